This design comes from an exercise in tuning for small area on the open sky130 flow, not from production work.
Only simulation tests tie the RTL to the original design; equivalence was not proved.
The runs stand in the order in which they began. Some may have run side by side, so a run need not build on the results above it, and the first need not be the original design.
Some runs may be left out. An edit can pass the tests and still lose a function that they never use.

===== flow/design.v =====
localparam STAGE_WIDTH = 3;
localparam [STAGE_WIDTH-1:0]
    STAGE_IDLE = 0,
    STAGE_SPREAD_CLUSTER = 1,
    STAGE_GROW_BOUNDARY = 2,
    STAGE_SYNC_IS_ODD_CLUSTER = 3,
    STAGE_MEASUREMENT_LOADING = 4;
module fifo_fwft #(
    parameter DEPTH     = 16,        
    parameter WIDTH     = 4          
    ) (
    input  wire             clk,
    input wire srst,
    input  wire             wr_en,
    input  wire [WIDTH-1:0] din,
    output wire             full,
    output wire             empty,
    output wire [WIDTH-1:0] dout,
    input  wire             rd_en
    );
    localparam PW = $clog2(DEPTH);
    reg  [PW-1:0]   head;    
    reg  [PW-1:0]   tail;    
    wire in_ready;
    wire out_valid;
    reg  [WIDTH-1:0] fifo [0:DEPTH-1];
    reg [PW:0] count;
    always @(posedge clk) begin
        if (srst) begin
            count <= 0;
        end else begin
            if (wr_en & in_ready & out_valid & rd_en) begin
                count <= count;
            end else if (wr_en & in_ready) begin
                count <= count + 1;
            end else if (out_valid & rd_en) begin
                count <= count - 1;
            end
        end
    end
    always @(posedge clk) begin
        if (srst) begin
            tail <= 0;
        end else begin
            if (wr_en & in_ready) begin
                tail <= tail + 1;
                fifo[tail] <= din;
            end
        end
    end
    always @(posedge clk) begin
        if (srst) begin
            head <= 0;
        end else begin
            if (rd_en & out_valid) begin
                head <= head + 1;
            end
        end
    end
    assign out_valid = head != tail;
    assign in_ready = (tail + 1) != head;
    assign dout = fifo[head];
    assign full = !in_ready;
    assign empty = !out_valid;
endmodule
`timescale 1ns / 1ps
module blocking_channel #(
    parameter WIDTH = 8   
) (
    input [WIDTH-1:0] in_data,
    input in_valid,
    output in_is_full,
    output [WIDTH-1:0] out_data,
    output out_valid,
    input out_is_taken,
    input clk,
    input reset,
    input initialize
);
wire empty;
assign out_valid = !empty;
fifo_fwft #(.DEPTH(4), .WIDTH(WIDTH)) temp_fifo 
    (
    .clk(clk),
    .srst(initialize | reset),
    .wr_en(in_valid),
    .din(in_data),
    .full(in_is_full),
    .empty(empty),
    .dout(out_data),
    .rd_en(out_is_taken)
);
endmodule
`timescale 1ns / 1ps
module nonblocking_channel #(
    parameter WIDTH = 8   
) (
    input [WIDTH-1:0] in_data,
    input in_valid,
    output [WIDTH-1:0] out_data,
    output out_valid,
    input clk,
    input reset,
    input initialize
);
reg [WIDTH-1:0] buffer_data;
reg buffer_valid;
assign out_data = buffer_data;
assign out_valid = buffer_valid;
always @(posedge clk) begin
    if (reset) begin
        buffer_valid <= 0;
    end else if (initialize) begin
        buffer_valid <= 0;
    end else begin
        buffer_valid <= in_valid;
        buffer_data <= in_data;
    end
end
endmodule
`timescale 1ns / 1ps
module neighbor_link #(
    parameter LENGTH = 2,   
    parameter ADDRESS_WIDTH = 12   
) (
    input clk,
    input reset,
    input initialize,
    output is_fully_grown,
    input [ADDRESS_WIDTH-1:0] a_old_root_in,
    output [ADDRESS_WIDTH-1:0] b_old_root_out,
    input a_increase,   
    input [ADDRESS_WIDTH-1:0] b_old_root_in,
    output [ADDRESS_WIDTH-1:0] a_old_root_out,
    input b_increase   
);
localparam COUNTER_WIDTH = $clog2(LENGTH + 2);   
reg [ADDRESS_WIDTH-1:0] a_old_root;
reg [ADDRESS_WIDTH-1:0] b_old_root;
reg [COUNTER_WIDTH-1:0] increased;
assign a_old_root_out = a_old_root;
assign b_old_root_out = b_old_root;
assign is_fully_grown = increased >= LENGTH;
always @(posedge clk) begin
    if (reset) begin
        increased <= 0;
        a_old_root <= 0;
        b_old_root <= 0;
    end else if (initialize) begin
        increased <= 0;
        a_old_root <= 0;
        b_old_root <= 0;
    end else begin
        a_old_root <= a_old_root_in;
        b_old_root <= b_old_root_in;
        if (increased < LENGTH) begin
            increased <= increased + a_increase + b_increase;
        end
    end
end
endmodule
`timescale 1ns / 1ps
module tree_compare_solver #(
    parameter DATA_WIDTH = 8,   
    parameter CHANNEL_COUNT = 6   
) (
    input wire [DATA_WIDTH-1:0] default_value,
    input wire [(DATA_WIDTH * CHANNEL_COUNT)-1:0] values,
    input wire [CHANNEL_COUNT-1:0] valids,
    output wire [DATA_WIDTH-1:0] result
);
localparam DEPTH = $clog2(CHANNEL_COUNT);
localparam EXPAND_COUNT = 2 ** DEPTH;
localparam ALL_EXPAND_COUNT = 2 * EXPAND_COUNT - 1;   
wire [ALL_EXPAND_COUNT-1:0] expanded_valids;
wire [(DATA_WIDTH * ALL_EXPAND_COUNT)-1:0] expanded_values;
generate
genvar i;
for (i=0; i < EXPAND_COUNT; i=i+1) begin: initialization
    if (i < CHANNEL_COUNT) begin
        assign expanded_values[((i+1) * DATA_WIDTH) - 1 : (i * DATA_WIDTH)] = values[((i+1) * DATA_WIDTH) - 1 : (i * DATA_WIDTH)];
        assign expanded_valids[i] = valids[i];
    end else begin
        assign expanded_valids[i] = 0;   
    end
end
for (i=0; i < DEPTH; i=i+1) begin: election
    genvar j;
    for (j=0; j < (2 ** (DEPTH - 1 - i)); j=j+1) begin: layer_election
        assign expanded_valids[((2 ** (DEPTH + 1) - 2 ** (DEPTH - i)) + j)] = expanded_valids[((2 ** (DEPTH + 1) - 2 ** (DEPTH + 1 - i)) + 2 * j)] || expanded_valids[(((2 ** (DEPTH + 1) - 2 ** (DEPTH + 1 - i)) + 2 * j) + 1)];
        assign expanded_values[((((2 ** (DEPTH + 1) - 2 ** (DEPTH - i)) + j)+1) * DATA_WIDTH) - 1 : (((2 ** (DEPTH + 1) - 2 ** (DEPTH - i)) + j) * DATA_WIDTH)] = expanded_valids[((2 ** (DEPTH + 1) - 2 ** (DEPTH + 1 - i)) + 2 * j)] ? 
            (expanded_valids[(((2 ** (DEPTH + 1) - 2 ** (DEPTH + 1 - i)) + 2 * j) + 1)] ? (
                expanded_values[((((2 ** (DEPTH + 1) - 2 ** (DEPTH + 1 - i)) + 2 * j)+1) * DATA_WIDTH) - 1 : (((2 ** (DEPTH + 1) - 2 ** (DEPTH + 1 - i)) + 2 * j) * DATA_WIDTH)] < expanded_values[(((((2 ** (DEPTH + 1) - 2 ** (DEPTH + 1 - i)) + 2 * j) + 1)+1) * DATA_WIDTH) - 1 : ((((2 ** (DEPTH + 1) - 2 ** (DEPTH + 1 - i)) + 2 * j) + 1) * DATA_WIDTH)] ? expanded_values[((((2 ** (DEPTH + 1) - 2 ** (DEPTH + 1 - i)) + 2 * j)+1) * DATA_WIDTH) - 1 : (((2 ** (DEPTH + 1) - 2 ** (DEPTH + 1 - i)) + 2 * j) * DATA_WIDTH)] : expanded_values[(((((2 ** (DEPTH + 1) - 2 ** (DEPTH + 1 - i)) + 2 * j) + 1)+1) * DATA_WIDTH) - 1 : ((((2 ** (DEPTH + 1) - 2 ** (DEPTH + 1 - i)) + 2 * j) + 1) * DATA_WIDTH)]
            ) : (expanded_values[((((2 ** (DEPTH + 1) - 2 ** (DEPTH + 1 - i)) + 2 * j)+1) * DATA_WIDTH) - 1 : (((2 ** (DEPTH + 1) - 2 ** (DEPTH + 1 - i)) + 2 * j) * DATA_WIDTH)])):
            (expanded_valids[(((2 ** (DEPTH + 1) - 2 ** (DEPTH + 1 - i)) + 2 * j) + 1)] ? (expanded_values[(((((2 ** (DEPTH + 1) - 2 ** (DEPTH + 1 - i)) + 2 * j) + 1)+1) * DATA_WIDTH) - 1 : ((((2 ** (DEPTH + 1) - 2 ** (DEPTH + 1 - i)) + 2 * j) + 1) * DATA_WIDTH)]) : (0));
    end
end
endgenerate
localparam ROOT_IDX = ALL_EXPAND_COUNT - 1;
assign result = expanded_valids[ROOT_IDX] ? (
    expanded_values[((ROOT_IDX+1) * DATA_WIDTH) - 1 : (ROOT_IDX * DATA_WIDTH)] < default_value ? expanded_values[((ROOT_IDX+1) * DATA_WIDTH) - 1 : (ROOT_IDX * DATA_WIDTH)] : default_value
) : (default_value);
endmodule
`timescale 1ns / 1ps
module tree_distance_3d_solver #(
    parameter PER_DIMENSION_WIDTH = 4,   
    parameter CHANNEL_COUNT = 6   
) (
    points,
    target,
    result_idx
);
localparam ADDRESS_WIDTH = PER_DIMENSION_WIDTH * 3;
localparam CHANNEL_WIDTH = $clog2(CHANNEL_COUNT);   
localparam DISTANCE_WIDTH = 2 + PER_DIMENSION_WIDTH;   
localparam DEPTH = $clog2(CHANNEL_COUNT);
localparam EXPAND_COUNT = 2 ** DEPTH;
localparam ALL_EXPAND_COUNT = 2 * EXPAND_COUNT - 1;   
input [(ADDRESS_WIDTH * CHANNEL_COUNT)-1:0] points;
input [ADDRESS_WIDTH-1:0] target;
output [CHANNEL_WIDTH-1:0] result_idx;
wire [ALL_EXPAND_COUNT:0] expanded_valids;
wire [(CHANNEL_WIDTH * ALL_EXPAND_COUNT)-1:0] expanded_indices;
wire [(DISTANCE_WIDTH * ALL_EXPAND_COUNT)-1:0] expanded_distances;
generate
genvar i;
for (i=0; i < EXPAND_COUNT; i=i+1) begin: initialization
    if (i < CHANNEL_COUNT) begin
        assign expanded_valids[i] = 1;
        assign expanded_indices[((i+1) * CHANNEL_WIDTH) - 1 : (i * CHANNEL_WIDTH)] = i;
        wire [DISTANCE_WIDTH-1:0] distance_x;
        assign distance_x = { 2'b0, ((points[((i+1) * ADDRESS_WIDTH) - 1 - PER_DIMENSION_WIDTH : (i * ADDRESS_WIDTH) + PER_DIMENSION_WIDTH] < target[PER_DIMENSION_WIDTH*2 - 1 : PER_DIMENSION_WIDTH]) ? (target[PER_DIMENSION_WIDTH*2 - 1 : PER_DIMENSION_WIDTH] - points[((i+1) * ADDRESS_WIDTH) - 1 - PER_DIMENSION_WIDTH : (i * ADDRESS_WIDTH) + PER_DIMENSION_WIDTH]) : (points[((i+1) * ADDRESS_WIDTH) - 1 - PER_DIMENSION_WIDTH : (i * ADDRESS_WIDTH) + PER_DIMENSION_WIDTH] - target[PER_DIMENSION_WIDTH*2 - 1 : PER_DIMENSION_WIDTH])) };
        wire [DISTANCE_WIDTH-1:0] distance_y;
        assign distance_y = { 2'b0, ((points[((i+1) * ADDRESS_WIDTH) - 1 - 2*PER_DIMENSION_WIDTH : (i * ADDRESS_WIDTH)] < target[PER_DIMENSION_WIDTH - 1 : 0]) ? (target[PER_DIMENSION_WIDTH - 1 : 0] - points[((i+1) * ADDRESS_WIDTH) - 1 - 2*PER_DIMENSION_WIDTH : (i * ADDRESS_WIDTH)]) : (points[((i+1) * ADDRESS_WIDTH) - 1 - 2*PER_DIMENSION_WIDTH : (i * ADDRESS_WIDTH)] - target[PER_DIMENSION_WIDTH - 1 : 0])) };
        wire [DISTANCE_WIDTH-1:0] distance_z;
        assign distance_z = { 2'b0, ((points[((i+1) * ADDRESS_WIDTH) - 1 : (i * ADDRESS_WIDTH) + 2*PER_DIMENSION_WIDTH] < target[ADDRESS_WIDTH - 1 : PER_DIMENSION_WIDTH*2]) ? (target[ADDRESS_WIDTH - 1 : PER_DIMENSION_WIDTH*2] - points[((i+1) * ADDRESS_WIDTH) - 1 : (i * ADDRESS_WIDTH) + 2*PER_DIMENSION_WIDTH]) : (points[((i+1) * ADDRESS_WIDTH) - 1 : (i * ADDRESS_WIDTH) + 2*PER_DIMENSION_WIDTH] - target[ADDRESS_WIDTH - 1 : PER_DIMENSION_WIDTH*2])) };
        assign expanded_distances[((i+1) * DISTANCE_WIDTH) - 1 : (i * DISTANCE_WIDTH)] = distance_x + distance_y + distance_z;
    end else begin
        assign expanded_valids[i] = 0;   
    end
end
for (i=0; i < DEPTH; i=i+1) begin: election
    genvar j;
    for (j=0; j < (2 ** (DEPTH - 1 - i)); j=j+1) begin: layer_election
        wire is_child_1_smaller;
        assign is_child_1_smaller = (expanded_distances[((((2 ** (DEPTH + 1) - 2 ** (DEPTH + 1 - i)) + 2 * j)+1) * DISTANCE_WIDTH) - 1 : (((2 ** (DEPTH + 1) - 2 ** (DEPTH + 1 - i)) + 2 * j) * DISTANCE_WIDTH)] < expanded_distances[(((((2 ** (DEPTH + 1) - 2 ** (DEPTH + 1 - i)) + 2 * j) + 1)+1) * DISTANCE_WIDTH) - 1 : ((((2 ** (DEPTH + 1) - 2 ** (DEPTH + 1 - i)) + 2 * j) + 1) * DISTANCE_WIDTH)]);
        assign expanded_valids[((2 ** (DEPTH + 1) - 2 ** (DEPTH - i)) + j)] = expanded_valids[((2 ** (DEPTH + 1) - 2 ** (DEPTH + 1 - i)) + 2 * j)] | expanded_valids[(((2 ** (DEPTH + 1) - 2 ** (DEPTH + 1 - i)) + 2 * j) + 1)];
        assign expanded_distances[((((2 ** (DEPTH + 1) - 2 ** (DEPTH - i)) + j)+1) * DISTANCE_WIDTH) - 1 : (((2 ** (DEPTH + 1) - 2 ** (DEPTH - i)) + j) * DISTANCE_WIDTH)] = expanded_valids[((2 ** (DEPTH + 1) - 2 ** (DEPTH + 1 - i)) + 2 * j)] ? (
            expanded_valids[(((2 ** (DEPTH + 1) - 2 ** (DEPTH + 1 - i)) + 2 * j) + 1)] ? (
                is_child_1_smaller ? expanded_distances[((((2 ** (DEPTH + 1) - 2 ** (DEPTH + 1 - i)) + 2 * j)+1) * DISTANCE_WIDTH) - 1 : (((2 ** (DEPTH + 1) - 2 ** (DEPTH + 1 - i)) + 2 * j) * DISTANCE_WIDTH)] : expanded_distances[(((((2 ** (DEPTH + 1) - 2 ** (DEPTH + 1 - i)) + 2 * j) + 1)+1) * DISTANCE_WIDTH) - 1 : ((((2 ** (DEPTH + 1) - 2 ** (DEPTH + 1 - i)) + 2 * j) + 1) * DISTANCE_WIDTH)]
            ) : (expanded_distances[((((2 ** (DEPTH + 1) - 2 ** (DEPTH + 1 - i)) + 2 * j)+1) * DISTANCE_WIDTH) - 1 : (((2 ** (DEPTH + 1) - 2 ** (DEPTH + 1 - i)) + 2 * j) * DISTANCE_WIDTH)])
        ) : (
            expanded_distances[(((((2 ** (DEPTH + 1) - 2 ** (DEPTH + 1 - i)) + 2 * j) + 1)+1) * DISTANCE_WIDTH) - 1 : ((((2 ** (DEPTH + 1) - 2 ** (DEPTH + 1 - i)) + 2 * j) + 1) * DISTANCE_WIDTH)]
        );
        assign expanded_indices[((((2 ** (DEPTH + 1) - 2 ** (DEPTH - i)) + j)+1) * CHANNEL_WIDTH) - 1 : (((2 ** (DEPTH + 1) - 2 ** (DEPTH - i)) + j) * CHANNEL_WIDTH)] = expanded_valids[((2 ** (DEPTH + 1) - 2 ** (DEPTH + 1 - i)) + 2 * j)] ? (
            expanded_valids[(((2 ** (DEPTH + 1) - 2 ** (DEPTH + 1 - i)) + 2 * j) + 1)] ? (
                is_child_1_smaller ? expanded_indices[((((2 ** (DEPTH + 1) - 2 ** (DEPTH + 1 - i)) + 2 * j)+1) * CHANNEL_WIDTH) - 1 : (((2 ** (DEPTH + 1) - 2 ** (DEPTH + 1 - i)) + 2 * j) * CHANNEL_WIDTH)] : expanded_indices[(((((2 ** (DEPTH + 1) - 2 ** (DEPTH + 1 - i)) + 2 * j) + 1)+1) * CHANNEL_WIDTH) - 1 : ((((2 ** (DEPTH + 1) - 2 ** (DEPTH + 1 - i)) + 2 * j) + 1) * CHANNEL_WIDTH)]
            ) : (expanded_indices[((((2 ** (DEPTH + 1) - 2 ** (DEPTH + 1 - i)) + 2 * j)+1) * CHANNEL_WIDTH) - 1 : (((2 ** (DEPTH + 1) - 2 ** (DEPTH + 1 - i)) + 2 * j) * CHANNEL_WIDTH)])
        ) : (
            expanded_indices[(((((2 ** (DEPTH + 1) - 2 ** (DEPTH + 1 - i)) + 2 * j) + 1)+1) * CHANNEL_WIDTH) - 1 : ((((2 ** (DEPTH + 1) - 2 ** (DEPTH + 1 - i)) + 2 * j) + 1) * CHANNEL_WIDTH)]
        );
    end
end
endgenerate
localparam ROOT_IDX = ALL_EXPAND_COUNT - 1;
assign result_idx = expanded_indices[((ROOT_IDX+1) * CHANNEL_WIDTH) - 1 : (ROOT_IDX * CHANNEL_WIDTH)];
endmodule
`timescale 1ns / 1ps
module processing_unit #(
    parameter ADDRESS_WIDTH = 18,   
    parameter DISTANCE_WIDTH = 6,   
    parameter BOUNDARY_WIDTH = 2,   
    parameter NEIGHBOR_COUNT = 6,   
    parameter FAST_CHANNEL_COUNT = 0,   
    parameter I = 0,
    parameter J = 0,
    parameter K = 0,
    parameter CODE_DISTANCE = 5,
    parameter INIT_BOUNDARY_COST = 2
) (
    clk,
    reset,
    init_is_error_syndrome,
    stage_in,
    neighbor_is_fully_grown,
    neighbor_old_roots,   
    neighbor_increase,   
    union_out_channels_data,
    union_out_channels_valid,
    union_in_channels_data,
    union_in_channels_valid,
    direct_out_channels_data_single,
    direct_out_channels_valid,
    direct_out_channels_is_full,
    direct_in_channels_data,
    direct_in_channels_valid,
    direct_in_channels_is_taken,
    old_root,
    updated_root,
    is_error_syndrome,
    boundary_increased,
    is_odd_cluster,
    is_touching_boundary,
    is_odd_cardinality,
    pending_tell_new_root_touching_boundary,
    is_processing
);
localparam STAGE_WIDTH = 3;
localparam [STAGE_WIDTH-1:0]
    STAGE_IDLE = 0,
    STAGE_SPREAD_CLUSTER = 1,
    STAGE_GROW_BOUNDARY = 2,
    STAGE_SYNC_IS_ODD_CLUSTER = 3,
    STAGE_MEASUREMENT_LOADING = 4;
localparam CHANNEL_COUNT = NEIGHBOR_COUNT + FAST_CHANNEL_COUNT;
localparam CHANNEL_WIDTH = $clog2(CHANNEL_COUNT);   
localparam UNION_MESSAGE_WIDTH = 2 * ADDRESS_WIDTH;   
localparam DIRECT_MESSAGE_WIDTH = ADDRESS_WIDTH + 1 + 1;   
localparam PER_DIMENSION_WIDTH = DISTANCE_WIDTH - 1;
input clk;
input reset;
input init_is_error_syndrome;
input [STAGE_WIDTH-1:0] stage_in;
input [NEIGHBOR_COUNT-1:0] neighbor_is_fully_grown;
input [(ADDRESS_WIDTH * NEIGHBOR_COUNT)-1:0] neighbor_old_roots;   
output neighbor_increase;   
output [(UNION_MESSAGE_WIDTH * CHANNEL_COUNT)-1:0] union_out_channels_data;
output union_out_channels_valid;  
input [(UNION_MESSAGE_WIDTH * CHANNEL_COUNT)-1:0] union_in_channels_data;
input [CHANNEL_COUNT-1:0] union_in_channels_valid;
output [DIRECT_MESSAGE_WIDTH-1:0] direct_out_channels_data_single;
output [CHANNEL_COUNT-1:0] direct_out_channels_valid;
input [CHANNEL_COUNT-1:0] direct_out_channels_is_full;
input [(DIRECT_MESSAGE_WIDTH * CHANNEL_COUNT)-1:0] direct_in_channels_data;
input [CHANNEL_COUNT-1:0] direct_in_channels_valid;
output [CHANNEL_COUNT-1:0] direct_in_channels_is_taken;
reg [ADDRESS_WIDTH-1:0] address;   
output reg [ADDRESS_WIDTH-1:0] old_root;
output reg [ADDRESS_WIDTH-1:0] updated_root;
reg [STAGE_WIDTH-1:0] last_stage;
reg [STAGE_WIDTH-1:0] stage;
reg [STAGE_WIDTH-1:0] stage_delayed;
output reg is_error_syndrome;
reg has_boundary;
reg [BOUNDARY_WIDTH-1:0] boundary_cost;
output reg [BOUNDARY_WIDTH-1:0] boundary_increased;
output reg is_odd_cluster;
output reg is_touching_boundary;
output reg is_odd_cardinality;
output reg pending_tell_new_root_touching_boundary;
output is_processing;
assign is_processing = union_out_channels_valid | (|union_in_channels_valid) | (|direct_out_channels_valid) | (|direct_in_channels_valid) | pending_direct_message_valid_delayed | my_stored_direct_message_valid;
wire [ADDRESS_WIDTH-1:0] init_address;
assign init_address[ADDRESS_WIDTH-1:PER_DIMENSION_WIDTH*2] = K;
assign init_address[PER_DIMENSION_WIDTH*2-1:PER_DIMENSION_WIDTH] = I;
assign init_address[PER_DIMENSION_WIDTH-1:0] = J;
wire init_has_boundary;
assign init_has_boundary = ((J==0) || (J==(CODE_DISTANCE-2)) || K==0);
wire [BOUNDARY_WIDTH-1:0] init_boundary_cost;
assign init_boundary_cost = INIT_BOUNDARY_COST;
genvar i;
wire is_stage_spread_cluster;
assign is_stage_spread_cluster = (stage == STAGE_SPREAD_CLUSTER);
wire is_stage_spread_cluster_delayed;
assign is_stage_spread_cluster_delayed = (stage_delayed == STAGE_SPREAD_CLUSTER);
wire [ADDRESS_WIDTH-1:0] compare_solver_default_addr;
wire [(ADDRESS_WIDTH * CHANNEL_COUNT)-1:0] compare_solver_addrs;
wire [CHANNEL_COUNT-1:0] compare_solver_addrs_valid;
wire [ADDRESS_WIDTH-1:0] compare_solver_result;
reg [ADDRESS_WIDTH-1:0] compare_solver_result_stored;
tree_compare_solver #(
    .DATA_WIDTH(ADDRESS_WIDTH),
    .CHANNEL_COUNT(NEIGHBOR_COUNT)
) u_tree_compare_solver (
    .default_value(compare_solver_default_addr),
    .values(compare_solver_addrs),
    .valids(compare_solver_addrs_valid),
    .result(compare_solver_result)
);
wire [ADDRESS_WIDTH-1:0] distance_solver_target;
wire [CHANNEL_WIDTH-1:0] distance_solver_result_idx;
wire [(ADDRESS_WIDTH * CHANNEL_COUNT)-1:0] channel_addresses;
generate
    if (I>0) begin
        if (I<(CODE_DISTANCE-1)) begin
            if (J>0) begin
                if (J<(CODE_DISTANCE-2)) begin
                    assign channel_addresses[(0+1)*ADDRESS_WIDTH-1-PER_DIMENSION_WIDTH : 0*ADDRESS_WIDTH+PER_DIMENSION_WIDTH] = I - 1;
                    assign channel_addresses[(0+1)*ADDRESS_WIDTH-1-2*PER_DIMENSION_WIDTH : 0*ADDRESS_WIDTH] = J;
                    assign channel_addresses[(0+1)*ADDRESS_WIDTH-1 : 0*ADDRESS_WIDTH+2*PER_DIMENSION_WIDTH] = K;
                    assign channel_addresses[(1+1)*ADDRESS_WIDTH-1-PER_DIMENSION_WIDTH : 1*ADDRESS_WIDTH+PER_DIMENSION_WIDTH] = I + 1;
                    assign channel_addresses[(1+1)*ADDRESS_WIDTH-1-2*PER_DIMENSION_WIDTH : 1*ADDRESS_WIDTH] = J;
                    assign channel_addresses[(1+1)*ADDRESS_WIDTH-1 : 1*ADDRESS_WIDTH+2*PER_DIMENSION_WIDTH] = K;
                    assign channel_addresses[(2+1)*ADDRESS_WIDTH-1-PER_DIMENSION_WIDTH : 2*ADDRESS_WIDTH+PER_DIMENSION_WIDTH] = I;
                    assign channel_addresses[(2+1)*ADDRESS_WIDTH-1-2*PER_DIMENSION_WIDTH : 2*ADDRESS_WIDTH] = J - 1;
                    assign channel_addresses[(2+1)*ADDRESS_WIDTH-1 : 2*ADDRESS_WIDTH+2*PER_DIMENSION_WIDTH] = K;
                    assign channel_addresses[(3+1)*ADDRESS_WIDTH-1-PER_DIMENSION_WIDTH : 3*ADDRESS_WIDTH+PER_DIMENSION_WIDTH] = I;
                    assign channel_addresses[(3+1)*ADDRESS_WIDTH-1-2*PER_DIMENSION_WIDTH : 3*ADDRESS_WIDTH] = J + 1;
                    assign channel_addresses[(3+1)*ADDRESS_WIDTH-1 : 3*ADDRESS_WIDTH+2*PER_DIMENSION_WIDTH] = K;
                    if (K>0) begin
                        if (K < CODE_DISTANCE - 1) begin
                            assign channel_addresses[(4+1)*ADDRESS_WIDTH-1-PER_DIMENSION_WIDTH : 4*ADDRESS_WIDTH+PER_DIMENSION_WIDTH] = I;
                            assign channel_addresses[(4+1)*ADDRESS_WIDTH-1-2*PER_DIMENSION_WIDTH : 4*ADDRESS_WIDTH] = J;
                            assign channel_addresses[(4+1)*ADDRESS_WIDTH-1 : 4*ADDRESS_WIDTH+2*PER_DIMENSION_WIDTH] = K-1;
                            assign channel_addresses[(5+1)*ADDRESS_WIDTH-1-PER_DIMENSION_WIDTH : 5*ADDRESS_WIDTH+PER_DIMENSION_WIDTH] = I;
                            assign channel_addresses[(5+1)*ADDRESS_WIDTH-1-2*PER_DIMENSION_WIDTH : 5*ADDRESS_WIDTH] = J;
                            assign channel_addresses[(5+1)*ADDRESS_WIDTH-1 : 5*ADDRESS_WIDTH+2*PER_DIMENSION_WIDTH] = K+1;
                        end else begin
                            assign channel_addresses[(4+1)*ADDRESS_WIDTH-1-PER_DIMENSION_WIDTH : 4*ADDRESS_WIDTH+PER_DIMENSION_WIDTH] = I;
                            assign channel_addresses[(4+1)*ADDRESS_WIDTH-1-2*PER_DIMENSION_WIDTH : 4*ADDRESS_WIDTH] = J;
                            assign channel_addresses[(4+1)*ADDRESS_WIDTH-1 : 4*ADDRESS_WIDTH+2*PER_DIMENSION_WIDTH] = K-1;
                        end
                    end else begin
                        assign channel_addresses[(4+1)*ADDRESS_WIDTH-1-PER_DIMENSION_WIDTH : 4*ADDRESS_WIDTH+PER_DIMENSION_WIDTH] = I;
                        assign channel_addresses[(4+1)*ADDRESS_WIDTH-1-2*PER_DIMENSION_WIDTH : 4*ADDRESS_WIDTH] = J;
                        assign channel_addresses[(4+1)*ADDRESS_WIDTH-1 : 4*ADDRESS_WIDTH+2*PER_DIMENSION_WIDTH] = K+1;
                    end
                end else begin   
                    assign channel_addresses[(0+1)*ADDRESS_WIDTH-1-PER_DIMENSION_WIDTH : 0*ADDRESS_WIDTH+PER_DIMENSION_WIDTH] = I - 1;
                    assign channel_addresses[(0+1)*ADDRESS_WIDTH-1-2*PER_DIMENSION_WIDTH : 0*ADDRESS_WIDTH] = J;
                    assign channel_addresses[(0+1)*ADDRESS_WIDTH-1 : 0*ADDRESS_WIDTH+2*PER_DIMENSION_WIDTH] = K;
                    assign channel_addresses[(1+1)*ADDRESS_WIDTH-1-PER_DIMENSION_WIDTH : 1*ADDRESS_WIDTH+PER_DIMENSION_WIDTH] = I + 1;
                    assign channel_addresses[(1+1)*ADDRESS_WIDTH-1-2*PER_DIMENSION_WIDTH : 1*ADDRESS_WIDTH] = J;
                    assign channel_addresses[(1+1)*ADDRESS_WIDTH-1 : 1*ADDRESS_WIDTH+2*PER_DIMENSION_WIDTH] = K;
                    assign channel_addresses[(2+1)*ADDRESS_WIDTH-1-PER_DIMENSION_WIDTH : 2*ADDRESS_WIDTH+PER_DIMENSION_WIDTH] = I;
                    assign channel_addresses[(2+1)*ADDRESS_WIDTH-1-2*PER_DIMENSION_WIDTH : 2*ADDRESS_WIDTH] = J - 1;
                    assign channel_addresses[(2+1)*ADDRESS_WIDTH-1 : 2*ADDRESS_WIDTH+2*PER_DIMENSION_WIDTH] = K;
                    if (K>0) begin
                        if (K < CODE_DISTANCE - 1) begin
                            assign channel_addresses[(3+1)*ADDRESS_WIDTH-1-PER_DIMENSION_WIDTH : 3*ADDRESS_WIDTH+PER_DIMENSION_WIDTH] = I;
                            assign channel_addresses[(3+1)*ADDRESS_WIDTH-1-2*PER_DIMENSION_WIDTH : 3*ADDRESS_WIDTH] = J;
                            assign channel_addresses[(3+1)*ADDRESS_WIDTH-1 : 3*ADDRESS_WIDTH+2*PER_DIMENSION_WIDTH] = K-1;
                            assign channel_addresses[(4+1)*ADDRESS_WIDTH-1-PER_DIMENSION_WIDTH : 4*ADDRESS_WIDTH+PER_DIMENSION_WIDTH] = I;
                            assign channel_addresses[(4+1)*ADDRESS_WIDTH-1-2*PER_DIMENSION_WIDTH : 4*ADDRESS_WIDTH] = J;
                            assign channel_addresses[(4+1)*ADDRESS_WIDTH-1 : 4*ADDRESS_WIDTH+2*PER_DIMENSION_WIDTH] = K+1;
                        end else begin
                            assign channel_addresses[(3+1)*ADDRESS_WIDTH-1-PER_DIMENSION_WIDTH : 3*ADDRESS_WIDTH+PER_DIMENSION_WIDTH] = I;
                            assign channel_addresses[(3+1)*ADDRESS_WIDTH-1-2*PER_DIMENSION_WIDTH : 3*ADDRESS_WIDTH] = J;
                            assign channel_addresses[(3+1)*ADDRESS_WIDTH-1 : 3*ADDRESS_WIDTH+2*PER_DIMENSION_WIDTH] = K-1;
                        end
                    end else begin
                        assign channel_addresses[(3+1)*ADDRESS_WIDTH-1-PER_DIMENSION_WIDTH : 3*ADDRESS_WIDTH+PER_DIMENSION_WIDTH] = I;
                        assign channel_addresses[(3+1)*ADDRESS_WIDTH-1-2*PER_DIMENSION_WIDTH : 3*ADDRESS_WIDTH] = J;
                        assign channel_addresses[(3+1)*ADDRESS_WIDTH-1 : 3*ADDRESS_WIDTH+2*PER_DIMENSION_WIDTH] = K+1;
                    end
                end   
            end else begin   
                assign channel_addresses[(0+1)*ADDRESS_WIDTH-1-PER_DIMENSION_WIDTH : 0*ADDRESS_WIDTH+PER_DIMENSION_WIDTH] = I - 1;
                assign channel_addresses[(0+1)*ADDRESS_WIDTH-1-2*PER_DIMENSION_WIDTH : 0*ADDRESS_WIDTH] = J;
                assign channel_addresses[(0+1)*ADDRESS_WIDTH-1 : 0*ADDRESS_WIDTH+2*PER_DIMENSION_WIDTH] = K;
                assign channel_addresses[(1+1)*ADDRESS_WIDTH-1-PER_DIMENSION_WIDTH : 1*ADDRESS_WIDTH+PER_DIMENSION_WIDTH] = I + 1;
                assign channel_addresses[(1+1)*ADDRESS_WIDTH-1-2*PER_DIMENSION_WIDTH : 1*ADDRESS_WIDTH] = J;
                assign channel_addresses[(1+1)*ADDRESS_WIDTH-1 : 1*ADDRESS_WIDTH+2*PER_DIMENSION_WIDTH] = K;
                assign channel_addresses[(2+1)*ADDRESS_WIDTH-1-PER_DIMENSION_WIDTH : 2*ADDRESS_WIDTH+PER_DIMENSION_WIDTH] = I;
                assign channel_addresses[(2+1)*ADDRESS_WIDTH-1-2*PER_DIMENSION_WIDTH : 2*ADDRESS_WIDTH] = J + 1;
                assign channel_addresses[(2+1)*ADDRESS_WIDTH-1 : 2*ADDRESS_WIDTH+2*PER_DIMENSION_WIDTH] = K;
                if (K>0) begin
                    if (K < CODE_DISTANCE - 1) begin
                        assign channel_addresses[(3+1)*ADDRESS_WIDTH-1-PER_DIMENSION_WIDTH : 3*ADDRESS_WIDTH+PER_DIMENSION_WIDTH] = I;
                        assign channel_addresses[(3+1)*ADDRESS_WIDTH-1-2*PER_DIMENSION_WIDTH : 3*ADDRESS_WIDTH] = J;
                        assign channel_addresses[(3+1)*ADDRESS_WIDTH-1 : 3*ADDRESS_WIDTH+2*PER_DIMENSION_WIDTH] = K-1;
                        assign channel_addresses[(4+1)*ADDRESS_WIDTH-1-PER_DIMENSION_WIDTH : 4*ADDRESS_WIDTH+PER_DIMENSION_WIDTH] = I;
                        assign channel_addresses[(4+1)*ADDRESS_WIDTH-1-2*PER_DIMENSION_WIDTH : 4*ADDRESS_WIDTH] = J;
                        assign channel_addresses[(4+1)*ADDRESS_WIDTH-1 : 4*ADDRESS_WIDTH+2*PER_DIMENSION_WIDTH] = K+1;
                    end else begin
                        assign channel_addresses[(3+1)*ADDRESS_WIDTH-1-PER_DIMENSION_WIDTH : 3*ADDRESS_WIDTH+PER_DIMENSION_WIDTH] = I;
                        assign channel_addresses[(3+1)*ADDRESS_WIDTH-1-2*PER_DIMENSION_WIDTH : 3*ADDRESS_WIDTH] = J;
                        assign channel_addresses[(3+1)*ADDRESS_WIDTH-1 : 3*ADDRESS_WIDTH+2*PER_DIMENSION_WIDTH] = K-1;
                    end
                end else begin
                    assign channel_addresses[(3+1)*ADDRESS_WIDTH-1-PER_DIMENSION_WIDTH : 3*ADDRESS_WIDTH+PER_DIMENSION_WIDTH] = I;
                    assign channel_addresses[(3+1)*ADDRESS_WIDTH-1-2*PER_DIMENSION_WIDTH : 3*ADDRESS_WIDTH] = J;
                    assign channel_addresses[(3+1)*ADDRESS_WIDTH-1 : 3*ADDRESS_WIDTH+2*PER_DIMENSION_WIDTH] = K+1;
                end
            end   
        end else begin   
            if (J>0) begin
                if (J<(CODE_DISTANCE-2)) begin
                    assign channel_addresses[(0+1)*ADDRESS_WIDTH-1-PER_DIMENSION_WIDTH : 0*ADDRESS_WIDTH+PER_DIMENSION_WIDTH] = I - 1;
                    assign channel_addresses[(0+1)*ADDRESS_WIDTH-1-2*PER_DIMENSION_WIDTH : 0*ADDRESS_WIDTH] = J;
                    assign channel_addresses[(0+1)*ADDRESS_WIDTH-1 : 0*ADDRESS_WIDTH+2*PER_DIMENSION_WIDTH] = K;
                    assign channel_addresses[(1+1)*ADDRESS_WIDTH-1-PER_DIMENSION_WIDTH : 1*ADDRESS_WIDTH+PER_DIMENSION_WIDTH] = I;
                    assign channel_addresses[(1+1)*ADDRESS_WIDTH-1-2*PER_DIMENSION_WIDTH : 1*ADDRESS_WIDTH] = J - 1;
                    assign channel_addresses[(1+1)*ADDRESS_WIDTH-1 : 1*ADDRESS_WIDTH+2*PER_DIMENSION_WIDTH] = K;
                    assign channel_addresses[(2+1)*ADDRESS_WIDTH-1-PER_DIMENSION_WIDTH : 2*ADDRESS_WIDTH+PER_DIMENSION_WIDTH] = I;
                    assign channel_addresses[(2+1)*ADDRESS_WIDTH-1-2*PER_DIMENSION_WIDTH : 2*ADDRESS_WIDTH] = J + 1;
                    assign channel_addresses[(2+1)*ADDRESS_WIDTH-1 : 2*ADDRESS_WIDTH+2*PER_DIMENSION_WIDTH] = K;
                    if (K>0) begin
                        if (K < CODE_DISTANCE - 1) begin
                            assign channel_addresses[(3+1)*ADDRESS_WIDTH-1-PER_DIMENSION_WIDTH : 3*ADDRESS_WIDTH+PER_DIMENSION_WIDTH] = I;
                            assign channel_addresses[(3+1)*ADDRESS_WIDTH-1-2*PER_DIMENSION_WIDTH : 3*ADDRESS_WIDTH] = J;
                            assign channel_addresses[(3+1)*ADDRESS_WIDTH-1 : 3*ADDRESS_WIDTH+2*PER_DIMENSION_WIDTH] = K-1;
                            assign channel_addresses[(4+1)*ADDRESS_WIDTH-1-PER_DIMENSION_WIDTH : 4*ADDRESS_WIDTH+PER_DIMENSION_WIDTH] = I;
                            assign channel_addresses[(4+1)*ADDRESS_WIDTH-1-2*PER_DIMENSION_WIDTH : 4*ADDRESS_WIDTH] = J;
                            assign channel_addresses[(4+1)*ADDRESS_WIDTH-1 : 4*ADDRESS_WIDTH+2*PER_DIMENSION_WIDTH] = K+1;
                        end else begin
                            assign channel_addresses[(3+1)*ADDRESS_WIDTH-1-PER_DIMENSION_WIDTH : 3*ADDRESS_WIDTH+PER_DIMENSION_WIDTH] = I;
                            assign channel_addresses[(3+1)*ADDRESS_WIDTH-1-2*PER_DIMENSION_WIDTH : 3*ADDRESS_WIDTH] = J;
                            assign channel_addresses[(3+1)*ADDRESS_WIDTH-1 : 3*ADDRESS_WIDTH+2*PER_DIMENSION_WIDTH] = K-1;
                        end
                    end else begin
                        assign channel_addresses[(3+1)*ADDRESS_WIDTH-1-PER_DIMENSION_WIDTH : 3*ADDRESS_WIDTH+PER_DIMENSION_WIDTH] = I;
                        assign channel_addresses[(3+1)*ADDRESS_WIDTH-1-2*PER_DIMENSION_WIDTH : 3*ADDRESS_WIDTH] = J;
                        assign channel_addresses[(3+1)*ADDRESS_WIDTH-1 : 3*ADDRESS_WIDTH+2*PER_DIMENSION_WIDTH] = K+1;
                    end
                end else begin   
                    assign channel_addresses[(0+1)*ADDRESS_WIDTH-1-PER_DIMENSION_WIDTH : 0*ADDRESS_WIDTH+PER_DIMENSION_WIDTH] = I - 1;
                    assign channel_addresses[(0+1)*ADDRESS_WIDTH-1-2*PER_DIMENSION_WIDTH : 0*ADDRESS_WIDTH] = J;
                    assign channel_addresses[(0+1)*ADDRESS_WIDTH-1 : 0*ADDRESS_WIDTH+2*PER_DIMENSION_WIDTH] = K;
                    assign channel_addresses[(1+1)*ADDRESS_WIDTH-1-PER_DIMENSION_WIDTH : 1*ADDRESS_WIDTH+PER_DIMENSION_WIDTH] = I;
                    assign channel_addresses[(1+1)*ADDRESS_WIDTH-1-2*PER_DIMENSION_WIDTH : 1*ADDRESS_WIDTH] = J - 1;
                    assign channel_addresses[(1+1)*ADDRESS_WIDTH-1 : 1*ADDRESS_WIDTH+2*PER_DIMENSION_WIDTH] = K;
                    if (K>0) begin
                        if (K < CODE_DISTANCE - 1) begin
                            assign channel_addresses[(2+1)*ADDRESS_WIDTH-1-PER_DIMENSION_WIDTH : 2*ADDRESS_WIDTH+PER_DIMENSION_WIDTH] = I;
                            assign channel_addresses[(2+1)*ADDRESS_WIDTH-1-2*PER_DIMENSION_WIDTH : 2*ADDRESS_WIDTH] = J;
                            assign channel_addresses[(2+1)*ADDRESS_WIDTH-1 : 2*ADDRESS_WIDTH+2*PER_DIMENSION_WIDTH] = K-1;
                            assign channel_addresses[(3+1)*ADDRESS_WIDTH-1-PER_DIMENSION_WIDTH : 3*ADDRESS_WIDTH+PER_DIMENSION_WIDTH] = I;
                            assign channel_addresses[(3+1)*ADDRESS_WIDTH-1-2*PER_DIMENSION_WIDTH : 3*ADDRESS_WIDTH] = J;
                            assign channel_addresses[(3+1)*ADDRESS_WIDTH-1 : 3*ADDRESS_WIDTH+2*PER_DIMENSION_WIDTH] = K+1;
                        end else begin
                            assign channel_addresses[(2+1)*ADDRESS_WIDTH-1-PER_DIMENSION_WIDTH : 2*ADDRESS_WIDTH+PER_DIMENSION_WIDTH] = I;
                            assign channel_addresses[(2+1)*ADDRESS_WIDTH-1-2*PER_DIMENSION_WIDTH : 2*ADDRESS_WIDTH] = J;
                            assign channel_addresses[(2+1)*ADDRESS_WIDTH-1 : 2*ADDRESS_WIDTH+2*PER_DIMENSION_WIDTH] = K-1;
                        end
                    end else begin
                        assign channel_addresses[(2+1)*ADDRESS_WIDTH-1-PER_DIMENSION_WIDTH : 2*ADDRESS_WIDTH+PER_DIMENSION_WIDTH] = I;
                        assign channel_addresses[(2+1)*ADDRESS_WIDTH-1-2*PER_DIMENSION_WIDTH : 2*ADDRESS_WIDTH] = J;
                        assign channel_addresses[(2+1)*ADDRESS_WIDTH-1 : 2*ADDRESS_WIDTH+2*PER_DIMENSION_WIDTH] = K+1;
                    end
                end   
            end else begin   
                assign channel_addresses[(0+1)*ADDRESS_WIDTH-1-PER_DIMENSION_WIDTH : 0*ADDRESS_WIDTH+PER_DIMENSION_WIDTH] = I - 1;
                assign channel_addresses[(0+1)*ADDRESS_WIDTH-1-2*PER_DIMENSION_WIDTH : 0*ADDRESS_WIDTH] = J;
                assign channel_addresses[(0+1)*ADDRESS_WIDTH-1 : 0*ADDRESS_WIDTH+2*PER_DIMENSION_WIDTH] = K;
                assign channel_addresses[(1+1)*ADDRESS_WIDTH-1-PER_DIMENSION_WIDTH : 1*ADDRESS_WIDTH+PER_DIMENSION_WIDTH] = I;
                assign channel_addresses[(1+1)*ADDRESS_WIDTH-1-2*PER_DIMENSION_WIDTH : 1*ADDRESS_WIDTH] = J + 1;
                assign channel_addresses[(1+1)*ADDRESS_WIDTH-1 : 1*ADDRESS_WIDTH+2*PER_DIMENSION_WIDTH] = K;
                if (K>0) begin
                    if (K < CODE_DISTANCE - 1) begin
                        assign channel_addresses[(2+1)*ADDRESS_WIDTH-1-PER_DIMENSION_WIDTH : 2*ADDRESS_WIDTH+PER_DIMENSION_WIDTH] = I;
                        assign channel_addresses[(2+1)*ADDRESS_WIDTH-1-2*PER_DIMENSION_WIDTH : 2*ADDRESS_WIDTH] = J;
                        assign channel_addresses[(2+1)*ADDRESS_WIDTH-1 : 2*ADDRESS_WIDTH+2*PER_DIMENSION_WIDTH] = K-1;
                        assign channel_addresses[(3+1)*ADDRESS_WIDTH-1-PER_DIMENSION_WIDTH : 3*ADDRESS_WIDTH+PER_DIMENSION_WIDTH] = I;
                        assign channel_addresses[(3+1)*ADDRESS_WIDTH-1-2*PER_DIMENSION_WIDTH : 3*ADDRESS_WIDTH] = J;
                        assign channel_addresses[(3+1)*ADDRESS_WIDTH-1 : 3*ADDRESS_WIDTH+2*PER_DIMENSION_WIDTH] = K+1;
                    end else begin
                        assign channel_addresses[(2+1)*ADDRESS_WIDTH-1-PER_DIMENSION_WIDTH : 2*ADDRESS_WIDTH+PER_DIMENSION_WIDTH] = I;
                        assign channel_addresses[(2+1)*ADDRESS_WIDTH-1-2*PER_DIMENSION_WIDTH : 2*ADDRESS_WIDTH] = J;
                        assign channel_addresses[(2+1)*ADDRESS_WIDTH-1 : 2*ADDRESS_WIDTH+2*PER_DIMENSION_WIDTH] = K-1;
                    end
                end else begin
                    assign channel_addresses[(2+1)*ADDRESS_WIDTH-1-PER_DIMENSION_WIDTH : 2*ADDRESS_WIDTH+PER_DIMENSION_WIDTH] = I;
                    assign channel_addresses[(2+1)*ADDRESS_WIDTH-1-2*PER_DIMENSION_WIDTH : 2*ADDRESS_WIDTH] = J;
                    assign channel_addresses[(2+1)*ADDRESS_WIDTH-1 : 2*ADDRESS_WIDTH+2*PER_DIMENSION_WIDTH] = K+1;
                end
            end   
        end   
    end else begin   
        if (J>0) begin
            if (J<(CODE_DISTANCE-2)) begin
                assign channel_addresses[(0+1)*ADDRESS_WIDTH-1-PER_DIMENSION_WIDTH : 0*ADDRESS_WIDTH+PER_DIMENSION_WIDTH] = I + 1;
                assign channel_addresses[(0+1)*ADDRESS_WIDTH-1-2*PER_DIMENSION_WIDTH : 0*ADDRESS_WIDTH] = J;
                assign channel_addresses[(0+1)*ADDRESS_WIDTH-1 : 0*ADDRESS_WIDTH+2*PER_DIMENSION_WIDTH] = K;
                assign channel_addresses[(1+1)*ADDRESS_WIDTH-1-PER_DIMENSION_WIDTH : 1*ADDRESS_WIDTH+PER_DIMENSION_WIDTH] = I;
                assign channel_addresses[(1+1)*ADDRESS_WIDTH-1-2*PER_DIMENSION_WIDTH : 1*ADDRESS_WIDTH] = J - 1;
                assign channel_addresses[(1+1)*ADDRESS_WIDTH-1 : 1*ADDRESS_WIDTH+2*PER_DIMENSION_WIDTH] = K;
                assign channel_addresses[(2+1)*ADDRESS_WIDTH-1-PER_DIMENSION_WIDTH : 2*ADDRESS_WIDTH+PER_DIMENSION_WIDTH] = I;
                assign channel_addresses[(2+1)*ADDRESS_WIDTH-1-2*PER_DIMENSION_WIDTH : 2*ADDRESS_WIDTH] = J + 1;
                assign channel_addresses[(2+1)*ADDRESS_WIDTH-1 : 2*ADDRESS_WIDTH+2*PER_DIMENSION_WIDTH] = K;
                if (K>0) begin
                    if (K < CODE_DISTANCE - 1) begin
                        assign channel_addresses[(3+1)*ADDRESS_WIDTH-1-PER_DIMENSION_WIDTH : 3*ADDRESS_WIDTH+PER_DIMENSION_WIDTH] = I;
                        assign channel_addresses[(3+1)*ADDRESS_WIDTH-1-2*PER_DIMENSION_WIDTH : 3*ADDRESS_WIDTH] = J;
                        assign channel_addresses[(3+1)*ADDRESS_WIDTH-1 : 3*ADDRESS_WIDTH+2*PER_DIMENSION_WIDTH] = K-1;
                        assign channel_addresses[(4+1)*ADDRESS_WIDTH-1-PER_DIMENSION_WIDTH : 4*ADDRESS_WIDTH+PER_DIMENSION_WIDTH] = I;
                        assign channel_addresses[(4+1)*ADDRESS_WIDTH-1-2*PER_DIMENSION_WIDTH : 4*ADDRESS_WIDTH] = J;
                        assign channel_addresses[(4+1)*ADDRESS_WIDTH-1 : 4*ADDRESS_WIDTH+2*PER_DIMENSION_WIDTH] = K+1;
                    end else begin
                        assign channel_addresses[(3+1)*ADDRESS_WIDTH-1-PER_DIMENSION_WIDTH : 3*ADDRESS_WIDTH+PER_DIMENSION_WIDTH] = I;
                        assign channel_addresses[(3+1)*ADDRESS_WIDTH-1-2*PER_DIMENSION_WIDTH : 3*ADDRESS_WIDTH] = J;
                        assign channel_addresses[(3+1)*ADDRESS_WIDTH-1 : 3*ADDRESS_WIDTH+2*PER_DIMENSION_WIDTH] = K-1;
                    end
                end else begin
                    assign channel_addresses[(3+1)*ADDRESS_WIDTH-1-PER_DIMENSION_WIDTH : 3*ADDRESS_WIDTH+PER_DIMENSION_WIDTH] = I;
                    assign channel_addresses[(3+1)*ADDRESS_WIDTH-1-2*PER_DIMENSION_WIDTH : 3*ADDRESS_WIDTH] = J;
                    assign channel_addresses[(3+1)*ADDRESS_WIDTH-1 : 3*ADDRESS_WIDTH+2*PER_DIMENSION_WIDTH] = K+1;
                end
            end else begin   
                assign channel_addresses[(0+1)*ADDRESS_WIDTH-1-PER_DIMENSION_WIDTH : 0*ADDRESS_WIDTH+PER_DIMENSION_WIDTH] = I + 1;
                assign channel_addresses[(0+1)*ADDRESS_WIDTH-1-2*PER_DIMENSION_WIDTH : 0*ADDRESS_WIDTH] = J;
                assign channel_addresses[(0+1)*ADDRESS_WIDTH-1 : 0*ADDRESS_WIDTH+2*PER_DIMENSION_WIDTH] = K;
                assign channel_addresses[(1+1)*ADDRESS_WIDTH-1-PER_DIMENSION_WIDTH : 1*ADDRESS_WIDTH+PER_DIMENSION_WIDTH] = I;
                assign channel_addresses[(1+1)*ADDRESS_WIDTH-1-2*PER_DIMENSION_WIDTH : 1*ADDRESS_WIDTH] = J - 1;
                assign channel_addresses[(1+1)*ADDRESS_WIDTH-1 : 1*ADDRESS_WIDTH+2*PER_DIMENSION_WIDTH] = K;
                if (K>0) begin
                    if (K < CODE_DISTANCE - 1) begin
                        assign channel_addresses[(2+1)*ADDRESS_WIDTH-1-PER_DIMENSION_WIDTH : 2*ADDRESS_WIDTH+PER_DIMENSION_WIDTH] = I;
                        assign channel_addresses[(2+1)*ADDRESS_WIDTH-1-2*PER_DIMENSION_WIDTH : 2*ADDRESS_WIDTH] = J;
                        assign channel_addresses[(2+1)*ADDRESS_WIDTH-1 : 2*ADDRESS_WIDTH+2*PER_DIMENSION_WIDTH] = K-1;
                        assign channel_addresses[(3+1)*ADDRESS_WIDTH-1-PER_DIMENSION_WIDTH : 3*ADDRESS_WIDTH+PER_DIMENSION_WIDTH] = I;
                        assign channel_addresses[(3+1)*ADDRESS_WIDTH-1-2*PER_DIMENSION_WIDTH : 3*ADDRESS_WIDTH] = J;
                        assign channel_addresses[(3+1)*ADDRESS_WIDTH-1 : 3*ADDRESS_WIDTH+2*PER_DIMENSION_WIDTH] = K+1;
                    end else begin
                        assign channel_addresses[(2+1)*ADDRESS_WIDTH-1-PER_DIMENSION_WIDTH : 2*ADDRESS_WIDTH+PER_DIMENSION_WIDTH] = I;
                        assign channel_addresses[(2+1)*ADDRESS_WIDTH-1-2*PER_DIMENSION_WIDTH : 2*ADDRESS_WIDTH] = J;
                        assign channel_addresses[(2+1)*ADDRESS_WIDTH-1 : 2*ADDRESS_WIDTH+2*PER_DIMENSION_WIDTH] = K-1;
                    end
                end else begin
                    assign channel_addresses[(2+1)*ADDRESS_WIDTH-1-PER_DIMENSION_WIDTH : 2*ADDRESS_WIDTH+PER_DIMENSION_WIDTH] = I;
                    assign channel_addresses[(2+1)*ADDRESS_WIDTH-1-2*PER_DIMENSION_WIDTH : 2*ADDRESS_WIDTH] = J;
                    assign channel_addresses[(2+1)*ADDRESS_WIDTH-1 : 2*ADDRESS_WIDTH+2*PER_DIMENSION_WIDTH] = K+1;
                end
            end   
        end else begin   
            assign channel_addresses[(0+1)*ADDRESS_WIDTH-1-PER_DIMENSION_WIDTH : 0*ADDRESS_WIDTH+PER_DIMENSION_WIDTH] = I + 1;
            assign channel_addresses[(0+1)*ADDRESS_WIDTH-1-2*PER_DIMENSION_WIDTH : 0*ADDRESS_WIDTH] = J;
            assign channel_addresses[(0+1)*ADDRESS_WIDTH-1 : 0*ADDRESS_WIDTH+2*PER_DIMENSION_WIDTH] = K;
            assign channel_addresses[(1+1)*ADDRESS_WIDTH-1-PER_DIMENSION_WIDTH : 1*ADDRESS_WIDTH+PER_DIMENSION_WIDTH] = I;
            assign channel_addresses[(1+1)*ADDRESS_WIDTH-1-2*PER_DIMENSION_WIDTH : 1*ADDRESS_WIDTH] = J + 1;
            assign channel_addresses[(1+1)*ADDRESS_WIDTH-1 : 1*ADDRESS_WIDTH+2*PER_DIMENSION_WIDTH] = K;
            if (K>0) begin
                if (K < CODE_DISTANCE - 1) begin
                    assign channel_addresses[(2+1)*ADDRESS_WIDTH-1-PER_DIMENSION_WIDTH : 2*ADDRESS_WIDTH+PER_DIMENSION_WIDTH] = I;
                    assign channel_addresses[(2+1)*ADDRESS_WIDTH-1-2*PER_DIMENSION_WIDTH : 2*ADDRESS_WIDTH] = J;
                    assign channel_addresses[(2+1)*ADDRESS_WIDTH-1 : 2*ADDRESS_WIDTH+2*PER_DIMENSION_WIDTH] = K-1;
                    assign channel_addresses[(3+1)*ADDRESS_WIDTH-1-PER_DIMENSION_WIDTH : 3*ADDRESS_WIDTH+PER_DIMENSION_WIDTH] = I;
                    assign channel_addresses[(3+1)*ADDRESS_WIDTH-1-2*PER_DIMENSION_WIDTH : 3*ADDRESS_WIDTH] = J;
                    assign channel_addresses[(3+1)*ADDRESS_WIDTH-1 : 3*ADDRESS_WIDTH+2*PER_DIMENSION_WIDTH] = K+1;
                end else begin
                    assign channel_addresses[(2+1)*ADDRESS_WIDTH-1-PER_DIMENSION_WIDTH : 2*ADDRESS_WIDTH+PER_DIMENSION_WIDTH] = I;
                    assign channel_addresses[(2+1)*ADDRESS_WIDTH-1-2*PER_DIMENSION_WIDTH : 2*ADDRESS_WIDTH] = J;
                    assign channel_addresses[(2+1)*ADDRESS_WIDTH-1 : 2*ADDRESS_WIDTH+2*PER_DIMENSION_WIDTH] = K-1;
                end
            end else begin
                assign channel_addresses[(2+1)*ADDRESS_WIDTH-1-PER_DIMENSION_WIDTH : 2*ADDRESS_WIDTH+PER_DIMENSION_WIDTH] = I;
                assign channel_addresses[(2+1)*ADDRESS_WIDTH-1-2*PER_DIMENSION_WIDTH : 2*ADDRESS_WIDTH] = J;
                assign channel_addresses[(2+1)*ADDRESS_WIDTH-1 : 2*ADDRESS_WIDTH+2*PER_DIMENSION_WIDTH] = K+1;
            end
        end   
    end   
endgenerate
tree_distance_3d_solver #(
    .PER_DIMENSION_WIDTH(PER_DIMENSION_WIDTH),
    .CHANNEL_COUNT(NEIGHBOR_COUNT)
) u_tree_distance_3d_solver (
    .points(channel_addresses),
    .target(distance_solver_target),
    .result_idx(distance_solver_result_idx)
);
localparam CHANNEL_DEPTH = $clog2(CHANNEL_COUNT);  
localparam CHANNEL_EXPAND_COUNT = 2 ** CHANNEL_DEPTH;  
localparam CHANNEL_ALL_EXPAND_COUNT = 2 * CHANNEL_EXPAND_COUNT - 1;   
wire [CHANNEL_COUNT-1:0] direct_in_channels_data_is_odd_cardinality;
wire [CHANNEL_COUNT-1:0] direct_in_channels_data_is_touching_boundary;
generate
    for (i=0; i < CHANNEL_EXPAND_COUNT; i=i+1) begin: splitting_direct_in_channel_messages
        assign direct_in_channels_data_is_odd_cardinality[i] = direct_in_channels_data[(i * DIRECT_MESSAGE_WIDTH) + 1];
        assign direct_in_channels_data_is_touching_boundary[i] = direct_in_channels_data[(i * DIRECT_MESSAGE_WIDTH)];
    end
endgenerate
localparam CHANNEL_ROOT_IDX = CHANNEL_ALL_EXPAND_COUNT - 1;  
wire myself_is_odd_cardinality_but_not_touching_boundary;
assign myself_is_odd_cardinality_but_not_touching_boundary = (address == updated_root) && (!is_touching_boundary) && is_odd_cardinality;
wire updated_is_odd_cluster;
wire [CHANNEL_ALL_EXPAND_COUNT-1:0] tree_gathering_is_odd_cluster;
generate
    for (i=0; i < CHANNEL_EXPAND_COUNT; i=i+1) begin: pending_is_odd_cluster_gathering_initialization
        if (i < CHANNEL_COUNT) begin
            assign tree_gathering_is_odd_cluster[i] = union_in_channels_valid[i] && union_in_channels_data[((i+1) * UNION_MESSAGE_WIDTH) - 1 : (i * UNION_MESSAGE_WIDTH) + ADDRESS_WIDTH] == old_root;
        end else begin
            assign tree_gathering_is_odd_cluster[i] = 0;
        end
    end
    for (i=0; i < CHANNEL_DEPTH; i=i+1) begin: pending_is_odd_cluster_gathering_election
        genvar j;
        for (j=0; j < (2 ** (CHANNEL_DEPTH - 1 - i)); j=j+1) begin: direct_channel_gathering_layer_election
            assign tree_gathering_is_odd_cluster[((2 ** (CHANNEL_DEPTH + 1) - 2 ** (CHANNEL_DEPTH - i)) + j)] =
                tree_gathering_is_odd_cluster[((2 ** (CHANNEL_DEPTH + 1) - 2 ** (CHANNEL_DEPTH + 1 - i)) + 2 * j)] | tree_gathering_is_odd_cluster[(((2 ** (CHANNEL_DEPTH + 1) - 2 ** (CHANNEL_DEPTH + 1 - i)) + 2 * j) + 1)];
        end
    end
endgenerate
assign updated_is_odd_cluster = is_odd_cluster | (tree_gathering_is_odd_cluster[CHANNEL_ROOT_IDX]);
wire should_broadcast_is_odd_cardinality;
assign should_broadcast_is_odd_cardinality = (stage == STAGE_SYNC_IS_ODD_CLUSTER) && 
    ((last_stage != STAGE_SYNC_IS_ODD_CLUSTER) ? (myself_is_odd_cardinality_but_not_touching_boundary) : (updated_is_odd_cluster != is_odd_cluster));
wire [ADDRESS_WIDTH-1:0] new_updated_root;
assign compare_solver_default_addr = updated_root;
generate
    for (i=0; i < CHANNEL_COUNT; i=i+1) begin: compare_new_updated_root
        wire [ADDRESS_WIDTH-1:0] elected_updated_root;
        wire elected_valid;
        wire union_in_accepted;
        assign union_in_accepted = union_in_channels_valid[i] && union_in_channels_data[((i+1) * UNION_MESSAGE_WIDTH) - 1 : (i * UNION_MESSAGE_WIDTH) + ADDRESS_WIDTH] == old_root;
        if (i < NEIGHBOR_COUNT) begin   
            assign elected_valid = union_in_accepted || neighbor_is_fully_grown[i];
            assign elected_updated_root = union_in_accepted ? union_in_channels_data[((i+1) * UNION_MESSAGE_WIDTH) - 1 - ADDRESS_WIDTH : (i * UNION_MESSAGE_WIDTH)] : neighbor_old_roots[((i+1) * ADDRESS_WIDTH) - 1 : (i * ADDRESS_WIDTH)];
        end else begin   
            assign elected_valid = union_in_accepted;
            assign elected_updated_root = union_in_channels_data[((i+1) * UNION_MESSAGE_WIDTH) - 1 - ADDRESS_WIDTH : (i * UNION_MESSAGE_WIDTH)];
        end
        assign compare_solver_addrs[((i+1) * ADDRESS_WIDTH) - 1 : (i * ADDRESS_WIDTH)] = elected_updated_root;
        assign compare_solver_addrs_valid[i] = elected_valid;
    end
endgenerate
assign new_updated_root = compare_solver_result;   
wire should_send_union_messages;
assign union_out_channels_valid = (is_stage_spread_cluster && (new_updated_root != updated_root)) || should_broadcast_is_odd_cardinality;
generate
    for (i=0; i < CHANNEL_COUNT; i=i+1) begin: sending_union_messages
        assign union_out_channels_data[((i+1) * UNION_MESSAGE_WIDTH) - 1 : (i * UNION_MESSAGE_WIDTH)] = should_broadcast_is_odd_cardinality ? (
            { updated_root, updated_root }
        ) : (
            { ((i < NEIGHBOR_COUNT && neighbor_is_fully_grown[i]) ? (neighbor_old_roots[((i+1) * ADDRESS_WIDTH) - 1 : (i * ADDRESS_WIDTH)]) : (old_root)), new_updated_root }
        );
    end
endgenerate
wire [CHANNEL_COUNT-1:0] direct_in_channels_local_handled;
wire [CHANNEL_COUNT-1:0] direct_in_channels_address_matched;
generate
    for (i=0; i < CHANNEL_COUNT; i=i+1) begin: direct_in_channels_local_handling
        assign direct_in_channels_address_matched[i] = (direct_in_channels_data[((i+1) * DIRECT_MESSAGE_WIDTH) - 1 : (i * DIRECT_MESSAGE_WIDTH) + 2] == address);
        assign direct_in_channels_local_handled[i] = direct_in_channels_valid[i] && direct_in_channels_address_matched[i];
    end
endgenerate
wire [CHANNEL_ALL_EXPAND_COUNT-1:0] tree_gathering_elected_direct_message_valid;
wire [(DIRECT_MESSAGE_WIDTH * CHANNEL_ALL_EXPAND_COUNT)-1:0] tree_gathering_elected_direct_message_data;
wire [(CHANNEL_WIDTH * CHANNEL_ALL_EXPAND_COUNT)-1:0] tree_gathering_elected_direct_message_index;
generate
    for (i=0; i < CHANNEL_EXPAND_COUNT; i=i+1) begin: direct_channel_gathering_initialization
        if (i < CHANNEL_COUNT) begin
            assign tree_gathering_elected_direct_message_valid[i] = direct_in_channels_valid[i] && !direct_in_channels_address_matched[i];
            assign tree_gathering_elected_direct_message_index[((i+1) * CHANNEL_WIDTH) - 1 : (i * CHANNEL_WIDTH)] = i;
            assign tree_gathering_elected_direct_message_data[((i+1) * DIRECT_MESSAGE_WIDTH) - 1 : (i * DIRECT_MESSAGE_WIDTH)] = direct_in_channels_data[((i+1) * DIRECT_MESSAGE_WIDTH) - 1 : (i * DIRECT_MESSAGE_WIDTH)];
        end else begin
            assign tree_gathering_elected_direct_message_valid[i] = 0;
        end
    end
    for (i=0; i < CHANNEL_DEPTH; i=i+1) begin: direct_channel_gathering_election
        genvar j;
        for (j=0; j < (2 ** (CHANNEL_DEPTH - 1 - i)); j=j+1) begin: direct_channel_gathering_layer_election
            assign tree_gathering_elected_direct_message_valid[((2 ** (CHANNEL_DEPTH + 1) - 2 ** (CHANNEL_DEPTH - i)) + j)] = tree_gathering_elected_direct_message_valid[((2 ** (CHANNEL_DEPTH + 1) - 2 ** (CHANNEL_DEPTH + 1 - i)) + 2 * j)] | tree_gathering_elected_direct_message_valid[(((2 ** (CHANNEL_DEPTH + 1) - 2 ** (CHANNEL_DEPTH + 1 - i)) + 2 * j) + 1)];
            assign tree_gathering_elected_direct_message_index[((((2 ** (CHANNEL_DEPTH + 1) - 2 ** (CHANNEL_DEPTH - i)) + j)+1) * CHANNEL_WIDTH) - 1 : (((2 ** (CHANNEL_DEPTH + 1) - 2 ** (CHANNEL_DEPTH - i)) + j) * CHANNEL_WIDTH)] = tree_gathering_elected_direct_message_valid[((2 ** (CHANNEL_DEPTH + 1) - 2 ** (CHANNEL_DEPTH + 1 - i)) + 2 * j)] ? (
                tree_gathering_elected_direct_message_index[((((2 ** (CHANNEL_DEPTH + 1) - 2 ** (CHANNEL_DEPTH + 1 - i)) + 2 * j)+1) * CHANNEL_WIDTH) - 1 : (((2 ** (CHANNEL_DEPTH + 1) - 2 ** (CHANNEL_DEPTH + 1 - i)) + 2 * j) * CHANNEL_WIDTH)]
            ) : (
                tree_gathering_elected_direct_message_index[(((((2 ** (CHANNEL_DEPTH + 1) - 2 ** (CHANNEL_DEPTH + 1 - i)) + 2 * j) + 1)+1) * CHANNEL_WIDTH) - 1 : ((((2 ** (CHANNEL_DEPTH + 1) - 2 ** (CHANNEL_DEPTH + 1 - i)) + 2 * j) + 1) * CHANNEL_WIDTH)]
            );
            assign tree_gathering_elected_direct_message_data[((((2 ** (CHANNEL_DEPTH + 1) - 2 ** (CHANNEL_DEPTH - i)) + j)+1) * DIRECT_MESSAGE_WIDTH) - 1 : (((2 ** (CHANNEL_DEPTH + 1) - 2 ** (CHANNEL_DEPTH - i)) + j) * DIRECT_MESSAGE_WIDTH)] = tree_gathering_elected_direct_message_valid[((2 ** (CHANNEL_DEPTH + 1) - 2 ** (CHANNEL_DEPTH + 1 - i)) + 2 * j)] ? (
                tree_gathering_elected_direct_message_data[((((2 ** (CHANNEL_DEPTH + 1) - 2 ** (CHANNEL_DEPTH + 1 - i)) + 2 * j)+1) * DIRECT_MESSAGE_WIDTH) - 1 : (((2 ** (CHANNEL_DEPTH + 1) - 2 ** (CHANNEL_DEPTH + 1 - i)) + 2 * j) * DIRECT_MESSAGE_WIDTH)]
            ) : (
                tree_gathering_elected_direct_message_data[(((((2 ** (CHANNEL_DEPTH + 1) - 2 ** (CHANNEL_DEPTH + 1 - i)) + 2 * j) + 1)+1) * DIRECT_MESSAGE_WIDTH) - 1 : ((((2 ** (CHANNEL_DEPTH + 1) - 2 ** (CHANNEL_DEPTH + 1 - i)) + 2 * j) + 1) * DIRECT_MESSAGE_WIDTH)]
            );
        end
    end
endgenerate
wire updated_is_touching_boundary;
assign updated_is_touching_boundary = is_touching_boundary || (has_boundary && (boundary_increased == boundary_cost)) || (|(direct_in_channels_local_handled & direct_in_channels_data_is_touching_boundary));
wire updated_is_odd_cardinality;
assign updated_is_odd_cardinality = is_odd_cardinality ^ (^(direct_in_channels_local_handled & direct_in_channels_data_is_odd_cardinality));
wire intermediate_pending_tell_new_root_cardinality;
wire intermediate_pending_tell_new_root_touching_boundary;
assign intermediate_pending_tell_new_root_cardinality = 
    new_updated_root != updated_root && is_error_syndrome ;
assign intermediate_pending_tell_new_root_touching_boundary = 
     ((new_updated_root != updated_root && updated_is_touching_boundary) || (updated_is_touching_boundary != is_touching_boundary));
wire pending_message_sent_successfully;
wire pending_direct_message_valid;
wire [DIRECT_MESSAGE_WIDTH-1:0] pending_direct_message;
wire intermediate_buffer_is_full;
wire pending_direct_message_valid_delayed;
wire [DIRECT_MESSAGE_WIDTH-1:0] pending_direct_message_delayed;
wire intermediate_buffer_is_taken;
wire intermediatre_initialize;
wire intermediate_message_sent_sucessfully;
assign intermediatre_initialize = stage == STAGE_MEASUREMENT_LOADING;
assign intermediate_message_sent_sucessfully = pending_direct_message_valid && !intermediate_buffer_is_full;
blocking_channel #(
    .WIDTH(DIRECT_MESSAGE_WIDTH)  
) intermediate_stage (
    .in_data(pending_direct_message),
    .in_valid(pending_direct_message_valid),
    .in_is_full(intermediate_buffer_is_full),
    .out_data(pending_direct_message_delayed),
    .out_valid(pending_direct_message_valid_delayed),
    .out_is_taken(pending_message_sent_successfully),
    .clk(clk),
    .reset(reset),
    .initialize(intermediatre_initialize)
);
reg my_stored_direct_message_valid;
reg [DIRECT_MESSAGE_WIDTH-1:0] my_stored_direct_message;
wire generate_my_direct_message;
assign generate_my_direct_message = intermediate_pending_tell_new_root_cardinality || intermediate_pending_tell_new_root_touching_boundary;
assign pending_direct_message_valid = ((tree_gathering_elected_direct_message_valid[CHANNEL_ROOT_IDX]) || my_stored_direct_message_valid);
assign pending_direct_message = (tree_gathering_elected_direct_message_valid[CHANNEL_ROOT_IDX]) ? (
    (tree_gathering_elected_direct_message_data[((CHANNEL_ROOT_IDX+1) * DIRECT_MESSAGE_WIDTH) - 1 : (CHANNEL_ROOT_IDX * DIRECT_MESSAGE_WIDTH)]) ) : (
        my_stored_direct_message
);
always@(posedge clk) begin
    if (reset) begin
        my_stored_direct_message_valid <= 0;
    end else begin
        if (intermediatre_initialize) begin
            my_stored_direct_message_valid <= 0;
        end else if (generate_my_direct_message && is_stage_spread_cluster) begin
            my_stored_direct_message_valid <= 1;
        end else if (intermediate_message_sent_sucessfully && !(tree_gathering_elected_direct_message_valid[CHANNEL_ROOT_IDX])) begin
            my_stored_direct_message_valid <= 0;
        end
    end
end
always@(posedge clk) begin
    if (generate_my_direct_message) begin
        my_stored_direct_message <= { new_updated_root, intermediate_pending_tell_new_root_cardinality, intermediate_pending_tell_new_root_touching_boundary };
    end
end 
assign distance_solver_target = (pending_direct_message_delayed[DIRECT_MESSAGE_WIDTH-1:2]);
wire [CHANNEL_ALL_EXPAND_COUNT-1:0] tree_gathering_pending_message_sent_successfully;
generate
    for (i=0; i < CHANNEL_EXPAND_COUNT; i=i+1) begin: pending_message_sent_successfully_gathering_initialization
        if (i < CHANNEL_COUNT) begin
            assign tree_gathering_pending_message_sent_successfully[i] = (i == distance_solver_result_idx) ? (
                !direct_out_channels_is_full[i]
            ) : 0;
        end else begin
            assign tree_gathering_pending_message_sent_successfully[i] = 0;
        end
    end
    for (i=0; i < CHANNEL_DEPTH; i=i+1) begin: pending_message_sent_successfully_gathering_election
        genvar j;
        for (j=0; j < (2 ** (CHANNEL_DEPTH - 1 - i)); j=j+1) begin: direct_channel_gathering_layer_election
            assign tree_gathering_pending_message_sent_successfully[((2 ** (CHANNEL_DEPTH + 1) - 2 ** (CHANNEL_DEPTH - i)) + j)] =
                tree_gathering_pending_message_sent_successfully[((2 ** (CHANNEL_DEPTH + 1) - 2 ** (CHANNEL_DEPTH + 1 - i)) + 2 * j)] | tree_gathering_pending_message_sent_successfully[(((2 ** (CHANNEL_DEPTH + 1) - 2 ** (CHANNEL_DEPTH + 1 - i)) + 2 * j) + 1)];
        end
    end
endgenerate
assign pending_message_sent_successfully = (tree_gathering_pending_message_sent_successfully[CHANNEL_ROOT_IDX]) && pending_direct_message_valid_delayed;
wire new_pending_tell_new_root_cardinality;
wire new_pending_tell_new_root_touching_boundary;
assign new_pending_tell_new_root_cardinality = intermediate_pending_tell_new_root_cardinality && !intermediate_message_sent_sucessfully;
assign new_pending_tell_new_root_touching_boundary = intermediate_pending_tell_new_root_touching_boundary && !intermediate_message_sent_sucessfully;
assign direct_out_channels_data_single = pending_direct_message_delayed;
wire not_addressed_to_me;
assign not_addressed_to_me = (pending_direct_message_delayed[DIRECT_MESSAGE_WIDTH-1:2]) != address;
generate
    for (i=0; i < CHANNEL_COUNT; i=i+1) begin: sending_direct_message
        assign direct_out_channels_valid[i] = is_stage_spread_cluster_delayed && pending_direct_message_valid_delayed && (i == distance_solver_result_idx) && not_addressed_to_me;
    end
endgenerate
generate
    for (i=0; i < CHANNEL_COUNT; i=i+1) begin: taking_direct_message
        assign direct_in_channels_is_taken[i] = is_stage_spread_cluster && 
            (((i == (tree_gathering_elected_direct_message_index[((CHANNEL_ROOT_IDX+1) * CHANNEL_WIDTH) - 1 : (CHANNEL_ROOT_IDX * CHANNEL_WIDTH)])) && (tree_gathering_elected_direct_message_valid[CHANNEL_ROOT_IDX])  && intermediate_message_sent_sucessfully) || 
                direct_in_channels_local_handled[i]);   
    end
endgenerate
assign neighbor_increase = is_odd_cluster && (stage == STAGE_GROW_BOUNDARY) && (last_stage != STAGE_GROW_BOUNDARY);
always @(posedge clk) begin
    if (reset) begin
        address <= init_address;  
        old_root <= init_address;  
        updated_root <= init_address;  
        last_stage <= STAGE_IDLE;
        is_error_syndrome <= 0;
        has_boundary <= init_has_boundary;  
        boundary_cost <= init_boundary_cost;  
        boundary_increased <= 0;
        is_odd_cluster <= 0;
        is_touching_boundary <= 0;
        is_odd_cardinality <= 0;
    end else begin
        last_stage <= stage;   
        if (stage == STAGE_IDLE) begin
        end else if (stage == STAGE_SPREAD_CLUSTER) begin
            is_touching_boundary <= updated_is_touching_boundary;
            is_odd_cardinality <= updated_is_odd_cardinality;
            updated_root <= new_updated_root;
        end else if (stage == STAGE_GROW_BOUNDARY) begin
            if (is_odd_cluster && last_stage != STAGE_GROW_BOUNDARY) begin
                if (has_boundary && (boundary_increased < boundary_cost)) begin
                    boundary_increased <= boundary_increased + 1;
                end
            end
        end else if (stage == STAGE_SYNC_IS_ODD_CLUSTER) begin
            if (last_stage != STAGE_SYNC_IS_ODD_CLUSTER) begin
                is_odd_cluster <= myself_is_odd_cardinality_but_not_touching_boundary;
                old_root <= updated_root;   
            end else begin
                is_odd_cluster <= updated_is_odd_cluster;
            end
        end else if (stage == STAGE_MEASUREMENT_LOADING) begin
            address <= init_address;
            old_root <= init_address;
            updated_root <= init_address;
            last_stage <= STAGE_IDLE;
            is_error_syndrome <= init_is_error_syndrome;
            has_boundary <= init_has_boundary;
            boundary_cost <= init_boundary_cost;
            boundary_increased <= 0;
            is_odd_cluster <= init_is_error_syndrome;
            is_touching_boundary <= 0;
            is_odd_cardinality <= init_is_error_syndrome;
        end
    end
end
always @(posedge clk) begin
    if (reset) begin
        stage <= STAGE_IDLE;
        stage_delayed <= STAGE_IDLE;
    end else begin
        stage <= stage_in;
        stage_delayed <= stage;
    end
end
endmodule
`timescale 1ns / 1ps
module duf_decoder (
    input clk,
    input reset,
    input [2:0] stage,
    input [17:0] is_error_syndromes,
    output [107:0] roots,
    output [17:0] is_odd_clusters,
    output [17:0] is_odd_cardinalities,
    output [17:0] is_touching_boundaries,
    output has_message_flying
);
localparam STAGE_WIDTH = 3;
localparam [STAGE_WIDTH-1:0]
    STAGE_IDLE = 0,
    STAGE_SPREAD_CLUSTER = 1,
    STAGE_GROW_BOUNDARY = 2,
    STAGE_SYNC_IS_ODD_CLUSTER = 3,
    STAGE_MEASUREMENT_LOADING = 4;
localparam CODE_DISTANCE = 3;
localparam PU_COUNT = 18;
localparam PER_DIMENSION_WIDTH = 2;
localparam ADDRESS_WIDTH = 6;
localparam DISTANCE_WIDTH = PER_DIMENSION_WIDTH + 1;
localparam UNION_MESSAGE_WIDTH = 2 * ADDRESS_WIDTH;
localparam DIRECT_MESSAGE_WIDTH = ADDRESS_WIDTH + 1 + 1;
wire [PU_COUNT-1:0] has_message_flyings;
reg [PU_COUNT-1:0] has_message_flyings_reg;
reg [STAGE_WIDTH-1:0] stage_internal;
wire initialize_neighbors;
assign has_message_flying = |has_message_flyings_reg;
always @(posedge clk) begin
    has_message_flyings_reg <= has_message_flyings;
end
always @(posedge clk) begin
    if (reset) begin
        stage_internal <= STAGE_IDLE;
    end else begin
        stage_internal <= stage;
    end
end
assign initialize_neighbors = (stage_internal == STAGE_MEASUREMENT_LOADING);
wire [2:0] pu_0_0_0_neighbor_is_fully_grown;
wire [17:0] pu_0_0_0_neighbor_old_roots;
wire pu_0_0_0_neighbor_increase;
wire [35:0] pu_0_0_0_union_out_channels_data;
wire pu_0_0_0_union_out_channels_valid;
wire [35:0] pu_0_0_0_union_in_channels_data;
wire [2:0] pu_0_0_0_union_in_channels_valid;
wire [7:0] pu_0_0_0_direct_out_channels_data_single;
wire [2:0] pu_0_0_0_direct_out_channels_valid;
wire [2:0] pu_0_0_0_direct_out_channels_is_full;
wire [23:0] pu_0_0_0_direct_in_channels_data;
wire [2:0] pu_0_0_0_direct_in_channels_valid;
wire [2:0] pu_0_0_0_direct_in_channels_is_taken;
wire [ADDRESS_WIDTH-1:0] pu_0_0_0_old_root;
wire [1:0] pu_0_0_0_boundary_increased;
wire pu_0_0_0_is_error_syndrome;
wire pu_0_0_0_pending_tell_new_root_touching_boundary;
processing_unit #(
    .ADDRESS_WIDTH(ADDRESS_WIDTH), .DISTANCE_WIDTH(DISTANCE_WIDTH), .BOUNDARY_WIDTH(2),
    .NEIGHBOR_COUNT(3), .FAST_CHANNEL_COUNT(0), .I(0), .J(0), .K(0),
    .CODE_DISTANCE(CODE_DISTANCE), .INIT_BOUNDARY_COST(2)
) u_pu_0_0_0 (
    .clk(clk), .reset(reset),
    .init_is_error_syndrome(is_error_syndromes[0]),
    .stage_in(stage),
    .neighbor_is_fully_grown(pu_0_0_0_neighbor_is_fully_grown),
    .neighbor_old_roots(pu_0_0_0_neighbor_old_roots),
    .neighbor_increase(pu_0_0_0_neighbor_increase),
    .union_out_channels_data(pu_0_0_0_union_out_channels_data),
    .union_out_channels_valid(pu_0_0_0_union_out_channels_valid),
    .union_in_channels_data(pu_0_0_0_union_in_channels_data),
    .union_in_channels_valid(pu_0_0_0_union_in_channels_valid),
    .direct_out_channels_data_single(pu_0_0_0_direct_out_channels_data_single),
    .direct_out_channels_valid(pu_0_0_0_direct_out_channels_valid),
    .direct_out_channels_is_full(pu_0_0_0_direct_out_channels_is_full),
    .direct_in_channels_data(pu_0_0_0_direct_in_channels_data),
    .direct_in_channels_valid(pu_0_0_0_direct_in_channels_valid),
    .direct_in_channels_is_taken(pu_0_0_0_direct_in_channels_is_taken),
    .old_root(pu_0_0_0_old_root),
    .is_error_syndrome(pu_0_0_0_is_error_syndrome),
    .boundary_increased(pu_0_0_0_boundary_increased),
    .pending_tell_new_root_touching_boundary(pu_0_0_0_pending_tell_new_root_touching_boundary),
    .updated_root(roots[5:0]),
    .is_odd_cluster(is_odd_clusters[0]),
    .is_touching_boundary(is_touching_boundaries[0]),
    .is_odd_cardinality(is_odd_cardinalities[0]),
    .is_processing(has_message_flyings[0])
);
wire [2:0] pu_0_1_0_neighbor_is_fully_grown;
wire [17:0] pu_0_1_0_neighbor_old_roots;
wire pu_0_1_0_neighbor_increase;
wire [35:0] pu_0_1_0_union_out_channels_data;
wire pu_0_1_0_union_out_channels_valid;
wire [35:0] pu_0_1_0_union_in_channels_data;
wire [2:0] pu_0_1_0_union_in_channels_valid;
wire [7:0] pu_0_1_0_direct_out_channels_data_single;
wire [2:0] pu_0_1_0_direct_out_channels_valid;
wire [2:0] pu_0_1_0_direct_out_channels_is_full;
wire [23:0] pu_0_1_0_direct_in_channels_data;
wire [2:0] pu_0_1_0_direct_in_channels_valid;
wire [2:0] pu_0_1_0_direct_in_channels_is_taken;
wire [ADDRESS_WIDTH-1:0] pu_0_1_0_old_root;
wire [1:0] pu_0_1_0_boundary_increased;
wire pu_0_1_0_is_error_syndrome;
wire pu_0_1_0_pending_tell_new_root_touching_boundary;
processing_unit #(
    .ADDRESS_WIDTH(ADDRESS_WIDTH), .DISTANCE_WIDTH(DISTANCE_WIDTH), .BOUNDARY_WIDTH(2),
    .NEIGHBOR_COUNT(3), .FAST_CHANNEL_COUNT(0), .I(0), .J(1), .K(0),
    .CODE_DISTANCE(CODE_DISTANCE), .INIT_BOUNDARY_COST(2)
) u_pu_0_1_0 (
    .clk(clk), .reset(reset),
    .init_is_error_syndrome(is_error_syndromes[1]),
    .stage_in(stage),
    .neighbor_is_fully_grown(pu_0_1_0_neighbor_is_fully_grown),
    .neighbor_old_roots(pu_0_1_0_neighbor_old_roots),
    .neighbor_increase(pu_0_1_0_neighbor_increase),
    .union_out_channels_data(pu_0_1_0_union_out_channels_data),
    .union_out_channels_valid(pu_0_1_0_union_out_channels_valid),
    .union_in_channels_data(pu_0_1_0_union_in_channels_data),
    .union_in_channels_valid(pu_0_1_0_union_in_channels_valid),
    .direct_out_channels_data_single(pu_0_1_0_direct_out_channels_data_single),
    .direct_out_channels_valid(pu_0_1_0_direct_out_channels_valid),
    .direct_out_channels_is_full(pu_0_1_0_direct_out_channels_is_full),
    .direct_in_channels_data(pu_0_1_0_direct_in_channels_data),
    .direct_in_channels_valid(pu_0_1_0_direct_in_channels_valid),
    .direct_in_channels_is_taken(pu_0_1_0_direct_in_channels_is_taken),
    .old_root(pu_0_1_0_old_root),
    .is_error_syndrome(pu_0_1_0_is_error_syndrome),
    .boundary_increased(pu_0_1_0_boundary_increased),
    .pending_tell_new_root_touching_boundary(pu_0_1_0_pending_tell_new_root_touching_boundary),
    .updated_root(roots[11:6]),
    .is_odd_cluster(is_odd_clusters[1]),
    .is_touching_boundary(is_touching_boundaries[1]),
    .is_odd_cardinality(is_odd_cardinalities[1]),
    .is_processing(has_message_flyings[1])
);
wire [3:0] pu_1_0_0_neighbor_is_fully_grown;
wire [23:0] pu_1_0_0_neighbor_old_roots;
wire pu_1_0_0_neighbor_increase;
wire [47:0] pu_1_0_0_union_out_channels_data;
wire pu_1_0_0_union_out_channels_valid;
wire [47:0] pu_1_0_0_union_in_channels_data;
wire [3:0] pu_1_0_0_union_in_channels_valid;
wire [7:0] pu_1_0_0_direct_out_channels_data_single;
wire [3:0] pu_1_0_0_direct_out_channels_valid;
wire [3:0] pu_1_0_0_direct_out_channels_is_full;
wire [31:0] pu_1_0_0_direct_in_channels_data;
wire [3:0] pu_1_0_0_direct_in_channels_valid;
wire [3:0] pu_1_0_0_direct_in_channels_is_taken;
wire [ADDRESS_WIDTH-1:0] pu_1_0_0_old_root;
wire [1:0] pu_1_0_0_boundary_increased;
wire pu_1_0_0_is_error_syndrome;
wire pu_1_0_0_pending_tell_new_root_touching_boundary;
processing_unit #(
    .ADDRESS_WIDTH(ADDRESS_WIDTH), .DISTANCE_WIDTH(DISTANCE_WIDTH), .BOUNDARY_WIDTH(2),
    .NEIGHBOR_COUNT(4), .FAST_CHANNEL_COUNT(0), .I(1), .J(0), .K(0),
    .CODE_DISTANCE(CODE_DISTANCE), .INIT_BOUNDARY_COST(2)
) u_pu_1_0_0 (
    .clk(clk), .reset(reset),
    .init_is_error_syndrome(is_error_syndromes[2]),
    .stage_in(stage),
    .neighbor_is_fully_grown(pu_1_0_0_neighbor_is_fully_grown),
    .neighbor_old_roots(pu_1_0_0_neighbor_old_roots),
    .neighbor_increase(pu_1_0_0_neighbor_increase),
    .union_out_channels_data(pu_1_0_0_union_out_channels_data),
    .union_out_channels_valid(pu_1_0_0_union_out_channels_valid),
    .union_in_channels_data(pu_1_0_0_union_in_channels_data),
    .union_in_channels_valid(pu_1_0_0_union_in_channels_valid),
    .direct_out_channels_data_single(pu_1_0_0_direct_out_channels_data_single),
    .direct_out_channels_valid(pu_1_0_0_direct_out_channels_valid),
    .direct_out_channels_is_full(pu_1_0_0_direct_out_channels_is_full),
    .direct_in_channels_data(pu_1_0_0_direct_in_channels_data),
    .direct_in_channels_valid(pu_1_0_0_direct_in_channels_valid),
    .direct_in_channels_is_taken(pu_1_0_0_direct_in_channels_is_taken),
    .old_root(pu_1_0_0_old_root),
    .is_error_syndrome(pu_1_0_0_is_error_syndrome),
    .boundary_increased(pu_1_0_0_boundary_increased),
    .pending_tell_new_root_touching_boundary(pu_1_0_0_pending_tell_new_root_touching_boundary),
    .updated_root(roots[17:12]),
    .is_odd_cluster(is_odd_clusters[2]),
    .is_touching_boundary(is_touching_boundaries[2]),
    .is_odd_cardinality(is_odd_cardinalities[2]),
    .is_processing(has_message_flyings[2])
);
wire [3:0] pu_1_1_0_neighbor_is_fully_grown;
wire [23:0] pu_1_1_0_neighbor_old_roots;
wire pu_1_1_0_neighbor_increase;
wire [47:0] pu_1_1_0_union_out_channels_data;
wire pu_1_1_0_union_out_channels_valid;
wire [47:0] pu_1_1_0_union_in_channels_data;
wire [3:0] pu_1_1_0_union_in_channels_valid;
wire [7:0] pu_1_1_0_direct_out_channels_data_single;
wire [3:0] pu_1_1_0_direct_out_channels_valid;
wire [3:0] pu_1_1_0_direct_out_channels_is_full;
wire [31:0] pu_1_1_0_direct_in_channels_data;
wire [3:0] pu_1_1_0_direct_in_channels_valid;
wire [3:0] pu_1_1_0_direct_in_channels_is_taken;
wire [ADDRESS_WIDTH-1:0] pu_1_1_0_old_root;
wire [1:0] pu_1_1_0_boundary_increased;
wire pu_1_1_0_is_error_syndrome;
wire pu_1_1_0_pending_tell_new_root_touching_boundary;
processing_unit #(
    .ADDRESS_WIDTH(ADDRESS_WIDTH), .DISTANCE_WIDTH(DISTANCE_WIDTH), .BOUNDARY_WIDTH(2),
    .NEIGHBOR_COUNT(4), .FAST_CHANNEL_COUNT(0), .I(1), .J(1), .K(0),
    .CODE_DISTANCE(CODE_DISTANCE), .INIT_BOUNDARY_COST(2)
) u_pu_1_1_0 (
    .clk(clk), .reset(reset),
    .init_is_error_syndrome(is_error_syndromes[3]),
    .stage_in(stage),
    .neighbor_is_fully_grown(pu_1_1_0_neighbor_is_fully_grown),
    .neighbor_old_roots(pu_1_1_0_neighbor_old_roots),
    .neighbor_increase(pu_1_1_0_neighbor_increase),
    .union_out_channels_data(pu_1_1_0_union_out_channels_data),
    .union_out_channels_valid(pu_1_1_0_union_out_channels_valid),
    .union_in_channels_data(pu_1_1_0_union_in_channels_data),
    .union_in_channels_valid(pu_1_1_0_union_in_channels_valid),
    .direct_out_channels_data_single(pu_1_1_0_direct_out_channels_data_single),
    .direct_out_channels_valid(pu_1_1_0_direct_out_channels_valid),
    .direct_out_channels_is_full(pu_1_1_0_direct_out_channels_is_full),
    .direct_in_channels_data(pu_1_1_0_direct_in_channels_data),
    .direct_in_channels_valid(pu_1_1_0_direct_in_channels_valid),
    .direct_in_channels_is_taken(pu_1_1_0_direct_in_channels_is_taken),
    .old_root(pu_1_1_0_old_root),
    .is_error_syndrome(pu_1_1_0_is_error_syndrome),
    .boundary_increased(pu_1_1_0_boundary_increased),
    .pending_tell_new_root_touching_boundary(pu_1_1_0_pending_tell_new_root_touching_boundary),
    .updated_root(roots[23:18]),
    .is_odd_cluster(is_odd_clusters[3]),
    .is_touching_boundary(is_touching_boundaries[3]),
    .is_odd_cardinality(is_odd_cardinalities[3]),
    .is_processing(has_message_flyings[3])
);
wire [2:0] pu_2_0_0_neighbor_is_fully_grown;
wire [17:0] pu_2_0_0_neighbor_old_roots;
wire pu_2_0_0_neighbor_increase;
wire [35:0] pu_2_0_0_union_out_channels_data;
wire pu_2_0_0_union_out_channels_valid;
wire [35:0] pu_2_0_0_union_in_channels_data;
wire [2:0] pu_2_0_0_union_in_channels_valid;
wire [7:0] pu_2_0_0_direct_out_channels_data_single;
wire [2:0] pu_2_0_0_direct_out_channels_valid;
wire [2:0] pu_2_0_0_direct_out_channels_is_full;
wire [23:0] pu_2_0_0_direct_in_channels_data;
wire [2:0] pu_2_0_0_direct_in_channels_valid;
wire [2:0] pu_2_0_0_direct_in_channels_is_taken;
wire [ADDRESS_WIDTH-1:0] pu_2_0_0_old_root;
wire [1:0] pu_2_0_0_boundary_increased;
wire pu_2_0_0_is_error_syndrome;
wire pu_2_0_0_pending_tell_new_root_touching_boundary;
processing_unit #(
    .ADDRESS_WIDTH(ADDRESS_WIDTH), .DISTANCE_WIDTH(DISTANCE_WIDTH), .BOUNDARY_WIDTH(2),
    .NEIGHBOR_COUNT(3), .FAST_CHANNEL_COUNT(0), .I(2), .J(0), .K(0),
    .CODE_DISTANCE(CODE_DISTANCE), .INIT_BOUNDARY_COST(2)
) u_pu_2_0_0 (
    .clk(clk), .reset(reset),
    .init_is_error_syndrome(is_error_syndromes[4]),
    .stage_in(stage),
    .neighbor_is_fully_grown(pu_2_0_0_neighbor_is_fully_grown),
    .neighbor_old_roots(pu_2_0_0_neighbor_old_roots),
    .neighbor_increase(pu_2_0_0_neighbor_increase),
    .union_out_channels_data(pu_2_0_0_union_out_channels_data),
    .union_out_channels_valid(pu_2_0_0_union_out_channels_valid),
    .union_in_channels_data(pu_2_0_0_union_in_channels_data),
    .union_in_channels_valid(pu_2_0_0_union_in_channels_valid),
    .direct_out_channels_data_single(pu_2_0_0_direct_out_channels_data_single),
    .direct_out_channels_valid(pu_2_0_0_direct_out_channels_valid),
    .direct_out_channels_is_full(pu_2_0_0_direct_out_channels_is_full),
    .direct_in_channels_data(pu_2_0_0_direct_in_channels_data),
    .direct_in_channels_valid(pu_2_0_0_direct_in_channels_valid),
    .direct_in_channels_is_taken(pu_2_0_0_direct_in_channels_is_taken),
    .old_root(pu_2_0_0_old_root),
    .is_error_syndrome(pu_2_0_0_is_error_syndrome),
    .boundary_increased(pu_2_0_0_boundary_increased),
    .pending_tell_new_root_touching_boundary(pu_2_0_0_pending_tell_new_root_touching_boundary),
    .updated_root(roots[29:24]),
    .is_odd_cluster(is_odd_clusters[4]),
    .is_touching_boundary(is_touching_boundaries[4]),
    .is_odd_cardinality(is_odd_cardinalities[4]),
    .is_processing(has_message_flyings[4])
);
wire [2:0] pu_2_1_0_neighbor_is_fully_grown;
wire [17:0] pu_2_1_0_neighbor_old_roots;
wire pu_2_1_0_neighbor_increase;
wire [35:0] pu_2_1_0_union_out_channels_data;
wire pu_2_1_0_union_out_channels_valid;
wire [35:0] pu_2_1_0_union_in_channels_data;
wire [2:0] pu_2_1_0_union_in_channels_valid;
wire [7:0] pu_2_1_0_direct_out_channels_data_single;
wire [2:0] pu_2_1_0_direct_out_channels_valid;
wire [2:0] pu_2_1_0_direct_out_channels_is_full;
wire [23:0] pu_2_1_0_direct_in_channels_data;
wire [2:0] pu_2_1_0_direct_in_channels_valid;
wire [2:0] pu_2_1_0_direct_in_channels_is_taken;
wire [ADDRESS_WIDTH-1:0] pu_2_1_0_old_root;
wire [1:0] pu_2_1_0_boundary_increased;
wire pu_2_1_0_is_error_syndrome;
wire pu_2_1_0_pending_tell_new_root_touching_boundary;
processing_unit #(
    .ADDRESS_WIDTH(ADDRESS_WIDTH), .DISTANCE_WIDTH(DISTANCE_WIDTH), .BOUNDARY_WIDTH(2),
    .NEIGHBOR_COUNT(3), .FAST_CHANNEL_COUNT(0), .I(2), .J(1), .K(0),
    .CODE_DISTANCE(CODE_DISTANCE), .INIT_BOUNDARY_COST(2)
) u_pu_2_1_0 (
    .clk(clk), .reset(reset),
    .init_is_error_syndrome(is_error_syndromes[5]),
    .stage_in(stage),
    .neighbor_is_fully_grown(pu_2_1_0_neighbor_is_fully_grown),
    .neighbor_old_roots(pu_2_1_0_neighbor_old_roots),
    .neighbor_increase(pu_2_1_0_neighbor_increase),
    .union_out_channels_data(pu_2_1_0_union_out_channels_data),
    .union_out_channels_valid(pu_2_1_0_union_out_channels_valid),
    .union_in_channels_data(pu_2_1_0_union_in_channels_data),
    .union_in_channels_valid(pu_2_1_0_union_in_channels_valid),
    .direct_out_channels_data_single(pu_2_1_0_direct_out_channels_data_single),
    .direct_out_channels_valid(pu_2_1_0_direct_out_channels_valid),
    .direct_out_channels_is_full(pu_2_1_0_direct_out_channels_is_full),
    .direct_in_channels_data(pu_2_1_0_direct_in_channels_data),
    .direct_in_channels_valid(pu_2_1_0_direct_in_channels_valid),
    .direct_in_channels_is_taken(pu_2_1_0_direct_in_channels_is_taken),
    .old_root(pu_2_1_0_old_root),
    .is_error_syndrome(pu_2_1_0_is_error_syndrome),
    .boundary_increased(pu_2_1_0_boundary_increased),
    .pending_tell_new_root_touching_boundary(pu_2_1_0_pending_tell_new_root_touching_boundary),
    .updated_root(roots[35:30]),
    .is_odd_cluster(is_odd_clusters[5]),
    .is_touching_boundary(is_touching_boundaries[5]),
    .is_odd_cardinality(is_odd_cardinalities[5]),
    .is_processing(has_message_flyings[5])
);
wire [3:0] pu_0_0_1_neighbor_is_fully_grown;
wire [23:0] pu_0_0_1_neighbor_old_roots;
wire pu_0_0_1_neighbor_increase;
wire [47:0] pu_0_0_1_union_out_channels_data;
wire pu_0_0_1_union_out_channels_valid;
wire [47:0] pu_0_0_1_union_in_channels_data;
wire [3:0] pu_0_0_1_union_in_channels_valid;
wire [7:0] pu_0_0_1_direct_out_channels_data_single;
wire [3:0] pu_0_0_1_direct_out_channels_valid;
wire [3:0] pu_0_0_1_direct_out_channels_is_full;
wire [31:0] pu_0_0_1_direct_in_channels_data;
wire [3:0] pu_0_0_1_direct_in_channels_valid;
wire [3:0] pu_0_0_1_direct_in_channels_is_taken;
wire [ADDRESS_WIDTH-1:0] pu_0_0_1_old_root;
wire [1:0] pu_0_0_1_boundary_increased;
wire pu_0_0_1_is_error_syndrome;
wire pu_0_0_1_pending_tell_new_root_touching_boundary;
processing_unit #(
    .ADDRESS_WIDTH(ADDRESS_WIDTH), .DISTANCE_WIDTH(DISTANCE_WIDTH), .BOUNDARY_WIDTH(2),
    .NEIGHBOR_COUNT(4), .FAST_CHANNEL_COUNT(0), .I(0), .J(0), .K(1),
    .CODE_DISTANCE(CODE_DISTANCE), .INIT_BOUNDARY_COST(2)
) u_pu_0_0_1 (
    .clk(clk), .reset(reset),
    .init_is_error_syndrome(is_error_syndromes[6]),
    .stage_in(stage),
    .neighbor_is_fully_grown(pu_0_0_1_neighbor_is_fully_grown),
    .neighbor_old_roots(pu_0_0_1_neighbor_old_roots),
    .neighbor_increase(pu_0_0_1_neighbor_increase),
    .union_out_channels_data(pu_0_0_1_union_out_channels_data),
    .union_out_channels_valid(pu_0_0_1_union_out_channels_valid),
    .union_in_channels_data(pu_0_0_1_union_in_channels_data),
    .union_in_channels_valid(pu_0_0_1_union_in_channels_valid),
    .direct_out_channels_data_single(pu_0_0_1_direct_out_channels_data_single),
    .direct_out_channels_valid(pu_0_0_1_direct_out_channels_valid),
    .direct_out_channels_is_full(pu_0_0_1_direct_out_channels_is_full),
    .direct_in_channels_data(pu_0_0_1_direct_in_channels_data),
    .direct_in_channels_valid(pu_0_0_1_direct_in_channels_valid),
    .direct_in_channels_is_taken(pu_0_0_1_direct_in_channels_is_taken),
    .old_root(pu_0_0_1_old_root),
    .is_error_syndrome(pu_0_0_1_is_error_syndrome),
    .boundary_increased(pu_0_0_1_boundary_increased),
    .pending_tell_new_root_touching_boundary(pu_0_0_1_pending_tell_new_root_touching_boundary),
    .updated_root(roots[41:36]),
    .is_odd_cluster(is_odd_clusters[6]),
    .is_touching_boundary(is_touching_boundaries[6]),
    .is_odd_cardinality(is_odd_cardinalities[6]),
    .is_processing(has_message_flyings[6])
);
wire [3:0] pu_0_1_1_neighbor_is_fully_grown;
wire [23:0] pu_0_1_1_neighbor_old_roots;
wire pu_0_1_1_neighbor_increase;
wire [47:0] pu_0_1_1_union_out_channels_data;
wire pu_0_1_1_union_out_channels_valid;
wire [47:0] pu_0_1_1_union_in_channels_data;
wire [3:0] pu_0_1_1_union_in_channels_valid;
wire [7:0] pu_0_1_1_direct_out_channels_data_single;
wire [3:0] pu_0_1_1_direct_out_channels_valid;
wire [3:0] pu_0_1_1_direct_out_channels_is_full;
wire [31:0] pu_0_1_1_direct_in_channels_data;
wire [3:0] pu_0_1_1_direct_in_channels_valid;
wire [3:0] pu_0_1_1_direct_in_channels_is_taken;
wire [ADDRESS_WIDTH-1:0] pu_0_1_1_old_root;
wire [1:0] pu_0_1_1_boundary_increased;
wire pu_0_1_1_is_error_syndrome;
wire pu_0_1_1_pending_tell_new_root_touching_boundary;
processing_unit #(
    .ADDRESS_WIDTH(ADDRESS_WIDTH), .DISTANCE_WIDTH(DISTANCE_WIDTH), .BOUNDARY_WIDTH(2),
    .NEIGHBOR_COUNT(4), .FAST_CHANNEL_COUNT(0), .I(0), .J(1), .K(1),
    .CODE_DISTANCE(CODE_DISTANCE), .INIT_BOUNDARY_COST(2)
) u_pu_0_1_1 (
    .clk(clk), .reset(reset),
    .init_is_error_syndrome(is_error_syndromes[7]),
    .stage_in(stage),
    .neighbor_is_fully_grown(pu_0_1_1_neighbor_is_fully_grown),
    .neighbor_old_roots(pu_0_1_1_neighbor_old_roots),
    .neighbor_increase(pu_0_1_1_neighbor_increase),
    .union_out_channels_data(pu_0_1_1_union_out_channels_data),
    .union_out_channels_valid(pu_0_1_1_union_out_channels_valid),
    .union_in_channels_data(pu_0_1_1_union_in_channels_data),
    .union_in_channels_valid(pu_0_1_1_union_in_channels_valid),
    .direct_out_channels_data_single(pu_0_1_1_direct_out_channels_data_single),
    .direct_out_channels_valid(pu_0_1_1_direct_out_channels_valid),
    .direct_out_channels_is_full(pu_0_1_1_direct_out_channels_is_full),
    .direct_in_channels_data(pu_0_1_1_direct_in_channels_data),
    .direct_in_channels_valid(pu_0_1_1_direct_in_channels_valid),
    .direct_in_channels_is_taken(pu_0_1_1_direct_in_channels_is_taken),
    .old_root(pu_0_1_1_old_root),
    .is_error_syndrome(pu_0_1_1_is_error_syndrome),
    .boundary_increased(pu_0_1_1_boundary_increased),
    .pending_tell_new_root_touching_boundary(pu_0_1_1_pending_tell_new_root_touching_boundary),
    .updated_root(roots[47:42]),
    .is_odd_cluster(is_odd_clusters[7]),
    .is_touching_boundary(is_touching_boundaries[7]),
    .is_odd_cardinality(is_odd_cardinalities[7]),
    .is_processing(has_message_flyings[7])
);
wire [4:0] pu_1_0_1_neighbor_is_fully_grown;
wire [29:0] pu_1_0_1_neighbor_old_roots;
wire pu_1_0_1_neighbor_increase;
wire [59:0] pu_1_0_1_union_out_channels_data;
wire pu_1_0_1_union_out_channels_valid;
wire [59:0] pu_1_0_1_union_in_channels_data;
wire [4:0] pu_1_0_1_union_in_channels_valid;
wire [7:0] pu_1_0_1_direct_out_channels_data_single;
wire [4:0] pu_1_0_1_direct_out_channels_valid;
wire [4:0] pu_1_0_1_direct_out_channels_is_full;
wire [39:0] pu_1_0_1_direct_in_channels_data;
wire [4:0] pu_1_0_1_direct_in_channels_valid;
wire [4:0] pu_1_0_1_direct_in_channels_is_taken;
wire [ADDRESS_WIDTH-1:0] pu_1_0_1_old_root;
wire [1:0] pu_1_0_1_boundary_increased;
wire pu_1_0_1_is_error_syndrome;
wire pu_1_0_1_pending_tell_new_root_touching_boundary;
processing_unit #(
    .ADDRESS_WIDTH(ADDRESS_WIDTH), .DISTANCE_WIDTH(DISTANCE_WIDTH), .BOUNDARY_WIDTH(2),
    .NEIGHBOR_COUNT(5), .FAST_CHANNEL_COUNT(0), .I(1), .J(0), .K(1),
    .CODE_DISTANCE(CODE_DISTANCE), .INIT_BOUNDARY_COST(2)
) u_pu_1_0_1 (
    .clk(clk), .reset(reset),
    .init_is_error_syndrome(is_error_syndromes[8]),
    .stage_in(stage),
    .neighbor_is_fully_grown(pu_1_0_1_neighbor_is_fully_grown),
    .neighbor_old_roots(pu_1_0_1_neighbor_old_roots),
    .neighbor_increase(pu_1_0_1_neighbor_increase),
    .union_out_channels_data(pu_1_0_1_union_out_channels_data),
    .union_out_channels_valid(pu_1_0_1_union_out_channels_valid),
    .union_in_channels_data(pu_1_0_1_union_in_channels_data),
    .union_in_channels_valid(pu_1_0_1_union_in_channels_valid),
    .direct_out_channels_data_single(pu_1_0_1_direct_out_channels_data_single),
    .direct_out_channels_valid(pu_1_0_1_direct_out_channels_valid),
    .direct_out_channels_is_full(pu_1_0_1_direct_out_channels_is_full),
    .direct_in_channels_data(pu_1_0_1_direct_in_channels_data),
    .direct_in_channels_valid(pu_1_0_1_direct_in_channels_valid),
    .direct_in_channels_is_taken(pu_1_0_1_direct_in_channels_is_taken),
    .old_root(pu_1_0_1_old_root),
    .is_error_syndrome(pu_1_0_1_is_error_syndrome),
    .boundary_increased(pu_1_0_1_boundary_increased),
    .pending_tell_new_root_touching_boundary(pu_1_0_1_pending_tell_new_root_touching_boundary),
    .updated_root(roots[53:48]),
    .is_odd_cluster(is_odd_clusters[8]),
    .is_touching_boundary(is_touching_boundaries[8]),
    .is_odd_cardinality(is_odd_cardinalities[8]),
    .is_processing(has_message_flyings[8])
);
wire [4:0] pu_1_1_1_neighbor_is_fully_grown;
wire [29:0] pu_1_1_1_neighbor_old_roots;
wire pu_1_1_1_neighbor_increase;
wire [59:0] pu_1_1_1_union_out_channels_data;
wire pu_1_1_1_union_out_channels_valid;
wire [59:0] pu_1_1_1_union_in_channels_data;
wire [4:0] pu_1_1_1_union_in_channels_valid;
wire [7:0] pu_1_1_1_direct_out_channels_data_single;
wire [4:0] pu_1_1_1_direct_out_channels_valid;
wire [4:0] pu_1_1_1_direct_out_channels_is_full;
wire [39:0] pu_1_1_1_direct_in_channels_data;
wire [4:0] pu_1_1_1_direct_in_channels_valid;
wire [4:0] pu_1_1_1_direct_in_channels_is_taken;
wire [ADDRESS_WIDTH-1:0] pu_1_1_1_old_root;
wire [1:0] pu_1_1_1_boundary_increased;
wire pu_1_1_1_is_error_syndrome;
wire pu_1_1_1_pending_tell_new_root_touching_boundary;
processing_unit #(
    .ADDRESS_WIDTH(ADDRESS_WIDTH), .DISTANCE_WIDTH(DISTANCE_WIDTH), .BOUNDARY_WIDTH(2),
    .NEIGHBOR_COUNT(5), .FAST_CHANNEL_COUNT(0), .I(1), .J(1), .K(1),
    .CODE_DISTANCE(CODE_DISTANCE), .INIT_BOUNDARY_COST(2)
) u_pu_1_1_1 (
    .clk(clk), .reset(reset),
    .init_is_error_syndrome(is_error_syndromes[9]),
    .stage_in(stage),
    .neighbor_is_fully_grown(pu_1_1_1_neighbor_is_fully_grown),
    .neighbor_old_roots(pu_1_1_1_neighbor_old_roots),
    .neighbor_increase(pu_1_1_1_neighbor_increase),
    .union_out_channels_data(pu_1_1_1_union_out_channels_data),
    .union_out_channels_valid(pu_1_1_1_union_out_channels_valid),
    .union_in_channels_data(pu_1_1_1_union_in_channels_data),
    .union_in_channels_valid(pu_1_1_1_union_in_channels_valid),
    .direct_out_channels_data_single(pu_1_1_1_direct_out_channels_data_single),
    .direct_out_channels_valid(pu_1_1_1_direct_out_channels_valid),
    .direct_out_channels_is_full(pu_1_1_1_direct_out_channels_is_full),
    .direct_in_channels_data(pu_1_1_1_direct_in_channels_data),
    .direct_in_channels_valid(pu_1_1_1_direct_in_channels_valid),
    .direct_in_channels_is_taken(pu_1_1_1_direct_in_channels_is_taken),
    .old_root(pu_1_1_1_old_root),
    .is_error_syndrome(pu_1_1_1_is_error_syndrome),
    .boundary_increased(pu_1_1_1_boundary_increased),
    .pending_tell_new_root_touching_boundary(pu_1_1_1_pending_tell_new_root_touching_boundary),
    .updated_root(roots[59:54]),
    .is_odd_cluster(is_odd_clusters[9]),
    .is_touching_boundary(is_touching_boundaries[9]),
    .is_odd_cardinality(is_odd_cardinalities[9]),
    .is_processing(has_message_flyings[9])
);
wire [3:0] pu_2_0_1_neighbor_is_fully_grown;
wire [23:0] pu_2_0_1_neighbor_old_roots;
wire pu_2_0_1_neighbor_increase;
wire [47:0] pu_2_0_1_union_out_channels_data;
wire pu_2_0_1_union_out_channels_valid;
wire [47:0] pu_2_0_1_union_in_channels_data;
wire [3:0] pu_2_0_1_union_in_channels_valid;
wire [7:0] pu_2_0_1_direct_out_channels_data_single;
wire [3:0] pu_2_0_1_direct_out_channels_valid;
wire [3:0] pu_2_0_1_direct_out_channels_is_full;
wire [31:0] pu_2_0_1_direct_in_channels_data;
wire [3:0] pu_2_0_1_direct_in_channels_valid;
wire [3:0] pu_2_0_1_direct_in_channels_is_taken;
wire [ADDRESS_WIDTH-1:0] pu_2_0_1_old_root;
wire [1:0] pu_2_0_1_boundary_increased;
wire pu_2_0_1_is_error_syndrome;
wire pu_2_0_1_pending_tell_new_root_touching_boundary;
processing_unit #(
    .ADDRESS_WIDTH(ADDRESS_WIDTH), .DISTANCE_WIDTH(DISTANCE_WIDTH), .BOUNDARY_WIDTH(2),
    .NEIGHBOR_COUNT(4), .FAST_CHANNEL_COUNT(0), .I(2), .J(0), .K(1),
    .CODE_DISTANCE(CODE_DISTANCE), .INIT_BOUNDARY_COST(2)
) u_pu_2_0_1 (
    .clk(clk), .reset(reset),
    .init_is_error_syndrome(is_error_syndromes[10]),
    .stage_in(stage),
    .neighbor_is_fully_grown(pu_2_0_1_neighbor_is_fully_grown),
    .neighbor_old_roots(pu_2_0_1_neighbor_old_roots),
    .neighbor_increase(pu_2_0_1_neighbor_increase),
    .union_out_channels_data(pu_2_0_1_union_out_channels_data),
    .union_out_channels_valid(pu_2_0_1_union_out_channels_valid),
    .union_in_channels_data(pu_2_0_1_union_in_channels_data),
    .union_in_channels_valid(pu_2_0_1_union_in_channels_valid),
    .direct_out_channels_data_single(pu_2_0_1_direct_out_channels_data_single),
    .direct_out_channels_valid(pu_2_0_1_direct_out_channels_valid),
    .direct_out_channels_is_full(pu_2_0_1_direct_out_channels_is_full),
    .direct_in_channels_data(pu_2_0_1_direct_in_channels_data),
    .direct_in_channels_valid(pu_2_0_1_direct_in_channels_valid),
    .direct_in_channels_is_taken(pu_2_0_1_direct_in_channels_is_taken),
    .old_root(pu_2_0_1_old_root),
    .is_error_syndrome(pu_2_0_1_is_error_syndrome),
    .boundary_increased(pu_2_0_1_boundary_increased),
    .pending_tell_new_root_touching_boundary(pu_2_0_1_pending_tell_new_root_touching_boundary),
    .updated_root(roots[65:60]),
    .is_odd_cluster(is_odd_clusters[10]),
    .is_touching_boundary(is_touching_boundaries[10]),
    .is_odd_cardinality(is_odd_cardinalities[10]),
    .is_processing(has_message_flyings[10])
);
wire [3:0] pu_2_1_1_neighbor_is_fully_grown;
wire [23:0] pu_2_1_1_neighbor_old_roots;
wire pu_2_1_1_neighbor_increase;
wire [47:0] pu_2_1_1_union_out_channels_data;
wire pu_2_1_1_union_out_channels_valid;
wire [47:0] pu_2_1_1_union_in_channels_data;
wire [3:0] pu_2_1_1_union_in_channels_valid;
wire [7:0] pu_2_1_1_direct_out_channels_data_single;
wire [3:0] pu_2_1_1_direct_out_channels_valid;
wire [3:0] pu_2_1_1_direct_out_channels_is_full;
wire [31:0] pu_2_1_1_direct_in_channels_data;
wire [3:0] pu_2_1_1_direct_in_channels_valid;
wire [3:0] pu_2_1_1_direct_in_channels_is_taken;
wire [ADDRESS_WIDTH-1:0] pu_2_1_1_old_root;
wire [1:0] pu_2_1_1_boundary_increased;
wire pu_2_1_1_is_error_syndrome;
wire pu_2_1_1_pending_tell_new_root_touching_boundary;
processing_unit #(
    .ADDRESS_WIDTH(ADDRESS_WIDTH), .DISTANCE_WIDTH(DISTANCE_WIDTH), .BOUNDARY_WIDTH(2),
    .NEIGHBOR_COUNT(4), .FAST_CHANNEL_COUNT(0), .I(2), .J(1), .K(1),
    .CODE_DISTANCE(CODE_DISTANCE), .INIT_BOUNDARY_COST(2)
) u_pu_2_1_1 (
    .clk(clk), .reset(reset),
    .init_is_error_syndrome(is_error_syndromes[11]),
    .stage_in(stage),
    .neighbor_is_fully_grown(pu_2_1_1_neighbor_is_fully_grown),
    .neighbor_old_roots(pu_2_1_1_neighbor_old_roots),
    .neighbor_increase(pu_2_1_1_neighbor_increase),
    .union_out_channels_data(pu_2_1_1_union_out_channels_data),
    .union_out_channels_valid(pu_2_1_1_union_out_channels_valid),
    .union_in_channels_data(pu_2_1_1_union_in_channels_data),
    .union_in_channels_valid(pu_2_1_1_union_in_channels_valid),
    .direct_out_channels_data_single(pu_2_1_1_direct_out_channels_data_single),
    .direct_out_channels_valid(pu_2_1_1_direct_out_channels_valid),
    .direct_out_channels_is_full(pu_2_1_1_direct_out_channels_is_full),
    .direct_in_channels_data(pu_2_1_1_direct_in_channels_data),
    .direct_in_channels_valid(pu_2_1_1_direct_in_channels_valid),
    .direct_in_channels_is_taken(pu_2_1_1_direct_in_channels_is_taken),
    .old_root(pu_2_1_1_old_root),
    .is_error_syndrome(pu_2_1_1_is_error_syndrome),
    .boundary_increased(pu_2_1_1_boundary_increased),
    .pending_tell_new_root_touching_boundary(pu_2_1_1_pending_tell_new_root_touching_boundary),
    .updated_root(roots[71:66]),
    .is_odd_cluster(is_odd_clusters[11]),
    .is_touching_boundary(is_touching_boundaries[11]),
    .is_odd_cardinality(is_odd_cardinalities[11]),
    .is_processing(has_message_flyings[11])
);
wire [2:0] pu_0_0_2_neighbor_is_fully_grown;
wire [17:0] pu_0_0_2_neighbor_old_roots;
wire pu_0_0_2_neighbor_increase;
wire [35:0] pu_0_0_2_union_out_channels_data;
wire pu_0_0_2_union_out_channels_valid;
wire [35:0] pu_0_0_2_union_in_channels_data;
wire [2:0] pu_0_0_2_union_in_channels_valid;
wire [7:0] pu_0_0_2_direct_out_channels_data_single;
wire [2:0] pu_0_0_2_direct_out_channels_valid;
wire [2:0] pu_0_0_2_direct_out_channels_is_full;
wire [23:0] pu_0_0_2_direct_in_channels_data;
wire [2:0] pu_0_0_2_direct_in_channels_valid;
wire [2:0] pu_0_0_2_direct_in_channels_is_taken;
wire [ADDRESS_WIDTH-1:0] pu_0_0_2_old_root;
wire [1:0] pu_0_0_2_boundary_increased;
wire pu_0_0_2_is_error_syndrome;
wire pu_0_0_2_pending_tell_new_root_touching_boundary;
processing_unit #(
    .ADDRESS_WIDTH(ADDRESS_WIDTH), .DISTANCE_WIDTH(DISTANCE_WIDTH), .BOUNDARY_WIDTH(2),
    .NEIGHBOR_COUNT(3), .FAST_CHANNEL_COUNT(0), .I(0), .J(0), .K(2),
    .CODE_DISTANCE(CODE_DISTANCE), .INIT_BOUNDARY_COST(2)
) u_pu_0_0_2 (
    .clk(clk), .reset(reset),
    .init_is_error_syndrome(is_error_syndromes[12]),
    .stage_in(stage),
    .neighbor_is_fully_grown(pu_0_0_2_neighbor_is_fully_grown),
    .neighbor_old_roots(pu_0_0_2_neighbor_old_roots),
    .neighbor_increase(pu_0_0_2_neighbor_increase),
    .union_out_channels_data(pu_0_0_2_union_out_channels_data),
    .union_out_channels_valid(pu_0_0_2_union_out_channels_valid),
    .union_in_channels_data(pu_0_0_2_union_in_channels_data),
    .union_in_channels_valid(pu_0_0_2_union_in_channels_valid),
    .direct_out_channels_data_single(pu_0_0_2_direct_out_channels_data_single),
    .direct_out_channels_valid(pu_0_0_2_direct_out_channels_valid),
    .direct_out_channels_is_full(pu_0_0_2_direct_out_channels_is_full),
    .direct_in_channels_data(pu_0_0_2_direct_in_channels_data),
    .direct_in_channels_valid(pu_0_0_2_direct_in_channels_valid),
    .direct_in_channels_is_taken(pu_0_0_2_direct_in_channels_is_taken),
    .old_root(pu_0_0_2_old_root),
    .is_error_syndrome(pu_0_0_2_is_error_syndrome),
    .boundary_increased(pu_0_0_2_boundary_increased),
    .pending_tell_new_root_touching_boundary(pu_0_0_2_pending_tell_new_root_touching_boundary),
    .updated_root(roots[77:72]),
    .is_odd_cluster(is_odd_clusters[12]),
    .is_touching_boundary(is_touching_boundaries[12]),
    .is_odd_cardinality(is_odd_cardinalities[12]),
    .is_processing(has_message_flyings[12])
);
wire [2:0] pu_0_1_2_neighbor_is_fully_grown;
wire [17:0] pu_0_1_2_neighbor_old_roots;
wire pu_0_1_2_neighbor_increase;
wire [35:0] pu_0_1_2_union_out_channels_data;
wire pu_0_1_2_union_out_channels_valid;
wire [35:0] pu_0_1_2_union_in_channels_data;
wire [2:0] pu_0_1_2_union_in_channels_valid;
wire [7:0] pu_0_1_2_direct_out_channels_data_single;
wire [2:0] pu_0_1_2_direct_out_channels_valid;
wire [2:0] pu_0_1_2_direct_out_channels_is_full;
wire [23:0] pu_0_1_2_direct_in_channels_data;
wire [2:0] pu_0_1_2_direct_in_channels_valid;
wire [2:0] pu_0_1_2_direct_in_channels_is_taken;
wire [ADDRESS_WIDTH-1:0] pu_0_1_2_old_root;
wire [1:0] pu_0_1_2_boundary_increased;
wire pu_0_1_2_is_error_syndrome;
wire pu_0_1_2_pending_tell_new_root_touching_boundary;
processing_unit #(
    .ADDRESS_WIDTH(ADDRESS_WIDTH), .DISTANCE_WIDTH(DISTANCE_WIDTH), .BOUNDARY_WIDTH(2),
    .NEIGHBOR_COUNT(3), .FAST_CHANNEL_COUNT(0), .I(0), .J(1), .K(2),
    .CODE_DISTANCE(CODE_DISTANCE), .INIT_BOUNDARY_COST(2)
) u_pu_0_1_2 (
    .clk(clk), .reset(reset),
    .init_is_error_syndrome(is_error_syndromes[13]),
    .stage_in(stage),
    .neighbor_is_fully_grown(pu_0_1_2_neighbor_is_fully_grown),
    .neighbor_old_roots(pu_0_1_2_neighbor_old_roots),
    .neighbor_increase(pu_0_1_2_neighbor_increase),
    .union_out_channels_data(pu_0_1_2_union_out_channels_data),
    .union_out_channels_valid(pu_0_1_2_union_out_channels_valid),
    .union_in_channels_data(pu_0_1_2_union_in_channels_data),
    .union_in_channels_valid(pu_0_1_2_union_in_channels_valid),
    .direct_out_channels_data_single(pu_0_1_2_direct_out_channels_data_single),
    .direct_out_channels_valid(pu_0_1_2_direct_out_channels_valid),
    .direct_out_channels_is_full(pu_0_1_2_direct_out_channels_is_full),
    .direct_in_channels_data(pu_0_1_2_direct_in_channels_data),
    .direct_in_channels_valid(pu_0_1_2_direct_in_channels_valid),
    .direct_in_channels_is_taken(pu_0_1_2_direct_in_channels_is_taken),
    .old_root(pu_0_1_2_old_root),
    .is_error_syndrome(pu_0_1_2_is_error_syndrome),
    .boundary_increased(pu_0_1_2_boundary_increased),
    .pending_tell_new_root_touching_boundary(pu_0_1_2_pending_tell_new_root_touching_boundary),
    .updated_root(roots[83:78]),
    .is_odd_cluster(is_odd_clusters[13]),
    .is_touching_boundary(is_touching_boundaries[13]),
    .is_odd_cardinality(is_odd_cardinalities[13]),
    .is_processing(has_message_flyings[13])
);
wire [3:0] pu_1_0_2_neighbor_is_fully_grown;
wire [23:0] pu_1_0_2_neighbor_old_roots;
wire pu_1_0_2_neighbor_increase;
wire [47:0] pu_1_0_2_union_out_channels_data;
wire pu_1_0_2_union_out_channels_valid;
wire [47:0] pu_1_0_2_union_in_channels_data;
wire [3:0] pu_1_0_2_union_in_channels_valid;
wire [7:0] pu_1_0_2_direct_out_channels_data_single;
wire [3:0] pu_1_0_2_direct_out_channels_valid;
wire [3:0] pu_1_0_2_direct_out_channels_is_full;
wire [31:0] pu_1_0_2_direct_in_channels_data;
wire [3:0] pu_1_0_2_direct_in_channels_valid;
wire [3:0] pu_1_0_2_direct_in_channels_is_taken;
wire [ADDRESS_WIDTH-1:0] pu_1_0_2_old_root;
wire [1:0] pu_1_0_2_boundary_increased;
wire pu_1_0_2_is_error_syndrome;
wire pu_1_0_2_pending_tell_new_root_touching_boundary;
processing_unit #(
    .ADDRESS_WIDTH(ADDRESS_WIDTH), .DISTANCE_WIDTH(DISTANCE_WIDTH), .BOUNDARY_WIDTH(2),
    .NEIGHBOR_COUNT(4), .FAST_CHANNEL_COUNT(0), .I(1), .J(0), .K(2),
    .CODE_DISTANCE(CODE_DISTANCE), .INIT_BOUNDARY_COST(2)
) u_pu_1_0_2 (
    .clk(clk), .reset(reset),
    .init_is_error_syndrome(is_error_syndromes[14]),
    .stage_in(stage),
    .neighbor_is_fully_grown(pu_1_0_2_neighbor_is_fully_grown),
    .neighbor_old_roots(pu_1_0_2_neighbor_old_roots),
    .neighbor_increase(pu_1_0_2_neighbor_increase),
    .union_out_channels_data(pu_1_0_2_union_out_channels_data),
    .union_out_channels_valid(pu_1_0_2_union_out_channels_valid),
    .union_in_channels_data(pu_1_0_2_union_in_channels_data),
    .union_in_channels_valid(pu_1_0_2_union_in_channels_valid),
    .direct_out_channels_data_single(pu_1_0_2_direct_out_channels_data_single),
    .direct_out_channels_valid(pu_1_0_2_direct_out_channels_valid),
    .direct_out_channels_is_full(pu_1_0_2_direct_out_channels_is_full),
    .direct_in_channels_data(pu_1_0_2_direct_in_channels_data),
    .direct_in_channels_valid(pu_1_0_2_direct_in_channels_valid),
    .direct_in_channels_is_taken(pu_1_0_2_direct_in_channels_is_taken),
    .old_root(pu_1_0_2_old_root),
    .is_error_syndrome(pu_1_0_2_is_error_syndrome),
    .boundary_increased(pu_1_0_2_boundary_increased),
    .pending_tell_new_root_touching_boundary(pu_1_0_2_pending_tell_new_root_touching_boundary),
    .updated_root(roots[89:84]),
    .is_odd_cluster(is_odd_clusters[14]),
    .is_touching_boundary(is_touching_boundaries[14]),
    .is_odd_cardinality(is_odd_cardinalities[14]),
    .is_processing(has_message_flyings[14])
);
wire [3:0] pu_1_1_2_neighbor_is_fully_grown;
wire [23:0] pu_1_1_2_neighbor_old_roots;
wire pu_1_1_2_neighbor_increase;
wire [47:0] pu_1_1_2_union_out_channels_data;
wire pu_1_1_2_union_out_channels_valid;
wire [47:0] pu_1_1_2_union_in_channels_data;
wire [3:0] pu_1_1_2_union_in_channels_valid;
wire [7:0] pu_1_1_2_direct_out_channels_data_single;
wire [3:0] pu_1_1_2_direct_out_channels_valid;
wire [3:0] pu_1_1_2_direct_out_channels_is_full;
wire [31:0] pu_1_1_2_direct_in_channels_data;
wire [3:0] pu_1_1_2_direct_in_channels_valid;
wire [3:0] pu_1_1_2_direct_in_channels_is_taken;
wire [ADDRESS_WIDTH-1:0] pu_1_1_2_old_root;
wire [1:0] pu_1_1_2_boundary_increased;
wire pu_1_1_2_is_error_syndrome;
wire pu_1_1_2_pending_tell_new_root_touching_boundary;
processing_unit #(
    .ADDRESS_WIDTH(ADDRESS_WIDTH), .DISTANCE_WIDTH(DISTANCE_WIDTH), .BOUNDARY_WIDTH(2),
    .NEIGHBOR_COUNT(4), .FAST_CHANNEL_COUNT(0), .I(1), .J(1), .K(2),
    .CODE_DISTANCE(CODE_DISTANCE), .INIT_BOUNDARY_COST(2)
) u_pu_1_1_2 (
    .clk(clk), .reset(reset),
    .init_is_error_syndrome(is_error_syndromes[15]),
    .stage_in(stage),
    .neighbor_is_fully_grown(pu_1_1_2_neighbor_is_fully_grown),
    .neighbor_old_roots(pu_1_1_2_neighbor_old_roots),
    .neighbor_increase(pu_1_1_2_neighbor_increase),
    .union_out_channels_data(pu_1_1_2_union_out_channels_data),
    .union_out_channels_valid(pu_1_1_2_union_out_channels_valid),
    .union_in_channels_data(pu_1_1_2_union_in_channels_data),
    .union_in_channels_valid(pu_1_1_2_union_in_channels_valid),
    .direct_out_channels_data_single(pu_1_1_2_direct_out_channels_data_single),
    .direct_out_channels_valid(pu_1_1_2_direct_out_channels_valid),
    .direct_out_channels_is_full(pu_1_1_2_direct_out_channels_is_full),
    .direct_in_channels_data(pu_1_1_2_direct_in_channels_data),
    .direct_in_channels_valid(pu_1_1_2_direct_in_channels_valid),
    .direct_in_channels_is_taken(pu_1_1_2_direct_in_channels_is_taken),
    .old_root(pu_1_1_2_old_root),
    .is_error_syndrome(pu_1_1_2_is_error_syndrome),
    .boundary_increased(pu_1_1_2_boundary_increased),
    .pending_tell_new_root_touching_boundary(pu_1_1_2_pending_tell_new_root_touching_boundary),
    .updated_root(roots[95:90]),
    .is_odd_cluster(is_odd_clusters[15]),
    .is_touching_boundary(is_touching_boundaries[15]),
    .is_odd_cardinality(is_odd_cardinalities[15]),
    .is_processing(has_message_flyings[15])
);
wire [2:0] pu_2_0_2_neighbor_is_fully_grown;
wire [17:0] pu_2_0_2_neighbor_old_roots;
wire pu_2_0_2_neighbor_increase;
wire [35:0] pu_2_0_2_union_out_channels_data;
wire pu_2_0_2_union_out_channels_valid;
wire [35:0] pu_2_0_2_union_in_channels_data;
wire [2:0] pu_2_0_2_union_in_channels_valid;
wire [7:0] pu_2_0_2_direct_out_channels_data_single;
wire [2:0] pu_2_0_2_direct_out_channels_valid;
wire [2:0] pu_2_0_2_direct_out_channels_is_full;
wire [23:0] pu_2_0_2_direct_in_channels_data;
wire [2:0] pu_2_0_2_direct_in_channels_valid;
wire [2:0] pu_2_0_2_direct_in_channels_is_taken;
wire [ADDRESS_WIDTH-1:0] pu_2_0_2_old_root;
wire [1:0] pu_2_0_2_boundary_increased;
wire pu_2_0_2_is_error_syndrome;
wire pu_2_0_2_pending_tell_new_root_touching_boundary;
processing_unit #(
    .ADDRESS_WIDTH(ADDRESS_WIDTH), .DISTANCE_WIDTH(DISTANCE_WIDTH), .BOUNDARY_WIDTH(2),
    .NEIGHBOR_COUNT(3), .FAST_CHANNEL_COUNT(0), .I(2), .J(0), .K(2),
    .CODE_DISTANCE(CODE_DISTANCE), .INIT_BOUNDARY_COST(2)
) u_pu_2_0_2 (
    .clk(clk), .reset(reset),
    .init_is_error_syndrome(is_error_syndromes[16]),
    .stage_in(stage),
    .neighbor_is_fully_grown(pu_2_0_2_neighbor_is_fully_grown),
    .neighbor_old_roots(pu_2_0_2_neighbor_old_roots),
    .neighbor_increase(pu_2_0_2_neighbor_increase),
    .union_out_channels_data(pu_2_0_2_union_out_channels_data),
    .union_out_channels_valid(pu_2_0_2_union_out_channels_valid),
    .union_in_channels_data(pu_2_0_2_union_in_channels_data),
    .union_in_channels_valid(pu_2_0_2_union_in_channels_valid),
    .direct_out_channels_data_single(pu_2_0_2_direct_out_channels_data_single),
    .direct_out_channels_valid(pu_2_0_2_direct_out_channels_valid),
    .direct_out_channels_is_full(pu_2_0_2_direct_out_channels_is_full),
    .direct_in_channels_data(pu_2_0_2_direct_in_channels_data),
    .direct_in_channels_valid(pu_2_0_2_direct_in_channels_valid),
    .direct_in_channels_is_taken(pu_2_0_2_direct_in_channels_is_taken),
    .old_root(pu_2_0_2_old_root),
    .is_error_syndrome(pu_2_0_2_is_error_syndrome),
    .boundary_increased(pu_2_0_2_boundary_increased),
    .pending_tell_new_root_touching_boundary(pu_2_0_2_pending_tell_new_root_touching_boundary),
    .updated_root(roots[101:96]),
    .is_odd_cluster(is_odd_clusters[16]),
    .is_touching_boundary(is_touching_boundaries[16]),
    .is_odd_cardinality(is_odd_cardinalities[16]),
    .is_processing(has_message_flyings[16])
);
wire [2:0] pu_2_1_2_neighbor_is_fully_grown;
wire [17:0] pu_2_1_2_neighbor_old_roots;
wire pu_2_1_2_neighbor_increase;
wire [35:0] pu_2_1_2_union_out_channels_data;
wire pu_2_1_2_union_out_channels_valid;
wire [35:0] pu_2_1_2_union_in_channels_data;
wire [2:0] pu_2_1_2_union_in_channels_valid;
wire [7:0] pu_2_1_2_direct_out_channels_data_single;
wire [2:0] pu_2_1_2_direct_out_channels_valid;
wire [2:0] pu_2_1_2_direct_out_channels_is_full;
wire [23:0] pu_2_1_2_direct_in_channels_data;
wire [2:0] pu_2_1_2_direct_in_channels_valid;
wire [2:0] pu_2_1_2_direct_in_channels_is_taken;
wire [ADDRESS_WIDTH-1:0] pu_2_1_2_old_root;
wire [1:0] pu_2_1_2_boundary_increased;
wire pu_2_1_2_is_error_syndrome;
wire pu_2_1_2_pending_tell_new_root_touching_boundary;
processing_unit #(
    .ADDRESS_WIDTH(ADDRESS_WIDTH), .DISTANCE_WIDTH(DISTANCE_WIDTH), .BOUNDARY_WIDTH(2),
    .NEIGHBOR_COUNT(3), .FAST_CHANNEL_COUNT(0), .I(2), .J(1), .K(2),
    .CODE_DISTANCE(CODE_DISTANCE), .INIT_BOUNDARY_COST(2)
) u_pu_2_1_2 (
    .clk(clk), .reset(reset),
    .init_is_error_syndrome(is_error_syndromes[17]),
    .stage_in(stage),
    .neighbor_is_fully_grown(pu_2_1_2_neighbor_is_fully_grown),
    .neighbor_old_roots(pu_2_1_2_neighbor_old_roots),
    .neighbor_increase(pu_2_1_2_neighbor_increase),
    .union_out_channels_data(pu_2_1_2_union_out_channels_data),
    .union_out_channels_valid(pu_2_1_2_union_out_channels_valid),
    .union_in_channels_data(pu_2_1_2_union_in_channels_data),
    .union_in_channels_valid(pu_2_1_2_union_in_channels_valid),
    .direct_out_channels_data_single(pu_2_1_2_direct_out_channels_data_single),
    .direct_out_channels_valid(pu_2_1_2_direct_out_channels_valid),
    .direct_out_channels_is_full(pu_2_1_2_direct_out_channels_is_full),
    .direct_in_channels_data(pu_2_1_2_direct_in_channels_data),
    .direct_in_channels_valid(pu_2_1_2_direct_in_channels_valid),
    .direct_in_channels_is_taken(pu_2_1_2_direct_in_channels_is_taken),
    .old_root(pu_2_1_2_old_root),
    .is_error_syndrome(pu_2_1_2_is_error_syndrome),
    .boundary_increased(pu_2_1_2_boundary_increased),
    .pending_tell_new_root_touching_boundary(pu_2_1_2_pending_tell_new_root_touching_boundary),
    .updated_root(roots[107:102]),
    .is_odd_cluster(is_odd_clusters[17]),
    .is_touching_boundary(is_touching_boundaries[17]),
    .is_odd_cardinality(is_odd_cardinalities[17]),
    .is_processing(has_message_flyings[17])
);
neighbor_link #(.LENGTH(2), .ADDRESS_WIDTH(ADDRESS_WIDTH)) link_pu_0_0_0_pu_1_0_0 (
    .clk(clk), .reset(reset), .initialize(initialize_neighbors), .is_fully_grown(pu_0_0_0_neighbor_is_fully_grown[0]),
    .a_old_root_in(pu_0_0_0_old_root), .a_increase(pu_0_0_0_neighbor_increase),
    .b_old_root_out(pu_0_0_0_neighbor_old_roots[5:0]),
    .b_old_root_in(pu_1_0_0_old_root), .b_increase(pu_1_0_0_neighbor_increase),
    .a_old_root_out(pu_1_0_0_neighbor_old_roots[5:0])
);
assign pu_1_0_0_neighbor_is_fully_grown[0] = pu_0_0_0_neighbor_is_fully_grown[0];
nonblocking_channel #(.WIDTH(UNION_MESSAGE_WIDTH)) union_pu_0_0_0_to_pu_1_0_0 (
    .clk(clk), .reset(reset), .initialize(initialize_neighbors),
    .in_data(pu_0_0_0_union_out_channels_data[11:0]), .in_valid(pu_0_0_0_union_out_channels_valid),
    .out_data(pu_1_0_0_union_in_channels_data[11:0]), .out_valid(pu_1_0_0_union_in_channels_valid[0])
);
blocking_channel #(.WIDTH(DIRECT_MESSAGE_WIDTH)) direct_pu_0_0_0_to_pu_1_0_0 (
    .clk(clk), .reset(reset), .initialize(initialize_neighbors),
    .in_data(pu_0_0_0_direct_out_channels_data_single), .in_valid(pu_0_0_0_direct_out_channels_valid[0]),
    .in_is_full(pu_0_0_0_direct_out_channels_is_full[0]),
    .out_data(pu_1_0_0_direct_in_channels_data[7:0]), .out_valid(pu_1_0_0_direct_in_channels_valid[0]),
    .out_is_taken(pu_1_0_0_direct_in_channels_is_taken[0])
);
nonblocking_channel #(.WIDTH(UNION_MESSAGE_WIDTH)) union_pu_1_0_0_to_pu_0_0_0 (
    .clk(clk), .reset(reset), .initialize(initialize_neighbors),
    .in_data(pu_1_0_0_union_out_channels_data[11:0]), .in_valid(pu_1_0_0_union_out_channels_valid),
    .out_data(pu_0_0_0_union_in_channels_data[11:0]), .out_valid(pu_0_0_0_union_in_channels_valid[0])
);
blocking_channel #(.WIDTH(DIRECT_MESSAGE_WIDTH)) direct_pu_1_0_0_to_pu_0_0_0 (
    .clk(clk), .reset(reset), .initialize(initialize_neighbors),
    .in_data(pu_1_0_0_direct_out_channels_data_single), .in_valid(pu_1_0_0_direct_out_channels_valid[0]),
    .in_is_full(pu_1_0_0_direct_out_channels_is_full[0]),
    .out_data(pu_0_0_0_direct_in_channels_data[7:0]), .out_valid(pu_0_0_0_direct_in_channels_valid[0]),
    .out_is_taken(pu_0_0_0_direct_in_channels_is_taken[0])
);
neighbor_link #(.LENGTH(2), .ADDRESS_WIDTH(ADDRESS_WIDTH)) link_pu_0_0_0_pu_0_1_0 (
    .clk(clk), .reset(reset), .initialize(initialize_neighbors), .is_fully_grown(pu_0_0_0_neighbor_is_fully_grown[1]),
    .a_old_root_in(pu_0_0_0_old_root), .a_increase(pu_0_0_0_neighbor_increase),
    .b_old_root_out(pu_0_0_0_neighbor_old_roots[11:6]),
    .b_old_root_in(pu_0_1_0_old_root), .b_increase(pu_0_1_0_neighbor_increase),
    .a_old_root_out(pu_0_1_0_neighbor_old_roots[11:6])
);
assign pu_0_1_0_neighbor_is_fully_grown[1] = pu_0_0_0_neighbor_is_fully_grown[1];
nonblocking_channel #(.WIDTH(UNION_MESSAGE_WIDTH)) union_pu_0_0_0_to_pu_0_1_0 (
    .clk(clk), .reset(reset), .initialize(initialize_neighbors),
    .in_data(pu_0_0_0_union_out_channels_data[23:12]), .in_valid(pu_0_0_0_union_out_channels_valid),
    .out_data(pu_0_1_0_union_in_channels_data[23:12]), .out_valid(pu_0_1_0_union_in_channels_valid[1])
);
blocking_channel #(.WIDTH(DIRECT_MESSAGE_WIDTH)) direct_pu_0_0_0_to_pu_0_1_0 (
    .clk(clk), .reset(reset), .initialize(initialize_neighbors),
    .in_data(pu_0_0_0_direct_out_channels_data_single), .in_valid(pu_0_0_0_direct_out_channels_valid[1]),
    .in_is_full(pu_0_0_0_direct_out_channels_is_full[1]),
    .out_data(pu_0_1_0_direct_in_channels_data[15:8]), .out_valid(pu_0_1_0_direct_in_channels_valid[1]),
    .out_is_taken(pu_0_1_0_direct_in_channels_is_taken[1])
);
nonblocking_channel #(.WIDTH(UNION_MESSAGE_WIDTH)) union_pu_0_1_0_to_pu_0_0_0 (
    .clk(clk), .reset(reset), .initialize(initialize_neighbors),
    .in_data(pu_0_1_0_union_out_channels_data[23:12]), .in_valid(pu_0_1_0_union_out_channels_valid),
    .out_data(pu_0_0_0_union_in_channels_data[23:12]), .out_valid(pu_0_0_0_union_in_channels_valid[1])
);
blocking_channel #(.WIDTH(DIRECT_MESSAGE_WIDTH)) direct_pu_0_1_0_to_pu_0_0_0 (
    .clk(clk), .reset(reset), .initialize(initialize_neighbors),
    .in_data(pu_0_1_0_direct_out_channels_data_single), .in_valid(pu_0_1_0_direct_out_channels_valid[1]),
    .in_is_full(pu_0_1_0_direct_out_channels_is_full[1]),
    .out_data(pu_0_0_0_direct_in_channels_data[15:8]), .out_valid(pu_0_0_0_direct_in_channels_valid[1]),
    .out_is_taken(pu_0_0_0_direct_in_channels_is_taken[1])
);
neighbor_link #(.LENGTH(2), .ADDRESS_WIDTH(ADDRESS_WIDTH)) link_pu_0_0_0_pu_0_0_1 (
    .clk(clk), .reset(reset), .initialize(initialize_neighbors), .is_fully_grown(pu_0_0_0_neighbor_is_fully_grown[2]),
    .a_old_root_in(pu_0_0_0_old_root), .a_increase(pu_0_0_0_neighbor_increase),
    .b_old_root_out(pu_0_0_0_neighbor_old_roots[17:12]),
    .b_old_root_in(pu_0_0_1_old_root), .b_increase(pu_0_0_1_neighbor_increase),
    .a_old_root_out(pu_0_0_1_neighbor_old_roots[17:12])
);
assign pu_0_0_1_neighbor_is_fully_grown[2] = pu_0_0_0_neighbor_is_fully_grown[2];
nonblocking_channel #(.WIDTH(UNION_MESSAGE_WIDTH)) union_pu_0_0_0_to_pu_0_0_1 (
    .clk(clk), .reset(reset), .initialize(initialize_neighbors),
    .in_data(pu_0_0_0_union_out_channels_data[35:24]), .in_valid(pu_0_0_0_union_out_channels_valid),
    .out_data(pu_0_0_1_union_in_channels_data[35:24]), .out_valid(pu_0_0_1_union_in_channels_valid[2])
);
blocking_channel #(.WIDTH(DIRECT_MESSAGE_WIDTH)) direct_pu_0_0_0_to_pu_0_0_1 (
    .clk(clk), .reset(reset), .initialize(initialize_neighbors),
    .in_data(pu_0_0_0_direct_out_channels_data_single), .in_valid(pu_0_0_0_direct_out_channels_valid[2]),
    .in_is_full(pu_0_0_0_direct_out_channels_is_full[2]),
    .out_data(pu_0_0_1_direct_in_channels_data[23:16]), .out_valid(pu_0_0_1_direct_in_channels_valid[2]),
    .out_is_taken(pu_0_0_1_direct_in_channels_is_taken[2])
);
nonblocking_channel #(.WIDTH(UNION_MESSAGE_WIDTH)) union_pu_0_0_1_to_pu_0_0_0 (
    .clk(clk), .reset(reset), .initialize(initialize_neighbors),
    .in_data(pu_0_0_1_union_out_channels_data[35:24]), .in_valid(pu_0_0_1_union_out_channels_valid),
    .out_data(pu_0_0_0_union_in_channels_data[35:24]), .out_valid(pu_0_0_0_union_in_channels_valid[2])
);
blocking_channel #(.WIDTH(DIRECT_MESSAGE_WIDTH)) direct_pu_0_0_1_to_pu_0_0_0 (
    .clk(clk), .reset(reset), .initialize(initialize_neighbors),
    .in_data(pu_0_0_1_direct_out_channels_data_single), .in_valid(pu_0_0_1_direct_out_channels_valid[2]),
    .in_is_full(pu_0_0_1_direct_out_channels_is_full[2]),
    .out_data(pu_0_0_0_direct_in_channels_data[23:16]), .out_valid(pu_0_0_0_direct_in_channels_valid[2]),
    .out_is_taken(pu_0_0_0_direct_in_channels_is_taken[2])
);
neighbor_link #(.LENGTH(2), .ADDRESS_WIDTH(ADDRESS_WIDTH)) link_pu_0_1_0_pu_1_1_0 (
    .clk(clk), .reset(reset), .initialize(initialize_neighbors), .is_fully_grown(pu_0_1_0_neighbor_is_fully_grown[0]),
    .a_old_root_in(pu_0_1_0_old_root), .a_increase(pu_0_1_0_neighbor_increase),
    .b_old_root_out(pu_0_1_0_neighbor_old_roots[5:0]),
    .b_old_root_in(pu_1_1_0_old_root), .b_increase(pu_1_1_0_neighbor_increase),
    .a_old_root_out(pu_1_1_0_neighbor_old_roots[5:0])
);
assign pu_1_1_0_neighbor_is_fully_grown[0] = pu_0_1_0_neighbor_is_fully_grown[0];
nonblocking_channel #(.WIDTH(UNION_MESSAGE_WIDTH)) union_pu_0_1_0_to_pu_1_1_0 (
    .clk(clk), .reset(reset), .initialize(initialize_neighbors),
    .in_data(pu_0_1_0_union_out_channels_data[11:0]), .in_valid(pu_0_1_0_union_out_channels_valid),
    .out_data(pu_1_1_0_union_in_channels_data[11:0]), .out_valid(pu_1_1_0_union_in_channels_valid[0])
);
blocking_channel #(.WIDTH(DIRECT_MESSAGE_WIDTH)) direct_pu_0_1_0_to_pu_1_1_0 (
    .clk(clk), .reset(reset), .initialize(initialize_neighbors),
    .in_data(pu_0_1_0_direct_out_channels_data_single), .in_valid(pu_0_1_0_direct_out_channels_valid[0]),
    .in_is_full(pu_0_1_0_direct_out_channels_is_full[0]),
    .out_data(pu_1_1_0_direct_in_channels_data[7:0]), .out_valid(pu_1_1_0_direct_in_channels_valid[0]),
    .out_is_taken(pu_1_1_0_direct_in_channels_is_taken[0])
);
nonblocking_channel #(.WIDTH(UNION_MESSAGE_WIDTH)) union_pu_1_1_0_to_pu_0_1_0 (
    .clk(clk), .reset(reset), .initialize(initialize_neighbors),
    .in_data(pu_1_1_0_union_out_channels_data[11:0]), .in_valid(pu_1_1_0_union_out_channels_valid),
    .out_data(pu_0_1_0_union_in_channels_data[11:0]), .out_valid(pu_0_1_0_union_in_channels_valid[0])
);
blocking_channel #(.WIDTH(DIRECT_MESSAGE_WIDTH)) direct_pu_1_1_0_to_pu_0_1_0 (
    .clk(clk), .reset(reset), .initialize(initialize_neighbors),
    .in_data(pu_1_1_0_direct_out_channels_data_single), .in_valid(pu_1_1_0_direct_out_channels_valid[0]),
    .in_is_full(pu_1_1_0_direct_out_channels_is_full[0]),
    .out_data(pu_0_1_0_direct_in_channels_data[7:0]), .out_valid(pu_0_1_0_direct_in_channels_valid[0]),
    .out_is_taken(pu_0_1_0_direct_in_channels_is_taken[0])
);
neighbor_link #(.LENGTH(2), .ADDRESS_WIDTH(ADDRESS_WIDTH)) link_pu_0_1_0_pu_0_1_1 (
    .clk(clk), .reset(reset), .initialize(initialize_neighbors), .is_fully_grown(pu_0_1_0_neighbor_is_fully_grown[2]),
    .a_old_root_in(pu_0_1_0_old_root), .a_increase(pu_0_1_0_neighbor_increase),
    .b_old_root_out(pu_0_1_0_neighbor_old_roots[17:12]),
    .b_old_root_in(pu_0_1_1_old_root), .b_increase(pu_0_1_1_neighbor_increase),
    .a_old_root_out(pu_0_1_1_neighbor_old_roots[17:12])
);
assign pu_0_1_1_neighbor_is_fully_grown[2] = pu_0_1_0_neighbor_is_fully_grown[2];
nonblocking_channel #(.WIDTH(UNION_MESSAGE_WIDTH)) union_pu_0_1_0_to_pu_0_1_1 (
    .clk(clk), .reset(reset), .initialize(initialize_neighbors),
    .in_data(pu_0_1_0_union_out_channels_data[35:24]), .in_valid(pu_0_1_0_union_out_channels_valid),
    .out_data(pu_0_1_1_union_in_channels_data[35:24]), .out_valid(pu_0_1_1_union_in_channels_valid[2])
);
blocking_channel #(.WIDTH(DIRECT_MESSAGE_WIDTH)) direct_pu_0_1_0_to_pu_0_1_1 (
    .clk(clk), .reset(reset), .initialize(initialize_neighbors),
    .in_data(pu_0_1_0_direct_out_channels_data_single), .in_valid(pu_0_1_0_direct_out_channels_valid[2]),
    .in_is_full(pu_0_1_0_direct_out_channels_is_full[2]),
    .out_data(pu_0_1_1_direct_in_channels_data[23:16]), .out_valid(pu_0_1_1_direct_in_channels_valid[2]),
    .out_is_taken(pu_0_1_1_direct_in_channels_is_taken[2])
);
nonblocking_channel #(.WIDTH(UNION_MESSAGE_WIDTH)) union_pu_0_1_1_to_pu_0_1_0 (
    .clk(clk), .reset(reset), .initialize(initialize_neighbors),
    .in_data(pu_0_1_1_union_out_channels_data[35:24]), .in_valid(pu_0_1_1_union_out_channels_valid),
    .out_data(pu_0_1_0_union_in_channels_data[35:24]), .out_valid(pu_0_1_0_union_in_channels_valid[2])
);
blocking_channel #(.WIDTH(DIRECT_MESSAGE_WIDTH)) direct_pu_0_1_1_to_pu_0_1_0 (
    .clk(clk), .reset(reset), .initialize(initialize_neighbors),
    .in_data(pu_0_1_1_direct_out_channels_data_single), .in_valid(pu_0_1_1_direct_out_channels_valid[2]),
    .in_is_full(pu_0_1_1_direct_out_channels_is_full[2]),
    .out_data(pu_0_1_0_direct_in_channels_data[23:16]), .out_valid(pu_0_1_0_direct_in_channels_valid[2]),
    .out_is_taken(pu_0_1_0_direct_in_channels_is_taken[2])
);
neighbor_link #(.LENGTH(2), .ADDRESS_WIDTH(ADDRESS_WIDTH)) link_pu_1_0_0_pu_2_0_0 (
    .clk(clk), .reset(reset), .initialize(initialize_neighbors), .is_fully_grown(pu_1_0_0_neighbor_is_fully_grown[1]),
    .a_old_root_in(pu_1_0_0_old_root), .a_increase(pu_1_0_0_neighbor_increase),
    .b_old_root_out(pu_1_0_0_neighbor_old_roots[11:6]),
    .b_old_root_in(pu_2_0_0_old_root), .b_increase(pu_2_0_0_neighbor_increase),
    .a_old_root_out(pu_2_0_0_neighbor_old_roots[5:0])
);
assign pu_2_0_0_neighbor_is_fully_grown[0] = pu_1_0_0_neighbor_is_fully_grown[1];
nonblocking_channel #(.WIDTH(UNION_MESSAGE_WIDTH)) union_pu_1_0_0_to_pu_2_0_0 (
    .clk(clk), .reset(reset), .initialize(initialize_neighbors),
    .in_data(pu_1_0_0_union_out_channels_data[23:12]), .in_valid(pu_1_0_0_union_out_channels_valid),
    .out_data(pu_2_0_0_union_in_channels_data[11:0]), .out_valid(pu_2_0_0_union_in_channels_valid[0])
);
blocking_channel #(.WIDTH(DIRECT_MESSAGE_WIDTH)) direct_pu_1_0_0_to_pu_2_0_0 (
    .clk(clk), .reset(reset), .initialize(initialize_neighbors),
    .in_data(pu_1_0_0_direct_out_channels_data_single), .in_valid(pu_1_0_0_direct_out_channels_valid[1]),
    .in_is_full(pu_1_0_0_direct_out_channels_is_full[1]),
    .out_data(pu_2_0_0_direct_in_channels_data[7:0]), .out_valid(pu_2_0_0_direct_in_channels_valid[0]),
    .out_is_taken(pu_2_0_0_direct_in_channels_is_taken[0])
);
nonblocking_channel #(.WIDTH(UNION_MESSAGE_WIDTH)) union_pu_2_0_0_to_pu_1_0_0 (
    .clk(clk), .reset(reset), .initialize(initialize_neighbors),
    .in_data(pu_2_0_0_union_out_channels_data[11:0]), .in_valid(pu_2_0_0_union_out_channels_valid),
    .out_data(pu_1_0_0_union_in_channels_data[23:12]), .out_valid(pu_1_0_0_union_in_channels_valid[1])
);
blocking_channel #(.WIDTH(DIRECT_MESSAGE_WIDTH)) direct_pu_2_0_0_to_pu_1_0_0 (
    .clk(clk), .reset(reset), .initialize(initialize_neighbors),
    .in_data(pu_2_0_0_direct_out_channels_data_single), .in_valid(pu_2_0_0_direct_out_channels_valid[0]),
    .in_is_full(pu_2_0_0_direct_out_channels_is_full[0]),
    .out_data(pu_1_0_0_direct_in_channels_data[15:8]), .out_valid(pu_1_0_0_direct_in_channels_valid[1]),
    .out_is_taken(pu_1_0_0_direct_in_channels_is_taken[1])
);
neighbor_link #(.LENGTH(2), .ADDRESS_WIDTH(ADDRESS_WIDTH)) link_pu_1_0_0_pu_1_1_0 (
    .clk(clk), .reset(reset), .initialize(initialize_neighbors), .is_fully_grown(pu_1_0_0_neighbor_is_fully_grown[2]),
    .a_old_root_in(pu_1_0_0_old_root), .a_increase(pu_1_0_0_neighbor_increase),
    .b_old_root_out(pu_1_0_0_neighbor_old_roots[17:12]),
    .b_old_root_in(pu_1_1_0_old_root), .b_increase(pu_1_1_0_neighbor_increase),
    .a_old_root_out(pu_1_1_0_neighbor_old_roots[17:12])
);
assign pu_1_1_0_neighbor_is_fully_grown[2] = pu_1_0_0_neighbor_is_fully_grown[2];
nonblocking_channel #(.WIDTH(UNION_MESSAGE_WIDTH)) union_pu_1_0_0_to_pu_1_1_0 (
    .clk(clk), .reset(reset), .initialize(initialize_neighbors),
    .in_data(pu_1_0_0_union_out_channels_data[35:24]), .in_valid(pu_1_0_0_union_out_channels_valid),
    .out_data(pu_1_1_0_union_in_channels_data[35:24]), .out_valid(pu_1_1_0_union_in_channels_valid[2])
);
blocking_channel #(.WIDTH(DIRECT_MESSAGE_WIDTH)) direct_pu_1_0_0_to_pu_1_1_0 (
    .clk(clk), .reset(reset), .initialize(initialize_neighbors),
    .in_data(pu_1_0_0_direct_out_channels_data_single), .in_valid(pu_1_0_0_direct_out_channels_valid[2]),
    .in_is_full(pu_1_0_0_direct_out_channels_is_full[2]),
    .out_data(pu_1_1_0_direct_in_channels_data[23:16]), .out_valid(pu_1_1_0_direct_in_channels_valid[2]),
    .out_is_taken(pu_1_1_0_direct_in_channels_is_taken[2])
);
nonblocking_channel #(.WIDTH(UNION_MESSAGE_WIDTH)) union_pu_1_1_0_to_pu_1_0_0 (
    .clk(clk), .reset(reset), .initialize(initialize_neighbors),
    .in_data(pu_1_1_0_union_out_channels_data[35:24]), .in_valid(pu_1_1_0_union_out_channels_valid),
    .out_data(pu_1_0_0_union_in_channels_data[35:24]), .out_valid(pu_1_0_0_union_in_channels_valid[2])
);
blocking_channel #(.WIDTH(DIRECT_MESSAGE_WIDTH)) direct_pu_1_1_0_to_pu_1_0_0 (
    .clk(clk), .reset(reset), .initialize(initialize_neighbors),
    .in_data(pu_1_1_0_direct_out_channels_data_single), .in_valid(pu_1_1_0_direct_out_channels_valid[2]),
    .in_is_full(pu_1_1_0_direct_out_channels_is_full[2]),
    .out_data(pu_1_0_0_direct_in_channels_data[23:16]), .out_valid(pu_1_0_0_direct_in_channels_valid[2]),
    .out_is_taken(pu_1_0_0_direct_in_channels_is_taken[2])
);
neighbor_link #(.LENGTH(2), .ADDRESS_WIDTH(ADDRESS_WIDTH)) link_pu_1_0_0_pu_1_0_1 (
    .clk(clk), .reset(reset), .initialize(initialize_neighbors), .is_fully_grown(pu_1_0_0_neighbor_is_fully_grown[3]),
    .a_old_root_in(pu_1_0_0_old_root), .a_increase(pu_1_0_0_neighbor_increase),
    .b_old_root_out(pu_1_0_0_neighbor_old_roots[23:18]),
    .b_old_root_in(pu_1_0_1_old_root), .b_increase(pu_1_0_1_neighbor_increase),
    .a_old_root_out(pu_1_0_1_neighbor_old_roots[23:18])
);
assign pu_1_0_1_neighbor_is_fully_grown[3] = pu_1_0_0_neighbor_is_fully_grown[3];
nonblocking_channel #(.WIDTH(UNION_MESSAGE_WIDTH)) union_pu_1_0_0_to_pu_1_0_1 (
    .clk(clk), .reset(reset), .initialize(initialize_neighbors),
    .in_data(pu_1_0_0_union_out_channels_data[47:36]), .in_valid(pu_1_0_0_union_out_channels_valid),
    .out_data(pu_1_0_1_union_in_channels_data[47:36]), .out_valid(pu_1_0_1_union_in_channels_valid[3])
);
blocking_channel #(.WIDTH(DIRECT_MESSAGE_WIDTH)) direct_pu_1_0_0_to_pu_1_0_1 (
    .clk(clk), .reset(reset), .initialize(initialize_neighbors),
    .in_data(pu_1_0_0_direct_out_channels_data_single), .in_valid(pu_1_0_0_direct_out_channels_valid[3]),
    .in_is_full(pu_1_0_0_direct_out_channels_is_full[3]),
    .out_data(pu_1_0_1_direct_in_channels_data[31:24]), .out_valid(pu_1_0_1_direct_in_channels_valid[3]),
    .out_is_taken(pu_1_0_1_direct_in_channels_is_taken[3])
);
nonblocking_channel #(.WIDTH(UNION_MESSAGE_WIDTH)) union_pu_1_0_1_to_pu_1_0_0 (
    .clk(clk), .reset(reset), .initialize(initialize_neighbors),
    .in_data(pu_1_0_1_union_out_channels_data[47:36]), .in_valid(pu_1_0_1_union_out_channels_valid),
    .out_data(pu_1_0_0_union_in_channels_data[47:36]), .out_valid(pu_1_0_0_union_in_channels_valid[3])
);
blocking_channel #(.WIDTH(DIRECT_MESSAGE_WIDTH)) direct_pu_1_0_1_to_pu_1_0_0 (
    .clk(clk), .reset(reset), .initialize(initialize_neighbors),
    .in_data(pu_1_0_1_direct_out_channels_data_single), .in_valid(pu_1_0_1_direct_out_channels_valid[3]),
    .in_is_full(pu_1_0_1_direct_out_channels_is_full[3]),
    .out_data(pu_1_0_0_direct_in_channels_data[31:24]), .out_valid(pu_1_0_0_direct_in_channels_valid[3]),
    .out_is_taken(pu_1_0_0_direct_in_channels_is_taken[3])
);
neighbor_link #(.LENGTH(2), .ADDRESS_WIDTH(ADDRESS_WIDTH)) link_pu_1_1_0_pu_2_1_0 (
    .clk(clk), .reset(reset), .initialize(initialize_neighbors), .is_fully_grown(pu_1_1_0_neighbor_is_fully_grown[1]),
    .a_old_root_in(pu_1_1_0_old_root), .a_increase(pu_1_1_0_neighbor_increase),
    .b_old_root_out(pu_1_1_0_neighbor_old_roots[11:6]),
    .b_old_root_in(pu_2_1_0_old_root), .b_increase(pu_2_1_0_neighbor_increase),
    .a_old_root_out(pu_2_1_0_neighbor_old_roots[5:0])
);
assign pu_2_1_0_neighbor_is_fully_grown[0] = pu_1_1_0_neighbor_is_fully_grown[1];
nonblocking_channel #(.WIDTH(UNION_MESSAGE_WIDTH)) union_pu_1_1_0_to_pu_2_1_0 (
    .clk(clk), .reset(reset), .initialize(initialize_neighbors),
    .in_data(pu_1_1_0_union_out_channels_data[23:12]), .in_valid(pu_1_1_0_union_out_channels_valid),
    .out_data(pu_2_1_0_union_in_channels_data[11:0]), .out_valid(pu_2_1_0_union_in_channels_valid[0])
);
blocking_channel #(.WIDTH(DIRECT_MESSAGE_WIDTH)) direct_pu_1_1_0_to_pu_2_1_0 (
    .clk(clk), .reset(reset), .initialize(initialize_neighbors),
    .in_data(pu_1_1_0_direct_out_channels_data_single), .in_valid(pu_1_1_0_direct_out_channels_valid[1]),
    .in_is_full(pu_1_1_0_direct_out_channels_is_full[1]),
    .out_data(pu_2_1_0_direct_in_channels_data[7:0]), .out_valid(pu_2_1_0_direct_in_channels_valid[0]),
    .out_is_taken(pu_2_1_0_direct_in_channels_is_taken[0])
);
nonblocking_channel #(.WIDTH(UNION_MESSAGE_WIDTH)) union_pu_2_1_0_to_pu_1_1_0 (
    .clk(clk), .reset(reset), .initialize(initialize_neighbors),
    .in_data(pu_2_1_0_union_out_channels_data[11:0]), .in_valid(pu_2_1_0_union_out_channels_valid),
    .out_data(pu_1_1_0_union_in_channels_data[23:12]), .out_valid(pu_1_1_0_union_in_channels_valid[1])
);
blocking_channel #(.WIDTH(DIRECT_MESSAGE_WIDTH)) direct_pu_2_1_0_to_pu_1_1_0 (
    .clk(clk), .reset(reset), .initialize(initialize_neighbors),
    .in_data(pu_2_1_0_direct_out_channels_data_single), .in_valid(pu_2_1_0_direct_out_channels_valid[0]),
    .in_is_full(pu_2_1_0_direct_out_channels_is_full[0]),
    .out_data(pu_1_1_0_direct_in_channels_data[15:8]), .out_valid(pu_1_1_0_direct_in_channels_valid[1]),
    .out_is_taken(pu_1_1_0_direct_in_channels_is_taken[1])
);
neighbor_link #(.LENGTH(2), .ADDRESS_WIDTH(ADDRESS_WIDTH)) link_pu_1_1_0_pu_1_1_1 (
    .clk(clk), .reset(reset), .initialize(initialize_neighbors), .is_fully_grown(pu_1_1_0_neighbor_is_fully_grown[3]),
    .a_old_root_in(pu_1_1_0_old_root), .a_increase(pu_1_1_0_neighbor_increase),
    .b_old_root_out(pu_1_1_0_neighbor_old_roots[23:18]),
    .b_old_root_in(pu_1_1_1_old_root), .b_increase(pu_1_1_1_neighbor_increase),
    .a_old_root_out(pu_1_1_1_neighbor_old_roots[23:18])
);
assign pu_1_1_1_neighbor_is_fully_grown[3] = pu_1_1_0_neighbor_is_fully_grown[3];
nonblocking_channel #(.WIDTH(UNION_MESSAGE_WIDTH)) union_pu_1_1_0_to_pu_1_1_1 (
    .clk(clk), .reset(reset), .initialize(initialize_neighbors),
    .in_data(pu_1_1_0_union_out_channels_data[47:36]), .in_valid(pu_1_1_0_union_out_channels_valid),
    .out_data(pu_1_1_1_union_in_channels_data[47:36]), .out_valid(pu_1_1_1_union_in_channels_valid[3])
);
blocking_channel #(.WIDTH(DIRECT_MESSAGE_WIDTH)) direct_pu_1_1_0_to_pu_1_1_1 (
    .clk(clk), .reset(reset), .initialize(initialize_neighbors),
    .in_data(pu_1_1_0_direct_out_channels_data_single), .in_valid(pu_1_1_0_direct_out_channels_valid[3]),
    .in_is_full(pu_1_1_0_direct_out_channels_is_full[3]),
    .out_data(pu_1_1_1_direct_in_channels_data[31:24]), .out_valid(pu_1_1_1_direct_in_channels_valid[3]),
    .out_is_taken(pu_1_1_1_direct_in_channels_is_taken[3])
);
nonblocking_channel #(.WIDTH(UNION_MESSAGE_WIDTH)) union_pu_1_1_1_to_pu_1_1_0 (
    .clk(clk), .reset(reset), .initialize(initialize_neighbors),
    .in_data(pu_1_1_1_union_out_channels_data[47:36]), .in_valid(pu_1_1_1_union_out_channels_valid),
    .out_data(pu_1_1_0_union_in_channels_data[47:36]), .out_valid(pu_1_1_0_union_in_channels_valid[3])
);
blocking_channel #(.WIDTH(DIRECT_MESSAGE_WIDTH)) direct_pu_1_1_1_to_pu_1_1_0 (
    .clk(clk), .reset(reset), .initialize(initialize_neighbors),
    .in_data(pu_1_1_1_direct_out_channels_data_single), .in_valid(pu_1_1_1_direct_out_channels_valid[3]),
    .in_is_full(pu_1_1_1_direct_out_channels_is_full[3]),
    .out_data(pu_1_1_0_direct_in_channels_data[31:24]), .out_valid(pu_1_1_0_direct_in_channels_valid[3]),
    .out_is_taken(pu_1_1_0_direct_in_channels_is_taken[3])
);
neighbor_link #(.LENGTH(2), .ADDRESS_WIDTH(ADDRESS_WIDTH)) link_pu_2_0_0_pu_2_1_0 (
    .clk(clk), .reset(reset), .initialize(initialize_neighbors), .is_fully_grown(pu_2_0_0_neighbor_is_fully_grown[1]),
    .a_old_root_in(pu_2_0_0_old_root), .a_increase(pu_2_0_0_neighbor_increase),
    .b_old_root_out(pu_2_0_0_neighbor_old_roots[11:6]),
    .b_old_root_in(pu_2_1_0_old_root), .b_increase(pu_2_1_0_neighbor_increase),
    .a_old_root_out(pu_2_1_0_neighbor_old_roots[11:6])
);
assign pu_2_1_0_neighbor_is_fully_grown[1] = pu_2_0_0_neighbor_is_fully_grown[1];
nonblocking_channel #(.WIDTH(UNION_MESSAGE_WIDTH)) union_pu_2_0_0_to_pu_2_1_0 (
    .clk(clk), .reset(reset), .initialize(initialize_neighbors),
    .in_data(pu_2_0_0_union_out_channels_data[23:12]), .in_valid(pu_2_0_0_union_out_channels_valid),
    .out_data(pu_2_1_0_union_in_channels_data[23:12]), .out_valid(pu_2_1_0_union_in_channels_valid[1])
);
blocking_channel #(.WIDTH(DIRECT_MESSAGE_WIDTH)) direct_pu_2_0_0_to_pu_2_1_0 (
    .clk(clk), .reset(reset), .initialize(initialize_neighbors),
    .in_data(pu_2_0_0_direct_out_channels_data_single), .in_valid(pu_2_0_0_direct_out_channels_valid[1]),
    .in_is_full(pu_2_0_0_direct_out_channels_is_full[1]),
    .out_data(pu_2_1_0_direct_in_channels_data[15:8]), .out_valid(pu_2_1_0_direct_in_channels_valid[1]),
    .out_is_taken(pu_2_1_0_direct_in_channels_is_taken[1])
);
nonblocking_channel #(.WIDTH(UNION_MESSAGE_WIDTH)) union_pu_2_1_0_to_pu_2_0_0 (
    .clk(clk), .reset(reset), .initialize(initialize_neighbors),
    .in_data(pu_2_1_0_union_out_channels_data[23:12]), .in_valid(pu_2_1_0_union_out_channels_valid),
    .out_data(pu_2_0_0_union_in_channels_data[23:12]), .out_valid(pu_2_0_0_union_in_channels_valid[1])
);
blocking_channel #(.WIDTH(DIRECT_MESSAGE_WIDTH)) direct_pu_2_1_0_to_pu_2_0_0 (
    .clk(clk), .reset(reset), .initialize(initialize_neighbors),
    .in_data(pu_2_1_0_direct_out_channels_data_single), .in_valid(pu_2_1_0_direct_out_channels_valid[1]),
    .in_is_full(pu_2_1_0_direct_out_channels_is_full[1]),
    .out_data(pu_2_0_0_direct_in_channels_data[15:8]), .out_valid(pu_2_0_0_direct_in_channels_valid[1]),
    .out_is_taken(pu_2_0_0_direct_in_channels_is_taken[1])
);
neighbor_link #(.LENGTH(2), .ADDRESS_WIDTH(ADDRESS_WIDTH)) link_pu_2_0_0_pu_2_0_1 (
    .clk(clk), .reset(reset), .initialize(initialize_neighbors), .is_fully_grown(pu_2_0_0_neighbor_is_fully_grown[2]),
    .a_old_root_in(pu_2_0_0_old_root), .a_increase(pu_2_0_0_neighbor_increase),
    .b_old_root_out(pu_2_0_0_neighbor_old_roots[17:12]),
    .b_old_root_in(pu_2_0_1_old_root), .b_increase(pu_2_0_1_neighbor_increase),
    .a_old_root_out(pu_2_0_1_neighbor_old_roots[17:12])
);
assign pu_2_0_1_neighbor_is_fully_grown[2] = pu_2_0_0_neighbor_is_fully_grown[2];
nonblocking_channel #(.WIDTH(UNION_MESSAGE_WIDTH)) union_pu_2_0_0_to_pu_2_0_1 (
    .clk(clk), .reset(reset), .initialize(initialize_neighbors),
    .in_data(pu_2_0_0_union_out_channels_data[35:24]), .in_valid(pu_2_0_0_union_out_channels_valid),
    .out_data(pu_2_0_1_union_in_channels_data[35:24]), .out_valid(pu_2_0_1_union_in_channels_valid[2])
);
blocking_channel #(.WIDTH(DIRECT_MESSAGE_WIDTH)) direct_pu_2_0_0_to_pu_2_0_1 (
    .clk(clk), .reset(reset), .initialize(initialize_neighbors),
    .in_data(pu_2_0_0_direct_out_channels_data_single), .in_valid(pu_2_0_0_direct_out_channels_valid[2]),
    .in_is_full(pu_2_0_0_direct_out_channels_is_full[2]),
    .out_data(pu_2_0_1_direct_in_channels_data[23:16]), .out_valid(pu_2_0_1_direct_in_channels_valid[2]),
    .out_is_taken(pu_2_0_1_direct_in_channels_is_taken[2])
);
nonblocking_channel #(.WIDTH(UNION_MESSAGE_WIDTH)) union_pu_2_0_1_to_pu_2_0_0 (
    .clk(clk), .reset(reset), .initialize(initialize_neighbors),
    .in_data(pu_2_0_1_union_out_channels_data[35:24]), .in_valid(pu_2_0_1_union_out_channels_valid),
    .out_data(pu_2_0_0_union_in_channels_data[35:24]), .out_valid(pu_2_0_0_union_in_channels_valid[2])
);
blocking_channel #(.WIDTH(DIRECT_MESSAGE_WIDTH)) direct_pu_2_0_1_to_pu_2_0_0 (
    .clk(clk), .reset(reset), .initialize(initialize_neighbors),
    .in_data(pu_2_0_1_direct_out_channels_data_single), .in_valid(pu_2_0_1_direct_out_channels_valid[2]),
    .in_is_full(pu_2_0_1_direct_out_channels_is_full[2]),
    .out_data(pu_2_0_0_direct_in_channels_data[23:16]), .out_valid(pu_2_0_0_direct_in_channels_valid[2]),
    .out_is_taken(pu_2_0_0_direct_in_channels_is_taken[2])
);
neighbor_link #(.LENGTH(2), .ADDRESS_WIDTH(ADDRESS_WIDTH)) link_pu_2_1_0_pu_2_1_1 (
    .clk(clk), .reset(reset), .initialize(initialize_neighbors), .is_fully_grown(pu_2_1_0_neighbor_is_fully_grown[2]),
    .a_old_root_in(pu_2_1_0_old_root), .a_increase(pu_2_1_0_neighbor_increase),
    .b_old_root_out(pu_2_1_0_neighbor_old_roots[17:12]),
    .b_old_root_in(pu_2_1_1_old_root), .b_increase(pu_2_1_1_neighbor_increase),
    .a_old_root_out(pu_2_1_1_neighbor_old_roots[17:12])
);
assign pu_2_1_1_neighbor_is_fully_grown[2] = pu_2_1_0_neighbor_is_fully_grown[2];
nonblocking_channel #(.WIDTH(UNION_MESSAGE_WIDTH)) union_pu_2_1_0_to_pu_2_1_1 (
    .clk(clk), .reset(reset), .initialize(initialize_neighbors),
    .in_data(pu_2_1_0_union_out_channels_data[35:24]), .in_valid(pu_2_1_0_union_out_channels_valid),
    .out_data(pu_2_1_1_union_in_channels_data[35:24]), .out_valid(pu_2_1_1_union_in_channels_valid[2])
);
blocking_channel #(.WIDTH(DIRECT_MESSAGE_WIDTH)) direct_pu_2_1_0_to_pu_2_1_1 (
    .clk(clk), .reset(reset), .initialize(initialize_neighbors),
    .in_data(pu_2_1_0_direct_out_channels_data_single), .in_valid(pu_2_1_0_direct_out_channels_valid[2]),
    .in_is_full(pu_2_1_0_direct_out_channels_is_full[2]),
    .out_data(pu_2_1_1_direct_in_channels_data[23:16]), .out_valid(pu_2_1_1_direct_in_channels_valid[2]),
    .out_is_taken(pu_2_1_1_direct_in_channels_is_taken[2])
);
nonblocking_channel #(.WIDTH(UNION_MESSAGE_WIDTH)) union_pu_2_1_1_to_pu_2_1_0 (
    .clk(clk), .reset(reset), .initialize(initialize_neighbors),
    .in_data(pu_2_1_1_union_out_channels_data[35:24]), .in_valid(pu_2_1_1_union_out_channels_valid),
    .out_data(pu_2_1_0_union_in_channels_data[35:24]), .out_valid(pu_2_1_0_union_in_channels_valid[2])
);
blocking_channel #(.WIDTH(DIRECT_MESSAGE_WIDTH)) direct_pu_2_1_1_to_pu_2_1_0 (
    .clk(clk), .reset(reset), .initialize(initialize_neighbors),
    .in_data(pu_2_1_1_direct_out_channels_data_single), .in_valid(pu_2_1_1_direct_out_channels_valid[2]),
    .in_is_full(pu_2_1_1_direct_out_channels_is_full[2]),
    .out_data(pu_2_1_0_direct_in_channels_data[23:16]), .out_valid(pu_2_1_0_direct_in_channels_valid[2]),
    .out_is_taken(pu_2_1_0_direct_in_channels_is_taken[2])
);
neighbor_link #(.LENGTH(2), .ADDRESS_WIDTH(ADDRESS_WIDTH)) link_pu_0_0_1_pu_1_0_1 (
    .clk(clk), .reset(reset), .initialize(initialize_neighbors), .is_fully_grown(pu_0_0_1_neighbor_is_fully_grown[0]),
    .a_old_root_in(pu_0_0_1_old_root), .a_increase(pu_0_0_1_neighbor_increase),
    .b_old_root_out(pu_0_0_1_neighbor_old_roots[5:0]),
    .b_old_root_in(pu_1_0_1_old_root), .b_increase(pu_1_0_1_neighbor_increase),
    .a_old_root_out(pu_1_0_1_neighbor_old_roots[5:0])
);
assign pu_1_0_1_neighbor_is_fully_grown[0] = pu_0_0_1_neighbor_is_fully_grown[0];
nonblocking_channel #(.WIDTH(UNION_MESSAGE_WIDTH)) union_pu_0_0_1_to_pu_1_0_1 (
    .clk(clk), .reset(reset), .initialize(initialize_neighbors),
    .in_data(pu_0_0_1_union_out_channels_data[11:0]), .in_valid(pu_0_0_1_union_out_channels_valid),
    .out_data(pu_1_0_1_union_in_channels_data[11:0]), .out_valid(pu_1_0_1_union_in_channels_valid[0])
);
blocking_channel #(.WIDTH(DIRECT_MESSAGE_WIDTH)) direct_pu_0_0_1_to_pu_1_0_1 (
    .clk(clk), .reset(reset), .initialize(initialize_neighbors),
    .in_data(pu_0_0_1_direct_out_channels_data_single), .in_valid(pu_0_0_1_direct_out_channels_valid[0]),
    .in_is_full(pu_0_0_1_direct_out_channels_is_full[0]),
    .out_data(pu_1_0_1_direct_in_channels_data[7:0]), .out_valid(pu_1_0_1_direct_in_channels_valid[0]),
    .out_is_taken(pu_1_0_1_direct_in_channels_is_taken[0])
);
nonblocking_channel #(.WIDTH(UNION_MESSAGE_WIDTH)) union_pu_1_0_1_to_pu_0_0_1 (
    .clk(clk), .reset(reset), .initialize(initialize_neighbors),
    .in_data(pu_1_0_1_union_out_channels_data[11:0]), .in_valid(pu_1_0_1_union_out_channels_valid),
    .out_data(pu_0_0_1_union_in_channels_data[11:0]), .out_valid(pu_0_0_1_union_in_channels_valid[0])
);
blocking_channel #(.WIDTH(DIRECT_MESSAGE_WIDTH)) direct_pu_1_0_1_to_pu_0_0_1 (
    .clk(clk), .reset(reset), .initialize(initialize_neighbors),
    .in_data(pu_1_0_1_direct_out_channels_data_single), .in_valid(pu_1_0_1_direct_out_channels_valid[0]),
    .in_is_full(pu_1_0_1_direct_out_channels_is_full[0]),
    .out_data(pu_0_0_1_direct_in_channels_data[7:0]), .out_valid(pu_0_0_1_direct_in_channels_valid[0]),
    .out_is_taken(pu_0_0_1_direct_in_channels_is_taken[0])
);
neighbor_link #(.LENGTH(2), .ADDRESS_WIDTH(ADDRESS_WIDTH)) link_pu_0_0_1_pu_0_1_1 (
    .clk(clk), .reset(reset), .initialize(initialize_neighbors), .is_fully_grown(pu_0_0_1_neighbor_is_fully_grown[1]),
    .a_old_root_in(pu_0_0_1_old_root), .a_increase(pu_0_0_1_neighbor_increase),
    .b_old_root_out(pu_0_0_1_neighbor_old_roots[11:6]),
    .b_old_root_in(pu_0_1_1_old_root), .b_increase(pu_0_1_1_neighbor_increase),
    .a_old_root_out(pu_0_1_1_neighbor_old_roots[11:6])
);
assign pu_0_1_1_neighbor_is_fully_grown[1] = pu_0_0_1_neighbor_is_fully_grown[1];
nonblocking_channel #(.WIDTH(UNION_MESSAGE_WIDTH)) union_pu_0_0_1_to_pu_0_1_1 (
    .clk(clk), .reset(reset), .initialize(initialize_neighbors),
    .in_data(pu_0_0_1_union_out_channels_data[23:12]), .in_valid(pu_0_0_1_union_out_channels_valid),
    .out_data(pu_0_1_1_union_in_channels_data[23:12]), .out_valid(pu_0_1_1_union_in_channels_valid[1])
);
blocking_channel #(.WIDTH(DIRECT_MESSAGE_WIDTH)) direct_pu_0_0_1_to_pu_0_1_1 (
    .clk(clk), .reset(reset), .initialize(initialize_neighbors),
    .in_data(pu_0_0_1_direct_out_channels_data_single), .in_valid(pu_0_0_1_direct_out_channels_valid[1]),
    .in_is_full(pu_0_0_1_direct_out_channels_is_full[1]),
    .out_data(pu_0_1_1_direct_in_channels_data[15:8]), .out_valid(pu_0_1_1_direct_in_channels_valid[1]),
    .out_is_taken(pu_0_1_1_direct_in_channels_is_taken[1])
);
nonblocking_channel #(.WIDTH(UNION_MESSAGE_WIDTH)) union_pu_0_1_1_to_pu_0_0_1 (
    .clk(clk), .reset(reset), .initialize(initialize_neighbors),
    .in_data(pu_0_1_1_union_out_channels_data[23:12]), .in_valid(pu_0_1_1_union_out_channels_valid),
    .out_data(pu_0_0_1_union_in_channels_data[23:12]), .out_valid(pu_0_0_1_union_in_channels_valid[1])
);
blocking_channel #(.WIDTH(DIRECT_MESSAGE_WIDTH)) direct_pu_0_1_1_to_pu_0_0_1 (
    .clk(clk), .reset(reset), .initialize(initialize_neighbors),
    .in_data(pu_0_1_1_direct_out_channels_data_single), .in_valid(pu_0_1_1_direct_out_channels_valid[1]),
    .in_is_full(pu_0_1_1_direct_out_channels_is_full[1]),
    .out_data(pu_0_0_1_direct_in_channels_data[15:8]), .out_valid(pu_0_0_1_direct_in_channels_valid[1]),
    .out_is_taken(pu_0_0_1_direct_in_channels_is_taken[1])
);
neighbor_link #(.LENGTH(2), .ADDRESS_WIDTH(ADDRESS_WIDTH)) link_pu_0_0_1_pu_0_0_2 (
    .clk(clk), .reset(reset), .initialize(initialize_neighbors), .is_fully_grown(pu_0_0_1_neighbor_is_fully_grown[3]),
    .a_old_root_in(pu_0_0_1_old_root), .a_increase(pu_0_0_1_neighbor_increase),
    .b_old_root_out(pu_0_0_1_neighbor_old_roots[23:18]),
    .b_old_root_in(pu_0_0_2_old_root), .b_increase(pu_0_0_2_neighbor_increase),
    .a_old_root_out(pu_0_0_2_neighbor_old_roots[17:12])
);
assign pu_0_0_2_neighbor_is_fully_grown[2] = pu_0_0_1_neighbor_is_fully_grown[3];
nonblocking_channel #(.WIDTH(UNION_MESSAGE_WIDTH)) union_pu_0_0_1_to_pu_0_0_2 (
    .clk(clk), .reset(reset), .initialize(initialize_neighbors),
    .in_data(pu_0_0_1_union_out_channels_data[47:36]), .in_valid(pu_0_0_1_union_out_channels_valid),
    .out_data(pu_0_0_2_union_in_channels_data[35:24]), .out_valid(pu_0_0_2_union_in_channels_valid[2])
);
blocking_channel #(.WIDTH(DIRECT_MESSAGE_WIDTH)) direct_pu_0_0_1_to_pu_0_0_2 (
    .clk(clk), .reset(reset), .initialize(initialize_neighbors),
    .in_data(pu_0_0_1_direct_out_channels_data_single), .in_valid(pu_0_0_1_direct_out_channels_valid[3]),
    .in_is_full(pu_0_0_1_direct_out_channels_is_full[3]),
    .out_data(pu_0_0_2_direct_in_channels_data[23:16]), .out_valid(pu_0_0_2_direct_in_channels_valid[2]),
    .out_is_taken(pu_0_0_2_direct_in_channels_is_taken[2])
);
nonblocking_channel #(.WIDTH(UNION_MESSAGE_WIDTH)) union_pu_0_0_2_to_pu_0_0_1 (
    .clk(clk), .reset(reset), .initialize(initialize_neighbors),
    .in_data(pu_0_0_2_union_out_channels_data[35:24]), .in_valid(pu_0_0_2_union_out_channels_valid),
    .out_data(pu_0_0_1_union_in_channels_data[47:36]), .out_valid(pu_0_0_1_union_in_channels_valid[3])
);
blocking_channel #(.WIDTH(DIRECT_MESSAGE_WIDTH)) direct_pu_0_0_2_to_pu_0_0_1 (
    .clk(clk), .reset(reset), .initialize(initialize_neighbors),
    .in_data(pu_0_0_2_direct_out_channels_data_single), .in_valid(pu_0_0_2_direct_out_channels_valid[2]),
    .in_is_full(pu_0_0_2_direct_out_channels_is_full[2]),
    .out_data(pu_0_0_1_direct_in_channels_data[31:24]), .out_valid(pu_0_0_1_direct_in_channels_valid[3]),
    .out_is_taken(pu_0_0_1_direct_in_channels_is_taken[3])
);
neighbor_link #(.LENGTH(2), .ADDRESS_WIDTH(ADDRESS_WIDTH)) link_pu_0_1_1_pu_1_1_1 (
    .clk(clk), .reset(reset), .initialize(initialize_neighbors), .is_fully_grown(pu_0_1_1_neighbor_is_fully_grown[0]),
    .a_old_root_in(pu_0_1_1_old_root), .a_increase(pu_0_1_1_neighbor_increase),
    .b_old_root_out(pu_0_1_1_neighbor_old_roots[5:0]),
    .b_old_root_in(pu_1_1_1_old_root), .b_increase(pu_1_1_1_neighbor_increase),
    .a_old_root_out(pu_1_1_1_neighbor_old_roots[5:0])
);
assign pu_1_1_1_neighbor_is_fully_grown[0] = pu_0_1_1_neighbor_is_fully_grown[0];
nonblocking_channel #(.WIDTH(UNION_MESSAGE_WIDTH)) union_pu_0_1_1_to_pu_1_1_1 (
    .clk(clk), .reset(reset), .initialize(initialize_neighbors),
    .in_data(pu_0_1_1_union_out_channels_data[11:0]), .in_valid(pu_0_1_1_union_out_channels_valid),
    .out_data(pu_1_1_1_union_in_channels_data[11:0]), .out_valid(pu_1_1_1_union_in_channels_valid[0])
);
blocking_channel #(.WIDTH(DIRECT_MESSAGE_WIDTH)) direct_pu_0_1_1_to_pu_1_1_1 (
    .clk(clk), .reset(reset), .initialize(initialize_neighbors),
    .in_data(pu_0_1_1_direct_out_channels_data_single), .in_valid(pu_0_1_1_direct_out_channels_valid[0]),
    .in_is_full(pu_0_1_1_direct_out_channels_is_full[0]),
    .out_data(pu_1_1_1_direct_in_channels_data[7:0]), .out_valid(pu_1_1_1_direct_in_channels_valid[0]),
    .out_is_taken(pu_1_1_1_direct_in_channels_is_taken[0])
);
nonblocking_channel #(.WIDTH(UNION_MESSAGE_WIDTH)) union_pu_1_1_1_to_pu_0_1_1 (
    .clk(clk), .reset(reset), .initialize(initialize_neighbors),
    .in_data(pu_1_1_1_union_out_channels_data[11:0]), .in_valid(pu_1_1_1_union_out_channels_valid),
    .out_data(pu_0_1_1_union_in_channels_data[11:0]), .out_valid(pu_0_1_1_union_in_channels_valid[0])
);
blocking_channel #(.WIDTH(DIRECT_MESSAGE_WIDTH)) direct_pu_1_1_1_to_pu_0_1_1 (
    .clk(clk), .reset(reset), .initialize(initialize_neighbors),
    .in_data(pu_1_1_1_direct_out_channels_data_single), .in_valid(pu_1_1_1_direct_out_channels_valid[0]),
    .in_is_full(pu_1_1_1_direct_out_channels_is_full[0]),
    .out_data(pu_0_1_1_direct_in_channels_data[7:0]), .out_valid(pu_0_1_1_direct_in_channels_valid[0]),
    .out_is_taken(pu_0_1_1_direct_in_channels_is_taken[0])
);
neighbor_link #(.LENGTH(2), .ADDRESS_WIDTH(ADDRESS_WIDTH)) link_pu_0_1_1_pu_0_1_2 (
    .clk(clk), .reset(reset), .initialize(initialize_neighbors), .is_fully_grown(pu_0_1_1_neighbor_is_fully_grown[3]),
    .a_old_root_in(pu_0_1_1_old_root), .a_increase(pu_0_1_1_neighbor_increase),
    .b_old_root_out(pu_0_1_1_neighbor_old_roots[23:18]),
    .b_old_root_in(pu_0_1_2_old_root), .b_increase(pu_0_1_2_neighbor_increase),
    .a_old_root_out(pu_0_1_2_neighbor_old_roots[17:12])
);
assign pu_0_1_2_neighbor_is_fully_grown[2] = pu_0_1_1_neighbor_is_fully_grown[3];
nonblocking_channel #(.WIDTH(UNION_MESSAGE_WIDTH)) union_pu_0_1_1_to_pu_0_1_2 (
    .clk(clk), .reset(reset), .initialize(initialize_neighbors),
    .in_data(pu_0_1_1_union_out_channels_data[47:36]), .in_valid(pu_0_1_1_union_out_channels_valid),
    .out_data(pu_0_1_2_union_in_channels_data[35:24]), .out_valid(pu_0_1_2_union_in_channels_valid[2])
);
blocking_channel #(.WIDTH(DIRECT_MESSAGE_WIDTH)) direct_pu_0_1_1_to_pu_0_1_2 (
    .clk(clk), .reset(reset), .initialize(initialize_neighbors),
    .in_data(pu_0_1_1_direct_out_channels_data_single), .in_valid(pu_0_1_1_direct_out_channels_valid[3]),
    .in_is_full(pu_0_1_1_direct_out_channels_is_full[3]),
    .out_data(pu_0_1_2_direct_in_channels_data[23:16]), .out_valid(pu_0_1_2_direct_in_channels_valid[2]),
    .out_is_taken(pu_0_1_2_direct_in_channels_is_taken[2])
);
nonblocking_channel #(.WIDTH(UNION_MESSAGE_WIDTH)) union_pu_0_1_2_to_pu_0_1_1 (
    .clk(clk), .reset(reset), .initialize(initialize_neighbors),
    .in_data(pu_0_1_2_union_out_channels_data[35:24]), .in_valid(pu_0_1_2_union_out_channels_valid),
    .out_data(pu_0_1_1_union_in_channels_data[47:36]), .out_valid(pu_0_1_1_union_in_channels_valid[3])
);
blocking_channel #(.WIDTH(DIRECT_MESSAGE_WIDTH)) direct_pu_0_1_2_to_pu_0_1_1 (
    .clk(clk), .reset(reset), .initialize(initialize_neighbors),
    .in_data(pu_0_1_2_direct_out_channels_data_single), .in_valid(pu_0_1_2_direct_out_channels_valid[2]),
    .in_is_full(pu_0_1_2_direct_out_channels_is_full[2]),
    .out_data(pu_0_1_1_direct_in_channels_data[31:24]), .out_valid(pu_0_1_1_direct_in_channels_valid[3]),
    .out_is_taken(pu_0_1_1_direct_in_channels_is_taken[3])
);
neighbor_link #(.LENGTH(2), .ADDRESS_WIDTH(ADDRESS_WIDTH)) link_pu_1_0_1_pu_2_0_1 (
    .clk(clk), .reset(reset), .initialize(initialize_neighbors), .is_fully_grown(pu_1_0_1_neighbor_is_fully_grown[1]),
    .a_old_root_in(pu_1_0_1_old_root), .a_increase(pu_1_0_1_neighbor_increase),
    .b_old_root_out(pu_1_0_1_neighbor_old_roots[11:6]),
    .b_old_root_in(pu_2_0_1_old_root), .b_increase(pu_2_0_1_neighbor_increase),
    .a_old_root_out(pu_2_0_1_neighbor_old_roots[5:0])
);
assign pu_2_0_1_neighbor_is_fully_grown[0] = pu_1_0_1_neighbor_is_fully_grown[1];
nonblocking_channel #(.WIDTH(UNION_MESSAGE_WIDTH)) union_pu_1_0_1_to_pu_2_0_1 (
    .clk(clk), .reset(reset), .initialize(initialize_neighbors),
    .in_data(pu_1_0_1_union_out_channels_data[23:12]), .in_valid(pu_1_0_1_union_out_channels_valid),
    .out_data(pu_2_0_1_union_in_channels_data[11:0]), .out_valid(pu_2_0_1_union_in_channels_valid[0])
);
blocking_channel #(.WIDTH(DIRECT_MESSAGE_WIDTH)) direct_pu_1_0_1_to_pu_2_0_1 (
    .clk(clk), .reset(reset), .initialize(initialize_neighbors),
    .in_data(pu_1_0_1_direct_out_channels_data_single), .in_valid(pu_1_0_1_direct_out_channels_valid[1]),
    .in_is_full(pu_1_0_1_direct_out_channels_is_full[1]),
    .out_data(pu_2_0_1_direct_in_channels_data[7:0]), .out_valid(pu_2_0_1_direct_in_channels_valid[0]),
    .out_is_taken(pu_2_0_1_direct_in_channels_is_taken[0])
);
nonblocking_channel #(.WIDTH(UNION_MESSAGE_WIDTH)) union_pu_2_0_1_to_pu_1_0_1 (
    .clk(clk), .reset(reset), .initialize(initialize_neighbors),
    .in_data(pu_2_0_1_union_out_channels_data[11:0]), .in_valid(pu_2_0_1_union_out_channels_valid),
    .out_data(pu_1_0_1_union_in_channels_data[23:12]), .out_valid(pu_1_0_1_union_in_channels_valid[1])
);
blocking_channel #(.WIDTH(DIRECT_MESSAGE_WIDTH)) direct_pu_2_0_1_to_pu_1_0_1 (
    .clk(clk), .reset(reset), .initialize(initialize_neighbors),
    .in_data(pu_2_0_1_direct_out_channels_data_single), .in_valid(pu_2_0_1_direct_out_channels_valid[0]),
    .in_is_full(pu_2_0_1_direct_out_channels_is_full[0]),
    .out_data(pu_1_0_1_direct_in_channels_data[15:8]), .out_valid(pu_1_0_1_direct_in_channels_valid[1]),
    .out_is_taken(pu_1_0_1_direct_in_channels_is_taken[1])
);
neighbor_link #(.LENGTH(2), .ADDRESS_WIDTH(ADDRESS_WIDTH)) link_pu_1_0_1_pu_1_1_1 (
    .clk(clk), .reset(reset), .initialize(initialize_neighbors), .is_fully_grown(pu_1_0_1_neighbor_is_fully_grown[2]),
    .a_old_root_in(pu_1_0_1_old_root), .a_increase(pu_1_0_1_neighbor_increase),
    .b_old_root_out(pu_1_0_1_neighbor_old_roots[17:12]),
    .b_old_root_in(pu_1_1_1_old_root), .b_increase(pu_1_1_1_neighbor_increase),
    .a_old_root_out(pu_1_1_1_neighbor_old_roots[17:12])
);
assign pu_1_1_1_neighbor_is_fully_grown[2] = pu_1_0_1_neighbor_is_fully_grown[2];
nonblocking_channel #(.WIDTH(UNION_MESSAGE_WIDTH)) union_pu_1_0_1_to_pu_1_1_1 (
    .clk(clk), .reset(reset), .initialize(initialize_neighbors),
    .in_data(pu_1_0_1_union_out_channels_data[35:24]), .in_valid(pu_1_0_1_union_out_channels_valid),
    .out_data(pu_1_1_1_union_in_channels_data[35:24]), .out_valid(pu_1_1_1_union_in_channels_valid[2])
);
blocking_channel #(.WIDTH(DIRECT_MESSAGE_WIDTH)) direct_pu_1_0_1_to_pu_1_1_1 (
    .clk(clk), .reset(reset), .initialize(initialize_neighbors),
    .in_data(pu_1_0_1_direct_out_channels_data_single), .in_valid(pu_1_0_1_direct_out_channels_valid[2]),
    .in_is_full(pu_1_0_1_direct_out_channels_is_full[2]),
    .out_data(pu_1_1_1_direct_in_channels_data[23:16]), .out_valid(pu_1_1_1_direct_in_channels_valid[2]),
    .out_is_taken(pu_1_1_1_direct_in_channels_is_taken[2])
);
nonblocking_channel #(.WIDTH(UNION_MESSAGE_WIDTH)) union_pu_1_1_1_to_pu_1_0_1 (
    .clk(clk), .reset(reset), .initialize(initialize_neighbors),
    .in_data(pu_1_1_1_union_out_channels_data[35:24]), .in_valid(pu_1_1_1_union_out_channels_valid),
    .out_data(pu_1_0_1_union_in_channels_data[35:24]), .out_valid(pu_1_0_1_union_in_channels_valid[2])
);
blocking_channel #(.WIDTH(DIRECT_MESSAGE_WIDTH)) direct_pu_1_1_1_to_pu_1_0_1 (
    .clk(clk), .reset(reset), .initialize(initialize_neighbors),
    .in_data(pu_1_1_1_direct_out_channels_data_single), .in_valid(pu_1_1_1_direct_out_channels_valid[2]),
    .in_is_full(pu_1_1_1_direct_out_channels_is_full[2]),
    .out_data(pu_1_0_1_direct_in_channels_data[23:16]), .out_valid(pu_1_0_1_direct_in_channels_valid[2]),
    .out_is_taken(pu_1_0_1_direct_in_channels_is_taken[2])
);
neighbor_link #(.LENGTH(2), .ADDRESS_WIDTH(ADDRESS_WIDTH)) link_pu_1_0_1_pu_1_0_2 (
    .clk(clk), .reset(reset), .initialize(initialize_neighbors), .is_fully_grown(pu_1_0_1_neighbor_is_fully_grown[4]),
    .a_old_root_in(pu_1_0_1_old_root), .a_increase(pu_1_0_1_neighbor_increase),
    .b_old_root_out(pu_1_0_1_neighbor_old_roots[29:24]),
    .b_old_root_in(pu_1_0_2_old_root), .b_increase(pu_1_0_2_neighbor_increase),
    .a_old_root_out(pu_1_0_2_neighbor_old_roots[23:18])
);
assign pu_1_0_2_neighbor_is_fully_grown[3] = pu_1_0_1_neighbor_is_fully_grown[4];
nonblocking_channel #(.WIDTH(UNION_MESSAGE_WIDTH)) union_pu_1_0_1_to_pu_1_0_2 (
    .clk(clk), .reset(reset), .initialize(initialize_neighbors),
    .in_data(pu_1_0_1_union_out_channels_data[59:48]), .in_valid(pu_1_0_1_union_out_channels_valid),
    .out_data(pu_1_0_2_union_in_channels_data[47:36]), .out_valid(pu_1_0_2_union_in_channels_valid[3])
);
blocking_channel #(.WIDTH(DIRECT_MESSAGE_WIDTH)) direct_pu_1_0_1_to_pu_1_0_2 (
    .clk(clk), .reset(reset), .initialize(initialize_neighbors),
    .in_data(pu_1_0_1_direct_out_channels_data_single), .in_valid(pu_1_0_1_direct_out_channels_valid[4]),
    .in_is_full(pu_1_0_1_direct_out_channels_is_full[4]),
    .out_data(pu_1_0_2_direct_in_channels_data[31:24]), .out_valid(pu_1_0_2_direct_in_channels_valid[3]),
    .out_is_taken(pu_1_0_2_direct_in_channels_is_taken[3])
);
nonblocking_channel #(.WIDTH(UNION_MESSAGE_WIDTH)) union_pu_1_0_2_to_pu_1_0_1 (
    .clk(clk), .reset(reset), .initialize(initialize_neighbors),
    .in_data(pu_1_0_2_union_out_channels_data[47:36]), .in_valid(pu_1_0_2_union_out_channels_valid),
    .out_data(pu_1_0_1_union_in_channels_data[59:48]), .out_valid(pu_1_0_1_union_in_channels_valid[4])
);
blocking_channel #(.WIDTH(DIRECT_MESSAGE_WIDTH)) direct_pu_1_0_2_to_pu_1_0_1 (
    .clk(clk), .reset(reset), .initialize(initialize_neighbors),
    .in_data(pu_1_0_2_direct_out_channels_data_single), .in_valid(pu_1_0_2_direct_out_channels_valid[3]),
    .in_is_full(pu_1_0_2_direct_out_channels_is_full[3]),
    .out_data(pu_1_0_1_direct_in_channels_data[39:32]), .out_valid(pu_1_0_1_direct_in_channels_valid[4]),
    .out_is_taken(pu_1_0_1_direct_in_channels_is_taken[4])
);
neighbor_link #(.LENGTH(2), .ADDRESS_WIDTH(ADDRESS_WIDTH)) link_pu_1_1_1_pu_2_1_1 (
    .clk(clk), .reset(reset), .initialize(initialize_neighbors), .is_fully_grown(pu_1_1_1_neighbor_is_fully_grown[1]),
    .a_old_root_in(pu_1_1_1_old_root), .a_increase(pu_1_1_1_neighbor_increase),
    .b_old_root_out(pu_1_1_1_neighbor_old_roots[11:6]),
    .b_old_root_in(pu_2_1_1_old_root), .b_increase(pu_2_1_1_neighbor_increase),
    .a_old_root_out(pu_2_1_1_neighbor_old_roots[5:0])
);
assign pu_2_1_1_neighbor_is_fully_grown[0] = pu_1_1_1_neighbor_is_fully_grown[1];
nonblocking_channel #(.WIDTH(UNION_MESSAGE_WIDTH)) union_pu_1_1_1_to_pu_2_1_1 (
    .clk(clk), .reset(reset), .initialize(initialize_neighbors),
    .in_data(pu_1_1_1_union_out_channels_data[23:12]), .in_valid(pu_1_1_1_union_out_channels_valid),
    .out_data(pu_2_1_1_union_in_channels_data[11:0]), .out_valid(pu_2_1_1_union_in_channels_valid[0])
);
blocking_channel #(.WIDTH(DIRECT_MESSAGE_WIDTH)) direct_pu_1_1_1_to_pu_2_1_1 (
    .clk(clk), .reset(reset), .initialize(initialize_neighbors),
    .in_data(pu_1_1_1_direct_out_channels_data_single), .in_valid(pu_1_1_1_direct_out_channels_valid[1]),
    .in_is_full(pu_1_1_1_direct_out_channels_is_full[1]),
    .out_data(pu_2_1_1_direct_in_channels_data[7:0]), .out_valid(pu_2_1_1_direct_in_channels_valid[0]),
    .out_is_taken(pu_2_1_1_direct_in_channels_is_taken[0])
);
nonblocking_channel #(.WIDTH(UNION_MESSAGE_WIDTH)) union_pu_2_1_1_to_pu_1_1_1 (
    .clk(clk), .reset(reset), .initialize(initialize_neighbors),
    .in_data(pu_2_1_1_union_out_channels_data[11:0]), .in_valid(pu_2_1_1_union_out_channels_valid),
    .out_data(pu_1_1_1_union_in_channels_data[23:12]), .out_valid(pu_1_1_1_union_in_channels_valid[1])
);
blocking_channel #(.WIDTH(DIRECT_MESSAGE_WIDTH)) direct_pu_2_1_1_to_pu_1_1_1 (
    .clk(clk), .reset(reset), .initialize(initialize_neighbors),
    .in_data(pu_2_1_1_direct_out_channels_data_single), .in_valid(pu_2_1_1_direct_out_channels_valid[0]),
    .in_is_full(pu_2_1_1_direct_out_channels_is_full[0]),
    .out_data(pu_1_1_1_direct_in_channels_data[15:8]), .out_valid(pu_1_1_1_direct_in_channels_valid[1]),
    .out_is_taken(pu_1_1_1_direct_in_channels_is_taken[1])
);
neighbor_link #(.LENGTH(2), .ADDRESS_WIDTH(ADDRESS_WIDTH)) link_pu_1_1_1_pu_1_1_2 (
    .clk(clk), .reset(reset), .initialize(initialize_neighbors), .is_fully_grown(pu_1_1_1_neighbor_is_fully_grown[4]),
    .a_old_root_in(pu_1_1_1_old_root), .a_increase(pu_1_1_1_neighbor_increase),
    .b_old_root_out(pu_1_1_1_neighbor_old_roots[29:24]),
    .b_old_root_in(pu_1_1_2_old_root), .b_increase(pu_1_1_2_neighbor_increase),
    .a_old_root_out(pu_1_1_2_neighbor_old_roots[23:18])
);
assign pu_1_1_2_neighbor_is_fully_grown[3] = pu_1_1_1_neighbor_is_fully_grown[4];
nonblocking_channel #(.WIDTH(UNION_MESSAGE_WIDTH)) union_pu_1_1_1_to_pu_1_1_2 (
    .clk(clk), .reset(reset), .initialize(initialize_neighbors),
    .in_data(pu_1_1_1_union_out_channels_data[59:48]), .in_valid(pu_1_1_1_union_out_channels_valid),
    .out_data(pu_1_1_2_union_in_channels_data[47:36]), .out_valid(pu_1_1_2_union_in_channels_valid[3])
);
blocking_channel #(.WIDTH(DIRECT_MESSAGE_WIDTH)) direct_pu_1_1_1_to_pu_1_1_2 (
    .clk(clk), .reset(reset), .initialize(initialize_neighbors),
    .in_data(pu_1_1_1_direct_out_channels_data_single), .in_valid(pu_1_1_1_direct_out_channels_valid[4]),
    .in_is_full(pu_1_1_1_direct_out_channels_is_full[4]),
    .out_data(pu_1_1_2_direct_in_channels_data[31:24]), .out_valid(pu_1_1_2_direct_in_channels_valid[3]),
    .out_is_taken(pu_1_1_2_direct_in_channels_is_taken[3])
);
nonblocking_channel #(.WIDTH(UNION_MESSAGE_WIDTH)) union_pu_1_1_2_to_pu_1_1_1 (
    .clk(clk), .reset(reset), .initialize(initialize_neighbors),
    .in_data(pu_1_1_2_union_out_channels_data[47:36]), .in_valid(pu_1_1_2_union_out_channels_valid),
    .out_data(pu_1_1_1_union_in_channels_data[59:48]), .out_valid(pu_1_1_1_union_in_channels_valid[4])
);
blocking_channel #(.WIDTH(DIRECT_MESSAGE_WIDTH)) direct_pu_1_1_2_to_pu_1_1_1 (
    .clk(clk), .reset(reset), .initialize(initialize_neighbors),
    .in_data(pu_1_1_2_direct_out_channels_data_single), .in_valid(pu_1_1_2_direct_out_channels_valid[3]),
    .in_is_full(pu_1_1_2_direct_out_channels_is_full[3]),
    .out_data(pu_1_1_1_direct_in_channels_data[39:32]), .out_valid(pu_1_1_1_direct_in_channels_valid[4]),
    .out_is_taken(pu_1_1_1_direct_in_channels_is_taken[4])
);
neighbor_link #(.LENGTH(2), .ADDRESS_WIDTH(ADDRESS_WIDTH)) link_pu_2_0_1_pu_2_1_1 (
    .clk(clk), .reset(reset), .initialize(initialize_neighbors), .is_fully_grown(pu_2_0_1_neighbor_is_fully_grown[1]),
    .a_old_root_in(pu_2_0_1_old_root), .a_increase(pu_2_0_1_neighbor_increase),
    .b_old_root_out(pu_2_0_1_neighbor_old_roots[11:6]),
    .b_old_root_in(pu_2_1_1_old_root), .b_increase(pu_2_1_1_neighbor_increase),
    .a_old_root_out(pu_2_1_1_neighbor_old_roots[11:6])
);
assign pu_2_1_1_neighbor_is_fully_grown[1] = pu_2_0_1_neighbor_is_fully_grown[1];
nonblocking_channel #(.WIDTH(UNION_MESSAGE_WIDTH)) union_pu_2_0_1_to_pu_2_1_1 (
    .clk(clk), .reset(reset), .initialize(initialize_neighbors),
    .in_data(pu_2_0_1_union_out_channels_data[23:12]), .in_valid(pu_2_0_1_union_out_channels_valid),
    .out_data(pu_2_1_1_union_in_channels_data[23:12]), .out_valid(pu_2_1_1_union_in_channels_valid[1])
);
blocking_channel #(.WIDTH(DIRECT_MESSAGE_WIDTH)) direct_pu_2_0_1_to_pu_2_1_1 (
    .clk(clk), .reset(reset), .initialize(initialize_neighbors),
    .in_data(pu_2_0_1_direct_out_channels_data_single), .in_valid(pu_2_0_1_direct_out_channels_valid[1]),
    .in_is_full(pu_2_0_1_direct_out_channels_is_full[1]),
    .out_data(pu_2_1_1_direct_in_channels_data[15:8]), .out_valid(pu_2_1_1_direct_in_channels_valid[1]),
    .out_is_taken(pu_2_1_1_direct_in_channels_is_taken[1])
);
nonblocking_channel #(.WIDTH(UNION_MESSAGE_WIDTH)) union_pu_2_1_1_to_pu_2_0_1 (
    .clk(clk), .reset(reset), .initialize(initialize_neighbors),
    .in_data(pu_2_1_1_union_out_channels_data[23:12]), .in_valid(pu_2_1_1_union_out_channels_valid),
    .out_data(pu_2_0_1_union_in_channels_data[23:12]), .out_valid(pu_2_0_1_union_in_channels_valid[1])
);
blocking_channel #(.WIDTH(DIRECT_MESSAGE_WIDTH)) direct_pu_2_1_1_to_pu_2_0_1 (
    .clk(clk), .reset(reset), .initialize(initialize_neighbors),
    .in_data(pu_2_1_1_direct_out_channels_data_single), .in_valid(pu_2_1_1_direct_out_channels_valid[1]),
    .in_is_full(pu_2_1_1_direct_out_channels_is_full[1]),
    .out_data(pu_2_0_1_direct_in_channels_data[15:8]), .out_valid(pu_2_0_1_direct_in_channels_valid[1]),
    .out_is_taken(pu_2_0_1_direct_in_channels_is_taken[1])
);
neighbor_link #(.LENGTH(2), .ADDRESS_WIDTH(ADDRESS_WIDTH)) link_pu_2_0_1_pu_2_0_2 (
    .clk(clk), .reset(reset), .initialize(initialize_neighbors), .is_fully_grown(pu_2_0_1_neighbor_is_fully_grown[3]),
    .a_old_root_in(pu_2_0_1_old_root), .a_increase(pu_2_0_1_neighbor_increase),
    .b_old_root_out(pu_2_0_1_neighbor_old_roots[23:18]),
    .b_old_root_in(pu_2_0_2_old_root), .b_increase(pu_2_0_2_neighbor_increase),
    .a_old_root_out(pu_2_0_2_neighbor_old_roots[17:12])
);
assign pu_2_0_2_neighbor_is_fully_grown[2] = pu_2_0_1_neighbor_is_fully_grown[3];
nonblocking_channel #(.WIDTH(UNION_MESSAGE_WIDTH)) union_pu_2_0_1_to_pu_2_0_2 (
    .clk(clk), .reset(reset), .initialize(initialize_neighbors),
    .in_data(pu_2_0_1_union_out_channels_data[47:36]), .in_valid(pu_2_0_1_union_out_channels_valid),
    .out_data(pu_2_0_2_union_in_channels_data[35:24]), .out_valid(pu_2_0_2_union_in_channels_valid[2])
);
blocking_channel #(.WIDTH(DIRECT_MESSAGE_WIDTH)) direct_pu_2_0_1_to_pu_2_0_2 (
    .clk(clk), .reset(reset), .initialize(initialize_neighbors),
    .in_data(pu_2_0_1_direct_out_channels_data_single), .in_valid(pu_2_0_1_direct_out_channels_valid[3]),
    .in_is_full(pu_2_0_1_direct_out_channels_is_full[3]),
    .out_data(pu_2_0_2_direct_in_channels_data[23:16]), .out_valid(pu_2_0_2_direct_in_channels_valid[2]),
    .out_is_taken(pu_2_0_2_direct_in_channels_is_taken[2])
);
nonblocking_channel #(.WIDTH(UNION_MESSAGE_WIDTH)) union_pu_2_0_2_to_pu_2_0_1 (
    .clk(clk), .reset(reset), .initialize(initialize_neighbors),
    .in_data(pu_2_0_2_union_out_channels_data[35:24]), .in_valid(pu_2_0_2_union_out_channels_valid),
    .out_data(pu_2_0_1_union_in_channels_data[47:36]), .out_valid(pu_2_0_1_union_in_channels_valid[3])
);
blocking_channel #(.WIDTH(DIRECT_MESSAGE_WIDTH)) direct_pu_2_0_2_to_pu_2_0_1 (
    .clk(clk), .reset(reset), .initialize(initialize_neighbors),
    .in_data(pu_2_0_2_direct_out_channels_data_single), .in_valid(pu_2_0_2_direct_out_channels_valid[2]),
    .in_is_full(pu_2_0_2_direct_out_channels_is_full[2]),
    .out_data(pu_2_0_1_direct_in_channels_data[31:24]), .out_valid(pu_2_0_1_direct_in_channels_valid[3]),
    .out_is_taken(pu_2_0_1_direct_in_channels_is_taken[3])
);
neighbor_link #(.LENGTH(2), .ADDRESS_WIDTH(ADDRESS_WIDTH)) link_pu_2_1_1_pu_2_1_2 (
    .clk(clk), .reset(reset), .initialize(initialize_neighbors), .is_fully_grown(pu_2_1_1_neighbor_is_fully_grown[3]),
    .a_old_root_in(pu_2_1_1_old_root), .a_increase(pu_2_1_1_neighbor_increase),
    .b_old_root_out(pu_2_1_1_neighbor_old_roots[23:18]),
    .b_old_root_in(pu_2_1_2_old_root), .b_increase(pu_2_1_2_neighbor_increase),
    .a_old_root_out(pu_2_1_2_neighbor_old_roots[17:12])
);
assign pu_2_1_2_neighbor_is_fully_grown[2] = pu_2_1_1_neighbor_is_fully_grown[3];
nonblocking_channel #(.WIDTH(UNION_MESSAGE_WIDTH)) union_pu_2_1_1_to_pu_2_1_2 (
    .clk(clk), .reset(reset), .initialize(initialize_neighbors),
    .in_data(pu_2_1_1_union_out_channels_data[47:36]), .in_valid(pu_2_1_1_union_out_channels_valid),
    .out_data(pu_2_1_2_union_in_channels_data[35:24]), .out_valid(pu_2_1_2_union_in_channels_valid[2])
);
blocking_channel #(.WIDTH(DIRECT_MESSAGE_WIDTH)) direct_pu_2_1_1_to_pu_2_1_2 (
    .clk(clk), .reset(reset), .initialize(initialize_neighbors),
    .in_data(pu_2_1_1_direct_out_channels_data_single), .in_valid(pu_2_1_1_direct_out_channels_valid[3]),
    .in_is_full(pu_2_1_1_direct_out_channels_is_full[3]),
    .out_data(pu_2_1_2_direct_in_channels_data[23:16]), .out_valid(pu_2_1_2_direct_in_channels_valid[2]),
    .out_is_taken(pu_2_1_2_direct_in_channels_is_taken[2])
);
nonblocking_channel #(.WIDTH(UNION_MESSAGE_WIDTH)) union_pu_2_1_2_to_pu_2_1_1 (
    .clk(clk), .reset(reset), .initialize(initialize_neighbors),
    .in_data(pu_2_1_2_union_out_channels_data[35:24]), .in_valid(pu_2_1_2_union_out_channels_valid),
    .out_data(pu_2_1_1_union_in_channels_data[47:36]), .out_valid(pu_2_1_1_union_in_channels_valid[3])
);
blocking_channel #(.WIDTH(DIRECT_MESSAGE_WIDTH)) direct_pu_2_1_2_to_pu_2_1_1 (
    .clk(clk), .reset(reset), .initialize(initialize_neighbors),
    .in_data(pu_2_1_2_direct_out_channels_data_single), .in_valid(pu_2_1_2_direct_out_channels_valid[2]),
    .in_is_full(pu_2_1_2_direct_out_channels_is_full[2]),
    .out_data(pu_2_1_1_direct_in_channels_data[31:24]), .out_valid(pu_2_1_1_direct_in_channels_valid[3]),
    .out_is_taken(pu_2_1_1_direct_in_channels_is_taken[3])
);
neighbor_link #(.LENGTH(2), .ADDRESS_WIDTH(ADDRESS_WIDTH)) link_pu_0_0_2_pu_1_0_2 (
    .clk(clk), .reset(reset), .initialize(initialize_neighbors), .is_fully_grown(pu_0_0_2_neighbor_is_fully_grown[0]),
    .a_old_root_in(pu_0_0_2_old_root), .a_increase(pu_0_0_2_neighbor_increase),
    .b_old_root_out(pu_0_0_2_neighbor_old_roots[5:0]),
    .b_old_root_in(pu_1_0_2_old_root), .b_increase(pu_1_0_2_neighbor_increase),
    .a_old_root_out(pu_1_0_2_neighbor_old_roots[5:0])
);
assign pu_1_0_2_neighbor_is_fully_grown[0] = pu_0_0_2_neighbor_is_fully_grown[0];
nonblocking_channel #(.WIDTH(UNION_MESSAGE_WIDTH)) union_pu_0_0_2_to_pu_1_0_2 (
    .clk(clk), .reset(reset), .initialize(initialize_neighbors),
    .in_data(pu_0_0_2_union_out_channels_data[11:0]), .in_valid(pu_0_0_2_union_out_channels_valid),
    .out_data(pu_1_0_2_union_in_channels_data[11:0]), .out_valid(pu_1_0_2_union_in_channels_valid[0])
);
blocking_channel #(.WIDTH(DIRECT_MESSAGE_WIDTH)) direct_pu_0_0_2_to_pu_1_0_2 (
    .clk(clk), .reset(reset), .initialize(initialize_neighbors),
    .in_data(pu_0_0_2_direct_out_channels_data_single), .in_valid(pu_0_0_2_direct_out_channels_valid[0]),
    .in_is_full(pu_0_0_2_direct_out_channels_is_full[0]),
    .out_data(pu_1_0_2_direct_in_channels_data[7:0]), .out_valid(pu_1_0_2_direct_in_channels_valid[0]),
    .out_is_taken(pu_1_0_2_direct_in_channels_is_taken[0])
);
nonblocking_channel #(.WIDTH(UNION_MESSAGE_WIDTH)) union_pu_1_0_2_to_pu_0_0_2 (
    .clk(clk), .reset(reset), .initialize(initialize_neighbors),
    .in_data(pu_1_0_2_union_out_channels_data[11:0]), .in_valid(pu_1_0_2_union_out_channels_valid),
    .out_data(pu_0_0_2_union_in_channels_data[11:0]), .out_valid(pu_0_0_2_union_in_channels_valid[0])
);
blocking_channel #(.WIDTH(DIRECT_MESSAGE_WIDTH)) direct_pu_1_0_2_to_pu_0_0_2 (
    .clk(clk), .reset(reset), .initialize(initialize_neighbors),
    .in_data(pu_1_0_2_direct_out_channels_data_single), .in_valid(pu_1_0_2_direct_out_channels_valid[0]),
    .in_is_full(pu_1_0_2_direct_out_channels_is_full[0]),
    .out_data(pu_0_0_2_direct_in_channels_data[7:0]), .out_valid(pu_0_0_2_direct_in_channels_valid[0]),
    .out_is_taken(pu_0_0_2_direct_in_channels_is_taken[0])
);
neighbor_link #(.LENGTH(2), .ADDRESS_WIDTH(ADDRESS_WIDTH)) link_pu_0_0_2_pu_0_1_2 (
    .clk(clk), .reset(reset), .initialize(initialize_neighbors), .is_fully_grown(pu_0_0_2_neighbor_is_fully_grown[1]),
    .a_old_root_in(pu_0_0_2_old_root), .a_increase(pu_0_0_2_neighbor_increase),
    .b_old_root_out(pu_0_0_2_neighbor_old_roots[11:6]),
    .b_old_root_in(pu_0_1_2_old_root), .b_increase(pu_0_1_2_neighbor_increase),
    .a_old_root_out(pu_0_1_2_neighbor_old_roots[11:6])
);
assign pu_0_1_2_neighbor_is_fully_grown[1] = pu_0_0_2_neighbor_is_fully_grown[1];
nonblocking_channel #(.WIDTH(UNION_MESSAGE_WIDTH)) union_pu_0_0_2_to_pu_0_1_2 (
    .clk(clk), .reset(reset), .initialize(initialize_neighbors),
    .in_data(pu_0_0_2_union_out_channels_data[23:12]), .in_valid(pu_0_0_2_union_out_channels_valid),
    .out_data(pu_0_1_2_union_in_channels_data[23:12]), .out_valid(pu_0_1_2_union_in_channels_valid[1])
);
blocking_channel #(.WIDTH(DIRECT_MESSAGE_WIDTH)) direct_pu_0_0_2_to_pu_0_1_2 (
    .clk(clk), .reset(reset), .initialize(initialize_neighbors),
    .in_data(pu_0_0_2_direct_out_channels_data_single), .in_valid(pu_0_0_2_direct_out_channels_valid[1]),
    .in_is_full(pu_0_0_2_direct_out_channels_is_full[1]),
    .out_data(pu_0_1_2_direct_in_channels_data[15:8]), .out_valid(pu_0_1_2_direct_in_channels_valid[1]),
    .out_is_taken(pu_0_1_2_direct_in_channels_is_taken[1])
);
nonblocking_channel #(.WIDTH(UNION_MESSAGE_WIDTH)) union_pu_0_1_2_to_pu_0_0_2 (
    .clk(clk), .reset(reset), .initialize(initialize_neighbors),
    .in_data(pu_0_1_2_union_out_channels_data[23:12]), .in_valid(pu_0_1_2_union_out_channels_valid),
    .out_data(pu_0_0_2_union_in_channels_data[23:12]), .out_valid(pu_0_0_2_union_in_channels_valid[1])
);
blocking_channel #(.WIDTH(DIRECT_MESSAGE_WIDTH)) direct_pu_0_1_2_to_pu_0_0_2 (
    .clk(clk), .reset(reset), .initialize(initialize_neighbors),
    .in_data(pu_0_1_2_direct_out_channels_data_single), .in_valid(pu_0_1_2_direct_out_channels_valid[1]),
    .in_is_full(pu_0_1_2_direct_out_channels_is_full[1]),
    .out_data(pu_0_0_2_direct_in_channels_data[15:8]), .out_valid(pu_0_0_2_direct_in_channels_valid[1]),
    .out_is_taken(pu_0_0_2_direct_in_channels_is_taken[1])
);
neighbor_link #(.LENGTH(2), .ADDRESS_WIDTH(ADDRESS_WIDTH)) link_pu_0_1_2_pu_1_1_2 (
    .clk(clk), .reset(reset), .initialize(initialize_neighbors), .is_fully_grown(pu_0_1_2_neighbor_is_fully_grown[0]),
    .a_old_root_in(pu_0_1_2_old_root), .a_increase(pu_0_1_2_neighbor_increase),
    .b_old_root_out(pu_0_1_2_neighbor_old_roots[5:0]),
    .b_old_root_in(pu_1_1_2_old_root), .b_increase(pu_1_1_2_neighbor_increase),
    .a_old_root_out(pu_1_1_2_neighbor_old_roots[5:0])
);
assign pu_1_1_2_neighbor_is_fully_grown[0] = pu_0_1_2_neighbor_is_fully_grown[0];
nonblocking_channel #(.WIDTH(UNION_MESSAGE_WIDTH)) union_pu_0_1_2_to_pu_1_1_2 (
    .clk(clk), .reset(reset), .initialize(initialize_neighbors),
    .in_data(pu_0_1_2_union_out_channels_data[11:0]), .in_valid(pu_0_1_2_union_out_channels_valid),
    .out_data(pu_1_1_2_union_in_channels_data[11:0]), .out_valid(pu_1_1_2_union_in_channels_valid[0])
);
blocking_channel #(.WIDTH(DIRECT_MESSAGE_WIDTH)) direct_pu_0_1_2_to_pu_1_1_2 (
    .clk(clk), .reset(reset), .initialize(initialize_neighbors),
    .in_data(pu_0_1_2_direct_out_channels_data_single), .in_valid(pu_0_1_2_direct_out_channels_valid[0]),
    .in_is_full(pu_0_1_2_direct_out_channels_is_full[0]),
    .out_data(pu_1_1_2_direct_in_channels_data[7:0]), .out_valid(pu_1_1_2_direct_in_channels_valid[0]),
    .out_is_taken(pu_1_1_2_direct_in_channels_is_taken[0])
);
nonblocking_channel #(.WIDTH(UNION_MESSAGE_WIDTH)) union_pu_1_1_2_to_pu_0_1_2 (
    .clk(clk), .reset(reset), .initialize(initialize_neighbors),
    .in_data(pu_1_1_2_union_out_channels_data[11:0]), .in_valid(pu_1_1_2_union_out_channels_valid),
    .out_data(pu_0_1_2_union_in_channels_data[11:0]), .out_valid(pu_0_1_2_union_in_channels_valid[0])
);
blocking_channel #(.WIDTH(DIRECT_MESSAGE_WIDTH)) direct_pu_1_1_2_to_pu_0_1_2 (
    .clk(clk), .reset(reset), .initialize(initialize_neighbors),
    .in_data(pu_1_1_2_direct_out_channels_data_single), .in_valid(pu_1_1_2_direct_out_channels_valid[0]),
    .in_is_full(pu_1_1_2_direct_out_channels_is_full[0]),
    .out_data(pu_0_1_2_direct_in_channels_data[7:0]), .out_valid(pu_0_1_2_direct_in_channels_valid[0]),
    .out_is_taken(pu_0_1_2_direct_in_channels_is_taken[0])
);
neighbor_link #(.LENGTH(2), .ADDRESS_WIDTH(ADDRESS_WIDTH)) link_pu_1_0_2_pu_2_0_2 (
    .clk(clk), .reset(reset), .initialize(initialize_neighbors), .is_fully_grown(pu_1_0_2_neighbor_is_fully_grown[1]),
    .a_old_root_in(pu_1_0_2_old_root), .a_increase(pu_1_0_2_neighbor_increase),
    .b_old_root_out(pu_1_0_2_neighbor_old_roots[11:6]),
    .b_old_root_in(pu_2_0_2_old_root), .b_increase(pu_2_0_2_neighbor_increase),
    .a_old_root_out(pu_2_0_2_neighbor_old_roots[5:0])
);
assign pu_2_0_2_neighbor_is_fully_grown[0] = pu_1_0_2_neighbor_is_fully_grown[1];
nonblocking_channel #(.WIDTH(UNION_MESSAGE_WIDTH)) union_pu_1_0_2_to_pu_2_0_2 (
    .clk(clk), .reset(reset), .initialize(initialize_neighbors),
    .in_data(pu_1_0_2_union_out_channels_data[23:12]), .in_valid(pu_1_0_2_union_out_channels_valid),
    .out_data(pu_2_0_2_union_in_channels_data[11:0]), .out_valid(pu_2_0_2_union_in_channels_valid[0])
);
blocking_channel #(.WIDTH(DIRECT_MESSAGE_WIDTH)) direct_pu_1_0_2_to_pu_2_0_2 (
    .clk(clk), .reset(reset), .initialize(initialize_neighbors),
    .in_data(pu_1_0_2_direct_out_channels_data_single), .in_valid(pu_1_0_2_direct_out_channels_valid[1]),
    .in_is_full(pu_1_0_2_direct_out_channels_is_full[1]),
    .out_data(pu_2_0_2_direct_in_channels_data[7:0]), .out_valid(pu_2_0_2_direct_in_channels_valid[0]),
    .out_is_taken(pu_2_0_2_direct_in_channels_is_taken[0])
);
nonblocking_channel #(.WIDTH(UNION_MESSAGE_WIDTH)) union_pu_2_0_2_to_pu_1_0_2 (
    .clk(clk), .reset(reset), .initialize(initialize_neighbors),
    .in_data(pu_2_0_2_union_out_channels_data[11:0]), .in_valid(pu_2_0_2_union_out_channels_valid),
    .out_data(pu_1_0_2_union_in_channels_data[23:12]), .out_valid(pu_1_0_2_union_in_channels_valid[1])
);
blocking_channel #(.WIDTH(DIRECT_MESSAGE_WIDTH)) direct_pu_2_0_2_to_pu_1_0_2 (
    .clk(clk), .reset(reset), .initialize(initialize_neighbors),
    .in_data(pu_2_0_2_direct_out_channels_data_single), .in_valid(pu_2_0_2_direct_out_channels_valid[0]),
    .in_is_full(pu_2_0_2_direct_out_channels_is_full[0]),
    .out_data(pu_1_0_2_direct_in_channels_data[15:8]), .out_valid(pu_1_0_2_direct_in_channels_valid[1]),
    .out_is_taken(pu_1_0_2_direct_in_channels_is_taken[1])
);
neighbor_link #(.LENGTH(2), .ADDRESS_WIDTH(ADDRESS_WIDTH)) link_pu_1_0_2_pu_1_1_2 (
    .clk(clk), .reset(reset), .initialize(initialize_neighbors), .is_fully_grown(pu_1_0_2_neighbor_is_fully_grown[2]),
    .a_old_root_in(pu_1_0_2_old_root), .a_increase(pu_1_0_2_neighbor_increase),
    .b_old_root_out(pu_1_0_2_neighbor_old_roots[17:12]),
    .b_old_root_in(pu_1_1_2_old_root), .b_increase(pu_1_1_2_neighbor_increase),
    .a_old_root_out(pu_1_1_2_neighbor_old_roots[17:12])
);
assign pu_1_1_2_neighbor_is_fully_grown[2] = pu_1_0_2_neighbor_is_fully_grown[2];
nonblocking_channel #(.WIDTH(UNION_MESSAGE_WIDTH)) union_pu_1_0_2_to_pu_1_1_2 (
    .clk(clk), .reset(reset), .initialize(initialize_neighbors),
    .in_data(pu_1_0_2_union_out_channels_data[35:24]), .in_valid(pu_1_0_2_union_out_channels_valid),
    .out_data(pu_1_1_2_union_in_channels_data[35:24]), .out_valid(pu_1_1_2_union_in_channels_valid[2])
);
blocking_channel #(.WIDTH(DIRECT_MESSAGE_WIDTH)) direct_pu_1_0_2_to_pu_1_1_2 (
    .clk(clk), .reset(reset), .initialize(initialize_neighbors),
    .in_data(pu_1_0_2_direct_out_channels_data_single), .in_valid(pu_1_0_2_direct_out_channels_valid[2]),
    .in_is_full(pu_1_0_2_direct_out_channels_is_full[2]),
    .out_data(pu_1_1_2_direct_in_channels_data[23:16]), .out_valid(pu_1_1_2_direct_in_channels_valid[2]),
    .out_is_taken(pu_1_1_2_direct_in_channels_is_taken[2])
);
nonblocking_channel #(.WIDTH(UNION_MESSAGE_WIDTH)) union_pu_1_1_2_to_pu_1_0_2 (
    .clk(clk), .reset(reset), .initialize(initialize_neighbors),
    .in_data(pu_1_1_2_union_out_channels_data[35:24]), .in_valid(pu_1_1_2_union_out_channels_valid),
    .out_data(pu_1_0_2_union_in_channels_data[35:24]), .out_valid(pu_1_0_2_union_in_channels_valid[2])
);
blocking_channel #(.WIDTH(DIRECT_MESSAGE_WIDTH)) direct_pu_1_1_2_to_pu_1_0_2 (
    .clk(clk), .reset(reset), .initialize(initialize_neighbors),
    .in_data(pu_1_1_2_direct_out_channels_data_single), .in_valid(pu_1_1_2_direct_out_channels_valid[2]),
    .in_is_full(pu_1_1_2_direct_out_channels_is_full[2]),
    .out_data(pu_1_0_2_direct_in_channels_data[23:16]), .out_valid(pu_1_0_2_direct_in_channels_valid[2]),
    .out_is_taken(pu_1_0_2_direct_in_channels_is_taken[2])
);
neighbor_link #(.LENGTH(2), .ADDRESS_WIDTH(ADDRESS_WIDTH)) link_pu_1_1_2_pu_2_1_2 (
    .clk(clk), .reset(reset), .initialize(initialize_neighbors), .is_fully_grown(pu_1_1_2_neighbor_is_fully_grown[1]),
    .a_old_root_in(pu_1_1_2_old_root), .a_increase(pu_1_1_2_neighbor_increase),
    .b_old_root_out(pu_1_1_2_neighbor_old_roots[11:6]),
    .b_old_root_in(pu_2_1_2_old_root), .b_increase(pu_2_1_2_neighbor_increase),
    .a_old_root_out(pu_2_1_2_neighbor_old_roots[5:0])
);
assign pu_2_1_2_neighbor_is_fully_grown[0] = pu_1_1_2_neighbor_is_fully_grown[1];
nonblocking_channel #(.WIDTH(UNION_MESSAGE_WIDTH)) union_pu_1_1_2_to_pu_2_1_2 (
    .clk(clk), .reset(reset), .initialize(initialize_neighbors),
    .in_data(pu_1_1_2_union_out_channels_data[23:12]), .in_valid(pu_1_1_2_union_out_channels_valid),
    .out_data(pu_2_1_2_union_in_channels_data[11:0]), .out_valid(pu_2_1_2_union_in_channels_valid[0])
);
blocking_channel #(.WIDTH(DIRECT_MESSAGE_WIDTH)) direct_pu_1_1_2_to_pu_2_1_2 (
    .clk(clk), .reset(reset), .initialize(initialize_neighbors),
    .in_data(pu_1_1_2_direct_out_channels_data_single), .in_valid(pu_1_1_2_direct_out_channels_valid[1]),
    .in_is_full(pu_1_1_2_direct_out_channels_is_full[1]),
    .out_data(pu_2_1_2_direct_in_channels_data[7:0]), .out_valid(pu_2_1_2_direct_in_channels_valid[0]),
    .out_is_taken(pu_2_1_2_direct_in_channels_is_taken[0])
);
nonblocking_channel #(.WIDTH(UNION_MESSAGE_WIDTH)) union_pu_2_1_2_to_pu_1_1_2 (
    .clk(clk), .reset(reset), .initialize(initialize_neighbors),
    .in_data(pu_2_1_2_union_out_channels_data[11:0]), .in_valid(pu_2_1_2_union_out_channels_valid),
    .out_data(pu_1_1_2_union_in_channels_data[23:12]), .out_valid(pu_1_1_2_union_in_channels_valid[1])
);
blocking_channel #(.WIDTH(DIRECT_MESSAGE_WIDTH)) direct_pu_2_1_2_to_pu_1_1_2 (
    .clk(clk), .reset(reset), .initialize(initialize_neighbors),
    .in_data(pu_2_1_2_direct_out_channels_data_single), .in_valid(pu_2_1_2_direct_out_channels_valid[0]),
    .in_is_full(pu_2_1_2_direct_out_channels_is_full[0]),
    .out_data(pu_1_1_2_direct_in_channels_data[15:8]), .out_valid(pu_1_1_2_direct_in_channels_valid[1]),
    .out_is_taken(pu_1_1_2_direct_in_channels_is_taken[1])
);
neighbor_link #(.LENGTH(2), .ADDRESS_WIDTH(ADDRESS_WIDTH)) link_pu_2_0_2_pu_2_1_2 (
    .clk(clk), .reset(reset), .initialize(initialize_neighbors), .is_fully_grown(pu_2_0_2_neighbor_is_fully_grown[1]),
    .a_old_root_in(pu_2_0_2_old_root), .a_increase(pu_2_0_2_neighbor_increase),
    .b_old_root_out(pu_2_0_2_neighbor_old_roots[11:6]),
    .b_old_root_in(pu_2_1_2_old_root), .b_increase(pu_2_1_2_neighbor_increase),
    .a_old_root_out(pu_2_1_2_neighbor_old_roots[11:6])
);
assign pu_2_1_2_neighbor_is_fully_grown[1] = pu_2_0_2_neighbor_is_fully_grown[1];
nonblocking_channel #(.WIDTH(UNION_MESSAGE_WIDTH)) union_pu_2_0_2_to_pu_2_1_2 (
    .clk(clk), .reset(reset), .initialize(initialize_neighbors),
    .in_data(pu_2_0_2_union_out_channels_data[23:12]), .in_valid(pu_2_0_2_union_out_channels_valid),
    .out_data(pu_2_1_2_union_in_channels_data[23:12]), .out_valid(pu_2_1_2_union_in_channels_valid[1])
);
blocking_channel #(.WIDTH(DIRECT_MESSAGE_WIDTH)) direct_pu_2_0_2_to_pu_2_1_2 (
    .clk(clk), .reset(reset), .initialize(initialize_neighbors),
    .in_data(pu_2_0_2_direct_out_channels_data_single), .in_valid(pu_2_0_2_direct_out_channels_valid[1]),
    .in_is_full(pu_2_0_2_direct_out_channels_is_full[1]),
    .out_data(pu_2_1_2_direct_in_channels_data[15:8]), .out_valid(pu_2_1_2_direct_in_channels_valid[1]),
    .out_is_taken(pu_2_1_2_direct_in_channels_is_taken[1])
);
nonblocking_channel #(.WIDTH(UNION_MESSAGE_WIDTH)) union_pu_2_1_2_to_pu_2_0_2 (
    .clk(clk), .reset(reset), .initialize(initialize_neighbors),
    .in_data(pu_2_1_2_union_out_channels_data[23:12]), .in_valid(pu_2_1_2_union_out_channels_valid),
    .out_data(pu_2_0_2_union_in_channels_data[23:12]), .out_valid(pu_2_0_2_union_in_channels_valid[1])
);
blocking_channel #(.WIDTH(DIRECT_MESSAGE_WIDTH)) direct_pu_2_1_2_to_pu_2_0_2 (
    .clk(clk), .reset(reset), .initialize(initialize_neighbors),
    .in_data(pu_2_1_2_direct_out_channels_data_single), .in_valid(pu_2_1_2_direct_out_channels_valid[1]),
    .in_is_full(pu_2_1_2_direct_out_channels_is_full[1]),
    .out_data(pu_2_0_2_direct_in_channels_data[15:8]), .out_valid(pu_2_0_2_direct_in_channels_valid[1]),
    .out_is_taken(pu_2_0_2_direct_in_channels_is_taken[1])
);
endmodule

===== flow/run.sh =====
#!/bin/bash
# synth_recipe.tcl (not shown) runs the flow's synth.tcl, then flattens the netlist and writes it again
# the make line also repeats each setting of config.mk as NAME=value (left out here)
make -C /OpenROAD-flow-scripts/flow DESIGN_CONFIG=/design/flow/config.mk WORK_HOME=/design/flow/orfs CLKGATE_MAP_FILE= SYNTH_SCRIPT=/design/flow/synth_recipe.tcl finish

===== flow/config.mk =====
export PLATFORM = sky130hd
export DESIGN_NAME = duf_decoder
export DESIGN_NICKNAME = duf_decoder
export VERILOG_FILES = /design/flow/design.v
export SDC_FILE = /design/flow/constraint.sdc
export NUM_CORES = 4
export LEC_CHECK = 0
export CAP_MARGIN = 20
export CORE_MARGIN = 2
export CORE_UTILIZATION = 40
export SLEW_MARGIN = 20

===== flow/constraint.sdc =====
create_clock -name core_clock -period 12.0 [get_ports {clk}]
set_input_delay 2.4000 -clock core_clock [delete_from_list [all_inputs] [get_ports {clk}]]
set_output_delay 2.4000 -clock core_clock [all_outputs]
set_load 0.01 [all_outputs]

==> results of run 1 <==
-- per-stage QoR --
step                instance area, µm²  setup WS [ns]  hold slack [ns]  utilization
floorplan                       222000           1.80            0.436            -
global placement                232000           1.06            0.445        0.420
detailed placement              232000           1.10            0.451        0.420
CTS                             248000           1.08            0.460        0.448
global route                    248000          0.216            0.487        0.448
finish                          248000          0.755            0.462        0.448
-- placed cells by master, fill, tap and decap left out, drive strengths merged, types with 87 or more instances in the layout --
master / Yosys / final
nor4: 103 / 103
nor3: 272 / 272
a31oi: 102 / 102
a211oi: 124 / 124
nand4: 117 / 117
o211ai: 90 / 90
inv: 1062 / 1081
or3: 106 / 106
xnor2: 712 / 712
nand2b: 87 / 87
and3: 156 / 156
nand3: 278 / 278
mux2i: 850 / 850
o21ai: 539 / 539
and2: 442 / 442
dfxtp: 1065 / 1065
clkdlybuf4s50: 0 / 184
nor2: 1397 / 1397
xor2: 352 / 352
o21a: 101 / 101
ha: 1037 / 1037
mux2: 296 / 296
a21oi: 1101 / 1101
clkbuf: 561 / 592
clkinv: 1 / 170
a22oi: 95 / 95
a21o: 169 / 169
nand2: 1006 / 1006
mux4: 693 / 693
buf: 318 / 375
edfxtp: 3336 / 3336
fa: 153 / 153
nor2b: 94 / 94
-- worst max-delay path, delay by kind of cell, from the launching register on --
family / cells / cell delay [ns]
multiplexers: 3 / 1.35
flip-flops: 1 / 0.82
AO/OA/AOI/OAI: 21 / 5.44
AND/OR/NAND/NOR: 7 / 1.64
buffers and inverters: 1 / 0.08
XOR/XNOR: 1 / 0.21
adder cells (fa/ha/maj): 4 / 1.30
-- kinds of logic (layout without fill, tap and decap cells) --
family	count (synthesis)	count (layout)
flops	4401	4401
compound gates	2923	2923
xor+xnor	1064	1064
mux	1839	1839
buf+inv	1942	2483
fa+ha+maj	1190	1190
simple gates	4344	4344
other cells	0	70
-- metal layers --
layer / wire, µm / track usage / vias up / share of wire
li1: - / - / 65500 / -
met5: 227 / 0 / - / 0.00027
met1: 340000 / 0.401 / 78300 / 0.40
met4: 46700 / 0.136 / 30 / 0.056
met3: 97200 / 0.0786 / 1605 / 0.12
met2: 356000 / 0.423 / 8477 / 0.42
-- worst max-delay path by stage --
stage / endpoint / depth (start not counted)
after floorplan: union_pu_0_0_0_to_pu_0_0_1.buffer_data[10] / 5
after global placement: u_pu_1_1_1.my_stored_direct_message[3] / 37
after detailed placement: u_pu_1_1_1.my_stored_direct_message[3] / 37
after CTS: u_pu_1_1_1.my_stored_direct_message[1] / 37
after global routing: u_pu_1_1_1.my_stored_direct_message[1] / 37
final: u_pu_1_1_1.my_stored_direct_message[6] / 37
-- final cells by class --
class	count	area (µm²)	share of cell area
clock buffer	591	12300	0.0496
tap	7287	9120	0.0368
multi-input combinational	11400	92900	0.375
inverter	1063	4000	0.0161
antenna	70	175	0.000707
timing repair buffer	560	4760	0.0192
clock inverter	269	3100	0.0125
sequential	4401	121000	0.490
==> results.py, run 1 <==
metrics = {
    "timing": {
        "max_slew_margin": 0.0737,
        "fin_crit_sh": 0.937,
        "grt_setup_unrepaired": "no",
        "finalSetupTns_ns": 0,
        "setup_viol": 0,
        "finalMaxSlewViolations": 0,
        "worst_pin_slew_ns": 1.38,
        "hold_viol_final": 0,
        "fin_crit_ns": 11.25,
        "fin_skew_ns": 0.0921,
        "fmax_ghz": 0.0889,
    },
    "placement": {
        "dp_cells": 24700,
        "place_hpwl_um": 636000,
        "globalplace.congestion": 1.03,
        "port_buffers": 185,
    },
    "global_routing": {
        "grt_pass1_vias": 144000,
        "grt_pass1_wl_um": 1150000,
        "grt_max_degree": 168,
        "antenna_found_initial": 90,
        "gr-usage-all-layers": 0.290,
        "grt_overflow": 0,
    },
    "cts": {
        "cts_setup_buffers": 0,
        "clkTransAtPathRegs_ns": 0.06,
        "cts_max_level": 5,
        "post_cts_resized": 0,
        "clk_latency_ns": 1.09,
        "numCtsBuffers": 452,
        "clock_path_buffers": 4,
        "cts_tree": "done",
        "hold_buffers": 0,
        "cts.sinks": 4401,
        "cts_root_buf": "clkbuf_16",
    },
    "floorplan": {
        "rows": 273,
        "die_height_um": 749,
        "start_util": 0.401,
        "dieArea_um2": 560000,
        "ios": 186,
        "core-area_um2": 553000,
        "die_w_um": 749,
    },
    "worst_setup_path": {
        "critPathLaunchType": "register",
        "worstReg2RegEnd": "u_pu_1_1_1.my_stored_direct_message[6]",
        "critPathMaxStageDelay_ns": 0.85,
        "end_kind": "register",
        "crit_top_cell": "a21oi_1",
        "reg2reg_depth": 37,
        "crit_start": "u_pu_1_1_1.old_root[1]",
        "rrSetupSlack_ns": 0.75,
        "required_ns": 12.68,
        "critPathKind": "reg -> reg",
        "r2r_start": "u_pu_1_1_1.old_root[1]",
        "slowest_stage": "o22ai_1",
        "path_max_fanout": 12,
        "arrival_ns": 11.93,
    },
    "detailed_routing": {
        "wl_per_cell_um": 32.8,
        "drcViolationCount": 0,
        "drt_wl_total_um": 840000,
        "viasPerCell": 6.01,
        "vias": 154000,
        "drt_first_iter_violations": 22000,
        "first_pass_iters": 6,
        "postRouteAntennaNets": 0,
    },
    "hold_path": {
        "hold_end": "u_pu_1_1_1.is_error_syndrome",
        "worstHoldStart": "u_pu_1_1_1.is_error_syndrome",
        "whs_path_depth": 2,
        "hold_class": "reg -> reg",
    },
    "logic_synthesis": {
        "syn_avg_cell_area_um2": 12.5,
        "yosysTopAreaCell": "edfxtp_1",
        "synth_mux_area_frac": 0.124,
        "synth_area_um2": 222000,
        "synth-edff-count": 3336,
        "syn_inst": 17700,
        "synth_top_area_share": 0.452,
        "synth_most_common_cell": "edfxtp_1",
        "synth_top_family_by_area": "multiplexers",
        "yosys-top-cells-count": "edfxtp_1 (3,336), nor2_1 (1,388), a21oi_1 (1,098)",
        "synth_seq_area_share": 0.548,
        "synth-seq-cells": 4401,
        "yosys_warnings": 230,
        "synthSimpleGateAreaFrac": 0.0956,
        "synth-compound-area-share": 0.0834,
        "ys.flop_type": "edfxtp_1",
        "synth_cell_types": 130,
        "synth_fa_ha_area_frac": 0.0723,
        "synthXorXnorAreaFrac": 0.0421,
        "synth_area_leaders": "edfxtp_1 (45%), dfxtp_1 (9.6%), mux4_2 (7.0%)",
        "async_reset_ff_frac": 0,
    },
    "layout": {
        "instances_no_fill": 25600,
        "area_delta_synth_final_pct": 11.8,
        "final_layout_size_suffix_gt1_frac": 0.128,
        "fill_cells": 50100,
        "final_nets": 19100,
    },
    "outcome": {
        "status": "no timing/DRC/antenna violations",
    },
    "run": {
        "max_cap_viol_count": 0,
    },
}
Power of run 1 is not shown: the default activity estimate is doubtful for this run.
## Run 2: large edit since run 1, in outline
flow/design.v: 2878 -> 2325 lines; modules unchanged: 0
  fifo_fwft: edited, 58 -> 34 lines
  duf_decoder: edited, 1962 -> 2283 lines, shown in part
  removed: blocking_channel, nonblocking_channel, neighbor_link, tree_compare_solver, tree_distance_3d_solver, processing_unit
  code outside the modules changed too, not shown
==> module fifo_fwft as of run 2 <==
module fifo_fwft #(
    parameter WIDTH = 4
) (
    input  wire             clk,
    input  wire             srst,
    input  wire             wr_en,
    input  wire [WIDTH-1:0] din,
    output wire             full,
    output wire             empty,
    output wire [WIDTH-1:0] dout,
    input  wire             rd_en
);
reg [1:0] cnt;
reg [1:0] tail;
reg [WIDTH-1:0] e0, e1, e2;
assign empty = cnt == 2'd0;
assign full = (cnt == 2'd3) && (tail != 2'd3);
assign dout = e0;
wire w = wr_en && !full;
wire r = rd_en && !empty;
wire [1:0] pos = cnt - {1'b0, r};
always @(posedge clk) begin
    if (srst) begin
        cnt <= 2'd0;
        tail <= 2'd0;
    end else begin
        cnt <= cnt + {1'b0, w} - {1'b0, r};
        tail <= tail + {1'b0, w};
    end
    e0 <= (w && pos == 2'd0) ? din : (r ? e1 : e0);
    e1 <= (w && pos == 2'd1) ? din : (r ? e2 : e1);
    if (w && pos == 2'd2) e2 <= din;
end
endmodule
==> module duf_decoder, changes in run 2, first 56 of 4220 lines <==
@@ -9,1954 +9,2275 @@
     output [17:0] is_touching_boundaries,
     output has_message_flying
 );
-localparam STAGE_WIDTH = 3;
-localparam [STAGE_WIDTH-1:0]
-    STAGE_IDLE = 0,
-    STAGE_SPREAD_CLUSTER = 1,
-    STAGE_GROW_BOUNDARY = 2,
-    STAGE_SYNC_IS_ODD_CLUSTER = 3,
-    STAGE_MEASUREMENT_LOADING = 4;
-localparam CODE_DISTANCE = 3;
-localparam PU_COUNT = 18;
-localparam PER_DIMENSION_WIDTH = 2;
-localparam ADDRESS_WIDTH = 6;
-localparam DISTANCE_WIDTH = PER_DIMENSION_WIDTH + 1;
-localparam UNION_MESSAGE_WIDTH = 2 * ADDRESS_WIDTH;
-localparam DIRECT_MESSAGE_WIDTH = ADDRESS_WIDTH + 1 + 1;
-wire [PU_COUNT-1:0] has_message_flyings;
-reg [PU_COUNT-1:0] has_message_flyings_reg;
-reg [STAGE_WIDTH-1:0] stage_internal;
-wire initialize_neighbors;
-assign has_message_flying = |has_message_flyings_reg;
+reg [2:0] st;
+reg spread_d, last_sync, last_grow;
 always @(posedge clk) begin
-    has_message_flyings_reg <= has_message_flyings;
+    st <= reset ? 3'd0 : stage;
+    spread_d <= !reset && st == 3'd1;
+    last_sync <= !reset && st == 3'd3;
+    last_grow <= !reset && st == 3'd2;
 end
+wire s_spread = st == 3'd1;
+wire s_grow = st == 3'd2;
+wire s_sync = st == 3'd3;
+wire s_load = st == 3'd4;
+wire clr = reset | s_load;
+reg [4:0] p0_or, p0_ur, p0_l;
+reg p0_e, p0_oc, p0_tb, p0_ocd, p0_sv, p0_g, p0_uv;
+reg [1:0] p0_bi;
+reg [6:0] p0_sm;
+wire p0_uov, p0_inc;
+reg [4:0] p1_or, p1_ur, p1_l;
+reg p1_e, p1_oc, p1_tb, p1_ocd, p1_sv, p1_g, p1_uv;
+reg [1:0] p1_bi;
+reg [6:0] p1_sm;
+wire p1_uov, p1_inc;
+reg [4:0] p2_or, p2_ur, p2_l;
+reg p2_e, p2_oc, p2_tb, p2_ocd, p2_sv, p2_g, p2_uv;
+reg [1:0] p2_bi;
+reg [6:0] p2_sm;
+wire p2_uov, p2_inc;
+reg [4:0] p3_or, p3_ur, p3_l;
+reg p3_e, p3_oc, p3_tb, p3_ocd, p3_sv, p3_g, p3_uv;
+reg [1:0] p3_bi;
+reg [6:0] p3_sm;
==> run 2 against run 1 <==
Against the previous run: fmax down 2.3%; count of clock-buffer cells in the layout down 274; register-to-register slack worse by 0.27 ns; largest cell class is now multi-input combinational cells; worst setup slack worse by 0.27 ns; sequential share of layout area down 6.5 points; final cell count down 39%; clock skew up 0.011 ns.
==> results.py, run 2 <==
metrics = {
    "global_routing": {
        "grt_overflow": 0,
        "grt_pass1_vias": 88100,
        "grt_pass1_wl_um": 644000,
        "gr-usage-all-layers": 0.303,
        "antenna_found_initial": 38,
        "grt_max_degree": 116,
    },
    "floorplan": {
        "rows": 198,
        "dieArea_um2": 296000,
        "ios": 186,
        "start_util": 0.402,
        "core-area_um2": 291000,
        "die_w_um": 545,
        "die_height_um": 545,
    },
    "detailed_routing": {
        "wl_met3_um": 36100,
        "wl_per_cell_um": 29.4,
        "postRouteAntennaNets": 0,
        "routed.top_layer": "met5",
        "vias": 92000,
        "wirelength_met1_um": 182000,
        "drt_wl_total_um": 461000,
        "first_pass_iters": 8,
        "route.met2.wl_um": 204000,
        "drt_first_iter_violations": 9892,
        "viasPerCell": 5.86,
        "drcViolationCount": 0,
    },
    "layout": {
        "layout_commonest_cell": "edfxtp_1",
        "area_delta_synth_final_pct": 12.3,
        "final_nets": 12200,
        "final_layout_size_suffix_gt1_frac": 0.135,
        "final_cell_mix": "edfxtp_1 (1,296), nand2_1 (1,066), nor2_1 (1,054)",
        "final_cell_area_um2": 131000,
        "instances_no_fill": 15700,
    },
    "cts": {
        "cts_root_buf": "clkbuf_16",
        "cts_tree": "done",
        "cts_max_level": 4,
        "cts.sinks": 2137,
        "hold_buffers": 0,
        "numCtsBuffers": 234,
        "clock_path_buffers": 4,
        "clkTransAtPathRegs_ns": 0.06,
        "clk_latency_ns": 0.96,
    },
    "worst_setup_path": {
        "path_max_fanout": 5,
        "rrSetupSlack_ns": 0.49,
        "end_kind": "register",
        "r2r_start": "p8_or[0]",
        "critPathMaxStageDelay_ns": 0.46,
        "arrival_ns": 12.29,
        "worstReg2RegEnd": "fly",
        "critPathKind": "reg -> reg",
        "crit_start": "p8_or[0]",
        "required_ns": 12.78,
        "reg2reg_depth": 49,
        "crit_family": "compound AO/OA/AOI/OAI gates",
        "path_buf_inv": 3,
        "critPathLaunchType": "register",
        "crit_top_cell": "a21o_1",
        "slowest_stage": "a2111oi_1",
    },
    "timing": {
        "worst_pin_slew_ns": 1.22,
        "fin_crit_sh": 0.959,
        "fin_crit_ns": 11.51,
        "finalMaxSlewViolations": 0,
        "fin_skew_ns": 0.103,
        "fmax_ghz": 0.0869,
        "finalSetupTns_ns": 0,
        "hold_viol_final": 0,
        "max_slew_margin": 0.184,
        "setup_viol": 0,
    },
    "placement": {
        "dp_cells": 15300,
        "globalplace.congestion": 0.999,
        "port_buffers": 167,
        "place_hpwl_um": 358000,
        "postPlaceCellArea_um2": 123000,
    },
    "logic_synthesis": {
        "synth-compound-area-share": 0.114,
        "synth_fa_ha_area_frac": 0.0626,
        "synth_seq_area_share": 0.477,
        "synth-seq-cells": 2137,
        "ys.flop_type": "edfxtp_1",
        "synth-edff-count": 1296,
        "synth_area_leaders": "edfxtp_1 (33%), dfxtp_1 (14%), mux2_2 (7.5%)",
        "synth_cell_types": 111,
        "syn_inst": 11400,
        "synth_top_family_by_area": "simple AND/OR/NAND/NOR gates",
        "synth_top_area_share": 0.333,
        "synth_area_um2": 117000,
        "synth_most_common_cell": "edfxtp_1",
        "yosys-top-cells-count": "edfxtp_1 (1,296), nand2_1 (1,071), nor2_1 (1,064)",
        "yosys_warnings": 7,
        "synthSimpleGateAreaFrac": 0.153,
        "synthXorXnorAreaFrac": 0.0520,
        "yosysTopAreaCell": "edfxtp_1",
        "synth_mux_area_frac": 0.0989,
        "syn_avg_cell_area_um2": 10.2,
        "async_reset_ff_frac": 0,
    },
    "hold_path": {
        "hold_class": "reg -> reg",
        "whs_path_depth": 2,
        "worstHoldStart": "p12_bi[1]",
        "hold_end": "p12_bi[1]",
    },
    "outcome": {
        "status": "no timing/DRC/antenna violations",
    },
    "run": {
        "max_cap_viol_count": 0,
    },
}
[run 2: cells by family after synthesis]
kind of cell | Yosys count
compound gates | 2040
mux | 1055
simple gates | 3726
flops | 2137
xor+xnor | 691
other cells | 1
buf+inv | 1220
fa+ha+maj | 565
[run 2: worst max path at each step]
stage,endpoint,slack [ns],depth (start not counted)
6_report,fly,0.49,49
5_1_grt,fly,-0.15,49
4_1_cts,p14_sv,0.17,42
3_5_place_dp,p8_sm[1],0.25,47
3_3_place_gp,p8_sm[6],0.26,47
2_1_floorplan,fly,0.77,53
[run 2: repair_timing]
action / 4_1_cts / 5_1_grt
setup endpoints to repair: 0 / 47
resized for setup: 0 / 34
setup buffers: 0 / 3
[run 2: metrics by stage]
| step | hold WS (ns) | worst slack, ns | util |
|---|---|---|---|
| after floorplan | 0.436 | 0.771 | - |
| after global placement | 0.442 | 0.260 | 0.423 |
| after detailed placement | 0.450 | 0.251 | 0.423 |
| after CTS | 0.457 | 0.174 | 0.450 |
| after global routing | 0.477 | -0.149 | 0.451 |
| final | 0.461 | 0.487 | 0.451 |
[run 2: tightest hold or removal path: stages (launching register included)]
cell     delay [ns]
dfxtp_1        0.32
nand2_1        0.05
a21oi_1        0.05
[run 2: final cells by class]
class	instances	area (µm²)
timing repair buffer	424	3660
clock inverter	116	1320
clock buffer	317	6560
multi-input combinational	8095	56400
sequential	2137	55800
tap	3900	4880
fill	27300	160000
antenna	8	20.0
inverter	699	2630
[run 2: per-layer routing]
layer | vias up | GRT usage
met3 | 1106 | 0.0450
met4 | 6 | 0.217
met5 | - | 0
met2 | 4273 | 0.474
met1 | 45400 | 0.382
li1 | 41200 | -
Power of run 2 is not shown: the default activity estimate is doubtful for this run.
==> run 3: changes to the inputs <==
--- a/flow/design.v
+++ b/flow/design.v
@@ -17,26 +17,30 @@
     output wire [WIDTH-1:0] dout,
     input  wire             rd_en
 );
-reg [1:0] cnt;
-reg [1:0] tail;
+reg c0, c1, t0, t1;
 reg [WIDTH-1:0] e0, e1, e2;
-assign empty = cnt == 2'd0;
-assign full = (cnt == 2'd3) && (tail != 2'd3);
+assign empty = !c0 && !c1;
+assign full = c0 && c1 && !(t0 && t1);
 assign dout = e0;
 wire w = wr_en && !full;
 wire r = rd_en && !empty;
-wire [1:0] pos = cnt - {1'b0, r};
-always @(posedge clk) begin
-    if (srst) begin
-        cnt <= 2'd0;
-        tail <= 2'd0;
-    end else begin
-        cnt <= cnt + {1'b0, w} - {1'b0, r};
-        tail <= tail + {1'b0, w};
-    end
-    e0 <= (w && pos == 2'd0) ? din : (r ? e1 : e0);
-    e1 <= (w && pos == 2'd1) ? din : (r ? e2 : e1);
-    if (w && pos == 2'd2) e2 <= din;
+wire inc = w && !r;
+wire dec = r && !w;
+wire l0 = !c1 && (!c0 || r);
+wire l1 = !c1 || (!c0 && r);
+wire h2 = c1 && c0 && !r;
+wire k0 = !l0 && !r;
+wire s0 = !l0 && r;
+wire k1 = !l1 && !r;
+wire s1 = !l1 && r;
+always @(posedge clk) begin
+    c0 <= !srst && (c0 ^ (inc || dec));
+    c1 <= !srst && (c1 ^ ((inc && c0) || (dec && !c0)));
+    t0 <= !srst && (t0 ^ w);
+    t1 <= !srst && (t1 ^ (w && t0));
+    e0 <= ({WIDTH{l0}} & din) | ({WIDTH{s0}} & e1) | ({WIDTH{k0}} & e0);
+    e1 <= ({WIDTH{l1}} & din) | ({WIDTH{s1}} & e2) | ({WIDTH{k1}} & e1);
+    if (!h2) e2 <= din;
 end
 endmodule
 `timescale 1ns / 1ps
@@ -427,12 +431,33 @@
 wire p0_acc2 = p6_uv && ((lk2[1] && !last_sync) ? p0_g : eq2);
 wire p0_cv2 = p0_acc2 || lk2[1];
 wire [4:0] p0_cr2 = p0_acc2 ? p6_ur : p6_l;
-wire [4:0] p0_m0 = p0_ur;
-wire [4:0] p0_m1 = (p0_cv0 && p0_cr0 < p0_m0) ? p0_cr0 : p0_m0;
-wire [4:0] p0_m2 = (p0_cv1 && p0_cr1 < p0_m1) ? p0_cr1 : p0_m1;
-wire [4:0] p0_m3 = (p0_cv2 && p0_cr2 < p0_m2) ? p0_cr2 : p0_m2;
-wire [4:0] p0_nur = p0_m3;
-wire p0_chg = p0_nur != p0_ur;
+wire p0_z4 = (p0_cv0 & !p0_cr0[4]) | (p0_cv1 & !p0_cr1[4]) | (p0_cv2 & !p0_cr2[4]) | (1'b1 & !p0_ur[4]);
+wire p0_a4_0 = p0_cv0 & !(p0_z4 & p0_cr0[4]);
+wire p0_a4_1 = p0_cv1 & !(p0_z4 & p0_cr1[4]);
+wire p0_a4_2 = p0_cv2 & !(p0_z4 & p0_cr2[4]);
+wire p0_a4_3 = 1'b1 & !(p0_z4 & p0_ur[4]);
+wire p0_z3 = (p0_a4_0 & !p0_cr0[3]) | (p0_a4_1 & !p0_cr1[3]) | (p0_a4_2 & !p0_cr2[3]) | (p0_a4_3 & !p0_ur[3]);
+wire p0_a3_0 = p0_a4_0 & !(p0_z3 & p0_cr0[3]);
+wire p0_a3_1 = p0_a4_1 & !(p0_z3 & p0_cr1[3]);
+wire p0_a3_2 = p0_a4_2 & !(p0_z3 & p0_cr2[3]);
+wire p0_a3_3 = p0_a4_3 & !(p0_z3 & p0_ur[3]);
+wire p0_z2 = (p0_a3_0 & !p0_cr0[2]) | (p0_a3_1 & !p0_cr1[2]) | (p0_a3_2 & !p0_cr2[2]) | (p0_a3_3 & !p0_ur[2]);
+wire p0_a2_0 = p0_a3_0 & !(p0_z2 & p0_cr0[2]);
+wire p0_a2_1 = p0_a3_1 & !(p0_z2 & p0_cr1[2]);
+wire p0_a2_2 = p0_a3_2 & !(p0_z2 & p0_cr2[2]);
+wire p0_a2_3 = p0_a3_3 & !(p0_z2 & p0_ur[2]);
+wire p0_z1 = (p0_a2_0 & !p0_cr0[1]) | (p0_a2_1 & !p0_cr1[1]) | (p0_a2_2 & !p0_cr2[1]) | (p0_a2_3 & !p0_ur[1]);
+wire p0_a1_0 = p0_a2_0 & !(p0_z1 & p0_cr0[1]);
+wire p0_a1_1 = p0_a2_1 & !(p0_z1 & p0_cr1[1]);
+wire p0_a1_2 = p0_a2_2 & !(p0_z1 & p0_cr2[1]);
+wire p0_a1_3 = p0_a2_3 & !(p0_z1 & p0_ur[1]);
+wire p0_z0 = (p0_a1_0 & !p0_cr0[0]) | (p0_a1_1 & !p0_cr1[0]) | (p0_a1_2 & !p0_cr2[0]) | (p0_a1_3 & !p0_ur[0]);
+wire p0_a0_0 = p0_a1_0 & !(p0_z0 & p0_cr0[0]);
+wire p0_a0_1 = p0_a1_1 & !(p0_z0 & p0_cr1[0]);
+wire p0_a0_2 = p0_a1_2 & !(p0_z0 & p0_cr2[0]);
+wire p0_a0_3 = p0_a1_3 & !(p0_z0 & p0_ur[0]);
+wire [4:0] p0_nur = {!p0_z4, !p0_z3, !p0_z2, !p0_z1, !p0_z0};
+wire p0_chg = !p0_a0_3;
 wire p0_uoc = p0_oc | p0_acc0 | p0_acc1 | p0_acc2;
 wire p0_myself = (p0_ur == 5'd0) && !p0_tb && p0_ocd;
 wire p0_bc = s_sync && (!last_sync ? p0_myself : (p0_uoc != p0_oc));
@@ -522,12 +547,33 @@
 wire p1_acc2 = p7_uv && ((lk4[1] && !last_sync) ? p1_g : eq4);
 wire p1_cv2 = p1_acc2 || lk4[1];
 wire [4:0] p1_cr2 = p1_acc2 ? p7_ur : p7_l;
-wire [4:0] p1_m0 = p1_ur;
-wire [4:0] p1_m1 = (p1_cv0 && p1_cr0 < p1_m0) ? p1_cr0 : p1_m0;
-wire [4:0] p1_m2 = (p1_cv1 && p1_cr1 < p1_m1) ? p1_cr1 : p1_m1;
-wire [4:0] p1_m3 = (p1_cv2 && p1_cr2 < p1_m2) ? p1_cr2 : p1_m2;
-wire [4:0] p1_nur = p1_m3;
-wire p1_chg = p1_nur != p1_ur;
+wire p1_z4 = (p1_cv0 & !p1_cr0[4]) | (p1_cv1 & !p1_cr1[4]) | (p1_cv2 & !p1_cr2[4]) | (1'b1 & !p1_ur[4]);
+wire p1_a4_0 = p1_cv0 & !(p1_z4 & p1_cr0[4]);
+wire p1_a4_1 = p1_cv1 & !(p1_z4 & p1_cr1[4]);
+wire p1_a4_2 = p1_cv2 & !(p1_z4 & p1_cr2[4]);
+wire p1_a4_3 = 1'b1 & !(p1_z4 & p1_ur[4]);
+wire p1_z3 = (p1_a4_0 & !p1_cr0[3]) | (p1_a4_1 & !p1_cr1[3]) | (p1_a4_2 & !p1_cr2[3]) | (p1_a4_3 & !p1_ur[3]);
+wire p1_a3_0 = p1_a4_0 & !(p1_z3 & p1_cr0[3]);
+wire p1_a3_1 = p1_a4_1 & !(p1_z3 & p1_cr1[3]);
+wire p1_a3_2 = p1_a4_2 & !(p1_z3 & p1_cr2[3]);
+wire p1_a3_3 = p1_a4_3 & !(p1_z3 & p1_ur[3]);
+wire p1_z2 = (p1_a3_0 & !p1_cr0[2]) | (p1_a3_1 & !p1_cr1[2]) | (p1_a3_2 & !p1_cr2[2]) | (p1_a3_3 & !p1_ur[2]);
+wire p1_a2_0 = p1_a3_0 & !(p1_z2 & p1_cr0[2]);
+wire p1_a2_1 = p1_a3_1 & !(p1_z2 & p1_cr1[2]);
+wire p1_a2_2 = p1_a3_2 & !(p1_z2 & p1_cr2[2]);
+wire p1_a2_3 = p1_a3_3 & !(p1_z2 & p1_ur[2]);
+wire p1_z1 = (p1_a2_0 & !p1_cr0[1]) | (p1_a2_1 & !p1_cr1[1]) | (p1_a2_2 & !p1_cr2[1]) | (p1_a2_3 & !p1_ur[1]);
+wire p1_a1_0 = p1_a2_0 & !(p1_z1 & p1_cr0[1]);
+wire p1_a1_1 = p1_a2_1 & !(p1_z1 & p1_cr1[1]);
+wire p1_a1_2 = p1_a2_2 & !(p1_z1 & p1_cr2[1]);
+wire p1_a1_3 = p1_a2_3 & !(p1_z1 & p1_ur[1]);
+wire p1_z0 = (p1_a1_0 & !p1_cr0[0]) | (p1_a1_1 & !p1_cr1[0]) | (p1_a1_2 & !p1_cr2[0]) | (p1_a1_3 & !p1_ur[0]);
+wire p1_a0_0 = p1_a1_0 & !(p1_z0 & p1_cr0[0]);
+wire p1_a0_1 = p1_a1_1 & !(p1_z0 & p1_cr1[0]);
+wire p1_a0_2 = p1_a1_2 & !(p1_z0 & p1_cr2[0]);
+wire p1_a0_3 = p1_a1_3 & !(p1_z0 & p1_ur[0]);
+wire [4:0] p1_nur = {!p1_z4, !p1_z3, !p1_z2, !p1_z1, !p1_z0};
+wire p1_chg = !p1_a0_3;
 wire p1_uoc = p1_oc | p1_acc0 | p1_acc1 | p1_acc2;
 wire p1_myself = (p1_ur == 5'd1) && !p1_tb && p1_ocd;
 wire p1_bc = s_sync && (!last_sync ? p1_myself : (p1_uoc != p1_oc));
@@ -620,13 +666,38 @@
 wire p2_acc3 = p8_uv && ((lk7[1] && !last_sync) ? p2_g : eq7);
 wire p2_cv3 = p2_acc3 || lk7[1];
 wire [4:0] p2_cr3 = p2_acc3 ? p8_ur : p8_l;
-wire [4:0] p2_m0 = p2_ur;
-wire [4:0] p2_m1 = (p2_cv0 && p2_cr0 < p2_m0) ? p2_cr0 : p2_m0;
-wire [4:0] p2_m2 = (p2_cv1 && p2_cr1 < p2_m1) ? p2_cr1 : p2_m1;
-wire [4:0] p2_m3 = (p2_cv2 && p2_cr2 < p2_m2) ? p2_cr2 : p2_m2;
-wire [4:0] p2_m4 = (p2_cv3 && p2_cr3 < p2_m3) ? p2_cr3 : p2_m3;
-wire [4:0] p2_nur = p2_m4;
-wire p2_chg = p2_nur != p2_ur;
+wire p2_z4 = (p2_cv0 & !p2_cr0[4]) | (p2_cv1 & !p2_cr1[4]) | (p2_cv2 & !p2_cr2[4]) | (p2_cv3 & !p2_cr3[4]) | (1'b1 & !p2_ur[4]);
+wire p2_a4_0 = p2_cv0 & !(p2_z4 & p2_cr0[4]);
+wire p2_a4_1 = p2_cv1 & !(p2_z4 & p2_cr1[4]);
+wire p2_a4_2 = p2_cv2 & !(p2_z4 & p2_cr2[4]);
+wire p2_a4_3 = p2_cv3 & !(p2_z4 & p2_cr3[4]);
+wire p2_a4_4 = 1'b1 & !(p2_z4 & p2_ur[4]);
+wire p2_z3 = (p2_a4_0 & !p2_cr0[3]) | (p2_a4_1 & !p2_cr1[3]) | (p2_a4_2 & !p2_cr2[3]) | (p2_a4_3 & !p2_cr3[3]) | (p2_a4_4 & !p2_ur[3]);
+wire p2_a3_0 = p2_a4_0 & !(p2_z3 & p2_cr0[3]);
+wire p2_a3_1 = p2_a4_1 & !(p2_z3 & p2_cr1[3]);
+wire p2_a3_2 = p2_a4_2 & !(p2_z3 & p2_cr2[3]);
+wire p2_a3_3 = p2_a4_3 & !(p2_z3 & p2_cr3[3]);
+wire p2_a3_4 = p2_a4_4 & !(p2_z3 & p2_ur[3]);
+wire p2_z2 = (p2_a3_0 & !p2_cr0[2]) | (p2_a3_1 & !p2_cr1[2]) | (p2_a3_2 & !p2_cr2[2]) | (p2_a3_3 & !p2_cr3[2]) | (p2_a3_4 & !p2_ur[2]);
+wire p2_a2_0 = p2_a3_0 & !(p2_z2 & p2_cr0[2]);
+wire p2_a2_1 = p2_a3_1 & !(p2_z2 & p2_cr1[2]);
+wire p2_a2_2 = p2_a3_2 & !(p2_z2 & p2_cr2[2]);
+wire p2_a2_3 = p2_a3_3 & !(p2_z2 & p2_cr3[2]);
+wire p2_a2_4 = p2_a3_4 & !(p2_z2 & p2_ur[2]);
+wire p2_z1 = (p2_a2_0 & !p2_cr0[1]) | (p2_a2_1 & !p2_cr1[1]) | (p2_a2_2 & !p2_cr2[1]) | (p2_a2_3 & !p2_cr3[1]) | (p2_a2_4 & !p2_ur[1]);
+wire p2_a1_0 = p2_a2_0 & !(p2_z1 & p2_cr0[1]);
+wire p2_a1_1 = p2_a2_1 & !(p2_z1 & p2_cr1[1]);
+wire p2_a1_2 = p2_a2_2 & !(p2_z1 & p2_cr2[1]);
+wire p2_a1_3 = p2_a2_3 & !(p2_z1 & p2_cr3[1]);
+wire p2_a1_4 = p2_a2_4 & !(p2_z1 & p2_ur[1]);
+wire p2_z0 = (p2_a1_0 & !p2_cr0[0]) | (p2_a1_1 & !p2_cr1[0]) | (p2_a1_2 & !p2_cr2[0]) | (p2_a1_3 & !p2_cr3[0]) | (p2_a1_4 & !p2_ur[0]);
+wire p2_a0_0 = p2_a1_0 & !(p2_z0 & p2_cr0[0]);
+wire p2_a0_1 = p2_a1_1 & !(p2_z0 & p2_cr1[0]);
+wire p2_a0_2 = p2_a1_2 & !(p2_z0 & p2_cr2[0]);
+wire p2_a0_3 = p2_a1_3 & !(p2_z0 & p2_cr3[0]);
+wire p2_a0_4 = p2_a1_4 & !(p2_z0 & p2_ur[0]);
+wire [4:0] p2_nur = {!p2_z4, !p2_z3, !p2_z2, !p2_z1, !p2_z0};
+wire p2_chg = !p2_a0_4;
 wire p2_uoc = p2_oc | p2_acc0 | p2_acc1 | p2_acc2 | p2_acc3;
 wire p2_myself = (p2_ur == 5'd2) && !p2_tb && p2_ocd;
 wire p2_bc = s_sync && (!last_sync ? p2_myself : (p2_uoc != p2_oc));
@@ -728,13 +799,38 @@
 wire p3_acc3 = p9_uv && ((lk9[1] && !last_sync) ? p3_g : eq9);
 wire p3_cv3 = p3_acc3 || lk9[1];
 wire [4:0] p3_cr3 = p3_acc3 ? p9_ur : p9_l;
-wire [4:0] p3_m0 = p3_ur;
-wire [4:0] p3_m1 = (p3_cv0 && p3_cr0 < p3_m0) ? p3_cr0 : p3_m0;
-wire [4:0] p3_m2 = (p3_cv1 && p3_cr1 < p3_m1) ? p3_cr1 : p3_m1;
-wire [4:0] p3_m3 = (p3_cv2 && p3_cr2 < p3_m2) ? p3_cr2 : p3_m2;
-wire [4:0] p3_m4 = (p3_cv3 && p3_cr3 < p3_m3) ? p3_cr3 : p3_m3;
-wire [4:0] p3_nur = p3_m4;
-wire p3_chg = p3_nur != p3_ur;
+wire p3_z4 = (p3_cv0 & !p3_cr0[4]) | (p3_cv1 & !p3_cr1[4]) | (p3_cv2 & !p3_cr2[4]) | (p3_cv3 & !p3_cr3[4]) | (1'b1 & !p3_ur[4]);
+wire p3_a4_0 = p3_cv0 & !(p3_z4 & p3_cr0[4]);
+wire p3_a4_1 = p3_cv1 & !(p3_z4 & p3_cr1[4]);
+wire p3_a4_2 = p3_cv2 & !(p3_z4 & p3_cr2[4]);
+wire p3_a4_3 = p3_cv3 & !(p3_z4 & p3_cr3[4]);
+wire p3_a4_4 = 1'b1 & !(p3_z4 & p3_ur[4]);
+wire p3_z3 = (p3_a4_0 & !p3_cr0[3]) | (p3_a4_1 & !p3_cr1[3]) | (p3_a4_2 & !p3_cr2[3]) | (p3_a4_3 & !p3_cr3[3]) | (p3_a4_4 & !p3_ur[3]);
+wire p3_a3_0 = p3_a4_0 & !(p3_z3 & p3_cr0[3]);
+wire p3_a3_1 = p3_a4_1 & !(p3_z3 & p3_cr1[3]);
+wire p3_a3_2 = p3_a4_2 & !(p3_z3 & p3_cr2[3]);
+wire p3_a3_3 = p3_a4_3 & !(p3_z3 & p3_cr3[3]);
+wire p3_a3_4 = p3_a4_4 & !(p3_z3 & p3_ur[3]);
+wire p3_z2 = (p3_a3_0 & !p3_cr0[2]) | (p3_a3_1 & !p3_cr1[2]) | (p3_a3_2 & !p3_cr2[2]) | (p3_a3_3 & !p3_cr3[2]) | (p3_a3_4 & !p3_ur[2]);
+wire p3_a2_0 = p3_a3_0 & !(p3_z2 & p3_cr0[2]);
+wire p3_a2_1 = p3_a3_1 & !(p3_z2 & p3_cr1[2]);
+wire p3_a2_2 = p3_a3_2 & !(p3_z2 & p3_cr2[2]);
+wire p3_a2_3 = p3_a3_3 & !(p3_z2 & p3_cr3[2]);
+wire p3_a2_4 = p3_a3_4 & !(p3_z2 & p3_ur[2]);
+wire p3_z1 = (p3_a2_0 & !p3_cr0[1]) | (p3_a2_1 & !p3_cr1[1]) | (p3_a2_2 & !p3_cr2[1]) | (p3_a2_3 & !p3_cr3[1]) | (p3_a2_4 & !p3_ur[1]);
+wire p3_a1_0 = p3_a2_0 & !(p3_z1 & p3_cr0[1]);
+wire p3_a1_1 = p3_a2_1 & !(p3_z1 & p3_cr1[1]);
+wire p3_a1_2 = p3_a2_2 & !(p3_z1 & p3_cr2[1]);
+wire p3_a1_3 = p3_a2_3 & !(p3_z1 & p3_cr3[1]);
+wire p3_a1_4 = p3_a2_4 & !(p3_z1 & p3_ur[1]);
+wire p3_z0 = (p3_a1_0 & !p3_cr0[0]) | (p3_a1_1 & !p3_cr1[0]) | (p3_a1_2 & !p3_cr2[0]) | (p3_a1_3 & !p3_cr3[0]) | (p3_a1_4 & !p3_ur[0]);
+wire p3_a0_0 = p3_a1_0 & !(p3_z0 & p3_cr0[0]);
+wire p3_a0_1 = p3_a1_1 & !(p3_z0 & p3_cr1[0]);
+wire p3_a0_2 = p3_a1_2 & !(p3_z0 & p3_cr2[0]);
+wire p3_a0_3 = p3_a1_3 & !(p3_z0 & p3_cr3[0]);
+wire p3_a0_4 = p3_a1_4 & !(p3_z0 & p3_ur[0]);
+wire [4:0] p3_nur = {!p3_z4, !p3_z3, !p3_z2, !p3_z1, !p3_z0};
+wire p3_chg = !p3_a0_4;
 wire p3_uoc = p3_oc | p3_acc0 | p3_acc1 | p3_acc2 | p3_acc3;
 wire p3_myself = (p3_ur == 5'd3) && !p3_tb && p3_ocd;
 wire p3_bc = s_sync && (!last_sync ? p3_myself : (p3_uoc != p3_oc));
@@ -833,12 +929,33 @@
 wire p4_acc2 = p10_uv && ((lk11[1] && !last_sync) ? p4_g : eq11);
 wire p4_cv2 = p4_acc2 || lk11[1];
 wire [4:0] p4_cr2 = p4_acc2 ? p10_ur : p10_l;
-wire [4:0] p4_m0 = p4_ur;
-wire [4:0] p4_m1 = (p4_cv0 && p4_cr0 < p4_m0) ? p4_cr0 : p4_m0;
-wire [4:0] p4_m2 = (p4_cv1 && p4_cr1 < p4_m1) ? p4_cr1 : p4_m1;
-wire [4:0] p4_m3 = (p4_cv2 && p4_cr2 < p4_m2) ? p4_cr2 : p4_m2;
-wire [4:0] p4_nur = p4_m3;
-wire p4_chg = p4_nur != p4_ur;
+wire p4_z4 = (p4_cv0 & !p4_cr0[4]) | (p4_cv1 & !p4_cr1[4]) | (p4_cv2 & !p4_cr2[4]) | (1'b1 & !p4_ur[4]);
+wire p4_a4_0 = p4_cv0 & !(p4_z4 & p4_cr0[4]);
+wire p4_a4_1 = p4_cv1 & !(p4_z4 & p4_cr1[4]);
+wire p4_a4_2 = p4_cv2 & !(p4_z4 & p4_cr2[4]);
+wire p4_a4_3 = 1'b1 & !(p4_z4 & p4_ur[4]);
+wire p4_z3 = (p4_a4_0 & !p4_cr0[3]) | (p4_a4_1 & !p4_cr1[3]) | (p4_a4_2 & !p4_cr2[3]) | (p4_a4_3 & !p4_ur[3]);
+wire p4_a3_0 = p4_a4_0 & !(p4_z3 & p4_cr0[3]);
+wire p4_a3_1 = p4_a4_1 & !(p4_z3 & p4_cr1[3]);
+wire p4_a3_2 = p4_a4_2 & !(p4_z3 & p4_cr2[3]);
+wire p4_a3_3 = p4_a4_3 & !(p4_z3 & p4_ur[3]);
+wire p4_z2 = (p4_a3_0 & !p4_cr0[2]) | (p4_a3_1 & !p4_cr1[2]) | (p4_a3_2 & !p4_cr2[2]) | (p4_a3_3 & !p4_ur[2]);
+wire p4_a2_0 = p4_a3_0 & !(p4_z2 & p4_cr0[2]);
+wire p4_a2_1 = p4_a3_1 & !(p4_z2 & p4_cr1[2]);
+wire p4_a2_2 = p4_a3_2 & !(p4_z2 & p4_cr2[2]);
+wire p4_a2_3 = p4_a3_3 & !(p4_z2 & p4_ur[2]);
+wire p4_z1 = (p4_a2_0 & !p4_cr0[1]) | (p4_a2_1 & !p4_cr1[1]) | (p4_a2_2 & !p4_cr2[1]) | (p4_a2_3 & !p4_ur[1]);
+wire p4_a1_0 = p4_a2_0 & !(p4_z1 & p4_cr0[1]);
+wire p4_a1_1 = p4_a2_1 & !(p4_z1 & p4_cr1[1]);
+wire p4_a1_2 = p4_a2_2 & !(p4_z1 & p4_cr2[1]);
+wire p4_a1_3 = p4_a2_3 & !(p4_z1 & p4_ur[1]);
+wire p4_z0 = (p4_a1_0 & !p4_cr0[0]) | (p4_a1_1 & !p4_cr1[0]) | (p4_a1_2 & !p4_cr2[0]) | (p4_a1_3 & !p4_ur[0]);
+wire p4_a0_0 = p4_a1_0 & !(p4_z0 & p4_cr0[0]);
+wire p4_a0_1 = p4_a1_1 & !(p4_z0 & p4_cr1[0]);
+wire p4_a0_2 = p4_a1_2 & !(p4_z0 & p4_cr2[0]);
+wire p4_a0_3 = p4_a1_3 & !(p4_z0 & p4_ur[0]);
+wire [4:0] p4_nur = {!p4_z4, !p4_z3, !p4_z2, !p4_z1, !p4_z0};
+wire p4_chg = !p4_a0_3;
 wire p4_uoc = p4_oc | p4_acc0 | p4_acc1 | p4_acc2;
 wire p4_myself = (p4_ur == 5'd4) && !p4_tb && p4_ocd;
 wire p4_bc = s_sync && (!last_sync ? p4_myself : (p4_uoc != p4_oc));
@@ -928,12 +1045,33 @@
 wire p5_acc2 = p11_uv && ((lk12[1] && !last_sync) ? p5_g : eq12);
 wire p5_cv2 = p5_acc2 || lk12[1];
 wire [4:0] p5_cr2 = p5_acc2 ? p11_ur : p11_l;
-wire [4:0] p5_m0 = p5_ur;
-wire [4:0] p5_m1 = (p5_cv0 && p5_cr0 < p5_m0) ? p5_cr0 : p5_m0;
-wire [4:0] p5_m2 = (p5_cv1 && p5_cr1 < p5_m1) ? p5_cr1 : p5_m1;
-wire [4:0] p5_m3 = (p5_cv2 && p5_cr2 < p5_m2) ? p5_cr2 : p5_m2;
-wire [4:0] p5_nur = p5_m3;
-wire p5_chg = p5_nur != p5_ur;
+wire p5_z4 = (p5_cv0 & !p5_cr0[4]) | (p5_cv1 & !p5_cr1[4]) | (p5_cv2 & !p5_cr2[4]) | (1'b1 & !p5_ur[4]);
+wire p5_a4_0 = p5_cv0 & !(p5_z4 & p5_cr0[4]);
+wire p5_a4_1 = p5_cv1 & !(p5_z4 & p5_cr1[4]);
+wire p5_a4_2 = p5_cv2 & !(p5_z4 & p5_cr2[4]);
+wire p5_a4_3 = 1'b1 & !(p5_z4 & p5_ur[4]);
+wire p5_z3 = (p5_a4_0 & !p5_cr0[3]) | (p5_a4_1 & !p5_cr1[3]) | (p5_a4_2 & !p5_cr2[3]) | (p5_a4_3 & !p5_ur[3]);
+wire p5_a3_0 = p5_a4_0 & !(p5_z3 & p5_cr0[3]);
+wire p5_a3_1 = p5_a4_1 & !(p5_z3 & p5_cr1[3]);
+wire p5_a3_2 = p5_a4_2 & !(p5_z3 & p5_cr2[3]);
+wire p5_a3_3 = p5_a4_3 & !(p5_z3 & p5_ur[3]);
+wire p5_z2 = (p5_a3_0 & !p5_cr0[2]) | (p5_a3_1 & !p5_cr1[2]) | (p5_a3_2 & !p5_cr2[2]) | (p5_a3_3 & !p5_ur[2]);
+wire p5_a2_0 = p5_a3_0 & !(p5_z2 & p5_cr0[2]);
+wire p5_a2_1 = p5_a3_1 & !(p5_z2 & p5_cr1[2]);
+wire p5_a2_2 = p5_a3_2 & !(p5_z2 & p5_cr2[2]);
+wire p5_a2_3 = p5_a3_3 & !(p5_z2 & p5_ur[2]);
+wire p5_z1 = (p5_a2_0 & !p5_cr0[1]) | (p5_a2_1 & !p5_cr1[1]) | (p5_a2_2 & !p5_cr2[1]) | (p5_a2_3 & !p5_ur[1]);
+wire p5_a1_0 = p5_a2_0 & !(p5_z1 & p5_cr0[1]);
+wire p5_a1_1 = p5_a2_1 & !(p5_z1 & p5_cr1[1]);
+wire p5_a1_2 = p5_a2_2 & !(p5_z1 & p5_cr2[1]);
+wire p5_a1_3 = p5_a2_3 & !(p5_z1 & p5_ur[1]);
+wire p5_z0 = (p5_a1_0 & !p5_cr0[0]) | (p5_a1_1 & !p5_cr1[0]) | (p5_a1_2 & !p5_cr2[0]) | (p5_a1_3 & !p5_ur[0]);
+wire p5_a0_0 = p5_a1_0 & !(p5_z0 & p5_cr0[0]);
+wire p5_a0_1 = p5_a1_1 & !(p5_z0 & p5_cr1[0]);
+wire p5_a0_2 = p5_a1_2 & !(p5_z0 & p5_cr2[0]);
+wire p5_a0_3 = p5_a1_3 & !(p5_z0 & p5_ur[0]);
+wire [4:0] p5_nur = {!p5_z4, !p5_z3, !p5_z2, !p5_z1, !p5_z0};
+wire p5_chg = !p5_a0_3;
 wire p5_uoc = p5_oc | p5_acc0 | p5_acc1 | p5_acc2;
 wire p5_myself = (p5_ur == 5'd5) && !p5_tb && p5_ocd;
 wire p5_bc = s_sync && (!last_sync ? p5_myself : (p5_uoc != p5_oc));
@@ -1026,13 +1164,38 @@
 wire p6_acc3 = p12_uv && ((lk15[1] && !last_sync) ? p6_g : eq15);
 wire p6_cv3 = p6_acc3 || lk15[1];
 wire [4:0] p6_cr3 = p6_acc3 ? p12_ur : p12_l;
-wire [4:0] p6_m0 = p6_ur;
-wire [4:0] p6_m1 = (p6_cv0 && p6_cr0 < p6_m0) ? p6_cr0 : p6_m0;
-wire [4:0] p6_m2 = (p6_cv1 && p6_cr1 < p6_m1) ? p6_cr1 : p6_m1;
-wire [4:0] p6_m3 = (p6_cv2 && p6_cr2 < p6_m2) ? p6_cr2 : p6_m2;
-wire [4:0] p6_m4 = (p6_cv3 && p6_cr3 < p6_m3) ? p6_cr3 : p6_m3;
-wire [4:0] p6_nur = p6_m4;
-wire p6_chg = p6_nur != p6_ur;
+wire p6_z4 = (p6_cv0 & !p6_cr0[4]) | (p6_cv1 & !p6_cr1[4]) | (p6_cv2 & !p6_cr2[4]) | (p6_cv3 & !p6_cr3[4]) | (1'b1 & !p6_ur[4]);
+wire p6_a4_0 = p6_cv0 & !(p6_z4 & p6_cr0[4]);
+wire p6_a4_1 = p6_cv1 & !(p6_z4 & p6_cr1[4]);
+wire p6_a4_2 = p6_cv2 & !(p6_z4 & p6_cr2[4]);
+wire p6_a4_3 = p6_cv3 & !(p6_z4 & p6_cr3[4]);
+wire p6_a4_4 = 1'b1 & !(p6_z4 & p6_ur[4]);
+wire p6_z3 = (p6_a4_0 & !p6_cr0[3]) | (p6_a4_1 & !p6_cr1[3]) | (p6_a4_2 & !p6_cr2[3]) | (p6_a4_3 & !p6_cr3[3]) | (p6_a4_4 & !p6_ur[3]);
+wire p6_a3_0 = p6_a4_0 & !(p6_z3 & p6_cr0[3]);
+wire p6_a3_1 = p6_a4_1 & !(p6_z3 & p6_cr1[3]);
+wire p6_a3_2 = p6_a4_2 & !(p6_z3 & p6_cr2[3]);
+wire p6_a3_3 = p6_a4_3 & !(p6_z3 & p6_cr3[3]);
+wire p6_a3_4 = p6_a4_4 & !(p6_z3 & p6_ur[3]);
+wire p6_z2 = (p6_a3_0 & !p6_cr0[2]) | (p6_a3_1 & !p6_cr1[2]) | (p6_a3_2 & !p6_cr2[2]) | (p6_a3_3 & !p6_cr3[2]) | (p6_a3_4 & !p6_ur[2]);
+wire p6_a2_0 = p6_a3_0 & !(p6_z2 & p6_cr0[2]);
+wire p6_a2_1 = p6_a3_1 & !(p6_z2 & p6_cr1[2]);
+wire p6_a2_2 = p6_a3_2 & !(p6_z2 & p6_cr2[2]);
+wire p6_a2_3 = p6_a3_3 & !(p6_z2 & p6_cr3[2]);
+wire p6_a2_4 = p6_a3_4 & !(p6_z2 & p6_ur[2]);
+wire p6_z1 = (p6_a2_0 & !p6_cr0[1]) | (p6_a2_1 & !p6_cr1[1]) | (p6_a2_2 & !p6_cr2[1]) | (p6_a2_3 & !p6_cr3[1]) | (p6_a2_4 & !p6_ur[1]);
+wire p6_a1_0 = p6_a2_0 & !(p6_z1 & p6_cr0[1]);
+wire p6_a1_1 = p6_a2_1 & !(p6_z1 & p6_cr1[1]);
+wire p6_a1_2 = p6_a2_2 & !(p6_z1 & p6_cr2[1]);
+wire p6_a1_3 = p6_a2_3 & !(p6_z1 & p6_cr3[1]);
+wire p6_a1_4 = p6_a2_4 & !(p6_z1 & p6_ur[1]);
+wire p6_z0 = (p6_a1_0 & !p6_cr0[0]) | (p6_a1_1 & !p6_cr1[0]) | (p6_a1_2 & !p6_cr2[0]) | (p6_a1_3 & !p6_cr3[0]) | (p6_a1_4 & !p6_ur[0]);
+wire p6_a0_0 = p6_a1_0 & !(p6_z0 & p6_cr0[0]);
+wire p6_a0_1 = p6_a1_1 & !(p6_z0 & p6_cr1[0]);
+wire p6_a0_2 = p6_a1_2 & !(p6_z0 & p6_cr2[0]);
+wire p6_a0_3 = p6_a1_3 & !(p6_z0 & p6_cr3[0]);
+wire p6_a0_4 = p6_a1_4 & !(p6_z0 & p6_ur[0]);
+wire [4:0] p6_nur = {!p6_z4, !p6_z3, !p6_z2, !p6_z1, !p6_z0};
+wire p6_chg = !p6_a0_4;
 wire p6_uoc = p6_oc | p6_acc0 | p6_acc1 | p6_acc2 | p6_acc3;
 wire p6_myself = (p6_ur == 5'd8) && !p6_tb && p6_ocd;
 wire p6_bc = s_sync && (!last_sync ? p6_myself : (p6_uoc != p6_oc));
@@ -1134,13 +1297,38 @@
 wire p7_acc3 = p13_uv && ((lk17[1] && !last_sync) ? p7_g : eq17);
 wire p7_cv3 = p7_acc3 || lk17[1];
 wire [4:0] p7_cr3 = p7_acc3 ? p13_ur : p13_l;
-wire [4:0] p7_m0 = p7_ur;
-wire [4:0] p7_m1 = (p7_cv0 && p7_cr0 < p7_m0) ? p7_cr0 : p7_m0;
-wire [4:0] p7_m2 = (p7_cv1 && p7_cr1 < p7_m1) ? p7_cr1 : p7_m1;
-wire [4:0] p7_m3 = (p7_cv2 && p7_cr2 < p7_m2) ? p7_cr2 : p7_m2;
-wire [4:0] p7_m4 = (p7_cv3 && p7_cr3 < p7_m3) ? p7_cr3 : p7_m3;
-wire [4:0] p7_nur = p7_m4;
-wire p7_chg = p7_nur != p7_ur;
+wire p7_z4 = (p7_cv0 & !p7_cr0[4]) | (p7_cv1 & !p7_cr1[4]) | (p7_cv2 & !p7_cr2[4]) | (p7_cv3 & !p7_cr3[4]) | (1'b1 & !p7_ur[4]);
+wire p7_a4_0 = p7_cv0 & !(p7_z4 & p7_cr0[4]);
+wire p7_a4_1 = p7_cv1 & !(p7_z4 & p7_cr1[4]);
+wire p7_a4_2 = p7_cv2 & !(p7_z4 & p7_cr2[4]);
+wire p7_a4_3 = p7_cv3 & !(p7_z4 & p7_cr3[4]);
+wire p7_a4_4 = 1'b1 & !(p7_z4 & p7_ur[4]);
+wire p7_z3 = (p7_a4_0 & !p7_cr0[3]) | (p7_a4_1 & !p7_cr1[3]) | (p7_a4_2 & !p7_cr2[3]) | (p7_a4_3 & !p7_cr3[3]) | (p7_a4_4 & !p7_ur[3]);
+wire p7_a3_0 = p7_a4_0 & !(p7_z3 & p7_cr0[3]);
+wire p7_a3_1 = p7_a4_1 & !(p7_z3 & p7_cr1[3]);
+wire p7_a3_2 = p7_a4_2 & !(p7_z3 & p7_cr2[3]);
+wire p7_a3_3 = p7_a4_3 & !(p7_z3 & p7_cr3[3]);
+wire p7_a3_4 = p7_a4_4 & !(p7_z3 & p7_ur[3]);
+wire p7_z2 = (p7_a3_0 & !p7_cr0[2]) | (p7_a3_1 & !p7_cr1[2]) | (p7_a3_2 & !p7_cr2[2]) | (p7_a3_3 & !p7_cr3[2]) | (p7_a3_4 & !p7_ur[2]);
+wire p7_a2_0 = p7_a3_0 & !(p7_z2 & p7_cr0[2]);
+wire p7_a2_1 = p7_a3_1 & !(p7_z2 & p7_cr1[2]);
+wire p7_a2_2 = p7_a3_2 & !(p7_z2 & p7_cr2[2]);
+wire p7_a2_3 = p7_a3_3 & !(p7_z2 & p7_cr3[2]);
+wire p7_a2_4 = p7_a3_4 & !(p7_z2 & p7_ur[2]);
+wire p7_z1 = (p7_a2_0 & !p7_cr0[1]) | (p7_a2_1 & !p7_cr1[1]) | (p7_a2_2 & !p7_cr2[1]) | (p7_a2_3 & !p7_cr3[1]) | (p7_a2_4 & !p7_ur[1]);
+wire p7_a1_0 = p7_a2_0 & !(p7_z1 & p7_cr0[1]);
+wire p7_a1_1 = p7_a2_1 & !(p7_z1 & p7_cr1[1]);
+wire p7_a1_2 = p7_a2_2 & !(p7_z1 & p7_cr2[1]);
+wire p7_a1_3 = p7_a2_3 & !(p7_z1 & p7_cr3[1]);
+wire p7_a1_4 = p7_a2_4 & !(p7_z1 & p7_ur[1]);
+wire p7_z0 = (p7_a1_0 & !p7_cr0[0]) | (p7_a1_1 & !p7_cr1[0]) | (p7_a1_2 & !p7_cr2[0]) | (p7_a1_3 & !p7_cr3[0]) | (p7_a1_4 & !p7_ur[0]);
+wire p7_a0_0 = p7_a1_0 & !(p7_z0 & p7_cr0[0]);
+wire p7_a0_1 = p7_a1_1 & !(p7_z0 & p7_cr1[0]);
+wire p7_a0_2 = p7_a1_2 & !(p7_z0 & p7_cr2[0]);
+wire p7_a0_3 = p7_a1_3 & !(p7_z0 & p7_cr3[0]);
+wire p7_a0_4 = p7_a1_4 & !(p7_z0 & p7_ur[0]);
+wire [4:0] p7_nur = {!p7_z4, !p7_z3, !p7_z2, !p7_z1, !p7_z0};
+wire p7_chg = !p7_a0_4;
 wire p7_uoc = p7_oc | p7_acc0 | p7_acc1 | p7_acc2 | p7_acc3;
 wire p7_myself = (p7_ur == 5'd9) && !p7_tb && p7_ocd;
 wire p7_bc = s_sync && (!last_sync ? p7_myself : (p7_uoc != p7_oc));
@@ -1245,14 +1433,43 @@
 wire p8_acc4 = p14_uv && ((lk20[1] && !last_sync) ? p8_g : eq20);
 wire p8_cv4 = p8_acc4 || lk20[1];
 wire [4:0] p8_cr4 = p8_acc4 ? p14_ur : p14_l;
-wire [4:0] p8_m0 = p8_ur;
-wire [4:0] p8_m1 = (p8_cv0 && p8_cr0 < p8_m0) ? p8_cr0 : p8_m0;
-wire [4:0] p8_m2 = (p8_cv1 && p8_cr1 < p8_m1) ? p8_cr1 : p8_m1;
-wire [4:0] p8_m3 = (p8_cv2 && p8_cr2 < p8_m2) ? p8_cr2 : p8_m2;
-wire [4:0] p8_m4 = (p8_cv3 && p8_cr3 < p8_m3) ? p8_cr3 : p8_m3;
-wire [4:0] p8_m5 = (p8_cv4 && p8_cr4 < p8_m4) ? p8_cr4 : p8_m4;
-wire [4:0] p8_nur = p8_m5;
-wire p8_chg = p8_nur != p8_ur;
+wire p8_z4 = (p8_cv0 & !p8_cr0[4]) | (p8_cv1 & !p8_cr1[4]) | (p8_cv2 & !p8_cr2[4]) | (p8_cv3 & !p8_cr3[4]) | (p8_cv4 & !p8_cr4[4]) | (1'b1 & !p8_ur[4]);
+wire p8_a4_0 = p8_cv0 & !(p8_z4 & p8_cr0[4]);
+wire p8_a4_1 = p8_cv1 & !(p8_z4 & p8_cr1[4]);
+wire p8_a4_2 = p8_cv2 & !(p8_z4 & p8_cr2[4]);
+wire p8_a4_3 = p8_cv3 & !(p8_z4 & p8_cr3[4]);
+wire p8_a4_4 = p8_cv4 & !(p8_z4 & p8_cr4[4]);
+wire p8_a4_5 = 1'b1 & !(p8_z4 & p8_ur[4]);
+wire p8_z3 = (p8_a4_0 & !p8_cr0[3]) | (p8_a4_1 & !p8_cr1[3]) | (p8_a4_2 & !p8_cr2[3]) | (p8_a4_3 & !p8_cr3[3]) | (p8_a4_4 & !p8_cr4[3]) | (p8_a4_5 & !p8_ur[3]);
+wire p8_a3_0 = p8_a4_0 & !(p8_z3 & p8_cr0[3]);
+wire p8_a3_1 = p8_a4_1 & !(p8_z3 & p8_cr1[3]);
+wire p8_a3_2 = p8_a4_2 & !(p8_z3 & p8_cr2[3]);
+wire p8_a3_3 = p8_a4_3 & !(p8_z3 & p8_cr3[3]);
+wire p8_a3_4 = p8_a4_4 & !(p8_z3 & p8_cr4[3]);
+wire p8_a3_5 = p8_a4_5 & !(p8_z3 & p8_ur[3]);
+wire p8_z2 = (p8_a3_0 & !p8_cr0[2]) | (p8_a3_1 & !p8_cr1[2]) | (p8_a3_2 & !p8_cr2[2]) | (p8_a3_3 & !p8_cr3[2]) | (p8_a3_4 & !p8_cr4[2]) | (p8_a3_5 & !p8_ur[2]);
+wire p8_a2_0 = p8_a3_0 & !(p8_z2 & p8_cr0[2]);
+wire p8_a2_1 = p8_a3_1 & !(p8_z2 & p8_cr1[2]);
+wire p8_a2_2 = p8_a3_2 & !(p8_z2 & p8_cr2[2]);
+wire p8_a2_3 = p8_a3_3 & !(p8_z2 & p8_cr3[2]);
+wire p8_a2_4 = p8_a3_4 & !(p8_z2 & p8_cr4[2]);
+wire p8_a2_5 = p8_a3_5 & !(p8_z2 & p8_ur[2]);
+wire p8_z1 = (p8_a2_0 & !p8_cr0[1]) | (p8_a2_1 & !p8_cr1[1]) | (p8_a2_2 & !p8_cr2[1]) | (p8_a2_3 & !p8_cr3[1]) | (p8_a2_4 & !p8_cr4[1]) | (p8_a2_5 & !p8_ur[1]);
+wire p8_a1_0 = p8_a2_0 & !(p8_z1 & p8_cr0[1]);
+wire p8_a1_1 = p8_a2_1 & !(p8_z1 & p8_cr1[1]);
+wire p8_a1_2 = p8_a2_2 & !(p8_z1 & p8_cr2[1]);
+wire p8_a1_3 = p8_a2_3 & !(p8_z1 & p8_cr3[1]);
+wire p8_a1_4 = p8_a2_4 & !(p8_z1 & p8_cr4[1]);
+wire p8_a1_5 = p8_a2_5 & !(p8_z1 & p8_ur[1]);
+wire p8_z0 = (p8_a1_0 & !p8_cr0[0]) | (p8_a1_1 & !p8_cr1[0]) | (p8_a1_2 & !p8_cr2[0]) | (p8_a1_3 & !p8_cr3[0]) | (p8_a1_4 & !p8_cr4[0]) | (p8_a1_5 & !p8_ur[0]);
+wire p8_a0_0 = p8_a1_0 & !(p8_z0 & p8_cr0[0]);
+wire p8_a0_1 = p8_a1_1 & !(p8_z0 & p8_cr1[0]);
+wire p8_a0_2 = p8_a1_2 & !(p8_z0 & p8_cr2[0]);
+wire p8_a0_3 = p8_a1_3 & !(p8_z0 & p8_cr3[0]);
+wire p8_a0_4 = p8_a1_4 & !(p8_z0 & p8_cr4[0]);
+wire p8_a0_5 = p8_a1_5 & !(p8_z0 & p8_ur[0]);
+wire [4:0] p8_nur = {!p8_z4, !p8_z3, !p8_z2, !p8_z1, !p8_z0};
+wire p8_chg = !p8_a0_5;
 wire p8_uoc = p8_oc | p8_acc0 | p8_acc1 | p8_acc2 | p8_acc3 | p8_acc4;
 wire p8_myself = (p8_ur == 5'd10) && !p8_tb && p8_ocd;
 wire p8_bc = s_sync && (!last_sync ? p8_myself : (p8_uoc != p8_oc));
@@ -1366,14 +1583,43 @@
 wire p9_acc4 = p15_uv && ((lk22[1] && !last_sync) ? p9_g : eq22);
 wire p9_cv4 = p9_acc4 || lk22[1];
 wire [4:0] p9_cr4 = p9_acc4 ? p15_ur : p15_l;
-wire [4:0] p9_m0 = p9_ur;
-wire [4:0] p9_m1 = (p9_cv0 && p9_cr0 < p9_m0) ? p9_cr0 : p9_m0;
-wire [4:0] p9_m2 = (p9_cv1 && p9_cr1 < p9_m1) ? p9_cr1 : p9_m1;
-wire [4:0] p9_m3 = (p9_cv2 && p9_cr2 < p9_m2) ? p9_cr2 : p9_m2;
-wire [4:0] p9_m4 = (p9_cv3 && p9_cr3 < p9_m3) ? p9_cr3 : p9_m3;
-wire [4:0] p9_m5 = (p9_cv4 && p9_cr4 < p9_m4) ? p9_cr4 : p9_m4;
-wire [4:0] p9_nur = p9_m5;
-wire p9_chg = p9_nur != p9_ur;
+wire p9_z4 = (p9_cv0 & !p9_cr0[4]) | (p9_cv1 & !p9_cr1[4]) | (p9_cv2 & !p9_cr2[4]) | (p9_cv3 & !p9_cr3[4]) | (p9_cv4 & !p9_cr4[4]) | (1'b1 & !p9_ur[4]);
+wire p9_a4_0 = p9_cv0 & !(p9_z4 & p9_cr0[4]);
+wire p9_a4_1 = p9_cv1 & !(p9_z4 & p9_cr1[4]);
+wire p9_a4_2 = p9_cv2 & !(p9_z4 & p9_cr2[4]);
+wire p9_a4_3 = p9_cv3 & !(p9_z4 & p9_cr3[4]);
+wire p9_a4_4 = p9_cv4 & !(p9_z4 & p9_cr4[4]);
+wire p9_a4_5 = 1'b1 & !(p9_z4 & p9_ur[4]);
+wire p9_z3 = (p9_a4_0 & !p9_cr0[3]) | (p9_a4_1 & !p9_cr1[3]) | (p9_a4_2 & !p9_cr2[3]) | (p9_a4_3 & !p9_cr3[3]) | (p9_a4_4 & !p9_cr4[3]) | (p9_a4_5 & !p9_ur[3]);
+wire p9_a3_0 = p9_a4_0 & !(p9_z3 & p9_cr0[3]);
+wire p9_a3_1 = p9_a4_1 & !(p9_z3 & p9_cr1[3]);
+wire p9_a3_2 = p9_a4_2 & !(p9_z3 & p9_cr2[3]);
+wire p9_a3_3 = p9_a4_3 & !(p9_z3 & p9_cr3[3]);
+wire p9_a3_4 = p9_a4_4 & !(p9_z3 & p9_cr4[3]);
+wire p9_a3_5 = p9_a4_5 & !(p9_z3 & p9_ur[3]);
+wire p9_z2 = (p9_a3_0 & !p9_cr0[2]) | (p9_a3_1 & !p9_cr1[2]) | (p9_a3_2 & !p9_cr2[2]) | (p9_a3_3 & !p9_cr3[2]) | (p9_a3_4 & !p9_cr4[2]) | (p9_a3_5 & !p9_ur[2]);
+wire p9_a2_0 = p9_a3_0 & !(p9_z2 & p9_cr0[2]);
+wire p9_a2_1 = p9_a3_1 & !(p9_z2 & p9_cr1[2]);
+wire p9_a2_2 = p9_a3_2 & !(p9_z2 & p9_cr2[2]);
+wire p9_a2_3 = p9_a3_3 & !(p9_z2 & p9_cr3[2]);
+wire p9_a2_4 = p9_a3_4 & !(p9_z2 & p9_cr4[2]);
+wire p9_a2_5 = p9_a3_5 & !(p9_z2 & p9_ur[2]);
+wire p9_z1 = (p9_a2_0 & !p9_cr0[1]) | (p9_a2_1 & !p9_cr1[1]) | (p9_a2_2 & !p9_cr2[1]) | (p9_a2_3 & !p9_cr3[1]) | (p9_a2_4 & !p9_cr4[1]) | (p9_a2_5 & !p9_ur[1]);
+wire p9_a1_0 = p9_a2_0 & !(p9_z1 & p9_cr0[1]);
+wire p9_a1_1 = p9_a2_1 & !(p9_z1 & p9_cr1[1]);
+wire p9_a1_2 = p9_a2_2 & !(p9_z1 & p9_cr2[1]);
+wire p9_a1_3 = p9_a2_3 & !(p9_z1 & p9_cr3[1]);
+wire p9_a1_4 = p9_a2_4 & !(p9_z1 & p9_cr4[1]);
+wire p9_a1_5 = p9_a2_5 & !(p9_z1 & p9_ur[1]);
+wire p9_z0 = (p9_a1_0 & !p9_cr0[0]) | (p9_a1_1 & !p9_cr1[0]) | (p9_a1_2 & !p9_cr2[0]) | (p9_a1_3 & !p9_cr3[0]) | (p9_a1_4 & !p9_cr4[0]) | (p9_a1_5 & !p9_ur[0]);
+wire p9_a0_0 = p9_a1_0 & !(p9_z0 & p9_cr0[0]);
+wire p9_a0_1 = p9_a1_1 & !(p9_z0 & p9_cr1[0]);
+wire p9_a0_2 = p9_a1_2 & !(p9_z0 & p9_cr2[0]);
+wire p9_a0_3 = p9_a1_3 & !(p9_z0 & p9_cr3[0]);
+wire p9_a0_4 = p9_a1_4 & !(p9_z0 & p9_cr4[0]);
+wire p9_a0_5 = p9_a1_5 & !(p9_z0 & p9_ur[0]);
+wire [4:0] p9_nur = {!p9_z4, !p9_z3, !p9_z2, !p9_z1, !p9_z0};
+wire p9_chg = !p9_a0_5;
 wire p9_uoc = p9_oc | p9_acc0 | p9_acc1 | p9_acc2 | p9_acc3 | p9_acc4;
 wire p9_myself = (p9_ur == 5'd11) && !p9_tb && p9_ocd;
 wire p9_bc = s_sync && (!last_sync ? p9_myself : (p9_uoc != p9_oc));
@@ -1484,13 +1730,38 @@
 wire p10_acc3 = p16_uv && ((lk24[1] && !last_sync) ? p10_g : eq24);
 wire p10_cv3 = p10_acc3 || lk24[1];
 wire [4:0] p10_cr3 = p10_acc3 ? p16_ur : p16_l;
-wire [4:0] p10_m0 = p10_ur;
-wire [4:0] p10_m1 = (p10_cv0 && p10_cr0 < p10_m0) ? p10_cr0 : p10_m0;
-wire [4:0] p10_m2 = (p10_cv1 && p10_cr1 < p10_m1) ? p10_cr1 : p10_m1;
-wire [4:0] p10_m3 = (p10_cv2 && p10_cr2 < p10_m2) ? p10_cr2 : p10_m2;
-wire [4:0] p10_m4 = (p10_cv3 && p10_cr3 < p10_m3) ? p10_cr3 : p10_m3;
-wire [4:0] p10_nur = p10_m4;
-wire p10_chg = p10_nur != p10_ur;
+wire p10_z4 = (p10_cv0 & !p10_cr0[4]) | (p10_cv1 & !p10_cr1[4]) | (p10_cv2 & !p10_cr2[4]) | (p10_cv3 & !p10_cr3[4]) | (1'b1 & !p10_ur[4]);
+wire p10_a4_0 = p10_cv0 & !(p10_z4 & p10_cr0[4]);
+wire p10_a4_1 = p10_cv1 & !(p10_z4 & p10_cr1[4]);
+wire p10_a4_2 = p10_cv2 & !(p10_z4 & p10_cr2[4]);
+wire p10_a4_3 = p10_cv3 & !(p10_z4 & p10_cr3[4]);
+wire p10_a4_4 = 1'b1 & !(p10_z4 & p10_ur[4]);
+wire p10_z3 = (p10_a4_0 & !p10_cr0[3]) | (p10_a4_1 & !p10_cr1[3]) | (p10_a4_2 & !p10_cr2[3]) | (p10_a4_3 & !p10_cr3[3]) | (p10_a4_4 & !p10_ur[3]);
+wire p10_a3_0 = p10_a4_0 & !(p10_z3 & p10_cr0[3]);
+wire p10_a3_1 = p10_a4_1 & !(p10_z3 & p10_cr1[3]);
+wire p10_a3_2 = p10_a4_2 & !(p10_z3 & p10_cr2[3]);
+wire p10_a3_3 = p10_a4_3 & !(p10_z3 & p10_cr3[3]);
+wire p10_a3_4 = p10_a4_4 & !(p10_z3 & p10_ur[3]);
+wire p10_z2 = (p10_a3_0 & !p10_cr0[2]) | (p10_a3_1 & !p10_cr1[2]) | (p10_a3_2 & !p10_cr2[2]) | (p10_a3_3 & !p10_cr3[2]) | (p10_a3_4 & !p10_ur[2]);
+wire p10_a2_0 = p10_a3_0 & !(p10_z2 & p10_cr0[2]);
+wire p10_a2_1 = p10_a3_1 & !(p10_z2 & p10_cr1[2]);
+wire p10_a2_2 = p10_a3_2 & !(p10_z2 & p10_cr2[2]);
+wire p10_a2_3 = p10_a3_3 & !(p10_z2 & p10_cr3[2]);
+wire p10_a2_4 = p10_a3_4 & !(p10_z2 & p10_ur[2]);
+wire p10_z1 = (p10_a2_0 & !p10_cr0[1]) | (p10_a2_1 & !p10_cr1[1]) | (p10_a2_2 & !p10_cr2[1]) | (p10_a2_3 & !p10_cr3[1]) | (p10_a2_4 & !p10_ur[1]);
+wire p10_a1_0 = p10_a2_0 & !(p10_z1 & p10_cr0[1]);
+wire p10_a1_1 = p10_a2_1 & !(p10_z1 & p10_cr1[1]);
+wire p10_a1_2 = p10_a2_2 & !(p10_z1 & p10_cr2[1]);
+wire p10_a1_3 = p10_a2_3 & !(p10_z1 & p10_cr3[1]);
+wire p10_a1_4 = p10_a2_4 & !(p10_z1 & p10_ur[1]);
+wire p10_z0 = (p10_a1_0 & !p10_cr0[0]) | (p10_a1_1 & !p10_cr1[0]) | (p10_a1_2 & !p10_cr2[0]) | (p10_a1_3 & !p10_cr3[0]) | (p10_a1_4 & !p10_ur[0]);
+wire p10_a0_0 = p10_a1_0 & !(p10_z0 & p10_cr0[0]);
+wire p10_a0_1 = p10_a1_1 & !(p10_z0 & p10_cr1[0]);
+wire p10_a0_2 = p10_a1_2 & !(p10_z0 & p10_cr2[0]);
+wire p10_a0_3 = p10_a1_3 & !(p10_z0 & p10_cr3[0]);
+wire p10_a0_4 = p10_a1_4 & !(p10_z0 & p10_ur[0]);
+wire [4:0] p10_nur = {!p10_z4, !p10_z3, !p10_z2, !p10_z1, !p10_z0};
+wire p10_chg = !p10_a0_4;
 wire p10_uoc = p10_oc | p10_acc0 | p10_acc1 | p10_acc2 | p10_acc3;
 wire p10_myself = (p10_ur == 5'd12) && !p10_tb && p10_ocd;
 wire p10_bc = s_sync && (!last_sync ? p10_myself : (p10_uoc != p10_oc));
@@ -1592,13 +1863,38 @@
 wire p11_acc3 = p17_uv && ((lk25[1] && !last_sync) ? p11_g : eq25);
 wire p11_cv3 = p11_acc3 || lk25[1];
 wire [4:0] p11_cr3 = p11_acc3 ? p17_ur : p17_l;
-wire [4:0] p11_m0 = p11_ur;
-wire [4:0] p11_m1 = (p11_cv0 && p11_cr0 < p11_m0) ? p11_cr0 : p11_m0;
-wire [4:0] p11_m2 = (p11_cv1 && p11_cr1 < p11_m1) ? p11_cr1 : p11_m1;
-wire [4:0] p11_m3 = (p11_cv2 && p11_cr2 < p11_m2) ? p11_cr2 : p11_m2;
-wire [4:0] p11_m4 = (p11_cv3 && p11_cr3 < p11_m3) ? p11_cr3 : p11_m3;
-wire [4:0] p11_nur = p11_m4;
-wire p11_chg = p11_nur != p11_ur;
+wire p11_z4 = (p11_cv0 & !p11_cr0[4]) | (p11_cv1 & !p11_cr1[4]) | (p11_cv2 & !p11_cr2[4]) | (p11_cv3 & !p11_cr3[4]) | (1'b1 & !p11_ur[4]);
+wire p11_a4_0 = p11_cv0 & !(p11_z4 & p11_cr0[4]);
+wire p11_a4_1 = p11_cv1 & !(p11_z4 & p11_cr1[4]);
+wire p11_a4_2 = p11_cv2 & !(p11_z4 & p11_cr2[4]);
+wire p11_a4_3 = p11_cv3 & !(p11_z4 & p11_cr3[4]);
+wire p11_a4_4 = 1'b1 & !(p11_z4 & p11_ur[4]);
+wire p11_z3 = (p11_a4_0 & !p11_cr0[3]) | (p11_a4_1 & !p11_cr1[3]) | (p11_a4_2 & !p11_cr2[3]) | (p11_a4_3 & !p11_cr3[3]) | (p11_a4_4 & !p11_ur[3]);
+wire p11_a3_0 = p11_a4_0 & !(p11_z3 & p11_cr0[3]);
+wire p11_a3_1 = p11_a4_1 & !(p11_z3 & p11_cr1[3]);
+wire p11_a3_2 = p11_a4_2 & !(p11_z3 & p11_cr2[3]);
+wire p11_a3_3 = p11_a4_3 & !(p11_z3 & p11_cr3[3]);
+wire p11_a3_4 = p11_a4_4 & !(p11_z3 & p11_ur[3]);
+wire p11_z2 = (p11_a3_0 & !p11_cr0[2]) | (p11_a3_1 & !p11_cr1[2]) | (p11_a3_2 & !p11_cr2[2]) | (p11_a3_3 & !p11_cr3[2]) | (p11_a3_4 & !p11_ur[2]);
+wire p11_a2_0 = p11_a3_0 & !(p11_z2 & p11_cr0[2]);
+wire p11_a2_1 = p11_a3_1 & !(p11_z2 & p11_cr1[2]);
+wire p11_a2_2 = p11_a3_2 & !(p11_z2 & p11_cr2[2]);
+wire p11_a2_3 = p11_a3_3 & !(p11_z2 & p11_cr3[2]);
+wire p11_a2_4 = p11_a3_4 & !(p11_z2 & p11_ur[2]);
+wire p11_z1 = (p11_a2_0 & !p11_cr0[1]) | (p11_a2_1 & !p11_cr1[1]) | (p11_a2_2 & !p11_cr2[1]) | (p11_a2_3 & !p11_cr3[1]) | (p11_a2_4 & !p11_ur[1]);
+wire p11_a1_0 = p11_a2_0 & !(p11_z1 & p11_cr0[1]);
+wire p11_a1_1 = p11_a2_1 & !(p11_z1 & p11_cr1[1]);
+wire p11_a1_2 = p11_a2_2 & !(p11_z1 & p11_cr2[1]);
+wire p11_a1_3 = p11_a2_3 & !(p11_z1 & p11_cr3[1]);
+wire p11_a1_4 = p11_a2_4 & !(p11_z1 & p11_ur[1]);
+wire p11_z0 = (p11_a1_0 & !p11_cr0[0]) | (p11_a1_1 & !p11_cr1[0]) | (p11_a1_2 & !p11_cr2[0]) | (p11_a1_3 & !p11_cr3[0]) | (p11_a1_4 & !p11_ur[0]);
+wire p11_a0_0 = p11_a1_0 & !(p11_z0 & p11_cr0[0]);
+wire p11_a0_1 = p11_a1_1 & !(p11_z0 & p11_cr1[0]);
+wire p11_a0_2 = p11_a1_2 & !(p11_z0 & p11_cr2[0]);
+wire p11_a0_3 = p11_a1_3 & !(p11_z0 & p11_cr3[0]);
+wire p11_a0_4 = p11_a1_4 & !(p11_z0 & p11_ur[0]);
+wire [4:0] p11_nur = {!p11_z4, !p11_z3, !p11_z2, !p11_z1, !p11_z0};
+wire p11_chg = !p11_a0_4;
 wire p11_uoc = p11_oc | p11_acc0 | p11_acc1 | p11_acc2 | p11_acc3;
 wire p11_myself = (p11_ur == 5'd13) && !p11_tb && p11_ocd;
 wire p11_bc = s_sync && (!last_sync ? p11_myself : (p11_uoc != p11_oc));
@@ -1697,12 +1993,33 @@
 wire p12_acc2 = p6_uv && ((lk15[1] && !last_sync) ? p12_g : eq15);
 wire p12_cv2 = p12_acc2 || lk15[1];
 wire [4:0] p12_cr2 = p12_acc2 ? p6_ur : p6_l;
-wire [4:0] p12_m0 = p12_ur;
-wire [4:0] p12_m1 = (p12_cv0 && p12_cr0 < p12_m0) ? p12_cr0 : p12_m0;
-wire [4:0] p12_m2 = (p12_cv1 && p12_cr1 < p12_m1) ? p12_cr1 : p12_m1;
-wire [4:0] p12_m3 = (p12_cv2 && p12_cr2 < p12_m2) ? p12_cr2 : p12_m2;
-wire [4:0] p12_nur = p12_m3;
-wire p12_chg = p12_nur != p12_ur;
+wire p12_z4 = (p12_cv0 & !p12_cr0[4]) | (p12_cv1 & !p12_cr1[4]) | (p12_cv2 & !p12_cr2[4]) | (1'b1 & !p12_ur[4]);
+wire p12_a4_0 = p12_cv0 & !(p12_z4 & p12_cr0[4]);
+wire p12_a4_1 = p12_cv1 & !(p12_z4 & p12_cr1[4]);
+wire p12_a4_2 = p12_cv2 & !(p12_z4 & p12_cr2[4]);
+wire p12_a4_3 = 1'b1 & !(p12_z4 & p12_ur[4]);
+wire p12_z3 = (p12_a4_0 & !p12_cr0[3]) | (p12_a4_1 & !p12_cr1[3]) | (p12_a4_2 & !p12_cr2[3]) | (p12_a4_3 & !p12_ur[3]);
+wire p12_a3_0 = p12_a4_0 & !(p12_z3 & p12_cr0[3]);
+wire p12_a3_1 = p12_a4_1 & !(p12_z3 & p12_cr1[3]);
+wire p12_a3_2 = p12_a4_2 & !(p12_z3 & p12_cr2[3]);
+wire p12_a3_3 = p12_a4_3 & !(p12_z3 & p12_ur[3]);
+wire p12_z2 = (p12_a3_0 & !p12_cr0[2]) | (p12_a3_1 & !p12_cr1[2]) | (p12_a3_2 & !p12_cr2[2]) | (p12_a3_3 & !p12_ur[2]);
+wire p12_a2_0 = p12_a3_0 & !(p12_z2 & p12_cr0[2]);
+wire p12_a2_1 = p12_a3_1 & !(p12_z2 & p12_cr1[2]);
+wire p12_a2_2 = p12_a3_2 & !(p12_z2 & p12_cr2[2]);
+wire p12_a2_3 = p12_a3_3 & !(p12_z2 & p12_ur[2]);
+wire p12_z1 = (p12_a2_0 & !p12_cr0[1]) | (p12_a2_1 & !p12_cr1[1]) | (p12_a2_2 & !p12_cr2[1]) | (p12_a2_3 & !p12_ur[1]);
+wire p12_a1_0 = p12_a2_0 & !(p12_z1 & p12_cr0[1]);
+wire p12_a1_1 = p12_a2_1 & !(p12_z1 & p12_cr1[1]);
+wire p12_a1_2 = p12_a2_2 & !(p12_z1 & p12_cr2[1]);
+wire p12_a1_3 = p12_a2_3 & !(p12_z1 & p12_ur[1]);
+wire p12_z0 = (p12_a1_0 & !p12_cr0[0]) | (p12_a1_1 & !p12_cr1[0]) | (p12_a1_2 & !p12_cr2[0]) | (p12_a1_3 & !p12_ur[0]);
+wire p12_a0_0 = p12_a1_0 & !(p12_z0 & p12_cr0[0]);
+wire p12_a0_1 = p12_a1_1 & !(p12_z0 & p12_cr1[0]);
+wire p12_a0_2 = p12_a1_2 & !(p12_z0 & p12_cr2[0]);
+wire p12_a0_3 = p12_a1_3 & !(p12_z0 & p12_ur[0]);
+wire [4:0] p12_nur = {!p12_z4, !p12_z3, !p12_z2, !p12_z1, !p12_z0};
+wire p12_chg = !p12_a0_3;
 wire p12_uoc = p12_oc | p12_acc0 | p12_acc1 | p12_acc2;
 wire p12_myself = (p12_ur == 5'd16) && !p12_tb && p12_ocd;
 wire p12_bc = s_sync && (!last_sync ? p12_myself : (p12_uoc != p12_oc));
@@ -1792,12 +2109,33 @@
 wire p13_acc2 = p7_uv && ((lk17[1] && !last_sync) ? p13_g : eq17);
 wire p13_cv2 = p13_acc2 || lk17[1];
 wire [4:0] p13_cr2 = p13_acc2 ? p7_ur : p7_l;
-wire [4:0] p13_m0 = p13_ur;
-wire [4:0] p13_m1 = (p13_cv0 && p13_cr0 < p13_m0) ? p13_cr0 : p13_m0;
-wire [4:0] p13_m2 = (p13_cv1 && p13_cr1 < p13_m1) ? p13_cr1 : p13_m1;
-wire [4:0] p13_m3 = (p13_cv2 && p13_cr2 < p13_m2) ? p13_cr2 : p13_m2;
-wire [4:0] p13_nur = p13_m3;
-wire p13_chg = p13_nur != p13_ur;
+wire p13_z4 = (p13_cv0 & !p13_cr0[4]) | (p13_cv1 & !p13_cr1[4]) | (p13_cv2 & !p13_cr2[4]) | (1'b1 & !p13_ur[4]);
+wire p13_a4_0 = p13_cv0 & !(p13_z4 & p13_cr0[4]);
+wire p13_a4_1 = p13_cv1 & !(p13_z4 & p13_cr1[4]);
+wire p13_a4_2 = p13_cv2 & !(p13_z4 & p13_cr2[4]);
+wire p13_a4_3 = 1'b1 & !(p13_z4 & p13_ur[4]);
+wire p13_z3 = (p13_a4_0 & !p13_cr0[3]) | (p13_a4_1 & !p13_cr1[3]) | (p13_a4_2 & !p13_cr2[3]) | (p13_a4_3 & !p13_ur[3]);
+wire p13_a3_0 = p13_a4_0 & !(p13_z3 & p13_cr0[3]);
+wire p13_a3_1 = p13_a4_1 & !(p13_z3 & p13_cr1[3]);
+wire p13_a3_2 = p13_a4_2 & !(p13_z3 & p13_cr2[3]);
+wire p13_a3_3 = p13_a4_3 & !(p13_z3 & p13_ur[3]);
+wire p13_z2 = (p13_a3_0 & !p13_cr0[2]) | (p13_a3_1 & !p13_cr1[2]) | (p13_a3_2 & !p13_cr2[2]) | (p13_a3_3 & !p13_ur[2]);
+wire p13_a2_0 = p13_a3_0 & !(p13_z2 & p13_cr0[2]);
+wire p13_a2_1 = p13_a3_1 & !(p13_z2 & p13_cr1[2]);
+wire p13_a2_2 = p13_a3_2 & !(p13_z2 & p13_cr2[2]);
+wire p13_a2_3 = p13_a3_3 & !(p13_z2 & p13_ur[2]);
+wire p13_z1 = (p13_a2_0 & !p13_cr0[1]) | (p13_a2_1 & !p13_cr1[1]) | (p13_a2_2 & !p13_cr2[1]) | (p13_a2_3 & !p13_ur[1]);
+wire p13_a1_0 = p13_a2_0 & !(p13_z1 & p13_cr0[1]);
+wire p13_a1_1 = p13_a2_1 & !(p13_z1 & p13_cr1[1]);
+wire p13_a1_2 = p13_a2_2 & !(p13_z1 & p13_cr2[1]);
+wire p13_a1_3 = p13_a2_3 & !(p13_z1 & p13_ur[1]);
+wire p13_z0 = (p13_a1_0 & !p13_cr0[0]) | (p13_a1_1 & !p13_cr1[0]) | (p13_a1_2 & !p13_cr2[0]) | (p13_a1_3 & !p13_ur[0]);
+wire p13_a0_0 = p13_a1_0 & !(p13_z0 & p13_cr0[0]);
+wire p13_a0_1 = p13_a1_1 & !(p13_z0 & p13_cr1[0]);
+wire p13_a0_2 = p13_a1_2 & !(p13_z0 & p13_cr2[0]);
+wire p13_a0_3 = p13_a1_3 & !(p13_z0 & p13_ur[0]);
+wire [4:0] p13_nur = {!p13_z4, !p13_z3, !p13_z2, !p13_z1, !p13_z0};
+wire p13_chg = !p13_a0_3;
 wire p13_uoc = p13_oc | p13_acc0 | p13_acc1 | p13_acc2;
 wire p13_myself = (p13_ur == 5'd17) && !p13_tb && p13_ocd;
 wire p13_bc = s_sync && (!last_sync ? p13_myself : (p13_uoc != p13_oc));
@@ -1890,13 +2228,38 @@
 wire p14_acc3 = p8_uv && ((lk20[1] && !last_sync) ? p14_g : eq20);
 wire p14_cv3 = p14_acc3 || lk20[1];
 wire [4:0] p14_cr3 = p14_acc3 ? p8_ur : p8_l;
-wire [4:0] p14_m0 = p14_ur;
-wire [4:0] p14_m1 = (p14_cv0 && p14_cr0 < p14_m0) ? p14_cr0 : p14_m0;
-wire [4:0] p14_m2 = (p14_cv1 && p14_cr1 < p14_m1) ? p14_cr1 : p14_m1;
-wire [4:0] p14_m3 = (p14_cv2 && p14_cr2 < p14_m2) ? p14_cr2 : p14_m2;
-wire [4:0] p14_m4 = (p14_cv3 && p14_cr3 < p14_m3) ? p14_cr3 : p14_m3;
-wire [4:0] p14_nur = p14_m4;
-wire p14_chg = p14_nur != p14_ur;
+wire p14_z4 = (p14_cv0 & !p14_cr0[4]) | (p14_cv1 & !p14_cr1[4]) | (p14_cv2 & !p14_cr2[4]) | (p14_cv3 & !p14_cr3[4]) | (1'b1 & !p14_ur[4]);
+wire p14_a4_0 = p14_cv0 & !(p14_z4 & p14_cr0[4]);
+wire p14_a4_1 = p14_cv1 & !(p14_z4 & p14_cr1[4]);
+wire p14_a4_2 = p14_cv2 & !(p14_z4 & p14_cr2[4]);
+wire p14_a4_3 = p14_cv3 & !(p14_z4 & p14_cr3[4]);
+wire p14_a4_4 = 1'b1 & !(p14_z4 & p14_ur[4]);
+wire p14_z3 = (p14_a4_0 & !p14_cr0[3]) | (p14_a4_1 & !p14_cr1[3]) | (p14_a4_2 & !p14_cr2[3]) | (p14_a4_3 & !p14_cr3[3]) | (p14_a4_4 & !p14_ur[3]);
+wire p14_a3_0 = p14_a4_0 & !(p14_z3 & p14_cr0[3]);
+wire p14_a3_1 = p14_a4_1 & !(p14_z3 & p14_cr1[3]);
+wire p14_a3_2 = p14_a4_2 & !(p14_z3 & p14_cr2[3]);
+wire p14_a3_3 = p14_a4_3 & !(p14_z3 & p14_cr3[3]);
+wire p14_a3_4 = p14_a4_4 & !(p14_z3 & p14_ur[3]);
+wire p14_z2 = (p14_a3_0 & !p14_cr0[2]) | (p14_a3_1 & !p14_cr1[2]) | (p14_a3_2 & !p14_cr2[2]) | (p14_a3_3 & !p14_cr3[2]) | (p14_a3_4 & !p14_ur[2]);
+wire p14_a2_0 = p14_a3_0 & !(p14_z2 & p14_cr0[2]);
+wire p14_a2_1 = p14_a3_1 & !(p14_z2 & p14_cr1[2]);
+wire p14_a2_2 = p14_a3_2 & !(p14_z2 & p14_cr2[2]);
+wire p14_a2_3 = p14_a3_3 & !(p14_z2 & p14_cr3[2]);
+wire p14_a2_4 = p14_a3_4 & !(p14_z2 & p14_ur[2]);
+wire p14_z1 = (p14_a2_0 & !p14_cr0[1]) | (p14_a2_1 & !p14_cr1[1]) | (p14_a2_2 & !p14_cr2[1]) | (p14_a2_3 & !p14_cr3[1]) | (p14_a2_4 & !p14_ur[1]);
+wire p14_a1_0 = p14_a2_0 & !(p14_z1 & p14_cr0[1]);
+wire p14_a1_1 = p14_a2_1 & !(p14_z1 & p14_cr1[1]);
+wire p14_a1_2 = p14_a2_2 & !(p14_z1 & p14_cr2[1]);
+wire p14_a1_3 = p14_a2_3 & !(p14_z1 & p14_cr3[1]);
+wire p14_a1_4 = p14_a2_4 & !(p14_z1 & p14_ur[1]);
+wire p14_z0 = (p14_a1_0 & !p14_cr0[0]) | (p14_a1_1 & !p14_cr1[0]) | (p14_a1_2 & !p14_cr2[0]) | (p14_a1_3 & !p14_cr3[0]) | (p14_a1_4 & !p14_ur[0]);
+wire p14_a0_0 = p14_a1_0 & !(p14_z0 & p14_cr0[0]);
+wire p14_a0_1 = p14_a1_1 & !(p14_z0 & p14_cr1[0]);
+wire p14_a0_2 = p14_a1_2 & !(p14_z0 & p14_cr2[0]);
+wire p14_a0_3 = p14_a1_3 & !(p14_z0 & p14_cr3[0]);
+wire p14_a0_4 = p14_a1_4 & !(p14_z0 & p14_ur[0]);
+wire [4:0] p14_nur = {!p14_z4, !p14_z3, !p14_z2, !p14_z1, !p14_z0};
+wire p14_chg = !p14_a0_4;
 wire p14_uoc = p14_oc | p14_acc0 | p14_acc1 | p14_acc2 | p14_acc3;
 wire p14_myself = (p14_ur == 5'd18) && !p14_tb && p14_ocd;
 wire p14_bc = s_sync && (!last_sync ? p14_myself : (p14_uoc != p14_oc));
@@ -1998,13 +2361,38 @@
 wire p15_acc3 = p9_uv && ((lk22[1] && !last_sync) ? p15_g : eq22);
 wire p15_cv3 = p15_acc3 || lk22[1];
 wire [4:0] p15_cr3 = p15_acc3 ? p9_ur : p9_l;
-wire [4:0] p15_m0 = p15_ur;
-wire [4:0] p15_m1 = (p15_cv0 && p15_cr0 < p15_m0) ? p15_cr0 : p15_m0;
-wire [4:0] p15_m2 = (p15_cv1 && p15_cr1 < p15_m1) ? p15_cr1 : p15_m1;
-wire [4:0] p15_m3 = (p15_cv2 && p15_cr2 < p15_m2) ? p15_cr2 : p15_m2;
-wire [4:0] p15_m4 = (p15_cv3 && p15_cr3 < p15_m3) ? p15_cr3 : p15_m3;
-wire [4:0] p15_nur = p15_m4;
-wire p15_chg = p15_nur != p15_ur;
+wire p15_z4 = (p15_cv0 & !p15_cr0[4]) | (p15_cv1 & !p15_cr1[4]) | (p15_cv2 & !p15_cr2[4]) | (p15_cv3 & !p15_cr3[4]) | (1'b1 & !p15_ur[4]);
+wire p15_a4_0 = p15_cv0 & !(p15_z4 & p15_cr0[4]);
+wire p15_a4_1 = p15_cv1 & !(p15_z4 & p15_cr1[4]);
+wire p15_a4_2 = p15_cv2 & !(p15_z4 & p15_cr2[4]);
+wire p15_a4_3 = p15_cv3 & !(p15_z4 & p15_cr3[4]);
+wire p15_a4_4 = 1'b1 & !(p15_z4 & p15_ur[4]);
+wire p15_z3 = (p15_a4_0 & !p15_cr0[3]) | (p15_a4_1 & !p15_cr1[3]) | (p15_a4_2 & !p15_cr2[3]) | (p15_a4_3 & !p15_cr3[3]) | (p15_a4_4 & !p15_ur[3]);
+wire p15_a3_0 = p15_a4_0 & !(p15_z3 & p15_cr0[3]);
+wire p15_a3_1 = p15_a4_1 & !(p15_z3 & p15_cr1[3]);
+wire p15_a3_2 = p15_a4_2 & !(p15_z3 & p15_cr2[3]);
+wire p15_a3_3 = p15_a4_3 & !(p15_z3 & p15_cr3[3]);
+wire p15_a3_4 = p15_a4_4 & !(p15_z3 & p15_ur[3]);
+wire p15_z2 = (p15_a3_0 & !p15_cr0[2]) | (p15_a3_1 & !p15_cr1[2]) | (p15_a3_2 & !p15_cr2[2]) | (p15_a3_3 & !p15_cr3[2]) | (p15_a3_4 & !p15_ur[2]);
+wire p15_a2_0 = p15_a3_0 & !(p15_z2 & p15_cr0[2]);
+wire p15_a2_1 = p15_a3_1 & !(p15_z2 & p15_cr1[2]);
+wire p15_a2_2 = p15_a3_2 & !(p15_z2 & p15_cr2[2]);
+wire p15_a2_3 = p15_a3_3 & !(p15_z2 & p15_cr3[2]);
+wire p15_a2_4 = p15_a3_4 & !(p15_z2 & p15_ur[2]);
+wire p15_z1 = (p15_a2_0 & !p15_cr0[1]) | (p15_a2_1 & !p15_cr1[1]) | (p15_a2_2 & !p15_cr2[1]) | (p15_a2_3 & !p15_cr3[1]) | (p15_a2_4 & !p15_ur[1]);
+wire p15_a1_0 = p15_a2_0 & !(p15_z1 & p15_cr0[1]);
+wire p15_a1_1 = p15_a2_1 & !(p15_z1 & p15_cr1[1]);
+wire p15_a1_2 = p15_a2_2 & !(p15_z1 & p15_cr2[1]);
+wire p15_a1_3 = p15_a2_3 & !(p15_z1 & p15_cr3[1]);
+wire p15_a1_4 = p15_a2_4 & !(p15_z1 & p15_ur[1]);
+wire p15_z0 = (p15_a1_0 & !p15_cr0[0]) | (p15_a1_1 & !p15_cr1[0]) | (p15_a1_2 & !p15_cr2[0]) | (p15_a1_3 & !p15_cr3[0]) | (p15_a1_4 & !p15_ur[0]);
+wire p15_a0_0 = p15_a1_0 & !(p15_z0 & p15_cr0[0]);
+wire p15_a0_1 = p15_a1_1 & !(p15_z0 & p15_cr1[0]);
+wire p15_a0_2 = p15_a1_2 & !(p15_z0 & p15_cr2[0]);
+wire p15_a0_3 = p15_a1_3 & !(p15_z0 & p15_cr3[0]);
+wire p15_a0_4 = p15_a1_4 & !(p15_z0 & p15_ur[0]);
+wire [4:0] p15_nur = {!p15_z4, !p15_z3, !p15_z2, !p15_z1, !p15_z0};
+wire p15_chg = !p15_a0_4;
 wire p15_uoc = p15_oc | p15_acc0 | p15_acc1 | p15_acc2 | p15_acc3;
 wire p15_myself = (p15_ur == 5'd19) && !p15_tb && p15_ocd;
 wire p15_bc = s_sync && (!last_sync ? p15_myself : (p15_uoc != p15_oc));
@@ -2103,12 +2491,33 @@
 wire p16_acc2 = p10_uv && ((lk24[1] && !last_sync) ? p16_g : eq24);
 wire p16_cv2 = p16_acc2 || lk24[1];
 wire [4:0] p16_cr2 = p16_acc2 ? p10_ur : p10_l;
-wire [4:0] p16_m0 = p16_ur;
-wire [4:0] p16_m1 = (p16_cv0 && p16_cr0 < p16_m0) ? p16_cr0 : p16_m0;
-wire [4:0] p16_m2 = (p16_cv1 && p16_cr1 < p16_m1) ? p16_cr1 : p16_m1;
-wire [4:0] p16_m3 = (p16_cv2 && p16_cr2 < p16_m2) ? p16_cr2 : p16_m2;
-wire [4:0] p16_nur = p16_m3;
-wire p16_chg = p16_nur != p16_ur;
+wire p16_z4 = (p16_cv0 & !p16_cr0[4]) | (p16_cv1 & !p16_cr1[4]) | (p16_cv2 & !p16_cr2[4]) | (1'b1 & !p16_ur[4]);
+wire p16_a4_0 = p16_cv0 & !(p16_z4 & p16_cr0[4]);
+wire p16_a4_1 = p16_cv1 & !(p16_z4 & p16_cr1[4]);
+wire p16_a4_2 = p16_cv2 & !(p16_z4 & p16_cr2[4]);
+wire p16_a4_3 = 1'b1 & !(p16_z4 & p16_ur[4]);
+wire p16_z3 = (p16_a4_0 & !p16_cr0[3]) | (p16_a4_1 & !p16_cr1[3]) | (p16_a4_2 & !p16_cr2[3]) | (p16_a4_3 & !p16_ur[3]);
+wire p16_a3_0 = p16_a4_0 & !(p16_z3 & p16_cr0[3]);
+wire p16_a3_1 = p16_a4_1 & !(p16_z3 & p16_cr1[3]);
+wire p16_a3_2 = p16_a4_2 & !(p16_z3 & p16_cr2[3]);
+wire p16_a3_3 = p16_a4_3 & !(p16_z3 & p16_ur[3]);
+wire p16_z2 = (p16_a3_0 & !p16_cr0[2]) | (p16_a3_1 & !p16_cr1[2]) | (p16_a3_2 & !p16_cr2[2]) | (p16_a3_3 & !p16_ur[2]);
+wire p16_a2_0 = p16_a3_0 & !(p16_z2 & p16_cr0[2]);
+wire p16_a2_1 = p16_a3_1 & !(p16_z2 & p16_cr1[2]);
+wire p16_a2_2 = p16_a3_2 & !(p16_z2 & p16_cr2[2]);
+wire p16_a2_3 = p16_a3_3 & !(p16_z2 & p16_ur[2]);
+wire p16_z1 = (p16_a2_0 & !p16_cr0[1]) | (p16_a2_1 & !p16_cr1[1]) | (p16_a2_2 & !p16_cr2[1]) | (p16_a2_3 & !p16_ur[1]);
+wire p16_a1_0 = p16_a2_0 & !(p16_z1 & p16_cr0[1]);
+wire p16_a1_1 = p16_a2_1 & !(p16_z1 & p16_cr1[1]);
+wire p16_a1_2 = p16_a2_2 & !(p16_z1 & p16_cr2[1]);
+wire p16_a1_3 = p16_a2_3 & !(p16_z1 & p16_ur[1]);
+wire p16_z0 = (p16_a1_0 & !p16_cr0[0]) | (p16_a1_1 & !p16_cr1[0]) | (p16_a1_2 & !p16_cr2[0]) | (p16_a1_3 & !p16_ur[0]);
+wire p16_a0_0 = p16_a1_0 & !(p16_z0 & p16_cr0[0]);
+wire p16_a0_1 = p16_a1_1 & !(p16_z0 & p16_cr1[0]);
+wire p16_a0_2 = p16_a1_2 & !(p16_z0 & p16_cr2[0]);
+wire p16_a0_3 = p16_a1_3 & !(p16_z0 & p16_ur[0]);
+wire [4:0] p16_nur = {!p16_z4, !p16_z3, !p16_z2, !p16_z1, !p16_z0};
+wire p16_chg = !p16_a0_3;
 wire p16_uoc = p16_oc | p16_acc0 | p16_acc1 | p16_acc2;
 wire p16_myself = (p16_ur == 5'd20) && !p16_tb && p16_ocd;
 wire p16_bc = s_sync && (!last_sync ? p16_myself : (p16_uoc != p16_oc));
@@ -2198,12 +2607,33 @@
 wire p17_acc2 = p11_uv && ((lk25[1] && !last_sync) ? p17_g : eq25);
 wire p17_cv2 = p17_acc2 || lk25[1];
 wire [4:0] p17_cr2 = p17_acc2 ? p11_ur : p11_l;
-wire [4:0] p17_m0 = p17_ur;
-wire [4:0] p17_m1 = (p17_cv0 && p17_cr0 < p17_m0) ? p17_cr0 : p17_m0;
-wire [4:0] p17_m2 = (p17_cv1 && p17_cr1 < p17_m1) ? p17_cr1 : p17_m1;
-wire [4:0] p17_m3 = (p17_cv2 && p17_cr2 < p17_m2) ? p17_cr2 : p17_m2;
-wire [4:0] p17_nur = p17_m3;
-wire p17_chg = p17_nur != p17_ur;
+wire p17_z4 = (p17_cv0 & !p17_cr0[4]) | (p17_cv1 & !p17_cr1[4]) | (p17_cv2 & !p17_cr2[4]) | (1'b1 & !p17_ur[4]);
+wire p17_a4_0 = p17_cv0 & !(p17_z4 & p17_cr0[4]);
+wire p17_a4_1 = p17_cv1 & !(p17_z4 & p17_cr1[4]);
+wire p17_a4_2 = p17_cv2 & !(p17_z4 & p17_cr2[4]);
+wire p17_a4_3 = 1'b1 & !(p17_z4 & p17_ur[4]);
+wire p17_z3 = (p17_a4_0 & !p17_cr0[3]) | (p17_a4_1 & !p17_cr1[3]) | (p17_a4_2 & !p17_cr2[3]) | (p17_a4_3 & !p17_ur[3]);
+wire p17_a3_0 = p17_a4_0 & !(p17_z3 & p17_cr0[3]);
+wire p17_a3_1 = p17_a4_1 & !(p17_z3 & p17_cr1[3]);
+wire p17_a3_2 = p17_a4_2 & !(p17_z3 & p17_cr2[3]);
+wire p17_a3_3 = p17_a4_3 & !(p17_z3 & p17_ur[3]);
+wire p17_z2 = (p17_a3_0 & !p17_cr0[2]) | (p17_a3_1 & !p17_cr1[2]) | (p17_a3_2 & !p17_cr2[2]) | (p17_a3_3 & !p17_ur[2]);
+wire p17_a2_0 = p17_a3_0 & !(p17_z2 & p17_cr0[2]);
+wire p17_a2_1 = p17_a3_1 & !(p17_z2 & p17_cr1[2]);
+wire p17_a2_2 = p17_a3_2 & !(p17_z2 & p17_cr2[2]);
+wire p17_a2_3 = p17_a3_3 & !(p17_z2 & p17_ur[2]);
+wire p17_z1 = (p17_a2_0 & !p17_cr0[1]) | (p17_a2_1 & !p17_cr1[1]) | (p17_a2_2 & !p17_cr2[1]) | (p17_a2_3 & !p17_ur[1]);
+wire p17_a1_0 = p17_a2_0 & !(p17_z1 & p17_cr0[1]);
+wire p17_a1_1 = p17_a2_1 & !(p17_z1 & p17_cr1[1]);
+wire p17_a1_2 = p17_a2_2 & !(p17_z1 & p17_cr2[1]);
+wire p17_a1_3 = p17_a2_3 & !(p17_z1 & p17_ur[1]);
+wire p17_z0 = (p17_a1_0 & !p17_cr0[0]) | (p17_a1_1 & !p17_cr1[0]) | (p17_a1_2 & !p17_cr2[0]) | (p17_a1_3 & !p17_ur[0]);
+wire p17_a0_0 = p17_a1_0 & !(p17_z0 & p17_cr0[0]);
+wire p17_a0_1 = p17_a1_1 & !(p17_z0 & p17_cr1[0]);
+wire p17_a0_2 = p17_a1_2 & !(p17_z0 & p17_cr2[0]);
+wire p17_a0_3 = p17_a1_3 & !(p17_z0 & p17_ur[0]);
+wire [4:0] p17_nur = {!p17_z4, !p17_z3, !p17_z2, !p17_z1, !p17_z0};
+wire p17_chg = !p17_a0_3;
 wire p17_uoc = p17_oc | p17_acc0 | p17_acc1 | p17_acc2;
 wire p17_myself = (p17_ur == 5'd21) && !p17_tb && p17_ocd;
 wire p17_bc = s_sync && (!last_sync ? p17_myself : (p17_uoc != p17_oc));
@@ -2285,39 +2715,72 @@
 assign is_odd_cardinalities[17] = p17_ocd;
 assign is_touching_boundaries[17] = p17_tb;
 always @(posedge clk) begin
-    if (clr) lk0 <= 2'd0; else if (!lk0[1]) lk0 <= lk0 + p0_inc + p2_inc;
-    if (clr) lk1 <= 2'd0; else if (!lk1[1]) lk1 <= lk1 + p0_inc + p1_inc;
-    if (clr) lk2 <= 2'd0; else if (!lk2[1]) lk2 <= lk2 + p0_inc + p6_inc;
-    if (clr) lk3 <= 2'd0; else if (!lk3[1]) lk3 <= lk3 + p1_inc + p3_inc;
-    if (clr) lk4 <= 2'd0; else if (!lk4[1]) lk4 <= lk4 + p1_inc + p7_inc;
-    if (clr) lk5 <= 2'd0; else if (!lk5[1]) lk5 <= lk5 + p2_inc + p4_inc;
-    if (clr) lk6 <= 2'd0; else if (!lk6[1]) lk6 <= lk6 + p2_inc + p3_inc;
-    if (clr) lk7 <= 2'd0; else if (!lk7[1]) lk7 <= lk7 + p2_inc + p8_inc;
-    if (clr) lk8 <= 2'd0; else if (!lk8[1]) lk8 <= lk8 + p3_inc + p5_inc;
-    if (clr) lk9 <= 2'd0; else if (!lk9[1]) lk9 <= lk9 + p3_inc + p9_inc;
-    if (clr) lk10 <= 2'd0; else if (!lk10[1]) lk10 <= lk10 + p4_inc + p5_inc;
-    if (clr) lk11 <= 2'd0; else if (!lk11[1]) lk11 <= lk11 + p4_inc + p10_inc;
-    if (clr) lk12 <= 2'd0; else if (!lk12[1]) lk12 <= lk12 + p5_inc + p11_inc;
-    if (clr) lk13 <= 2'd0; else if (!lk13[1]) lk13 <= lk13 + p6_inc + p8_inc;
-    if (clr) lk14 <= 2'd0; else if (!lk14[1]) lk14 <= lk14 + p6_inc + p7_inc;
-    if (clr) lk15 <= 2'd0; else if (!lk15[1]) lk15 <= lk15 + p6_inc + p12_inc;
-    if (clr) lk16 <= 2'd0; else if (!lk16[1]) lk16 <= lk16 + p7_inc + p9_inc;
-    if (clr) lk17 <= 2'd0; else if (!lk17[1]) lk17 <= lk17 + p7_inc + p13_inc;
-    if (clr) lk18 <= 2'd0; else if (!lk18[1]) lk18 <= lk18 + p8_inc + p10_inc;
-    if (clr) lk19 <= 2'd0; else if (!lk19[1]) lk19 <= lk19 + p8_inc + p9_inc;
-    if (clr) lk20 <= 2'd0; else if (!lk20[1]) lk20 <= lk20 + p8_inc + p14_inc;
-    if (clr) lk21 <= 2'd0; else if (!lk21[1]) lk21 <= lk21 + p9_inc + p11_inc;
-    if (clr) lk22 <= 2'd0; else if (!lk22[1]) lk22 <= lk22 + p9_inc + p15_inc;
-    if (clr) lk23 <= 2'd0; else if (!lk23[1]) lk23 <= lk23 + p10_inc + p11_inc;
-    if (clr) lk24 <= 2'd0; else if (!lk24[1]) lk24 <= lk24 + p10_inc + p16_inc;
-    if (clr) lk25 <= 2'd0; else if (!lk25[1]) lk25 <= lk25 + p11_inc + p17_inc;
-    if (clr) lk26 <= 2'd0; else if (!lk26[1]) lk26 <= lk26 + p12_inc + p14_inc;
-    if (clr) lk27 <= 2'd0; else if (!lk27[1]) lk27 <= lk27 + p12_inc + p13_inc;
-    if (clr) lk28 <= 2'd0; else if (!lk28[1]) lk28 <= lk28 + p13_inc + p15_inc;
-    if (clr) lk29 <= 2'd0; else if (!lk29[1]) lk29 <= lk29 + p14_inc + p16_inc;
-    if (clr) lk30 <= 2'd0; else if (!lk30[1]) lk30 <= lk30 + p14_inc + p15_inc;
-    if (clr) lk31 <= 2'd0; else if (!lk31[1]) lk31 <= lk31 + p15_inc + p17_inc;
-    if (clr) lk32 <= 2'd0; else if (!lk32[1]) lk32 <= lk32 + p16_inc + p17_inc;
+    lk0[1] <= !clr && (lk0[1] || (p0_inc && p2_inc) || (lk0[0] && (p0_inc || p2_inc)));
+    lk0[0] <= !clr && (lk0[0] || p0_inc || p2_inc);
+    lk1[1] <= !clr && (lk1[1] || (p0_inc && p1_inc) || (lk1[0] && (p0_inc || p1_inc)));
+    lk1[0] <= !clr && (lk1[0] || p0_inc || p1_inc);
+    lk2[1] <= !clr && (lk2[1] || (p0_inc && p6_inc) || (lk2[0] && (p0_inc || p6_inc)));
+    lk2[0] <= !clr && (lk2[0] || p0_inc || p6_inc);
+    lk3[1] <= !clr && (lk3[1] || (p1_inc && p3_inc) || (lk3[0] && (p1_inc || p3_inc)));
+    lk3[0] <= !clr && (lk3[0] || p1_inc || p3_inc);
+    lk4[1] <= !clr && (lk4[1] || (p1_inc && p7_inc) || (lk4[0] && (p1_inc || p7_inc)));
+    lk4[0] <= !clr && (lk4[0] || p1_inc || p7_inc);
+    lk5[1] <= !clr && (lk5[1] || (p2_inc && p4_inc) || (lk5[0] && (p2_inc || p4_inc)));
+    lk5[0] <= !clr && (lk5[0] || p2_inc || p4_inc);
+    lk6[1] <= !clr && (lk6[1] || (p2_inc && p3_inc) || (lk6[0] && (p2_inc || p3_inc)));
+    lk6[0] <= !clr && (lk6[0] || p2_inc || p3_inc);
+    lk7[1] <= !clr && (lk7[1] || (p2_inc && p8_inc) || (lk7[0] && (p2_inc || p8_inc)));
+    lk7[0] <= !clr && (lk7[0] || p2_inc || p8_inc);
+    lk8[1] <= !clr && (lk8[1] || (p3_inc && p5_inc) || (lk8[0] && (p3_inc || p5_inc)));
+    lk8[0] <= !clr && (lk8[0] || p3_inc || p5_inc);
+    lk9[1] <= !clr && (lk9[1] || (p3_inc && p9_inc) || (lk9[0] && (p3_inc || p9_inc)));
+    lk9[0] <= !clr && (lk9[0] || p3_inc || p9_inc);
+    lk10[1] <= !clr && (lk10[1] || (p4_inc && p5_inc) || (lk10[0] && (p4_inc || p5_inc)));
+    lk10[0] <= !clr && (lk10[0] || p4_inc || p5_inc);
+    lk11[1] <= !clr && (lk11[1] || (p4_inc && p10_inc) || (lk11[0] && (p4_inc || p10_inc)));
+    lk11[0] <= !clr && (lk11[0] || p4_inc || p10_inc);
+    lk12[1] <= !clr && (lk12[1] || (p5_inc && p11_inc) || (lk12[0] && (p5_inc || p11_inc)));
+    lk12[0] <= !clr && (lk12[0] || p5_inc || p11_inc);
+    lk13[1] <= !clr && (lk13[1] || (p6_inc && p8_inc) || (lk13[0] && (p6_inc || p8_inc)));
+    lk13[0] <= !clr && (lk13[0] || p6_inc || p8_inc);
+    lk14[1] <= !clr && (lk14[1] || (p6_inc && p7_inc) || (lk14[0] && (p6_inc || p7_inc)));
+    lk14[0] <= !clr && (lk14[0] || p6_inc || p7_inc);
+    lk15[1] <= !clr && (lk15[1] || (p6_inc && p12_inc) || (lk15[0] && (p6_inc || p12_inc)));
+    lk15[0] <= !clr && (lk15[0] || p6_inc || p12_inc);
+    lk16[1] <= !clr && (lk16[1] || (p7_inc && p9_inc) || (lk16[0] && (p7_inc || p9_inc)));
+    lk16[0] <= !clr && (lk16[0] || p7_inc || p9_inc);
+    lk17[1] <= !clr && (lk17[1] || (p7_inc && p13_inc) || (lk17[0] && (p7_inc || p13_inc)));
+    lk17[0] <= !clr && (lk17[0] || p7_inc || p13_inc);
+    lk18[1] <= !clr && (lk18[1] || (p8_inc && p10_inc) || (lk18[0] && (p8_inc || p10_inc)));
+    lk18[0] <= !clr && (lk18[0] || p8_inc || p10_inc);
+    lk19[1] <= !clr && (lk19[1] || (p8_inc && p9_inc) || (lk19[0] && (p8_inc || p9_inc)));
+    lk19[0] <= !clr && (lk19[0] || p8_inc || p9_inc);
+    lk20[1] <= !clr && (lk20[1] || (p8_inc && p14_inc) || (lk20[0] && (p8_inc || p14_inc)));
+    lk20[0] <= !clr && (lk20[0] || p8_inc || p14_inc);
+    lk21[1] <= !clr && (lk21[1] || (p9_inc && p11_inc) || (lk21[0] && (p9_inc || p11_inc)));
+    lk21[0] <= !clr && (lk21[0] || p9_inc || p11_inc);
+    lk22[1] <= !clr && (lk22[1] || (p9_inc && p15_inc) || (lk22[0] && (p9_inc || p15_inc)));
+    lk22[0] <= !clr && (lk22[0] || p9_inc || p15_inc);
+    lk23[1] <= !clr && (lk23[1] || (p10_inc && p11_inc) || (lk23[0] && (p10_inc || p11_inc)));
+    lk23[0] <= !clr && (lk23[0] || p10_inc || p11_inc);
+    lk24[1] <= !clr && (lk24[1] || (p10_inc && p16_inc) || (lk24[0] && (p10_inc || p16_inc)));
+    lk24[0] <= !clr && (lk24[0] || p10_inc || p16_inc);
+    lk25[1] <= !clr && (lk25[1] || (p11_inc && p17_inc) || (lk25[0] && (p11_inc || p17_inc)));
+    lk25[0] <= !clr && (lk25[0] || p11_inc || p17_inc);
+    lk26[1] <= !clr && (lk26[1] || (p12_inc && p14_inc) || (lk26[0] && (p12_inc || p14_inc)));
+    lk26[0] <= !clr && (lk26[0] || p12_inc || p14_inc);
+    lk27[1] <= !clr && (lk27[1] || (p12_inc && p13_inc) || (lk27[0] && (p12_inc || p13_inc)));
+    lk27[0] <= !clr && (lk27[0] || p12_inc || p13_inc);
+    lk28[1] <= !clr && (lk28[1] || (p13_inc && p15_inc) || (lk28[0] && (p13_inc || p15_inc)));
+    lk28[0] <= !clr && (lk28[0] || p13_inc || p15_inc);
+    lk29[1] <= !clr && (lk29[1] || (p14_inc && p16_inc) || (lk29[0] && (p14_inc || p16_inc)));
+    lk29[0] <= !clr && (lk29[0] || p14_inc || p16_inc);
+    lk30[1] <= !clr && (lk30[1] || (p14_inc && p15_inc) || (lk30[0] && (p14_inc || p15_inc)));
+    lk30[0] <= !clr && (lk30[0] || p14_inc || p15_inc);
+    lk31[1] <= !clr && (lk31[1] || (p15_inc && p17_inc) || (lk31[0] && (p15_inc || p17_inc)));
+    lk31[0] <= !clr && (lk31[0] || p15_inc || p17_inc);
+    lk32[1] <= !clr && (lk32[1] || (p16_inc && p17_inc) || (lk32[0] && (p16_inc || p17_inc)));
+    lk32[0] <= !clr && (lk32[0] || p16_inc || p17_inc);
 end
 reg fly;
 always @(posedge clk) fly <= p0_uov | p0_uv | !p0_iempty | p0_sv | !dc_p2_p0_empty | !dc_p1_p0_empty | !dc_p6_p0_empty | p1_uov | p1_uv | !p1_iempty | p1_sv | !dc_p3_p1_empty | !dc_p0_p1_empty | !dc_p7_p1_empty | p2_uov | p2_uv | !p2_iempty | p2_sv | !dc_p0_p2_empty | !dc_p4_p2_empty | !dc_p3_p2_empty | !dc_p8_p2_empty | p3_uov | p3_uv | !p3_iempty | p3_sv | !dc_p1_p3_empty | !dc_p5_p3_empty | !dc_p2_p3_empty | !dc_p9_p3_empty | p4_uov | p4_uv | !p4_iempty | p4_sv | !dc_p2_p4_empty | !dc_p5_p4_empty | !dc_p10_p4_empty | p5_uov | p5_uv | !p5_iempty | p5_sv | !dc_p3_p5_empty | !dc_p4_p5_empty | !dc_p11_p5_empty | p6_uov | p6_uv | !p6_iempty | p6_sv | !dc_p8_p6_empty | !dc_p7_p6_empty | !dc_p0_p6_empty | !dc_p12_p6_empty | p7_uov | p7_uv | !p7_iempty | p7_sv | !dc_p9_p7_empty | !dc_p6_p7_empty | !dc_p1_p7_empty | !dc_p13_p7_empty | p8_uov | p8_uv | !p8_iempty | p8_sv | !dc_p6_p8_empty | !dc_p10_p8_empty | !dc_p9_p8_empty | !dc_p2_p8_empty | !dc_p14_p8_empty | p9_uov | p9_uv | !p9_iempty | p9_sv | !dc_p7_p9_empty | !dc_p11_p9_empty | !dc_p8_p9_empty | !dc_p3_p9_empty | !dc_p15_p9_empty | p10_uov | p10_uv | !p10_iempty | p10_sv | !dc_p8_p10_empty | !dc_p11_p10_empty | !dc_p4_p10_empty | !dc_p16_p10_empty | p11_uov | p11_uv | !p11_iempty | p11_sv | !dc_p9_p11_empty | !dc_p10_p11_empty | !dc_p5_p11_empty | !dc_p17_p11_empty | p12_uov | p12_uv | !p12_iempty | p12_sv | !dc_p14_p12_empty | !dc_p13_p12_empty | !dc_p6_p12_empty | p13_uov | p13_uv | !p13_iempty | p13_sv | !dc_p15_p13_empty | !dc_p12_p13_empty | !dc_p7_p13_empty | p14_uov | p14_uv | !p14_iempty | p14_sv | !dc_p12_p14_empty | !dc_p16_p14_empty | !dc_p15_p14_empty | !dc_p8_p14_empty | p15_uov | p15_uv | !p15_iempty | p15_sv | !dc_p13_p15_empty | !dc_p17_p15_empty | !dc_p14_p15_empty | !dc_p9_p15_empty | p16_uov | p16_uv | !p16_iempty | p16_sv | !dc_p14_p16_empty | !dc_p17_p16_empty | !dc_p10_p16_empty | p17_uov | p17_uv | !p17_iempty | p17_sv | !dc_p15_p17_empty | !dc_p16_p17_empty | !dc_p11_p17_empty;
==> flow/flow/run.sh (new file) <==
#!/bin/bash
# Own layout flow: the standard ORFS flow (standard.sh), with two changes:
#  - synthesis is synth_recipe.tcl unchanged except that ABC maps with flow/area.abc
#    (an area-oriented mapping) instead of ORFS's script; registers are untouched;
#  - CTS uses small clock buffers and no dummy loads.
# Each tool's output goes to a log file in this folder (and ORFS's own logs under orfs/logs).
set -euo pipefail
W=$(pwd)
cat > "$W/own_synth.tcl" <<EOT
proc abc {args} {
  set i [lsearch -exact \$args -script]
  if {\$i >= 0} { lset args [expr {\$i + 1}] {$W/flow/area.abc} }
  yosys abc {*}\$args
}
source {$W/synth_recipe.tcl}
EOT
CTS="-sink_clustering_enable -repair_clock_nets -dont_use_dummy_load"
if [[ -f flow/cts_bufs.txt ]]; then CTS="$CTS -buf_list {$(cat flow/cts_bufs.txt)}"; fi
bash standard.sh "SYNTH_SCRIPT=$W/own_synth.tcl" "CTS_ARGS=$CTS" finish > "$W/orfs_make.log" 2>&1
==> flow/flow/area.abc (new file) <==
strash; &get -n; &dch; &nf -R 1000; &put; topo; dnsize -c
==> flow/flow/cts_bufs.txt (new file) <==
sky130_fd_sc_hd__clkbuf_4 sky130_fd_sc_hd__clkbuf_8
==> flow/standard.sh (new file) <==
#!/bin/bash
# synth_recipe.tcl (not shown) runs the flow's synth.tcl, then flattens the netlist and writes it again
# the make line also repeats each setting of config.mk as NAME=value (left out here)
make -C /OpenROAD-flow-scripts/flow DESIGN_CONFIG=/design/flow/config.mk WORK_HOME=/design/flow/orfs CLKGATE_MAP_FILE= SYNTH_SCRIPT=/design/flow/synth_recipe.tcl "${@:-finish}"
--- a/flow/config.mk
+++ b/flow/config.mk
@@ -7,5 +7,5 @@
 export LEC_CHECK = 0
 export CAP_MARGIN = 20
 export CORE_MARGIN = 2
-export CORE_UTILIZATION = 40
+export CORE_UTILIZATION = 65
 export SLEW_MARGIN = 20
removed: flow/run.sh
==> run 3 against run 2 <==
Against the previous run: clock skew fell by 0.019 ns; sequential share of layout area rose by 1.9 points; worst setup slack improved by 3.2 ns; core utilization rose by 27 points; die area fell by 48%; count of clock-buffer cells in the layout rose by 38; flip-flop and latch count did not move; global-route usage rose by 18 points; first-iteration DRC count rose by 41%; wire length fell by 16%; via count rose by 1.4%; register-to-register slack improved by 3.2 ns; critical endpoint is now p8_sm[5]; highest routed layer unchanged.
==> results.py, run 3 <==
metrics = {
    "logic_synthesis": {
        "syn_avg_cell_area_um2": 8.97,
        "synth-seq-cells": 2137,
        "ys.flop_type": "dfxtp_1",
        "synth_area_um2": 98300,
        "synth_cell_types": 65,
        "synth_seq_area_share": 0.488,
        "yosys_warnings": 7,
        "syn_inst": 11000,
        "synth-edff-count": 516,
        "yosysTopAreaCell": "dfxtp_1",
        "synth_top_area_share": 0.330,
        "async_reset_ff_frac": 0,
        "synth_most_common_cell": "nand2_1",
        "yosys-top-cells-count": "nand2_1 (2,026), dfxtp_1 (1,621), nor2_1 (1,255)",
        "synth_area_leaders": "dfxtp_1 (33%), edfxtp_1 (16%), nand2_1 (7.7%)",
    },
    "timing": {
        "fin_skew_ns": 0.0835,
        "finalSetupTns_ns": 0,
        "finalMaxSlewViolations": 0,
        "setup_viol": 0,
        "max_slew_margin": 0.145,
        "fin_crit_ns": 8.30,
        "fmax_ghz": 0.121,
        "fin_crit_sh": 0.691,
        "grt_setup_unrepaired": "no",
        "worst_pin_slew_ns": 1.28,
        "hold_viol_final": 0,
    },
    "layout": {
        "regArea_um2": 48000,
        "fill_cells": 11200,
        "area_delta_synth_final_pct": 10.1,
        "final_layout_size_suffix_gt1_frac": 0.0454,
        "final_nets": 11800,
        "layout_commonest_cell": "nand2_1",
        "multiInputGateArea_um2": 48500,
        "instances_no_fill": 13600,
        "final_cell_mix": "nand2_1 (2,025), dfxtp_1 (1,619), nor2_1 (1,246)",
    },
    "worst_setup_path": {
        "arrival_ns": 8.93,
        "critPathLaunchType": "register",
        "critPathKind": "reg -> reg",
        "slowest_stage": "buf_4",
        "critical_path_depth": 31,
        "reg2reg_depth": 31,
        "required_ns": 12.63,
        "rrSetupSlack_ns": 3.70,
        "path_buf_inv": 5,
        "worstReg2RegEnd": "p8_sm[5]",
        "crit_start": "last_sync",
        "r2r_start": "last_sync",
        "path_max_fanout": 63,
        "crit_end": "p8_sm[5]",
        "critPathMaxStageDelay_ns": 0.63,
        "end_kind": "register",
        "crit_family": "compound AO/OA/AOI/OAI gates",
    },
    "detailed_routing": {
        "wirelength_met1_um": 140000,
        "postRouteAntennaNets": 0,
        "routed.top_layer": "met5",
        "drcViolationCount": 0,
        "viasPerCell": 6.87,
        "vias": 93200,
        "wl_met3_um": 61400,
        "route.met2.wl_um": 154000,
        "drt_first_iter_violations": 14000,
        "first_pass_iters": 9,
        "drt_wl_total_um": 388000,
        "wl_per_cell_um": 28.5,
    },
    "cts": {
        "post_cts_resized": 0,
        "clk_latency_ns": 1.07,
        "cts_root_buf": "clkbuf_8",
        "cts_max_level": 5,
        "cts_tree": "done",
        "clock_path_buffers": 4,
        "numCtsBuffers": 355,
        "cts_setup_buffers": 0,
        "cts.sinks": 2137,
        "clkTransAtPathRegs_ns": 0.06,
        "hold_buffers": 0,
    },
    "hold_path": {
        "worstHoldStart": "u_p9_int.e2[4]",
        "whs_path_depth": 2,
        "hold_class": "reg -> reg",
    },
    "floorplan": {
        "rows": 142,
        "die_height_um": 393,
        "ios": 186,
        "die_w_um": 393,
        "start_util": 0.655,
        "core-area_um2": 150000,
        "dieArea_um2": 154000,
    },
    "global_routing": {
        "grt_pass1_vias": 86700,
        "antenna_found_initial": 28,
        "grt_pass1_wl_um": 556000,
        "gr-usage-all-layers": 0.488,
        "grt_overflow": 0,
        "grt_max_degree": 138,
    },
    "run": {
        "max_cap_viol_count": 0,
    },
    "placement": {
        "place_hpwl_um": 284000,
        "globalplace.congestion": 1.07,
        "dp_cells": 13200,
        "port_buffers": 167,
    },
    "outcome": {
        "status": "no timing/DRC/antenna violations",
    },
}
## run 3: changes by cell type in the layout (fill, tap and decap cells not counted), moves of 331 or more
cell      previous run  this run
dfxtp_1            840      1619
inv_1              682         0
a22oi_1             49       874
nand2_1           1066      2025
clkbuf_8            24       355
mux2_2             779         0
edfxtp_1          1296       516
clkinv_1            32       396
## run 3: worst min path at each step
stage | to | slack (ns)
final | u_p9_int.e1[4] | 0.42
after global routing | u_dc_p0_p6.e1[0] | 0.45
after floorplan | u_dc_p3_p1.e0[0] | 0.41
after CTS | u_p9_int.e1[4] | 0.43
after detailed placement | u_p9_int.e1[4] | 0.43
after global placement | u_p9_int.e1[4] | 0.42
## run 3: worst reg2reg max path: cells and delay by family (launching register included)
kind / cells / cell delay (ns)
and+or+nand+nor: 12 / 2.87
AOI/OAI and AO/OA: 14 / 3.41
DFF: 1 / 0.34
buffers and inverters: 5 / 1.24
## run 3: logic make-up (layout without fill, tap and decap cells)
logic type,after synthesis,count (layout),synth area share
xor+xnor,489,489,0.0436
other cells,1,30,0.0000382
simple gates,4413,4413,0.194
mux,283,283,0.0300
flops,2137,2137,0.488
fa+ha+maj,270,270,0.0344
compound gates,2891,2891,0.189
buf+inv,469,1053,0.0207
## run 3: area by class of cell
class                   count  share of cell area
multi-input cells        8364               0.449
flip-flops and latches   2137               0.443
clock buffers             355              0.0452
repair buffers            301              0.0255
well taps                2016              0.0233
inverters                 397              0.0138
diodes                     12            0.000278
## run 3: through the flow
step           area [µm²]  hold slack, ns   util  setup slack, ns
2_1_floorplan       98300           0.408      -             2.05
3_3_place_gp       103000           0.417  0.688             4.11
3_5_place_dp       103000           0.428  0.688             3.98
4_1_cts            108000           0.426  0.721             3.94
5_1_grt            108000           0.451  0.721             3.22
6_report           108000           0.420  0.721             3.70
## run 3: layer usage
metal	vias up	track usage
met5	-	0
met4	28	0.340
met3	1619	0.181
met2	7136	0.677
met1	44000	0.625
li1	40400	-
Power of run 3 is not shown: the default activity estimate is doubtful for this run.
==> run 4: changes to the inputs <==
--- a/flow/design.v
+++ b/flow/design.v
@@ -530,7 +530,7 @@
     else if (p0_gen && s_spread) p0_sv <= 1'b1;
     else if (p0_iso && !p0_ev) p0_sv <= 1'b0;
     if (p0_gen) p0_sm <= {p0_nur, p0_tc, p0_tt};
-    p0_l <= clr ? 5'd0 : p0_or;
+    p0_l <= p0_or;   
     p0_g <= p0_l == p0_or;
     p0_uv <= !clr && p0_uov;
 end
@@ -646,7 +646,7 @@
     else if (p1_gen && s_spread) p1_sv <= 1'b1;
     else if (p1_iso && !p1_ev) p1_sv <= 1'b0;
     if (p1_gen) p1_sm <= {p1_nur, p1_tc, p1_tt};
-    p1_l <= clr ? 5'd0 : p1_or;
+    p1_l <= p1_or;   
     p1_g <= p1_l == p1_or;
     p1_uv <= !clr && p1_uov;
 end
@@ -779,7 +779,7 @@
     else if (p2_gen && s_spread) p2_sv <= 1'b1;
     else if (p2_iso && !p2_ev) p2_sv <= 1'b0;
     if (p2_gen) p2_sm <= {p2_nur, p2_tc, p2_tt};
-    p2_l <= clr ? 5'd0 : p2_or;
+    p2_l <= p2_or;   
     p2_g <= p2_l == p2_or;
     p2_uv <= !clr && p2_uov;
 end
@@ -912,7 +912,7 @@
     else if (p3_gen && s_spread) p3_sv <= 1'b1;
     else if (p3_iso && !p3_ev) p3_sv <= 1'b0;
     if (p3_gen) p3_sm <= {p3_nur, p3_tc, p3_tt};
-    p3_l <= clr ? 5'd0 : p3_or;
+    p3_l <= p3_or;   
     p3_g <= p3_l == p3_or;
     p3_uv <= !clr && p3_uov;
 end
@@ -1028,7 +1028,7 @@
     else if (p4_gen && s_spread) p4_sv <= 1'b1;
     else if (p4_iso && !p4_ev) p4_sv <= 1'b0;
     if (p4_gen) p4_sm <= {p4_nur, p4_tc, p4_tt};
-    p4_l <= clr ? 5'd0 : p4_or;
+    p4_l <= p4_or;   
     p4_g <= p4_l == p4_or;
     p4_uv <= !clr && p4_uov;
 end
@@ -1144,7 +1144,7 @@
     else if (p5_gen && s_spread) p5_sv <= 1'b1;
     else if (p5_iso && !p5_ev) p5_sv <= 1'b0;
     if (p5_gen) p5_sm <= {p5_nur, p5_tc, p5_tt};
-    p5_l <= clr ? 5'd0 : p5_or;
+    p5_l <= p5_or;   
     p5_g <= p5_l == p5_or;
     p5_uv <= !clr && p5_uov;
 end
@@ -1277,7 +1277,7 @@
     else if (p6_gen && s_spread) p6_sv <= 1'b1;
     else if (p6_iso && !p6_ev) p6_sv <= 1'b0;
     if (p6_gen) p6_sm <= {p6_nur, p6_tc, p6_tt};
-    p6_l <= clr ? 5'd0 : p6_or;
+    p6_l <= p6_or;   
     p6_g <= p6_l == p6_or;
     p6_uv <= !clr && p6_uov;
 end
@@ -1410,7 +1410,7 @@
     else if (p7_gen && s_spread) p7_sv <= 1'b1;
     else if (p7_iso && !p7_ev) p7_sv <= 1'b0;
     if (p7_gen) p7_sm <= {p7_nur, p7_tc, p7_tt};
-    p7_l <= clr ? 5'd0 : p7_or;
+    p7_l <= p7_or;   
     p7_g <= p7_l == p7_or;
     p7_uv <= !clr && p7_uov;
 end
@@ -1560,7 +1560,7 @@
     else if (p8_gen && s_spread) p8_sv <= 1'b1;
     else if (p8_iso && !p8_ev) p8_sv <= 1'b0;
     if (p8_gen) p8_sm <= {p8_nur, p8_tc, p8_tt};
-    p8_l <= clr ? 5'd0 : p8_or;
+    p8_l <= p8_or;   
     p8_g <= p8_l == p8_or;
     p8_uv <= !clr && p8_uov;
 end
@@ -1710,7 +1710,7 @@
     else if (p9_gen && s_spread) p9_sv <= 1'b1;
     else if (p9_iso && !p9_ev) p9_sv <= 1'b0;
     if (p9_gen) p9_sm <= {p9_nur, p9_tc, p9_tt};
-    p9_l <= clr ? 5'd0 : p9_or;
+    p9_l <= p9_or;   
     p9_g <= p9_l == p9_or;
     p9_uv <= !clr && p9_uov;
 end
@@ -1843,7 +1843,7 @@
     else if (p10_gen && s_spread) p10_sv <= 1'b1;
     else if (p10_iso && !p10_ev) p10_sv <= 1'b0;
     if (p10_gen) p10_sm <= {p10_nur, p10_tc, p10_tt};
-    p10_l <= clr ? 5'd0 : p10_or;
+    p10_l <= p10_or;   
     p10_g <= p10_l == p10_or;
     p10_uv <= !clr && p10_uov;
 end
@@ -1976,7 +1976,7 @@
     else if (p11_gen && s_spread) p11_sv <= 1'b1;
     else if (p11_iso && !p11_ev) p11_sv <= 1'b0;
     if (p11_gen) p11_sm <= {p11_nur, p11_tc, p11_tt};
-    p11_l <= clr ? 5'd0 : p11_or;
+    p11_l <= p11_or;   
     p11_g <= p11_l == p11_or;
     p11_uv <= !clr && p11_uov;
 end
@@ -2092,7 +2092,7 @@
     else if (p12_gen && s_spread) p12_sv <= 1'b1;
     else if (p12_iso && !p12_ev) p12_sv <= 1'b0;
     if (p12_gen) p12_sm <= {p12_nur, p12_tc, p12_tt};
-    p12_l <= clr ? 5'd0 : p12_or;
+    p12_l <= p12_or;   
     p12_g <= p12_l == p12_or;
     p12_uv <= !clr && p12_uov;
 end
@@ -2208,7 +2208,7 @@
     else if (p13_gen && s_spread) p13_sv <= 1'b1;
     else if (p13_iso && !p13_ev) p13_sv <= 1'b0;
     if (p13_gen) p13_sm <= {p13_nur, p13_tc, p13_tt};
-    p13_l <= clr ? 5'd0 : p13_or;
+    p13_l <= p13_or;   
     p13_g <= p13_l == p13_or;
     p13_uv <= !clr && p13_uov;
 end
@@ -2341,7 +2341,7 @@
     else if (p14_gen && s_spread) p14_sv <= 1'b1;
     else if (p14_iso && !p14_ev) p14_sv <= 1'b0;
     if (p14_gen) p14_sm <= {p14_nur, p14_tc, p14_tt};
-    p14_l <= clr ? 5'd0 : p14_or;
+    p14_l <= p14_or;   
     p14_g <= p14_l == p14_or;
     p14_uv <= !clr && p14_uov;
 end
@@ -2474,7 +2474,7 @@
     else if (p15_gen && s_spread) p15_sv <= 1'b1;
     else if (p15_iso && !p15_ev) p15_sv <= 1'b0;
     if (p15_gen) p15_sm <= {p15_nur, p15_tc, p15_tt};
-    p15_l <= clr ? 5'd0 : p15_or;
+    p15_l <= p15_or;   
     p15_g <= p15_l == p15_or;
     p15_uv <= !clr && p15_uov;
 end
@@ -2590,7 +2590,7 @@
     else if (p16_gen && s_spread) p16_sv <= 1'b1;
     else if (p16_iso && !p16_ev) p16_sv <= 1'b0;
     if (p16_gen) p16_sm <= {p16_nur, p16_tc, p16_tt};
-    p16_l <= clr ? 5'd0 : p16_or;
+    p16_l <= p16_or;   
     p16_g <= p16_l == p16_or;
     p16_uv <= !clr && p16_uov;
 end
@@ -2706,7 +2706,7 @@
     else if (p17_gen && s_spread) p17_sv <= 1'b1;
     else if (p17_iso && !p17_ev) p17_sv <= 1'b0;
     if (p17_gen) p17_sm <= {p17_nur, p17_tc, p17_tt};
-    p17_l <= clr ? 5'd0 : p17_or;
+    p17_l <= p17_or;   
     p17_g <= p17_l == p17_or;
     p17_uv <= !clr && p17_uov;
 end
==> flow/flow/run.sh (replaced) <==
#!/bin/bash
# Own layout flow: the standard ORFS flow (standard.sh) with these changes:
#  - synthesis is synth_recipe.tcl unchanged except that ABC maps with flow/area.abc
#    (an area-oriented mapping) instead of ORFS's script; registers are untouched;
#  - CTS uses clkbuf_8 with larger sink clusters and no dummy loads (the clock tree
#    stays balanced: every register is reached through the same number of buffers);
#  - the port buffers that the standard flow inserts on every input and output are buf_1.
# Each tool's output goes to its own log under orfs/logs/ (ORFS), and make's to orfs_make.log.
set -euo pipefail
W=$(pwd)
cat > "$W/own_synth.tcl" <<EOT
proc abc {args} {
  set i [lsearch -exact \$args -script]
  if {\$i >= 0} { lset args [expr {\$i + 1}] {$W/flow/area.abc} }
  yosys abc {*}\$args
}
source {$W/synth_recipe.tcl}
EOT
CTS="-sink_clustering_enable -repair_clock_nets -dont_use_dummy_load -buf_list sky130_fd_sc_hd__clkbuf_8 -sink_clustering_size 16 -sink_clustering_max_diameter 60"
PORTS="-inputs -outputs -buffer_cell sky130_fd_sc_hd__buf_1"
bash standard.sh "SYNTH_SCRIPT=$W/own_synth.tcl" "CTS_ARGS=$CTS" "BUFFER_PORTS_ARGS=$PORTS" finish > "$W/orfs_make.log" 2>&1
--- a/flow/config.mk
+++ b/flow/config.mk
@@ -7,5 +7,5 @@
 export LEC_CHECK = 0
 export CAP_MARGIN = 20
 export CORE_MARGIN = 2
-export CORE_UTILIZATION = 65
+export CORE_UTILIZATION = 45
 export SLEW_MARGIN = 20
removed: flow/flow/cts_bufs.txt
==> run 4 against run 3 <==
Against the previous run: wire length up 0.61%; via count is 6.3% lower; synthesized cell count fell by 0.56%; final cell count increased by 4.6%; fmax shrank 6.7%; die area is 43% higher; first-iteration DRC count is 21% lower; flip-flop and latch count unchanged; core utilization down 23 points; global-route usage down 15 points.
==> results.py, run 4 <==
metrics = {
    "detailed_routing": {
        "first_pass_iters": 8,
        "wl_per_cell_um": 27.5,
        "viasPerCell": 6.15,
        "vias": 87400,
        "drt_first_iter_violations": 11000,
        "drcViolationCount": 0,
        "drt_wl_total_um": 390000,
        "postRouteAntennaNets": 0,
    },
    "layout": {
        "area_delta_synth_final_pct": 7.74,
        "final_cell_mix": "nand2_1 (1,954), dfxtp_1 (1,617), nor2_1 (1,336)",
        "multiInputGateArea_um2": 48000,
        "final_nets": 11600,
        "regArea_um2": 48000,
        "final_layout_size_suffix_gt1_frac": 0.0316,
        "fill_cells": 20600,
        "layout_commonest_cell": "nand2_1",
    },
    "cts": {
        "clkTransAtPathRegs_ns": 0.10,
        "post_cts_resized": 0,
        "cts_tree": "done",
        "cts.sinks": 2137,
        "cts_setup_buffers": 0,
        "numCtsBuffers": 184,
        "clock_path_buffers": 3,
        "cts_root_buf": "clkbuf_8",
        "cts_max_level": 4,
        "clk_latency_ns": 1.02,
        "hold_buffers": 0,
    },
    "worst_setup_path": {
        "reg2reg_depth": 26,
        "critPathKind": "reg -> reg",
        "crit_top_cell": "o21ai_0",
        "rrSetupSlack_ns": 3.11,
        "required_ns": 12.61,
        "critPathLaunchType": "register",
        "r2r_start": "last_sync",
        "arrival_ns": 9.50,
        "slowest_stage": "dfxtp_4",
        "path_max_fanout": 51,
        "end_kind": "register",
        "critPathMaxStageDelay_ns": 0.87,
        "worstReg2RegEnd": "p8_sm[0]",
    },
    "placement": {
        "globalplace.congestion": 1.01,
        "port_buffers": 167,
        "place_hpwl_um": 292000,
    },
    "logic_synthesis": {
        "yosys_warnings": 7,
        "synth_top_family_by_area": "simple AND/OR/NAND/NOR gates",
        "ys.flop_type": "dfxtp_1",
        "synth-seq-cells": 2137,
        "synth-compound-area-share": 0.190,
        "syn_inst": 10900,
        "synthXorXnorAreaFrac": 0.0435,
        "yosysTopAreaCell": "dfxtp_1",
        "synth_area_leaders": "dfxtp_1 (33%), edfxtp_1 (16%), nand2_1 (7.5%)",
        "async_reset_ff_frac": 0,
        "synth_most_common_cell": "nand2_1",
        "synth_top_area_share": 0.332,
        "synthSimpleGateAreaFrac": 0.191,
        "synth_cell_types": 63,
        "synth_area_um2": 97800,
        "syn_avg_cell_area_um2": 8.98,
        "synth_fa_ha_area_frac": 0.0346,
        "yosys-top-cells-count": "nand2_1 (1,956), dfxtp_1 (1,621), nor2_1 (1,343)",
        "synth-edff-count": 516,
        "synth_mux_area_frac": 0.0291,
        "synth_seq_area_share": 0.490,
    },
    "floorplan": {
        "start_util": 0.452,
        "die_w_um": 470,
        "ios": 186,
        "dieArea_um2": 221000,
        "core-area_um2": 217000,
        "die_height_um": 470,
        "rows": 171,
    },
    "global_routing": {
        "grt_pass1_vias": 80900,
        "grt_pass1_wl_um": 560000,
        "grt_max_degree": 144,
        "grt_overflow": 0,
        "gr-usage-all-layers": 0.341,
        "antenna_found_initial": 27,
    },
    "timing": {
        "setup_viol": 0,
        "finalMaxSlewViolations": 0,
        "worst_pin_slew_ns": 1.25,
        "grt_setup_unrepaired": "no",
        "fin_crit_ns": 8.89,
        "hold_viol_final": 0,
        "max_slew_margin": 0.160,
        "finalSetupTns_ns": 0,
        "fin_skew_ns": 0.130,
        "fmax_ghz": 0.112,
        "fin_crit_sh": 0.741,
    },
    "hold_path": {
        "hold_class": "reg -> reg",
        "hold_end": "u_dc_p9_p11.e1[0]",
        "whs_path_depth": 2,
        "worstHoldStart": "u_dc_p9_p11.e2[0]",
    },
    "outcome": {
        "status": "no timing/DRC/antenna violations",
    },
    "run": {
        "max_cap_viol_count": 0,
    },
}
-- run 4: worst max-delay path by stage --
stage,slack (ns),from,cells after the start,to
after global routing,2.78,last_sync,33,fly
after CTS,3.44,last_sync,33,fly
after floorplan,3.56,st[2],5,p11_ocd
after detailed placement,3.47,last_sync,33,fly
after global placement,3.58,last_sync,30,p9_sm[6]
final,3.11,last_sync,26,p8_sm[0]
-- run 4: worst max-delay path, delay by kind of cell, from the launching register on --
| kind | cells | cell delay (ns) |
|---|---|---|
| flops | 1 | 0.87 |
| simple gates | 10 | 2.92 |
| buf+inv | 2 | 0.87 |
| compound gates | 13 | 3.52 |
| mux | 1 | 0.24 |
-- run 4: cell type report --
class / instances / share of cell area
Inverter: 401 / 0.0143
Multi-Input combinational cell: 8299 / 0.456
Sequential cell: 2137 / 0.455
Clock buffer: 184 / 0.0240
Antenna cell: 20 / 0.000475
Tap cell: 2854 / 0.0339
Timing Repair Buffer: 308 / 0.0165
-- run 4: kinds of logic (layout without fill, tap and decap cells) --
group | after synthesis | after routing
XOR/XNOR | 485 | 485
multiplexers | 272 | 272
buffers and inverters | 473 | 893
adder cells (fa/ha/maj) | 270 | 270
other | 1 | 38
AND/OR/NAND/NOR | 4352 | 4352
AO/OA/AOI/OAI | 2902 | 2902
flip-flops | 2137 | 2137
-- run 4: routing by layer --
metal,routed length (µm),share of wire,track usage,vias to the layer above
met5,90,0.00023,0,-
met4,24200,0.062,0.180,14
met3,38000,0.097,0.0775,947
met2,165000,0.42,0.510,4297
met1,163000,0.42,0.458,42200
li1,-,-,-,40000
-- run 4: stage by stage --
stage	instance area, µm²	instances	utilization	setup WS [ns]	hold WS [ns]
2_1_floorplan	97800	10900	-	3.56	0.408
3_3_place_gp	103000	14000	0.474	3.58	0.416
3_5_place_dp	103000	14000	0.474	3.47	0.426
4_1_cts	105000	14200	0.486	3.44	0.386
5_1_grt	105000	14200	0.486	2.78	0.408
6_report	105000	14200	0.486	3.11	0.394
Power of run 4 is not shown: the default activity estimate is doubtful for this run.
==> run 5: changes to the inputs <==
--- a/flow/design.v
+++ b/flow/design.v
@@ -17,27 +17,36 @@
     output wire [WIDTH-1:0] dout,
     input  wire             rd_en
 );
-reg c0, c1, t0, t1;
+reg c1, c0;    
+reg t1, t0;    
 reg [WIDTH-1:0] e0, e1, e2;
-assign empty = !c0 && !c1;
-assign full = c0 && c1 && !(t0 && t1);
+wire n0 = !c1 && !c0;
+wire n1 = !c1 && c0;
+wire n2 = c1 && c0;
+wire n3 = c1 && !c0;
+assign empty = n0;
+assign full = n3 && !(t1 && !t0);
 assign dout = e0;
 wire w = wr_en && !full;
 wire r = rd_en && !empty;
 wire inc = w && !r;
 wire dec = r && !w;
-wire l0 = !c1 && (!c0 || r);
-wire l1 = !c1 || (!c0 && r);
-wire h2 = c1 && c0 && !r;
+wire l0 = n0 || (n1 && r);
+wire l1 = n0 || n1 || (n2 && r);
+wire h2 = n3 && !r;
 wire k0 = !l0 && !r;
 wire s0 = !l0 && r;
 wire k1 = !l1 && !r;
 wire s1 = !l1 && r;
 always @(posedge clk) begin
-    c0 <= !srst && (c0 ^ (inc || dec));
-    c1 <= !srst && (c1 ^ ((inc && c0) || (dec && !c0)));
-    t0 <= !srst && (t0 ^ w);
-    t1 <= !srst && (t1 ^ (w && t0));
+    if (srst) begin
+        c1 <= 1'b0; c0 <= 1'b0;
+        t1 <= 1'b0; t0 <= 1'b0;
+    end else begin
+        if (inc) begin c1 <= c0; c0 <= !c1; end
+        else if (dec) begin c1 <= !c0; c0 <= c1; end
+        if (w) begin t1 <= t0; t0 <= !t1; end
+    end
     e0 <= ({WIDTH{l0}} & din) | ({WIDTH{s0}} & e1) | ({WIDTH{k0}} & e0);
     e1 <= ({WIDTH{l1}} & din) | ({WIDTH{s1}} & e2) | ({WIDTH{k1}} & e1);
     if (!h2) e2 <= din;
@@ -482,7 +491,7 @@
 wire [6:0] p0_ed = (p0_fw0 ? p0_di0 : (p0_fw1 ? p0_di1 : p0_di2));
 wire p0_godd = (p0_lh0 & p0_di0[1]) ^ (p0_lh1 & p0_di1[1]) ^ (p0_lh2 & p0_di2[1]);
 wire p0_gtb = (p0_lh0 & p0_di0[0]) | (p0_lh1 & p0_di1[0]) | (p0_lh2 & p0_di2[0]);
-wire p0_utb = p0_tb || (p0_bi == 2'd2) || p0_gtb;
+wire p0_utb = p0_tb || p0_bi[1] || p0_gtb;
 wire p0_uocd = p0_ocd ^ p0_godd;
 wire p0_tc = p0_chg && p0_e;
 wire p0_tt = (p0_chg && p0_utb) || (p0_utb != p0_tb);
@@ -518,7 +527,7 @@
     end else if (s_spread) begin
         p0_tb <= p0_utb; p0_ocd <= p0_uocd; p0_ur <= p0_nur;
     end else if (s_grow) begin
-        if (p0_oc && !last_grow && p0_bi != 2'd2) p0_bi <= p0_bi + 2'd1;
+        if (p0_oc && !last_grow && !p0_bi[1]) p0_bi <= {p0_bi[0], 1'b1};
     end else if (s_sync) begin
         if (!last_sync) begin p0_oc <= p0_myself; p0_or <= p0_ur; end
         else p0_oc <= p0_uoc;
@@ -598,7 +607,7 @@
 wire [6:0] p1_ed = (p1_fw0 ? p1_di0 : (p1_fw1 ? p1_di1 : p1_di2));
 wire p1_godd = (p1_lh0 & p1_di0[1]) ^ (p1_lh1 & p1_di1[1]) ^ (p1_lh2 & p1_di2[1]);
 wire p1_gtb = (p1_lh0 & p1_di0[0]) | (p1_lh1 & p1_di1[0]) | (p1_lh2 & p1_di2[0]);
-wire p1_utb = p1_tb || (p1_bi == 2'd2) || p1_gtb;
+wire p1_utb = p1_tb || p1_bi[1] || p1_gtb;
 wire p1_uocd = p1_ocd ^ p1_godd;
 wire p1_tc = p1_chg && p1_e;
 wire p1_tt = (p1_chg && p1_utb) || (p1_utb != p1_tb);
@@ -634,7 +643,7 @@
     end else if (s_spread) begin
         p1_tb <= p1_utb; p1_ocd <= p1_uocd; p1_ur <= p1_nur;
     end else if (s_grow) begin
-        if (p1_oc && !last_grow && p1_bi != 2'd2) p1_bi <= p1_bi + 2'd1;
+        if (p1_oc && !last_grow && !p1_bi[1]) p1_bi <= {p1_bi[0], 1'b1};
     end else if (s_sync) begin
         if (!last_sync) begin p1_oc <= p1_myself; p1_or <= p1_ur; end
         else p1_oc <= p1_uoc;
@@ -727,7 +736,7 @@
 wire [6:0] p2_ed = (p2_fw0 ? p2_di0 : (p2_fw1 ? p2_di1 : (p2_fw2 ? p2_di2 : p2_di3)));
 wire p2_godd = (p2_lh0 & p2_di0[1]) ^ (p2_lh1 & p2_di1[1]) ^ (p2_lh2 & p2_di2[1]) ^ (p2_lh3 & p2_di3[1]);
 wire p2_gtb = (p2_lh0 & p2_di0[0]) | (p2_lh1 & p2_di1[0]) | (p2_lh2 & p2_di2[0]) | (p2_lh3 & p2_di3[0]);
-wire p2_utb = p2_tb || (p2_bi == 2'd2) || p2_gtb;
+wire p2_utb = p2_tb || p2_bi[1] || p2_gtb;
 wire p2_uocd = p2_ocd ^ p2_godd;
 wire p2_tc = p2_chg && p2_e;
 wire p2_tt = (p2_chg && p2_utb) || (p2_utb != p2_tb);
@@ -767,7 +776,7 @@
     end else if (s_spread) begin
         p2_tb <= p2_utb; p2_ocd <= p2_uocd; p2_ur <= p2_nur;
     end else if (s_grow) begin
-        if (p2_oc && !last_grow && p2_bi != 2'd2) p2_bi <= p2_bi + 2'd1;
+        if (p2_oc && !last_grow && !p2_bi[1]) p2_bi <= {p2_bi[0], 1'b1};
     end else if (s_sync) begin
         if (!last_sync) begin p2_oc <= p2_myself; p2_or <= p2_ur; end
         else p2_oc <= p2_uoc;
@@ -860,7 +869,7 @@
 wire [6:0] p3_ed = (p3_fw0 ? p3_di0 : (p3_fw1 ? p3_di1 : (p3_fw2 ? p3_di2 : p3_di3)));
 wire p3_godd = (p3_lh0 & p3_di0[1]) ^ (p3_lh1 & p3_di1[1]) ^ (p3_lh2 & p3_di2[1]) ^ (p3_lh3 & p3_di3[1]);
 wire p3_gtb = (p3_lh0 & p3_di0[0]) | (p3_lh1 & p3_di1[0]) | (p3_lh2 & p3_di2[0]) | (p3_lh3 & p3_di3[0]);
-wire p3_utb = p3_tb || (p3_bi == 2'd2) || p3_gtb;
+wire p3_utb = p3_tb || p3_bi[1] || p3_gtb;
 wire p3_uocd = p3_ocd ^ p3_godd;
 wire p3_tc = p3_chg && p3_e;
 wire p3_tt = (p3_chg && p3_utb) || (p3_utb != p3_tb);
@@ -900,7 +909,7 @@
     end else if (s_spread) begin
         p3_tb <= p3_utb; p3_ocd <= p3_uocd; p3_ur <= p3_nur;
     end else if (s_grow) begin
-        if (p3_oc && !last_grow && p3_bi != 2'd2) p3_bi <= p3_bi + 2'd1;
+        if (p3_oc && !last_grow && !p3_bi[1]) p3_bi <= {p3_bi[0], 1'b1};
     end else if (s_sync) begin
         if (!last_sync) begin p3_oc <= p3_myself; p3_or <= p3_ur; end
         else p3_oc <= p3_uoc;
@@ -980,7 +989,7 @@
 wire [6:0] p4_ed = (p4_fw0 ? p4_di0 : (p4_fw1 ? p4_di1 : p4_di2));
 wire p4_godd = (p4_lh0 & p4_di0[1]) ^ (p4_lh1 & p4_di1[1]) ^ (p4_lh2 & p4_di2[1]);
 wire p4_gtb = (p4_lh0 & p4_di0[0]) | (p4_lh1 & p4_di1[0]) | (p4_lh2 & p4_di2[0]);
-wire p4_utb = p4_tb || (p4_bi == 2'd2) || p4_gtb;
+wire p4_utb = p4_tb || p4_bi[1] || p4_gtb;
 wire p4_uocd = p4_ocd ^ p4_godd;
 wire p4_tc = p4_chg && p4_e;
 wire p4_tt = (p4_chg && p4_utb) || (p4_utb != p4_tb);
@@ -1016,7 +1025,7 @@
     end else if (s_spread) begin
         p4_tb <= p4_utb; p4_ocd <= p4_uocd; p4_ur <= p4_nur;
     end else if (s_grow) begin
-        if (p4_oc && !last_grow && p4_bi != 2'd2) p4_bi <= p4_bi + 2'd1;
+        if (p4_oc && !last_grow && !p4_bi[1]) p4_bi <= {p4_bi[0], 1'b1};
     end else if (s_sync) begin
         if (!last_sync) begin p4_oc <= p4_myself; p4_or <= p4_ur; end
         else p4_oc <= p4_uoc;
@@ -1096,7 +1105,7 @@
 wire [6:0] p5_ed = (p5_fw0 ? p5_di0 : (p5_fw1 ? p5_di1 : p5_di2));
 wire p5_godd = (p5_lh0 & p5_di0[1]) ^ (p5_lh1 & p5_di1[1]) ^ (p5_lh2 & p5_di2[1]);
 wire p5_gtb = (p5_lh0 & p5_di0[0]) | (p5_lh1 & p5_di1[0]) | (p5_lh2 & p5_di2[0]);
-wire p5_utb = p5_tb || (p5_bi == 2'd2) || p5_gtb;
+wire p5_utb = p5_tb || p5_bi[1] || p5_gtb;
 wire p5_uocd = p5_ocd ^ p5_godd;
 wire p5_tc = p5_chg && p5_e;
 wire p5_tt = (p5_chg && p5_utb) || (p5_utb != p5_tb);
@@ -1132,7 +1141,7 @@
     end else if (s_spread) begin
         p5_tb <= p5_utb; p5_ocd <= p5_uocd; p5_ur <= p5_nur;
     end else if (s_grow) begin
-        if (p5_oc && !last_grow && p5_bi != 2'd2) p5_bi <= p5_bi + 2'd1;
+        if (p5_oc && !last_grow && !p5_bi[1]) p5_bi <= {p5_bi[0], 1'b1};
     end else if (s_sync) begin
         if (!last_sync) begin p5_oc <= p5_myself; p5_or <= p5_ur; end
         else p5_oc <= p5_uoc;
@@ -1225,7 +1234,7 @@
 wire [6:0] p6_ed = (p6_fw0 ? p6_di0 : (p6_fw1 ? p6_di1 : (p6_fw2 ? p6_di2 : p6_di3)));
 wire p6_godd = (p6_lh0 & p6_di0[1]) ^ (p6_lh1 & p6_di1[1]) ^ (p6_lh2 & p6_di2[1]) ^ (p6_lh3 & p6_di3[1]);
 wire p6_gtb = (p6_lh0 & p6_di0[0]) | (p6_lh1 & p6_di1[0]) | (p6_lh2 & p6_di2[0]) | (p6_lh3 & p6_di3[0]);
-wire p6_utb = p6_tb || (p6_bi == 2'd2) || p6_gtb;
+wire p6_utb = p6_tb || p6_bi[1] || p6_gtb;
 wire p6_uocd = p6_ocd ^ p6_godd;
 wire p6_tc = p6_chg && p6_e;
 wire p6_tt = (p6_chg && p6_utb) || (p6_utb != p6_tb);
@@ -1265,7 +1274,7 @@
     end else if (s_spread) begin
         p6_tb <= p6_utb; p6_ocd <= p6_uocd; p6_ur <= p6_nur;
     end else if (s_grow) begin
-        if (p6_oc && !last_grow && p6_bi != 2'd2) p6_bi <= p6_bi + 2'd1;
+        if (p6_oc && !last_grow && !p6_bi[1]) p6_bi <= {p6_bi[0], 1'b1};
     end else if (s_sync) begin
         if (!last_sync) begin p6_oc <= p6_myself; p6_or <= p6_ur; end
         else p6_oc <= p6_uoc;
@@ -1358,7 +1367,7 @@
 wire [6:0] p7_ed = (p7_fw0 ? p7_di0 : (p7_fw1 ? p7_di1 : (p7_fw2 ? p7_di2 : p7_di3)));
 wire p7_godd = (p7_lh0 & p7_di0[1]) ^ (p7_lh1 & p7_di1[1]) ^ (p7_lh2 & p7_di2[1]) ^ (p7_lh3 & p7_di3[1]);
 wire p7_gtb = (p7_lh0 & p7_di0[0]) | (p7_lh1 & p7_di1[0]) | (p7_lh2 & p7_di2[0]) | (p7_lh3 & p7_di3[0]);
-wire p7_utb = p7_tb || (p7_bi == 2'd2) || p7_gtb;
+wire p7_utb = p7_tb || p7_bi[1] || p7_gtb;
 wire p7_uocd = p7_ocd ^ p7_godd;
 wire p7_tc = p7_chg && p7_e;
 wire p7_tt = (p7_chg && p7_utb) || (p7_utb != p7_tb);
@@ -1398,7 +1407,7 @@
     end else if (s_spread) begin
         p7_tb <= p7_utb; p7_ocd <= p7_uocd; p7_ur <= p7_nur;
     end else if (s_grow) begin
-        if (p7_oc && !last_grow && p7_bi != 2'd2) p7_bi <= p7_bi + 2'd1;
+        if (p7_oc && !last_grow && !p7_bi[1]) p7_bi <= {p7_bi[0], 1'b1};
     end else if (s_sync) begin
         if (!last_sync) begin p7_oc <= p7_myself; p7_or <= p7_ur; end
         else p7_oc <= p7_uoc;
@@ -1504,7 +1513,7 @@
 wire [6:0] p8_ed = (p8_fw0 ? p8_di0 : (p8_fw1 ? p8_di1 : (p8_fw2 ? p8_di2 : (p8_fw3 ? p8_di3 : p8_di4))));
 wire p8_godd = (p8_lh0 & p8_di0[1]) ^ (p8_lh1 & p8_di1[1]) ^ (p8_lh2 & p8_di2[1]) ^ (p8_lh3 & p8_di3[1]) ^ (p8_lh4 & p8_di4[1]);
 wire p8_gtb = (p8_lh0 & p8_di0[0]) | (p8_lh1 & p8_di1[0]) | (p8_lh2 & p8_di2[0]) | (p8_lh3 & p8_di3[0]) | (p8_lh4 & p8_di4[0]);
-wire p8_utb = p8_tb || (p8_bi == 2'd2) || p8_gtb;
+wire p8_utb = p8_tb || p8_bi[1] || p8_gtb;
 wire p8_uocd = p8_ocd ^ p8_godd;
 wire p8_tc = p8_chg && p8_e;
 wire p8_tt = (p8_chg && p8_utb) || (p8_utb != p8_tb);
@@ -1548,7 +1557,7 @@
     end else if (s_spread) begin
         p8_tb <= p8_utb; p8_ocd <= p8_uocd; p8_ur <= p8_nur;
     end else if (s_grow) begin
-        if (p8_oc && !last_grow && p8_bi != 2'd2) p8_bi <= p8_bi + 2'd1;
+        if (p8_oc && !last_grow && !p8_bi[1]) p8_bi <= {p8_bi[0], 1'b1};
     end else if (s_sync) begin
         if (!last_sync) begin p8_oc <= p8_myself; p8_or <= p8_ur; end
         else p8_oc <= p8_uoc;
@@ -1654,7 +1663,7 @@
 wire [6:0] p9_ed = (p9_fw0 ? p9_di0 : (p9_fw1 ? p9_di1 : (p9_fw2 ? p9_di2 : (p9_fw3 ? p9_di3 : p9_di4))));
 wire p9_godd = (p9_lh0 & p9_di0[1]) ^ (p9_lh1 & p9_di1[1]) ^ (p9_lh2 & p9_di2[1]) ^ (p9_lh3 & p9_di3[1]) ^ (p9_lh4 & p9_di4[1]);
 wire p9_gtb = (p9_lh0 & p9_di0[0]) | (p9_lh1 & p9_di1[0]) | (p9_lh2 & p9_di2[0]) | (p9_lh3 & p9_di3[0]) | (p9_lh4 & p9_di4[0]);
-wire p9_utb = p9_tb || (p9_bi == 2'd2) || p9_gtb;
+wire p9_utb = p9_tb || p9_bi[1] || p9_gtb;
 wire p9_uocd = p9_ocd ^ p9_godd;
 wire p9_tc = p9_chg && p9_e;
 wire p9_tt = (p9_chg && p9_utb) || (p9_utb != p9_tb);
@@ -1698,7 +1707,7 @@
     end else if (s_spread) begin
         p9_tb <= p9_utb; p9_ocd <= p9_uocd; p9_ur <= p9_nur;
     end else if (s_grow) begin
-        if (p9_oc && !last_grow && p9_bi != 2'd2) p9_bi <= p9_bi + 2'd1;
+        if (p9_oc && !last_grow && !p9_bi[1]) p9_bi <= {p9_bi[0], 1'b1};
     end else if (s_sync) begin
         if (!last_sync) begin p9_oc <= p9_myself; p9_or <= p9_ur; end
         else p9_oc <= p9_uoc;
@@ -1791,7 +1800,7 @@
 wire [6:0] p10_ed = (p10_fw0 ? p10_di0 : (p10_fw1 ? p10_di1 : (p10_fw2 ? p10_di2 : p10_di3)));
 wire p10_godd = (p10_lh0 & p10_di0[1]) ^ (p10_lh1 & p10_di1[1]) ^ (p10_lh2 & p10_di2[1]) ^ (p10_lh3 & p10_di3[1]);
 wire p10_gtb = (p10_lh0 & p10_di0[0]) | (p10_lh1 & p10_di1[0]) | (p10_lh2 & p10_di2[0]) | (p10_lh3 & p10_di3[0]);
-wire p10_utb = p10_tb || (p10_bi == 2'd2) || p10_gtb;
+wire p10_utb = p10_tb || p10_bi[1] || p10_gtb;
 wire p10_uocd = p10_ocd ^ p10_godd;
 wire p10_tc = p10_chg && p10_e;
 wire p10_tt = (p10_chg && p10_utb) || (p10_utb != p10_tb);
@@ -1831,7 +1840,7 @@
     end else if (s_spread) begin
         p10_tb <= p10_utb; p10_ocd <= p10_uocd; p10_ur <= p10_nur;
     end else if (s_grow) begin
-        if (p10_oc && !last_grow && p10_bi != 2'd2) p10_bi <= p10_bi + 2'd1;
+        if (p10_oc && !last_grow && !p10_bi[1]) p10_bi <= {p10_bi[0], 1'b1};
     end else if (s_sync) begin
         if (!last_sync) begin p10_oc <= p10_myself; p10_or <= p10_ur; end
         else p10_oc <= p10_uoc;
@@ -1924,7 +1933,7 @@
 wire [6:0] p11_ed = (p11_fw0 ? p11_di0 : (p11_fw1 ? p11_di1 : (p11_fw2 ? p11_di2 : p11_di3)));
 wire p11_godd = (p11_lh0 & p11_di0[1]) ^ (p11_lh1 & p11_di1[1]) ^ (p11_lh2 & p11_di2[1]) ^ (p11_lh3 & p11_di3[1]);
 wire p11_gtb = (p11_lh0 & p11_di0[0]) | (p11_lh1 & p11_di1[0]) | (p11_lh2 & p11_di2[0]) | (p11_lh3 & p11_di3[0]);
-wire p11_utb = p11_tb || (p11_bi == 2'd2) || p11_gtb;
+wire p11_utb = p11_tb || p11_bi[1] || p11_gtb;
 wire p11_uocd = p11_ocd ^ p11_godd;
 wire p11_tc = p11_chg && p11_e;
 wire p11_tt = (p11_chg && p11_utb) || (p11_utb != p11_tb);
@@ -1964,7 +1973,7 @@
     end else if (s_spread) begin
         p11_tb <= p11_utb; p11_ocd <= p11_uocd; p11_ur <= p11_nur;
     end else if (s_grow) begin
-        if (p11_oc && !last_grow && p11_bi != 2'd2) p11_bi <= p11_bi + 2'd1;
+        if (p11_oc && !last_grow && !p11_bi[1]) p11_bi <= {p11_bi[0], 1'b1};
     end else if (s_sync) begin
         if (!last_sync) begin p11_oc <= p11_myself; p11_or <= p11_ur; end
         else p11_oc <= p11_uoc;
@@ -2044,7 +2053,7 @@
 wire [6:0] p12_ed = (p12_fw0 ? p12_di0 : (p12_fw1 ? p12_di1 : p12_di2));
 wire p12_godd = (p12_lh0 & p12_di0[1]) ^ (p12_lh1 & p12_di1[1]) ^ (p12_lh2 & p12_di2[1]);
 wire p12_gtb = (p12_lh0 & p12_di0[0]) | (p12_lh1 & p12_di1[0]) | (p12_lh2 & p12_di2[0]);
-wire p12_utb = p12_tb || (p12_bi == 2'd2) || p12_gtb;
+wire p12_utb = p12_tb || p12_bi[1] || p12_gtb;
 wire p12_uocd = p12_ocd ^ p12_godd;
 wire p12_tc = p12_chg && p12_e;
 wire p12_tt = (p12_chg && p12_utb) || (p12_utb != p12_tb);
@@ -2080,7 +2089,7 @@
     end else if (s_spread) begin
         p12_tb <= p12_utb; p12_ocd <= p12_uocd; p12_ur <= p12_nur;
     end else if (s_grow) begin
-        if (p12_oc && !last_grow && p12_bi != 2'd2) p12_bi <= p12_bi + 2'd1;
+        if (p12_oc && !last_grow && !p12_bi[1]) p12_bi <= {p12_bi[0], 1'b1};
     end else if (s_sync) begin
         if (!last_sync) begin p12_oc <= p12_myself; p12_or <= p12_ur; end
         else p12_oc <= p12_uoc;
@@ -2160,7 +2169,7 @@
 wire [6:0] p13_ed = (p13_fw0 ? p13_di0 : (p13_fw1 ? p13_di1 : p13_di2));
 wire p13_godd = (p13_lh0 & p13_di0[1]) ^ (p13_lh1 & p13_di1[1]) ^ (p13_lh2 & p13_di2[1]);
 wire p13_gtb = (p13_lh0 & p13_di0[0]) | (p13_lh1 & p13_di1[0]) | (p13_lh2 & p13_di2[0]);
-wire p13_utb = p13_tb || (p13_bi == 2'd2) || p13_gtb;
+wire p13_utb = p13_tb || p13_bi[1] || p13_gtb;
 wire p13_uocd = p13_ocd ^ p13_godd;
 wire p13_tc = p13_chg && p13_e;
 wire p13_tt = (p13_chg && p13_utb) || (p13_utb != p13_tb);
@@ -2196,7 +2205,7 @@
     end else if (s_spread) begin
         p13_tb <= p13_utb; p13_ocd <= p13_uocd; p13_ur <= p13_nur;
     end else if (s_grow) begin
-        if (p13_oc && !last_grow && p13_bi != 2'd2) p13_bi <= p13_bi + 2'd1;
+        if (p13_oc && !last_grow && !p13_bi[1]) p13_bi <= {p13_bi[0], 1'b1};
     end else if (s_sync) begin
         if (!last_sync) begin p13_oc <= p13_myself; p13_or <= p13_ur; end
         else p13_oc <= p13_uoc;
@@ -2289,7 +2298,7 @@
 wire [6:0] p14_ed = (p14_fw0 ? p14_di0 : (p14_fw1 ? p14_di1 : (p14_fw2 ? p14_di2 : p14_di3)));
 wire p14_godd = (p14_lh0 & p14_di0[1]) ^ (p14_lh1 & p14_di1[1]) ^ (p14_lh2 & p14_di2[1]) ^ (p14_lh3 & p14_di3[1]);
 wire p14_gtb = (p14_lh0 & p14_di0[0]) | (p14_lh1 & p14_di1[0]) | (p14_lh2 & p14_di2[0]) | (p14_lh3 & p14_di3[0]);
-wire p14_utb = p14_tb || (p14_bi == 2'd2) || p14_gtb;
+wire p14_utb = p14_tb || p14_bi[1] || p14_gtb;
 wire p14_uocd = p14_ocd ^ p14_godd;
 wire p14_tc = p14_chg && p14_e;
 wire p14_tt = (p14_chg && p14_utb) || (p14_utb != p14_tb);
@@ -2329,7 +2338,7 @@
     end else if (s_spread) begin
         p14_tb <= p14_utb; p14_ocd <= p14_uocd; p14_ur <= p14_nur;
     end else if (s_grow) begin
-        if (p14_oc && !last_grow && p14_bi != 2'd2) p14_bi <= p14_bi + 2'd1;
+        if (p14_oc && !last_grow && !p14_bi[1]) p14_bi <= {p14_bi[0], 1'b1};
     end else if (s_sync) begin
         if (!last_sync) begin p14_oc <= p14_myself; p14_or <= p14_ur; end
         else p14_oc <= p14_uoc;
@@ -2422,7 +2431,7 @@
 wire [6:0] p15_ed = (p15_fw0 ? p15_di0 : (p15_fw1 ? p15_di1 : (p15_fw2 ? p15_di2 : p15_di3)));
 wire p15_godd = (p15_lh0 & p15_di0[1]) ^ (p15_lh1 & p15_di1[1]) ^ (p15_lh2 & p15_di2[1]) ^ (p15_lh3 & p15_di3[1]);
 wire p15_gtb = (p15_lh0 & p15_di0[0]) | (p15_lh1 & p15_di1[0]) | (p15_lh2 & p15_di2[0]) | (p15_lh3 & p15_di3[0]);
-wire p15_utb = p15_tb || (p15_bi == 2'd2) || p15_gtb;
+wire p15_utb = p15_tb || p15_bi[1] || p15_gtb;
 wire p15_uocd = p15_ocd ^ p15_godd;
 wire p15_tc = p15_chg && p15_e;
 wire p15_tt = (p15_chg && p15_utb) || (p15_utb != p15_tb);
@@ -2462,7 +2471,7 @@
     end else if (s_spread) begin
         p15_tb <= p15_utb; p15_ocd <= p15_uocd; p15_ur <= p15_nur;
     end else if (s_grow) begin
-        if (p15_oc && !last_grow && p15_bi != 2'd2) p15_bi <= p15_bi + 2'd1;
+        if (p15_oc && !last_grow && !p15_bi[1]) p15_bi <= {p15_bi[0], 1'b1};
     end else if (s_sync) begin
         if (!last_sync) begin p15_oc <= p15_myself; p15_or <= p15_ur; end
         else p15_oc <= p15_uoc;
@@ -2542,7 +2551,7 @@
 wire [6:0] p16_ed = (p16_fw0 ? p16_di0 : (p16_fw1 ? p16_di1 : p16_di2));
 wire p16_godd = (p16_lh0 & p16_di0[1]) ^ (p16_lh1 & p16_di1[1]) ^ (p16_lh2 & p16_di2[1]);
 wire p16_gtb = (p16_lh0 & p16_di0[0]) | (p16_lh1 & p16_di1[0]) | (p16_lh2 & p16_di2[0]);
-wire p16_utb = p16_tb || (p16_bi == 2'd2) || p16_gtb;
+wire p16_utb = p16_tb || p16_bi[1] || p16_gtb;
 wire p16_uocd = p16_ocd ^ p16_godd;
 wire p16_tc = p16_chg && p16_e;
 wire p16_tt = (p16_chg && p16_utb) || (p16_utb != p16_tb);
@@ -2578,7 +2587,7 @@
     end else if (s_spread) begin
         p16_tb <= p16_utb; p16_ocd <= p16_uocd; p16_ur <= p16_nur;
     end else if (s_grow) begin
-        if (p16_oc && !last_grow && p16_bi != 2'd2) p16_bi <= p16_bi + 2'd1;
+        if (p16_oc && !last_grow && !p16_bi[1]) p16_bi <= {p16_bi[0], 1'b1};
     end else if (s_sync) begin
         if (!last_sync) begin p16_oc <= p16_myself; p16_or <= p16_ur; end
         else p16_oc <= p16_uoc;
@@ -2658,7 +2667,7 @@
 wire [6:0] p17_ed = (p17_fw0 ? p17_di0 : (p17_fw1 ? p17_di1 : p17_di2));
 wire p17_godd = (p17_lh0 & p17_di0[1]) ^ (p17_lh1 & p17_di1[1]) ^ (p17_lh2 & p17_di2[1]);
 wire p17_gtb = (p17_lh0 & p17_di0[0]) | (p17_lh1 & p17_di1[0]) | (p17_lh2 & p17_di2[0]);
-wire p17_utb = p17_tb || (p17_bi == 2'd2) || p17_gtb;
+wire p17_utb = p17_tb || p17_bi[1] || p17_gtb;
 wire p17_uocd = p17_ocd ^ p17_godd;
 wire p17_tc = p17_chg && p17_e;
 wire p17_tt = (p17_chg && p17_utb) || (p17_utb != p17_tb);
@@ -2694,7 +2703,7 @@
     end else if (s_spread) begin
         p17_tb <= p17_utb; p17_ocd <= p17_uocd; p17_ur <= p17_nur;
     end else if (s_grow) begin
-        if (p17_oc && !last_grow && p17_bi != 2'd2) p17_bi <= p17_bi + 2'd1;
+        if (p17_oc && !last_grow && !p17_bi[1]) p17_bi <= {p17_bi[0], 1'b1};
     end else if (s_sync) begin
         if (!last_sync) begin p17_oc <= p17_myself; p17_or <= p17_ur; end
         else p17_oc <= p17_uoc;
==> run 5 against run 4 <==
Against the previous run: final cell count up 0.11%; critical endpoint unchanged; first-iteration DRC count down 5.5%; via count about the same; clock skew down 0.020 ns; fmax up 4.8%; still clean; worst setup slack better by 0.41 ns; register-to-register slack better by 0.41 ns.
==> results.py, run 5 <==
metrics = {
    "timing": {
        "hold_viol_final": 0,
        "fin_skew_ns": 0.110,
        "fmax_ghz": 0.118,
        "fin_crit_ns": 8.48,
        "max_slew_margin": 0.214,
        "finalSetupTns_ns": 0,
        "setup_viol": 0,
        "grt_setup_unrepaired": "no",
        "fin_crit_sh": 0.707,
        "finalMaxSlewViolations": 0,
        "worst_pin_slew_ns": 1.18,
    },
    "layout": {
        "instances_no_fill": 14200,
        "layout_commonest_cell": "nand2_1",
        "final_cell_mix": "nand2_1 (1,972), dfxtp_1 (1,618), nor2_1 (1,471)",
        "final_nets": 11500,
        "area_delta_synth_final_pct": 7.66,
        "final_layout_size_suffix_gt1_frac": 0.0310,
        "final_cell_area_um2": 103000,
        "fin_util": 0.488,
    },
    "cts": {
        "clock_path_buffers": 3,
        "hold_buffers": 0,
        "numCtsBuffers": 176,
        "clkTransAtPathRegs_ns": 0.09,
        "cts_max_level": 4,
        "clk_latency_ns": 1.01,
        "cts.sinks": 2137,
        "cts_root_buf": "clkbuf_8",
        "cts_setup_buffers": 0,
        "post_cts_resized": 0,
        "cts_tree": "done",
    },
    "worst_setup_path": {
        "arrival_ns": 9.04,
        "path_max_fanout": 56,
        "critPathMaxStageDelay_ns": 0.82,
        "slowest_stage": "dfxtp_4",
        "critPathKind": "reg -> reg",
        "path_buf_inv": 5,
        "end_kind": "register",
        "critical_path_depth": 31,
        "required_ns": 12.56,
        "critPathLaunchType": "register",
        "crit_family": "simple AND/OR/NAND/NOR gates",
        "reg2reg_depth": 31,
    },
    "logic_synthesis": {
        "syn_avg_cell_area_um2": 8.77,
        "syn_inst": 11000,
        "yosys-top-cells-count": "nand2_1 (1,975), dfxtp_1 (1,621), nor2_1 (1,481)",
        "async_reset_ff_frac": 0,
        "yosysTopAreaCell": "dfxtp_1",
        "synth_seq_area_share": 0.499,
        "ys.flop_type": "dfxtp_1",
        "synth_area_um2": 96100,
        "yosys_warnings": 7,
        "synth-edff-count": 516,
        "synth-seq-cells": 2137,
        "synth_area_leaders": "dfxtp_1 (34%), edfxtp_1 (16%), nand2_1 (7.7%)",
        "synth_most_common_cell": "nand2_1",
        "synth_cell_types": 64,
        "synth_top_area_share": 0.338,
    },
    "floorplan": {
        "start_util": 0.453,
        "die_w_um": 466,
        "core-area_um2": 212000,
        "dieArea_um2": 217000,
        "rows": 169,
        "die_height_um": 466,
        "ios": 186,
    },
    "global_routing": {
        "grt_overflow": 0,
        "antenna_found_initial": 29,
        "grt_pass1_vias": 79900,
        "grt_pass1_wl_um": 545000,
        "gr-usage-all-layers": 0.339,
        "grt_max_degree": 131,
    },
    "placement": {
        "dp_cells": 14000,
        "globalplace.congestion": 1.00,
        "place_hpwl_um": 288000,
        "postPlaceCellArea_um2": 101000,
        "port_buffers": 167,
    },
    "hold_path": {
        "hold_class": "reg -> reg",
        "whs_path_depth": 2,
    },
    "detailed_routing": {
        "drcViolationCount": 0,
        "drt_first_iter_violations": 10400,
        "postRouteAntennaNets": 0,
        "drt_wl_total_um": 381000,
        "first_pass_iters": 8,
        "vias": 87400,
        "viasPerCell": 6.15,
        "wl_per_cell_um": 26.8,
    },
    "run": {
        "max_cap_viol_count": 0,
    },
    "outcome": {
        "status": "no timing/DRC/antenna violations",
    },
}
run 5: cell count changes after synthesis, sizes merged, moves of 52 or more:
| cell | change |
|---|---|
| a21oi | +204 |
| clkinv | -52 |
| a22oi | -90 |
| o21ai | +120 |
| and2 | -85 |
| mux2 | -89 |
| nor2b | +108 |
| ha | -186 |
| nand3 | -102 |
| nor2 | +138 |
run 5: layer usage:
| metal | GRT usage | up-vias | routed length (µm) |
|---|---|---|---|
| li1 | - | 40300 | - |
| met1 | 0.460 | 41800 | 158000 |
| met2 | 0.494 | 4386 | 158000 |
| met3 | 0.0768 | 887 | 39600 |
| met4 | 0.197 | 24 | 25500 |
| met5 | 0 | - | 157 |
run 5: tightest hold or removal path, delay by kind of cell (launching register included):
kind | cells | cell delay [ns]
flops | 1 | 0.31
simple gates | 1 | 0.07
compound gates | 1 | 0.08
run 5: logic make-up (layout without fill, tap and decap cells):
logic type | Yosys count | after routing | synth area share
fa+ha+maj | 84 | 84 | 0.0109
simple gates | 4435 | 4435 | 0.196
xor+xnor | 489 | 489 | 0.0446
flops | 2137 | 2137 | 0.499
compound gates | 3198 | 3198 | 0.210
buf+inv | 421 | 836 | 0.0193
other cells | 1 | 22 | 0.0000390
mux | 197 | 197 | 0.0206
run 5: metrics by stage:
stage	setup WS, ns	hold slack, ns
6_report	3.52	0.390
5_1_grt	2.76	0.433
4_1_cts	3.63	0.398
3_5_place_dp	3.76	0.416
3_3_place_gp	3.83	0.415
2_1_floorplan	3.92	0.408
run 5: final cells by class:
class / instances / area (µm²)
timing repair buffer: 311 / 1740
inverter: 349 / 1310
tap: 2821 / 3530
multi-input combinational: 8421 / 46500
antenna: 4 / 10.0
sequential: 2137 / 48000
clock buffer: 176 / 2420
fill: 20200 / 109000
run 5: path summary, 6_finish.rpt:
path / start / end / slack, ns
worst max register to register: last_sync / p8_sm[0] / 3.52
worst min-delay path: u_dc_p17_p15.e2[2] / u_dc_p17_p15.e1[2] / 0.39
worst max-delay path: last_sync / p8_sm[0] / 3.52
worst min register to register: u_dc_p17_p15.e2[2] / u_dc_p17_p15.e1[2] / 0.39
Power of run 5 is not shown: the default activity estimate is doubtful for this run.
==> run 6: too many edits to list; what changed since run 5 <==
flow/design.v: 2797 -> 2995 lines; modules unchanged: 1
  duf_decoder: edited, 2742 -> 2940 lines, shown in part
==> module duf_decoder, changes in run 6, first 29 of 1710 lines <==
@@ -377,41 +377,50 @@
 wire [5:0] dc_p17_p11_din, dc_p17_p11_dout;
 fifo_fwft #(.WIDTH(6)) u_dc_p17_p11 (.clk(clk), .srst(clr), .wr_en(dc_p17_p11_wr), .din(dc_p17_p11_din), .full(dc_p17_p11_full), .empty(dc_p17_p11_empty), .dout(dc_p17_p11_dout), .rd_en(dc_p17_p11_rd));
 wire p0_acc0 = p2_uv && ((lk0[1] && !last_sync) ? p0_g : eq0);
-wire p0_cv0 = p0_acc0 || lk0[1];
-wire [4:0] p0_cr0 = p0_acc0 ? p2_ur : p2_l;
 wire p0_acc1 = p1_uv && ((lk1[1] && !last_sync) ? p0_g : eq1);
-wire p0_cv1 = p0_acc1 || lk1[1];
-wire [4:0] p0_cr1 = p0_acc1 ? p1_ur : p1_l;
 wire p0_acc2 = p6_uv && ((lk2[1] && !last_sync) ? p0_g : eq2);
-wire p0_cv2 = p0_acc2 || lk2[1];
-wire [4:0] p0_cr2 = p0_acc2 ? p6_ur : p6_l;
-wire p0_z4 = (p0_cv0 & !p0_cr0[4]) | (p0_cv1 & !p0_cr1[4]) | (p0_cv2 & !p0_cr2[4]) | (1'b1 & !p0_ur[4]);
-wire p0_a4_0 = p0_cv0 & !(p0_z4 & p0_cr0[4]);
-wire p0_a4_1 = p0_cv1 & !(p0_z4 & p0_cr1[4]);
-wire p0_a4_2 = p0_cv2 & !(p0_z4 & p0_cr2[4]);
-wire p0_a4_3 = 1'b1 & !(p0_z4 & p0_ur[4]);
-wire p0_z3 = (p0_a4_0 & !p0_cr0[3]) | (p0_a4_1 & !p0_cr1[3]) | (p0_a4_2 & !p0_cr2[3]) | (p0_a4_3 & !p0_ur[3]);
-wire p0_a3_0 = p0_a4_0 & !(p0_z3 & p0_cr0[3]);
-wire p0_a3_1 = p0_a4_1 & !(p0_z3 & p0_cr1[3]);
-wire p0_a3_2 = p0_a4_2 & !(p0_z3 & p0_cr2[3]);
-wire p0_a3_3 = p0_a4_3 & !(p0_z3 & p0_ur[3]);
-wire p0_z2 = (p0_a3_0 & !p0_cr0[2]) | (p0_a3_1 & !p0_cr1[2]) | (p0_a3_2 & !p0_cr2[2]) | (p0_a3_3 & !p0_ur[2]);
-wire p0_a2_0 = p0_a3_0 & !(p0_z2 & p0_cr0[2]);
-wire p0_a2_1 = p0_a3_1 & !(p0_z2 & p0_cr1[2]);
-wire p0_a2_2 = p0_a3_2 & !(p0_z2 & p0_cr2[2]);
-wire p0_a2_3 = p0_a3_3 & !(p0_z2 & p0_ur[2]);
-wire p0_z1 = (p0_a2_0 & !p0_cr0[1]) | (p0_a2_1 & !p0_cr1[1]) | (p0_a2_2 & !p0_cr2[1]) | (p0_a2_3 & !p0_ur[1]);
-wire p0_a1_0 = p0_a2_0 & !(p0_z1 & p0_cr0[1]);
==> run 6 against run 5 <==
Against the previous run: critical endpoint is now fly; cell area increased by 0.26%; synthesized cell count increased by 0.40%; fmax decreased by 12%; non-clock buffer count increased by 41; hold slack improved by 0.014 ns; core utilization increased by 0.18 points; flip-flop and latch count unchanged; worst setup slack got worse by 1.1 ns; wire length increased by 8.1%.
==> results.py, run 6 <==
metrics = {
    "logic_synthesis": {
        "synth_most_common_cell": "nand2_1",
        "async_reset_ff_frac": 0,
        "synth_seq_area_share": 0.500,
        "syn_inst": 11000,
        "yosys_warnings": 7,
        "synth_area_leaders": "dfxtp_1 (34%), edfxtp_1 (16%), nand2_1 (7.7%)",
        "syn_avg_cell_area_um2": 8.71,
        "ys.flop_type": "dfxtp_1",
        "synth-edff-count": 516,
        "synth_cell_types": 68,
        "synth_area_um2": 95900,
        "yosys-top-cells-count": "nand2_1 (1,977), dfxtp_1 (1,621), nor2_1 (1,316)",
        "synth_top_area_share": 0.338,
        "synth-seq-cells": 2137,
        "yosysTopAreaCell": "dfxtp_1",
    },
    "global_routing": {
        "grt_max_degree": 124,
        "grt_pass1_wl_um": 585000,
        "grt_pass1_vias": 83300,
        "antenna_found_initial": 40,
        "gr-usage-all-layers": 0.367,
        "grt_overflow": 0,
    },
    "outcome": {
        "status": "no timing/DRC/antenna violations",
    },
    "detailed_routing": {
        "drt_first_iter_violations": 11300,
        "wl_per_cell_um": 28.8,
        "drcViolationCount": 0,
        "first_pass_iters": 9,
        "vias": 90800,
        "postRouteAntennaNets": 0,
        "viasPerCell": 6.33,
        "drt_wl_total_um": 412000,
    },
    "cts": {
        "clock_path_buffers": 3,
        "hold_buffers": 0,
        "cts_setup_buffers": 0,
        "clk_latency_ns": 1.00,
        "numCtsBuffers": 184,
        "clkTransAtPathRegs_ns": 0.11,
        "cts.sinks": 2137,
        "cts_root_buf": "clkbuf_8",
        "cts_tree": "done",
        "cts_max_level": 4,
        "post_cts_resized": 0,
    },
    "layout": {
        "final_nets": 11600,
        "layout_commonest_cell": "nand2_1",
        "final_layout_size_suffix_gt1_frac": 0.0345,
        "area_delta_synth_final_pct": 8.15,
        "final_cell_mix": "nand2_1 (1,973), dfxtp_1 (1,618), nor2_1 (1,307)",
        "fin_util": 0.490,
        "fill_cells": 20500,
        "instances_no_fill": 14300,
    },
    "worst_setup_path": {
        "critPathMaxStageDelay_ns": 1.02,
        "critPathLaunchType": "register",
        "end_kind": "register",
        "critPathKind": "reg -> reg",
        "arrival_ns": 10.43,
        "path_max_fanout": 55,
        "slowest_stage": "o311ai_0",
        "required_ns": 12.80,
    },
    "timing": {
        "grt_setup_unrepaired": "no",
        "fin_crit_sh": 0.802,
        "max_slew_margin": 0.159,
        "worst_pin_slew_ns": 1.26,
        "fmax_ghz": 0.104,
        "setup_viol": 0,
        "fin_skew_ns": 0.0894,
        "fin_crit_ns": 9.63,
        "finalSetupTns_ns": 0,
        "finalMaxSlewViolations": 0,
        "hold_viol_final": 0,
    },
    "placement": {
        "dp_cells": 14100,
        "globalplace.congestion": 1.02,
        "place_hpwl_um": 305000,
        "port_buffers": 167,
    },
    "hold_path": {
        "hold_class": "reg -> reg",
    },
    "run": {
        "max_cap_viol_count": 0,
    },
    "floorplan": {
        "rows": 169,
        "die_height_um": 466,
        "ios": 186,
        "core-area_um2": 212000,
        "start_util": 0.453,
        "die_w_um": 466,
        "dieArea_um2": 217000,
    },
}
[run 6: changes by cell type in the layout (fill, tap and decap cells not counted), sizes merged, moves of 66 or more]
cell and change:
nor2 -165, mux2i -183, clkinv +66, a21o +76
a211oi +132, o22ai +141
[run 6: area by class of cell]
cell class	instances	area, µm²	share of cell area
sequential	2137	48000	0.462
multi-input combinational	8400	46000	0.444
tap	2821	3530	0.0340
clock buffer	184	2530	0.0244
timing repair buffer	352	2050	0.0198
inverter	414	1550	0.0150
antenna	27	67.6	0.000651
[run 6: cell families after synthesis]
| family | Yosys count | share of synthesized area |
|---|---|---|
| AOI/OAI and AO/OA | 3465 | 0.228 |
| xor gates and xnor gates | 489 | 0.0447 |
| adders and majority gates | 84 | 0.0110 |
| buffers and inverters | 486 | 0.0218 |
| DFF | 2137 | 0.500 |
| muxes | 6 | 0.000626 |
| other | 1 | 0.0000391 |
| and+or+nand+nor | 4338 | 0.194 |
[run 6: path summary, 6_finish.rpt]
kind,startpoint,endpoint,slack (ns),depth (start not counted)
max reg2reg,last_sync,fly,2.37,33
min reg2reg,u_dc_p15_p17.t0,u_dc_p15_p17.t1,0.40,2
max,last_sync,fly,2.37,33
min,u_dc_p15_p17.t0,u_dc_p15_p17.t1,0.40,2
[run 6: critical path: cells and delay by family, from the launching register on]
kind	cells	cell delay, ns
compound gates	14	4.94
simple gates	15	2.95
buf+inv	4	0.97
flops	1	0.54
[run 6: stage by stage]
stage / area, µm² / hold WS (ns) / worst slack, ns
final: 104000 / 0.404 / 2.37
after global routing: 104000 / 0.436 / 2.02
after CTS: 104000 / 0.408 / 3.03
after detailed placement: 101000 / 0.429 / 3.10
after global placement: 101000 / 0.414 / 3.04
after floorplan: 96000 / 0.408 / 2.55
[run 6: routing by layer]
metal / vias to the layer above / wire, µm / GRT usage
li1: 40700 / - / -
met1: 43700 / 166000 / 0.481
met2: 5046 / 171000 / 0.539
met3: 1214 / 44100 / 0.0923
met4: 26 / 30200 / 0.234
met5: - / 168 / 0
Power of run 6 is not shown: the default activity estimate is doubtful for this run.
==> run 7: changes to the inputs <==
--- a/flow/design.v
+++ b/flow/design.v
@@ -64,18 +64,17 @@
     output [17:0] is_touching_boundaries,
     output has_message_flying
 );
-reg [2:0] st;
+reg s_spread, s_grow, s_sync, s_load;
 reg spread_d, last_sync, last_grow;
 always @(posedge clk) begin
-    st <= reset ? 3'd0 : stage;
-    spread_d <= !reset && st == 3'd1;
-    last_sync <= !reset && st == 3'd3;
-    last_grow <= !reset && st == 3'd2;
+    s_spread <= !reset && stage == 3'd1;
+    s_grow <= !reset && stage == 3'd2;
+    s_sync <= !reset && stage == 3'd3;
+    s_load <= !reset && stage == 3'd4;
+    spread_d <= !reset && s_spread;
+    last_sync <= !reset && s_sync;
+    last_grow <= !reset && s_grow;
 end
-wire s_spread = st == 3'd1;
-wire s_grow = st == 3'd2;
-wire s_sync = st == 3'd3;
-wire s_load = st == 3'd4;
 wire clr = reset | s_load;
 reg [4:0] p0_or, p0_ur, p0_l;
 reg p0_e, p0_oc, p0_tb, p0_ocd, p0_sv, p0_g, p0_uv;
==> run 7 against run 6 <==
Against the previous run: critical endpoint unchanged; count of clock-buffer cells in the layout is 2 higher; critical path type unchanged; clock skew is 0.043 ns higher; die area fell by 0.27%; critical path depth decreased by 3; fmax is 1.4% higher; global-route usage is 0.20 points lower; flip-flop and latch count grew 1; core utilization is 0.052 points lower; first-iteration DRC count down 2.4%; register-to-register slack better by 0.13 ns; sequential share of layout area grew 0.12 points.
==> results.py, run 7 <==
metrics = {
    "worst_setup_path": {
        "critPathMaxStageDelay_ns": 0.89,
        "critPathKind": "reg -> reg",
        "required_ns": 12.81,
        "reg2reg_depth": 30,
        "worstReg2RegEnd": "fly",
        "r2r_start": "lk14[1]",
        "critPathLaunchType": "register",
        "rrSetupSlack_ns": 2.50,
        "path_max_fanout": 10,
        "slowest_stage": "a21oi_1",
        "arrival_ns": 10.30,
        "end_kind": "register",
    },
    "hold_path": {
        "whs_path_depth": 1,
        "hold_end": "u_dc_p3_p1.t0",
        "worstHoldStart": "u_dc_p3_p1.t1",
        "hold_class": "reg -> reg",
    },
    "cts": {
        "cts_root_buf": "clkbuf_8",
        "post_cts_resized": 0,
        "clk_latency_ns": 1.02,
        "clock_path_buffers": 3,
        "cts_setup_buffers": 0,
        "clkTransAtPathRegs_ns": 0.10,
        "cts_max_level": 4,
        "numCtsBuffers": 186,
        "cts.sinks": 2138,
        "cts_tree": "done",
        "hold_buffers": 0,
    },
    "floorplan": {
        "start_util": 0.452,
        "die_height_um": 465,
        "ios": 186,
        "core-area_um2": 212000,
        "rows": 169,
        "dieArea_um2": 216000,
        "die_w_um": 465,
    },
    "global_routing": {
        "grt_pass1_wl_um": 580000,
        "antenna_found_initial": 37,
        "grt_max_degree": 161,
        "grt_pass1_vias": 82300,
        "grt_overflow": 0,
        "gr-usage-all-layers": 0.365,
    },
    "timing": {
        "fin_crit_ns": 9.50,
        "fin_crit_sh": 0.791,
        "grt_setup_unrepaired": "no",
        "max_slew_margin": 0.0817,
        "fmax_ghz": 0.105,
        "setup_viol": 0,
        "fin_ws_ns": 2.50,
        "finalMaxSlewViolations": 0,
        "worst_pin_slew_ns": 1.38,
        "hold_slack_ns": 0.385,
        "finalSetupTns_ns": 0,
        "fin_skew_ns": 0.132,
        "hold_viol_final": 0,
    },
    "logic_synthesis": {
        "synth-seq-cells": 2138,
        "synth_area_um2": 95600,
        "synth_cell_types": 69,
        "syn_inst": 10900,
        "ys.flop_type": "dfxtp_1",
        "syn_avg_cell_area_um2": 8.77,
        "async_reset_ff_frac": 0,
        "yosys_warnings": 7,
        "yosys-top-cells-count": "nand2_1 (2,013), dfxtp_1 (1,622), nor2_1 (1,330)",
        "synth_seq_area_share": 0.501,
        "yosysTopAreaCell": "dfxtp_1",
        "synth_most_common_cell": "nand2_1",
        "synth_top_area_share": 0.339,
        "synth_area_leaders": "dfxtp_1 (34%), edfxtp_1 (16%), nand2_1 (7.9%)",
        "synth-edff-count": 516,
    },
    "detailed_routing": {
        "viasPerCell": 6.27,
        "drt_wl_total_um": 409000,
        "postRouteAntennaNets": 0,
        "routed.top_layer": "met5",
        "drt_first_iter_violations": 11000,
        "first_pass_iters": 9,
        "drcViolationCount": 0,
        "vias": 89300,
        "wl_per_cell_um": 28.7,
        "wl_met3_um": 41300,
        "wirelength_met1_um": 167000,
        "route.met2.wl_um": 173000,
    },
    "layout": {
        "fill_cells": 20200,
        "final_layout_size_suffix_gt1_frac": 0.0354,
        "final_cell_area_um2": 104000,
        "area_delta_synth_final_pct": 8.23,
        "final_nets": 11500,
        "final_cell_mix": "nand2_1 (2,012), dfxtp_1 (1,617), nor2_1 (1,325)",
        "layout_commonest_cell": "nand2_1",
    },
    "placement": {
        "dp_slack_ns": 2.85,
        "postPlaceCellArea_um2": 101000,
        "port_buffers": 167,
        "place_hpwl_um": 307000,
        "globalplace.congestion": 1.03,
    },
    "run": {
        "max_cap_viol_count": 0,
    },
    "outcome": {
        "status": "no timing/DRC/antenna violations",
    },
}
==> run 7: area by class of cell <==
type	count	area, µm²	share of cell area
diodes	19	47.5	0.000459
inverters	413	1550	0.0150
repair buffers	359	2130	0.0205
well taps	2821	3530	0.0341
flip-flops and latches	2138	48000	0.463
multi-input cells	8304	45700	0.442
clock buffers	186	2560	0.0247
==> run 7: cells by family (layout without fill, tap and decap cells) <==
kind of cell,count (synthesis),in the layout,synth area share
AND/OR/NAND/NOR,4341,4341,0.195
AO/OA/AOI/OAI,3352,3352,0.224
flip-flops,2138,2138,0.501
XOR/XNOR,486,486,0.0445
buffers and inverters,485,958,0.0219
adder cells (fa/ha/maj),84,84,0.0110
multiplexers,23,23,0.00241
other,1,37,0.0000392
==> run 7: worst max-delay path by stage <==
stage / from / to / slack [ns] / cells after the start
CTS: last_sync / p9_sv / 2.83 / 32
global placement: lk14[1] / fly / 2.54 / 30
floorplan: reset / lk0[0] / 1.86 / 2
detailed placement: last_sync / p9_sv / 2.85 / 32
global route: lk20[1] / p8_sv / 2.21 / 33
finish: lk14[1] / fly / 2.50 / 30
==> run 7: metrics by stage <==
| step | std cells | util |
|---|---|---|
| finish | 14200 | 0.489 |
| global route | 14200 | 0.489 |
| CTS | 14200 | 0.489 |
| detailed placement | 14000 | 0.477 |
| global placement | 14000 | 0.477 |
| floorplan | 10900 | - |
==> run 7: metal layers <==
metal,vias up,track usage
met5,-,0.00417
met1,43200,0.478
met2,4526,0.544
met3,1124,0.0968
li1,40400,-
met4,38,0.207
==> run 7: worst max-delay path: cells and delay by family (launching register included) <==
family | cells | cell delay [ns]
AO/OA/AOI/OAI | 14 | 4.87
buffers and inverters | 3 | 0.78
flip-flops | 1 | 0.62
AND/OR/NAND/NOR | 13 | 3.03
Power of run 7 is not shown: the default activity estimate is doubtful for this run.
## Run 8: large edit since run 7, in outline
flow/design.v: 2994 -> 2796 lines; modules unchanged: 1
  duf_decoder: edited, 2939 -> 2741 lines, shown in part
==> module duf_decoder, changes in run 8, first 27 of 1710 lines <==
@@ -376,50 +376,41 @@
 wire [5:0] dc_p17_p11_din, dc_p17_p11_dout;
 fifo_fwft #(.WIDTH(6)) u_dc_p17_p11 (.clk(clk), .srst(clr), .wr_en(dc_p17_p11_wr), .din(dc_p17_p11_din), .full(dc_p17_p11_full), .empty(dc_p17_p11_empty), .dout(dc_p17_p11_dout), .rd_en(dc_p17_p11_rd));
 wire p0_acc0 = p2_uv && ((lk0[1] && !last_sync) ? p0_g : eq0);
+wire p0_cv0 = p0_acc0 || lk0[1];
+wire [4:0] p0_cr0 = p0_acc0 ? p2_ur : p2_l;
 wire p0_acc1 = p1_uv && ((lk1[1] && !last_sync) ? p0_g : eq1);
+wire p0_cv1 = p0_acc1 || lk1[1];
+wire [4:0] p0_cr1 = p0_acc1 ? p1_ur : p1_l;
 wire p0_acc2 = p6_uv && ((lk2[1] && !last_sync) ? p0_g : eq2);
-wire p0_z4 = (p0_acc0 & !p2_ur[4]) | (p0_acc1 & !p1_ur[4]) | (p0_acc2 & !p6_ur[4]) | (lk0[1] & !p2_l[4]) | (lk1[1] & !p1_l[4]) | (lk2[1] & !p6_l[4]) | (1'b1 & !p0_ur[4]);
-wire p0_a4_0 = p0_acc0 & !(p0_z4 & p2_ur[4]);
-wire p0_a4_1 = p0_acc1 & !(p0_z4 & p1_ur[4]);
-wire p0_a4_2 = p0_acc2 & !(p0_z4 & p6_ur[4]);
-wire p0_a4_3 = lk0[1] & !(p0_z4 & p2_l[4]);
-wire p0_a4_4 = lk1[1] & !(p0_z4 & p1_l[4]);
-wire p0_a4_5 = lk2[1] & !(p0_z4 & p6_l[4]);
-wire p0_a4_6 = 1'b1 & !(p0_z4 & p0_ur[4]);
-wire p0_z3 = (p0_a4_0 & !p2_ur[3]) | (p0_a4_1 & !p1_ur[3]) | (p0_a4_2 & !p6_ur[3]) | (p0_a4_3 & !p2_l[3]) | (p0_a4_4 & !p1_l[3]) | (p0_a4_5 & !p6_l[3]) | (p0_a4_6 & !p0_ur[3]);
-wire p0_a3_0 = p0_a4_0 & !(p0_z3 & p2_ur[3]);
-wire p0_a3_1 = p0_a4_1 & !(p0_z3 & p1_ur[3]);
-wire p0_a3_2 = p0_a4_2 & !(p0_z3 & p6_ur[3]);
-wire p0_a3_3 = p0_a4_3 & !(p0_z3 & p2_l[3]);
-wire p0_a3_4 = p0_a4_4 & !(p0_z3 & p1_l[3]);
-wire p0_a3_5 = p0_a4_5 & !(p0_z3 & p6_l[3]);
-wire p0_a3_6 = p0_a4_6 & !(p0_z3 & p0_ur[3]);
-wire p0_z2 = (p0_a3_0 & !p2_ur[2]) | (p0_a3_1 & !p1_ur[2]) | (p0_a3_2 & !p6_ur[2]) | (p0_a3_3 & !p2_l[2]) | (p0_a3_4 & !p1_l[2]) | (p0_a3_5 & !p6_l[2]) | (p0_a3_6 & !p0_ur[2]);
==> run 8 against run 7 <==
Against the previous run: first-iteration DRC count is 8.0% lower; largest cell class unchanged; critical path type unchanged; register-to-register slack better by 0.78 ns; highest routed layer unchanged; critical path depth is 2 lower.
==> results.py, run 8 <==
metrics = {
    "detailed_routing": {
        "drcViolationCount": 0,
        "drt_wl_total_um": 395000,
        "wl_per_cell_um": 27.9,
        "postRouteAntennaNets": 0,
        "first_pass_iters": 21,
        "vias": 87400,
        "drt_first_iter_violations": 10200,
        "viasPerCell": 6.18,
    },
    "placement": {
        "place_hpwl_um": 298000,
        "globalplace.congestion": 1.00,
        "dp_slack_ns": 3.61,
        "port_buffers": 167,
    },
    "worst_setup_path": {
        "critPathKind": "reg -> reg",
        "arrival_ns": 9.33,
        "crit_start": "last_sync",
        "required_ns": 12.61,
        "critPathMaxStageDelay_ns": 0.91,
        "path_buf_inv": 3,
        "path_max_fanout": 63,
        "crit_top_cell": "o21ai_0",
        "end_kind": "register",
        "r2r_start": "last_sync",
        "crit_family": "compound AO/OA/AOI/OAI gates",
        "slowest_stage": "dfxtp_4",
        "critical_path_depth": 28,
        "reg2reg_depth": 28,
        "critPathLaunchType": "register",
    },
    "timing": {
        "finalSetupTns_ns": 0,
        "fmax_ghz": 0.115,
        "max_slew_margin": 0.190,
        "hold_viol_final": 0,
        "grt_setup_unrepaired": "no",
        "fin_skew_ns": 0.0970,
        "worst_pin_slew_ns": 1.20,
        "fin_ws_ns": 3.28,
        "fin_crit_sh": 0.727,
        "fin_crit_ns": 8.72,
        "setup_viol": 0,
        "finalMaxSlewViolations": 0,
    },
    "logic_synthesis": {
        "async_reset_ff_frac": 0,
        "synth-edff-count": 516,
        "synth_seq_area_share": 0.500,
        "syn_inst": 10900,
        "synth_cell_types": 69,
        "ys.flop_type": "dfxtp_1",
        "synth_most_common_cell": "nand2_1",
        "syn_avg_cell_area_um2": 8.83,
        "yosysTopAreaCell": "dfxtp_1",
        "yosys-top-cells-count": "nand2_1 (1,863), dfxtp_1 (1,622), nor2_1 (1,544)",
        "synth_area_leaders": "dfxtp_1 (34%), edfxtp_1 (16%), nand2_1 (7.3%)",
        "yosys_warnings": 7,
        "synth_area_um2": 95900,
        "synth_top_area_share": 0.338,
        "synth-seq-cells": 2138,
    },
    "cts": {
        "post_cts_resized": 0,
        "clkTransAtPathRegs_ns": 0.10,
        "cts.sinks": 2138,
        "numCtsBuffers": 180,
        "cts_max_level": 4,
        "hold_buffers": 0,
        "cts_setup_buffers": 0,
        "cts_tree": "done",
        "clock_path_buffers": 3,
        "cts_root_buf": "clkbuf_8",
        "clk_latency_ns": 1.01,
    },
    "outcome": {
        "status": "no timing/DRC/antenna violations",
    },
    "layout": {
        "layout_commonest_cell": "nand2_1",
        "final_layout_size_suffix_gt1_frac": 0.0320,
        "area_delta_synth_final_pct": 7.75,
        "final_nets": 11400,
        "final_cell_mix": "nand2_1 (1,862), dfxtp_1 (1,616), nor2_1 (1,527)",
    },
    "global_routing": {
        "gr-usage-all-layers": 0.352,
        "use_met1": 0.463,
        "grt_max_degree": 70,
        "grt_pass1_vias": 80400,
        "grt_busiest_layer": "met2",
        "grt_use_met3": 0.0815,
        "grt_pass1_wl_um": 561000,
        "grt_overflow": 0,
        "grtUsageMet2": 0.532,
        "antenna_found_initial": 25,
    },
    "run": {
        "max_cap_viol_count": 0,
    },
    "floorplan": {
        "dieArea_um2": 217000,
        "rows": 169,
        "start_util": 0.452,
        "die_height_um": 466,
        "core-area_um2": 212000,
        "ios": 186,
        "die_w_um": 466,
    },
    "hold_path": {
        "worstHoldStart": "u_dc_p17_p15.t0",
        "whs_path_depth": 2,
        "hold_class": "reg -> reg",
    },
}
## run 8: cell types whose count changed in the layout (fill, tap and decap cells not counted), moves of 51 or more
cell / previous run / this run
mux2i_1: 23 / 204
a21o_1: 107 / 28
nand2_1: 2012 / 1862
a211oi_1: 159 / 48
o21ai_0: 712 / 791
nor2_1: 1325 / 1527
o311ai_0: 51 / 0
o211ai_1: 17 / 68
o22ai_1: 222 / 58
## run 8: metal layers
metal	routed length, µm	vias up
met5	111	-
met4	25200	16
met1	161000	42300
met3	39300	883
li1	-	39900
met2	169000	4291
## run 8: worst paths after layout
| kind | to | slack (ns) |
|---|---|---|
| worst max-delay path | p8_sm[1] | 3.28 |
| worst min-delay path | u_dc_p17_p15.t1 | 0.42 |
| worst max register to register | p8_sm[1] | 3.28 |
| worst min register to register | u_dc_p17_p15.t1 | 0.42 |
## run 8: logic make-up (layout without fill, tap and decap cells)
logic type	after synthesis	after routing	share of synthesized area
flops	2138	2138	0.500
other cells	1	33	0.0000391
simple gates	4323	4323	0.192
buf+inv	441	856	0.0201
mux	211	211	0.0221
compound gates	3179	3179	0.211
fa+ha+maj	84	84	0.0110
xor+xnor	486	486	0.0444
## run 8: tightest hold or removal path: cells and delay by family (launching register included)
kind | cells | cell delay (ns)
buffers and inverters | 1 | 0.05
DFF | 1 | 0.32
AOI/OAI and AO/OA | 1 | 0.06
## run 8: area by class of cell
class | instances | area [µm²]
diodes | 15 | 37.5
clock buffers | 180 | 2480
fillers | 20200 | 109000
inverters | 369 | 1390
multi-input cells | 8301 | 46300
flip-flops and latches | 2138 | 48000
well taps | 2821 | 3530
repair buffers | 307 | 1710
## run 8: through the flow
step,std cells,util,hold slack [ns],instance area (µm²)
2_1_floorplan,10900,-,0.408,96000
3_3_place_gp,13900,0.475,0.421,101000
3_5_place_dp,13900,0.475,0.427,101000
4_1_cts,14100,0.487,0.394,103000
5_1_grt,14100,0.487,0.418,103000
6_report,14100,0.487,0.416,103000
Power of run 8 is not shown: the default activity estimate is doubtful for this run.
==> run 9: changes to the inputs <==
--- a/flow/config.mk
+++ b/flow/config.mk
@@ -7,5 +7,5 @@
 export LEC_CHECK = 0
 export CAP_MARGIN = 20
 export CORE_MARGIN = 2
-export CORE_UTILIZATION = 45
+export CORE_UTILIZATION = 55
 export SLEW_MARGIN = 20
==> run 9 against run 8 <==
Against the previous run: fmax up 7.6%; die area down 18%; final cell count down 3.5%; synthesized cell count unchanged; wire length down 1.9%; clock skew down 0.024 ns; register-to-register slack better by 0.62 ns; worst setup slack better by 0.62 ns; global-route usage up 6.9 points; flip-flop and latch count unchanged; first-iteration DRC count up 4.0%; cell area down 0.63%.
==> results.py, run 9 <==
metrics = {
    "outcome": {
        "status": "no timing/DRC/antenna violations",
    },
    "logic_synthesis": {
        "synth_area_leaders": "dfxtp_1 (34%), edfxtp_1 (16%), nand2_1 (7.3%)",
        "synth-seq-cells": 2138,
        "synth_seq_area_share": 0.500,
        "synth_most_common_cell": "nand2_1",
        "synth_cell_types": 69,
        "yosys_warnings": 7,
        "async_reset_ff_frac": 0,
        "synth_top_area_share": 0.338,
        "synth-edff-count": 516,
        "yosysTopAreaCell": "dfxtp_1",
        "syn_avg_cell_area_um2": 8.83,
        "syn_inst": 10900,
        "synth_area_um2": 95900,
        "yosys-top-cells-count": "nand2_1 (1,863), dfxtp_1 (1,622), nor2_1 (1,544)",
        "ys.flop_type": "dfxtp_1",
    },
    "timing": {
        "fin_crit_sh": 0.675,
        "finalMaxSlewViolations": 0,
        "fin_skew_ns": 0.0734,
        "hold_viol_final": 0,
        "grt_setup_unrepaired": "no",
        "fmax_ghz": 0.123,
        "setup_viol": 0,
        "hold_slack_ns": 0.430,
        "max_slew_margin": 0.0954,
        "fin_crit_ns": 8.10,
        "finalSetupTns_ns": 0,
        "worst_pin_slew_ns": 1.34,
    },
    "global_routing": {
        "grt_pass1_wl_um": 553000,
        "grtUsageMet2": 0.613,
        "grt_max_degree": 163,
        "gr-usage-all-layers": 0.421,
        "antenna_found_initial": 52,
        "grt_pass1_vias": 80900,
        "use_met1": 0.534,
        "grt_busiest_layer": "met2",
        "grt_use_met3": 0.127,
        "grt_overflow": 0,
    },
    "floorplan": {
        "rows": 153,
        "start_util": 0.553,
        "dieArea_um2": 178000,
        "die_w_um": 422,
        "ios": 186,
        "core-area_um2": 174000,
        "die_height_um": 422,
    },
    "cts": {
        "cts.sinks": 2138,
        "cts_max_level": 4,
        "clk_latency_ns": 1.02,
        "cts_root_buf": "clkbuf_8",
        "post_cts_resized": 0,
        "cts_tree": "done",
        "numCtsBuffers": 178,
        "clock_path_buffers": 3,
        "cts_setup_buffers": 0,
        "hold_buffers": 0,
        "clkTransAtPathRegs_ns": 0.10,
    },
    "worst_setup_path": {
        "critPathKind": "reg -> reg",
        "critPathMaxStageDelay_ns": 0.90,
        "critPathLaunchType": "register",
        "rrSetupSlack_ns": 3.90,
        "end_kind": "register",
        "r2r_start": "last_sync",
        "worstReg2RegEnd": "p6_sm[2]",
        "path_max_fanout": 57,
        "required_ns": 12.66,
        "arrival_ns": 8.76,
        "crit_top_cell": "nor2_1",
        "reg2reg_depth": 29,
        "slowest_stage": "dfxtp_4",
    },
    "detailed_routing": {
        "drt_first_iter_violations": 10600,
        "drcViolationCount": 0,
        "vias": 88600,
        "viasPerCell": 6.50,
        "first_pass_iters": 6,
        "postRouteAntennaNets": 0,
        "drt_wl_total_um": 387000,
        "wl_per_cell_um": 28.4,
    },
    "layout": {
        "layout_commonest_cell": "nand2_1",
        "final_nets": 11400,
        "area_delta_synth_final_pct": 7.08,
        "final_cell_area_um2": 103000,
        "final_cell_mix": "nand2_1 (1,862), dfxtp_1 (1,616), nor2_1 (1,534)",
        "regArea_um2": 48000,
        "fill_cells": 15600,
        "final_layout_size_suffix_gt1_frac": 0.0310,
        "multiInputGateArea_um2": 46300,
    },
    "hold_path": {
        "hold_class": "reg -> reg",
        "hold_end": "u_dc_p15_p14.t1",
        "whs_path_depth": 2,
        "worstHoldStart": "u_dc_p15_p14.t0",
    },
    "placement": {
        "postPlaceCellArea_um2": 100000,
        "place_hpwl_um": 289000,
        "port_buffers": 167,
        "globalplace.congestion": 1.03,
    },
    "run": {
        "max_cap_viol_count": 0,
    },
}
## run 9: cell types whose count changed in the layout (fill, tap and decap cells not counted), moves of 4 or more
cell | before | now
o311ai_1 | 38 | 33
diode_2 | 15 | 27
o311ai_2 | 1 | 5
buf_4 | 138 | 133
nor2_1 | 1527 | 1534
nor2_2 | 11 | 5
## run 9: per-stage QoR
stage | util | cells | setup slack [ns]
final | 0.592 | 13600 | 3.90
after global routing | 0.591 | 13600 | 3.31
after CTS | 0.591 | 13600 | 4.18
after detailed placement | 0.577 | 13400 | 4.15
after global placement | 0.577 | 13400 | 4.47
after floorplan | - | 10900 | 1.85
## run 9: final cells by class
type	instances	share of cell area
Tap cell	2325	0.0283
Antenna cell	27	0.000658
Multi-Input combinational cell	8301	0.450
Inverter	369	0.0135
Clock buffer	178	0.0238
Sequential cell	2138	0.467
Timing Repair Buffer	303	0.0164
## run 9: worst max-delay path: cells and delay by family (launching register included)
family	cells	cell delay, ns
and+or+nand+nor	13	2.31
buffers and inverters	3	0.74
AOI/OAI and AO/OA	12	3.56
muxes	1	0.25
DFF	1	0.90
## run 9: cells by family (layout without fill, tap and decap cells)
kind of cell / after synthesis / count (layout) / share of synthesized area
and+or+nand+nor: 4323 / 4323 / 0.192
AOI/OAI and AO/OA: 3179 / 3179 / 0.211
DFF: 2138 / 2138 / 0.500
xor gates and xnor gates: 486 / 486 / 0.0444
buffers and inverters: 441 / 850 / 0.0201
muxes: 211 / 211 / 0.0221
adders and majority gates: 84 / 84 / 0.0110
other: 1 / 45 / 0.0000391
## run 9: per-layer routing
metal	vias up	part of all wire
met2	5082	0.42
met5	-	0.00095
met4	48	0.081
li1	39900	-
met3	1300	0.12
met1	42300	0.38
## run 9: worst max-delay path by stage
stage                    from        to  slack, ns  cells past startpoint
global placement    last_sync  p6_sm[4]       4.47                     29
global route        last_sync     p6_sv       3.31                     31
CTS                 last_sync  p6_sm[3]       4.18                     29
floorplan               reset    lk0[0]       1.85                      2
finish              last_sync  p6_sm[2]       3.90                     29
detailed placement  last_sync  p6_sm[6]       4.15                     29
Power of run 9 is not shown: the default activity estimate is doubtful for this run.
==> run 10: changes to the inputs <==
--- a/flow/config.mk
+++ b/flow/config.mk
@@ -7,5 +7,6 @@
 export LEC_CHECK = 0
 export CAP_MARGIN = 20
 export CORE_MARGIN = 2
-export CORE_UTILIZATION = 55
+export CORE_UTILIZATION = 45
+export GPL_TIMING_DRIVEN = 0
 export SLEW_MARGIN = 20
==> run 10 against run 9 <==
Against the previous run: still clean; synthesized area stayed put; wire length fell by 0.75%; critical path depth rose by 2; sequential share of layout area down 0.91 points; core utilization is 9.8 points lower; non-clock buffer count rose by 34; via count decreased by 1.8%; final cell count increased by 3.8%; first-iteration DRC count down 7.3%; clock skew rose by 0.025 ns; count of clock-buffer cells in the layout increased by 6; critical endpoint is now p9_sm[0]; largest cell class unchanged; highest routed layer unchanged.
==> results.py, run 10 <==
metrics = {
    "cts": {
        "hold_buffers": 0,
        "cts.sinks": 2138,
        "post_cts_resized": 0,
        "cts_tree": "done",
        "clock_path_buffers": 3,
        "clk_latency_ns": 1.04,
        "numCtsBuffers": 184,
        "clkTransAtPathRegs_ns": 0.10,
        "cts_setup_buffers": 0,
        "cts_root_buf": "clkbuf_8",
        "cts_max_level": 4,
    },
    "logic_synthesis": {
        "ys.flop_type": "dfxtp_1",
        "synth-seq-cells": 2138,
        "synth_cell_types": 69,
        "yosys_warnings": 7,
        "synth_seq_area_share": 0.500,
        "synth_most_common_cell": "nand2_1",
        "synth-edff-count": 516,
        "synth_area_um2": 95900,
        "async_reset_ff_frac": 0,
        "syn_avg_cell_area_um2": 8.83,
        "synth_area_leaders": "dfxtp_1 (34%), edfxtp_1 (16%), nand2_1 (7.3%)",
        "synth_top_area_share": 0.338,
        "yosysTopAreaCell": "dfxtp_1",
        "syn_inst": 10900,
        "yosys-top-cells-count": "nand2_1 (1,863), dfxtp_1 (1,622), nor2_1 (1,544)",
    },
    "layout": {
        "area_delta_synth_final_pct": 9.22,
        "fin_util": 0.494,
        "final_cell_mix": "nand2_1 (1,861), dfxtp_1 (1,614), nor2_1 (1,526)",
        "final_nets": 11400,
        "final_cell_area_um2": 105000,
        "layout_commonest_cell": "nand2_1",
        "final_layout_size_suffix_gt1_frac": 0.0390,
    },
    "worst_setup_path": {
        "path_max_fanout": 10,
        "r2r_start": "p9_or[0]",
        "crit_end": "p9_sm[0]",
        "end_kind": "register",
        "worstReg2RegEnd": "p9_sm[0]",
        "critPathMaxStageDelay_ns": 0.79,
        "crit_start": "p9_or[0]",
        "critPathKind": "reg -> reg",
        "critPathLaunchType": "register",
        "required_ns": 12.65,
        "reg2reg_depth": 31,
        "arrival_ns": 10.16,
        "slowest_stage": "nor2_1",
        "crit_top_cell": "nand4_1",
        "rrSetupSlack_ns": 2.49,
    },
    "placement": {
        "postPlaceCellArea_um2": 102000,
        "place_hpwl_um": 293000,
        "port_buffers": 167,
        "globalplace.congestion": 0.998,
    },
    "hold_path": {
        "hold_class": "reg -> reg",
    },
    "timing": {
        "finalSetupTns_ns": 0,
        "fin_crit_ns": 9.51,
        "finalMaxSlewViolations": 0,
        "setup_viol": 0,
        "fin_skew_ns": 0.0984,
        "hold_viol_final": 0,
        "worst_pin_slew_ns": 1.21,
        "max_slew_margin": 0.182,
        "fmax_ghz": 0.105,
        "fin_crit_sh": 0.792,
        "grt_setup_unrepaired": "no",
    },
    "detailed_routing": {
        "wl_per_cell_um": 27.1,
        "wirelength_met1_um": 158000,
        "drcViolationCount": 0,
        "route.met2.wl_um": 167000,
        "wl_met3_um": 36700,
        "vias": 87000,
        "drt_first_iter_violations": 9801,
        "viasPerCell": 6.14,
        "first_pass_iters": 23,
        "postRouteAntennaNets": 0,
        "drt_wl_total_um": 384000,
        "routed.top_layer": "met5",
    },
    "floorplan": {
        "start_util": 0.452,
        "ios": 186,
        "die_w_um": 466,
        "die_height_um": 466,
        "rows": 169,
        "dieArea_um2": 217000,
        "core-area_um2": 212000,
    },
    "run": {
        "max_cap_viol_count": 0,
    },
    "global_routing": {
        "grt_pass1_vias": 80000,
        "grt_pass1_wl_um": 546000,
        "antenna_found_initial": 26,
        "gr-usage-all-layers": 0.341,
        "grt_overflow": 0,
        "grt_max_degree": 57,
    },
    "outcome": {
        "status": "no timing/DRC/antenna violations",
    },
}
==> run 10: cell counts after synthesis <==
Identical to the previous run, type by type.
==> run 10: layer usage <==
metal / GRT usage / vias up
li1: - / 40000
met1: 0.450 / 42100
met2: 0.524 / 4058
met3: 0.0763 / 850
met4: 0.178 / 18
met5: 0 / -
==> run 10: worst max-delay path, delay by kind of cell, from the launching register on <==
kind	cells	cell delay (ns)
AOI/OAI and AO/OA	14	3.68
and+or+nand+nor	12	3.58
buffers and inverters	4	0.90
DFF	1	0.77
xor gates and xnor gates	1	0.19
==> run 10: cells by family after synthesis <==
logic type	count (synthesis)	synth area share
other	1	0.0000391
AO/OA/AOI/OAI	3179	0.211
flip-flops	2138	0.500
multiplexers	211	0.0221
adder cells (fa/ha/maj)	84	0.0110
buffers and inverters	441	0.0201
XOR/XNOR	486	0.0444
AND/OR/NAND/NOR	4323	0.192
==> run 10: worst min path at each step <==
stage | depth (start not counted) | slack (ns) | to | startpoint
after floorplan | 2 | 0.41 | u_dc_p10_p11.e1[0] | u_dc_p10_p11.e1[0]
after global placement | 2 | 0.42 | u_p9_int.e1[0] | u_p9_int.e2[0]
after detailed placement | 2 | 0.42 | u_p9_int.e1[0] | u_p9_int.e2[0]
after CTS | 2 | 0.42 | u_dc_p10_p8.t1 | u_dc_p10_p8.t0
after global routing | 2 | 0.44 | u_p9_int.e1[2] | u_p9_int.e2[2]
final | 2 | 0.42 | u_dc_p10_p8.t1 | u_dc_p10_p8.t0
==> run 10: final cells by class <==
| cell class | count | area (µm²) |
|---|---|---|
| Clock buffer | 184 | 2530 |
| Buffer | 72 | 541 |
| Fill cell | 20200 | 107000 |
| Tap cell | 2821 | 3530 |
| Sequential cell | 2138 | 48000 |
| Timing Repair Buffer | 265 | 2210 |
| Multi-Input combinational cell | 8301 | 46600 |
| Inverter | 369 | 1400 |
| Antenna cell | 12 | 30.0 |
==> run 10: through the flow <==
step | cells | setup WS (ns) | hold slack, ns
CTS | 14100 | 2.96 | 0.420
finish | 14200 | 2.49 | 0.425
detailed placement | 14000 | 3.00 | 0.417
floorplan | 10900 | 1.85 | 0.408
global placement | 13900 | -20.30 | 0.419
global route | 14200 | 2.29 | 0.441
Power of run 10 is not shown: the default activity estimate is doubtful for this run.

[static timing again, ports no longer ideal]
Ports are ideal in the flow. The routed layouts listed here were re-timed in OpenROAD.
Step 1, drivers: a clkbuf_16 drives clk and a buf_2 each remaining input, both assumed.
Step 2 also shifts input and output timing later by t, the mid clock arrival at the registers, as if the neighbouring blocks saw the same clock.
Three values: ideal, step 1, step 2; two values: the first two.
run | t, ns | slack for setup (ns) | worst setup path after step 2 | worst slew at a driven data input, ns
run 1 | 1.188 | 0.755 / 0.755 / 0.755 | register to register | 0.12
run 2 | 1.012 | 0.487 / 0.487 / 0.487 | register to register | 0.05
run 3 | 1.123 | 3.702 / 3.702 / 3.702 | register to register | 0.07
run 4 | 1.058 | 3.109 / 3.109 / 3.109 | register to register | 0.13
run 5 | 1.054 | 3.519 / 3.519 / 3.519 | register to register | 0.04
run 6 | 1.083 | 2.374 / 2.374 / 2.374 | register to register | 0.04
run 7 | 1.056 | 2.503 / 2.503 / 2.503 | register to register | 0.03
run 8 | 1.060 | 3.278 / 3.278 / 3.278 | register to register | 0.08
run 9 | 1.085 | 3.897 / 3.897 / 3.897 | register to register | 0.08
run 10 | 1.083 | 2.492 / 2.492 / 2.492 | register to register | 0.10
After both steps every run listed still meets setup and hold.
